This is an optimization exercise on Yosys and OpenROAD, whose aim is small area and a short achievable clock period, not a production implementation. RTL that was checked went through simulation tests only; none was proved equivalent to the original. Runs are listed by start time; runs that overlapped did not see each other's results, and the first one shown may already differ from the original design. Not every run is shown, and edits may drop behaviour that the tests do not exercise. Function not checked in runs 2 to 10, 13 to 17, 19, 21, 23, 30, 31, 34, 35, 42 to 44, 49 to 52, 59, 62, 64, 67, 69, 70, 75, 78, 79, 81 and 82: the RTL went through the layout flow alone.

--- flow/config.mk ---
export PLATFORM = sky130hd
export DESIGN_NAME = MAC_25
export DESIGN_NICKNAME = MAC_25
export VERILOG_FILES = /design/flow/design.v
export SDC_FILE = /design/flow/constraint.sdc
export NUM_CORES = 4
export LEC_CHECK = 0
export CAP_MARGIN = 20
export CORE_MARGIN = 2
export CORE_UTILIZATION = 40
export SLEW_MARGIN = 20
--- flow/constraint.sdc ---
create_clock -name core_clock -period 12.0 [get_ports {sys_clk}]
set_input_delay 2.4000 -clock core_clock [delete_from_list [all_inputs] [get_ports {sys_clk}]]
set_output_delay 2.4000 -clock core_clock [all_outputs]
set_load 0.01 [all_outputs]
--- flow/design.v ---
`timescale 1ns / 1ps
module HA(
    a,
    b,
    sum,
    carry
    );
    input a;
    input b;
    output sum;
    output carry;
    assign sum = a^b;
    assign carry = a&b;
endmodule
`timescale 1ns / 1ps
module FA(
    a,
    b,
    cin,
    sum,
    carry
    );
    input a;
    input b;
    input cin;
    output sum;
    output carry;
    assign sum = a^b^cin;
    assign carry = (cin&(a^b))|(a&b);
endmodule
`timescale 1ns / 1ps
module CLA_1(
    a,
    b,
    cin,
    SO,
    Gi,
    Pi
    );
    input a;
    input b;
    input cin;
    output SO;
    output Gi;
    output Pi;
    assign Gi = a&b;
    assign Pi = a|b;
    assign SO = a^b^cin;
endmodule
`timescale 1ns / 1ps
module carry_LA(
    P,
    G,
    cin,
    coi,
    Gm,
    Pm
    );
    input [3:0]P;
    input [3:0]G;
    input cin;
    output [3:0]coi;
    output Gm;
    output Pm;
    assign coi[0] = G[0]|(P[0]&cin);
    assign coi[1] = G[1]|(P[1]&G[0])|(P[1]&P[0]&cin);
    assign coi[2] = G[2]|(P[2]&G[1])|(P[2]&P[1]&G[0])|(P[2]&P[1]&P[0]&cin);
    assign coi[3] = G[3]|(P[3]&G[2])|(P[3]&P[2]&G[1])|(P[3]&P[2]&P[1]&G[0])|(P[3]&P[2]&P[1]&P[0]&cin);
    assign Gm = G[3]|P[3]&G[2]|P[3]&P[2]&G[1]|P[3]&P[2]&P[1]&G[0];
    assign Pm = P[3]&P[2]&P[1]&P[0];
endmodule
`timescale 1ns / 1ps
module carry_LA_2(
    P,
    G,
    cin,
    coi,
    Gm,
    Pm
    );
    input [1:0]P;
    input [1:0]G;
    input cin;
    output [1:0]coi;
    output Gm;
    output Pm;
    assign coi[0] = G[0]|(P[0]&cin);
    assign coi[1] = G[1]|(P[1]&G[0])|(P[1]&P[0]&cin);
    assign Gm = G[1]|(P[1]&G[0]);
    assign Pm = P[1]&P[0];
endmodule
`timescale 1ns / 1ps
module CLA_4(
    a,
    b,
    cin,
    SO,
    Pm,
    Gm,
    Cout
    );
    input [3:0]a;
    input [3:0]b;
    input cin;
    output [3:0]SO;
    output Pm;
    output Gm;
    output Cout;
    wire [3:0]CI;
    wire [3:0]Pi;
    wire [3:0]Gi;
    CLA_1 C1(.a(a[0]), .b(b[0]), .cin(cin), .SO(SO[0]), .Gi(Gi[0]), .Pi(Pi[0]));
    CLA_1 C2(.a(a[1]), .b(b[1]), .cin(CI[0]), .SO(SO[1]), .Gi(Gi[1]), .Pi(Pi[1]));
    CLA_1 C3(.a(a[2]), .b(b[2]), .cin(CI[1]), .SO(SO[2]), .Gi(Gi[2]), .Pi(Pi[2]));
    CLA_1 C4(.a(a[3]), .b(b[3]), .cin(CI[2]), .SO(SO[3]), .Gi(Gi[3]), .Pi(Pi[3]));
    carry_LA co(.P(Pi), .G(Gi), .cin(cin), .coi(CI), .Gm(Gm), .Pm(Pm));
    assign Cout = CI[3];
endmodule
`timescale 1ns / 1ps
module CLA_8(
    a,
    b,
    cin,
    SO,
    Gm,
    Pm,
    cout
    );
    input [7:0]a;
    input [7:0]b;
    input cin;
    output [7:0]SO;
    output Gm;
    output Pm;
    output cout;
    wire [1:0]Gi;
    wire [1:0]Pi;
    wire [1:0]CI;
    CLA_4 c1(.a(a[3:0]), .b(b[3:0]), .cin(cin), .SO(SO[3:0]), .Gm(Gi[0]), .Pm(Pi[0]));
    CLA_4 c2(.a(a[7:4]), .b(b[7:4]), .cin(CI[0]), .SO(SO[7:4]), .Gm(Gi[1]), .Pm(Pi[1]));
    carry_LA_2 co(.P(Pi), .G(Gi), .cin(cin), .coi(CI), .Gm(Gm), .Pm(Pm));
    assign cout = CI[1];
endmodule
`timescale 1ns / 1ps
module CLA_16(
    a,
    b,
    cin,
    SO,
    Gm,
    Pm,
    cout
    );
    input [15:0]a;
    input [15:0]b;
    input cin;
    output [15:0]SO;
    output Gm;
    output Pm;
    output cout;
    wire [3:0]Gi;
    wire [3:0]Pi;
    wire [3:0]CI;
    CLA_4 c1(.a(a[3:0]), .b(b[3:0]), .cin(cin), .SO(SO[3:0]), .Gm(Gi[0]), .Pm(Pi[0]));
    CLA_4 c2(.a(a[7:4]), .b(b[7:4]), .cin(CI[0]), .SO(SO[7:4]), .Gm(Gi[1]), .Pm(Pi[1]));
    CLA_4 c3(.a(a[11:8]), .b(b[11:8]), .cin(CI[1]), .SO(SO[11:8]), .Gm(Gi[2]), .Pm(Pi[2]));
    CLA_4 c4(.a(a[15:12]), .b(b[15:12]), .cin(CI[2]), .SO(SO[15:12]), .Gm(Gi[3]), .Pm(Pi[3]));
    carry_LA co(.P(Pi), .G(Gi), .cin(cin), .coi(CI), .Gm(Gm), .Pm(Pm));
    assign cout = CI[3];
endmodule
`timescale 1ns / 1ps
module CLA_24(
    a,
    b,
    cin,
    SO,
    cout
    );
    input [23:0]a;
    input [23:0]b;
    input cin;
    output [23:0]SO;
    output cout;
    wire carry_mid;
    CLA_16 c1(.a(a[15:0]), .b(b[15:0]), .cin(cin), .SO(SO[15:0]), .Gm(), .Pm(), .cout(carry_mid));
    CLA_8 c2(.a(a[23:16]), .b(b[23:16]), .cin(carry_mid), .SO(SO[23:16]), .Gm(), .Pm(), .cout(cout));
endmodule
`timescale 1ns / 1ps
module CLA_25(
    a,
    b,
    cin,
    SO,
    cout
    );
    input [24:0]a;
    input [24:0]b;
    input cin;
    output [24:0]SO;
    output cout;
    wire carry_mid;
    CLA_24 c1(.a(a[23:0]), .b(b[23:0]), .cin(cin), .SO(SO[23:0]), .cout(carry_mid));
    FA f1(.a(a[24]), .b(b[24]), .cin(carry_mid), .sum(SO[24]), .carry(cout));
endmodule
`timescale 1ns / 1ps
module DFF(
    sys_clk,
    sys_en,
    rst_n,
    d,
    q
    );
    input sys_clk;
    input sys_en;
    input rst_n;
    input d;
    output reg q;
    always @(posedge sys_clk or negedge rst_n) begin
        if(!rst_n)
            q <= 1'b0;
        else if(sys_en)
            q <= d;
            else    q <= q;
    end
endmodule
`timescale 1ns / 1ps
module DFF_25(
    sys_clk,
    sys_en,
    rst_n,
    data_in,
    data_out
    );
    input sys_clk;
    input sys_en;
    input rst_n;
    input [24:0]data_in;
    output [24:0]data_out;
    DFF d0(.sys_clk(sys_clk), .sys_en(sys_en), .rst_n(rst_n), .d(data_in[0]), .q(data_out[0]));
    DFF d1(.sys_clk(sys_clk), .sys_en(sys_en), .rst_n(rst_n), .d(data_in[1]), .q(data_out[1]));
    DFF d2(.sys_clk(sys_clk), .sys_en(sys_en), .rst_n(rst_n), .d(data_in[2]), .q(data_out[2]));
    DFF d3(.sys_clk(sys_clk), .sys_en(sys_en), .rst_n(rst_n), .d(data_in[3]), .q(data_out[3]));
    DFF d4(.sys_clk(sys_clk), .sys_en(sys_en), .rst_n(rst_n), .d(data_in[4]), .q(data_out[4]));
    DFF d5(.sys_clk(sys_clk), .sys_en(sys_en), .rst_n(rst_n), .d(data_in[5]), .q(data_out[5]));
    DFF d6(.sys_clk(sys_clk), .sys_en(sys_en), .rst_n(rst_n), .d(data_in[6]), .q(data_out[6]));
    DFF d7(.sys_clk(sys_clk), .sys_en(sys_en), .rst_n(rst_n), .d(data_in[7]), .q(data_out[7]));
    DFF d8(.sys_clk(sys_clk), .sys_en(sys_en), .rst_n(rst_n), .d(data_in[8]), .q(data_out[8]));
    DFF d9(.sys_clk(sys_clk), .sys_en(sys_en), .rst_n(rst_n), .d(data_in[9]), .q(data_out[9]));
    DFF d10(.sys_clk(sys_clk), .sys_en(sys_en), .rst_n(rst_n), .d(data_in[10]), .q(data_out[10]));
    DFF d11(.sys_clk(sys_clk), .sys_en(sys_en), .rst_n(rst_n), .d(data_in[11]), .q(data_out[11]));
    DFF d12(.sys_clk(sys_clk), .sys_en(sys_en), .rst_n(rst_n), .d(data_in[12]), .q(data_out[12]));
    DFF d13(.sys_clk(sys_clk), .sys_en(sys_en), .rst_n(rst_n), .d(data_in[13]), .q(data_out[13]));
    DFF d14(.sys_clk(sys_clk), .sys_en(sys_en), .rst_n(rst_n), .d(data_in[14]), .q(data_out[14]));
    DFF d15(.sys_clk(sys_clk), .sys_en(sys_en), .rst_n(rst_n), .d(data_in[15]), .q(data_out[15]));
    DFF d16(.sys_clk(sys_clk), .sys_en(sys_en), .rst_n(rst_n), .d(data_in[16]), .q(data_out[16]));
    DFF d17(.sys_clk(sys_clk), .sys_en(sys_en), .rst_n(rst_n), .d(data_in[17]), .q(data_out[17]));
    DFF d18(.sys_clk(sys_clk), .sys_en(sys_en), .rst_n(rst_n), .d(data_in[18]), .q(data_out[18]));
    DFF d19(.sys_clk(sys_clk), .sys_en(sys_en), .rst_n(rst_n), .d(data_in[19]), .q(data_out[19]));
    DFF d20(.sys_clk(sys_clk), .sys_en(sys_en), .rst_n(rst_n), .d(data_in[20]), .q(data_out[20]));
    DFF d21(.sys_clk(sys_clk), .sys_en(sys_en), .rst_n(rst_n), .d(data_in[21]), .q(data_out[21]));
    DFF d22(.sys_clk(sys_clk), .sys_en(sys_en), .rst_n(rst_n), .d(data_in[22]), .q(data_out[22]));
    DFF d23(.sys_clk(sys_clk), .sys_en(sys_en), .rst_n(rst_n), .d(data_in[23]), .q(data_out[23]));
    DFF d24(.sys_clk(sys_clk), .sys_en(sys_en), .rst_n(rst_n), .d(data_in[24]), .q(data_out[24]));
endmodule
`timescale 1ns / 1ps
module accumulation_25(
    sys_clk,
    sys_en,
    rst_n,
    data_in,
    data_out,
    cout
    );
    input sys_clk;
    input sys_en;
    input rst_n;
    input [24:0]data_in;
    output [24:0]data_out;
    output cout;
    wire dff_en;
    wire dff_rst;
    wire [24:0]data_mid;
    wire [24:0]DFF_out;
    CLA_25 c1(.a(data_in), .b(DFF_out), .cin(1'b0), .SO(data_mid), .cout(cout));
    DFF_25 d1(.sys_clk(sys_clk), .sys_en(sys_en), .rst_n(rst_n), .data_in(data_mid), .data_out(DFF_out));
    assign data_out = DFF_out;
endmodule
`timescale 1ns / 1ps
module sign_num_enc(
    data_in,
    mul_in,
    sign_bit
    );
    input [7:0]data_in;
    output sign_bit;
    output [7:0]mul_in;
    wire [6:0]unsign_num;
    wire [6:0]sign_num;
    assign unsign_num = data_in[6:0];
    assign sign_num = ~data_in[6:0]+1;
    assign mul_in = data_in[7]?{{1'b0}, sign_num}:{data_in[7], unsign_num};
    assign sign_bit = data_in[7];
endmodule
`timescale 1ns / 1ps
module multiply_CSA(
    a,
    b,
    mul
    );
    input [7:0]a;
    input [7:0]b;
    output [15:0]mul;
    wire [7:0]mul_mid[7:0];
    wire [7:1]cout[13:1];
    wire [7:1]sum[13:1];
    assign mul_mid[0] = b[0]?a:0;
    assign mul_mid[1] = b[1]?a:0;
    assign mul_mid[2] = b[2]?a:0;
    assign mul_mid[3] = b[3]?a:0;
    assign mul_mid[4] = b[4]?a:0;
    assign mul_mid[5] = b[5]?a:0;
    assign mul_mid[6] = b[6]?a:0;
    assign mul_mid[7] = b[7]?a:0;
    assign mul[0] = mul_mid[0][0];
    HA h11(.a(mul_mid[0][1]),.b(mul_mid[1][0]),.sum(mul[1]),.carry(cout[1][1]));
    FA f12(.a(mul_mid[0][2]),.b(mul_mid[1][1]),.cin(mul_mid[2][0]),.sum(sum[2][1]),.carry(cout[2][1]));
    FA f13(.a(mul_mid[0][3]),.b(mul_mid[1][2]),.cin(mul_mid[2][1]),.sum(sum[3][1]),.carry(cout[3][1]));
    FA f14(.a(mul_mid[0][4]),.b(mul_mid[1][3]),.cin(mul_mid[2][2]),.sum(sum[4][1]),.carry(cout[4][1]));
    FA f15(.a(mul_mid[0][5]),.b(mul_mid[1][4]),.cin(mul_mid[2][3]),.sum(sum[5][1]),.carry(cout[5][1]));
    FA f16(.a(mul_mid[0][6]),.b(mul_mid[1][5]),.cin(mul_mid[2][4]),.sum(sum[6][1]),.carry(cout[6][1]));
    FA f17(.a(mul_mid[0][7]),.b(mul_mid[1][6]),.cin(mul_mid[2][5]),.sum(sum[7][1]),.carry(cout[7][1]));
    HA h18(.a(mul_mid[1][7]),.b(mul_mid[2][6]),.sum(sum[8][1]),.carry(cout[8][1]));
    HA h22(.a(sum[2][1]),.b(cout[1][1]),.sum(mul[2]),.carry(cout[2][2]));
    FA f23(.a(sum[3][1]),.b(cout[2][1]),.cin(mul_mid[3][0]),.sum(sum[3][2]),.carry(cout[3][2]));
    FA f24(.a(sum[4][1]),.b(cout[3][1]),.cin(mul_mid[3][1]),.sum(sum[4][2]),.carry(cout[4][2]));
    FA f25(.a(sum[5][1]),.b(cout[4][1]),.cin(mul_mid[3][2]),.sum(sum[5][2]),.carry(cout[5][2]));
    FA f26(.a(sum[6][1]),.b(cout[5][1]),.cin(mul_mid[3][3]),.sum(sum[6][2]),.carry(cout[6][2]));
    FA f27(.a(sum[7][1]),.b(cout[6][1]),.cin(mul_mid[3][4]),.sum(sum[7][2]),.carry(cout[7][2]));
    FA f28(.a(sum[8][1]),.b(cout[7][1]),.cin(mul_mid[3][5]),.sum(sum[8][2]),.carry(cout[8][2]));
    FA f29(.a(mul_mid[2][7]),.b(cout[8][1]),.cin(mul_mid[3][6]),.sum(sum[9][2]),.carry(cout[9][2]));
    HA h33(.a(sum[3][2]),.b(cout[2][2]),.sum(mul[3]),.carry(cout[3][3]));
    FA f34(.a(sum[4][2]),.b(cout[3][2]),.cin(mul_mid[4][0]),.sum(sum[4][3]),.carry(cout[4][3]));
    FA f35(.a(sum[5][2]),.b(cout[4][2]),.cin(mul_mid[4][1]),.sum(sum[5][3]),.carry(cout[5][3]));
    FA f36(.a(sum[6][2]),.b(cout[5][2]),.cin(mul_mid[4][2]),.sum(sum[6][3]),.carry(cout[6][3]));
    FA f37(.a(sum[7][2]),.b(cout[6][2]),.cin(mul_mid[4][3]),.sum(sum[7][3]),.carry(cout[7][3]));
    FA f38(.a(sum[8][2]),.b(cout[7][2]),.cin(mul_mid[4][4]),.sum(sum[8][3]),.carry(cout[8][3]));
    FA f39(.a(sum[9][2]),.b(cout[8][2]),.cin(mul_mid[4][5]),.sum(sum[9][3]),.carry(cout[9][3]));
    FA f310(.a(mul_mid[3][7]),.b(cout[9][2]),.cin(mul_mid[4][6]),.sum(sum[10][3]),.carry(cout[10][3]));
    HA h44(.a(sum[4][3]),.b(cout[3][3]),.sum(mul[4]),.carry(cout[4][4]));
    FA f45(.a(sum[5][3]),.b(cout[4][3]),.cin(mul_mid[5][0]),.sum(sum[5][4]),.carry(cout[5][4]));
    FA f46(.a(sum[6][3]),.b(cout[5][3]),.cin(mul_mid[5][1]),.sum(sum[6][4]),.carry(cout[6][4]));
    FA f47(.a(sum[7][3]),.b(cout[6][3]),.cin(mul_mid[5][2]),.sum(sum[7][4]),.carry(cout[7][4]));
    FA f48(.a(sum[8][3]),.b(cout[7][3]),.cin(mul_mid[5][3]),.sum(sum[8][4]),.carry(cout[8][4]));
    FA f49(.a(sum[9][3]),.b(cout[8][3]),.cin(mul_mid[5][4]),.sum(sum[9][4]),.carry(cout[9][4]));
    FA f410(.a(sum[10][3]),.b(cout[9][3]),.cin(mul_mid[5][5]),.sum(sum[10][4]),.carry(cout[10][4]));
    FA f411(.a(mul_mid[4][7]),.b(cout[10][3]),.cin(mul_mid[5][6]),.sum(sum[11][4]),.carry(cout[11][4]));
    HA h55(.a(sum[5][4]),.b(cout[4][4]),.sum(mul[5]),.carry(cout[5][5]));
    FA f56(.a(sum[6][4]),.b(cout[5][4]),.cin(mul_mid[6][0]),.sum(sum[6][5]),.carry(cout[6][5]));
    FA f57(.a(sum[7][4]),.b(cout[6][4]),.cin(mul_mid[6][1]),.sum(sum[7][5]),.carry(cout[7][5]));
    FA f58(.a(sum[8][4]),.b(cout[7][4]),.cin(mul_mid[6][2]),.sum(sum[8][5]),.carry(cout[8][5]));
    FA f59(.a(sum[9][4]),.b(cout[8][4]),.cin(mul_mid[6][3]),.sum(sum[9][5]),.carry(cout[9][5]));
    FA f510(.a(sum[10][4]),.b(cout[9][4]),.cin(mul_mid[6][4]),.sum(sum[10][5]),.carry(cout[10][5]));
    FA f511(.a(sum[11][4]),.b(cout[10][4]),.cin(mul_mid[6][5]),.sum(sum[11][5]),.carry(cout[11][5]));
    FA f512(.a(mul_mid[5][7]),.b(cout[11][4]),.cin(mul_mid[6][6]),.sum(sum[12][5]),.carry(cout[12][5]));
    HA h66(.a(sum[6][5]),.b(cout[5][5]),.sum(mul[6]),.carry(cout[6][6]));
    FA f67(.a(sum[7][5]),.b(cout[6][5]),.cin(mul_mid[7][0]),.sum(sum[7][6]),.carry(cout[7][6]));
    FA f68(.a(sum[8][5]),.b(cout[7][5]),.cin(mul_mid[7][1]),.sum(sum[8][6]),.carry(cout[8][6]));
    FA f69(.a(sum[9][5]),.b(cout[8][5]),.cin(mul_mid[7][2]),.sum(sum[9][6]),.carry(cout[9][6]));
    FA f610(.a(sum[10][5]),.b(cout[9][5]),.cin(mul_mid[7][3]),.sum(sum[10][6]),.carry(cout[10][6]));
    FA f611(.a(sum[11][5]),.b(cout[10][5]),.cin(mul_mid[7][4]),.sum(sum[11][6]),.carry(cout[11][6]));
    FA f612(.a(sum[12][5]),.b(cout[11][5]),.cin(mul_mid[7][5]),.sum(sum[12][6]),.carry(cout[12][6]));
    FA f613(.a(mul_mid[6][7]),.b(cout[12][5]),.cin(mul_mid[7][6]),.sum(sum[13][6]),.carry(cout[13][6]));
    HA h77(.a(sum[7][6]),.b(cout[6][6]),.sum(mul[7]),.carry(cout[7][7]));
    FA f78(.a(sum[8][6]),.b(cout[7][6]),.cin(cout[7][7]),.sum(mul[8]),.carry(cout[8][7]));
    FA f79(.a(sum[9][6]),.b(cout[8][6]),.cin(cout[8][7]),.sum(mul[9]),.carry(cout[9][7]));
    FA f710(.a(sum[10][6]),.b(cout[9][6]),.cin(cout[9][7]),.sum(mul[10]),.carry(cout[10][7]));
    FA f711(.a(sum[11][6]),.b(cout[10][6]),.cin(cout[10][7]),.sum(mul[11]),.carry(cout[11][7]));
    FA f712(.a(sum[12][6]),.b(cout[11][6]),.cin(cout[11][7]),.sum(mul[12]),.carry(cout[12][7]));
    FA f713(.a(sum[13][6]),.b(cout[12][6]),.cin(cout[12][7]),.sum(mul[13]),.carry(cout[13][7]));
    FA f714(.a(mul_mid[7][7]),.b(cout[13][6]),.cin(cout[13][7]),.sum(mul[14]),.carry(mul[15]));
endmodule
`timescale 1ns / 1ps
module sign_mul_out(
    mul_out,
    sign_a,
    sign_b,
    data_out
    );
    input [15:0]mul_out;
    input sign_a;
    input sign_b;
    output [15:0]data_out;
    wire sign_out;
    wire [14:0]sign_num;
    assign sign_out = sign_a^sign_b;
    assign sign_num = ~mul_out[14:0]+1;
    assign data_out = (!mul_out)?0:(sign_out?{sign_out, sign_num}:{{1'b0}, mul_out});
endmodule
`timescale 1ns / 1ps
module MAC_25(
    sys_clk,
    sys_en,
    rst_n,
    data_in_a,
    sign_data_in_a,
    data_in_b,
    mul_output,
    mac_output
    );
    input sys_clk;
    input sys_en;
    input rst_n;
    input [7:0]data_in_a;
    input sign_data_in_a;
    input [7:0]data_in_b;
    output [15:0]mul_output;
    output [24:0]mac_output;
    wire [24:0]accu_in;
    wire [15:0]mul_output;
    wire [7:0]unsign_b;
    wire [15:0]unsign_mul_out;
    wire signa1;
    wire signa2;
    wire signa3;
    wire signa4;
    wire signb1;
    wire signb2;
    wire signb3;
    wire signb4;
    sign_num_enc s2(.data_in(data_in_b), .mul_in(unsign_b));
    multiply_CSA m1(.a(data_in_a), .b(unsign_b), .mul(unsign_mul_out));
    sign_mul_out s3(.mul_out(unsign_mul_out), .sign_a(sign_data_in_a), .sign_b(data_in_b[7]), .data_out(mul_output));
    accumulation_25 a1(.sys_clk(sys_clk), .sys_en(sys_en), .rst_n(rst_n), .data_in(accu_in), .data_out(mac_output), .cout());
    assign accu_in = {{9{mul_output[15]}}, mul_output};
endmodule
--- flow/run.sh ---
#!/bin/bash
# synth_recipe.tcl (not shown) runs the flow's synth.tcl, then flattens the netlist and writes it again
# the make line also repeats each setting of config.mk as NAME=value (left out here)
make -C /OpenROAD-flow-scripts/flow DESIGN_CONFIG=/design/flow/config.mk WORK_HOME=/design/flow/orfs CLKGATE_MAP_FILE= SYNTH_SCRIPT=/design/flow/synth_recipe.tcl finish
==> results of run 1 <==
==> final cells by class <==
class / instances / share of cell area [%]
Multi-Input combinational cell: 354 / 59.9
Clock inverter: 1 / 0.134
Inverter: 91 / 6.15
Clock buffer: 3 / 1.34
Timing Repair Buffer: 119 / 18.2
Sequential cell: 25 / 11.2
Tap cell: 140 / 3.13
==> worst min-delay path by stage <==
stage                               to               startpoint  depth (start not counted)  slack (ns)
6_report       a1.d1.d24.q$_DFFE_PN0P_  a1.d1.d24.q$_DFFE_PN0P_                          1        0.48
5_1_grt        a1.d1.d24.q$_DFFE_PN0P_  a1.d1.d24.q$_DFFE_PN0P_                          1        0.49
4_1_cts        a1.d1.d24.q$_DFFE_PN0P_  a1.d1.d24.q$_DFFE_PN0P_                          1        0.49
3_5_place_dp   a1.d1.d24.q$_DFFE_PN0P_  a1.d1.d24.q$_DFFE_PN0P_                          1        0.47
3_3_place_gp   a1.d1.d24.q$_DFFE_PN0P_  a1.d1.d24.q$_DFFE_PN0P_                          1        0.46
2_1_floorplan  a1.d1.d24.q$_DFFE_PN0P_  a1.d1.d24.q$_DFFE_PN0P_                          1        0.44
==> critical path: cells and delay by family <==
family / cells / cell delay (ns)
fa+ha+maj: 13 / 4.87
simple gates: 4 / 0.48
xor+xnor: 1 / 0.20
buf+inv: 10 / 1.33
==> kinds of logic after synthesis <==
| kind of cell | Yosys count |
|---|---|
| buffers and inverters | 139 |
| and+or+nand+nor | 129 |
| adders and majority gates | 112 |
| AOI/OAI and AO/OA | 66 |
| xor gates and xnor gates | 36 |
| DFF | 25 |
| muxes | 11 |
==> per-stage QoR <==
| stage | utilization (%) | worst slack [ns] | area, sq um | TNS (ns) |
|---|---|---|---|---|
| detailed placement | 49.3 | -1.02 | 5390 | -11.54 |
| finish | 51.2 | 0.312 | 5590 | 0 |
| global placement | 49.3 | -0.880 | 5390 | -8.59 |
| floorplan | - | 0.0150 | 4540 | 0 |
| global route | 51.2 | -0.00429 | 5590 | -0.00429 |
| CTS | 50.6 | 0.00332 | 5530 | 0 |
==> synth_stat cells (3+ instances only) <==
cell	count
a21oi_1	25
and2_1	29
nor4_1	4
fa_1	46
o31ai_1	3
buf_4	41
ha_1	66
nand2b_1	5
nor2_1	19
o21bai_1	5
mux2i_1	10
dfrtp_1	25
o21ai_0	19
nor2b_1	4
nor3_1	4
xor2_1	12
clkbuf_1	5
inv_1	91
nand2_1	56
xnor2_1	24
==> timing repair <==
item	in CTS	in global routing
gates resized for setup	59	18
setup buffers	6	1
pin swaps	16	22
setup endpoints to repair	12	11
==> per-layer routing <==
layer | GRT usage [%] | vias up | share of wire (%)
met5 | 0 | - | 0
met1 | 21.2 | 1657 | 47
met3 | 1.29 | 8 | 2.7
met4 | 3.21 | 0 | 1.2
met2 | 30.4 | 46 | 50
li1 | - | 1724 | -
==> flow_summary.ini, run 1 <==
[setup_path]
rr_worst_depth = 11
crit_start = data_in_b[2]
worstPathRequired_ns = 9.60
endpoint = mul_output[0]
cp-end-kind = output port
reg2reg_slack_ns = 9.30
r2r-end = a1.d1.d20.q$_DFFE_PN0P_
worst_ep_arrival_time_ns = 9.29
critPathLaunchType = input port
regToRegStartpoint = a1.d1.d5.q$_DFFE_PN0P_
crit_path_top_delay_cell = fa_2
timing_worst_setup_path_type = input port to output port
max_stage_delay_ns = 0.56
crit_fanout = 4
path_common_cell = fa_2

[floorplan]
die_h_um = 110
die_w_um = 110
top_level_ports = 61
dieArea_sq_mm = 0.0121
core_sq_mm = 0.0109
start_util_pct = 41.2
rows = 38

[placement]
dp_cells = 723
post-dp-hpwl_um = 7770
gp_congestion = 0.799
port_buffers = 60

[finish]
area_growth_pct = 24.0
nets = 726
regArea_sq_um = 626
finalNonFillerCells = 733
layout_common_cells = inv_1 (84), ha_1 (62), buf_4 (57)
drive_gt1_share_pct = 19.6
multi_input_area_sq_mm = 0.00335
fill_cells = 1040
final_common_cell = inv_1
antenna_cells = 0

[timing]
period_minus_slack_ns = 11.69
hold_viol_final = 0
fin_skew_ns = 0.00737
hold_slack_ns = 0.479
clock.fmax_mhz = 85.6
fin_crit_sh_pct = 97.4
slew_headroom_pct = 51.5
worst_pin_slew_ns = 0.723
finalMaxSlewViolations = 0
finalSetupViolations = 0

[cts]
cts_tree = done
cts_buffers = 3
htree_levels = 1
clk_path_buf_depth = 2
numClockSinks = 25
clk_latency_ns = 0.27
hold_buffers = 0
clkSlewWorstSetupHoldPaths_ns = 0.07
clock_tree.root_cell = clkbuf_16

[global_route]
grt.total_usage_pct = 16.5
grt_pass1_wl_um = 16200
overflow = 0
grt_max_degree = 42
antenna_found_initial = 0
grt_pass1_vias = 3640

[yosys]
synthArstFlopShare_pct = 100
synth_edf_count = 0
netlist.area_leader.share_pct = 20.4
synthXorXnorAreaFrac_pct = 6.99
synthAdderAreaFrac_pct = 38.7
synth_area_per_cell_sq_um = 8.71
ys_seq_elements = 25
synth_top_family_by_area = adder cells
synth.area.top_cells = fa_1 (20%), ha_1 (18%), dfrtp_1 (14%)
yosys_warnings = 2
synth_cells = 518
synth_compound_area_share_pct = 9.29
yosysTopAreaCell = fa_1
synth.area.mux_share_pct = 2.47
yosysUniqueCellTypes = 39
synth_ff_type = dfrtp_1
synthesis.area_sq_mm = 0.00451
synthSimpleGateAreaFrac_pct = 13.7
ys_seq_area_share_pct = 13.9

[job]
drv_cap = 0

[drt]
drc = 0
wl_um = 9440
ant_nets = 0
vias = 3435
firstDrtPassIters = 4
wl_per_cell_um = 12.9
first_iter_violations = 139
vias_per_cell = 4.69

[worst_hold_path]
min_path_type = flip-flop to flip-flop

[run_status]
status = complete, no violations
Power of run 1 is not shown: the default activity estimate is doubtful for this run.
## Run 2: large edit since run 1, in outline
flow/design.v: 435 -> 249 lines; modules unchanged: 0
  MAC_25: edited, 36 -> 249 lines, shown in part
  removed: HA, FA, CLA_1, carry_LA, carry_LA_2, CLA_4, CLA_8, CLA_16, CLA_24, CLA_25, DFF, DFF_25, accumulation_25, sign_num_enc, multiply_CSA, sign_mul_out
  code outside the modules changed too, not shown
==> module MAC_25, changes in run 2, first 34 of 284 lines <==
@@ -1,36 +1,249 @@
 module MAC_25(
-    sys_clk,
-    sys_en,
-    rst_n,
-    data_in_a,
-    sign_data_in_a,
-    data_in_b,
-    mul_output,
-    mac_output
-    );
-    input sys_clk;
-    input sys_en;
-    input rst_n;
-    input [7:0]data_in_a;
-    input sign_data_in_a;
-    input [7:0]data_in_b;
-    output [15:0]mul_output;
-    output [24:0]mac_output;
-    wire [24:0]accu_in;
-    wire [15:0]mul_output;
-    wire [7:0]unsign_b;
-    wire [15:0]unsign_mul_out;
-    wire signa1;
-    wire signa2;
-    wire signa3;
-    wire signa4;
-    wire signb1;
-    wire signb2;
-    wire signb3;
-    wire signb4;
-    sign_num_enc s2(.data_in(data_in_b), .mul_in(unsign_b));
-    multiply_CSA m1(.a(data_in_a), .b(unsign_b), .mul(unsign_mul_out));
-    sign_mul_out s3(.mul_out(unsign_mul_out), .sign_a(sign_data_in_a), .sign_b(data_in_b[7]), .data_out(mul_output));
==> run 2 against run 1 <==
  * Cell area shrank 12%
  * Critical path depth shrank 11
  * Non-clock buffer count fell by 57
  * Sequential share of layout area grew 1.5 points
  * Via count rose by 1.5%
  * Synthesized area down 7.2%
==> flow_summary.ini, run 2 <==
[finish]
final_common_cell = inv_1
regArea_sq_um = 626
multi_input_area_sq_mm = 0.00323
fill_cells = 1023
finalNonFillerCells = 672
layout_common_cells = inv_1 (62), clkdlybuf4s50_1 (60), nand2_1 (55)
antenna_cells = 0

[yosys]
synthesis.area_sq_mm = 0.00419
synthTopCellsByCount = inv_1 (62), nand2_1 (55), ha_1 (44), fa_1 (40), and2_1 (31)
synthSimpleGateAreaFrac_pct = 19.5
yosysTopAreaCell = fa_1
yosys_warnings = 1
synth_cells = 492
synth_compound_area_share_pct = 18.6
synthArstFlopShare_pct = 100
synth.area.mux_share_pct = 0
synthAdderAreaFrac_pct = 32.3
synth_ff_type = dfrtp_1
synth_area_per_cell_sq_um = 8.51
ys_seq_elements = 25
yosys.cell_count.top_type = inv_1
netlist.area_leader.share_pct = 19.1

[setup_path]
crit_path_top_delay_cell = clkdlybuf4s50_1
cp-end-kind = output port
crit_fanout = 9
crit_family = adder cells
path_common_cell = fa_1
critPathBufInv = 5

[cts]
cts_buffers = 3
cts_tree = done
clkSlewWorstSetupHoldPaths_ns = 0.10
htree_levels = 1
ctsResizeCount = 0
numClockSinks = 25
clk_path_buf_depth = 2
clk_latency_ns = 0.28

[drt]
wl_met1_um = 4820
first_iter_violations = 121
vias = 3488
wl_um = 9390
drc = 0
firstDrtPassIters = 4
ant_nets = 0
highest_layer = met3
met3WireLength_um = 338

[run_status]
status = complete, no violations

[global_route]
overflow = 0
met1_usage_pct = 26.0
grt.total_usage_pct = 17.0
grt_pass1_wl_um = 15900
grt_max_degree = 26
met3_usage_pct = 2.45

[placement]
port_buffers = 60
dp_cells = 668
gp_congestion = 0.807
post-dp-hpwl_um = 7700
place_ws_ns = 1.57

[floorplan]
die_w_um = 106
dieArea_sq_mm = 0.0113
rows = 37
core_sq_mm = 0.0102
start_util_pct = 40.9
top_level_ports = 61
die_h_um = 106

[worst_hold_path]
min_path_type = flip-flop to flip-flop

[job]
drv_cap = 0

[timing]
slew_headroom_pct = 49.5
clock.fmax_mhz = 95.6
fin_skew_ns = 0.00146
worst_pin_slew_ns = 0.752
period_minus_slack_ns = 10.46
[run 2: final cells by class]
class | instances | share of cell area, %
repair buffers | 62 | 12.5
well taps | 136 | 3.46
clock inverters | 1 | 0.153
flip-flops and latches | 25 | 12.7
clock buffers | 3 | 0.839
multi-input cells | 383 | 65.6
inverters | 62 | 4.73
[run 2: metrics by stage]
stage | cell area (sq um) | hold WS (ns) | utilization (%)
after floorplan | 4190 | 0.545 | -
after global placement | 4870 | 0.503 | 47.6
after detailed placement | 4870 | 0.514 | 47.6
after CTS | 4920 | 0.538 | 48.1
after global routing | 4920 | 0.552 | 48.1
final | 4920 | 0.534 | 48.1
[run 2: final timing paths]
check / start / endpoint / slack (ns) / cells after the start
worst max register to register: acc[8]$_DFF_PN0_ / acc[21]$_DFF_PN0_ / 9.52 / 8
worst min-delay path: acc[0]$_DFF_PN0_ / acc[0]$_DFF_PN0_ / 0.53 / 1
min in group asynchronous: rst_n / acc[16]$_DFF_PN0_ / 2.47 / 2
worst min register to register: acc[0]$_DFF_PN0_ / acc[0]$_DFF_PN0_ / 0.53 / 1
max in group asynchronous: rst_n / acc[15]$_DFF_PN0_ / 9.26 / 2
worst max-delay path: sign_data_in_a / mul_output[12] / 1.54 / 17
Power of run 2 is not shown: the default activity estimate is doubtful for this run.
==> run 3: too many edits to list; what changed since run 2 <==
flow/design.v: 249 -> 341 lines; modules unchanged: 0
  MAC_25: edited, 249 -> 341 lines, shown in part
==> module MAC_25 as of run 3, first 22 of 341 lines <==
module MAC_25(
    input         sys_clk,
    input         sys_en,
    input         rst_n,
    input  [7:0]  data_in_a,
    input         sign_data_in_a,
    input  [7:0]  data_in_b,
    output [15:0] mul_output,
    output [24:0] mac_output
);
    wire [7:0] a = data_in_a;
    wire       t = sign_data_in_a;
    wire       bz = |data_in_b[6:0];
    wire [7:0] bp = {data_in_b[7] & bz, data_in_b[6:0]} ^ {8{t}};
    wire       sel1 = data_in_b[0];
    wire       sel2 = t & ~data_in_b[0];
    wire pp0_0 = (sel1 & a[0]);
    wire pp0_1 = (sel1 & a[1]) | (sel2 & a[0]);
    wire pp0_2 = (sel1 & a[2]) | (sel2 & a[1]);
    wire pp0_3 = (sel1 & a[3]) | (sel2 & a[2]);
    wire pp0_4 = (sel1 & a[4]) | (sel2 & a[3]);
    wire pp0_5 = (sel1 & a[5]) | (sel2 & a[4]);
--- a/flow/config.mk
+++ b/flow/config.mk
@@ -8,4 +8,5 @@
 export CAP_MARGIN = 20
 export CORE_MARGIN = 2
 export CORE_UTILIZATION = 40
+export SETUP_SLACK_MARGIN = 3
 export SLEW_MARGIN = 20
==> run 3 against run 2 <==
  * Synthesized cell count decreased by 26%
  * Wire length shrank 11%
  * Non-clock buffer count grew 51
  * Register-to-register slack worse by 1.2 ns
  * First-iteration DRC count decreased by 40%
  * Utilization rose by 13 points
  * Sequential cell count did not move
==> flow_summary.ini, run 3 <==
[run_status]
status = complete, no violations

[drt]
met3WireLength_um = 224
vias_per_cell = 4.86
highest_layer = met4
wl_per_cell_um = 14.6
firstDrtPassIters = 4
wl_met1_um = 3650
wl_um = 8350

[worst_hold_path]
min_path_type = flip-flop to flip-flop
hold_end = acc[24]$_DFF_PN0_
hold_start = acc[24]$_DFF_PN0_

[yosys]
synth_area_per_cell_sq_um = 9.43
synthXorXnorAreaFrac_pct = 9.24
synthSimpleGateAreaFrac_pct = 18.9
synthTopCellsByCount = inv_1 (47), fa_1 (46), nand2_1 (43), and2_1 (41), ha_1 (30)
yosys.cell_count.top_type = inv_1
synth.area.top_cells = fa_1 (27%), dfrtp_1 (18%), ha_1 (11%)
synth_compound_area_share_pct = 8.36
synth.area.mux_share_pct = 0.587
ys_seq_area_share_pct = 18.3
ys_seq_elements = 25
synthAdderAreaFrac_pct = 38.0
yosys_warnings = 1

[global_route]
grt.total_usage_pct = 17.9
grt_pass1_wl_um = 13100
top_usage_layer = met2
met1_usage_pct = 24.5

[finish]
fill_cells = 711
finalNonFillerCells = 574
layout_common_cells = inv_1 (46), fa_1 (41), nand2_1 (38), clkdlybuf4s50_1 (38), buf_4 (38)
antenna_cells = 0

[setup_path]
worstPathRequired_ns = 9.60
cp-end-kind = output port
crit_start = data_in_b[6]
regToRegStartpoint = acc[0]$_DFF_PN0_
critPathLaunchType = input port
r2r-end = acc[24]$_DFF_PN0_

[timing]
clock.fmax_mhz = 109
fin_crit_sh_pct = 76.3
worst_pin_slew_ns = 0.723
fin_setup_tns_ns = 0
hold_slack_ns = 0.490
slew_headroom_pct = 51.6

[cts]
clk_latency_ns = 0.28
ctsResizeCount = 103
cts_tree = done
clkSlewWorstSetupHoldPaths_ns = 0.10

[floorplan]
core_sq_mm = 0.00826

[placement]
post-dp-hpwl_um = 5950
-- run 3: changes by cell type after synthesis, sizes merged, moves of 10 or more --
cell   change
a21oi     -13
and2      +10
ha        -14
inv       -15
nand2     -12
o21ai     -11
-- run 3: layout make-up --
class	instances	area, sq um	share of cell area, %
multi-input combinational	280	3050	60.1
timing repair buffer	113	1040	20.5
sequential	25	626	12.3
inverter	47	176	3.48
tap	105	131	2.59
clock buffer	3	41.3	0.815
clock inverter	1	7.51	0.148
-- run 3: per-stage QoR --
| stage | area [sq um] | util (%) |
|---|---|---|
| after floorplan | 3540 | - |
| final | 5070 | 61.4 |
| after global placement | 4220 | 51.1 |
| after global routing | 5070 | 61.4 |
| after detailed placement | 4220 | 51.1 |
| after CTS | 4710 | 57.1 |
-- run 3: critical path, stage by stage --
cell	delay, ns
buf_6	0.09
or4_4	0.55
o41ai_4	0.28
xnor2_2	0.17
and2_4	0.19
fa_1	0.47
inv_1	0.04
fa_1	0.47
fa_1	0.63
ha_4	0.23
a21o_1	0.17
a21oi_2	0.19
o21ai_4	0.09
buf_4	0.15
a21oi_4	0.16
xnor2_2	0.14
buf_4	0.13
buf_4	0.10
buf_6	0.09
Power of run 3 is not shown: the default activity estimate is doubtful for this run.
==> run 4: changes to the inputs <==
--- a/flow/design.v
+++ b/flow/design.v
@@ -107,8 +107,8 @@
     wire c26 = (pp6_0 & c14) | (pp6_0 & c16) | (c14 & c16);
     wire s27 = s21 ^ s23 ^ c18;
     wire c28 = (s21 & s23) | (s21 & c18) | (s23 & c18);
-    wire s29 = s25 ^ s27 ^ c20;
-    wire c30 = (s25 & s27) | (s25 & c20) | (s27 & c20);
+    wire s29 = s25 ^ s27;
+    wire c30 = s25 & s27;
     wire s31 = 1'b1 ^ pp0_7 ^ pp1_6;
     wire c32 = (1'b1 & pp0_7) | (1'b1 & pp1_6) | (pp0_7 & pp1_6);
     wire s33 = pp2_5 ^ pp3_4 ^ pp4_3;
@@ -163,8 +163,8 @@
     wire c82 = (c74 & c76) | (c74 & s79) | (c76 & s79);
     wire s83 = pp6_7 ^ pp7_6 ^ c80;
     wire c84 = (pp6_7 & pp7_6) | (pp6_7 & c80) | (pp7_6 & c80);
-    wire [15:0] ra = {1'b1, pp7_7, c82, s81, c72, c64, c54, c42, s41, s29, s19, s11, s5, s1, pp0_1, pp0_0};
-    wire [15:0] rb = {1'b0, c84, s83, c78, s77, s71, s63, s53, c30, 1'b0, 1'b0, 1'b0, 1'b0, 1'b0, pp1_0, 1'b0};
+    wire [15:0] ra = {1'b1, pp7_7, c82, s81, c72, c64, c54, c42, c30, c20, s19, s11, s5, s1, pp0_1, pp0_0};
+    wire [15:0] rb = {1'b0, c84, s83, c78, s77, s71, s63, s53, s41, s29, 1'b0, 1'b0, 1'b0, 1'b0, pp1_0, 1'b0};
     wire [15:0] prod;
     wire [15:0] g85 = ra & rb;
     wire [15:0] p86 = ra ^ rb;
==> run 4 against run 3 <==
  * Count of clock-buffer cells in the layout grew 1
  * Register-to-register slack gained 0.10 ns
  * Die area grew 3.0%
  * Critical endpoint is now mul_output[15]
  * Via count shrank 1.3%
  * Setup slack gained 0.042 ns
  * First-iteration DRC count grew 8.2%
  * Synthesized area grew 3.2%
  * Critical path depth shrank 2
  * Wire length shrank 8.7%
  * Highest routed layer unchanged
==> flow_summary.ini, run 4 <==
[drt]
wl_per_cell_um = 13.8
wl_um = 7620
drc = 0

[finish]
design.seq.count = 25
multi_input_cells = 285
nets = 541
antenna_cells = 0
inverters = 39
multi_input_area_share_pct = 63.2
final-clk-cell-share_pct = 0.948
area_growth_pct = 35.0
drive_gt1_share_pct = 21.9
layout_common_cells = and2_1 (49), inv_1 (39), fa_1 (39)
fill_cells = 774
regArea_sq_um = 626
final_util_pct = 55.0
num-clock-buffers = 4
finalNonFillerCells = 551
final_cell_area_sq_mm = 0.00475

[global_route]
grt_max_degree = 26
grt.total_usage_pct = 16.5
overflow = 0

[floorplan]
rows = 34
core_sq_mm = 0.00864
dieArea_sq_mm = 0.00957
die_w_um = 97.8

[cts]
clock_tree.root_cell = clkbuf_8
hold_buffers = 0
numClockSinks = 25

[yosys]
synthesis.area_sq_mm = 0.00352
yosysUniqueCellTypes = 50
synth_top_family_by_area = adder cells
synth_compound_area_share_pct = 11.0
synthTopCellsByCount = and2_1 (53), fa_1 (45), inv_1 (39), ha_1 (32), dfrtp_1 (25)
ys_seq_elements = 25
yosys_warnings = 1

[job]
drv_cap = 0

[setup_path]
crit_fanout = 4
critPathBufInv = 3
path_common_cell = fa_1
worstPathRequired_ns = 9.60
crit_path_top_delay_cell = or4_4

[timing]
finalMaxSlewViolations = 0
fin_crit_sh_pct = 75.9
hold_slack_ns = 0.479
slew_headroom_pct = 53.8

[placement]
port_buffers = 60
place_ws_ns = 1.82

[run_status]
status = complete, no violations
run 4: cell types whose count changed after synthesis, moves of 2 or more:
cell | before | now
a22o_1 | 3 | 6
and2_1 | 41 | 53
clkbuf_1 | 6 | 4
ha_1 | 30 | 32
inv_1 | 47 | 39
nand2_1 | 43 | 23
nor2_1 | 10 | 6
nor3_1 | 1 | 5
or3_1 | 2 | 0
or3b_1 | 0 | 2
xor2_1 | 21 | 19
run 4: final timing paths:
check,cells after the start,from,to
worst max-delay path,17,data_in_b[6],mul_output[15]
worst min-delay path,1,acc[24]$_DFF_PN0_,acc[24]$_DFF_PN0_
worst max register to register,16,acc[0]$_DFF_PN0_,acc[24]$_DFF_PN0_
worst min register to register,1,acc[24]$_DFF_PN0_,acc[24]$_DFF_PN0_
max in group asynchronous,2,rst_n,acc[19]$_DFF_PN0_
min in group asynchronous,2,rst_n,acc[2]$_DFF_PN0_
run 4: what timing repair did:
item,in CTS,in global routing
endpoints found under the setup margin,17,11
gates resized for setup,74,23
setup buffers,24,5
pin swaps,23,19
run 4: per-layer routing:
layer	global-route usage (%)	routed length, um	part of all wire [%]
met1	21.5	3500	46
met4	4.49	88	1.2
met2	29.9	3870	51
met3	0.859	163	2.1
met5	0	0	0
Power of run 4 is not shown: the default activity estimate is doubtful for this run.
==> run 5: changes to the inputs <==
--- a/flow/config.mk
+++ b/flow/config.mk
@@ -5,6 +5,7 @@
 export SDC_FILE = /design/flow/constraint.sdc
 export NUM_CORES = 4
 export LEC_CHECK = 0
+export ABC_CLOCK_PERIOD_IN_PS = 2500
 export CAP_MARGIN = 20
 export CORE_MARGIN = 2
 export CORE_UTILIZATION = 40
==> run 5 against run 4 <==
  * Count of clock-buffer cells in the layout unchanged
  * Non-clock buffer count stayed put
  * Wire length unchanged
  * Maximum frequency is the same
  * Sequential cell count is the same
==> flow_summary.ini, run 5 <==
[setup_path]
crit_path_top_delay_cell = or4_4
crit_family = adder cells
timing_worst_setup_path_type = input port to output port
path_common_cell = fa_1
r2r-end = acc[24]$_DFF_PN0_
worstPathRequired_ns = 9.60
regToRegStartpoint = acc[0]$_DFF_PN0_
critPathLaunchType = input port
endpoint = mul_output[15]
worst_ep_arrival_time_ns = 6.71
max_stage_delay_ns = 0.54

[yosys]
yosys.cell_count.top_type = and2_1
yosysTopAreaCell = fa_1
synth_edf_count = 0
synthArstFlopShare_pct = 100
yosys_warnings = 1
synth_cells = 356
yosysUniqueCellTypes = 50
synthesis.area_sq_mm = 0.00352
netlist.area_leader.share_pct = 25.6

[run_status]
status = complete, no violations

[floorplan]
rows = 34
dieArea_sq_mm = 0.00957
die_w_um = 97.8

[cts]
cts_buffers = 3
numClockSinks = 25
clock_tree.root_cell = clkbuf_8
clk_latency_ns = 0.26
hold_buffers = 0
clk_path_buf_depth = 2

[drt]
wl_met1_um = 3500
wl_per_cell_um = 13.8
ant_nets = 0
drc = 0

[worst_hold_path]
holdPathStages = 1
hold_start = acc[24]$_DFF_PN0_
hold_end = acc[24]$_DFF_PN0_

[finish]
layout_common_cells = and2_1 (49), inv_1 (39), fa_1 (39)
nets = 541
final_cell_area_sq_mm = 0.00475
area_growth_pct = 35.0

[timing]
finalSetupViolations = 0
fin_skew_ns = 0.00334
hold_viol_final = 0

[placement]
post-dp-hpwl_um = 6100
gp_congestion = 0.822
dp_cells = 518

[global_route]
grt_pass1_vias = 2899

[job]
drv_cap = 0
[run 5: per-stage QoR]
stage,worst slack (ns),utilization [%]
after floorplan,2.84,-
after global placement,1.92,50.0
after detailed placement,1.82,50.0
after CTS,2.80,53.5
after global routing,2.66,55.0
final,2.89,55.0
[run 5: cell type report]
class,count,area [sq um]
Fill cell,774,3880
Multi-Input combinational cell,285,3000
Timing Repair Buffer,90,798
Sequential cell,25,626
Inverter,39,146
Tap cell,108,135
Clock buffer,4,45.0
[run 5: logic make-up after synthesis]
| kind of cell | after synthesis | share of synthesized area (%) |
|---|---|---|
| compound gates | 52 | 11.0 |
| xor+xnor | 34 | 8.46 |
| fa+ha+maj | 77 | 37.0 |
| buf+inv | 46 | 5.01 |
| flops | 25 | 17.8 |
| mux | 1 | 0.284 |
| simple gates | 121 | 20.5 |
[run 5: timing repair]
action | in CTS | in global routing
resized for setup | 74 | 23
endpoints found under the setup margin | 17 | 11
cloned | 0 | 0
buffers inserted | 24 | 5
pin swaps | 23 | 19
[run 5: metal layers]
metal  GRT usage [%]  vias to the layer above
li1                -                     1352
met1            21.5                     1348
met2            29.9                       49
met3           0.859                        6
met4            4.49                        0
met5               0                        -
Power of run 5 is not shown: the default activity estimate is doubtful for this run.
==> run 6: changes to the inputs <==
--- a/flow/config.mk
+++ b/flow/config.mk
@@ -5,7 +5,7 @@
 export SDC_FILE = /design/flow/constraint.sdc
 export NUM_CORES = 4
 export LEC_CHECK = 0
-export ABC_CLOCK_PERIOD_IN_PS = 2500
+export ABC_CLOCK_PERIOD_IN_PS = 5000
 export CAP_MARGIN = 20
 export CORE_MARGIN = 2
 export CORE_UTILIZATION = 40
==> run 6 against run 5 <==
  * Sequential share of layout area unchanged
  * Synthesized cell count unchanged
  * Critical path type unchanged
  * Global-route usage unchanged
  * Die area unchanged
  * Register-to-register slack about the same
  * First-iteration DRC count unchanged
  * Maximum frequency unchanged
  * Synthesized area unchanged
  * Count of clock-buffer cells in the layout unchanged
  * Final cell count unchanged
  * Clock skew unchanged
==> flow_summary.ini, run 6 <==
[finish]
nets = 541
final_common_cell = and2_1
drive_gt1_share_pct = 21.9
area_growth_pct = 35.0
largest_cell_class = multi-input combinational cells
fill_cells = 774
layout_common_cells = and2_1 (49), inv_1 (39), fa_1 (39)
final_cell_area_sq_mm = 0.00475
seq_share_pct = 13.2
inverters = 39
finalNonFillerCells = 551

[setup_path]
crit_chain = buf_6 -> or4_4 -> o41ai_4 -> xnor2_4 -> and2_4 -> fa_1 -> inv_1 -> fa_1 -> fa_1 -> ha_4 -> a21o_1 -> a21o_1 -> a21oi_4 -> o21ai_4 -> o311ai_4 -> nor2b_1 -> buf_2
worst_ep_arrival_time_ns = 6.71
crit_cells = 17
regToRegStartpoint = acc[0]$_DFF_PN0_
reg2reg_slack_ns = 8.45
crit_start = data_in_b[6]
critPathBufInv = 3
path_common_cell = fa_1

[drt]
vias = 2755
wl_per_cell_um = 13.8
vias_per_cell = 5.00

[job]
drv_cap = 0

[cts]
clk_path_buf_depth = 2
clock_tree.root_cell = clkbuf_8
hold_buffers = 0

[yosys]
ys_seq_elements = 25
synthArstFlopShare_pct = 100
synth_cells = 356
yosysUniqueCellTypes = 50
synthTopCellsByCount = and2_1 (53), fa_1 (45), inv_1 (39), ha_1 (32), dfrtp_1 (25)
yosys_warnings = 1
yosysTopAreaCell = fa_1
synth.area.top_cells = fa_1 (26%), dfrtp_1 (18%), ha_1 (11%)
synth_edf_count = 0

[worst_hold_path]
hold_start = acc[24]$_DFF_PN0_

[timing]
fin_skew_ns = 0.00334
finalSetupViolations = 0
finalMaxSlewViolations = 0
fin_setup_tns_ns = 0

[floorplan]
die_w_um = 97.8
dieArea_sq_mm = 0.00957

[global_route]
grt_pass1_wl_um = 13200
grt.total_usage_pct = 16.5
overflow = 0

[run_status]
status = complete, no violations

[placement]
place_ws_ns = 1.82
gp_congestion = 0.822
post-dp-hpwl_um = 6100
==> run 6: cell counts after synthesis <==
Identical to the previous run, type by type.
==> run 6: worst reg2reg max path, cell delays in order, from the launching register on <==
cell and delay (ns):
dfrtp_1 0.40, ha_1 0.20, inv_1 0.06, fa_1 0.19
nand2b_1 0.14, a21oi_1 0.14, o21ai_2 0.22, a31oi_1 0.10
or3b_4 0.41, a21oi_4 0.17, ha_2 0.17, or3b_4 0.37
or3_4 0.35, nor3_4 0.15, nor3b_2 0.18, a21oi_1 0.06
xnor2_1 0.13
==> run 6: cell families after synthesis <==
logic type / share of synthesized area (%)
buffers and inverters: 5.01
flip-flops: 17.8
AND/OR/NAND/NOR: 20.5
multiplexers: 0.284
AO/OA/AOI/OAI: 11.0
XOR/XNOR: 8.46
adder cells (fa/ha/maj): 37.0
==> run 6: metal layers <==
| layer | wire length (um) | track usage [%] | vias to the layer above |
|---|---|---|---|
| li1 | - | - | 1352 |
| met1 | 3500 | 21.5 | 1348 |
| met2 | 3870 | 29.9 | 49 |
| met3 | 163 | 0.859 | 6 |
| met4 | 88 | 4.49 | 0 |
| met5 | 0 | 0 | - |
Power of run 6 is not shown: the default activity estimate is doubtful for this run.
==> run 7: changes to the inputs <==
==> flow/config.mk (replaced) <==
export PLATFORM = sky130hd
export DESIGN_NAME = MAC_25
export DESIGN_NICKNAME = MAC_25
export VERILOG_FILES = /design/flow/design.v
export SDC_FILE = /design/flow/constraint.sdc
export NUM_CORES = 4
export LEC_CHECK = 0
export CAP_MARGIN = 20
export CORE_MARGIN = 2
export CORE_UTILIZATION = 40
export SETUP_SLACK_MARGIN = 2
export SLEW_MARGIN = 20
==> run 7 against run 6 <==
  * Maximum frequency fell by 7.4%
  * Final cell count shrank 4.7%
  * Critical path depth fell by 4
  * Register-to-register slack worse by 0.07 ns
  * Still clean
  * Die area did not move
  * Sequential cell count is the same
  * Highest routed layer unchanged
  * Synthesized cell count stayed put
  * Hold slack better by 0.016 ns
  * Cell area decreased by 8.3%
==> flow_summary.ini, run 7 <==
[setup_path]
cp-end-kind = output port
crit_family = adder cells
crit_chain = clkdlybuf4s50_1 -> xor2_1 -> and2_1 -> fa_1 -> fa_1 -> fa_1 -> fa_1 -> ha_1 -> a41o_2 -> a21oi_4 -> fa_1 -> xnor2_1 -> clkdlybuf4s50_1
critPathBufInv = 2
reg2reg_slack_ns = 8.38
path_common_cell = fa_1

[finish]
final_cell_area_sq_mm = 0.00436
multi_input_area_sq_mm = 0.00277
num-clock-buffers = 3
buf_share_pct = 14.5
regArea_sq_um = 626
layout_common_cells = clkdlybuf4s50_1 (56), and2_1 (53), fa_1 (45)
fill_cells = 822

[drt]
vias = 2720
wl_per_cell_um = 14.1
dr_wl_met2_um = 3610
met3WireLength_um = 274
ant_nets = 0
firstDrtPassIters = 4
wl_um = 7420
highest_layer = met4
drc = 0

[timing]
finalMaxSlewViolations = 0
hold_viol_final = 0
clock.fmax_mhz = 102
hold_slack_ns = 0.495
fin_skew_ns = 0.0113
slew_headroom_pct = 56.6
worst_pin_slew_ns = 0.649
period_minus_slack_ns = 9.84

[yosys]
synthTopCellsByCount = and2_1 (53), fa_1 (45), inv_1 (39), ha_1 (32), dfrtp_1 (25)
yosysUniqueCellTypes = 50
synthesis.area_sq_mm = 0.00352
yosys.cell_count.top_type = and2_1

[floorplan]
tap-cell-count = 108
die_h_um = 97.8
dieArea_sq_mm = 0.00957

[cts]
clk_path_buf_depth = 2
clk_latency_ns = 0.27
clkSlewWorstSetupHoldPaths_ns = 0.09
numClockSinks = 25
cts_buffers = 3

[global_route]
overflow = 0
antenna_found_initial = 0
use_met2_pct = 25.8

[placement]
gp_congestion = 0.808
place_ws_ns = 1.76

[worst_hold_path]
min_path_type = flip-flop to flip-flop

[run_status]
status = complete, no violations
run 7: final timing paths:
check	from	end	depth (start not counted)
worst max-delay path	data_in_b[1]	mul_output[9]	13
worst min-delay path	acc[24]$_DFF_PN0_	acc[24]$_DFF_PN0_	1
worst max register to register	acc[0]$_DFF_PN0_	acc[24]$_DFF_PN0_	16
worst min register to register	acc[24]$_DFF_PN0_	acc[24]$_DFF_PN0_	1
max in group asynchronous	rst_n	acc[19]$_DFF_PN0_	2
min in group asynchronous	rst_n	acc[8]$_DFF_PN0_	2
run 7: logic make-up (layout without fill, tap and decap cells):
kind of cell               Yosys count  in the layout  share of synthesized area [%]
DFF                                 25             25                           17.8
and+or+nand+nor                    121            121                           20.5
buffers and inverters               46            107                           5.01
muxes                                1              1                          0.284
xor gates and xnor gates            34             34                           8.46
AOI/OAI and AO/OA                   52             52                           11.0
adders and majority gates           77             77                           37.0
run 7: timing repair:
action                                  CTS  global route
resized for setup                         7             4
endpoints found under the setup margin    5            12
hold endpoints to repair                  0             0
pin swaps                                 4             2
buffers inserted                          2             1
hold buffers                              0             0
Power of run 7 is not shown: the default activity estimate is doubtful for this run.
==> run 8: changes to the inputs <==
--- a/flow/config.mk
+++ b/flow/config.mk
@@ -8,5 +8,5 @@
 export CAP_MARGIN = 20
 export CORE_MARGIN = 2
 export CORE_UTILIZATION = 40
-export SETUP_SLACK_MARGIN = 2
+export SETUP_SLACK_MARGIN = 2.5
 export SLEW_MARGIN = 20
==> run 8 against run 7 <==
  * Still clean
  * Non-clock buffer count is 4 higher
  * Global-route usage rose by 0.38 points
  * Cell area grew 4.3%
  * Critical path type unchanged
  * Critical endpoint is now mul_output[14]
  * Largest cell class unchanged
  * Highest routed layer unchanged
==> flow_summary.ini, run 8 <==
[global_route]
grt_pass1_wl_um = 13300
antenna_found_initial = 0
grt.total_usage_pct = 16.6
use_met2_pct = 26.6
overflow = 0

[setup_path]
reg2reg_slack_ns = 8.42
worst_ep_arrival_time_ns = 6.96
path_common_cell = fa_1
crit_chain = dlygate4sd2_1 -> or4_4 -> o41ai_4 -> xnor2_2 -> and2_4 -> fa_1 -> inv_1 -> fa_1 -> fa_1 -> ha_4 -> a21o_1 -> a21o_1 -> a21oi_4 -> nor2_2 -> nor4_4 -> dlygate4sd2_1
r2r-end = acc[24]$_DFF_PN0_
regToRegStartpoint = acc[0]$_DFF_PN0_
max_stage_delay_ns = 0.57
critPathBufInv = 3
crit_path_top_delay_cell = fa_1

[floorplan]
rows = 34
die_h_um = 97.8
core_sq_mm = 0.00864
start_util_pct = 40.8
dieArea_sq_mm = 0.00957
top_level_ports = 61

[cts]
htree_levels = 1
hold_buffers = 0
clk_latency_ns = 0.27

[yosys]
synth_top_family_by_area = adder cells
netlist.area_leader.share_pct = 25.6
synth_area_per_cell_sq_um = 9.89
synth.area.top_cells = fa_1 (26%), dfrtp_1 (18%), ha_1 (11%)
synth_compound_area_share_pct = 11.0
yosysTopAreaCell = fa_1
ys_seq_elements = 25
synthesis.area_sq_mm = 0.00352
synth_cells = 356
ys_seq_area_share_pct = 17.8

[timing]
hold_slack_ns = 0.495
fin_setup_tns_ns = 0
hold_viol_final = 0
fin_skew_ns = 0.0111
slew_headroom_pct = 65.8
finalSetupViolations = 0

[finish]
drive_gt1_share_pct = 11.9
fill_cells = 810
final_common_cell = and2_1

[drt]
first_iter_violations = 124
vias_per_cell = 5.19
wl_per_cell_um = 14.5

[placement]
gp_congestion = 0.808
place_ws_ns = 1.76

[job]
drv_cap = 0

[run_status]
status = complete, no violations
==> run 8: cell count changes in the layout (fill, tap and decap cells not counted), sizes merged <==
cell / delta
buf: +5
clkbuf: +2
clkdlybuf4s15: +1
clkdlybuf4s50: -13
dlygate4sd2: +5
dlymetal6s2s: +4
==> run 8: how the worst max path moves through the flow <==
| stage | startpoint | endpoint | slack (ns) | cells after the start |
|---|---|---|---|---|
| finish | data_in_b[3] | mul_output[14] | 2.64 | 16 |
| global route | data_in_b[3] | acc[24]$_DFF_PN0_ | 2.45 | 29 |
| CTS | data_in_b[2] | mul_output[8] | 2.40 | 13 |
| detailed placement | data_in_b[3] | mul_output[15] | 1.76 | 17 |
| global placement | sign_data_in_a | mul_output[15] | 1.84 | 17 |
| floorplan | data_in_b[3] | acc[24]$_DFF_PN0_ | 2.71 | 27 |
==> run 8: logic make-up after synthesis <==
group           Yosys count
compound gates           52
fa+ha+maj                77
xor+xnor                 34
flops                    25
mux                       1
buf+inv                  46
simple gates            121
==> run 8: layout make-up <==
class | count | area share (%)
clock buffers | 3 | 0.909
clock inverters | 1 | 0.110
inverters | 39 | 3.22
multi-input cells | 285 | 64.6
flip-flops and latches | 25 | 13.8
well taps | 108 | 2.97
repair buffers | 68 | 14.4
Power of run 8 is not shown: the default activity estimate is doubtful for this run.
==> run 9: changes to the inputs <==
==> flow/flow/run.sh (new file) <==
#!/bin/bash
set -euo pipefail
bash standard.sh "BUFFER_PORTS_ARGS=-buffer_cell sky130_fd_sc_hd__buf_1" finish > standard.log 2>&1
==> flow/standard.sh (new file) <==
#!/bin/bash
# synth_recipe.tcl (not shown) runs the flow's synth.tcl, then flattens the netlist and writes it again
# the make line also repeats each setting of config.mk as NAME=value (left out here)
make -C /OpenROAD-flow-scripts/flow DESIGN_CONFIG=/design/flow/config.mk WORK_HOME=/design/flow/orfs CLKGATE_MAP_FILE= SYNTH_SCRIPT=/design/flow/synth_recipe.tcl "${@:-finish}"
--- a/flow/config.mk
+++ b/flow/config.mk
@@ -8,5 +8,5 @@
 export CAP_MARGIN = 20
 export CORE_MARGIN = 2
 export CORE_UTILIZATION = 40
-export SETUP_SLACK_MARGIN = 2.5
+export SETUP_SLACK_MARGIN = 3
 export SLEW_MARGIN = 20
removed: flow/run.sh
==> run 9 against run 8 <==
  * Sequential cell count did not move
  * Cell area decreased by 3.8%
  * Still clean on timing, DRC and antenna
  * Die area did not move
  * Synthesized cell count stayed put
  * First-iteration DRC count decreased by 48%
  * Register-to-register slack improved by 0.03 ns
  * Global-route usage is 0.41 points lower
==> flow_summary.ini, run 9 <==
[run_status]
status = complete, no violations

[yosys]
ys_seq_elements = 25
yosysTopAreaCell = fa_1
synthesis.area_sq_mm = 0.00352
synth.area.mux_share_pct = 0.284
ys_seq_area_share_pct = 17.8
synthXorXnorAreaFrac_pct = 8.46
yosys_warnings = 1
synth_edf_count = 0
yosys.cell_count.top_type = and2_1
synth_cells = 356
synth.area.top_cells = fa_1 (26%), dfrtp_1 (18%), ha_1 (11%)

[timing]
slew_headroom_pct = 64.2
clock.fmax_mhz = 109
period_minus_slack_ns = 9.17
fin_crit_sh_pct = 76.4
finalSetupViolations = 0

[cts]
cts_tree = done
numClockSinks = 25
cts_setup_buffers = 8
clkSlewWorstSetupHoldPaths_ns = 0.09
cts_buffers = 3
clock_tree.root_cell = clkbuf_8
ctsResizeCount = 22
htree_levels = 1

[drt]
vias = 2692
highest_layer = met4
firstDrtPassIters = 4
first_iter_violations = 64
wl_um = 7460

[setup_path]
worst_ep_arrival_time_ns = 6.77
rr_worst_depth = 16
cp-end-kind = output port
max_stage_delay_ns = 0.55
endpoint = mul_output[15]
reg2reg_slack_ns = 8.45
crit_path_top_delay_cell = fa_1
worstPathRequired_ns = 9.60
regToRegStartpoint = acc[0]$_DFF_PN0_
crit_start = data_in_b[6]
critPathBufInv = 3
crit_cells = 17
critPathLaunchType = input port

[floorplan]
dieArea_sq_mm = 0.00957
die_w_um = 97.8
start_util_pct = 40.8
tap-cell-count = 108
die_h_um = 97.8

[global_route]
grt.total_usage_pct = 16.1
grt_pass1_vias = 2829
antenna_found_initial = 0
use_met2_pct = 28.6
met1_usage_pct = 21.5
met3_usage_pct = 0.931
top_usage_layer = met2

[placement]
post-dp-hpwl_um = 6190

[finish]
area_growth_pct = 24.2
fill_cells = 839
multi_input_area_sq_mm = 0.00305
drive_gt1_share_pct = 18.9
inverters = 39
regArea_sq_um = 626
layout_common_cells = buf_1 (52), and2_1 (48), fa_1 (41)
seq_share_pct = 14.3
largest_cell_class = multi-input combinational cells
design.seq.count = 25
buf_share_pct = 8.39
num-clock-buffers = 4
antenna_cells = 0
multi_input_cells = 285

[job]
drv_cap = 0
## run 9: cell types whose count changed in the layout (fill, tap and decap cells not counted), sizes merged
cell and delta:
buf +63, clkdlybuf4s50 -43, dlygate4sd2 -7, dlymetal6s2s -6, clkbuf +2, clkdlybuf4s15 -1
clkinv -1
## run 9: worst min-delay path by stage
stage	depth (start not counted)	start	slack [ns]	endpoint
floorplan	1	acc[24]$_DFF_PN0_	0.50	acc[24]$_DFF_PN0_
global placement	1	acc[24]$_DFF_PN0_	0.46	acc[24]$_DFF_PN0_
detailed placement	1	acc[24]$_DFF_PN0_	0.47	acc[24]$_DFF_PN0_
CTS	1	acc[24]$_DFF_PN0_	0.48	acc[24]$_DFF_PN0_
global route	1	acc[24]$_DFF_PN0_	0.50	acc[24]$_DFF_PN0_
finish	1	acc[24]$_DFF_PN0_	0.48	acc[24]$_DFF_PN0_
## run 9: stage by stage
step,instance area (sq um),instances,setup slack [ns],hold slack [ns],util (%)
2_1_floorplan,3600,356,2.84,0.499,-
3_3_place_gp,3940,518,2.24,0.455,45.6
3_5_place_dp,3940,518,2.13,0.466,45.6
4_1_cts,4180,530,2.92,0.478,48.4
5_1_grt,4370,536,2.64,0.499,50.6
6_report,4370,536,2.83,0.477,50.6
Power of run 9 is not shown: the default activity estimate is doubtful for this run.
==> run 10: changes to the inputs <==
==> flow/run.sh (new file) <==
#!/bin/bash
# synth_recipe.tcl (not shown) runs the flow's synth.tcl, then flattens the netlist and writes it again
# the make line also repeats each setting of config.mk as NAME=value (left out here)
make -C /OpenROAD-flow-scripts/flow DESIGN_CONFIG=/design/flow/config.mk WORK_HOME=/design/flow/orfs CLKGATE_MAP_FILE= SYNTH_SCRIPT=/design/flow/synth_recipe.tcl finish
--- a/flow/config.mk
+++ b/flow/config.mk
@@ -7,6 +7,6 @@
 export LEC_CHECK = 0
 export CAP_MARGIN = 20
 export CORE_MARGIN = 2
-export CORE_UTILIZATION = 40
-export SETUP_SLACK_MARGIN = 3
+export CORE_UTILIZATION = 65
+export SETUP_SLACK_MARGIN = 2.5
 export SLEW_MARGIN = 20
removed: flow/flow/run.sh
removed: flow/standard.sh
==> run 10 against run 9 <==
  * Still clean on timing, DRC and antenna
  * Non-clock buffer count is 1 higher
  * Register-to-register slack worse by 0.13 ns
  * Clock skew grew 0.0038 ns
  * Sequential cell count unchanged
  * Highest routed layer unchanged
==> flow_summary.ini, run 10 <==
[yosys]
yosysUniqueCellTypes = 50
synthArstFlopShare_pct = 100
synthAdderAreaFrac_pct = 37.0
ys_seq_area_share_pct = 17.8
yosys.cell_count.top_type = and2_1
synth.area.top_cells = fa_1 (26%), dfrtp_1 (18%), ha_1 (11%)
yosysTopAreaCell = fa_1
netlist.area_leader.share_pct = 25.6
synthesis.area_sq_mm = 0.00352
synth_area_per_cell_sq_um = 9.89
synth_cells = 356

[cts]
clk_path_buf_depth = 2
cts_buffers = 3
htree_levels = 1
clkSlewWorstSetupHoldPaths_ns = 0.09
clk_latency_ns = 0.28
clock_tree.root_cell = clkbuf_8

[finish]
final_common_cell = and2_1
nets = 527
drive_gt1_share_pct = 15.9
area_growth_pct = 30.3

[global_route]
grt_max_degree = 26
use_met2_pct = 48.3
grt_pass1_vias = 2895
antenna_found_initial = 0
grt_pass1_wl_um = 13400
met1_usage_pct = 36.7
met3_usage_pct = 4.65
grt.total_usage_pct = 27.6

[floorplan]
dieArea_sq_mm = 0.00602
start_util_pct = 68.0
rows = 26
core_sq_mm = 0.00517
top_level_ports = 61
die_h_um = 77.6

[timing]
hold_slack_ns = 0.478
clock.fmax_mhz = 106
finalSetupViolations = 0
fin_crit_sh_pct = 78.7
hold_viol_final = 0
fin_setup_tns_ns = 0
finalMaxSlewViolations = 0

[setup_path]
cp-end-kind = output port
timing_worst_setup_path_type = input port to output port
crit_fanout = 4
crit_family = adder cells
worstPathRequired_ns = 9.60
critPathBufInv = 4
crit_path_top_delay_cell = fa_1
path_common_cell = fa_1
worst_ep_arrival_time_ns = 7.05
crit_cells = 18
crit_start = data_in_b[5]
critPathLaunchType = input port
rr_worst_depth = 16
endpoint = mul_output[15]
max_stage_delay_ns = 0.56

[placement]
gp_congestion = 0.829
port_buffers = 60
post-dp-hpwl_um = 5930

[drt]
firstDrtPassIters = 5
vias_per_cell = 5.76
ant_nets = 0
first_iter_violations = 159
met3WireLength_um = 429

[worst_hold_path]
hold_end = acc[24]$_DFF_PN0_
hold_start = acc[24]$_DFF_PN0_
min_path_type = flip-flop to flip-flop
holdPathStages = 1

[job]
drv_cap = 0

[run_status]
status = complete, no violations
==> run 10: cell counts after synthesis <==
Identical to the previous run, type by type.
==> run 10: final cells by class <==
| type | instances | area, sq um |
|---|---|---|
| Multi-Input combinational cell | 285 | 2980 |
| Timing Repair Buffer | 76 | 703 |
| Sequential cell | 25 | 626 |
| Fill cell | 251 | 586 |
| Inverter | 39 | 146 |
| Tap cell | 70 | 87.6 |
| Clock buffer | 3 | 41.3 |
| Clock inverter | 1 | 7.51 |
==> run 10: repair_timing <==
item,4_1_cts,5_1_grt
buffers inserted,12,3
endpoints found under the setup margin,14,9
hold buffers,0,0
gates cloned,0,0
gates resized for setup,51,20
pin swaps,16,15
==> run 10: per-stage QoR <==
step           setup slack (ns)  utilization, %  area [sq um]  instances
4_1_cts                    2.53            87.0          4500        496
5_1_grt                    2.45            88.7          4590        499
6_report                   2.55            88.7          4590        499
2_1_floorplan              2.71               -          3520        356
3_5_place_dp               1.70            80.9          4190        480
3_3_place_gp               1.87            80.9          4190        480
Power of run 10 is not shown: the default activity estimate is doubtful for this run.
--- run 11: outline of the changes from run 10 ---
flow/design.v: 341 -> 420 lines; modules unchanged: 0
  MAC_25: edited, 341 -> 27 lines, not shown
  mac_pp: new, 74 lines, not shown
  mac_tree: new, 153 lines, not shown
  mac_cpa: new, 69 lines, not shown
  mac_acc: new, 97 lines, not shown
removed: flow/run.sh
==> flow/flow/run.sh (new file) <==
#!/bin/bash
set -euo pipefail
bash standard.sh "BUFFER_PORTS_ARGS=-buffer_cell sky130_fd_sc_hd__buf_1" finish > standard.log 2>&1
==> flow/standard.sh (new file) <==
#!/bin/bash
# synth_recipe.tcl (not shown) runs the flow's synth.tcl, then flattens the netlist and writes it again
# the make line also repeats each setting of config.mk as NAME=value (left out here)
make -C /OpenROAD-flow-scripts/flow DESIGN_CONFIG=/design/flow/config.mk WORK_HOME=/design/flow/orfs CLKGATE_MAP_FILE= SYNTH_SCRIPT=/design/flow/synth_recipe.tcl "${@:-finish}"
--- a/flow/config.mk
+++ b/flow/config.mk
@@ -7,6 +7,6 @@
 export LEC_CHECK = 0
 export CAP_MARGIN = 20
 export CORE_MARGIN = 2
-export CORE_UTILIZATION = 65
-export SETUP_SLACK_MARGIN = 2.5
+export CORE_UTILIZATION = 40
+export SETUP_SLACK_MARGIN = 3
 export SLEW_MARGIN = 20
==> run 11 against run 10 <==
  * Synthesized cell count increased by 6.7%
  * Cell area decreased by 6.4%
  * Register-to-register slack better by 0.39 ns
==> flow_summary.ini, run 11 <==
[yosys]
synthXorXnorAreaFrac_pct = 8.12
synth_area_per_cell_sq_um = 9.36
yosysTopAreaCell = fa_1
synthAdderAreaFrac_pct = 36.6
synthSimpleGateAreaFrac_pct = 19.1
synth_top_family_by_area = adder cells
synth_compound_area_share_pct = 11.1
synth_ff_type = dfrtp_1
ys_seq_area_share_pct = 17.6

[placement]
port_buffers = 60
dp_cells = 540
post-dp-hpwl_um = 6280
gp_congestion = 0.848

[cts]
htree_levels = 1
cts_buffers = 3
clock_tree.root_cell = clkbuf_8
clk_latency_ns = 0.26
cts_tree = done
clk_path_buf_depth = 2
numClockSinks = 25

[finish]
fill_cells = 853
finalNonFillerCells = 552
antenna_cells = 0
drive_gt1_share_pct = 11.7
final_util_pct = 49.5
nets = 542
layout_common_cells = inv_1 (49), buf_1 (49), fa_1 (44)

[setup_path]
worst_ep_arrival_time_ns = 6.47
path_common_cell = fa_1
critPathLaunchType = input port
crit_start = sign_data_in_a
timing_worst_setup_path_type = input port to output port
crit_path_top_delay_cell = fa_1
crit_chain = buf_16 -> xor2_4 -> buf_4 -> and2_1 -> fa_1 -> inv_1 -> fa_1 -> fa_1 -> inv_1 -> fa_1 -> ha_4 -> a21o_1 -> a31oi_4 -> o21ai_4 -> a2111oi_4 -> buf_2
reg2reg_slack_ns = 8.71
worstPathRequired_ns = 9.60
crit_fanout = 11
regToRegStartpoint = acc[5]$_DFF_PN0_

[global_route]
grt_pass1_vias = 2731
grt_pass1_wl_um = 13200
overflow = 0
met1_usage_pct = 21.7
grt_max_degree = 26

[timing]
slew_headroom_pct = 59.8
fin_crit_sh_pct = 73.9
worst_pin_slew_ns = 0.603
hold_viol_final = 0
hold_slack_ns = 0.471
fin_setup_tns_ns = 0
fin_ws_ns = 3.13
period_minus_slack_ns = 8.87

[drt]
met3WireLength_um = 280
firstDrtPassIters = 4
vias = 2786
wl_met1_um = 3420
dr_wl_met2_um = 3980
first_iter_violations = 73
wl_um = 7720
wl_per_cell_um = 14.0
highest_layer = met4
ant_nets = 0

[floorplan]
rows = 34
die_h_um = 98.3
top_level_ports = 61
start_util_pct = 41.0
die_w_um = 98.3
core_sq_mm = 0.00868
dieArea_sq_mm = 0.00967

[worst_hold_path]
hold_start = acc[24]$_DFF_PN0_
min_path_type = flip-flop to flip-flop

[run_status]
status = complete, no violations
-- run 11: cell types whose count changed in the layout (fill, tap and decap cells not counted), sizes merged, moves of 10 or more --
| cell | delta |
|---|---|
| buf | +44 |
| clkdlybuf4s50 | -44 |
| nand2 | +13 |
| inv | +12 |
| nor2 | +12 |
| and2 | -10 |
-- run 11: final timing paths --
path	to	cells past startpoint
setup reg to reg	acc[24]$_DFF_PN0_	12
hold reg to reg	acc[24]$_DFF_PN0_	1
setup / recovery	mul_output[14]	16
max in group asynchronous	acc[12]$_DFF_PN0_	2
hold / removal	acc[24]$_DFF_PN0_	1
min in group asynchronous	acc[2]$_DFF_PN0_	2
-- run 11: final cells by class --
class	instances	area, sq um	share of cell area (%)
Multi-Input combinational cell	295	2950	68.8
Sequential cell	25	626	14.6
Timing Repair Buffer	69	344	8.01
Inverter	51	191	4.46
Tap cell	108	135	3.15
Clock buffer	4	45.0	1.05
-- run 11: repair_timing --
item | 4_1_cts | 5_1_grt
buffers inserted | 3 | 5
endpoints found under the setup margin | 12 | 12
gates resized for setup | 18 | 39
hold buffers | 0 | 0
pin swaps | 3 | 11
Power of run 11 is not shown: the default activity estimate is doubtful for this run.
==> run 12: changes to the inputs <==
--- a/flow/config.mk
+++ b/flow/config.mk
@@ -10,3 +10,5 @@
 export CORE_UTILIZATION = 40
 export SETUP_SLACK_MARGIN = 3
 export SLEW_MARGIN = 20
+export SYNTH_HIERARCHICAL = 1
+export SYNTH_MINIMUM_KEEP_SIZE = 0
==> run 12 against run 11 <==
  * Via count is 9.7% higher
  * Count of clock-buffer cells in the layout is 1 lower
  * Highest routed layer unchanged
  * Sequential share of layout area is 1.1 points lower
  * Critical path depth fell by 2
==> flow_summary.ini, run 12 <==
[cts]
cts_setup_buffers = 1
cts_buffers = 3
hold_buffers = 0
numClockSinks = 25
clock_tree.root_cell = clkbuf_16
cts_tree = done
htree_levels = 1
clkSlewWorstSetupHoldPaths_ns = 0.06
clk_path_buf_depth = 2

[timing]
clock.fmax_mhz = 112
hold_slack_ns = 0.470
period_minus_slack_ns = 8.89
worst_pin_slew_ns = 0.673
fin_crit_sh_pct = 74.1
finalMaxSlewViolations = 0
slew_headroom_pct = 54.9

[finish]
nets = 592
drive_gt1_share_pct = 11.0
antenna_cells = 0
final_common_cell = inv_1
regArea_sq_um = 626
final_cell_area_sq_mm = 0.00463
area_growth_pct = 0.298
fill_cells = 1123
layout_common_cells = inv_1 (67), and2_1 (62), buf_1 (50)

[yosys]
ys_seq_area_share_pct = 13.6
synthSimpleGateAreaFrac_pct = 15.8
yosysUniqueCellTypes = 52
synthesis.area_sq_mm = 0.00462
synthTopCellsByCount = buf_4 (97), inv_1 (69), and2_1 (65), fa_1 (48), ha_1 (34)
synth_top_family_by_area = adder cells
synthArstFlopShare_pct = 100
netlist.area_leader.share_pct = 20.8
synth_area_per_cell_sq_um = 8.95
yosysTopAreaCell = fa_1
synth.area.top_cells = fa_1 (21%), buf_4 (16%), dfrtp_1 (14%)
synth_cells = 516
synth_ff_type = dfrtp_1
yosys.cell_count.top_type = buf_4
ys_seq_elements = 25

[drt]
wl_met1_um = 4020
dr_wl_met2_um = 4190
firstDrtPassIters = 4
highest_layer = met4
wl_um = 8580
ant_nets = 0
first_iter_violations = 156
drc = 0
vias_per_cell = 4.84

[job]
drv_cap = 0

[placement]
gp_congestion = 0.819
port_buffers = 60
place_ws_ns = 2.40

[worst_hold_path]
min_path_type = flip-flop to flip-flop
hold_end = acc[24]$_DFF_PN0_
holdPathStages = 1

[global_route]
overflow = 0
met3_usage_pct = 1.42
use_met2_pct = 25.3
grt.total_usage_pct = 14.2
grt_max_degree = 26

[setup_path]
crit_start = sign_data_in_a
cp-end-kind = output port
r2r-end = acc[24]$_DFF_PN0_
critPathLaunchType = input port
timing_worst_setup_path_type = input port to output port
crit_fanout = 11

[floorplan]
start_util_pct = 40.8
rows = 39
dieArea_sq_mm = 0.0124

[run_status]
status = complete, no violations
==> run 12: cell count changes in the layout (fill, tap and decap cells not counted), sizes merged, moves of 7 or more <==
cell	change
and2	+22
conb	+7
inv	+18
nand2	-22
nand3	+7
nor2	-7
o21ai	+10
==> run 12: modules after synthesis (local to each module, per instance) <==
module / cells inside / cell area [sq um] / flip-flops and latches / copies in the design
mac_tree: 124 / 1250 / 0 / 1
mac_pp: 148 / 1030 / 0 / 1
mac_cpa: 77 / 639 / 0 / 1
MAC_25: 25 / 626 / 25 / 1
mac_acc: 142 / 1070 / 0 / 1
==> run 12: cell type report <==
| type | count | share of cell area (%) |
|---|---|---|
| flip-flops and latches | 25 | 13.5 |
| repair buffers | 66 | 6.48 |
| inverters | 69 | 5.59 |
| clock buffers | 3 | 1.62 |
| clock inverters | 1 | 0.108 |
| multi-input cells | 325 | 68.8 |
| well taps | 143 | 3.86 |
==> run 12: critical path, cell delays in order <==
cell and delay, ns:
buf_12 0.14, xor2_4 0.21, and2_4 0.18, fa_1 0.43
fa_1 0.52, fa_1 0.44, fa_1 0.50, ha_1 0.32
nand3_1 0.11, or3_4 0.36, a211o_1 0.35, a211o_1 0.28
o311ai_2 0.08, buf_2 0.18
Power of run 12 is not shown: the default activity estimate is doubtful for this run.
--- run 13: outline of the changes from run 12 ---
flow/design.v: 420 -> 424 lines; modules unchanged: 2
  MAC_25: edited, 27 -> 27 lines
  mac_pp: edited, 74 -> 76 lines, not shown
  mac_tree: edited, 153 -> 155 lines, not shown
==> module MAC_25, changes in run 13 <==
@@ -8,7 +8,7 @@
     output [15:0] mul_output,
     output [24:0] mac_output
 );
-    wire [64:0] pp;
+    wire [66:0] pp;
     wire [15:0] ra, rb, prod;
     wire [24:0] acc_next;
     reg  [24:0] acc;
==> flow/flow/run.sh (replaced) <==
#!/bin/bash
set -euo pipefail
sed 's/yosys synth -nofsm -noshare/yosys synth -nofsm -noshare -noabc/' synth_recipe.tcl > my_synth.tcl
bash standard.sh "SYNTH_SCRIPT=$PWD/my_synth.tcl" "BUFFER_PORTS_ARGS=-buffer_cell sky130_fd_sc_hd__buf_1" finish > standard.log 2>&1
--- a/flow/config.mk
+++ b/flow/config.mk
@@ -10,5 +10,3 @@
 export CORE_UTILIZATION = 40
 export SETUP_SLACK_MARGIN = 3
 export SLEW_MARGIN = 20
-export SYNTH_HIERARCHICAL = 1
-export SYNTH_MINIMUM_KEEP_SIZE = 0
==> run 13 against run 12 <==
  * Still clean on timing, DRC and antenna
  * Register-to-register slack got worse by 0.22 ns
  * Sequential share of layout area rose by 1.1 points
  * First-iteration DRC count fell by 65%
  * Sequential cell count did not move
  * Setup slack got worse by 0.033 ns
  * Maximum frequency fell by 0.37%
  * Final cell count fell by 21%
  * Largest cell class unchanged
  * Highest routed layer unchanged
==> flow_summary.ini, run 13 <==
[drt]
drc = 0
highest_layer = met4
wl_met1_um = 3410
first_iter_violations = 55

[placement]
post-dp-hpwl_um = 5780
postPlaceCellArea_sq_mm = 0.00378
place_ws_ns = 2.05
port_buffers = 60
dp_cells = 475

[finish]
drive_gt1_share_pct = 22.4
area_growth_pct = 25.5
fill_cells = 758
finalNonFillerCells = 498
antenna_cells = 0
layout_common_cells = and2_1 (56), buf_1 (49), fa_1 (33)
nets = 490
final_common_cell = and2_1

[floorplan]
die_w_um = 96.5
dieArea_sq_mm = 0.00931

[timing]
fin_crit_sh_pct = 74.4
fin_setup_tns_ns = 0
fin_ws_ns = 3.08
period_minus_slack_ns = 8.92
finalSetupViolations = 0
clock.fmax_mhz = 112
worst_pin_slew_ns = 0.485

[setup_path]
rr_worst_depth = 13
regToRegStartpoint = acc[0]$_DFF_PN0_
cp-end-kind = output port
timing_worst_setup_path_type = input port to output port

[yosys]
synth.area.top_cells = fa_1 (27%), dfrtp_1 (18%), and2_1 (12%)
yosysUniqueCellTypes = 50
synth_cells = 318
ys_seq_elements = 25
yosys.cell_count.top_type = and2_1
synth_ff_type = dfrtp_1
synthesis.area_sq_mm = 0.00342
ys_seq_area_share_pct = 18.3
netlist.area_leader.share_pct = 26.9
synth_area_per_cell_sq_um = 10.8
yosysTopAreaCell = fa_1

[cts]
hold_buffers = 0

[global_route]
grt_pass1_wl_um = 12400
overflow = 0
grt_pass1_vias = 2614
met3_usage_pct = 2.64

[worst_hold_path]
min_path_type = flip-flop to flip-flop
hold_start = acc[24]$_DFF_PN0_

[run_status]
status = complete, no violations
-- run 13: cell count changes after synthesis, moves of 7 or more --
cell,change
xor2_1,+8
a21oi_1,-9
buf_4,-94
inv_1,-62
nand3_1,-7
o21ai_1,-8
-- run 13: worst max path at each step --
stage,from,endpoint,slack (ns)
floorplan,sign_data_in_a,mul_output[15],3.00
global placement,sign_data_in_a,acc[24]$_DFF_PN0_,2.22
detailed placement,sign_data_in_a,acc[24]$_DFF_PN0_,2.05
CTS,sign_data_in_a,mul_output[14],2.96
global route,sign_data_in_a,mul_output[15],2.90
finish,sign_data_in_a,mul_output[14],3.08
-- run 13: logic make-up (layout without fill, tap and decap cells) --
family	after synthesis	in the layout	synth area share, %
and+or+nand+nor	114	114	20.0
adders and majority gates	76	76	37.9
AOI/OAI and AO/OA	48	48	10.9
xor gates and xnor gates	37	37	10.0
DFF	25	25	18.3
buffers and inverters	17	92	2.56
muxes	1	1	0.293
-- run 13: cell type report --
type	count	area [sq um]	share of cell area [%]
clock inverters	1	5.00	0.117
multi-input cells	276	3000	69.8
clock buffers	3	41.3	0.962
inverters	8	32.5	0.758
well taps	105	131	3.06
flip-flops and latches	25	626	14.6
repair buffers	80	459	10.7
Power of run 13 is not shown: the default activity estimate is doubtful for this run.
==> run 14: changes to the inputs <==
--- a/flow/design.v
+++ b/flow/design.v
@@ -187,8 +187,8 @@
     wire c16 = (pp3_2 & pp4_1) | (pp3_2 & pp5_0) | (pp4_1 & pp5_0);
     wire s17 = c8 ^ s13 ^ s15;
     wire c18 = (c8 & s13) | (c8 & s15) | (s13 & s15);
-    wire s19 = c10 ^ s17 ^ c12;
-    wire c20 = (c10 & s17) | (c10 & c12) | (s17 & c12);
+    wire s19 = c10 ^ s17;
+    wire c20 = c10 & s17;
     wire s21 = pp0_6 ^ pp1_5 ^ pp2_4;
     wire c22 = (pp0_6 & pp1_5) | (pp0_6 & pp2_4) | (pp1_5 & pp2_4);
     wire s23 = pp3_3 ^ pp4_2 ^ pp5_1;
@@ -197,8 +197,8 @@
     wire c26 = (pp6_0 & c14) | (pp6_0 & c16) | (c14 & c16);
     wire s27 = s21 ^ s23 ^ c18;
     wire c28 = (s21 & s23) | (s21 & c18) | (s23 & c18);
-    wire s29 = s25 ^ s27;
-    wire c30 = s25 & s27;
+    wire s29 = s25 ^ c20;
+    wire c30 = s25 & c20;
     wire s31 = pp0_7 ^ pp1_6 ^ pp2_5;
     wire c32 = (pp0_7 & pp1_6) | (pp0_7 & pp2_5) | (pp1_6 & pp2_5);
     wire s33 = pp3_4 ^ pp4_3 ^ pp5_2;
@@ -209,8 +209,8 @@
     wire c38 = (s31 & s33) | (s31 & c26) | (s33 & c26);
     wire s39 = pp7_c ^ pp7_0 ^ s35;
     wire c40 = (pp7_c & pp7_0) | (pp7_c & s35) | (pp7_0 & s35);
-    wire s41 = c28 ^ s37 ^ s39;
-    wire c42 = (c28 & s37) | (c28 & s39) | (s37 & s39);
+    wire s41 = c28 ^ s37 ^ c30;
+    wire c42 = (c28 & s37) | (c28 & c30) | (s37 & c30);
     wire s43 = pp0_8 ^ pp1_7 ^ pp2_6;
     wire c44 = (pp0_8 & pp1_7) | (pp0_8 & pp2_6) | (pp1_7 & pp2_6);
     wire s45 = pp3_5 ^ pp4_4 ^ pp5_3;
@@ -253,8 +253,8 @@
     wire c82 = (pp7_5 & s79) | (pp7_5 & c76) | (s79 & c76);
     wire s83 = pp6_7 ^ c80 ^ pp7_6;
     wire c84 = (pp6_7 & c80) | (pp6_7 & pp7_6) | (c80 & pp7_6);
-    assign ra = {pp7_8, pp7_7, s83, c78, s77, c64, c54, c42, c30, c20, s19, s11, s5, s1, pp0_1, pp0_0};
-    assign rb = {1'b0, c84, c82, s81, c72, s71, s63, s53, s41, s29, 1'b0, 1'b0, 1'b0, 1'b0, pp1_0, 1'b0};
+    assign ra = {pp7_8, pp7_7, s83, c78, s77, c64, c54, c42, s39, s27, c12, s11, s5, s1, pp0_1, pp0_0};
+    assign rb = {1'b0, c84, c82, s81, c72, s71, s63, s53, s41, s29, s19, 1'b0, 1'b0, 1'b0, pp1_0, 1'b0};
 endmodule
 module mac_cpa(input [15:0] ra, input [15:0] rb, output [15:0] prod);
     wire [15:0] g85 = ra & rb;
==> run 14 against run 13 <==
  * Critical path depth is the same
  * Global-route usage fell by 0.15 points
  * Utilization is 2.4 points lower
  * Maximum frequency decreased by 0.14%
  * Highest routed layer unchanged
==> flow_summary.ini, run 14 <==
[placement]
port_buffers = 60
postPlaceCellArea_sq_mm = 0.00383
gp_congestion = 0.794

[drt]
dr_wl_met2_um = 3710
firstDrtPassIters = 4
wl_met1_um = 3690
ant_nets = 0
first_iter_violations = 85
met3WireLength_um = 317

[yosys]
synthXorXnorAreaFrac_pct = 8.54
synthAdderAreaFrac_pct = 37.3
yosysUniqueCellTypes = 43
synth.area.top_cells = fa_1 (26%), dfrtp_1 (18%), ha_1 (11%)
yosys.cell_count.top_type = and2_1
ys_seq_elements = 25
synth_area_per_cell_sq_um = 10.1
synthSimpleGateAreaFrac_pct = 20.1
synthArstFlopShare_pct = 100
ys_seq_area_share_pct = 17.9
yosysTopAreaCell = fa_1

[setup_path]
timing_worst_setup_path_type = input port to output port
crit_fanout = 7
cp-end-kind = output port
rr_worst_depth = 13
worstPathRequired_ns = 9.60
r2r-end = acc[24]$_DFF_PN0_
reg2reg_slack_ns = 8.65

[job]
drv_cap = 0

[finish]
multi_input_area_sq_mm = 0.00302
final_cell_area_sq_mm = 0.00426
final_common_cell = and2_1
finalNonFillerCells = 521

[worst_hold_path]
hold_end = acc[24]$_DFF_PN0_
min_path_type = flip-flop to flip-flop

[floorplan]
core_sq_mm = 0.00859
rows = 34
top_level_ports = 61

[global_route]
use_met2_pct = 27.0
grt_pass1_wl_um = 13400
met1_usage_pct = 24.3
met3_usage_pct = 2.81

[timing]
fin_skew_ns = 0.00796
hold_slack_ns = 0.479
finalMaxSlewViolations = 0
slew_headroom_pct = 61.6

[cts]
clkSlewWorstSetupHoldPaths_ns = 0.09
cts_buffers = 3
clk_path_buf_depth = 2

[run_status]
status = complete, no violations
## run 14: cell count changes after synthesis, sizes merged, moves of 3 or more
cell / before / now
nand3: 1 / 10
a21oi: 6 / 14
buf: 3 / 7
nor3: 1 / 5
a211oi: 3 / 6
inv: 8 / 11
nand2b: 1 / 4
nor2: 16 / 13
nor2b: 2 / 5
or2: 3 / 0
or3: 1 / 4
xnor2: 16 / 13
## run 14: repair_timing
| item | 4_1_cts | 5_1_grt |
|---|---|---|
| pin swaps | 10 | 7 |
| resized for setup | 49 | 9 |
| buffers inserted | 7 | 8 |
| endpoints found under the setup margin | 12 | 6 |
## run 14: how the worst max path moves through the flow
stage	from	to	slack (ns)
6_report	data_in_b[5]	mul_output[14]	3.06
5_1_grt	data_in_b[4]	mul_output[14]	2.97
4_1_cts	sign_data_in_a	mul_output[15]	3.00
3_5_place_dp	sign_data_in_a	mul_output[13]	2.33
3_3_place_gp	sign_data_in_a	mul_output[14]	2.36
2_1_floorplan	sign_data_in_a	mul_output[14]	3.00
## run 14: cell type report
class	count	area share [%]
repair buffers	77	9.30
well taps	108	3.17
flip-flops and latches	25	14.7
inverters	11	0.969
multi-input cells	296	70.8
clock inverters	1	0.117
clock buffers	3	0.969
Power of run 14 is not shown: the default activity estimate is doubtful for this run.
==> run 15: too many edits to list; what changed since run 14 <==
flow/design.v: 424 -> 412 lines; modules unchanged: 2
  mac_tree: edited, 155 -> 155 lines, not shown
  mac_cpa: edited, 69 -> 57 lines, not shown
  mac_acc: edited, 97 -> 97 lines, shown in part
==> module mac_acc, changes in run 15, first 22 of 137 lines <==
@@ -2,74 +2,74 @@
     wire [15:0] pg = prod & {16{sys_en}};
     wire cy16;
     wire [15:0] lo_sum;
-    wire [15:0] g151 = acc[15:0] & pg;
-    wire [15:0] p152 = acc[15:0] ^ pg;
-    wire G153 = g151[1] | (p152[1] & g151[0]);
-    wire P154 = p152[1] & p152[0];
-    wire G155 = g151[3] | (p152[3] & g151[2]);
-    wire P156 = p152[3] & p152[2];
-    wire G157 = g151[5] | (p152[5] & g151[4]);
-    wire P158 = p152[5] & p152[4];
-    wire G159 = g151[7] | (p152[7] & g151[6]);
-    wire P160 = p152[7] & p152[6];
-    wire G161 = g151[9] | (p152[9] & g151[8]);
-    wire P162 = p152[9] & p152[8];
-    wire G163 = g151[11] | (p152[11] & g151[10]);
-    wire P164 = p152[11] & p152[10];
-    wire G165 = g151[13] | (p152[13] & g151[12]);
-    wire P166 = p152[13] & p152[12];
-    wire G167 = g151[15] | (p152[15] & g151[14]);
-    wire P168 = p152[15] & p152[14];
==> run 15 against run 14 <==
  * Still clean
  * Sequential share of layout area down 0.28 points
  * Synthesized cell count fell by 10%
  * Sequential cell count unchanged
  * Via count is 8.8% lower
  * Cell area grew 2.0%
  * First-iteration DRC count fell by 60%
  * Critical path depth rose by 1
  * Synthesized area is 3.7% lower
  * Utilization up 3.6 points
  * Wire length decreased by 2.1%
  * Critical endpoint is now mul_output[15]
  * Largest cell class unchanged
  * Highest routed layer unchanged
==> flow_summary.ini, run 15 <==
[run_status]
status = complete, no violations

[drt]
drc = 0
vias = 2528
firstDrtPassIters = 4
met3WireLength_um = 266
highest_layer = met4
dr_wl_met2_um = 3960
ant_nets = 0

[worst_hold_path]
min_path_type = flip-flop to flip-flop
hold_end = acc[24]$_DFF_PN0_
holdPathStages = 1

[finish]
final_cell_area_sq_mm = 0.00435
nets = 483
final_common_cell = and2_1

[global_route]
met3_usage_pct = 1.34
overflow = 0
use_met2_pct = 34.1
top_usage_layer = met2
grt.total_usage_pct = 18.0

[setup_path]
r2r-end = acc[24]$_DFF_PN0_
max_stage_delay_ns = 0.56
path_common_cell = fa_2
cp-end-kind = output port
timing_worst_setup_path_type = input port to output port

[timing]
fin_setup_tns_ns = 0
finalMaxSlewViolations = 0
hold_viol_final = 0
worst_pin_slew_ns = 0.589
slew_headroom_pct = 60.7
clock.fmax_mhz = 110

[floorplan]
rows = 33
die_h_um = 95.7
core_sq_mm = 0.00818
start_util_pct = 41.1

[yosys]
ys_seq_elements = 25
synth_cells = 309
synth_area_per_cell_sq_um = 10.9
yosysTopAreaCell = fa_1
yosys_warnings = 1
synthArstFlopShare_pct = 100
synth_edf_count = 0

[placement]
post-dp-hpwl_um = 5980
postPlaceCellArea_sq_mm = 0.00381
port_buffers = 60

[cts]
clock_tree.root_cell = clkbuf_8
cts_setup_buffers = 16
hold_buffers = 0
numClockSinks = 25
cts_buffers = 3
## run 15: cell count changes after synthesis, moves of 4 or more
| cell | delta |
|---|---|
| nand3_1 | -10 |
| inv_1 | -7 |
| and2_1 | +5 |
| fa_1 | +5 |
| a211oi_1 | -4 |
| a21oi_1 | -4 |
| nor2_1 | +4 |
| or3_1 | -4 |
| xor2_1 | -4 |
## run 15: critical path, delay by kind of cell
kind | cells | cell delay (ns)
AND/OR/NAND/NOR | 1 | 0.18
AO/OA/AOI/OAI | 4 | 0.71
buffers and inverters | 2 | 0.27
XOR/XNOR | 2 | 0.40
adder cells (fa/ha/maj) | 7 | 2.75
## run 15: area by class of cell
cell class                      count  area [sq um]  area share (%)
Clock buffer                        4          45.0            1.04
Inverter                            4          15.0           0.345
Multi-Input combinational cell    272          3070            70.7
Sequential cell                    25           626            14.4
Tap cell                          105           131            3.02
Timing Repair Buffer               78           457            10.5
## run 15: logic make-up (layout without fill, tap and decap cells)
kind of cell	count (synthesis)	count (layout)	share of synthesized area, %
compound gates	44	44	9.79
xor+xnor	33	33	8.82
fa+ha+maj	79	79	40.6
buf+inv	12	86	1.68
flops	25	25	18.6
mux	2	2	0.596
simple gates	114	114	19.9
Power of run 15 is not shown: the default activity estimate is doubtful for this run.
## Run 16: large edit since run 15, in outline
flow/design.v: 412 -> 412 lines; modules unchanged: 3
  mac_cpa: edited, 57 -> 69 lines, not shown
  mac_acc: edited, 97 -> 85 lines, shown in part
==> module mac_acc as of run 16, first 22 of 85 lines <==
module mac_acc(input sys_en, input [24:0] acc, input [15:0] prod, output [24:0] acc_next);
    wire [15:0] pg = prod & {16{sys_en}};
    wire cy16;
    wire [15:0] lo_sum;
    wire [15:0] g151 = acc[15:0] & pg;
    wire [15:0] p152 = acc[15:0] ^ pg;
    wire G153 = g151[1] | (p152[1] & g151[0]);
    wire P154 = p152[1] & p152[0];
    wire G155 = g151[3] | (p152[3] & g151[2]);
    wire P156 = p152[3] & p152[2];
    wire G157 = g151[5] | (p152[5] & g151[4]);
    wire P158 = p152[5] & p152[4];
    wire G159 = g151[7] | (p152[7] & g151[6]);
    wire P160 = p152[7] & p152[6];
    wire G161 = g151[9] | (p152[9] & g151[8]);
    wire P162 = p152[9] & p152[8];
    wire G163 = g151[11] | (p152[11] & g151[10]);
    wire P164 = p152[11] & p152[10];
    wire G165 = g151[13] | (p152[13] & g151[12]);
    wire P166 = p152[13] & p152[12];
    wire G167 = g151[15] | (p152[15] & g151[14]);
    wire P168 = p152[15] & p152[14];
==> run 16 against run 15 <==
  * Global-route usage decreased by 2.6 points
  * Clock skew increased by 0.0029 ns
  * Die area increased by 3.2%
  * Maximum frequency increased by 3.0%
  * Count of clock-buffer cells in the layout decreased by 1
  * Cell area decreased by 4.3%
  * Final cell count increased by 3.5%
  * First-iteration DRC count increased by 68%
  * Synthesized cell count increased by 5.5%
  * Largest cell class unchanged
  * Highest routed layer unchanged
==> flow_summary.ini, run 16 <==
[yosys]
synth.area.top_cells = fa_1 (29%), dfrtp_1 (18%), and2_1 (11%)
ys_seq_elements = 25
ys_seq_area_share_pct = 18.0
synthArstFlopShare_pct = 100
yosys_warnings = 1
synth_area_per_cell_sq_um = 10.7
synth.area.mux_share_pct = 1.19
synthAdderAreaFrac_pct = 39.6
yosysTopAreaCell = fa_1
synthXorXnorAreaFrac_pct = 8.86
synth_cells = 326
synth_ff_type = dfrtp_1
yosysUniqueCellTypes = 45
synth_compound_area_share_pct = 9.94

[setup_path]
crit_start = data_in_b[4]
worstPathRequired_ns = 9.60
crit_fanout = 6
r2r-end = acc[23]$_DFF_PN0_
regToRegStartpoint = acc[0]$_DFF_PN0_
endpoint = mul_output[13]
timing_worst_setup_path_type = input port to output port

[cts]
hold_buffers = 0
htree_levels = 1
cts_buffers = 3
cts_tree = done

[timing]
fin_ws_ns = 3.16
hold_slack_ns = 0.492
fin_skew_ns = 0.00830
period_minus_slack_ns = 8.84

[finish]
final_util_pct = 48.6
drive_gt1_share_pct = 13.9
area_growth_pct = 19.7
final_common_cell = and2_1

[floorplan]
die_w_um = 97.2
top_level_ports = 61
die_h_um = 97.2
dieArea_sq_mm = 0.00945

[worst_hold_path]
min_path_type = flip-flop to flip-flop

[global_route]
overflow = 0
grt_pass1_vias = 2562
grt.total_usage_pct = 15.5
grt_max_degree = 26
grt_pass1_wl_um = 12200

[drt]
firstDrtPassIters = 6
first_iter_violations = 57
wl_um = 7400

[placement]
post-dp-hpwl_um = 5990
postPlaceCellArea_sq_mm = 0.00380

[run_status]
status = complete, no violations
-- run 16: metal layers --
metal	global-route usage, %	up-vias	wire [um]
met3	1.80	6	253
met4	3.36	0	81
li1	-	1251	-
met1	23.4	1288	3650
met5	0	-	0
met2	24.0	52	3420
-- run 16: layout make-up --
cell class,instances,area [sq um],area share [%]
clock buffers,3,41.3,0.993
inverters,6,25.0,0.602
clock inverters,1,8.76,0.211
repair buffers,75,364,8.75
flip-flops and latches,25,626,15.0
well taps,108,135,3.25
multi-input cells,287,2960,71.1
-- run 16: cells by family after synthesis --
kind of cell | Yosys count
AO/OA/AOI/OAI | 48
buffers and inverters | 14
multiplexers | 4
AND/OR/NAND/NOR | 122
XOR/XNOR | 33
adder cells (fa/ha/maj) | 80
flip-flops | 25
-- run 16: timing repair --
action / CTS / global route
buffers inserted: 5 / 8
resized for setup: 20 / 22
endpoints found under the setup margin: 13 / 9
cloned: 0 / 0
pin swaps: 2 / 10
-- run 16: critical path, stage by stage --
cell and delay, ns:
clkbuf_2 0.14, xor2_4 0.22, and2_1 0.19, fa_1 0.41, fa_1 0.54, fa_1 0.44
fa_1 0.53, ha_4 0.21, and4_1 0.14, a221o_1 0.41, a21oi_2 0.24, mux2_2 0.37
nand2_1 0.06, clkbuf_2 0.12
Power of run 16 is not shown: the default activity estimate is doubtful for this run.
--- run 17: outline of the changes from run 16 ---
flow/design.v: 412 -> 458 lines; modules unchanged: 3
  mac_cpa: edited, 69 -> 103 lines, shown in part
  mac_acc: edited, 85 -> 97 lines, not shown
==> module mac_cpa as of run 17, first 24 of 103 lines <==
module mac_cpa(input [15:0] ra, input [15:0] rb, output [15:0] prod);
    wire [15:0] g85 = ra & rb;
    wire [15:0] p86 = ra ^ rb;
    wire G87 = g85[1] | (p86[1] & g85[0]);
    wire P88 = p86[1] & p86[0];
    wire G89 = g85[2] | (p86[2] & g85[1]);
    wire P90 = p86[2] & p86[1];
    wire G91 = g85[3] | (p86[3] & g85[2]);
    wire P92 = p86[3] & p86[2];
    wire G93 = g85[4] | (p86[4] & g85[3]);
    wire P94 = p86[4] & p86[3];
    wire G95 = g85[5] | (p86[5] & g85[4]);
    wire P96 = p86[5] & p86[4];
    wire G97 = g85[6] | (p86[6] & g85[5]);
    wire P98 = p86[6] & p86[5];
    wire G99 = g85[7] | (p86[7] & g85[6]);
    wire P100 = p86[7] & p86[6];
    wire G101 = g85[8] | (p86[8] & g85[7]);
    wire P102 = p86[8] & p86[7];
    wire G103 = g85[9] | (p86[9] & g85[8]);
    wire P104 = p86[9] & p86[8];
    wire G105 = g85[10] | (p86[10] & g85[9]);
    wire P106 = p86[10] & p86[9];
    wire G107 = g85[11] | (p86[11] & g85[10]);
==> run 17 against run 16 <==
  * Synthesized area grew 1.3%
  * Sequential share of layout area decreased by 0.44 points
  * Wire length up 9.0%
  * Sequential cell count stayed put
  * Setup slack got worse by 0.039 ns
  * Die area up 1.2%
  * Critical path type unchanged
  * Highest routed layer unchanged
==> flow_summary.ini, run 17 <==
[run_status]
status = complete, no violations

[setup_path]
critPathLaunchType = input port
crit_family = adder cells
crit_path_top_delay_cell = fa_1
critPathBufInv = 2
crit_fanout = 8
cp-end-kind = output port
max_stage_delay_ns = 0.52
crit_chain = buf_12 -> xor2_4 -> and2_1 -> fa_1 -> fa_1 -> fa_2 -> fa_1 -> fa_1 -> ha_4 -> nand4_1 -> o22ai_4 -> or2_4 -> a31oi_4 -> xnor2_2 -> buf_2

[timing]
fin_skew_ns = 0.00946
fin_crit_sh_pct = 74.0
slew_headroom_pct = 62.9
hold_viol_final = 0
finalMaxSlewViolations = 0
period_minus_slack_ns = 8.88

[yosys]
ys_seq_elements = 25
synthesis.area_sq_mm = 0.00352
synthArstFlopShare_pct = 100
synth_cells = 344
yosys_warnings = 1
synth_area_per_cell_sq_um = 10.2
synth.area.top_cells = fa_1 (26%), dfrtp_1 (18%), and2_1 (12%)
ys_seq_area_share_pct = 17.8
synthTopCellsByCount = and2_1 (65), fa_1 (45), ha_1 (29), dfrtp_1 (25), xnor2_1 (22)

[placement]
place_ws_ns = 2.10

[global_route]
grt.total_usage_pct = 16.6
grt_pass1_wl_um = 13100
met1_usage_pct = 23.5
grt_pass1_vias = 2765

[floorplan]
top_level_ports = 61
die_w_um = 97.8
core_sq_mm = 0.00864

[cts]
cts_tree = done
clk_path_buf_depth = 2
clkSlewWorstSetupHoldPaths_ns = 0.10
cts_buffers = 3
clk_latency_ns = 0.28
clock_tree.root_cell = clkbuf_8

[drt]
first_iter_violations = 81
ant_nets = 0
vias = 2696
wl_per_cell_um = 15.5
vias_per_cell = 5.18
wl_met1_um = 3790

[job]
drv_cap = 0

[finish]
finalNonFillerCells = 520
area_growth_pct = 21.7
final_util_pct = 49.6
layout_common_cells = and2_1 (63), buf_1 (50), fa_1 (40)
==> run 17: worst paths after layout <==
check / from / endpoint / cells past startpoint
max: sign_data_in_a / mul_output[11] / 15
min: acc[24]$_DFF_PN0_ / acc[24]$_DFF_PN0_ / 1
max reg2reg: acc[0]$_DFF_PN0_ / acc[23]$_DFF_PN0_ / 13
min reg2reg: acc[24]$_DFF_PN0_ / acc[24]$_DFF_PN0_ / 1
max in group asynchronous: rst_n / acc[9]$_DFF_PN0_ / 2
min in group asynchronous: rst_n / acc[18]$_DFF_PN0_ / 2
==> run 17: logic make-up after synthesis <==
group	share of synthesized area, %
multiplexers	0.569
AND/OR/NAND/NOR	21.5
XOR/XNOR	9.99
AO/OA/AOI/OAI	11.9
adder cells (fa/ha/maj)	35.9
flip-flops	17.8
buffers and inverters	2.31
==> run 17: area by class of cell <==
class	instances	area (sq um)
Clock buffer	3	41.3
Fill cell	816	4350
Inverter	8	32.5
Multi-Input combinational cell	303	3080
Sequential cell	25	626
Timing Repair Buffer	72	358
Clock inverter	1	7.51
Tap cell	108	135
==> run 17: repair_timing <==
action	4_1_cts	5_1_grt
pin swaps	7	15
buffers inserted	4	7
endpoints found under the setup margin	14	12
gates resized for setup	28	32
Power of run 17 is not shown: the default activity estimate is doubtful for this run.
==> run 18: changes to the inputs <==
==> flow/design.v: back to that of run 11 <==
==> run 18 against run 17 <==
  * Critical path type unchanged
  * Register-to-register slack got worse by 0.04 ns
  * Non-clock buffer count decreased by 3
  * Via count decreased by 8.6%
  * Still clean on timing, DRC and antenna
==> flow_summary.ini, run 18 <==
[yosys]
synth_compound_area_share_pct = 10.7
synthArstFlopShare_pct = 100
synthSimpleGateAreaFrac_pct = 18.4
yosys.cell_count.top_type = and2_1
synthesis.area_sq_mm = 0.00341
synth_area_per_cell_sq_um = 10.6
yosysUniqueCellTypes = 44
synth_edf_count = 0
ys_seq_elements = 25
ys_seq_area_share_pct = 18.4
yosysTopAreaCell = fa_1
synth_top_family_by_area = adder cells
synthXorXnorAreaFrac_pct = 9.73
synth.area.top_cells = fa_1 (26%), dfrtp_1 (18%), and2_1 (12%)
yosys_warnings = 1
netlist.area_leader.share_pct = 26.4

[floorplan]
start_util_pct = 41.5
rows = 33
die_h_um = 96.3
tap-cell-count = 105
top_level_ports = 61

[drt]
wl_um = 6810
first_iter_violations = 61
vias = 2464
vias_per_cell = 5.02

[timing]
finalSetupViolations = 0
finalMaxSlewViolations = 0
worst_pin_slew_ns = 0.628
slew_headroom_pct = 58.1
fin_setup_tns_ns = 0
hold_viol_final = 0

[placement]
port_buffers = 60
gp_congestion = 0.814
dp_cells = 479
post-dp-hpwl_um = 5700
place_ws_ns = 2.36

[job]
drv_cap = 0

[cts]
numClockSinks = 25
clock_tree.root_cell = clkbuf_8
htree_levels = 1
cts_tree = done
clk_path_buf_depth = 2
clk_latency_ns = 0.27
clkSlewWorstSetupHoldPaths_ns = 0.08

[finish]
largest_cell_class = multi-input combinational cells
final_cell_area_sq_mm = 0.00409
nets = 483
num-clock-buffers = 4
multi_input_cells = 263
area_growth_pct = 20.0
multi_input_area_sq_mm = 0.00288
multi_input_area_share_pct = 70.4
seq_share_pct = 15.3
final_common_cell = and2_1
regArea_sq_um = 626
buffers = 69
buf_share_pct = 7.68

[global_route]
overflow = 0
antenna_found_initial = 0
grt_max_degree = 26

[setup_path]
critPathBufInv = 4
crit_cells = 16
rr_worst_depth = 14
endpoint = mul_output[14]
cp-end-kind = output port
worstPathRequired_ns = 9.60
critPathLaunchType = input port
crit_family = adder cells
timing_worst_setup_path_type = input port to output port

[run_status]
status = complete, no violations

[worst_hold_path]
min_path_type = flip-flop to flip-flop
-- run 18: routing by layer --
metal / share of wire, % / global-route usage, % / vias to the layer above
li1: - / - / 1186
met1: 44 / 20.4 / 1237
met2: 52 / 26.7 / 35
met3: 3.4 / 1.72 / 6
met4: 1.1 / 3.05 / 0
met5: 0 / 0 / -
-- run 18: worst min-delay path by stage --
stage,startpoint,to,slack (ns),cells past startpoint
global route,acc[24]$_DFF_PN0_,acc[24]$_DFF_PN0_,0.49,1
global placement,acc[24]$_DFF_PN0_,acc[24]$_DFF_PN0_,0.46,1
finish,acc[24]$_DFF_PN0_,acc[24]$_DFF_PN0_,0.47,1
detailed placement,acc[24]$_DFF_PN0_,acc[24]$_DFF_PN0_,0.46,1
CTS,acc[24]$_DFF_PN0_,acc[24]$_DFF_PN0_,0.48,1
floorplan,acc[24]$_DFF_PN0_,acc[24]$_DFF_PN0_,0.50,1
-- run 18: timing repair --
item | CTS | global route
endpoints found under the setup margin | 12 | 11
gates resized for setup | 21 | 26
pin swaps | 5 | 14
hold buffers | 0 | 0
endpoints found under the hold margin | 0 | 0
buffers inserted | 3 | 5
Power of run 18 is not shown: the default activity estimate is doubtful for this run.
==> run 19: changes to the inputs <==
--- a/flow/design.v
+++ b/flow/design.v
@@ -343,56 +343,44 @@
     wire P166 = p152[13] & p152[12];
     wire G167 = g151[15] | (p152[15] & g151[14]);
     wire P168 = p152[15] & p152[14];
-    wire G169 = g151[2] | (p152[2] & G153);
-    wire P170 = p152[2] & P154;
-    wire G171 = G155 | (P156 & G153);
-    wire P172 = P156 & P154;
-    wire G173 = g151[6] | (p152[6] & G157);
-    wire P174 = p152[6] & P158;
-    wire G175 = G159 | (P160 & G157);
-    wire P176 = P160 & P158;
-    wire G177 = g151[10] | (p152[10] & G161);
-    wire P178 = p152[10] & P162;
-    wire G179 = G163 | (P164 & G161);
-    wire P180 = P164 & P162;
-    wire G181 = g151[14] | (p152[14] & G165);
-    wire P182 = p152[14] & P166;
-    wire G183 = G167 | (P168 & G165);
-    wire P184 = P168 & P166;
-    wire G185 = g151[4] | (p152[4] & G171);
-    wire P186 = p152[4] & P172;
-    wire G187 = G157 | (P158 & G171);
-    wire P188 = P158 & P172;
-    wire G189 = G173 | (P174 & G171);
-    wire P190 = P174 & P172;
-    wire G191 = G175 | (P176 & G171);
-    wire P192 = P176 & P172;
-    wire G193 = g151[12] | (p152[12] & G179);
-    wire P194 = p152[12] & P180;
-    wire G195 = G165 | (P166 & G179);
-    wire P196 = P166 & P180;
-    wire G197 = G181 | (P182 & G179);
-    wire P198 = P182 & P180;
-    wire G199 = G183 | (P184 & G179);
-    wire P200 = P184 & P180;
-    wire G201 = g151[8] | (p152[8] & G191);
-    wire P202 = p152[8] & P192;
-    wire G203 = G161 | (P162 & G191);
-    wire P204 = P162 & P192;
-    wire G205 = G177 | (P178 & G191);
-    wire P206 = P178 & P192;
-    wire G207 = G179 | (P180 & G191);
-    wire P208 = P180 & P192;
-    wire G209 = G193 | (P194 & G191);
-    wire P210 = P194 & P192;
-    wire G211 = G195 | (P196 & G191);
-    wire P212 = P196 & P192;
-    wire G213 = G197 | (P198 & G191);
-    wire P214 = P198 & P192;
-    wire G215 = G199 | (P200 & G191);
-    wire P216 = P200 & P192;
-    assign lo_sum = p152 ^ {G213, G211, G209, G207, G205, G203, G201, G191, G189, G187, G185, G171, G169, G153, g151[0], 1'b0};
-    assign cy16 = G215;
+    wire G169 = G155 | (P156 & G153);
+    wire P170 = P156 & P154;
+    wire G171 = G159 | (P160 & G157);
+    wire P172 = P160 & P158;
+    wire G173 = G163 | (P164 & G161);
+    wire P174 = P164 & P162;
+    wire G175 = G167 | (P168 & G165);
+    wire P176 = P168 & P166;
+    wire G177 = G171 | (P172 & G169);
+    wire P178 = P172 & P170;
+    wire G179 = G175 | (P176 & G173);
+    wire P180 = P176 & P174;
+    wire G181 = G179 | (P180 & G177);
+    wire P182 = P180 & P178;
+    wire G183 = G173 | (P174 & G177);
+    wire P184 = P174 & P178;
+    wire G185 = G157 | (P158 & G169);
+    wire P186 = P158 & P170;
+    wire G187 = G161 | (P162 & G177);
+    wire P188 = P162 & P178;
+    wire G189 = G165 | (P166 & G183);
+    wire P190 = P166 & P184;
+    wire G191 = g151[2] | (p152[2] & G153);
+    wire P192 = p152[2] & P154;
+    wire G193 = g151[4] | (p152[4] & G169);
+    wire P194 = p152[4] & P170;
+    wire G195 = g151[6] | (p152[6] & G185);
+    wire P196 = p152[6] & P186;
+    wire G197 = g151[8] | (p152[8] & G177);
+    wire P198 = p152[8] & P178;
+    wire G199 = g151[10] | (p152[10] & G187);
+    wire P200 = p152[10] & P188;
+    wire G201 = g151[12] | (p152[12] & G183);
+    wire P202 = p152[12] & P184;
+    wire G203 = g151[14] | (p152[14] & G189);
+    wire P204 = p152[14] & P190;
+    assign lo_sum = p152 ^ {G203, G189, G201, G183, G199, G187, G197, G177, G195, G185, G193, G169, G191, G153, g151[0], 1'b0};
+    assign cy16 = G181;
     assign acc_next[15:0] = lo_sum;
     wire inc = cy16 & ~pg[15];
     wire dec = pg[15] & ~cy16;
==> run 19 against run 18 <==
  * Cell area is 3.9% higher
  * Non-clock buffer count increased by 3
  * Highest routed layer unchanged
  * Global-route usage up 0.89 points
  * Count of clock-buffer cells in the layout shrank 1
  * Utilization shrank 0.30 points
  * Synthesized area is 2.8% higher
  * Die area grew 2.6%
  * Critical path type unchanged
==> flow_summary.ini, run 19 <==
[finish]
fill_cells = 805
regArea_sq_um = 626
final_util_pct = 49.4
finalNonFillerCells = 521
final-clk-cell-share_pct = 1.09
design.seq.count = 25
antenna_cells = 0
largest_cell_class = multi-input combinational cells
multi_input_area_share_pct = 70.3
nets = 514
final_cell_area_sq_mm = 0.00425
inverters = 30
multi_input_area_sq_mm = 0.00299

[drt]
first_iter_violations = 48
wl_per_cell_um = 14.4
wl_um = 7510
highest_layer = met4
firstDrtPassIters = 4
dr_wl_met2_um = 3600
wl_met1_um = 3610
drc = 0

[timing]
finalMaxSlewViolations = 0
hold_viol_final = 0
slew_headroom_pct = 56.8
fin_skew_ns = 0.00641
worst_pin_slew_ns = 0.646
fin_crit_sh_pct = 73.6
fin_ws_ns = 3.16
finalSetupViolations = 0
fin_setup_tns_ns = 0

[worst_hold_path]
hold_start = acc[24]$_DFF_PN0_

[global_route]
grt.total_usage_pct = 16.1
grt_pass1_wl_um = 12800
overflow = 0
grt_pass1_vias = 2686
met3_usage_pct = 1.15

[placement]
place_ws_ns = 2.36
post-dp-hpwl_um = 6020
gp_congestion = 0.891
dp_cells = 506

[cts]
clkSlewWorstSetupHoldPaths_ns = 0.09
numClockSinks = 25
htree_levels = 1
clock_tree.root_cell = clkbuf_8

[floorplan]
tap-cell-count = 108
top_level_ports = 61
dieArea_sq_mm = 0.00952
core_sq_mm = 0.00859
rows = 34
start_util_pct = 40.7
die_h_um = 97.6

[job]
drv_cap = 0

[run_status]
status = complete, no violations

[yosys]
netlist.area_leader.share_pct = 28.0
synthArstFlopShare_pct = 100
yosysTopAreaCell = fa_1
synth.area.top_cells = fa_1 (28%), dfrtp_1 (18%), and2_1 (11%)
synthTopCellsByCount = and2_1 (64), fa_1 (49), ha_1 (31), inv_1 (30), dfrtp_1 (25)
yosys.cell_count.top_type = and2_1
ys_seq_area_share_pct = 17.9
synth_area_per_cell_sq_um = 10.2
yosysUniqueCellTypes = 44
yosys_warnings = 1

[setup_path]
r2r-end = acc[24]$_DFF_PN0_
worstPathRequired_ns = 9.60
reg2reg_slack_ns = 8.61
rr_worst_depth = 13
worst_ep_arrival_time_ns = 6.44
critPathLaunchType = input port
crit_fanout = 7
cp-end-kind = output port
[run 19: cell types whose count changed in the layout (fill, tap and decap cells not counted), moves of 4 or more]
cell,previous run,this run
nand2_1,6,12
o21ai_0,0,6
a21o_1,9,5
nor2_1,7,12
buf_2,5,1
xnor2_1,14,9
fa_1,39,46
inv_1,23,30
[run 19: worst max-delay path, cell delays in order]
cell,delay [ns]
clkbuf_2,0.15
xor2_4,0.22
and2_1,0.19
fa_1,0.44
fa_1,0.55
inv_1,0.06
fa_1,0.51
inv_1,0.06
fa_2,0.62
ha_4,0.22
nand2_1,0.11
nor2_4,0.06
a21o_1,0.21
mux2i_1,0.14
or3_1,0.36
buf_1,0.13
[run 19: cells by family after synthesis]
logic type               count (synthesis)  share of synthesized area, %
AO/OA/AOI/OAI                           45                          9.61
adder cells (fa/ha/maj)                 80                          39.1
flip-flops                              25                          17.9
multiplexers                             2                         0.572
AND/OR/NAND/NOR                        125                          20.8
XOR/XNOR                                30                          7.72
buffers and inverters                   37                          4.29
[run 19: repair_timing]
action	CTS	global route
pin swaps	2	10
setup buffers	4	7
resized for setup	21	30
setup endpoints to repair	12	12
Power of run 19 is not shown: the default activity estimate is doubtful for this run.
==> run 20: changes to the inputs <==
==> flow/design.v: back to that of run 11 <==
==> flow/flow/run.sh (replaced) <==
#!/bin/bash
set -euo pipefail
sed 's/yosys synth -nofsm -noshare/yosys synth -nofsm -noshare -noabc/' synth_recipe.tcl > my_synth.tcl
export DONT_USE_CELLS="sky130_fd_sc_hd__ha_1 sky130_fd_sc_hd__ha_2 sky130_fd_sc_hd__ha_4"
bash standard.sh "SYNTH_SCRIPT=$PWD/my_synth.tcl" "BUFFER_PORTS_ARGS=-buffer_cell sky130_fd_sc_hd__buf_1" finish > standard.log 2>&1
==> run 20 against run 19 <==
  * Die area is 2.6% lower
  * Critical path depth unchanged
  * Cell area decreased by 3.8%
  * Critical path type unchanged
  * Setup slack worse by 0.013 ns
  * Utilization rose by 0.30 points
  * Sequential share of layout area increased by 0.58 points
  * Count of clock-buffer cells in the layout is 1 higher
  * Wire length shrank 9.3%
==> flow_summary.ini, run 20 <==
[placement]
dp_cells = 479
gp_congestion = 0.814
post-dp-hpwl_um = 5700
port_buffers = 60

[global_route]
grt_max_degree = 26
overflow = 0
grt_pass1_wl_um = 11200
grt_pass1_vias = 2422

[drt]
vias_per_cell = 5.02
wl_met1_um = 2980
ant_nets = 0
drc = 0
met3WireLength_um = 229
dr_wl_met2_um = 3530
first_iter_violations = 61
firstDrtPassIters = 4

[setup_path]
crit_path_top_delay_cell = fa_2
timing_worst_setup_path_type = input port to output port
crit_chain = buf_8 -> xor2_4 -> and2_4 -> fa_2 -> fa_2 -> inv_1 -> fa_1 -> inv_1 -> fa_1 -> ha_4 -> a21o_1 -> a31o_4 -> a221oi_4 -> a21oi_2 -> xor2_1 -> buf_2
cp-end-kind = output port

[finish]
antenna_cells = 0
drive_gt1_share_pct = 15.0
final_common_cell = and2_1
area_growth_pct = 20.0
nets = 483

[cts]
cts_buffers = 3
hold_buffers = 0
clk_path_buf_depth = 2
cts_tree = done

[yosys]
synth_ff_type = dfrtp_1
netlist.area_leader.share_pct = 26.4
yosysTopAreaCell = fa_1
yosysUniqueCellTypes = 44
yosys.cell_count.top_type = and2_1
synth_edf_count = 0
ys_seq_elements = 25
synth_area_per_cell_sq_um = 10.6
synth_cells = 322

[timing]
worst_pin_slew_ns = 0.628
hold_viol_final = 0
finalSetupViolations = 0
fin_ws_ns = 3.15
fin_skew_ns = 0.00201
period_minus_slack_ns = 8.85
slew_headroom_pct = 58.1

[worst_hold_path]
hold_start = acc[24]$_DFF_PN0_

[run_status]
status = complete, no violations

[floorplan]
dieArea_sq_mm = 0.00927

[job]
drv_cap = 0
## run 20: path summary, 6_finish.rpt
check / end / slack [ns] / cells past startpoint
max in group asynchronous: acc[3]$_DFF_PN0_ / 9.65 / 2
min: acc[24]$_DFF_PN0_ / 0.47 / 1
min reg2reg: acc[24]$_DFF_PN0_ / 0.47 / 1
max: mul_output[14] / 3.15 / 16
max reg2reg: acc[24]$_DFF_PN0_ / 8.29 / 14
min in group asynchronous: acc[16]$_DFF_PN0_ / 2.10 / 2
## run 20: final cells by class
type	count	area (sq um)	area share, %
multi-input combinational	263	2880	70.4
sequential	25	626	15.3
tap	105	131	3.21
timing repair buffer	69	314	7.68
inverter	25	93.8	2.30
clock buffer	4	45.0	1.10
## run 20: kinds of logic (layout without fill, tap and decap cells)
group	count (synthesis)	count (layout)	synth area share (%)
compound gates	45	45	10.7
flops	25	25	18.4
xor+xnor	37	37	9.73
simple gates	103	103	18.4
fa+ha+maj	76	76	37.8
buf+inv	34	98	4.33
mux	2	2	0.588
## run 20: repair_timing
item / CTS / global route
setup buffers: 3 / 5
gates cloned: 0 / 0
endpoints found under the setup margin: 12 / 11
pin swaps: 5 / 14
resized for setup: 21 / 26
Power of run 20 is not shown: the default activity estimate is doubtful for this run.
==> run 21: changes to the inputs <==
==> flow/design.v: back to that of run 19 <==
==> run 21 against run 20 <==
  * Wire length is 10% higher
  * Final cell count is 6.1% higher
  * Cell area is 3.9% higher
  * Global-route usage is 0.89 points higher
  * Critical path depth stayed put
  * Die area is 2.6% higher
  * Non-clock buffer count is 3 higher
  * Sequential share of layout area is 0.58 points lower
  * Sequential cell count stayed put
  * Count of clock-buffer cells in the layout is 1 lower
  * Critical endpoint is now mul_output[13]
  * Highest routed layer unchanged
==> flow_summary.ini, run 21 <==
[drt]
drc = 0
vias = 2648
highest_layer = met4
met3WireLength_um = 227
firstDrtPassIters = 4
dr_wl_met2_um = 3600

[yosys]
synth_compound_area_share_pct = 9.61
synth_area_per_cell_sq_um = 10.2
synth_ff_type = dfrtp_1
yosysTopAreaCell = fa_1
ys_seq_area_share_pct = 17.9
synthTopCellsByCount = and2_1 (64), fa_1 (49), ha_1 (31), inv_1 (30), dfrtp_1 (25)
synthAdderAreaFrac_pct = 39.1
synth_cells = 344
synth_top_family_by_area = adder cells
synthesis.area_sq_mm = 0.00350

[placement]
post-dp-hpwl_um = 6020
gp_congestion = 0.891

[job]
drv_cap = 0

[setup_path]
max_stage_delay_ns = 0.62
rr_worst_depth = 13
crit_fanout = 7
worst_ep_arrival_time_ns = 6.44
critPathBufInv = 4
crit_path_top_delay_cell = fa_2
worstPathRequired_ns = 9.60
critPathLaunchType = input port
crit_start = data_in_b[4]

[cts]
htree_levels = 1
numClockSinks = 25
hold_buffers = 0
clk_path_buf_depth = 2
clock_tree.root_cell = clkbuf_8
clk_latency_ns = 0.27

[run_status]
status = complete, no violations

[timing]
hold_viol_final = 0
fin_setup_tns_ns = 0
fin_crit_sh_pct = 73.6

[worst_hold_path]
holdPathStages = 1
hold_end = acc[24]$_DFF_PN0_

[global_route]
antenna_found_initial = 0
use_met2_pct = 26.7
met1_usage_pct = 23.2
met3_usage_pct = 1.15

[floorplan]
rows = 34
die_h_um = 97.6
core_sq_mm = 0.00859
start_util_pct = 40.7

[finish]
layout_common_cells = and2_1 (63), buf_1 (51), fa_1 (46)
[run 21: cell types whose count changed after synthesis, moves of 4 or more]
cell / delta
fa_1: +4
inv_1: +5
xnor2_1: -5
a21o_1: -4
nor2_1: +6
nand2_1: +7
o21ai_0: +8
[run 21: cell type report]
type	count	area, sq um
Inverter	30	113
Timing Repair Buffer	72	344
Clock buffer	3	41.3
Multi-Input combinational cell	282	2990
Clock inverter	1	5.00
Sequential cell	25	626
Tap cell	108	135
Fill cell	805	4340
[run 21: cells by family after synthesis]
logic type	Yosys count
simple gates	125
fa+ha+maj	80
compound gates	45
buf+inv	37
xor+xnor	30
flops	25
mux	2
[run 21: metrics by stage]
step | area (sq um) | hold WS, ns | std cells | util, % | worst slack [ns]
after detailed placement | 3840 | 0.474 | 506 | 44.7 | 2.36
after global routing | 4250 | 0.504 | 521 | 49.4 | 3.00
final | 4250 | 0.485 | 521 | 49.4 | 3.16
after global placement | 3840 | 0.465 | 506 | 44.7 | 2.44
after CTS | 4030 | 0.491 | 514 | 46.9 | 2.98
after floorplan | 3510 | 0.508 | 344 | - | 3.03
Power of run 21 is not shown: the default activity estimate is doubtful for this run.
==> run 22: changes to the inputs <==
==> flow/design.v: back to that of run 11 <==
==> flow/flow/run.sh (replaced) <==
#!/bin/bash
set -euo pipefail
sed 's/yosys synth -nofsm -noshare/yosys synth -nofsm -noshare -noabc/' synth_recipe.tcl > my_synth.tcl
DU="sky130_fd_sc_hd__probe_p_8 sky130_fd_sc_hd__probec_p_8 sky130_fd_sc_hd__lpflow_bleeder_1 sky130_fd_sc_hd__lpflow_clkbufkapwr_1 sky130_fd_sc_hd__lpflow_clkbufkapwr_16 sky130_fd_sc_hd__lpflow_clkbufkapwr_2 sky130_fd_sc_hd__lpflow_clkbufkapwr_4 sky130_fd_sc_hd__lpflow_clkbufkapwr_8 sky130_fd_sc_hd__lpflow_clkinvkapwr_1 sky130_fd_sc_hd__lpflow_clkinvkapwr_16 sky130_fd_sc_hd__lpflow_clkinvkapwr_2 sky130_fd_sc_hd__lpflow_clkinvkapwr_4 sky130_fd_sc_hd__lpflow_clkinvkapwr_8 sky130_fd_sc_hd__lpflow_decapkapwr_12 sky130_fd_sc_hd__lpflow_decapkapwr_3 sky130_fd_sc_hd__lpflow_decapkapwr_4 sky130_fd_sc_hd__lpflow_decapkapwr_6 sky130_fd_sc_hd__lpflow_decapkapwr_8 sky130_fd_sc_hd__lpflow_inputiso0n_1 sky130_fd_sc_hd__lpflow_inputiso0p_1 sky130_fd_sc_hd__lpflow_inputiso1n_1 sky130_fd_sc_hd__lpflow_inputiso1p_1 sky130_fd_sc_hd__lpflow_inputisolatch_1 sky130_fd_sc_hd__lpflow_isobufsrc_1 sky130_fd_sc_hd__lpflow_isobufsrc_16 sky130_fd_sc_hd__lpflow_isobufsrc_2 sky130_fd_sc_hd__lpflow_isobufsrc_4 sky130_fd_sc_hd__lpflow_isobufsrc_8 sky130_fd_sc_hd__lpflow_isobufsrckapwr_16 sky130_fd_sc_hd__lpflow_lsbuf_lh_hl_isowell_tap_1 sky130_fd_sc_hd__lpflow_lsbuf_lh_hl_isowell_tap_2 sky130_fd_sc_hd__lpflow_lsbuf_lh_hl_isowell_tap_4 sky130_fd_sc_hd__lpflow_lsbuf_lh_isowell_4 sky130_fd_sc_hd__lpflow_lsbuf_lh_isowell_tap_1 sky130_fd_sc_hd__lpflow_lsbuf_lh_isowell_tap_2 sky130_fd_sc_hd__lpflow_lsbuf_lh_isowell_tap_4 sky130_fd_sc_hd__ha_1 sky130_fd_sc_hd__ha_2 sky130_fd_sc_hd__ha_4"
bash standard.sh "SYNTH_SCRIPT=$PWD/my_synth.tcl" "DONT_USE_CELLS=$DU" "BUFFER_PORTS_ARGS=-buffer_cell sky130_fd_sc_hd__buf_1" finish > standard.log 2>&1
==> run 22 against run 21 <==
  * Still clean
  * Critical path depth grew 4
  * Maximum frequency down 2.6%
  * Setup slack worse by 0.24 ns
  * Clock skew grew 0.0011 ns
  * Non-clock buffer count up 14
  * Count of clock-buffer cells in the layout did not move
  * Die area rose by 13%
  * Sequential cell count unchanged
  * Cell area up 17%
  * Register-to-register slack worse by 0.78 ns
  * First-iteration DRC count rose to 3.9 times the previous value
  * Wire length grew 29%
  * Highest routed layer unchanged
==> flow_summary.ini, run 22 <==
[run_status]
status = complete, no violations

[worst_hold_path]
hold_end = acc[24]$_DFF_PN0_
holdPathStages = 1
hold_start = acc[24]$_DFF_PN0_

[yosys]
yosysUniqueCellTypes = 55
yosys.cell_count.top_type = and2_1
ys_seq_area_share_pct = 15.7
yosysTopAreaCell = fa_1
yosys_warnings = 1
synthesis.area_sq_mm = 0.00399
synth_cells = 456
synthArstFlopShare_pct = 100
synth.area.top_cells = fa_1 (23%), dfrtp_1 (16%), and2_1 (9.7%)

[setup_path]
cp-end-kind = output port
rr_worst_depth = 15
worstPathRequired_ns = 9.60
crit_family = adder cells
r2r-end = acc[22]$_DFF_PN0_
crit_start = sign_data_in_a
crit_chain = buf_16 -> nor2b_4 -> a22o_1 -> fa_2 -> fa_2 -> inv_2 -> fa_1 -> inv_2 -> fa_2 -> buf_6 -> nor3b_4 -> o21ai_2 -> a211oi_2 -> o21ai_2 -> buf_4 -> a211oi_4 -> buf_6 -> o31ai_2 -> and2_1 -> buf_2
worst_ep_arrival_time_ns = 6.68

[placement]
place_ws_ns = 1.96
dp_cells = 627
gp_congestion = 0.831
port_buffers = 60
postPlaceCellArea_sq_mm = 0.00435

[drt]
dr_wl_met2_um = 4730
wl_per_cell_um = 14.8
ant_nets = 0
highest_layer = met4

[timing]
slew_headroom_pct = 39.4
hold_viol_final = 0
hold_slack_ns = 0.478
fin_setup_tns_ns = 0

[global_route]
grt_pass1_vias = 3396
antenna_found_initial = 0
met1_usage_pct = 25.4
met3_usage_pct = 1.25
use_met2_pct = 30.6

[job]
drv_cap = 0

[finish]
final_common_cell = and2_1
finalNonFillerCells = 656
antenna_cells = 0
fill_cells = 928
area_growth_pct = 24.7

[floorplan]
die_h_um = 104
top_level_ports = 61
core_sq_mm = 0.00973

[cts]
cts_tree = done
[run 22: worst max path at each step]
stage	to	slack, ns	depth (start not counted)
6_report	mul_output[15]	2.92	20
5_1_grt	mul_output[15]	2.74	19
4_1_cts	mul_output[14]	2.94	18
3_5_place_dp	mul_output[14]	1.96	17
3_3_place_gp	mul_output[14]	2.15	17
2_1_floorplan	mul_output[13]	3.00	17
[run 22: cell families (layout without fill, tap and decap cells)]
family,count (synthesis),after routing
xor+xnor,57,57
simple gates,171,171
fa+ha+maj,55,56
flops,25,25
buf+inv,54,120
mux,12,12
compound gates,82,82
[run 22: repair_timing]
| action | in CTS | in global routing |
|---|---|---|
| gates resized for setup | 57 | 38 |
| buffers inserted | 18 | 5 |
| endpoints found under the setup margin | 22 | 17 |
| pin swaps | 22 | 26 |
| hold buffers | 0 | 0 |
| cloned | 1 | 1 |
[run 22: area by class of cell]
type	count	area share [%]
clock buffer	3	0.829
clock inverter	1	0.151
inverter	30	2.26
multi-input combinational	378	70.1
sequential	25	12.6
tap	133	3.34
timing repair buffer	86	10.8
Power of run 22 is not shown: the default activity estimate is doubtful for this run.
==> run 23: changes to the inputs <==
==> flow/design.v: back to that of run 19 <==
==> run 23 against run 22 <==
  * Utilization down 0.30 points
  * Hold slack is essentially flat
  * Wire length fell by 13%
  * Setup slack better by 0.16 ns
  * Maximum frequency is 1.8% higher
  * Critical endpoint unchanged
  * Highest routed layer unchanged
==> flow_summary.ini, run 23 <==
[run_status]
status = complete, no violations

[finish]
final-clk-cell-share_pct = 1.03
multi_input_area_share_pct = 69.0
multi_input_cells = 331
finalNonFillerCells = 605

[cts]
clk_path_buf_depth = 2
clock_tree.root_cell = clkbuf_8
clkSlewWorstSetupHoldPaths_ns = 0.10
ctsResizeCount = 48
cts_tree = done
hold_buffers = 0

[yosys]
synth_edf_count = 0
synth.area.top_cells = fa_1 (25%), dfrtp_1 (16%), and2_1 (9.0%)
synth_ff_type = dfrtp_1
synthArstFlopShare_pct = 100
yosysTopAreaCell = fa_1
synthAdderAreaFrac_pct = 26.6
synthXorXnorAreaFrac_pct = 11.5
yosys_warnings = 1
netlist.area_leader.share_pct = 25.3
yosys.cell_count.top_type = and2_1
ys_seq_area_share_pct = 16.2

[setup_path]
worstPathRequired_ns = 9.60
crit_chain = buf_16 -> xor2_4 -> and2_4 -> fa_2 -> fa_2 -> inv_1 -> fa_1 -> inv_2 -> fa_2 -> and4bb_2 -> a311oi_2 -> o31ai_2 -> a211oi_2 -> o22a_2 -> maj3_2 -> a21o_1 -> buf_2
max_stage_delay_ns = 0.55
crit_path_top_delay_cell = fa_2
cp-end-kind = output port
timing_worst_setup_path_type = input port to output port

[timing]
hold_slack_ns = 0.478
period_minus_slack_ns = 8.91
fin_skew_ns = 0.00544
finalSetupViolations = 0
clock.fmax_mhz = 112
finalMaxSlewViolations = 0
worst_pin_slew_ns = 1.00
fin_setup_tns_ns = 0

[global_route]
grt_pass1_vias = 3041
grt_max_degree = 26

[placement]
port_buffers = 60
place_ws_ns = 1.92
gp_congestion = 0.836
dp_cells = 574

[drt]
ant_nets = 0
first_iter_violations = 60
wl_um = 8450
vias = 3085
firstDrtPassIters = 4

[floorplan]
die_h_um = 102

[job]
drv_cap = 0
==> run 23: cell count changes after synthesis, moves of 6 or more <==
| cell | change |
|---|---|
| nor2_1 | -14 |
| nor3_1 | -9 |
| nand2_1 | -8 |
| a211oi_1 | -6 |
| and2_1 | -6 |
| clkbuf_1 | -6 |
| o21ai_0 | -6 |
==> run 23: worst paths after layout <==
path / from / end / slack [ns] / depth (start not counted)
max in group asynchronous: rst_n / acc[9]$_DFF_PN0_ / 9.65 / 2
worst min-delay path: acc[24]$_DFF_PN0_ / acc[24]$_DFF_PN0_ / 0.48 / 1
worst max register to register: acc[0]$_DFF_PN0_ / acc[24]$_DFF_PN0_ / 7.88 / 12
min in group asynchronous: rst_n / acc[3]$_DFF_PN0_ / 2.10 / 2
worst min register to register: acc[24]$_DFF_PN0_ / acc[24]$_DFF_PN0_ / 0.48 / 1
worst max-delay path: sign_data_in_a / mul_output[15] / 3.09 / 17
==> run 23: layer usage <==
layer,vias up,share of wire [%],track usage [%]
met5,-,0,0
met3,4,2.2,0.547
met4,0,0.65,2.77
li1,1518,-,-
met2,44,47,28.9
met1,1519,50,26.6
Power of run 23 is not shown: the default activity estimate is doubtful for this run.
==> run 24: changes to the inputs <==
==> flow/design.v: back to that of run 11 <==
==> flow/flow/run.sh (replaced) <==
#!/bin/bash
set -euo pipefail
sed 's/yosys synth -nofsm -noshare/yosys synth -nofsm -noshare -noabc/' synth_recipe.tcl > my_synth.tcl
bash standard.sh "SYNTH_SCRIPT=$PWD/my_synth.tcl" "BUFFER_PORTS_ARGS=-buffer_cell sky130_fd_sc_hd__buf_1" finish > standard.log 2>&1
--- a/flow/config.mk
+++ b/flow/config.mk
@@ -8,5 +8,5 @@
 export CAP_MARGIN = 20
 export CORE_MARGIN = 2
 export CORE_UTILIZATION = 40
-export SETUP_SLACK_MARGIN = 3
+export SETUP_SLACK_MARGIN = 3.5
 export SLEW_MARGIN = 20
==> run 24 against run 23 <==
  * Utilization is 2.6 points higher
  * Die area fell by 12%
  * Synthesized cell count is 19% lower
  * Sequential cell count unchanged
  * Setup slack improved by 0.15 ns
  * Largest cell class unchanged
  * Sequential share of layout area increased by 1.0 points
  * Critical path type unchanged
  * Cell area shrank 7.4%
  * Wire length down 14%
  * Critical endpoint is now mul_output[13]
  * Clock skew up 0.0016 ns
  * Non-clock buffer count up 2
==> flow_summary.ini, run 24 <==
[finish]
final_cell_area_sq_mm = 0.00440
area_growth_pct = 29.1
final_util_pct = 53.5
multi_input_area_sq_mm = 0.00297
regArea_sq_um = 626
final_common_cell = and2_1
antenna_cells = 0
layout_common_cells = and2_1 (59), buf_1 (45), fa_1 (38)
drive_gt1_share_pct = 24.8

[setup_path]
crit_chain = buf_16 -> xor2_4 -> and2_1 -> fa_2 -> fa_1 -> inv_1 -> fa_1 -> inv_2 -> fa_1 -> ha_4 -> a21o_1 -> a21o_1 -> a221oi_4 -> o21bai_1 -> xor2_1 -> buf_2
critPathLaunchType = input port
timing_worst_setup_path_type = input port to output port
regToRegStartpoint = acc[0]$_DFF_PN0_
cp-end-kind = output port
critPathBufInv = 4

[yosys]
yosysUniqueCellTypes = 44
synthArstFlopShare_pct = 100
synth_top_family_by_area = adder cells
ys_seq_area_share_pct = 18.4
synth_area_per_cell_sq_um = 10.6
synthAdderAreaFrac_pct = 37.8
yosys.cell_count.top_type = and2_1
synth_cells = 322
ys_seq_elements = 25

[cts]
clk_path_buf_depth = 2
cts_buffers = 3
cts_tree = done
cts_setup_buffers = 22
htree_levels = 1

[run_status]
status = complete, no violations

[placement]
gp_congestion = 0.784
post-dp-hpwl_um = 5730
place_ws_ns = 2.55

[worst_hold_path]
hold_start = acc[24]$_DFF_PN0_

[timing]
slew_headroom_pct = 61.6
fin_skew_ns = 0.00700
finalSetupViolations = 0
fin_ws_ns = 3.24

[job]
drv_cap = 0

[drt]
ant_nets = 0
vias_per_cell = 5.04
wl_um = 7230
vias = 2587

[floorplan]
die_h_um = 96.3
core_sq_mm = 0.00822
top_level_ports = 61

[global_route]
grt.total_usage_pct = 16.4
grt_pass1_vias = 2543
antenna_found_initial = 0
[run 24: cell count changes in the layout (fill, tap and decap cells not counted), sizes merged, moves of 5 or more]
cell   delta
maj3      -5
nor2      -5
mux2i     -7
xnor2    -16
nand2    -14
o21ai     -6
and2      +8
ha       +31
[run 24: area by class of cell]
type / count / share of cell area (%)
Inverter: 25 / 2.13
Multi-Input combinational cell: 263 / 67.6
Clock buffer: 3 / 0.939
Timing Repair Buffer: 91 / 11.9
Tap cell: 105 / 2.99
Sequential cell: 25 / 14.2
Clock inverter: 1 / 0.171
[run 24: final timing paths]
path	slack (ns)	endpoint	cells after the start
worst max-delay path	3.24	mul_output[13]	16
worst min-delay path	0.48	acc[24]$_DFF_PN0_	1
worst max register to register	8.26	acc[24]$_DFF_PN0_	14
worst min register to register	0.48	acc[24]$_DFF_PN0_	1
max in group asynchronous	9.67	acc[8]$_DFF_PN0_	2
min in group asynchronous	2.09	acc[13]$_DFF_PN0_	2
[run 24: routing by layer]
metal / vias up / track usage (%) / wire (um)
li1: 1227 / - / -
met2: 61 / 28.9 / 3730
met4: 0 / 2.82 / 40
met1: 1294 / 22.0 / 3150
met3: 5 / 1.72 / 303
met5: - / 0 / 0
Power of run 24 is not shown: the default activity estimate is doubtful for this run.
==> run 25: changes to the inputs <==
--- a/flow/config.mk
+++ b/flow/config.mk
@@ -8,5 +8,5 @@
 export CAP_MARGIN = 20
 export CORE_MARGIN = 2
 export CORE_UTILIZATION = 40
-export SETUP_SLACK_MARGIN = 3.5
+export SETUP_SLACK_MARGIN = 1.5
 export SLEW_MARGIN = 20
==> run 25 against run 24 <==
  * Cell area is 14% lower
  * Register-to-register slack lost 0.13 ns
  * Utilization shrank 7.6 points
  * Highest routed layer unchanged
  * Sequential cell count did not move
  * Setup slack got worse by 0.76 ns
  * Via count decreased by 6.7%
==> flow_summary.ini, run 25 <==
[run_status]
status = complete, no violations

[cts]
numClockSinks = 25
clk_path_buf_depth = 2
ctsResizeCount = 0
htree_levels = 1
cts_tree = done
cts_setup_buffers = 0

[finish]
drive_gt1_share_pct = 3.69
final_util_pct = 45.9
area_growth_pct = 10.7
final_common_cell = and2_1

[timing]
slew_headroom_pct = 60.8
finalMaxSlewViolations = 0
worst_pin_slew_ns = 0.587
fin_skew_ns = 0.00196

[yosys]
synthAdderAreaFrac_pct = 37.8
synthSimpleGateAreaFrac_pct = 18.4
synth_area_per_cell_sq_um = 10.6
netlist.area_leader.share_pct = 26.4
yosys.cell_count.top_type = and2_1
yosys_warnings = 1
ys_seq_elements = 25
synth.area.top_cells = fa_1 (26%), dfrtp_1 (18%), and2_1 (12%)
synth_compound_area_share_pct = 10.7
yosysUniqueCellTypes = 44
synth_cells = 322
synth.area.mux_share_pct = 0.588

[drt]
highest_layer = met4
vias_per_cell = 4.99
wl_met1_um = 3010
ant_nets = 0

[global_route]
antenna_found_initial = 0
top_usage_layer = met2
grt_max_degree = 26
use_met2_pct = 24.9

[worst_hold_path]
holdPathStages = 1
hold_start = acc[24]$_DFF_PN0_

[setup_path]
path_common_cell = fa_1
cp-end-kind = output port
rr_worst_depth = 14
crit_chain = buf_1 -> xor2_1 -> and2_1 -> fa_1 -> fa_1 -> fa_1 -> inv_1 -> fa_1 -> inv_1 -> fa_1 -> ha_1 -> a21o_1 -> a21o_1 -> a221oi_4 -> a21oi_2 -> xor2_1 -> buf_1
critPathLaunchType = input port
crit_cells = 17
timing_worst_setup_path_type = input port to output port
worstPathRequired_ns = 9.60
crit_start = sign_data_in_a
crit_path_top_delay_cell = fa_1

[placement]
post-dp-hpwl_um = 5630
port_buffers = 60
==> run 25: cell types whose count changed in the layout (fill, tap and decap cells not counted), sizes merged <==
cell,before,now
clkinvlp,1,0
buf,90,62
==> run 25: worst paths after layout <==
kind | end | slack, ns
max in group asynchronous | acc[0]$_DFF_PN0_ | 9.65
setup reg to reg | acc[24]$_DFF_PN0_ | 8.13
hold reg to reg | acc[24]$_DFF_PN0_ | 0.48
setup / recovery | mul_output[14] | 2.48
hold / removal | acc[24]$_DFF_PN0_ | 0.48
min in group asynchronous | acc[18]$_DFF_PN0_ | 2.10
==> run 25: through the flow <==
step / area, sq um / instances / setup WS (ns) / hold slack, ns
floorplan: 3410 / 322 / 2.81 / 0.504
global placement: 3720 / 480 / 2.48 / 0.462
detailed placement: 3720 / 480 / 2.33 / 0.468
CTS: 3770 / 484 / 2.45 / 0.485
global route: 3770 / 484 / 2.16 / 0.500
finish: 3770 / 484 / 2.48 / 0.476
==> run 25: layout make-up <==
type                            count  area (sq um)  share of cell area (%)
Clock buffer                        4          45.0                    1.19
Multi-Input combinational cell    263          2630                    69.9
Tap cell                          105           131                    3.48
Timing Repair Buffer               62           240                    6.37
Inverter                           25          93.8                    2.49
Sequential cell                    25           626                    16.6
Power of run 25 is not shown: the default activity estimate is doubtful for this run.
==> run 26: changes to the inputs <==
--- a/flow/config.mk
+++ b/flow/config.mk
@@ -8,5 +8,5 @@
 export CAP_MARGIN = 20
 export CORE_MARGIN = 2
 export CORE_UTILIZATION = 40
-export SETUP_SLACK_MARGIN = 1.5
+export SETUP_SLACK_MARGIN = 2.0
 export SLEW_MARGIN = 20
==> run 26 against run 25 <==
  * Via count stayed put
  * Synthesized area stayed put
  * First-iteration DRC count stayed put
  * Sequential cell count stayed put
  * Setup slack stayed put
  * Clock skew stayed put
  * Count of clock-buffer cells in the layout stayed put
  * Critical path depth stayed put
  * Final cell count stayed put
  * Cell area stayed put
  * Highest routed layer unchanged
  * Synthesized cell count stayed put
==> flow_summary.ini, run 26 <==
[timing]
finalMaxSlewViolations = 0
finalSetupViolations = 0
worst_pin_slew_ns = 0.587
slew_headroom_pct = 60.8
hold_slack_ns = 0.476
fin_crit_sh_pct = 79.3
fin_setup_tns_ns = 0

[yosys]
synthTopCellsByCount = and2_1 (64), fa_1 (45), ha_1 (31), dfrtp_1 (25), inv_1 (25)
synth.area.top_cells = fa_1 (26%), dfrtp_1 (18%), and2_1 (12%)
synth_edf_count = 0
synth_cells = 322
synthesis.area_sq_mm = 0.00341
synthArstFlopShare_pct = 100
yosysUniqueCellTypes = 44
yosys.cell_count.top_type = and2_1

[setup_path]
cp-end-kind = output port
worstPathRequired_ns = 9.60
crit_family = adder cells
reg2reg_slack_ns = 8.13
critPathBufInv = 4
path_common_cell = fa_1
regToRegStartpoint = acc[0]$_DFF_PN0_
crit_chain = buf_1 -> xor2_1 -> and2_1 -> fa_1 -> fa_1 -> fa_1 -> inv_1 -> fa_1 -> inv_1 -> fa_1 -> ha_1 -> a21o_1 -> a21o_1 -> a221oi_4 -> a21oi_2 -> xor2_1 -> buf_1

[finish]
final_cell_area_sq_mm = 0.00377
fill_cells = 789
antenna_cells = 0
final_util_pct = 45.9
drive_gt1_share_pct = 3.69

[worst_hold_path]
hold_end = acc[24]$_DFF_PN0_
holdPathStages = 1

[floorplan]
dieArea_sq_mm = 0.00927
die_h_um = 96.3
core_sq_mm = 0.00822
rows = 33

[cts]
ctsResizeCount = 0
clk_path_buf_depth = 2
clkSlewWorstSetupHoldPaths_ns = 0.09
htree_levels = 1
cts_tree = done
hold_buffers = 0

[run_status]
status = complete, no violations

[drt]
first_iter_violations = 71
wl_per_cell_um = 13.5
wl_met1_um = 3010

[placement]
dp_cells = 480

[global_route]
grt_max_degree = 26
use_met2_pct = 24.9
grt_pass1_wl_um = 10800
grt.total_usage_pct = 14.9
run 26: cell counts after synthesis:
No cell type changed its count.
run 26: worst max-delay path by stage:
stage,startpoint,to,slack [ns],cells past startpoint
floorplan,sign_data_in_a,acc[24]$_DFF_PN0_,2.81,28
global placement,sign_data_in_a,acc[24]$_DFF_PN0_,2.48,28
detailed placement,sign_data_in_a,acc[24]$_DFF_PN0_,2.33,28
CTS,sign_data_in_a,mul_output[14],2.45,17
global route,sign_data_in_a,acc[24]$_DFF_PN0_,2.16,28
finish,sign_data_in_a,mul_output[14],2.48,17
run 26: cell families (layout without fill, tap and decap cells):
| group | Yosys count | count (layout) | share of synthesized area, % |
|---|---|---|---|
| adders and majority gates | 76 | 76 | 37.8 |
| AOI/OAI and AO/OA | 45 | 45 | 10.7 |
| xor gates and xnor gates | 37 | 37 | 9.73 |
| muxes | 2 | 2 | 0.588 |
| DFF | 25 | 25 | 18.4 |
| buffers and inverters | 34 | 91 | 4.33 |
| and+or+nand+nor | 103 | 103 | 18.4 |
run 26: cell type report:
cell class                 count  area share [%]
tap                          105            3.48
multi-input combinational    263            69.9
sequential                    25            16.6
inverter                      25            2.49
clock buffer                   4            1.19
timing repair buffer          62            6.37
Power of run 26 is not shown: the default activity estimate is doubtful for this run.
==> run 27: changes to the inputs <==
--- a/flow/config.mk
+++ b/flow/config.mk
@@ -8,5 +8,6 @@
 export CAP_MARGIN = 20
 export CORE_MARGIN = 2
 export CORE_UTILIZATION = 40
-export SETUP_SLACK_MARGIN = 2.0
+export CTS_BUF_LIST = sky130_fd_sc_hd__clkbuf_8
+export SETUP_SLACK_MARGIN = 2.5
 export SLEW_MARGIN = 20
==> run 27 against run 26 <==
  * Utilization up 0.65 points
  * Still clean
  * Cell area is 1.4% higher
  * Clock skew about the same
  * Die area unchanged
  * Critical path type unchanged
  * Synthesized cell count stayed put
==> flow_summary.ini, run 27 <==
[global_route]
grt_pass1_wl_um = 10800
met3_usage_pct = 2.11
top_usage_layer = met2
grt_max_degree = 26
antenna_found_initial = 0
met1_usage_pct = 20.8
grt.total_usage_pct = 14.9
use_met2_pct = 24.9

[placement]
port_buffers = 60
gp_congestion = 0.783
post-dp-hpwl_um = 5630

[timing]
finalSetupViolations = 0
finalMaxSlewViolations = 0
period_minus_slack_ns = 9.25
fin_skew_ns = 0.00196
hold_viol_final = 0

[job]
drv_cap = 0

[cts]
cts_buffers = 3
hold_buffers = 0
cts_setup_buffers = 0
clock_tree.root_cell = clkbuf_8
clk_latency_ns = 0.27
clk_path_buf_depth = 2

[finish]
nets = 476
num-clock-buffers = 3
antenna_cells = 0
regArea_sq_um = 626
drive_gt1_share_pct = 5.80
inverters = 25
largest_cell_class = multi-input combinational cells
fill_cells = 778
multi_input_area_sq_mm = 0.00268
seq_share_pct = 16.4
buf_share_pct = 6.41
design.seq.count = 25
area_growth_pct = 12.2
multi_input_area_share_pct = 70.2

[yosys]
ys_seq_elements = 25
yosys.cell_count.top_type = and2_1
yosys_warnings = 1
yosysTopAreaCell = fa_1
synth_edf_count = 0
synth.area.top_cells = fa_1 (26%), dfrtp_1 (18%), and2_1 (12%)
yosysUniqueCellTypes = 44
synthArstFlopShare_pct = 100
synthesis.area_sq_mm = 0.00341
synthTopCellsByCount = and2_1 (64), fa_1 (45), ha_1 (31), dfrtp_1 (25), inv_1 (25)

[setup_path]
crit_start = sign_data_in_a
endpoint = mul_output[14]
reg2reg_slack_ns = 8.16
r2r-end = acc[24]$_DFF_PN0_
rr_worst_depth = 14
worstPathRequired_ns = 9.60
regToRegStartpoint = acc[0]$_DFF_PN0_
crit_fanout = 8

[drt]
met3WireLength_um = 213
wl_met1_um = 2960
wl_per_cell_um = 13.5
vias_per_cell = 4.99
vias = 2416
highest_layer = met4
drc = 0
firstDrtPassIters = 4
ant_nets = 0

[run_status]
status = complete, no violations

[floorplan]
rows = 33
die_w_um = 96.3
top_level_ports = 61
die_h_um = 96.3
start_util_pct = 41.5
tap-cell-count = 105
[run 27: cell counts after synthesis]
Identical to the previous run, type by type.
[run 27: stage by stage]
step / setup slack [ns] / util (%) / instance area (sq um) / instances
floorplan: 2.81 / - / 3410 / 322
global placement: 2.48 / 45.3 / 3720 / 480
detailed placement: 2.33 / 45.3 / 3720 / 480
CTS: 2.51 / 45.9 / 3770 / 484
global route: 2.51 / 46.5 / 3820 / 484
finish: 2.75 / 46.5 / 3820 / 484
[run 27: worst max-delay path: stages]
cell,delay (ns)
clkbuf_4,0.20
xor2_2,0.25
and2_1,0.21
fa_1,0.44
fa_1,0.40
fa_1,0.36
inv_1,0.08
fa_1,0.41
inv_1,0.09
fa_1,0.40
ha_1,0.37
a21o_1,0.19
a21o_1,0.21
a221oi_4,0.31
a21oi_2,0.12
xor2_1,0.22
buf_1,0.18
[run 27: timing repair]
item | in CTS | in global routing
endpoints found under the setup margin | 2 | 9
gates cloned | 0 | 0
gates resized for setup | 1 | 9
[run 27: cell families (layout without fill, tap and decap cells)]
family	Yosys count	in the layout	synth area share [%]
compound gates	45	45	10.7
xor+xnor	37	37	9.73
fa+ha+maj	76	76	37.8
buf+inv	34	91	4.33
flops	25	25	18.4
mux	2	2	0.588
simple gates	103	103	18.4
Power of run 27 is not shown: the default activity estimate is doubtful for this run.
==> run 28: changes to the inputs <==
--- a/flow/config.mk
+++ b/flow/config.mk
@@ -8,6 +8,6 @@
 export CAP_MARGIN = 20
 export CORE_MARGIN = 2
 export CORE_UTILIZATION = 40
-export CTS_BUF_LIST = sky130_fd_sc_hd__clkbuf_8
+export CTS_BUF_LIST = sky130_fd_sc_hd__clkbuf_4 sky130_fd_sc_hd__clkbuf_8
 export SETUP_SLACK_MARGIN = 2.5
 export SLEW_MARGIN = 20
==> run 28 against run 27 <==
  * Global-route usage is the same
  * Via count is essentially flat
  * Clock skew is essentially flat
  * Hold slack is the same
  * Non-clock buffer count is the same
  * Die area is the same
  * Critical endpoint unchanged
==> flow_summary.ini, run 28 <==
[run_status]
status = complete, no violations

[yosys]
synth_ff_type = dfrtp_1
ys_seq_elements = 25
synth_area_per_cell_sq_um = 10.6
synthXorXnorAreaFrac_pct = 9.73
synth.area.mux_share_pct = 0.588
yosysUniqueCellTypes = 44
synthSimpleGateAreaFrac_pct = 18.4
yosys.cell_count.top_type = and2_1
synthTopCellsByCount = and2_1 (64), fa_1 (45), ha_1 (31), dfrtp_1 (25), inv_1 (25)

[job]
drv_cap = 0

[cts]
cts_buffers = 3
clock_tree.root_cell = clkbuf_8
cts_tree = done
htree_levels = 1
clk_latency_ns = 0.27

[floorplan]
top_level_ports = 61
dieArea_sq_mm = 0.00927
die_w_um = 96.3
die_h_um = 96.3
rows = 33
core_sq_mm = 0.00822

[setup_path]
crit_family = adder cells
cp-end-kind = output port
crit_chain = clkbuf_4 -> xor2_2 -> and2_1 -> fa_1 -> fa_1 -> fa_1 -> inv_1 -> fa_1 -> inv_1 -> fa_1 -> ha_1 -> a21o_1 -> a21o_1 -> a221oi_4 -> a21oi_2 -> xor2_1 -> buf_1
critPathBufInv = 4
crit_fanout = 8
worstPathRequired_ns = 9.60
timing_worst_setup_path_type = input port to output port

[finish]
design.seq.count = 25
num-clock-buffers = 4
nets = 476
antenna_cells = 0
fill_cells = 777
final_common_cell = and2_1
buffers = 62
final_util_pct = 46.6
multi_input_area_sq_mm = 0.00268
final-clk-cell-share_pct = 1.27
seq_share_pct = 16.3

[drt]
ant_nets = 0
highest_layer = met4
first_iter_violations = 54

[global_route]
grt_pass1_wl_um = 10800
grt_pass1_vias = 2334
grt.total_usage_pct = 14.9

[timing]
fin_skew_ns = 0.00182
fin_setup_tns_ns = 0
period_minus_slack_ns = 9.25
[run 28: cell counts after synthesis]
No cell type changed its count.
[run 28: final timing paths]
check | start | slack [ns] | to | cells after the start
max in group asynchronous | rst_n | 9.65 | acc[0]$_DFF_PN0_ | 2
min in group asynchronous | rst_n | 2.10 | acc[18]$_DFF_PN0_ | 2
setup / recovery | sign_data_in_a | 2.75 | mul_output[14] | 17
hold reg to reg | acc[24]$_DFF_PN0_ | 0.48 | acc[24]$_DFF_PN0_ | 1
hold / removal | acc[24]$_DFF_PN0_ | 0.48 | acc[24]$_DFF_PN0_ | 1
setup reg to reg | acc[0]$_DFF_PN0_ | 8.16 | acc[24]$_DFF_PN0_ | 14
[run 28: repair_timing]
action,CTS,global route
gates resized for setup,1,9
setup buffers,0,0
pin swaps,0,0
endpoints found under the setup margin,2,9
[run 28: through the flow]
step	instance area (sq um)	hold slack, ns	cells
floorplan	3410	0.504	322
global placement	3720	0.462	480
detailed placement	3720	0.468	480
CTS	3770	0.485	484
global route	3830	0.500	484
finish	3830	0.476	484
[run 28: metal layers]
metal,vias up,GRT usage (%)
met1,1198,20.8
met4,0,3.17
met3,6,2.11
li1,1173,-
met5,-,0
met2,38,24.9
Power of run 28 is not shown: the default activity estimate is doubtful for this run.
==> run 29: changes to the inputs <==
--- a/flow/config.mk
+++ b/flow/config.mk
@@ -8,6 +8,5 @@
 export CAP_MARGIN = 20
 export CORE_MARGIN = 2
 export CORE_UTILIZATION = 40
-export CTS_BUF_LIST = sky130_fd_sc_hd__clkbuf_4 sky130_fd_sc_hd__clkbuf_8
 export SETUP_SLACK_MARGIN = 2.5
 export SLEW_MARGIN = 20
==> run 29 against run 28 <==
  * Sequential cell count is the same
  * Via count hardly changed
  * Synthesized cell count stayed put
  * Setup slack unchanged
  * Non-clock buffer count is the same
==> flow_summary.ini, run 29 <==
[global_route]
use_met2_pct = 24.9
grt_pass1_vias = 2334
grt.total_usage_pct = 14.9
overflow = 0
top_usage_layer = met2
grt_pass1_wl_um = 10800
grt_max_degree = 26
antenna_found_initial = 0

[timing]
fin_skew_ns = 0.00195
finalMaxSlewViolations = 0
finalSetupViolations = 0
period_minus_slack_ns = 9.25
clock.fmax_mhz = 108
slew_headroom_pct = 61.8

[yosys]
synthXorXnorAreaFrac_pct = 9.73
synthAdderAreaFrac_pct = 37.8
synth_cells = 322
yosysUniqueCellTypes = 44
synth_area_per_cell_sq_um = 10.6
synth_edf_count = 0
synthSimpleGateAreaFrac_pct = 18.4
synth_top_family_by_area = adder cells
netlist.area_leader.share_pct = 26.4
synth.area.top_cells = fa_1 (26%), dfrtp_1 (18%), and2_1 (12%)
yosys_warnings = 1
yosysTopAreaCell = fa_1
ys_seq_elements = 25
synth.area.mux_share_pct = 0.588

[cts]
clk_path_buf_depth = 2
cts_tree = done
clk_latency_ns = 0.27
cts_buffers = 3
numClockSinks = 25

[job]
drv_cap = 0

[worst_hold_path]
hold_start = acc[24]$_DFF_PN0_
min_path_type = flip-flop to flip-flop
holdPathStages = 1

[finish]
fill_cells = 778
finalNonFillerCells = 484
area_growth_pct = 12.2
final_cell_area_sq_mm = 0.00382
nets = 476
drive_gt1_share_pct = 5.80
final_common_cell = and2_1
final_util_pct = 46.5
antenna_cells = 0

[floorplan]
die_w_um = 96.3
rows = 33
top_level_ports = 61
core_sq_mm = 0.00822
start_util_pct = 41.5
dieArea_sq_mm = 0.00927

[drt]
firstDrtPassIters = 4
dr_wl_met2_um = 3260
highest_layer = met4
drc = 0
vias_per_cell = 4.99
wl_met1_um = 2960
first_iter_violations = 54

[setup_path]
cp-end-kind = output port
r2r-end = acc[24]$_DFF_PN0_
max_stage_delay_ns = 0.44
crit_path_top_delay_cell = fa_1
rr_worst_depth = 14
path_common_cell = fa_1
crit_fanout = 8
crit_family = adder cells
critPathBufInv = 4

[placement]
dp_cells = 480
place_ws_ns = 2.33

[run_status]
status = complete, no violations
[run 29: cell counts after synthesis]
No cell type changed its count.
[run 29: cell type report]
cell class | count | area [sq um] | area share (%)
multi-input cells | 263 | 2680 | 70.2
flip-flops and latches | 25 | 626 | 16.4
inverters | 25 | 93.8 | 2.45
clock buffers | 4 | 45.0 | 1.18
well taps | 105 | 131 | 3.44
repair buffers | 62 | 245 | 6.41
[run 29: worst max path at each step]
| stage | start | endpoint | slack, ns | depth (start not counted) |
|---|---|---|---|---|
| global route | sign_data_in_a | mul_output[15] | 2.51 | 17 |
| finish | sign_data_in_a | mul_output[14] | 2.75 | 17 |
| detailed placement | sign_data_in_a | acc[24]$_DFF_PN0_ | 2.33 | 28 |
| CTS | data_in_b[0] | mul_output[14] | 2.51 | 17 |
| global placement | sign_data_in_a | acc[24]$_DFF_PN0_ | 2.48 | 28 |
| floorplan | sign_data_in_a | acc[24]$_DFF_PN0_ | 2.81 | 28 |
[run 29: what timing repair did]
action / in CTS / in global routing
cloned: 0 / 0
hold buffers: 0 / 0
gates resized for setup: 1 / 9
setup endpoints to repair: 2 / 9
Power of run 29 is not shown: the default activity estimate is doubtful for this run.
==> run 30: changes to the inputs <==
==> flow/design.v: back to that of run 13 <==
--- a/flow/config.mk
+++ b/flow/config.mk
@@ -8,5 +8,5 @@
 export CAP_MARGIN = 20
 export CORE_MARGIN = 2
 export CORE_UTILIZATION = 40
-export SETUP_SLACK_MARGIN = 2.5
+export SETUP_SLACK_MARGIN = 2.0
 export SLEW_MARGIN = 20
==> run 30 against run 29 <==
  * Die area is 0.43% higher
  * Wire length is 5.6% higher
  * Critical endpoint is now mul_output[15]
  * Synthesized cell count is 1.2% lower
==> flow_summary.ini, run 30 <==
[run_status]
status = complete, no violations

[timing]
hold_slack_ns = 0.485
period_minus_slack_ns = 9.76
hold_viol_final = 0
worst_pin_slew_ns = 0.618
finalSetupViolations = 0
slew_headroom_pct = 58.8

[global_route]
grt.total_usage_pct = 15.6
antenna_found_initial = 0
grt_max_degree = 26

[setup_path]
rr_worst_depth = 13
crit_fanout = 8
crit_path_top_delay_cell = a221oi_1
max_stage_delay_ns = 0.59
cp-end-kind = output port
path_common_cell = fa_1
crit_family = adder cells
critPathBufInv = 2
r2r-end = acc[24]$_DFF_PN0_
worst_ep_arrival_time_ns = 7.36
timing_worst_setup_path_type = input port to output port

[yosys]
synth_top_family_by_area = adder cells
yosysUniqueCellTypes = 50
synth_cells = 318
synth.area.top_cells = fa_1 (27%), dfrtp_1 (18%), and2_1 (12%)
synthesis.area_sq_mm = 0.00342
synth_edf_count = 0
yosysTopAreaCell = fa_1
synthTopCellsByCount = and2_1 (64), fa_1 (46), ha_1 (30), dfrtp_1 (25), xor2_1 (20)
synthXorXnorAreaFrac_pct = 10.0
synth_ff_type = dfrtp_1
ys_seq_elements = 25
synthAdderAreaFrac_pct = 37.9
yosys.cell_count.top_type = and2_1
ys_seq_area_share_pct = 18.3
yosys_warnings = 1
synthSimpleGateAreaFrac_pct = 20.0

[placement]
gp_congestion = 0.747
post-dp-hpwl_um = 5930
postPlaceCellArea_sq_mm = 0.00373

[finish]
drive_gt1_share_pct = 5.61
antenna_cells = 0
area_growth_pct = 10.8
final_util_pct = 45.9
layout_common_cells = and2_1 (64), buf_1 (58), fa_1 (46)
finalNonFillerCells = 479
fill_cells = 843
nets = 471

[cts]
htree_levels = 1
hold_buffers = 0
clkSlewWorstSetupHoldPaths_ns = 0.09
clk_path_buf_depth = 2
cts_setup_buffers = 0
numClockSinks = 25

[floorplan]
die_h_um = 96.5
top_level_ports = 61
dieArea_sq_mm = 0.00931
rows = 33
core_sq_mm = 0.00826

[drt]
drc = 0
ant_nets = 0
wl_um = 6880
wl_per_cell_um = 14.4
firstDrtPassIters = 4
first_iter_violations = 61
vias_per_cell = 5.18

[worst_hold_path]
hold_end = acc[24]$_DFF_PN0_
holdPathStages = 1
hold_start = acc[24]$_DFF_PN0_
min_path_type = flip-flop to flip-flop

[job]
drv_cap = 0
-- run 30: cell types whose count changed after synthesis, moves of 4 or more --
| cell | previous run | this run |
|---|---|---|
| o21ai_1 | 4 | 0 |
| inv_1 | 25 | 7 |
| o21ai_0 | 0 | 5 |
| nor2b_1 | 8 | 2 |
| a21o_1 | 9 | 5 |
| nor2_1 | 7 | 16 |
-- run 30: cell type report --
cell class                      count  area, sq um  share of cell area, %
Clock inverter                      1         5.00                  0.132
Inverter                            8         32.5                  0.858
Sequential cell                    25          626                   16.5
Clock buffer                        3         41.3                   1.09
Multi-Input combinational cell    276         2720                   71.8
Tap cell                          105          131                   3.46
Timing Repair Buffer               61          235                   6.20
-- run 30: worst max-delay path by stage --
stage,to,slack (ns),depth (start not counted)
floorplan,mul_output[15],2.68,15
global placement,mul_output[15],1.96,15
detailed placement,acc[24]$_DFF_PN0_,1.81,25
CTS,mul_output[15],2.05,15
global route,acc[24]$_DFF_PN0_,1.95,25
finish,mul_output[15],2.24,15
-- run 30: routing by layer --
metal	vias to the layer above	share of wire, %	track usage (%)
li1	1204	-	-
met1	1235	46	21.6
met2	37	51	27.0
met3	3	3.5	2.33
met4	0	0.25	1.41
met5	-	0	0
Power of run 30 is not shown: the default activity estimate is doubtful for this run.
==> run 31: changes to the inputs <==
--- a/flow/config.mk
+++ b/flow/config.mk
@@ -8,5 +8,5 @@
 export CAP_MARGIN = 20
 export CORE_MARGIN = 2
 export CORE_UTILIZATION = 40
-export SETUP_SLACK_MARGIN = 2.0
+export SETUP_SLACK_MARGIN = 2.5
 export SLEW_MARGIN = 20
==> run 31 against run 30 <==
  * Via count up 0.77%
  * Wire length rose by 1.6%
  * Sequential cell count stayed put
  * Setup slack improved by 0.46 ns
  * Final cell count grew 0.63%
  * Count of clock-buffer cells in the layout did not move
  * First-iteration DRC count grew 26%
  * Cell area increased by 4.3%
  * Global-route usage grew 0.093 points
  * Die area unchanged
  * Maximum frequency up 5.0%
==> flow_summary.ini, run 31 <==
[run_status]
status = complete, no violations

[finish]
layout_common_cells = and2_1 (62), buf_1 (53), fa_1 (44)
finalNonFillerCells = 482
area_growth_pct = 15.6
final_common_cell = and2_1
antenna_cells = 0
drive_gt1_share_pct = 11.4

[cts]
htree_levels = 1
cts_tree = done
numClockSinks = 25
clkSlewWorstSetupHoldPaths_ns = 0.09
cts_setup_buffers = 0

[yosys]
yosysUniqueCellTypes = 50
netlist.area_leader.share_pct = 26.9
synth_ff_type = dfrtp_1
synthTopCellsByCount = and2_1 (64), fa_1 (46), ha_1 (30), dfrtp_1 (25), xor2_1 (20)
synthXorXnorAreaFrac_pct = 10.0
synthAdderAreaFrac_pct = 37.9
synthSimpleGateAreaFrac_pct = 20.0
ys_seq_elements = 25
synth_area_per_cell_sq_um = 10.8

[floorplan]
die_h_um = 96.5
rows = 33
start_util_pct = 41.4
die_w_um = 96.5

[global_route]
grt_max_degree = 26
antenna_found_initial = 0
grt_pass1_wl_um = 11600

[setup_path]
max_stage_delay_ns = 0.56
regToRegStartpoint = acc[0]$_DFF_PN0_
crit_start = sign_data_in_a
critPathBufInv = 2
r2r-end = acc[24]$_DFF_PN0_
rr_worst_depth = 13

[placement]
port_buffers = 60
dp_cells = 475
postPlaceCellArea_sq_mm = 0.00373

[worst_hold_path]
holdPathStages = 1
hold_end = acc[24]$_DFF_PN0_
min_path_type = flip-flop to flip-flop

[timing]
hold_viol_final = 0
finalMaxSlewViolations = 0
fin_setup_tns_ns = 0
fin_skew_ns = 0.00531

[drt]
firstDrtPassIters = 4
vias_per_cell = 5.18
first_iter_violations = 77
wl_per_cell_um = 14.5
drc = 0
==> run 31: changes by cell type in the layout (fill, tap and decap cells not counted), moves of 2 or more <==
cell,delta
xor2_1,-4
xor2_4,+3
buf_4,+3
fa_2,+2
and2_4,+2
buf_1,-5
and2_1,-2
fa_1,-2
clkbuf_2,+3
a221oi_4,+2
a221oi_1,-2
==> run 31: metrics by stage <==
stage               setup WS, ns  hold WS (ns)
floorplan                   2.68         0.508
global placement            1.96         0.465
detailed placement          1.81         0.475
CTS                         2.50         0.492
global route                2.51         0.519
finish                      2.70         0.485
==> run 31: per-layer routing <==
metal  wire (um)  part of all wire (%)  GRT usage (%)
met4          16                  0.23           1.41
met2        3560                    51           27.3
met1        3180                    45           21.6
met3         240                   3.4           2.33
met5           0                     0              0
==> run 31: final cells by class <==
class / instances / area (sq um)
timing repair buffer: 64 / 270
clock buffer: 3 / 41.3
sequential: 25 / 626
tap: 105 / 131
fill: 827 / 4300
clock inverter: 1 / 5.00
inverter: 8 / 32.5
multi-input combinational: 276 / 2850
Power of run 31 is not shown: the default activity estimate is doubtful for this run.
==> run 32: changes to the inputs <==
==> flow/design.v: back to that of run 11 <==
--- a/flow/config.mk
+++ b/flow/config.mk
@@ -8,5 +8,5 @@
 export CAP_MARGIN = 20
 export CORE_MARGIN = 2
 export CORE_UTILIZATION = 40
-export SETUP_SLACK_MARGIN = 2.5
+export SETUP_SLACK_MARGIN = 2.65
 export SLEW_MARGIN = 20
==> run 32 against run 31 <==
  * Count of clock-buffer cells in the layout up 1
  * Synthesized area down 0.44%
  * First-iteration DRC count down 23%
  * Final cell count up 0.62%
  * Non-clock buffer count down 1
  * Via count down 3.1%
  * Sequential cell count unchanged
  * Register-to-register slack worse by 0.09 ns
  * Hold slack worse by 0.0092 ns
  * Global-route usage down 0.76 points
  * Critical path depth up 2
  * Maximum frequency up 1.6%
  * Critical path type unchanged
  * Largest cell class unchanged
  * Highest routed layer unchanged
==> flow_summary.ini, run 32 <==
[drt]
highest_layer = met4
wl_met1_um = 2980
vias_per_cell = 4.99
drc = 0

[yosys]
synthesis.area_sq_mm = 0.00341
yosys_warnings = 1
synth_compound_area_share_pct = 10.7
synthSimpleGateAreaFrac_pct = 18.4
ys_seq_elements = 25
synth.area.mux_share_pct = 0.588
synthArstFlopShare_pct = 100
synthXorXnorAreaFrac_pct = 9.73

[setup_path]
cp-end-kind = output port
path_common_cell = fa_1
worst_ep_arrival_time_ns = 6.75
critPathBufInv = 4
crit_chain = clkbuf_4 -> xor2_4 -> and2_1 -> fa_1 -> fa_1 -> fa_1 -> inv_1 -> fa_1 -> inv_1 -> fa_1 -> ha_4 -> a21o_1 -> a21o_1 -> a221oi_4 -> a21oi_2 -> xor2_2 -> clkbuf_2
rr_worst_depth = 14
r2r-end = acc[24]$_DFF_PN0_
regToRegStartpoint = acc[0]$_DFF_PN0_
crit_cells = 17

[timing]
fin_setup_tns_ns = 0
hold_slack_ns = 0.476
slew_headroom_pct = 62.8

[finish]
nets = 477
antenna_cells = 0
area_growth_pct = 13.9
finalNonFillerCells = 485
layout_common_cells = and2_1 (64), buf_1 (56), fa_1 (45)
drive_gt1_share_pct = 8.16
final_common_cell = and2_1
final_cell_area_sq_mm = 0.00388

[placement]
postPlaceCellArea_sq_mm = 0.00372
gp_congestion = 0.783
place_ws_ns = 2.33

[floorplan]
top_level_ports = 61
die_h_um = 96.3
start_util_pct = 41.5

[global_route]
top_usage_layer = met2
overflow = 0
met1_usage_pct = 20.8
use_met2_pct = 24.9
met3_usage_pct = 2.11
antenna_found_initial = 0

[run_status]
status = complete, no violations

[cts]
clk_latency_ns = 0.27
hold_buffers = 0
htree_levels = 1

[job]
drv_cap = 0
## run 32: cell count changes in the layout (fill, tap and decap cells not counted), moves of 3 or more
cell      change
nor2b_1       +6
a21oi_2       +3
buf_1         +3
nor2_1        -8
xor2_2        +4
inv_1        +18
o21ai_1       +3
o21ai_0       -5
a21o_1        +4
nand2_1       -3
nand2b_1      +3
xor2_4        -3
## run 32: worst register-to-register path, cell delays in order (launching register included)
cell and delay [ns]:
dfrtp_1 0.40, ha_1 0.22, fa_1 0.46, a211oi_1 0.23, o21ai_1 0.18, o31ai_2 0.31, o21ai_2 0.15, o31a_1 0.33
a21oi_1 0.17, ha_2 0.21, nor4b_4 0.21, nand2b_1 0.12, or3_1 0.36, o31ai_2 0.21, xor2_1 0.16
## run 32: timing repair
action / in CTS / in global routing
buffers inserted: 0 / 1
resized for setup: 2 / 17
pin swaps: 0 / 2
setup endpoints to repair: 5 / 6
gates cloned: 0 / 0
## run 32: area by class of cell
cell class	count	area [sq um]
fill	777	4340
multi-input combinational	263	2730
inverter	25	93.8
tap	105	131
timing repair buffer	63	255
sequential	25	626
clock buffer	4	45.0
Power of run 32 is not shown: the default activity estimate is doubtful for this run.
==> run 33: changes to the inputs <==
--- a/flow/config.mk
+++ b/flow/config.mk
@@ -8,5 +8,5 @@
 export CAP_MARGIN = 20
 export CORE_MARGIN = 2
 export CORE_UTILIZATION = 40
-export SETUP_SLACK_MARGIN = 2.65
+export SETUP_SLACK_MARGIN = 2.8
 export SLEW_MARGIN = 20
==> run 33 against run 32 <==
  * Still clean on timing, DRC and antenna
  * Critical path depth decreased by 1
  * Non-clock buffer count increased by 2
  * Via count grew 0.66%
  * Cell area up 1.1%
  * First-iteration DRC count up 22%
  * Register-to-register slack better by 0.04 ns
  * Count of clock-buffer cells in the layout unchanged
  * Maximum frequency increased by 0.92%
  * Utilization rose by 0.50 points
  * Sequential share of layout area shrank 0.17 points
  * Hold slack better by 0.0036 ns
  * Critical endpoint unchanged
==> flow_summary.ini, run 33 <==
[global_route]
met3_usage_pct = 2.11
grt_pass1_wl_um = 10900
grt_max_degree = 26
use_met2_pct = 25.2

[finish]
area_growth_pct = 15.1
antenna_cells = 0
buf_share_pct = 6.89
regArea_sq_um = 626
multi_input_area_share_pct = 70.3
drive_gt1_share_pct = 9.95
final-clk-cell-share_pct = 1.15
num-clock-buffers = 4
fill_cells = 772
multi_input_cells = 263
largest_cell_class = multi-input combinational cells
buffers = 65

[setup_path]
worstPathRequired_ns = 9.60
critPathBufInv = 4
crit_chain = buf_4 -> xor2_2 -> and2_1 -> fa_1 -> fa_2 -> inv_1 -> fa_1 -> inv_1 -> fa_1 -> ha_4 -> a21o_1 -> a31o_2 -> a221oi_4 -> a21oi_2 -> xor2_2 -> buf_2
worst_ep_arrival_time_ns = 6.67
timing_worst_setup_path_type = input port to output port
crit_family = adder cells
crit_fanout = 8

[timing]
worst_pin_slew_ns = 0.563
fin_skew_ns = 0.00197
clock.fmax_mhz = 110

[floorplan]
die_w_um = 96.3
top_level_ports = 61
core_sq_mm = 0.00822

[yosys]
synth_edf_count = 0
synth_ff_type = dfrtp_1
yosys_warnings = 1
yosysUniqueCellTypes = 44
synthArstFlopShare_pct = 100
yosys.cell_count.top_type = and2_1

[cts]
cts_setup_buffers = 2
ctsResizeCount = 7
clk_latency_ns = 0.27
hold_buffers = 0

[run_status]
status = complete, no violations

[drt]
vias_per_cell = 5.00
highest_layer = met4
dr_wl_met2_um = 3370
wl_met1_um = 3020
ant_nets = 0

[placement]
gp_congestion = 0.783
port_buffers = 60

[worst_hold_path]
min_path_type = flip-flop to flip-flop

[job]
drv_cap = 0
==> run 33: per-stage QoR <==
step | area (sq um) | util, % | instances | hold WS (ns)
6_report | 3920 | 47.7 | 487 | 0.479
3_5_place_dp | 3720 | 45.3 | 480 | 0.468
5_1_grt | 3920 | 47.7 | 487 | 0.500
4_1_cts | 3830 | 46.6 | 486 | 0.485
2_1_floorplan | 3410 | - | 322 | 0.504
3_3_place_gp | 3720 | 45.3 | 480 | 0.462
==> run 33: path summary, 6_finish.rpt <==
kind                            depth (start not counted)               from                 to  slack [ns]
worst max register to register                         14   acc[0]$_DFF_PN0_  acc[24]$_DFF_PN0_        8.26
min in group asynchronous                               2              rst_n  acc[18]$_DFF_PN0_        2.10
worst min-delay path                                    1  acc[24]$_DFF_PN0_  acc[24]$_DFF_PN0_        0.48
max in group asynchronous                               2              rst_n   acc[0]$_DFF_PN0_        9.65
worst min register to register                          1  acc[24]$_DFF_PN0_  acc[24]$_DFF_PN0_        0.48
worst max-delay path                                   16     sign_data_in_a     mul_output[14]        2.93
==> run 33: cell families after synthesis <==
group	after synthesis	synth area share (%)
buf+inv	34	4.33
mux	2	0.588
xor+xnor	37	9.73
fa+ha+maj	76	37.8
simple gates	103	18.4
flops	25	18.4
compound gates	45	10.7
Power of run 33 is not shown: the default activity estimate is doubtful for this run.
==> run 34: changes to the inputs <==
--- a/flow/design.v
+++ b/flow/design.v
@@ -203,8 +203,8 @@
     wire c36 = (pp5_2 & pp6_1) | (pp5_2 & c22) | (pp6_1 & c22);
     wire s37 = c24 ^ s31 ^ s33;
     wire c38 = (c24 & s31) | (c24 & s33) | (s31 & s33);
-    wire s39 = c26 ^ pp7_0 ^ s35;
-    wire c40 = (c26 & pp7_0) | (c26 & s35) | (pp7_0 & s35);
+    wire s39 = pp7_0 ^ c26 ^ s35;
+    wire c40 = (pp7_0 & c26) | (pp7_0 & s35) | (c26 & s35);
     wire s41 = s37 ^ c28 ^ s39;
     wire c42 = (s37 & c28) | (s37 & s39) | (c28 & s39);
     wire s43 = pp0_8 ^ pp1_7 ^ pp2_6;
@@ -213,44 +213,44 @@
     wire c46 = (pp3_5 & pp4_4) | (pp3_5 & pp5_3) | (pp4_4 & pp5_3);
     wire s47 = pp6_2 ^ c32 ^ c34;
     wire c48 = (pp6_2 & c32) | (pp6_2 & c34) | (c32 & c34);
-    wire s49 = s43 ^ s45 ^ c36;
-    wire c50 = (s43 & s45) | (s43 & c36) | (s45 & c36);
-    wire s51 = c38 ^ pp7_1 ^ s47;
-    wire c52 = (c38 & pp7_1) | (c38 & s47) | (pp7_1 & s47);
-    wire s53 = c40 ^ s49 ^ s51;
-    wire c54 = (c40 & s49) | (c40 & s51) | (s49 & s51);
+    wire s49 = s43 ^ s45 ^ pp7_1;
+    wire c50 = (s43 & s45) | (s43 & pp7_1) | (s45 & pp7_1);
+    wire s51 = c36 ^ c38 ^ s47;
+    wire c52 = (c36 & c38) | (c36 & s47) | (c38 & s47);
+    wire s53 = s49 ^ c40 ^ s51;
+    wire c54 = (s49 & c40) | (s49 & s51) | (c40 & s51);
     wire s55 = pp2_7 ^ pp3_6 ^ pp4_5;
     wire c56 = (pp2_7 & pp3_6) | (pp2_7 & pp4_5) | (pp3_6 & pp4_5);
     wire s57 = pp5_4 ^ pp6_3 ^ c44;
     wire c58 = (pp5_4 & pp6_3) | (pp5_4 & c44) | (pp6_3 & c44);
-    wire s59 = c46 ^ s55 ^ c48;
-    wire c60 = (c46 & s55) | (c46 & c48) | (s55 & c48);
-    wire s61 = pp7_2 ^ s57 ^ c50;
-    wire c62 = (pp7_2 & s57) | (pp7_2 & c50) | (s57 & c50);
-    wire s63 = c52 ^ s59 ^ s61;
-    wire c64 = (c52 & s59) | (c52 & s61) | (s59 & s61);
+    wire s59 = c46 ^ s55 ^ pp7_2;
+    wire c60 = (c46 & s55) | (c46 & pp7_2) | (s55 & pp7_2);
+    wire s61 = c48 ^ s57 ^ c50;
+    wire c62 = (c48 & s57) | (c48 & c50) | (s57 & c50);
+    wire s63 = s59 ^ c52 ^ s61;
+    wire c64 = (s59 & c52) | (s59 & s61) | (c52 & s61);
     wire s65 = pp3_7 ^ pp4_6 ^ pp5_5;
     wire c66 = (pp3_7 & pp4_6) | (pp3_7 & pp5_5) | (pp4_6 & pp5_5);
     wire s67 = pp6_4 ^ c56 ^ s65;
     wire c68 = (pp6_4 & c56) | (pp6_4 & s65) | (c56 & s65);
-    wire s69 = c58 ^ pp7_3 ^ s67;
-    wire c70 = (c58 & pp7_3) | (c58 & s67) | (pp7_3 & s67);
+    wire s69 = pp7_3 ^ c58 ^ s67;
+    wire c70 = (pp7_3 & c58) | (pp7_3 & s67) | (c58 & s67);
     wire s71 = c60 ^ s69 ^ c62;
     wire c72 = (c60 & s69) | (c60 & c62) | (s69 & c62);
     wire s73 = pp4_7 ^ pp5_6 ^ pp6_5;
     wire c74 = (pp4_7 & pp5_6) | (pp4_7 & pp6_5) | (pp5_6 & pp6_5);
-    wire s75 = c66 ^ s73 ^ c68;
-    wire c76 = (c66 & s73) | (c66 & c68) | (s73 & c68);
-    wire s77 = pp7_4 ^ c70 ^ s75;
-    wire c78 = (pp7_4 & c70) | (pp7_4 & s75) | (c70 & s75);
+    wire s75 = c66 ^ s73 ^ pp7_4;
+    wire c76 = (c66 & s73) | (c66 & pp7_4) | (s73 & pp7_4);
+    wire s77 = c68 ^ s75 ^ c70;
+    wire c78 = (c68 & s75) | (c68 & c70) | (s75 & c70);
     wire s79 = pp5_7 ^ pp6_6 ^ c74;
     wire c80 = (pp5_7 & pp6_6) | (pp5_7 & c74) | (pp6_6 & c74);
     wire s81 = pp7_5 ^ s79 ^ c76;
     wire c82 = (pp7_5 & s79) | (pp7_5 & c76) | (s79 & c76);
-    wire s83 = pp6_7 ^ c80 ^ pp7_6;
-    wire c84 = (pp6_7 & c80) | (pp6_7 & pp7_6) | (c80 & pp7_6);
-    assign ra = {1'b1, pp7_7, s83, c78, s77, c64, c54, c42, c30, c20, s19, s11, s5, s1, pp0_1, pp0_0};
-    assign rb = {1'b0, c84, c82, s81, c72, s71, s63, s53, s41, s29, 1'b0, 1'b0, 1'b0, 1'b0, pp1_0, 1'b0};
+    wire s83 = pp6_7 ^ pp7_6 ^ c80;
+    wire c84 = (pp6_7 & pp7_6) | (pp6_7 & c80) | (pp7_6 & c80);
+    assign ra = {1'b1, pp7_7, s83, s81, s77, c64, c54, c42, c30, s29, s19, s11, s5, s1, pp0_1, pp0_0};
+    assign rb = {1'b0, c84, c82, c78, c72, s71, s63, s53, s41, c20, 1'b0, 1'b0, 1'b0, 1'b0, pp1_0, 1'b0};
 endmodule
 module mac_cpa(input [15:0] ra, input [15:0] rb, output [15:0] prod);
     wire [15:0] g85 = ra & rb;
--- a/flow/config.mk
+++ b/flow/config.mk
@@ -8,5 +8,5 @@
 export CAP_MARGIN = 20
 export CORE_MARGIN = 2
 export CORE_UTILIZATION = 40
-export SETUP_SLACK_MARGIN = 2.8
+export SETUP_SLACK_MARGIN = 2.0
 export SLEW_MARGIN = 20
==> run 34 against run 33 <==
  * Still clean
  * Sequential share of layout area rose by 0.24 points
  * Cell area fell by 1.5%
  * Die area rose by 2.2%
  * Sequential cell count did not move
  * Utilization fell by 2.8 points
  * Setup slack got worse by 0.30 ns
  * Global-route usage rose by 0.15 points
  * Critical path depth fell by 1
  * Synthesized cell count rose by 5.9%
  * Final cell count rose by 4.1%
  * Critical endpoint is now mul_output[15]
  * Highest routed layer unchanged
==> flow_summary.ini, run 34 <==
[run_status]
status = complete, no violations

[global_route]
met3_usage_pct = 2.37
grt_pass1_vias = 2621
top_usage_layer = met2
grt_pass1_wl_um = 12000

[cts]
clock_tree.root_cell = clkbuf_8
htree_levels = 1
numClockSinks = 25
hold_buffers = 0

[drt]
firstDrtPassIters = 6
met3WireLength_um = 214
vias_per_cell = 5.08
wl_um = 6980
dr_wl_met2_um = 3460
ant_nets = 0
drc = 0

[setup_path]
critPathLaunchType = input port
crit_family = adder cells
crit_path_top_delay_cell = or4_4
timing_worst_setup_path_type = input port to output port
regToRegStartpoint = acc[0]$_DFF_PN0_
worst_ep_arrival_time_ns = 6.97

[floorplan]
top_level_ports = 61
dieArea_sq_mm = 0.00948
rows = 34
die_w_um = 97.4
core_sq_mm = 0.00859

[finish]
finalNonFillerCells = 507
layout_common_cells = and2_1 (64), buf_1 (58), fa_1 (45)
area_growth_pct = 10.8
final_cell_area_sq_mm = 0.00386

[placement]
gp_congestion = 0.820
place_ws_ns = 2.17
port_buffers = 60

[worst_hold_path]
hold_start = acc[24]$_DFF_PN0_
min_path_type = flip-flop to flip-flop
holdPathStages = 1

[timing]
clock.fmax_mhz = 107
slew_headroom_pct = 58.6
worst_pin_slew_ns = 0.616
finalSetupViolations = 0
hold_viol_final = 0
hold_slack_ns = 0.501

[yosys]
ys_seq_elements = 25
synthTopCellsByCount = and2_1 (64), fa_1 (45), ha_1 (31), dfrtp_1 (25), inv_1 (23)
netlist.area_leader.share_pct = 25.8
yosysUniqueCellTypes = 47
synth_cells = 341
ys_seq_area_share_pct = 17.9
-- run 34: worst max-delay path by stage --
stage,start,endpoint,slack (ns),cells after the start
CTS,sign_data_in_a,mul_output[9],2.36,16
floorplan,sign_data_in_a,acc[24]$_DFF_PN0_,3.03,29
detailed placement,sign_data_in_a,acc[24]$_DFF_PN0_,2.17,28
global route,sign_data_in_a,acc[24]$_DFF_PN0_,2.13,26
global placement,sign_data_in_a,acc[24]$_DFF_PN0_,2.28,28
finish,data_in_b[3],mul_output[15],2.63,15
-- run 34: cells by family after synthesis --
| logic type | count (synthesis) | synth area share, % |
|---|---|---|
| and+or+nand+nor | 118 | 20.1 |
| muxes | 2 | 0.574 |
| buffers and inverters | 30 | 3.59 |
| xor gates and xnor gates | 34 | 8.54 |
| DFF | 25 | 17.9 |
| adders and majority gates | 76 | 37.0 |
| AOI/OAI and AO/OA | 56 | 12.2 |
-- run 34: final cells by class --
class / count / area [sq um]
Clock buffer: 3 / 41.3
Clock inverter: 1 / 5.00
Fill cell: 882 / 4730
Inverter: 23 / 86.3
Multi-Input combinational cell: 286 / 2740
Sequential cell: 25 / 626
Tap cell: 108 / 135
Timing Repair Buffer: 61 / 235
Power of run 34 is not shown: the default activity estimate is doubtful for this run.
==> run 35: changes to the inputs <==
--- a/flow/config.mk
+++ b/flow/config.mk
@@ -8,5 +8,5 @@
 export CAP_MARGIN = 20
 export CORE_MARGIN = 2
 export CORE_UTILIZATION = 40
-export SETUP_SLACK_MARGIN = 2.0
+export SETUP_SLACK_MARGIN = 2.5
 export SLEW_MARGIN = 20
==> run 35 against run 34 <==
  * Clock skew decreased by 0.00087 ns
  * Maximum frequency increased by 1.2%
  * Utilization increased by 0.82 points
  * Highest routed layer unchanged
  * First-iteration DRC count decreased by 7.6%
  * Setup slack improved by 0.11 ns
  * Final cell count unchanged
==> flow_summary.ini, run 35 <==
[setup_path]
worst_ep_arrival_time_ns = 6.86
crit_fanout = 8
cp-end-kind = output port
critPathLaunchType = input port
timing_worst_setup_path_type = input port to output port
crit_path_top_delay_cell = fa_1
critPathBufInv = 5

[placement]
gp_congestion = 0.820
port_buffers = 60

[drt]
vias = 2592
dr_wl_met2_um = 3470
ant_nets = 0
wl_um = 7000
wl_met1_um = 3250
vias_per_cell = 5.11
highest_layer = met4

[cts]
cts_setup_buffers = 0
hold_buffers = 0
numClockSinks = 25
cts_tree = done

[floorplan]
die_w_um = 97.4
start_util_pct = 40.6
dieArea_sq_mm = 0.00948
tap-cell-count = 108
core_sq_mm = 0.00859
rows = 34

[global_route]
grt_max_degree = 26
overflow = 0
antenna_found_initial = 0
met1_usage_pct = 20.7
grt_pass1_vias = 2621

[finish]
final_util_pct = 45.8
multi_input_area_share_pct = 71.2
final_common_cell = and2_1
design.seq.count = 25
final_cell_area_sq_mm = 0.00393
multi_input_cells = 286
drive_gt1_share_pct = 5.51
regArea_sq_um = 626

[timing]
clock.fmax_mhz = 108
fin_setup_tns_ns = 0
period_minus_slack_ns = 9.26
finalSetupViolations = 0

[yosys]
synthesis.area_sq_mm = 0.00349
synth_area_per_cell_sq_um = 10.2
synth_cells = 341
yosys_warnings = 1

[run_status]
status = complete, no violations

[worst_hold_path]
hold_start = acc[24]$_DFF_PN0_
==> run 35: cell counts after synthesis <==
Identical to the previous run, type by type.
==> run 35: timing repair <==
action	in CTS	in global routing
resized for setup	2	13
endpoints found under the hold margin	0	0
pin swaps	0	1
endpoints found under the setup margin	5	10
==> run 35: worst max path at each step <==
stage                   startpoint  slack (ns)  depth (start not counted)           endpoint
floorplan           sign_data_in_a        3.03                         29  acc[24]$_DFF_PN0_
global placement    sign_data_in_a        2.28                         28  acc[24]$_DFF_PN0_
detailed placement  sign_data_in_a        2.17                         28  acc[24]$_DFF_PN0_
CTS                 sign_data_in_a        2.60                         14      mul_output[9]
global route        sign_data_in_a        2.49                         16      mul_output[9]
finish              sign_data_in_a        2.74                         16      mul_output[9]
==> run 35: cell families after synthesis <==
group           synth area share [%]
mux                            0.574
simple gates                    20.1
compound gates                  12.2
xor+xnor                        8.54
flops                           17.9
fa+ha+maj                       37.0
buf+inv                         3.59
==> run 35: per-stage QoR <==
step | setup slack, ns | std cells
final | 2.74 | 507
after detailed placement | 2.17 | 503
after global routing | 2.49 | 507
after floorplan | 3.03 | 341
after global placement | 2.28 | 503
after CTS | 2.60 | 507
Power of run 35 is not shown: the default activity estimate is doubtful for this run.
==> run 36: changes to the inputs <==
==> flow/design.v: back to that of run 11 <==
--- a/flow/config.mk
+++ b/flow/config.mk
@@ -5,8 +5,9 @@
 export SDC_FILE = /design/flow/constraint.sdc
 export NUM_CORES = 4
 export LEC_CHECK = 0
+export ABC_AREA = 1
 export CAP_MARGIN = 20
 export CORE_MARGIN = 2
 export CORE_UTILIZATION = 40
-export SETUP_SLACK_MARGIN = 2.5
+export SETUP_SLACK_MARGIN = 2.0
 export SLEW_MARGIN = 20
==> run 36 against run 35 <==
  * Still clean
  * Critical path depth up 3
  * Cell area up 0.48%
  * Clock skew up 0.0025 ns
  * Synthesized cell count up 35%
  * Register-to-register slack better by 0.59 ns
  * Sequential share of layout area down 0.076 points
  * Final cell count up 24%
  * Synthesized area up 2.3%
  * Hold slack better by 0.011 ns
  * Count of clock-buffer cells in the layout unchanged
  * Maximum frequency down 0.72%
  * Critical endpoint unchanged
  * Largest cell class unchanged
  * Highest routed layer unchanged
==> flow_summary.ini, run 36 <==
[finish]
fill_cells = 918
area_growth_pct = 10.8
nets = 619
final_common_cell = nand2_1
layout_common_cells = nand2_1 (102), inv_1 (79), nor2_1 (74)
drive_gt1_share_pct = 5.17
final_util_pct = 45.5

[cts]
clock_tree.root_cell = clkbuf_8
cts_tree = done
clk_path_buf_depth = 2
htree_levels = 1
ctsResizeCount = 0
hold_buffers = 0

[drt]
first_iter_violations = 146
wl_um = 7310
firstDrtPassIters = 4

[timing]
hold_slack_ns = 0.512
clock.fmax_mhz = 107
worst_pin_slew_ns = 0.772
period_minus_slack_ns = 9.33
slew_headroom_pct = 48.2
fin_crit_sh_pct = 77.7
hold_viol_final = 0

[floorplan]
core_sq_mm = 0.00868
start_util_pct = 41.1

[yosys]
synth.area.mux_share_pct = 0.316
yosys.cell_count.top_type = nand2_1
synth.area.top_cells = fa_1 (25%), dfrtp_1 (18%), ha_1 (11%)
ys_seq_elements = 25
synth_ff_type = dfrtp_1
synth_edf_count = 0
yosysUniqueCellTypes = 33
synthSimpleGateAreaFrac_pct = 25.7
synthXorXnorAreaFrac_pct = 5.33
yosysTopAreaCell = fa_1
synth_compound_area_share_pct = 4.95
synth_area_per_cell_sq_um = 7.72

[setup_path]
crit_path_top_delay_cell = xnor2_1
crit_chain = buf_1 -> xnor2_1 -> nor2_1 -> fa_1 -> fa_1 -> inv_1 -> fa_1 -> inv_1 -> fa_1 -> ha_1 -> nand2_1 -> nor2_1 -> nand2_1 -> nand2_2 -> fa_1 -> inv_1 -> or2_2 -> nand2_1 -> buf_1
crit_fanout = 8
worst_ep_arrival_time_ns = 6.93
cp-end-kind = output port

[global_route]
antenna_found_initial = 0
grt.total_usage_pct = 16.7

[placement]
place_ws_ns = 2.69
port_buffers = 60
gp_congestion = 0.824
dp_cells = 626

[run_status]
status = complete, no violations
run 36: cell type report:
cell class	instances	share of cell area (%)
clock buffer	3	1.04
clock inverter	1	0.190
sequential	25	15.8
multi-input combinational	345	65.4
tap	108	3.42
timing repair buffer	61	5.89
inverter	87	8.26
run 36: metal layers:
layer | share of wire (%) | global-route usage, %
met1 | 47 | 23.3
met4 | 0.23 | 0.948
met2 | 49 | 29.6
met3 | 3.8 | 2.06
met5 | 0 | 0
run 36: final timing paths:
kind	from	endpoint	slack, ns	depth (start not counted)
worst min register to register	acc[0]$_DFF_PN0_	acc[0]$_DFF_PN0_	0.51	1
min in group asynchronous	rst_n	acc[24]$_DFF_PN0_	2.10	2
worst max register to register	acc[0]$_DFF_PN0_	acc[24]$_DFF_PN0_	9.28	19
worst min-delay path	acc[0]$_DFF_PN0_	acc[0]$_DFF_PN0_	0.51	1
worst max-delay path	sign_data_in_a	mul_output[9]	2.67	19
max in group asynchronous	rst_n	acc[11]$_DFF_PN0_	9.64	2
Power of run 36 is not shown: the default activity estimate is doubtful for this run.
==> run 37: changes to the inputs <==
--- a/flow/config.mk
+++ b/flow/config.mk
@@ -9,5 +9,5 @@
 export CAP_MARGIN = 20
 export CORE_MARGIN = 2
 export CORE_UTILIZATION = 40
-export SETUP_SLACK_MARGIN = 2.0
+export SETUP_SLACK_MARGIN = 2.5
 export SLEW_MARGIN = 20
==> run 37 against run 36 <==
  * Via count grew 0.17%
  * Utilization grew 0.10 points
  * Critical path type unchanged
  * Highest routed layer unchanged
  * Critical endpoint unchanged
  * Setup slack gained 0.29 ns
  * Still clean on timing, DRC and antenna
==> flow_summary.ini, run 37 <==
[floorplan]
die_h_um = 98.4
dieArea_sq_mm = 0.00969
top_level_ports = 61
die_w_um = 98.4
rows = 34
core_sq_mm = 0.00868
tap-cell-count = 108

[drt]
first_iter_violations = 119
ant_nets = 0
vias_per_cell = 4.79
vias = 3017
drc = 0

[timing]
fin_skew_ns = 0.00744
finalMaxSlewViolations = 0
fin_ws_ns = 2.96
period_minus_slack_ns = 9.04
worst_pin_slew_ns = 0.763
finalSetupViolations = 0
slew_headroom_pct = 48.8

[worst_hold_path]
min_path_type = flip-flop to flip-flop
hold_end = acc[0]$_DFF_PN0_
hold_start = acc[0]$_DFF_PN0_

[cts]
clk_latency_ns = 0.27
cts_tree = done
hold_buffers = 0
clkSlewWorstSetupHoldPaths_ns = 0.10
cts_buffers = 3
clock_tree.root_cell = clkbuf_8
clk_path_buf_depth = 2

[global_route]
grt_pass1_vias = 3103
grt_max_degree = 26
grt_pass1_wl_um = 13700
overflow = 0

[yosys]
ys_seq_area_share_pct = 17.5
synthArstFlopShare_pct = 100
synth_edf_count = 0
synthTopCellsByCount = nand2_1 (102), inv_1 (79), nor2_1 (74), fa_1 (45), ha_1 (31)
ys_seq_elements = 25
synth.area.top_cells = fa_1 (25%), dfrtp_1 (18%), ha_1 (11%)
yosysUniqueCellTypes = 33
synth_ff_type = dfrtp_1
synth_area_per_cell_sq_um = 7.72
synth_cells = 462
netlist.area_leader.share_pct = 25.3

[finish]
final_common_cell = nand2_1
drive_gt1_share_pct = 5.56
nets = 619
multi_input_area_share_pct = 65.4
antenna_cells = 0
regArea_sq_um = 626
fill_cells = 916
finalNonFillerCells = 630
design.seq.count = 25
area_growth_pct = 11.0
largest_cell_class = multi-input combinational cells
buf_share_pct = 5.91
num-clock-buffers = 3

[setup_path]
worstPathRequired_ns = 9.60
reg2reg_slack_ns = 9.28
rr_worst_depth = 19
worst_ep_arrival_time_ns = 6.64
timing_worst_setup_path_type = input port to output port
regToRegStartpoint = acc[0]$_DFF_PN0_
crit_start = sign_data_in_a
crit_fanout = 8

[placement]
gp_congestion = 0.824
post-dp-hpwl_um = 6250
dp_cells = 626
place_ws_ns = 2.69
port_buffers = 60

[run_status]
status = complete, no violations
[run 37: cell counts after synthesis]
No cell type changed its count.
[run 37: logic make-up (layout without fill, tap and decap cells)]
kind of cell | count (synthesis) | after routing | synth area share (%)
compound gates | 31 | 31 | 4.95
xor+xnor | 20 | 20 | 5.33
fa+ha+maj | 76 | 76 | 36.1
buf+inv | 92 | 152 | 10.0
flops | 25 | 25 | 17.5
mux | 1 | 1 | 0.316
simple gates | 217 | 217 | 25.7
[run 37: critical path, cell delays in order]
cell	delay (ns)
clkbuf_2	0.20
xnor2_1	0.67
nor2_1	0.14
fa_1	0.45
fa_1	0.39
inv_1	0.08
fa_1	0.41
inv_1	0.09
fa_1	0.40
ha_1	0.34
nand2_1	0.07
nor2_1	0.08
nand2_1	0.07
nand2_2	0.12
fa_1	0.18
inv_1	0.04
or2_2	0.27
nand2_1	0.06
buf_1	0.17
[run 37: routing by layer]
metal	vias to the layer above	part of all wire, %	global-route usage, %
li1	1524	-	-
met3	6	3.8	2.06
met5	-	0	0
met1	1420	47	23.3
met2	67	49	29.6
met4	0	0.29	0.948
Power of run 37 is not shown: the default activity estimate is doubtful for this run.
==> run 38: changes to the inputs <==
--- a/flow/config.mk
+++ b/flow/config.mk
@@ -5,9 +5,11 @@
 export SDC_FILE = /design/flow/constraint.sdc
 export NUM_CORES = 4
 export LEC_CHECK = 0
-export ABC_AREA = 1
 export CAP_MARGIN = 20
 export CORE_MARGIN = 2
 export CORE_UTILIZATION = 40
+export CTS_BUF_LIST = sky130_fd_sc_hd__clkbuf_8
+export CTS_CLUSTER_DIAMETER = 200
+export CTS_CLUSTER_SIZE = 30
 export SETUP_SLACK_MARGIN = 2.5
 export SLEW_MARGIN = 20
==> run 38 against run 37 <==
  * Largest cell class unchanged
  * Non-clock buffer count up 1
  * Sequential share of layout area up 0.57 points
  * Still clean
  * Final cell count down 23%
  * Synthesized area down 4.5%
  * Wire length down 11%
  * Critical endpoint is now mul_output[14]
  * Via count down 20%
  * Critical path depth down 2
  * Highest routed layer unchanged
  * Synthesized cell count down 30%
==> flow_summary.ini, run 38 <==
[placement]
dp_cells = 480
port_buffers = 60

[setup_path]
critPathBufInv = 4
crit_start = sign_data_in_a
worst_ep_arrival_time_ns = 6.85
regToRegStartpoint = acc[0]$_DFF_PN0_
crit_cells = 17
r2r-end = acc[24]$_DFF_PN0_
reg2reg_slack_ns = 8.16

[drt]
highest_layer = met4
dr_wl_met2_um = 3270
wl_per_cell_um = 13.5
first_iter_violations = 54
firstDrtPassIters = 4
met3WireLength_um = 213
wl_met1_um = 2960

[global_route]
met1_usage_pct = 20.8
overflow = 0
grt_pass1_vias = 2334
top_usage_layer = met2

[yosys]
yosys_warnings = 1
synthesis.area_sq_mm = 0.00341
yosys.cell_count.top_type = and2_1
synth.area.top_cells = fa_1 (26%), dfrtp_1 (18%), and2_1 (12%)
yosysUniqueCellTypes = 44
synth_edf_count = 0
netlist.area_leader.share_pct = 26.4
synth_ff_type = dfrtp_1
synthArstFlopShare_pct = 100

[worst_hold_path]
min_path_type = flip-flop to flip-flop
hold_end = acc[24]$_DFF_PN0_
hold_start = acc[24]$_DFF_PN0_

[timing]
fin_crit_sh_pct = 77.0
hold_viol_final = 0
clock.fmax_mhz = 108
slew_headroom_pct = 61.8

[floorplan]
rows = 33
top_level_ports = 61
die_w_um = 96.3
die_h_um = 96.3
core_sq_mm = 0.00822
start_util_pct = 41.5

[cts]
ctsResizeCount = 1
clk_path_buf_depth = 2
hold_buffers = 0
numClockSinks = 25

[finish]
area_growth_pct = 12.2
final_common_cell = and2_1

[run_status]
status = complete, no violations
==> run 38: cell types whose count changed after synthesis, sizes merged, moves of 7 or more <==
| cell | delta |
|---|---|
| nand2 | -100 |
| nor2b | +8 |
| o22ai | -7 |
| inv | -57 |
| nor2 | -72 |
| a21oi | -9 |
| xor2 | +11 |
| a21o | +8 |
| and2 | +64 |
| nand3 | -19 |
==> run 38: cell type report <==
class	instances	area (sq um)	share of cell area (%)
clock buffers	3	41.3	1.08
inverters	25	93.8	2.45
clock inverters	1	3.75	0.0982
well taps	105	131	3.44
flip-flops and latches	25	626	16.4
multi-input cells	263	2680	70.2
repair buffers	62	245	6.41
==> run 38: per-stage QoR <==
stage                     hold slack [ns]  cell area, sq um  util, %
after CTS                           0.485              3770     45.9
after global placement              0.462              3720     45.3
final                               0.476              3820     46.5
after detailed placement            0.468              3720     45.3
after global routing                0.500              3820     46.5
after floorplan                     0.504              3410        -
==> run 38: logic make-up after synthesis <==
family / Yosys count / synth area share, %
adders and majority gates: 76 / 37.8
DFF: 25 / 18.4
xor gates and xnor gates: 37 / 9.73
buffers and inverters: 34 / 4.33
AOI/OAI and AO/OA: 45 / 10.7
and+or+nand+nor: 103 / 18.4
muxes: 2 / 0.588
Power of run 38 is not shown: the default activity estimate is doubtful for this run.
==> run 39: changes to the inputs <==
--- a/flow/config.mk
+++ b/flow/config.mk
@@ -8,7 +8,7 @@
 export CAP_MARGIN = 20
 export CORE_MARGIN = 2
 export CORE_UTILIZATION = 40
-export CTS_BUF_LIST = sky130_fd_sc_hd__clkbuf_8
+export CTS_BUF_LIST = sky130_fd_sc_hd__clkbuf_16
 export CTS_CLUSTER_DIAMETER = 200
 export CTS_CLUSTER_SIZE = 30
 export SETUP_SLACK_MARGIN = 2.5
==> run 39 against run 38 <==
  * Non-clock buffer count unchanged
  * Hold slack worse by 0.0033 ns
  * Still clean
  * Die area unchanged
  * Maximum frequency about the same
  * Synthesized cell count unchanged
  * Sequential share of layout area down 0.14 points
  * Global-route usage about the same
  * Clock skew up 0.00099 ns
  * Wire length up 0.31%
  * Utilization up 0.41 points
==> flow_summary.ini, run 39 <==
[yosys]
synthXorXnorAreaFrac_pct = 9.73
ys_seq_area_share_pct = 18.4
synthesis.area_sq_mm = 0.00341
synthArstFlopShare_pct = 100
synth_cells = 322
netlist.area_leader.share_pct = 26.4
synthSimpleGateAreaFrac_pct = 18.4
yosysTopAreaCell = fa_1
ys_seq_elements = 25
synth.area.top_cells = fa_1 (26%), dfrtp_1 (18%), and2_1 (12%)
synth_compound_area_share_pct = 10.7

[global_route]
met1_usage_pct = 20.9
grt_pass1_wl_um = 10800
top_usage_layer = met2
antenna_found_initial = 0

[setup_path]
worstPathRequired_ns = 9.60
crit_fanout = 8
timing_worst_setup_path_type = input port to output port
endpoint = mul_output[14]
crit_family = adder cells
cp-end-kind = output port

[finish]
nets = 476
final_common_cell = and2_1
antenna_cells = 0
area_growth_pct = 13.2

[run_status]
status = complete, no violations

[floorplan]
core_sq_mm = 0.00822

[timing]
finalMaxSlewViolations = 0
fin_setup_tns_ns = 0
slew_headroom_pct = 61.5
worst_pin_slew_ns = 0.575
fin_crit_sh_pct = 77.1
fin_skew_ns = 0.00296
finalSetupViolations = 0

[placement]
port_buffers = 60
gp_congestion = 0.783
post-dp-hpwl_um = 5630

[drt]
wl_per_cell_um = 13.5
firstDrtPassIters = 4
wl_um = 6530
vias_per_cell = 4.98
dr_wl_met2_um = 3260

[worst_hold_path]
hold_end = acc[24]$_DFF_PN0_

[cts]
hold_buffers = 0
clk_latency_ns = 0.26
cts_buffers = 3
htree_levels = 1
numClockSinks = 25
clock_tree.root_cell = clkbuf_16
[run 39: cell counts after synthesis]
No cell type changed its count.
[run 39: through the flow]
| stage | hold slack, ns | cell area [sq um] | utilization, % | cells |
|---|---|---|---|---|
| 6_report | 0.473 | 3860 | 46.9 | 484 |
| 5_1_grt | 0.496 | 3860 | 46.9 | 484 |
| 4_1_cts | 0.481 | 3800 | 46.3 | 484 |
| 3_5_place_dp | 0.468 | 3720 | 45.3 | 480 |
| 3_3_place_gp | 0.462 | 3720 | 45.3 | 480 |
| 2_1_floorplan | 0.504 | 3410 | - | 322 |
[run 39: area by class of cell]
type / instances / area, sq um / area share (%)
tap: 105 / 131 / 3.41
inverter: 25 / 93.8 / 2.43
clock inverter: 1 / 3.75 / 0.0973
timing repair buffer: 62 / 245 / 6.36
sequential: 25 / 626 / 16.2
multi-input combinational: 263 / 2680 / 69.5
clock buffer: 3 / 75.1 / 1.95
[run 39: kinds of logic (layout without fill, tap and decap cells)]
| logic type | Yosys count | after routing |
|---|---|---|
| flops | 25 | 25 |
| xor+xnor | 37 | 37 |
| compound gates | 45 | 45 |
| buf+inv | 34 | 91 |
| fa+ha+maj | 76 | 76 |
| mux | 2 | 2 |
| simple gates | 103 | 103 |
Power of run 39 is not shown: the default activity estimate is doubtful for this run.
==> run 40: changes to the inputs <==
--- a/flow/design.v
+++ b/flow/design.v
@@ -89,14 +89,15 @@
     wire pp6_5 = a[5] & bp[6];
     wire pp6_6 = a[6] & bp[6];
     wire pp6_7 = a[7] & bp[6];
-    wire pp7_0 = ~(a[0] & bp[7]);
-    wire pp7_1 = ~(a[1] & bp[7]);
-    wire pp7_2 = ~(a[2] & bp[7]);
-    wire pp7_3 = ~(a[3] & bp[7]);
-    wire pp7_4 = ~(a[4] & bp[7]);
-    wire pp7_5 = ~(a[5] & bp[7]);
-    wire pp7_6 = ~(a[6] & bp[7]);
-    wire pp7_7 = ~(a[7] & bp[7]);
+    wire nbp7 = ~bp[7];
+    wire pp7_0 = ~a[0] | nbp7;
+    wire pp7_1 = ~a[1] | nbp7;
+    wire pp7_2 = ~a[2] | nbp7;
+    wire pp7_3 = ~a[3] | nbp7;
+    wire pp7_4 = ~a[4] | nbp7;
+    wire pp7_5 = ~a[5] | nbp7;
+    wire pp7_6 = ~a[6] | nbp7;
+    wire pp7_7 = ~a[7] | nbp7;
     assign pp = {pp7_7, pp7_6, pp6_7, pp7_5, pp6_6, pp5_7, pp7_4, pp6_5, pp5_6, pp4_7, pp7_3, pp6_4, pp5_5, pp4_6, pp3_7, pp7_2, pp6_3, pp5_4, pp4_5, pp3_6, pp2_7, pp7_1, pp6_2, pp5_3, pp4_4, pp3_5, pp2_6, pp1_7, pp0_8, pp7_0, pp6_1, pp5_2, pp4_3, pp3_4, pp2_5, pp1_6, pp0_7, pp6_0, pp5_1, pp4_2, pp3_3, pp2_4, pp1_5, pp0_6, pp5_0, pp4_1, pp3_2, pp2_3, pp1_4, pp0_5, pp4_0, pp3_1, pp2_2, pp1_3, pp0_4, pp3_0, pp2_1, pp1_2, pp0_3, pp2_0, pp1_1, pp0_2, pp1_0, pp0_1, pp0_0};
 endmodule
 module mac_tree(input [64:0] pp, output [15:0] ra, output [15:0] rb);
--- a/flow/config.mk
+++ b/flow/config.mk
@@ -8,8 +8,5 @@
 export CAP_MARGIN = 20
 export CORE_MARGIN = 2
 export CORE_UTILIZATION = 40
-export CTS_BUF_LIST = sky130_fd_sc_hd__clkbuf_16
-export CTS_CLUSTER_DIAMETER = 200
-export CTS_CLUSTER_SIZE = 30
-export SETUP_SLACK_MARGIN = 2.5
+export SETUP_SLACK_MARGIN = 2.0
 export SLEW_MARGIN = 20
==> run 40 against run 39 <==
  * Largest cell class unchanged
  * Utilization down 1.3 points
  * Die area down 0.81%
  * First-iteration DRC count is 49% higher
  * Critical path type unchanged
  * Wire length up 3.6%
  * Sequential cell count unchanged
  * Synthesized cell count fell by 0.62%
  * Cell area shrank 2.8%
  * Highest routed layer unchanged
==> flow_summary.ini, run 40 <==
[yosys]
synth_cells = 320
yosys.cell_count.top_type = and2_1
synth_ff_type = dfrtp_1
ys_seq_elements = 25
synthesis.area_sq_mm = 0.00338
synth_edf_count = 0

[setup_path]
worstPathRequired_ns = 9.60
cp-end-kind = output port
crit_family = adder cells
path_common_cell = fa_1
crit_fanout = 8
critPathBufInv = 2
worst_ep_arrival_time_ns = 7.05

[drt]
met3WireLength_um = 266
ant_nets = 0
wl_met1_um = 3100
wl_per_cell_um = 14.0
wl_um = 6770
vias_per_cell = 5.15
drc = 0

[cts]
cts_tree = done
clk_latency_ns = 0.27
cts_buffers = 3
hold_buffers = 0
clk_path_buf_depth = 2

[floorplan]
die_h_um = 95.9
rows = 33
start_util_pct = 41.1
tap-cell-count = 105

[placement]
place_ws_ns = 2.48
postPlaceCellArea_sq_mm = 0.00371
port_buffers = 60

[finish]
multi_input_area_share_pct = 71.5
seq_share_pct = 16.7
nets = 475
buf_share_pct = 6.40
final-clk-cell-share_pct = 1.20
design.seq.count = 25
buffers = 62
regArea_sq_um = 626

[timing]
slew_headroom_pct = 50.8
fin_crit_sh_pct = 78.7
clock.fmax_mhz = 106
hold_slack_ns = 0.470
hold_viol_final = 0

[global_route]
antenna_found_initial = 0
met1_usage_pct = 21.8
grt_pass1_wl_um = 11300

[run_status]
status = complete, no violations
[run 40: changes by cell type in the layout (fill, tap and decap cells not counted), sizes merged, moves of 3 or more]
cell    before  now
nand2b       4    0
a21oi        9   14
a31oi        2    5
nor2b        8    4
nor3         1    4
nand2        6   14
inv         26    7
xor2        23   20
[run 40: kinds of logic after synthesis]
kind of cell	share of synthesized area (%)
DFF	18.5
muxes	1.52
xor gates and xnor gates	9.07
adders and majority gates	38.1
AOI/OAI and AO/OA	11.2
and+or+nand+nor	19.4
buffers and inverters	2.07
[run 40: final timing paths]
| path | startpoint | end | slack, ns | cells after the start |
|---|---|---|---|---|
| min in group asynchronous | rst_n | acc[9]$_DFF_PN0_ | 2.10 | 2 |
| hold / removal | acc[24]$_DFF_PN0_ | acc[24]$_DFF_PN0_ | 0.47 | 1 |
| setup / recovery | sign_data_in_a | mul_output[13] | 2.55 | 15 |
| hold reg to reg | acc[24]$_DFF_PN0_ | acc[24]$_DFF_PN0_ | 0.47 | 1 |
| max in group asynchronous | rst_n | acc[21]$_DFF_PN0_ | 9.65 | 2 |
| setup reg to reg | acc[0]$_DFF_PN0_ | acc[23]$_DFF_PN0_ | 8.37 | 13 |
Power of run 40 is not shown: the default activity estimate is doubtful for this run.
==> run 41: changes to the inputs <==
--- a/flow/config.mk
+++ b/flow/config.mk
@@ -8,5 +8,5 @@
 export CAP_MARGIN = 20
 export CORE_MARGIN = 2
 export CORE_UTILIZATION = 40
-export SETUP_SLACK_MARGIN = 2.0
+export SETUP_SLACK_MARGIN = 2.5
 export SLEW_MARGIN = 20
==> run 41 against run 40 <==
  * Wire length about the same
  * Critical path type unchanged
  * Maximum frequency increased by 2.2%
  * Die area unchanged
  * Synthesized cell count unchanged
  * Critical endpoint unchanged
  * Global-route usage unchanged
  * Via count increased by 0.16%
==> flow_summary.ini, run 41 <==
[timing]
finalMaxSlewViolations = 0
hold_viol_final = 0
period_minus_slack_ns = 9.25
finalSetupViolations = 0
hold_slack_ns = 0.470

[floorplan]
die_h_um = 95.9
dieArea_sq_mm = 0.00920

[yosys]
netlist.area_leader.share_pct = 26.7
synthTopCellsByCount = and2_1 (63), fa_1 (45), ha_1 (31), dfrtp_1 (25), xor2_1 (20)
synth_area_per_cell_sq_um = 10.6
yosysUniqueCellTypes = 42
yosysTopAreaCell = fa_1
synth_compound_area_share_pct = 11.2
synth.area.mux_share_pct = 1.52
ys_seq_area_share_pct = 18.5
synthAdderAreaFrac_pct = 38.1
synth_top_family_by_area = adder cells

[placement]
post-dp-hpwl_um = 5690
place_ws_ns = 2.48
port_buffers = 60
gp_congestion = 0.852

[setup_path]
crit_chain = clkbuf_2 -> xor2_1 -> and2_1 -> fa_1 -> fa_1 -> fa_1 -> fa_1 -> fa_1 -> ha_1 -> a21o_1 -> a31oi_1 -> o21a_1 -> mux2i_1 -> nand2_1 -> buf_1
max_stage_delay_ns = 0.49
worst_ep_arrival_time_ns = 6.85
cp-end-kind = output port
critPathBufInv = 2
timing_worst_setup_path_type = input port to output port
crit_family = adder cells
crit_fanout = 8

[global_route]
overflow = 0
antenna_found_initial = 0
grt_pass1_wl_um = 11300
grt.total_usage_pct = 15.4
grt_max_degree = 26

[finish]
drive_gt1_share_pct = 3.97
final_util_pct = 45.8
nets = 475
antenna_cells = 0

[drt]
vias = 2490
drc = 0

[job]
drv_cap = 0

[cts]
clk_path_buf_depth = 2
cts_tree = done
htree_levels = 1
ctsResizeCount = 0
numClockSinks = 25
hold_buffers = 0
cts_setup_buffers = 0

[run_status]
status = complete, no violations
[run 41: cell types whose count changed in the layout (fill, tap and decap cells not counted)]
cell,previous run,this run
buf_1,60,58
clkbuf_2,0,2
xor2_1,20,19
xor2_2,0,1
[run 41: area by class of cell]
class | instances | area, sq um
fillers | 818 | 4460
inverters | 7 | 26.3
well taps | 105 | 131
clock buffers | 4 | 45.0
repair buffers | 62 | 243
flip-flops and latches | 25 | 626
multi-input cells | 280 | 2690
[run 41: path summary, 6_finish.rpt]
kind                                    from           endpoint  slack [ns]  depth (start not counted)
max in group asynchronous              rst_n  acc[21]$_DFF_PN0_        9.66                          2
min in group asynchronous              rst_n  acc[15]$_DFF_PN0_        2.10                          2
min                        acc[24]$_DFF_PN0_  acc[24]$_DFF_PN0_        0.47                          1
max reg2reg                 acc[0]$_DFF_PN0_  acc[23]$_DFF_PN0_        8.37                         13
min reg2reg                acc[24]$_DFF_PN0_  acc[24]$_DFF_PN0_        0.47                          1
max                           sign_data_in_a     mul_output[13]        2.75                         15
[run 41: metal layers]
layer	up-vias	global-route usage [%]	wire (um)
met5	-	0	0
met4	0	1.79	22
met3	2	2.35	260
met2	43	25.8	3390
met1	1237	21.8	3090
li1	1208	-	-
Power of run 41 is not shown: the default activity estimate is doubtful for this run.
==> run 42: changes to the inputs <==
--- a/flow/design.v
+++ b/flow/design.v
@@ -344,56 +344,44 @@
     wire P166 = p152[13] & p152[12];
     wire G167 = g151[15] | (p152[15] & g151[14]);
     wire P168 = p152[15] & p152[14];
-    wire G169 = g151[2] | (p152[2] & G153);
-    wire P170 = p152[2] & P154;
-    wire G171 = G155 | (P156 & G153);
-    wire P172 = P156 & P154;
-    wire G173 = g151[6] | (p152[6] & G157);
-    wire P174 = p152[6] & P158;
-    wire G175 = G159 | (P160 & G157);
-    wire P176 = P160 & P158;
-    wire G177 = g151[10] | (p152[10] & G161);
-    wire P178 = p152[10] & P162;
-    wire G179 = G163 | (P164 & G161);
-    wire P180 = P164 & P162;
-    wire G181 = g151[14] | (p152[14] & G165);
-    wire P182 = p152[14] & P166;
-    wire G183 = G167 | (P168 & G165);
-    wire P184 = P168 & P166;
-    wire G185 = g151[4] | (p152[4] & G171);
-    wire P186 = p152[4] & P172;
-    wire G187 = G157 | (P158 & G171);
-    wire P188 = P158 & P172;
-    wire G189 = G173 | (P174 & G171);
-    wire P190 = P174 & P172;
-    wire G191 = G175 | (P176 & G171);
-    wire P192 = P176 & P172;
-    wire G193 = g151[12] | (p152[12] & G179);
-    wire P194 = p152[12] & P180;
-    wire G195 = G165 | (P166 & G179);
-    wire P196 = P166 & P180;
-    wire G197 = G181 | (P182 & G179);
-    wire P198 = P182 & P180;
-    wire G199 = G183 | (P184 & G179);
-    wire P200 = P184 & P180;
-    wire G201 = g151[8] | (p152[8] & G191);
-    wire P202 = p152[8] & P192;
-    wire G203 = G161 | (P162 & G191);
-    wire P204 = P162 & P192;
-    wire G205 = G177 | (P178 & G191);
-    wire P206 = P178 & P192;
-    wire G207 = G179 | (P180 & G191);
-    wire P208 = P180 & P192;
-    wire G209 = G193 | (P194 & G191);
-    wire P210 = P194 & P192;
-    wire G211 = G195 | (P196 & G191);
-    wire P212 = P196 & P192;
-    wire G213 = G197 | (P198 & G191);
-    wire P214 = P198 & P192;
-    wire G215 = G199 | (P200 & G191);
-    wire P216 = P200 & P192;
-    assign lo_sum = p152 ^ {G213, G211, G209, G207, G205, G203, G201, G191, G189, G187, G185, G171, G169, G153, g151[0], 1'b0};
-    assign cy16 = G215;
+    wire G169 = G155 | (P156 & G153);
+    wire P170 = P156 & P154;
+    wire G171 = G159 | (P160 & G157);
+    wire P172 = P160 & P158;
+    wire G173 = G163 | (P164 & G161);
+    wire P174 = P164 & P162;
+    wire G175 = G167 | (P168 & G165);
+    wire P176 = P168 & P166;
+    wire G177 = G171 | (P172 & G169);
+    wire P178 = P172 & P170;
+    wire G179 = G175 | (P176 & G173);
+    wire P180 = P176 & P174;
+    wire G181 = G179 | (P180 & G177);
+    wire P182 = P180 & P178;
+    wire G183 = G173 | (P174 & G177);
+    wire P184 = P174 & P178;
+    wire G185 = G157 | (P158 & G169);
+    wire P186 = P158 & P170;
+    wire G187 = G161 | (P162 & G177);
+    wire P188 = P162 & P178;
+    wire G189 = G165 | (P166 & G183);
+    wire P190 = P166 & P184;
+    wire G191 = g151[2] | (p152[2] & G153);
+    wire P192 = p152[2] & P154;
+    wire G193 = g151[4] | (p152[4] & G169);
+    wire P194 = p152[4] & P170;
+    wire G195 = g151[6] | (p152[6] & G185);
+    wire P196 = p152[6] & P186;
+    wire G197 = g151[8] | (p152[8] & G177);
+    wire P198 = p152[8] & P178;
+    wire G199 = g151[10] | (p152[10] & G187);
+    wire P200 = p152[10] & P188;
+    wire G201 = g151[12] | (p152[12] & G183);
+    wire P202 = p152[12] & P184;
+    wire G203 = g151[14] | (p152[14] & G189);
+    wire P204 = p152[14] & P190;
+    assign lo_sum = p152 ^ {G203, G189, G201, G183, G199, G187, G197, G177, G195, G185, G193, G169, G191, G153, g151[0], 1'b0};
+    assign cy16 = G181;
     assign acc_next[15:0] = lo_sum;
     wire inc = cy16 & ~pg[15];
     wire dec = pg[15] & ~cy16;
==> run 42 against run 41 <==
  * Setup slack got worse by 0.11 ns
  * Non-clock buffer count unchanged
  * Die area decreased by 1.4%
  * Utilization increased by 0.80 points
  * Highest routed layer unchanged
  * Still clean on timing, DRC and antenna
  * Cell area increased by 0.73%
  * Global-route usage decreased by 0.27 points
  * Critical path depth unchanged
  * Wire length decreased by 1.1%
==> flow_summary.ini, run 42 <==
[drt]
vias_per_cell = 5.22
drc = 0
vias = 2458
firstDrtPassIters = 4
first_iter_violations = 103
ant_nets = 0
wl_um = 6690
wl_per_cell_um = 14.2

[setup_path]
cp-end-kind = output port
critPathLaunchType = input port
crit_path_top_delay_cell = fa_1
reg2reg_slack_ns = 8.66
crit_start = sign_data_in_a
path_common_cell = fa_1
worstPathRequired_ns = 9.60
worst_ep_arrival_time_ns = 6.95
rr_worst_depth = 13
crit_family = adder cells
r2r-end = acc[24]$_DFF_PN0_
regToRegStartpoint = acc[0]$_DFF_PN0_

[finish]
finalNonFillerCells = 471
area_growth_pct = 13.7
nets = 467
layout_common_cells = and2_1 (62), buf_1 (57), fa_1 (49)
final_common_cell = and2_1
final_cell_area_sq_mm = 0.00379
final_util_pct = 46.6

[yosys]
ys_seq_elements = 25
synthesis.area_sq_mm = 0.00333
yosys.cell_count.top_type = and2_1
synth_cells = 307
synth_edf_count = 0
synthArstFlopShare_pct = 100
yosysUniqueCellTypes = 42
synth_ff_type = dfrtp_1
yosysTopAreaCell = fa_1
yosys_warnings = 1

[floorplan]
die_w_um = 95.3
top_level_ports = 61
rows = 33
die_h_um = 95.3

[cts]
clock_tree.root_cell = clkbuf_8
cts_tree = done
numClockSinks = 25
clkSlewWorstSetupHoldPaths_ns = 0.09
htree_levels = 1
clk_path_buf_depth = 2

[global_route]
antenna_found_initial = 0
grt_pass1_vias = 2369
grt_pass1_wl_um = 10900
grt_max_degree = 26
grt.total_usage_pct = 15.1
overflow = 0

[timing]
fin_ws_ns = 2.65
fin_crit_sh_pct = 77.9
period_minus_slack_ns = 9.35
hold_slack_ns = 0.478
worst_pin_slew_ns = 0.588
slew_headroom_pct = 60.6
hold_viol_final = 0
fin_setup_tns_ns = 0
finalMaxSlewViolations = 0

[run_status]
status = complete, no violations

[placement]
gp_congestion = 0.792
postPlaceCellArea_sq_mm = 0.00366
dp_cells = 466
port_buffers = 60
place_ws_ns = 2.25

[worst_hold_path]
hold_start = acc[24]$_DFF_PN0_
holdPathStages = 1

[job]
drv_cap = 0
[run 42: logic make-up (layout without fill, tap and decap cells)]
logic type	after synthesis	in the layout	share of synthesized area, %
xor+xnor	32	32	8.41
buf+inv	13	72	1.80
mux	3	3	0.939
compound gates	37	37	9.02
fa+ha+maj	80	80	41.1
flops	25	25	18.8
simple gates	117	117	19.9
[run 42: layer usage]
layer / wire length, um / vias to the layer above / global-route usage, % / share of wire (%)
met5: 0 / - / 0 / 0
met4: 35 / 0 / 1.57 / 0.52
met3: 272 / 4 / 2.69 / 4.1
met2: 3380 / 38 / 25.4 / 51
met1: 3000 / 1257 / 21.1 / 45
li1: - / 1159 / - / -
[run 42: repair_timing]
| action | in CTS | in global routing |
|---|---|---|
| pin swaps | 0 | 1 |
| endpoints found under the setup margin | 4 | 6 |
| resized for setup | 3 | 13 |
| hold buffers | 0 | 0 |
| setup buffers | 0 | 1 |
[run 42: final cells by class]
cell class                      count  area [sq um]
Fill cell                         802          4350
Multi-Input combinational cell    269          2720
Sequential cell                    25           626
Timing Repair Buffer               62           246
Tap cell                          105           131
Clock buffer                        3          41.3
Inverter                            6          22.5
Clock inverter                      1          5.00
Power of run 42 is not shown: the default activity estimate is doubtful for this run.
--- run 43: outline of the changes from run 42 ---
flow/design.v: 409 -> 421 lines; modules unchanged: 3
  mac_tree: edited, 153 -> 153 lines, not shown
  mac_acc: edited, 85 -> 97 lines, not shown
==> run 43 against run 42 <==
  * Critical path type unchanged
  * Sequential cell count stayed put
  * Final cell count is 3.0% higher
  * Cell area is 1.6% higher
  * Sequential share of layout area fell by 0.26 points
==> flow_summary.ini, run 43 <==
[cts]
cts_tree = done
clock_tree.root_cell = clkbuf_8
clk_latency_ns = 0.27
clk_path_buf_depth = 2
hold_buffers = 0
numClockSinks = 25
htree_levels = 1
clkSlewWorstSetupHoldPaths_ns = 0.09

[placement]
post-dp-hpwl_um = 6020
dp_cells = 480
postPlaceCellArea_sq_mm = 0.00374
port_buffers = 60
gp_congestion = 0.842

[yosys]
synthesis.area_sq_mm = 0.00344
synth_cells = 323
synth_compound_area_share_pct = 11.3
synth.area.mux_share_pct = 0.873
netlist.area_leader.share_pct = 26.2
yosysUniqueCellTypes = 53
synthXorXnorAreaFrac_pct = 8.91
synth_edf_count = 0
synth.area.top_cells = fa_1 (26%), dfrtp_1 (18%), ha_1 (11%)
synth_top_family_by_area = adder cells
yosysTopAreaCell = fa_1
synthSimpleGateAreaFrac_pct = 21.1
yosys.cell_count.top_type = and2_1
synth_ff_type = dfrtp_1
synth_area_per_cell_sq_um = 10.7

[global_route]
grt_pass1_vias = 2692
antenna_found_initial = 0
overflow = 0
grt.total_usage_pct = 16.0
grt_max_degree = 26

[drt]
ant_nets = 0
vias = 2547
first_iter_violations = 83
wl_per_cell_um = 15.0
firstDrtPassIters = 4

[setup_path]
crit_fanout = 8
reg2reg_slack_ns = 8.49
r2r-end = acc[23]$_DFF_PN0_
regToRegStartpoint = acc[0]$_DFF_PN0_
crit_start = sign_data_in_a
worstPathRequired_ns = 9.60
endpoint = mul_output[13]
timing_worst_setup_path_type = input port to output port

[floorplan]
dieArea_sq_mm = 0.00936
top_level_ports = 61
die_w_um = 96.7
die_h_um = 96.7
rows = 33

[timing]
finalSetupViolations = 0
fin_skew_ns = 0.00195
worst_pin_slew_ns = 0.599
fin_setup_tns_ns = 0
finalMaxSlewViolations = 0
clock.fmax_mhz = 109
fin_ws_ns = 2.82
hold_viol_final = 0
fin_crit_sh_pct = 76.5

[finish]
finalNonFillerCells = 485
area_growth_pct = 11.9
fill_cells = 818
layout_common_cells = and2_1 (61), buf_1 (58), fa_1 (45)
final_common_cell = and2_1
nets = 477

[worst_hold_path]
hold_end = acc[24]$_DFF_PN0_
holdPathStages = 1
min_path_type = flip-flop to flip-flop

[run_status]
status = complete, no violations

[job]
drv_cap = 0
## run 43: cell types whose count changed in the layout (fill, tap and decap cells not counted), moves of 3 or more
cell     delta
nand3_1     -4
or3_1       +3
nor3_1      +5
a211o_1     -3
fa_1        -4
o21a_1      +5
xnor2_1     +5
## run 43: metal layers
layer | global-route usage, % | up-vias | routed length (um)
met5 | 0 | - | 0
met4 | 2.71 | 0 | 61
met3 | 2.60 | 6 | 215
met2 | 26.9 | 47 | 3590
met1 | 22.3 | 1268 | 3410
li1 | - | 1226 | -
## run 43: layout make-up
cell class	count	area [sq um]	area share (%)
multi-input cells	285	2790	72.4
flip-flops and latches	25	626	16.3
repair buffers	62	245	6.37
well taps	105	131	3.41
clock buffers	4	45.0	1.17
inverters	4	15.0	0.390
## run 43: critical path, stage by stage
cell and delay, ns:
clkbuf_4 0.21, xor2_2 0.25, and2_1 0.21, fa_1 0.45, fa_1 0.53, fa_1 0.46
fa_1 0.50, ha_1 0.39, and4_1 0.25, a221oi_4 0.08, buf_4 0.16, nor2_1 0.09
and4bb_2 0.25, or3_1 0.39, buf_1 0.14
## run 43: repair_timing
action / in CTS / in global routing
buffers inserted: 0 / 1
pin swaps: 0 / 1
endpoints found under the setup margin: 1 / 9
gates resized for setup: 2 / 8
Power of run 43 is not shown: the default activity estimate is doubtful for this run.
==> run 44: changes to the inputs <==
--- a/flow/design.v
+++ b/flow/design.v
@@ -176,16 +176,16 @@
     wire c8 = (pp0_4 & pp1_3) | (pp0_4 & pp2_2) | (pp1_3 & pp2_2);
     wire s9 = pp3_1 ^ pp4_0 ^ c4;
     wire c10 = (pp3_1 & pp4_0) | (pp3_1 & c4) | (pp4_0 & c4);
-    wire s11 = s7 ^ c6 ^ s9;
-    wire c12 = (s7 & c6) | (s7 & s9) | (c6 & s9);
+    wire s11 = s7 ^ c6;
+    wire c12 = s7 & c6;
     wire s13 = pp0_5 ^ pp1_4 ^ pp2_3;
     wire c14 = (pp0_5 & pp1_4) | (pp0_5 & pp2_3) | (pp1_4 & pp2_3);
     wire s15 = pp3_2 ^ pp4_1 ^ pp5_0;
     wire c16 = (pp3_2 & pp4_1) | (pp3_2 & pp5_0) | (pp4_1 & pp5_0);
     wire s17 = c8 ^ s13 ^ s15;
     wire c18 = (c8 & s13) | (c8 & s15) | (s13 & s15);
-    wire s19 = c10 ^ s17 ^ c12;
-    wire c20 = (c10 & s17) | (c10 & c12) | (s17 & c12);
+    wire s19 = c10 ^ s17;
+    wire c20 = c10 & s17;
     wire s21 = pp0_6 ^ pp1_5 ^ pp2_4;
     wire c22 = (pp0_6 & pp1_5) | (pp0_6 & pp2_4) | (pp1_5 & pp2_4);
     wire s23 = pp3_3 ^ pp4_2 ^ pp5_1;
@@ -194,8 +194,8 @@
     wire c26 = (pp6_0 & c14) | (pp6_0 & c16) | (c14 & c16);
     wire s27 = s21 ^ s23 ^ c18;
     wire c28 = (s21 & s23) | (s21 & c18) | (s23 & c18);
-    wire s29 = s25 ^ s27;
-    wire c30 = s25 & s27;
+    wire s29 = s25 ^ c20;
+    wire c30 = s25 & c20;
     wire s31 = 1'b1 ^ pp0_7 ^ pp1_6;
     wire c32 = (1'b1 & pp0_7) | (1'b1 & pp1_6) | (pp0_7 & pp1_6);
     wire s33 = pp2_5 ^ pp3_4 ^ pp4_3;
@@ -204,54 +204,54 @@
     wire c36 = (pp5_2 & pp6_1) | (pp5_2 & c22) | (pp6_1 & c22);
     wire s37 = c24 ^ s31 ^ s33;
     wire c38 = (c24 & s31) | (c24 & s33) | (s31 & s33);
-    wire s39 = pp7_0 ^ c26 ^ s35;
-    wire c40 = (pp7_0 & c26) | (pp7_0 & s35) | (c26 & s35);
-    wire s41 = s37 ^ c28 ^ s39;
-    wire c42 = (s37 & c28) | (s37 & s39) | (c28 & s39);
+    wire s39 = c26 ^ pp7_0 ^ s35;
+    wire c40 = (c26 & pp7_0) | (c26 & s35) | (pp7_0 & s35);
+    wire s41 = s37 ^ c28 ^ c30;
+    wire c42 = (s37 & c28) | (s37 & c30) | (c28 & c30);
     wire s43 = pp0_8 ^ pp1_7 ^ pp2_6;
     wire c44 = (pp0_8 & pp1_7) | (pp0_8 & pp2_6) | (pp1_7 & pp2_6);
     wire s45 = pp3_5 ^ pp4_4 ^ pp5_3;
     wire c46 = (pp3_5 & pp4_4) | (pp3_5 & pp5_3) | (pp4_4 & pp5_3);
     wire s47 = pp6_2 ^ c32 ^ c34;
     wire c48 = (pp6_2 & c32) | (pp6_2 & c34) | (c32 & c34);
-    wire s49 = s43 ^ s45 ^ pp7_1;
-    wire c50 = (s43 & s45) | (s43 & pp7_1) | (s45 & pp7_1);
-    wire s51 = c36 ^ c38 ^ s47;
-    wire c52 = (c36 & c38) | (c36 & s47) | (c38 & s47);
-    wire s53 = s49 ^ c40 ^ s51;
-    wire c54 = (s49 & c40) | (s49 & s51) | (c40 & s51);
+    wire s49 = s43 ^ s45 ^ c36;
+    wire c50 = (s43 & s45) | (s43 & c36) | (s45 & c36);
+    wire s51 = c38 ^ pp7_1 ^ s47;
+    wire c52 = (c38 & pp7_1) | (c38 & s47) | (pp7_1 & s47);
+    wire s53 = c40 ^ s49 ^ s51;
+    wire c54 = (c40 & s49) | (c40 & s51) | (s49 & s51);
     wire s55 = pp2_7 ^ pp3_6 ^ pp4_5;
     wire c56 = (pp2_7 & pp3_6) | (pp2_7 & pp4_5) | (pp3_6 & pp4_5);
     wire s57 = pp5_4 ^ pp6_3 ^ c44;
     wire c58 = (pp5_4 & pp6_3) | (pp5_4 & c44) | (pp6_3 & c44);
-    wire s59 = c46 ^ s55 ^ pp7_2;
-    wire c60 = (c46 & s55) | (c46 & pp7_2) | (s55 & pp7_2);
-    wire s61 = c48 ^ s57 ^ c50;
-    wire c62 = (c48 & s57) | (c48 & c50) | (s57 & c50);
-    wire s63 = s59 ^ c52 ^ s61;
-    wire c64 = (s59 & c52) | (s59 & s61) | (c52 & s61);
+    wire s59 = c46 ^ s55 ^ c48;
+    wire c60 = (c46 & s55) | (c46 & c48) | (s55 & c48);
+    wire s61 = pp7_2 ^ s57 ^ c50;
+    wire c62 = (pp7_2 & s57) | (pp7_2 & c50) | (s57 & c50);
+    wire s63 = c52 ^ s59 ^ s61;
+    wire c64 = (c52 & s59) | (c52 & s61) | (s59 & s61);
     wire s65 = pp3_7 ^ pp4_6 ^ pp5_5;
     wire c66 = (pp3_7 & pp4_6) | (pp3_7 & pp5_5) | (pp4_6 & pp5_5);
     wire s67 = pp6_4 ^ c56 ^ s65;
     wire c68 = (pp6_4 & c56) | (pp6_4 & s65) | (c56 & s65);
-    wire s69 = pp7_3 ^ c58 ^ s67;
-    wire c70 = (pp7_3 & c58) | (pp7_3 & s67) | (c58 & s67);
+    wire s69 = c58 ^ pp7_3 ^ s67;
+    wire c70 = (c58 & pp7_3) | (c58 & s67) | (pp7_3 & s67);
     wire s71 = c60 ^ s69 ^ c62;
     wire c72 = (c60 & s69) | (c60 & c62) | (s69 & c62);
     wire s73 = pp4_7 ^ pp5_6 ^ pp6_5;
     wire c74 = (pp4_7 & pp5_6) | (pp4_7 & pp6_5) | (pp5_6 & pp6_5);
-    wire s75 = c66 ^ s73 ^ pp7_4;
-    wire c76 = (c66 & s73) | (c66 & pp7_4) | (s73 & pp7_4);
-    wire s77 = c68 ^ s75 ^ c70;
-    wire c78 = (c68 & s75) | (c68 & c70) | (s75 & c70);
+    wire s75 = c66 ^ s73 ^ c68;
+    wire c76 = (c66 & s73) | (c66 & c68) | (s73 & c68);
+    wire s77 = pp7_4 ^ c70 ^ s75;
+    wire c78 = (pp7_4 & c70) | (pp7_4 & s75) | (c70 & s75);
     wire s79 = pp5_7 ^ pp6_6 ^ c74;
     wire c80 = (pp5_7 & pp6_6) | (pp5_7 & c74) | (pp6_6 & c74);
     wire s81 = pp7_5 ^ s79 ^ c76;
     wire c82 = (pp7_5 & s79) | (pp7_5 & c76) | (s79 & c76);
-    wire s83 = pp6_7 ^ pp7_6 ^ c80;
-    wire c84 = (pp6_7 & pp7_6) | (pp6_7 & c80) | (pp7_6 & c80);
-    assign ra = {1'b1, pp7_7, s83, s81, s77, c64, c54, c42, c30, s29, s19, s11, s5, s1, pp0_1, pp0_0};
-    assign rb = {1'b0, c84, c82, c78, c72, s71, s63, s53, s41, c20, 1'b0, 1'b0, 1'b0, 1'b0, pp1_0, 1'b0};
+    wire s83 = pp6_7 ^ c80 ^ pp7_6;
+    wire c84 = (pp6_7 & c80) | (pp6_7 & pp7_6) | (c80 & pp7_6);
+    assign ra = {1'b1, pp7_7, s83, c78, s77, c64, c54, c42, s39, s27, c12, s9, s5, s1, pp0_1, pp0_0};
+    assign rb = {1'b0, c84, c82, s81, c72, s71, s63, s53, s41, s29, s19, s11, 1'b0, 1'b0, pp1_0, 1'b0};
 endmodule
 module mac_cpa(input [15:0] ra, input [15:0] rb, output [15:0] prod);
     wire [15:0] g85 = ra & rb;
==> run 44 against run 43 <==
  * Still clean
  * Die area increased by 0.81%
  * Register-to-register slack got worse by 0.48 ns
  * Setup slack got worse by 0.15 ns
  * Critical endpoint unchanged
==> flow_summary.ini, run 44 <==
[drt]
wl_um = 7200
dr_wl_met2_um = 3500
wl_per_cell_um = 14.4
drc = 0
vias_per_cell = 5.22

[cts]
clk_latency_ns = 0.27
htree_levels = 1
hold_buffers = 0
clk_path_buf_depth = 2

[setup_path]
regToRegStartpoint = acc[0]$_DFF_PN0_
worst_ep_arrival_time_ns = 6.93
r2r-end = acc[24]$_DFF_PN0_
crit_chain = buf_4 -> xor2_4 -> and2_1 -> fa_1 -> fa_1 -> fa_1 -> fa_1 -> fa_1 -> ha_4 -> a21oi_4 -> or4b_4 -> o2111a_2 -> nor3_4 -> xnor2_1 -> clkbuf_2
reg2reg_slack_ns = 8.01
crit_path_top_delay_cell = fa_1
crit_start = sign_data_in_a
crit_fanout = 8
endpoint = mul_output[13]

[yosys]
synth_cells = 335
synth.area.top_cells = fa_1 (25%), dfrtp_1 (18%), ha_1 (12%)
synthesis.area_sq_mm = 0.00347
yosys.cell_count.top_type = and2_1
netlist.area_leader.share_pct = 25.4
synth_edf_count = 0
synth_ff_type = dfrtp_1

[floorplan]
rows = 33
top_level_ports = 61
start_util_pct = 41.8

[finish]
design.seq.count = 25
area_growth_pct = 13.3
multi_input_cells = 297
buffers = 62
buf_share_pct = 6.27
largest_cell_class = multi-input combinational cells
drive_gt1_share_pct = 6.09
final_common_cell = and2_1
seq_share_pct = 15.9

[timing]
hold_viol_final = 0
worst_pin_slew_ns = 0.726
period_minus_slack_ns = 9.33
fin_crit_sh_pct = 77.7

[global_route]
grt.total_usage_pct = 15.6
antenna_found_initial = 0
top_usage_layer = met2

[run_status]
status = complete, no violations

[placement]
port_buffers = 60
gp_congestion = 0.854

[worst_hold_path]
holdPathStages = 1

[job]
drv_cap = 0
==> run 44: cell count changes after synthesis, sizes merged, moves of 3 or more <==
cell	previous run	this run
nand2	18	15
a31oi	3	8
a21o	5	10
and2	61	65
xor2	21	18
ha	31	34
nor2	10	15
nand3	0	3
==> run 44: cell families (layout without fill, tap and decap cells) <==
family / Yosys count / in the layout / share of synthesized area, %
xor+xnor: 34 / 34 / 8.58
compound gates: 58 / 58 / 12.1
flops: 25 / 25 / 18.0
simple gates: 125 / 125 / 21.3
fa+ha+maj: 78 / 78 / 37.6
buf+inv: 13 / 72 / 1.73
mux: 2 / 2 / 0.577
==> run 44: timing repair <==
action,in CTS,in global routing
pin swaps,0,2
gates resized for setup,5,10
endpoints found under the setup margin,5,5
==> run 44: metrics by stage <==
stage | cells | hold WS, ns | cell area (sq um) | worst slack (ns)
after global routing | 499 | 0.496 | 3930 | 2.54
after floorplan | 335 | 0.508 | 3470 | 2.66
final | 499 | 0.478 | 3930 | 2.67
after detailed placement | 495 | 0.475 | 3800 | 2.12
after global placement | 495 | 0.464 | 3800 | 2.31
after CTS | 499 | 0.487 | 3880 | 2.52
Power of run 44 is not shown: the default activity estimate is doubtful for this run.
==> run 45: changes to the inputs <==
==> flow/design.v: back to that of run 40 <==
--- a/flow/config.mk
+++ b/flow/config.mk
@@ -8,5 +8,6 @@
 export CAP_MARGIN = 20
 export CORE_MARGIN = 2
 export CORE_UTILIZATION = 40
-export SETUP_SLACK_MARGIN = 2.5
+export SETUP_SLACK_MARGIN = 3.0
 export SLEW_MARGIN = 20
+export TNS_END_PERCENT = 5
==> run 45 against run 44 <==
  * Cell area shrank 0.38%
  * Highest routed layer unchanged
  * Setup slack better by 0.45 ns
  * Sequential share of layout area grew 0.061 points
==> flow_summary.ini, run 45 <==
[floorplan]
core_sq_mm = 0.00822
die_w_um = 95.9
dieArea_sq_mm = 0.00920
rows = 33

[timing]
hold_viol_final = 0
finalMaxSlewViolations = 0
slew_headroom_pct = 58.2
fin_ws_ns = 3.12
worst_pin_slew_ns = 0.625
fin_skew_ns = 0.00522
fin_crit_sh_pct = 74.0
period_minus_slack_ns = 8.88
fin_setup_tns_ns = 0
hold_slack_ns = 0.470

[finish]
multi_input_cells = 280
regArea_sq_um = 626
largest_cell_class = multi-input combinational cells
nets = 476
final_common_cell = and2_1
multi_input_area_share_pct = 72.3

[cts]
htree_levels = 1
cts_tree = done
clkSlewWorstSetupHoldPaths_ns = 0.08

[yosys]
synthArstFlopShare_pct = 100
synthSimpleGateAreaFrac_pct = 19.4
netlist.area_leader.share_pct = 26.7
yosysUniqueCellTypes = 42
synth.area.mux_share_pct = 1.52
yosys.cell_count.top_type = and2_1
yosys_warnings = 1
synth.area.top_cells = fa_1 (27%), dfrtp_1 (19%), and2_1 (12%)
ys_seq_area_share_pct = 18.5

[setup_path]
max_stage_delay_ns = 0.57
crit_fanout = 8
critPathBufInv = 2
cp-end-kind = output port
path_common_cell = fa_1
crit_chain = buf_6 -> xor2_4 -> and2_4 -> fa_1 -> fa_1 -> fa_2 -> fa_1 -> fa_1 -> ha_4 -> a21o_1 -> a31oi_4 -> o21a_1 -> mux2i_1 -> nand2_1 -> buf_1
regToRegStartpoint = acc[0]$_DFF_PN0_

[global_route]
grt_pass1_vias = 2496
grt.total_usage_pct = 15.5
grt_pass1_wl_um = 11400
overflow = 0

[drt]
vias = 2500
wl_per_cell_um = 14.1

[run_status]
status = complete, no violations

[placement]
gp_congestion = 0.852
port_buffers = 60

[worst_hold_path]
min_path_type = flip-flop to flip-flop
## run 45: cell count changes after synthesis, sizes merged, moves of 2 or more
cell / change
ha: -3
and2: -2
nand2b: -2
o21ai: -2
mux2i: +2
a31oi: -3
nand4: +2
xor2: +2
buf: +2
a21oi: +5
nor2: -7
## run 45: metal layers
layer  part of all wire (%)  vias up  global-route usage, %
li1                       -     1214                      -
met1                     46     1239                   21.8
met2                     50       43                   26.2
met3                    3.4        4                   2.35
met4                   0.78        0                   1.79
met5                      0        -                      0
## run 45: timing repair
item                       CTS  global route
gates cloned                 0             0
pin swaps                    2             1
setup buffers                0             1
setup endpoints to repair   13            12
gates resized for setup     11            14
hold buffers                 0             0
## run 45: path summary, 6_finish.rpt
kind / cells after the start / slack [ns] / to
max reg2reg: 13 / 8.51 / acc[23]$_DFF_PN0_
min in group asynchronous: 2 / 2.11 / acc[17]$_DFF_PN0_
max: 15 / 3.12 / mul_output[13]
min reg2reg: 1 / 0.47 / acc[24]$_DFF_PN0_
min: 1 / 0.47 / acc[24]$_DFF_PN0_
max in group asynchronous: 2 / 9.65 / acc[10]$_DFF_PN0_
Power of run 45 is not shown: the default activity estimate is doubtful for this run.
==> run 46: changes to the inputs <==
--- a/flow/config.mk
+++ b/flow/config.mk
@@ -8,6 +8,6 @@
 export CAP_MARGIN = 20
 export CORE_MARGIN = 2
 export CORE_UTILIZATION = 40
-export SETUP_SLACK_MARGIN = 3.0
+export SETUP_SLACK_MARGIN = 3.5
 export SLEW_MARGIN = 20
 export TNS_END_PERCENT = 5
==> run 46 against run 45 <==
  * Still clean on timing, DRC and antenna
  * Cell area rose by 4.6%
  * Sequential share of layout area fell by 0.70 points
  * Synthesized cell count did not move
  * Hold slack improved by 0.0076 ns
  * Global-route usage rose by 0.22 points
  * Non-clock buffer count rose by 7
  * Final cell count rose by 1.4%
  * Register-to-register slack got worse by 0.07 ns
  * First-iteration DRC count fell by 21%
  * Maximum frequency rose by 3.3%
  * Critical path depth did not move
  * Critical endpoint unchanged
==> flow_summary.ini, run 46 <==
[run_status]
status = complete, no violations

[global_route]
use_met2_pct = 28.1
grt_max_degree = 26

[cts]
htree_levels = 1
clock_tree.root_cell = clkbuf_8
cts_buffers = 3
clk_path_buf_depth = 2
ctsResizeCount = 21

[placement]
dp_cells = 478
postPlaceCellArea_sq_mm = 0.00377
gp_congestion = 0.810
place_ws_ns = 2.63

[drt]
ant_nets = 0
drc = 0
wl_met1_um = 3020
vias = 2533
wl_per_cell_um = 14.3
met3WireLength_um = 238

[finish]
final_cell_area_sq_mm = 0.00410
finalNonFillerCells = 491
nets = 483
drive_gt1_share_pct = 15.8
antenna_cells = 0

[setup_path]
worst_ep_arrival_time_ns = 6.20
regToRegStartpoint = acc[0]$_DFF_PN0_
crit_path_top_delay_cell = fa_1
critPathBufInv = 2
reg2reg_slack_ns = 8.44
rr_worst_depth = 13
worstPathRequired_ns = 9.60

[yosys]
ys_seq_elements = 25
synthTopCellsByCount = and2_1 (63), fa_1 (45), ha_1 (31), dfrtp_1 (25), xor2_1 (20)
ys_seq_area_share_pct = 18.5
synth_top_family_by_area = adder cells
synth.area.mux_share_pct = 1.52
synthSimpleGateAreaFrac_pct = 19.4
synth_cells = 320
synth_area_per_cell_sq_um = 10.6
synthXorXnorAreaFrac_pct = 9.07
synth_compound_area_share_pct = 11.2
synthesis.area_sq_mm = 0.00338

[worst_hold_path]
min_path_type = flip-flop to flip-flop
hold_end = acc[24]$_DFF_PN0_

[timing]
hold_slack_ns = 0.478
slew_headroom_pct = 60.2
fin_ws_ns = 3.40

[floorplan]
rows = 33
die_h_um = 95.9
top_level_ports = 61
==> run 46: area by class of cell <==
| type | count | area [sq um] |
|---|---|---|
| Fill cell | 758 | 4120 |
| Multi-Input combinational cell | 280 | 2940 |
| Sequential cell | 25 | 626 |
| Timing Repair Buffer | 70 | 329 |
| Tap cell | 105 | 131 |
| Clock buffer | 4 | 45.0 |
| Inverter | 7 | 26.3 |
==> run 46: worst register-to-register path, stage by stage (launching register included) <==
cell	delay, ns
dfrtp_1	0.39
ha_1	0.21
fa_1	0.45
a211oi_1	0.37
o211ai_2	0.21
a31oi_2	0.26
o31ai_2	0.12
a21oi_1	0.17
ha_1	0.19
or4b_4	0.50
nor3_4	0.17
nor3b_2	0.19
a31oi_1	0.07
xnor2_1	0.14
==> run 46: worst max path at each step <==
stage / endpoint / slack (ns) / cells past startpoint
detailed placement: acc[23]$_DFF_PN0_ / 2.63 / 26
finish: mul_output[13] / 3.40 / 15
global placement: mul_output[9] / 2.73 / 14
CTS: mul_output[13] / 3.22 / 15
global route: mul_output[14] / 3.26 / 12
floorplan: acc[23]$_DFF_PN0_ / 3.49 / 26
Power of run 46 is not shown: the default activity estimate is doubtful for this run.
==> run 47: changes to the inputs <==
--- a/flow/config.mk
+++ b/flow/config.mk
@@ -8,6 +8,6 @@
 export CAP_MARGIN = 20
 export CORE_MARGIN = 2
 export CORE_UTILIZATION = 40
-export SETUP_SLACK_MARGIN = 3.5
+export SETUP_SLACK_MARGIN = 3.0
 export SLEW_MARGIN = 20
-export TNS_END_PERCENT = 5
+export TNS_END_PERCENT = 0
==> run 47 against run 46 <==
  * Register-to-register slack improved by 0.07 ns
  * Via count decreased by 1.3%
  * Critical endpoint unchanged
  * Hold slack got worse by 0.0076 ns
  * Clock skew down 0.00062 ns
  * Cell area down 4.4%
  * Sequential cell count unchanged
  * Count of clock-buffer cells in the layout stayed put
  * Still clean
==> flow_summary.ini, run 47 <==
[cts]
htree_levels = 1
clkSlewWorstSetupHoldPaths_ns = 0.08
numClockSinks = 25
hold_buffers = 0

[drt]
drc = 0
wl_met1_um = 3150
vias_per_cell = 5.17
dr_wl_met2_um = 3400
first_iter_violations = 71

[global_route]
grt_pass1_wl_um = 11400
met1_usage_pct = 21.8
antenna_found_initial = 0
use_met2_pct = 26.2
top_usage_layer = met2

[yosys]
ys_seq_elements = 25
synth_cells = 320
ys_seq_area_share_pct = 18.5
yosysUniqueCellTypes = 42
synth.area.mux_share_pct = 1.52
synth_top_family_by_area = adder cells
synthArstFlopShare_pct = 100
synthAdderAreaFrac_pct = 38.1
synth_edf_count = 0
synth_compound_area_share_pct = 11.2
yosys_warnings = 1

[setup_path]
timing_worst_setup_path_type = input port to output port
path_common_cell = fa_1
cp-end-kind = output port
max_stage_delay_ns = 0.57
critPathBufInv = 2
crit_chain = buf_6 -> xor2_4 -> and2_4 -> fa_1 -> fa_1 -> fa_2 -> fa_1 -> fa_1 -> ha_4 -> a21o_1 -> a31oi_4 -> o21a_1 -> mux2i_1 -> nand2_1 -> buf_1

[finish]
antenna_cells = 0
multi_input_area_share_pct = 72.3
seq_share_pct = 16.0
layout_common_cells = and2_1 (62), buf_1 (57), fa_1 (44)
final_common_cell = and2_1
buffers = 63
nets = 476
regArea_sq_um = 626
multi_input_cells = 280

[floorplan]
core_sq_mm = 0.00822
die_h_um = 95.9
die_w_um = 95.9

[placement]
gp_congestion = 0.852

[run_status]
status = complete, no violations

[timing]
worst_pin_slew_ns = 0.625
finalMaxSlewViolations = 0

[job]
drv_cap = 0

[worst_hold_path]
min_path_type = flip-flop to flip-flop
==> run 47: cell counts after synthesis <==
Identical to the previous run, type by type.
==> run 47: worst paths after layout <==
kind                            slack, ns           endpoint  cells past startpoint               from
min in group asynchronous            2.11  acc[17]$_DFF_PN0_                      2              rst_n
max in group asynchronous            9.65  acc[10]$_DFF_PN0_                      2              rst_n
worst min register to register       0.47  acc[24]$_DFF_PN0_                      1  acc[24]$_DFF_PN0_
worst max register to register       8.51  acc[23]$_DFF_PN0_                     13   acc[0]$_DFF_PN0_
worst max-delay path                 3.12     mul_output[13]                     15     sign_data_in_a
worst min-delay path                 0.47  acc[24]$_DFF_PN0_                      1  acc[24]$_DFF_PN0_
==> run 47: kinds of logic (layout without fill, tap and decap cells) <==
logic type	Yosys count	in the layout
muxes	5	5
adders and majority gates	76	76
DFF	25	25
and+or+nand+nor	110	110
AOI/OAI and AO/OA	54	54
xor gates and xnor gates	35	35
buffers and inverters	15	74
==> run 47: metrics by stage <==
stage	hold slack, ns	cells	cell area (sq um)
2_1_floorplan	0.508	320	3380
3_3_place_gp	0.461	479	3710
3_5_place_dp	0.463	479	3710
4_1_cts	0.479	483	3810
5_1_grt	0.507	484	3920
6_report	0.470	484	3920
Power of run 47 is not shown: the default activity estimate is doubtful for this run.
==> run 48: changes to the inputs <==
--- a/flow/config.mk
+++ b/flow/config.mk
@@ -8,6 +8,6 @@
 export CAP_MARGIN = 20
 export CORE_MARGIN = 2
 export CORE_UTILIZATION = 40
-export SETUP_SLACK_MARGIN = 3.0
+export SETUP_SLACK_MARGIN = 3.25
 export SLEW_MARGIN = 20
-export TNS_END_PERCENT = 0
+export TNS_END_PERCENT = 1
==> run 48 against run 47 <==
  * Global-route usage rose by 0.60 points
  * Cell area rose by 4.9%
  * First-iteration DRC count rose by 27%
  * Highest routed layer unchanged
==> flow_summary.ini, run 48 <==
[setup_path]
critPathBufInv = 3
crit_start = sign_data_in_a
worst_ep_arrival_time_ns = 6.29
r2r-end = acc[23]$_DFF_PN0_
cp-end-kind = output port
regToRegStartpoint = acc[0]$_DFF_PN0_
rr_worst_depth = 13

[yosys]
yosys.cell_count.top_type = and2_1
synthArstFlopShare_pct = 100
synthXorXnorAreaFrac_pct = 9.07
synth_top_family_by_area = adder cells
synth_cells = 320
synthTopCellsByCount = and2_1 (63), fa_1 (45), ha_1 (31), dfrtp_1 (25), xor2_1 (20)
synthesis.area_sq_mm = 0.00338
synth_compound_area_share_pct = 11.2
synthAdderAreaFrac_pct = 38.1
synth_area_per_cell_sq_um = 10.6
synth.area.mux_share_pct = 1.52
yosys_warnings = 1
yosysUniqueCellTypes = 42

[drt]
wl_um = 7160
first_iter_violations = 90

[global_route]
antenna_found_initial = 0
grt_max_degree = 26
grt_pass1_vias = 2553
grt.total_usage_pct = 16.1
overflow = 0

[cts]
clkSlewWorstSetupHoldPaths_ns = 0.09
clk_path_buf_depth = 2
clk_latency_ns = 0.26
cts_setup_buffers = 6
cts_buffers = 3

[timing]
finalMaxSlewViolations = 0
fin_crit_sh_pct = 72.4
slew_headroom_pct = 63.4

[finish]
final_common_cell = and2_1
regArea_sq_um = 626
fill_cells = 773
layout_common_cells = and2_1 (59), buf_1 (50), fa_1 (38)
multi_input_area_sq_mm = 0.00294
nets = 484

[floorplan]
top_level_ports = 61
start_util_pct = 41.1
core_sq_mm = 0.00822
die_h_um = 95.9
dieArea_sq_mm = 0.00920

[job]
drv_cap = 0

[run_status]
status = complete, no violations

[worst_hold_path]
hold_end = acc[24]$_DFF_PN0_
run 48: layer usage:
layer | vias to the layer above | GRT usage (%) | part of all wire (%)
li1 | 1227 | - | -
met1 | 1264 | 22.0 | 44
met2 | 49 | 27.9 | 52
met3 | 6 | 2.27 | 2.8
met4 | 0 | 2.14 | 1.0
met5 | - | 0 | 0
run 48: through the flow:
step                hold WS (ns)  setup slack [ns]  instance area, sq um  instances  util (%)
global placement           0.461              2.73                  3720        478      45.2
detailed placement         0.471              2.57                  3720        478      45.2
global route               0.509              3.20                  4110        492      50.0
finish                     0.478              3.31                  4110        492      50.0
floorplan                  0.508              3.23                  3400        320         -
CTS                        0.483              3.20                  3980        488      48.4
run 48: final cells by class:
| type | count | area share [%] |
|---|---|---|
| timing repair buffer | 71 | 8.23 |
| tap | 105 | 3.20 |
| sequential | 25 | 15.2 |
| clock buffer | 4 | 1.10 |
| multi-input combinational | 280 | 71.6 |
| inverter | 7 | 0.640 |
run 48: cell families after synthesis:
group | count (synthesis)
buffers and inverters | 15
XOR/XNOR | 35
adder cells (fa/ha/maj) | 76
AO/OA/AOI/OAI | 54
multiplexers | 5
AND/OR/NAND/NOR | 110
flip-flops | 25
Power of run 48 is not shown: the default activity estimate is doubtful for this run.
## Run 49: large edit since run 48, in outline
flow/design.v: 421 -> 413 lines; modules unchanged: 3
  mac_cpa: edited, 69 -> 61 lines, not shown
  mac_acc: edited, 97 -> 97 lines, shown in part
==> module mac_acc, changes in run 49, first 18 of 133 lines <==
@@ -2,74 +2,74 @@
     wire [15:0] pg = prod & {16{sys_en}};
     wire cy16;
     wire [15:0] lo_sum;
-    wire [15:0] g151 = acc[15:0] & pg;
-    wire [15:0] p152 = acc[15:0] ^ pg;
-    wire G153 = g151[1] | (p152[1] & g151[0]);
-    wire P154 = p152[1] & p152[0];
-    wire G155 = g151[3] | (p152[3] & g151[2]);
-    wire P156 = p152[3] & p152[2];
-    wire G157 = g151[5] | (p152[5] & g151[4]);
-    wire P158 = p152[5] & p152[4];
-    wire G159 = g151[7] | (p152[7] & g151[6]);
-    wire P160 = p152[7] & p152[6];
-    wire G161 = g151[9] | (p152[9] & g151[8]);
-    wire P162 = p152[9] & p152[8];
-    wire G163 = g151[11] | (p152[11] & g151[10]);
-    wire P164 = p152[11] & p152[10];
--- a/flow/config.mk
+++ b/flow/config.mk
@@ -8,6 +8,5 @@
 export CAP_MARGIN = 20
 export CORE_MARGIN = 2
 export CORE_UTILIZATION = 40
-export SETUP_SLACK_MARGIN = 3.25
+export SETUP_SLACK_MARGIN = 2.5
 export SLEW_MARGIN = 20
-export TNS_END_PERCENT = 1
==> run 49 against run 48 <==
  * Hold slack got worse by 0.0048 ns
  * Sequential share of layout area is 1.1 points higher
  * Setup slack got worse by 0.62 ns
  * Sequential cell count did not move
  * Maximum frequency is 6.7% lower
  * Synthesized area rose by 0.96%
  * Clock skew hardly changed
  * Utilization shrank 3.6 points
  * Cell area fell by 6.8%
  * Non-clock buffer count fell by 10
  * First-iteration DRC count decreased by 6.7%
==> flow_summary.ini, run 49 <==
[setup_path]
crit_family = adder cells
worstPathRequired_ns = 9.60
timing_worst_setup_path_type = input port to output port
critPathBufInv = 2
path_common_cell = fa_1

[finish]
regArea_sq_um = 626
largest_cell_class = multi-input combinational cells
num-clock-buffers = 4
area_growth_pct = 12.2
layout_common_cells = and2_1 (61), buf_1 (58), fa_1 (45)
inverters = 9
final_cell_area_sq_mm = 0.00383
finalNonFillerCells = 482
antenna_cells = 0
fill_cells = 817
seq_share_pct = 16.3
multi_input_area_share_pct = 72.0

[placement]
postPlaceCellArea_sq_mm = 0.00372
gp_congestion = 0.814
place_ws_ns = 2.30

[timing]
clock.fmax_mhz = 107
hold_slack_ns = 0.473
finalSetupViolations = 0
fin_setup_tns_ns = 0

[floorplan]
dieArea_sq_mm = 0.00928
rows = 33
die_w_um = 96.3

[yosys]
yosys.cell_count.top_type = and2_1
yosysUniqueCellTypes = 45
synthXorXnorAreaFrac_pct = 8.99
synthAdderAreaFrac_pct = 37.8
synth_edf_count = 0
synthTopCellsByCount = and2_1 (61), fa_1 (45), ha_1 (31), dfrtp_1 (25), xor2_1 (21)
netlist.area_leader.share_pct = 26.4
synth_cells = 322

[global_route]
top_usage_layer = met2
grt.total_usage_pct = 15.6
use_met2_pct = 25.2
grt_pass1_vias = 2446
grt_pass1_wl_um = 11400

[cts]
clk_path_buf_depth = 2
cts_tree = done
cts_buffers = 3
clock_tree.root_cell = clkbuf_8
clkSlewWorstSetupHoldPaths_ns = 0.08

[drt]
wl_per_cell_um = 14.4
wl_um = 6920

[worst_hold_path]
min_path_type = flip-flop to flip-flop

[run_status]
status = complete, no violations
run 49: kinds of logic (layout without fill, tap and decap cells):
group / count (synthesis) / in the layout
fa+ha+maj: 76 / 76
xor+xnor: 35 / 35
simple gates: 110 / 110
mux: 2 / 2
buf+inv: 19 / 74
compound gates: 55 / 55
flops: 25 / 25
run 49: what timing repair did:
item                       in CTS  in global routing
hold buffers                    0                  0
resized for setup               1                 11
buffers inserted                0                  0
setup endpoints to repair       2                  9
run 49: worst paths after layout:
kind	slack [ns]	depth (start not counted)	end
max	2.69	14	mul_output[15]
min	0.47	1	acc[24]$_DFF_PN0_
max reg2reg	8.26	12	acc[24]$_DFF_PN0_
min reg2reg	0.47	1	acc[24]$_DFF_PN0_
max in group asynchronous	9.64	2	acc[0]$_DFF_PN0_
min in group asynchronous	2.10	2	acc[17]$_DFF_PN0_
run 49: metal layers:
| layer | wire length (um) | vias up |
|---|---|---|
| met4 | 48 | 0 |
| met2 | 3330 | 44 |
| met1 | 3240 | 1238 |
| met5 | 0 | - |
| li1 | - | 1213 |
| met3 | 303 | 5 |
Power of run 49 is not shown: the default activity estimate is doubtful for this run.
## Run 50: large edit since run 49, in outline
flow/design.v: 413 -> 455 lines; modules unchanged: 3
  mac_cpa: edited, 61 -> 103 lines, shown in part
  mac_acc: edited, 97 -> 97 lines, not shown
==> module mac_cpa as of run 50, first 24 of 103 lines <==
module mac_cpa(input [15:0] ra, input [15:0] rb, output [15:0] prod);
    wire [15:0] g85 = ra & rb;
    wire [15:0] p86 = ra ^ rb;
    wire G87 = g85[1] | (p86[1] & g85[0]);
    wire P88 = p86[1] & p86[0];
    wire G89 = g85[2] | (p86[2] & g85[1]);
    wire P90 = p86[2] & p86[1];
    wire G91 = g85[3] | (p86[3] & g85[2]);
    wire P92 = p86[3] & p86[2];
    wire G93 = g85[4] | (p86[4] & g85[3]);
    wire P94 = p86[4] & p86[3];
    wire G95 = g85[5] | (p86[5] & g85[4]);
    wire P96 = p86[5] & p86[4];
    wire G97 = g85[6] | (p86[6] & g85[5]);
    wire P98 = p86[6] & p86[5];
    wire G99 = g85[7] | (p86[7] & g85[6]);
    wire P100 = p86[7] & p86[6];
    wire G101 = g85[8] | (p86[8] & g85[7]);
    wire P102 = p86[8] & p86[7];
    wire G103 = g85[9] | (p86[9] & g85[8]);
    wire P104 = p86[9] & p86[8];
    wire G105 = g85[10] | (p86[10] & g85[9]);
    wire P106 = p86[10] & p86[9];
    wire G107 = g85[11] | (p86[11] & g85[10]);
==> run 50 against run 49 <==
  * Non-clock buffer count unchanged
  * Count of clock-buffer cells in the layout unchanged
  * Register-to-register slack better by 0.22 ns
  * Critical path type unchanged
  * Critical endpoint unchanged
  * Highest routed layer unchanged
==> flow_summary.ini, run 50 <==
[run_status]
status = complete, no violations

[finish]
drive_gt1_share_pct = 3.50
final_cell_area_sq_mm = 0.00385
nets = 495
final_common_cell = and2_1
antenna_cells = 0
finalNonFillerCells = 505

[floorplan]
start_util_pct = 41.7
die_w_um = 97.0
die_h_um = 97.0
top_level_ports = 61
dieArea_sq_mm = 0.00941
core_sq_mm = 0.00830

[global_route]
grt_max_degree = 26
overflow = 0
use_met2_pct = 26.2
antenna_found_initial = 0
top_usage_layer = met2
met1_usage_pct = 23.4
grt.total_usage_pct = 16.1
grt_pass1_wl_um = 12800

[setup_path]
crit_fanout = 8
cp-end-kind = output port
crit_path_top_delay_cell = fa_1
worstPathRequired_ns = 9.60
worst_ep_arrival_time_ns = 6.81
critPathLaunchType = input port
path_common_cell = fa_1
crit_chain = clkbuf_2 -> xor2_1 -> and2_1 -> fa_1 -> fa_1 -> fa_1 -> fa_1 -> ha_1 -> a21oi_1 -> o221ai_1 -> a21o_1 -> o21ai_1 -> nor2b_1 -> buf_1
crit_family = adder cells

[placement]
port_buffers = 60
gp_congestion = 0.796
post-dp-hpwl_um = 6150
dp_cells = 501
postPlaceCellArea_sq_mm = 0.00378

[yosys]
synthesis.area_sq_mm = 0.00346
yosys_warnings = 1
synth_cells = 343
synthArstFlopShare_pct = 100
ys_seq_elements = 25
ys_seq_area_share_pct = 18.1
yosysUniqueCellTypes = 49
synth_area_per_cell_sq_um = 10.1

[drt]
drc = 0
wl_um = 7460
highest_layer = met4
vias_per_cell = 5.29
first_iter_violations = 110
wl_met1_um = 3500
ant_nets = 0
met3WireLength_um = 262
wl_per_cell_um = 14.8
firstDrtPassIters = 4

[timing]
fin_skew_ns = 0.00535
hold_viol_final = 0
fin_crit_sh_pct = 76.7
worst_pin_slew_ns = 0.754
hold_slack_ns = 0.481
finalMaxSlewViolations = 0
finalSetupViolations = 0
fin_setup_tns_ns = 0
period_minus_slack_ns = 9.21
slew_headroom_pct = 49.4

[cts]
cts_buffers = 3
htree_levels = 1
hold_buffers = 0
numClockSinks = 25
cts_setup_buffers = 0
cts_tree = done
clkSlewWorstSetupHoldPaths_ns = 0.09

[worst_hold_path]
min_path_type = flip-flop to flip-flop
[run 50: area by class of cell]
cell class / count / area, sq um
Clock buffer: 4 / 45.0
Fill cell: 826 / 4450
Inverter: 10 / 37.5
Multi-Input combinational cell: 300 / 2770
Sequential cell: 25 / 626
Tap cell: 105 / 131
Timing Repair Buffer: 61 / 235
[run 50: kinds of logic after synthesis]
logic type	count (synthesis)	share of synthesized area, %
buffers and inverters	18	2.28
and+or+nand+nor	127	20.8
adders and majority gates	74	36.3
muxes	3	0.868
xor gates and xnor gates	36	9.11
AOI/OAI and AO/OA	60	12.5
DFF	25	18.1
[run 50: worst paths after layout]
check	from	end	slack [ns]	cells after the start
max	sign_data_in_a	mul_output[15]	2.79	14
min	acc[24]$_DFF_PN0_	acc[24]$_DFF_PN0_	0.48	1
max reg2reg	acc[0]$_DFF_PN0_	acc[23]$_DFF_PN0_	8.48	13
min reg2reg	acc[24]$_DFF_PN0_	acc[24]$_DFF_PN0_	0.48	1
max in group asynchronous	rst_n	acc[0]$_DFF_PN0_	9.65	2
min in group asynchronous	rst_n	acc[17]$_DFF_PN0_	2.09	2
Power of run 50 is not shown: the default activity estimate is doubtful for this run.
--- run 51: outline of the changes from run 50 ---
flow/design.v: 455 -> 355 lines; modules unchanged: 3
  mac_cpa: edited, 103 -> 3 lines
  mac_acc: edited, 97 -> 97 lines, shown in part
==> module mac_cpa as of run 51 <==
module mac_cpa(input [15:0] ra, input [15:0] rb, output [15:0] prod);
    assign prod = ra + rb;
endmodule
==> module mac_acc as of run 51, first 21 of 97 lines <==
module mac_acc(input sys_en, input [24:0] acc, input [15:0] prod, output [24:0] acc_next);
    wire [15:0] pg = prod & {16{sys_en}};
    wire cy16;
    wire [15:0] lo_sum;
    wire [15:0] g85 = acc[15:0] & pg;
    wire [15:0] p86 = acc[15:0] ^ pg;
    wire G87 = g85[1] | (p86[1] & g85[0]);
    wire P88 = p86[1] & p86[0];
    wire G89 = g85[3] | (p86[3] & g85[2]);
    wire P90 = p86[3] & p86[2];
    wire G91 = g85[5] | (p86[5] & g85[4]);
    wire P92 = p86[5] & p86[4];
    wire G93 = g85[7] | (p86[7] & g85[6]);
    wire P94 = p86[7] & p86[6];
    wire G95 = g85[9] | (p86[9] & g85[8]);
    wire P96 = p86[9] & p86[8];
    wire G97 = g85[11] | (p86[11] & g85[10]);
    wire P98 = p86[11] & p86[10];
    wire G99 = g85[13] | (p86[13] & g85[12]);
    wire P100 = p86[13] & p86[12];
    wire G101 = g85[15] | (p86[15] & g85[14]);
==> run 51 against run 50 <==
  * Utilization is 0.13 points lower
  * Cell area is 0.78% lower
  * Critical endpoint unchanged
  * Count of clock-buffer cells in the layout stayed put
  * Setup slack worse by 0.033 ns
  * Register-to-register slack worse by 0.31 ns
==> flow_summary.ini, run 51 <==
[run_status]
status = complete, no violations

[setup_path]
regToRegStartpoint = acc[0]$_DFF_PN0_
cp-end-kind = output port
reg2reg_slack_ns = 8.17
worstPathRequired_ns = 9.60
crit_path_top_delay_cell = fa_1
path_common_cell = fa_1
max_stage_delay_ns = 0.47
critPathLaunchType = input port
rr_worst_depth = 13
timing_worst_setup_path_type = input port to output port

[worst_hold_path]
hold_start = acc[24]$_DFF_PN0_
hold_end = acc[24]$_DFF_PN0_
holdPathStages = 1

[yosys]
synth_cells = 326
synthSimpleGateAreaFrac_pct = 19.5
synth_area_per_cell_sq_um = 10.5
synth_edf_count = 0
yosys.cell_count.top_type = and2_1
synthTopCellsByCount = and2_1 (64), fa_1 (44), ha_1 (30), dfrtp_1 (25), xor2_1 (20)
yosysUniqueCellTypes = 42
synth_compound_area_share_pct = 12.7
synth.area.top_cells = fa_1 (26%), dfrtp_1 (18%), and2_1 (12%)
yosysTopAreaCell = fa_1
ys_seq_area_share_pct = 18.4

[global_route]
antenna_found_initial = 0
met1_usage_pct = 23.5
top_usage_layer = met2
met3_usage_pct = 2.11
use_met2_pct = 26.9
grt_pass1_vias = 2508
grt_pass1_wl_um = 11900

[timing]
hold_viol_final = 0
fin_skew_ns = 0.00776
finalMaxSlewViolations = 0
hold_slack_ns = 0.468

[cts]
clock_tree.root_cell = clkbuf_8
ctsResizeCount = 0
clkSlewWorstSetupHoldPaths_ns = 0.08
clk_latency_ns = 0.27
cts_tree = done
clk_path_buf_depth = 2
htree_levels = 1

[drt]
vias = 2527
first_iter_violations = 70
dr_wl_met2_um = 3530
firstDrtPassIters = 4
wl_um = 7080
met3WireLength_um = 171
vias_per_cell = 5.17
ant_nets = 0
drc = 0
wl_met1_um = 3350

[placement]
port_buffers = 60
gp_congestion = 0.797
place_ws_ns = 2.55
dp_cells = 485

[finish]
area_growth_pct = 12.0
antenna_cells = 0
finalNonFillerCells = 489
nets = 479
final_cell_area_sq_mm = 0.00382
multi_input_area_sq_mm = 0.00276
fill_cells = 827
regArea_sq_um = 626

[floorplan]
core_sq_mm = 0.00826
rows = 33
start_util_pct = 41.3
dieArea_sq_mm = 0.00927
die_h_um = 96.3

[job]
drv_cap = 0
## run 51: changes by cell type after synthesis, moves of 3 or more
cell,previous run,this run
nand2_1,23,19
inv_1,10,6
a31oi_1,0,4
o21ai_0,7,10
xor2_1,16,20
a21oi_1,13,9
nor2_1,10,5
## run 51: final cells by class
cell class	instances	share of cell area (%)
multi-input combinational	288	72.2
sequential	25	16.4
timing repair buffer	61	6.16
tap	105	3.44
clock buffer	4	1.18
inverter	6	0.590
## run 51: worst max-delay path: cells and delay by family
kind,cells,cell delay [ns]
adders and majority gates,6,2.44
xor gates and xnor gates,1,0.27
AOI/OAI and AO/OA,4,0.99
and+or+nand+nor,1,0.25
buffers and inverters,2,0.46
## run 51: worst max path at each step
| stage | endpoint | depth (start not counted) |
|---|---|---|
| after floorplan | acc[24]$_DFF_PN0_ | 26 |
| after global placement | mul_output[15] | 13 |
| after detailed placement | acc[23]$_DFF_PN0_ | 25 |
| after CTS | mul_output[15] | 13 |
| after global routing | mul_output[15] | 14 |
| final | mul_output[15] | 14 |
Power of run 51 is not shown: the default activity estimate is doubtful for this run.
==> run 52: changes to the inputs <==
--- a/flow/design.v
+++ b/flow/design.v
@@ -254,80 +254,97 @@
     assign rb = {1'b0, c84, c82, s81, c72, s71, s63, s53, s41, s29, 1'b0, 1'b0, 1'b0, 1'b0, pp1_0, 1'b0};
 endmodule
 module mac_cpa(input [15:0] ra, input [15:0] rb, output [15:0] prod);
-    assign prod = ra + rb;
+    wire [15:0] g85 = ra & rb;
+    wire [15:0] p86 = ra ^ rb;
+    wire G87 = g85[1] | (p86[1] & g85[0]);
+    wire G88 = g85[2] | (p86[2] & G87);
+    wire G89 = g85[3] | (p86[3] & G88);
+    wire G90 = g85[4] | (p86[4] & G89);
+    wire G91 = g85[5] | (p86[5] & G90);
+    wire G92 = g85[6] | (p86[6] & G91);
+    wire G93 = g85[7] | (p86[7] & G92);
+    wire G94 = g85[8] | (p86[8] & G93);
+    wire G95 = g85[9] | (p86[9] & G94);
+    wire G96 = g85[10] | (p86[10] & G95);
+    wire G97 = g85[11] | (p86[11] & G96);
+    wire G98 = g85[12] | (p86[12] & G97);
+    wire G99 = g85[13] | (p86[13] & G98);
+    wire G100 = g85[14] | (p86[14] & G99);
+    wire G101 = g85[15] | (p86[15] & G100);
+    assign prod = p86 ^ {G100, G99, G98, G97, G96, G95, G94, G93, G92, G91, G90, G89, G88, G87, g85[0], 1'b0};
 endmodule
 module mac_acc(input sys_en, input [24:0] acc, input [15:0] prod, output [24:0] acc_next);
     wire [15:0] pg = prod & {16{sys_en}};
     wire cy16;
     wire [15:0] lo_sum;
-    wire [15:0] g85 = acc[15:0] & pg;
-    wire [15:0] p86 = acc[15:0] ^ pg;
-    wire G87 = g85[1] | (p86[1] & g85[0]);
-    wire P88 = p86[1] & p86[0];
-    wire G89 = g85[3] | (p86[3] & g85[2]);
-    wire P90 = p86[3] & p86[2];
-    wire G91 = g85[5] | (p86[5] & g85[4]);
-    wire P92 = p86[5] & p86[4];
-    wire G93 = g85[7] | (p86[7] & g85[6]);
-    wire P94 = p86[7] & p86[6];
-    wire G95 = g85[9] | (p86[9] & g85[8]);
-    wire P96 = p86[9] & p86[8];
-    wire G97 = g85[11] | (p86[11] & g85[10]);
-    wire P98 = p86[11] & p86[10];
-    wire G99 = g85[13] | (p86[13] & g85[12]);
-    wire P100 = p86[13] & p86[12];
-    wire G101 = g85[15] | (p86[15] & g85[14]);
-    wire P102 = p86[15] & p86[14];
-    wire G103 = g85[2] | (p86[2] & G87);
-    wire P104 = p86[2] & P88;
-    wire G105 = G89 | (P90 & G87);
-    wire P106 = P90 & P88;
-    wire G107 = g85[6] | (p86[6] & G91);
-    wire P108 = p86[6] & P92;
-    wire G109 = G93 | (P94 & G91);
-    wire P110 = P94 & P92;
-    wire G111 = g85[10] | (p86[10] & G95);
-    wire P112 = p86[10] & P96;
-    wire G113 = G97 | (P98 & G95);
-    wire P114 = P98 & P96;
-    wire G115 = g85[14] | (p86[14] & G99);
-    wire P116 = p86[14] & P100;
-    wire G117 = G101 | (P102 & G99);
-    wire P118 = P102 & P100;
-    wire G119 = g85[4] | (p86[4] & G105);
-    wire P120 = p86[4] & P106;
-    wire G121 = G91 | (P92 & G105);
-    wire P122 = P92 & P106;
-    wire G123 = G107 | (P108 & G105);
-    wire P124 = P108 & P106;
-    wire G125 = G109 | (P110 & G105);
-    wire P126 = P110 & P106;
-    wire G127 = g85[12] | (p86[12] & G113);
-    wire P128 = p86[12] & P114;
-    wire G129 = G99 | (P100 & G113);
-    wire P130 = P100 & P114;
-    wire G131 = G115 | (P116 & G113);
-    wire P132 = P116 & P114;
-    wire G133 = G117 | (P118 & G113);
-    wire P134 = P118 & P114;
-    wire G135 = g85[8] | (p86[8] & G125);
-    wire P136 = p86[8] & P126;
-    wire G137 = G95 | (P96 & G125);
-    wire P138 = P96 & P126;
-    wire G139 = G111 | (P112 & G125);
-    wire P140 = P112 & P126;
-    wire G141 = G113 | (P114 & G125);
-    wire P142 = P114 & P126;
-    wire G143 = G127 | (P128 & G125);
-    wire P144 = P128 & P126;
-    wire G145 = G129 | (P130 & G125);
-    wire P146 = P130 & P126;
-    wire G147 = G131 | (P132 & G125);
-    wire P148 = P132 & P126;
-    wire G149 = G133 | (P134 & G125);
-    wire P150 = P134 & P126;
-    assign lo_sum = p86 ^ {G147, G145, G143, G141, G139, G137, G135, G125, G123, G121, G119, G105, G103, G87, g85[0], 1'b0};
-    assign cy16 = G149;
+    wire [15:0] g102 = acc[15:0] & pg;
+    wire [15:0] p103 = acc[15:0] ^ pg;
+    wire G104 = g102[1] | (p103[1] & g102[0]);
+    wire P105 = p103[1] & p103[0];
+    wire G106 = g102[3] | (p103[3] & g102[2]);
+    wire P107 = p103[3] & p103[2];
+    wire G108 = g102[5] | (p103[5] & g102[4]);
+    wire P109 = p103[5] & p103[4];
+    wire G110 = g102[7] | (p103[7] & g102[6]);
+    wire P111 = p103[7] & p103[6];
+    wire G112 = g102[9] | (p103[9] & g102[8]);
+    wire P113 = p103[9] & p103[8];
+    wire G114 = g102[11] | (p103[11] & g102[10]);
+    wire P115 = p103[11] & p103[10];
+    wire G116 = g102[13] | (p103[13] & g102[12]);
+    wire P117 = p103[13] & p103[12];
+    wire G118 = g102[15] | (p103[15] & g102[14]);
+    wire P119 = p103[15] & p103[14];
+    wire G120 = g102[2] | (p103[2] & G104);
+    wire P121 = p103[2] & P105;
+    wire G122 = G106 | (P107 & G104);
+    wire P123 = P107 & P105;
+    wire G124 = g102[6] | (p103[6] & G108);
+    wire P125 = p103[6] & P109;
+    wire G126 = G110 | (P111 & G108);
+    wire P127 = P111 & P109;
+    wire G128 = g102[10] | (p103[10] & G112);
+    wire P129 = p103[10] & P113;
+    wire G130 = G114 | (P115 & G112);
+    wire P131 = P115 & P113;
+    wire G132 = g102[14] | (p103[14] & G116);
+    wire P133 = p103[14] & P117;
+    wire G134 = G118 | (P119 & G116);
+    wire P135 = P119 & P117;
+    wire G136 = g102[4] | (p103[4] & G122);
+    wire P137 = p103[4] & P123;
+    wire G138 = G108 | (P109 & G122);
+    wire P139 = P109 & P123;
+    wire G140 = G124 | (P125 & G122);
+    wire P141 = P125 & P123;
+    wire G142 = G126 | (P127 & G122);
+    wire P143 = P127 & P123;
+    wire G144 = g102[12] | (p103[12] & G130);
+    wire P145 = p103[12] & P131;
+    wire G146 = G116 | (P117 & G130);
+    wire P147 = P117 & P131;
+    wire G148 = G132 | (P133 & G130);
+    wire P149 = P133 & P131;
+    wire G150 = G134 | (P135 & G130);
+    wire P151 = P135 & P131;
+    wire G152 = g102[8] | (p103[8] & G142);
+    wire P153 = p103[8] & P143;
+    wire G154 = G112 | (P113 & G142);
+    wire P155 = P113 & P143;
+    wire G156 = G128 | (P129 & G142);
+    wire P157 = P129 & P143;
+    wire G158 = G130 | (P131 & G142);
+    wire P159 = P131 & P143;
+    wire G160 = G144 | (P145 & G142);
+    wire P161 = P145 & P143;
+    wire G162 = G146 | (P147 & G142);
+    wire P163 = P147 & P143;
+    wire G164 = G148 | (P149 & G142);
+    wire P165 = P149 & P143;
+    wire G166 = G150 | (P151 & G142);
+    wire P167 = P151 & P143;
+    assign lo_sum = p103 ^ {G164, G162, G160, G158, G156, G154, G152, G142, G140, G138, G136, G122, G120, G104, g102[0], 1'b0};
+    assign cy16 = G166;
     assign acc_next[15:0] = lo_sum;
     wire inc = cy16 & ~pg[15];
     wire dec = pg[15] & ~cy16;
==> run 52 against run 51 <==
  * Sequential cell count is the same
  * Via count shrank 2.1%
  * Largest cell class unchanged
  * First-iteration DRC count grew 11%
  * Setup slack lost 1.4 ns
  * Hold slack gained 0.0033 ns
  * Non-clock buffer count grew 13
  * Cell area grew 4.8%
  * Die area shrank 2.9%
  * Still clean
  * Global-route usage grew 0.19 points
  * Maximum frequency shrank 14%
  * Highest routed layer unchanged
  * Utilization grew 3.2 points
  * Register-to-register slack gained 0.37 ns
==> flow_summary.ini, run 52 <==
[cts]
ctsResizeCount = 25
clkSlewWorstSetupHoldPaths_ns = 0.10
cts_tree = done
htree_levels = 1
clock_tree.root_cell = clkbuf_8
clk_path_buf_depth = 2

[timing]
fin_crit_sh_pct = 89.0
slew_headroom_pct = 61.0
fin_skew_ns = 0.0113
worst_pin_slew_ns = 0.583
fin_setup_tns_ns = 0
clock.fmax_mhz = 93.6
finalMaxSlewViolations = 0
hold_viol_final = 0

[finish]
multi_input_area_sq_mm = 0.00276
drive_gt1_share_pct = 16.8
final_cell_area_sq_mm = 0.00400
area_growth_pct = 21.0
final_common_cell = and2_1
layout_common_cells = and2_1 (62), buf_1 (50), fa_1 (39)

[yosys]
synth_area_per_cell_sq_um = 10.5
synth_edf_count = 0
ys_seq_area_share_pct = 18.9
synthesis.area_sq_mm = 0.00330
synthTopCellsByCount = and2_1 (64), fa_1 (53), nand2_1 (31), dfrtp_1 (25), ha_1 (24)
netlist.area_leader.share_pct = 32.1
synth.area.top_cells = fa_1 (32%), dfrtp_1 (19%), and2_1 (12%)

[floorplan]
rows = 33
die_w_um = 94.9
top_level_ports = 61
dieArea_sq_mm = 0.00900
die_h_um = 94.9

[global_route]
grt.total_usage_pct = 16.5
grt_pass1_vias = 2581

[setup_path]
max_stage_delay_ns = 0.55
reg2reg_slack_ns = 8.54
worst_ep_arrival_time_ns = 8.28
critPathBufInv = 3
worstPathRequired_ns = 9.60
crit_fanout = 7

[drt]
firstDrtPassIters = 4
wl_per_cell_um = 14.3
ant_nets = 0

[placement]
gp_congestion = 0.772
dp_cells = 474
post-dp-hpwl_um = 5690

[worst_hold_path]
min_path_type = flip-flop to flip-flop
hold_start = acc[24]$_DFF_PN0_

[run_status]
status = complete, no violations
-- run 52: changes by cell type after synthesis, moves of 4 or more --
cell     before  now
ha_1         30   24
xnor2_1      18   10
nand2_1      19   31
xor2_1       20   14
a22o_1        6    0
a21o_1       10    3
mux2i_1       4    0
fa_1         44   53
-- run 52: layer usage --
metal / vias to the layer above / global-route usage, % / wire length [um]
met5: - / 0 / 0
met4: 0 / 1.69 / 25
met3: 4 / 3.03 / 298
met2: 49 / 27.7 / 3410
met1: 1228 / 23.1 / 3240
li1: 1193 / - / -
-- run 52: cell families after synthesis --
| family | synth area share [%] |
|---|---|
| buf+inv | 2.35 |
| fa+ha+maj | 41.2 |
| xor+xnor | 6.85 |
| flops | 18.9 |
| simple gates | 21.2 |
| compound gates | 9.43 |
-- run 52: worst max-delay path by stage --
stage                          end  cells past startpoint
floorplan           mul_output[14]                     18
global placement    mul_output[14]                     18
detailed placement  mul_output[14]                     18
CTS                 mul_output[14]                     19
global route        mul_output[14]                     19
finish              mul_output[14]                     19
-- run 52: cell type report --
class	instances	area share, %
multi-input combinational	271	69.1
timing repair buffer	74	10.1
clock inverter	1	0.125
clock buffer	3	1.03
tap	105	3.29
sequential	25	15.6
inverter	8	0.751
Power of run 52 is not shown: the default activity estimate is doubtful for this run.
==> run 53: changes to the inputs <==
==> flow/design.v: back to that of run 40 <==
==> flow/flow/run.sh (replaced) <==
#!/bin/bash
set -euo pipefail
HERE=$PWD
sed -e 's#^source \$::env(SCRIPTS_DIR)/synth_preamble.tcl#source $::env(SCRIPTS_DIR)/synth_preamble.tcl\nset abc_args [lreplace $abc_args 1 1 '"$HERE"'/flow/abc.script]#' \
    "$FLOW_HOME/scripts/synth.tcl" > my_synth_core.tcl
sed -e 's/yosys synth -nofsm -noshare/yosys synth -nofsm -noshare -noabc/' \
    -e 's#^source \$::env(SCRIPTS_DIR)/synth.tcl#source '"$HERE"'/my_synth_core.tcl#' synth_recipe.tcl > my_synth.tcl
bash standard.sh "SYNTH_SCRIPT=$HERE/my_synth.tcl" "BUFFER_PORTS_ARGS=-buffer_cell sky130_fd_sc_hd__buf_1" finish > standard.log 2>&1
==> flow/flow/abc.script (new file) <==
&get -n
&st
&dch
&nf
&put
buffer -c
topo
stime -c
upsize -c
dnsize -c
==> run 53 against run 52 <==
  * Sequential share of layout area grew 1.0 points
  * Cell area shrank 6.0%
  * Hold slack gained 0.0088 ns
  * Critical endpoint unchanged
==> flow_summary.ini, run 53 <==
[yosys]
yosys.cell_count.top_type = and2_1
synth_top_family_by_area = adder cells
yosysUniqueCellTypes = 37
synth_cells = 317
synth_edf_count = 0
synth.area.top_cells = fa_1 (27%), dfrtp_1 (19%), and2_1 (13%)
synth_compound_area_share_pct = 10.5
synth_area_per_cell_sq_um = 10.5
synthArstFlopShare_pct = 100
synth.area.mux_share_pct = 0.602
synth_ff_type = dfrtp_1
ys_seq_elements = 25
ys_seq_area_share_pct = 18.8
synthSimpleGateAreaFrac_pct = 19.8
yosys_warnings = 1
synthXorXnorAreaFrac_pct = 9.48

[setup_path]
worstPathRequired_ns = 9.60
crit_start = sign_data_in_a
worst_ep_arrival_time_ns = 6.91
max_stage_delay_ns = 0.49
timing_worst_setup_path_type = input port to output port
rr_worst_depth = 13
regToRegStartpoint = acc[0]$_DFF_PN0_
crit_chain = clkbuf_2 -> xor2_2 -> and2_1 -> fa_1 -> fa_1 -> fa_1 -> fa_1 -> fa_1 -> ha_1 -> a21o_1 -> a31o_2 -> a221oi_2 -> xnor2_1 -> buf_1
endpoint = mul_output[14]
cp-end-kind = output port

[drt]
met3WireLength_um = 228
wl_um = 6700
wl_per_cell_um = 14.0
firstDrtPassIters = 4
ant_nets = 0
vias = 2444
vias_per_cell = 5.09
dr_wl_met2_um = 3330

[global_route]
antenna_found_initial = 0
grt.total_usage_pct = 15.2
grt_max_degree = 26
met1_usage_pct = 22.2
overflow = 0
top_usage_layer = met2

[finish]
drive_gt1_share_pct = 6.13
nets = 472
layout_common_cells = and2_1 (67), buf_1 (58), fa_1 (45)
area_growth_pct = 13.1
fill_cells = 775
multi_input_area_sq_mm = 0.00269
final_common_cell = and2_1
antenna_cells = 0

[floorplan]
die_h_um = 95.2
die_w_um = 95.2
core_sq_mm = 0.00813
start_util_pct = 40.9
dieArea_sq_mm = 0.00906

[cts]
clock_tree.root_cell = clkbuf_8
cts_setup_buffers = 0
ctsResizeCount = 0
hold_buffers = 0
cts_buffers = 3

[worst_hold_path]
hold_start = acc[24]$_DFF_PN0_
holdPathStages = 1

[timing]
slew_headroom_pct = 58.2
period_minus_slack_ns = 9.31
finalMaxSlewViolations = 0
hold_viol_final = 0
finalSetupViolations = 0
clock.fmax_mhz = 107
worst_pin_slew_ns = 0.625
fin_skew_ns = 0.00217

[placement]
post-dp-hpwl_um = 5670
port_buffers = 60

[run_status]
status = complete, no violations
==> run 53: layout make-up <==
| type | instances | area share (%) |
|---|---|---|
| clock buffers | 3 | 1.10 |
| clock inverters | 1 | 0.133 |
| inverters | 8 | 0.799 |
| multi-input cells | 277 | 71.6 |
| flip-flops and latches | 25 | 16.6 |
| well taps | 105 | 3.50 |
| repair buffers | 61 | 6.26 |
==> run 53: through the flow <==
| stage | cells | setup slack [ns] | instance area, sq um | hold WS [ns] | utilization [%] |
|---|---|---|---|---|---|
| floorplan | 317 | 3.02 | 3320 | 0.504 | - |
| global placement | 476 | 2.56 | 3650 | 0.458 | 44.9 |
| detailed placement | 476 | 2.44 | 3650 | 0.473 | 44.9 |
| CTS | 480 | 2.57 | 3700 | 0.487 | 45.5 |
| global route | 480 | 2.51 | 3760 | 0.515 | 46.2 |
| finish | 480 | 2.69 | 3760 | 0.480 | 46.2 |
==> run 53: critical path: cells and delay by family <==
family | cells | cell delay [ns]
compound gates | 3 | 0.80
simple gates | 1 | 0.22
buf+inv | 2 | 0.43
xor+xnor | 2 | 0.47
fa+ha+maj | 6 | 2.58
Power of run 53 is not shown: the default activity estimate is doubtful for this run.
==> run 54: changes to the inputs <==
==> flow/flow/abc.script (replaced) <==
&get -n
&st
&dch
&nf
&st
&syn2
&synch2
&nf
&st
&syn2
&synch2
&nf
&st
&syn2
&synch2
&nf
&st
&syn2
&synch2
&nf
&st
&syn2
&synch2
&nf
&put
buffer -c
topo
stime -c
upsize -c
dnsize -c
==> run 54 against run 53 <==
  * Cell area is 1.1% lower
  * First-iteration DRC count shrank 39%
  * Sequential cell count unchanged
  * Maximum frequency about the same
  * Utilization up 1.9 points
  * Critical path type unchanged
==> flow_summary.ini, run 54 <==
[run_status]
status = complete, no violations

[finish]
area_growth_pct = 16.2
finalNonFillerCells = 463
antenna_cells = 0
final_common_cell = and2_1
nets = 458

[global_route]
met3_usage_pct = 2.58
grt_pass1_vias = 2279
use_met2_pct = 26.1
grt_pass1_wl_um = 10800
grt_max_degree = 26
antenna_found_initial = 0
top_usage_layer = met2
met1_usage_pct = 21.6
grt.total_usage_pct = 15.4

[timing]
fin_setup_tns_ns = 0
hold_viol_final = 0
fin_crit_sh_pct = 77.6
slew_headroom_pct = 60.4
worst_pin_slew_ns = 0.593
fin_skew_ns = 0.00487
clock.fmax_mhz = 107
period_minus_slack_ns = 9.31

[drt]
first_iter_violations = 67
vias = 2270
dr_wl_met2_um = 3240
vias_per_cell = 4.90
ant_nets = 0
wl_um = 6300
highest_layer = met4
firstDrtPassIters = 4
wl_met1_um = 2840
met3WireLength_um = 210
drc = 0

[cts]
htree_levels = 1
clock_tree.root_cell = clkbuf_8
clk_latency_ns = 0.27
clk_path_buf_depth = 2
cts_tree = done
cts_buffers = 3
hold_buffers = 0

[placement]
gp_congestion = 0.827
post-dp-hpwl_um = 5290

[yosys]
synthSimpleGateAreaFrac_pct = 19.7
synth_compound_area_share_pct = 8.64
synthAdderAreaFrac_pct = 40.3
synth_top_family_by_area = adder cells
synthArstFlopShare_pct = 100
netlist.area_leader.share_pct = 28.2
synthTopCellsByCount = and2_1 (63), fa_1 (45), ha_1 (31), dfrtp_1 (25), nand2_1 (25)
synth_ff_type = dfrtp_1
synth_cells = 303
yosysUniqueCellTypes = 35
synthesis.area_sq_mm = 0.00320

[floorplan]
dieArea_sq_mm = 0.00873
start_util_pct = 41.4
die_h_um = 93.4
die_w_um = 93.4
rows = 32

[setup_path]
worstPathRequired_ns = 9.60
crit_start = sign_data_in_a
crit_family = adder cells
r2r-end = acc[24]$_DFF_PN0_
critPathBufInv = 2
crit_cells = 17
crit_path_top_delay_cell = fa_1
endpoint = mul_output[15]
rr_worst_depth = 21

[worst_hold_path]
min_path_type = flip-flop to flip-flop
holdPathStages = 1
hold_end = acc[24]$_DFF_PN0_
==> run 54: cell count changes after synthesis, sizes merged, moves of 4 or more <==
cell,before,now
a22o,6,0
and2,67,63
a21oi,20,8
nor3,1,6
nand2,20,25
xor2,21,16
nor2,4,10
o21a,1,5
==> run 54: repair_timing <==
action	4_1_cts	5_1_grt
resized for setup	14	10
setup endpoints to repair	4	3
pin swaps	0	2
buffers inserted	0	2
==> run 54: metrics by stage <==
step,instance area [sq um],hold WS [ns],setup WS [ns],utilization (%)
2_1_floorplan,3200,0.508,2.55,-
3_3_place_gp,3510,0.458,2.09,45.5
3_5_place_dp,3510,0.468,1.94,45.5
4_1_cts,3660,0.486,2.56,47.4
5_1_grt,3720,0.511,2.48,48.1
6_report,3720,0.480,2.69,48.1
==> run 54: final cells by class <==
cell class | instances | area [sq um] | share of cell area [%]
inverters | 9 | 33.8 | 0.909
well taps | 102 | 128 | 3.43
repair buffers | 63 | 265 | 7.14
flip-flops and latches | 25 | 626 | 16.8
multi-input cells | 260 | 2620 | 70.4
clock inverters | 1 | 5.00 | 0.135
clock buffers | 3 | 41.3 | 1.11
Power of run 54 is not shown: the default activity estimate is doubtful for this run.
==> run 55: changes to the inputs <==
==> flow/flow/abc.script (replaced) <==
&get -n
&st
&dch
&nf
&st
&syn2
&synch2
&nf
&put
buffer -c
topo
stime -c
upsize -c
dnsize -c
==> run 55 against run 54 <==
  * Still clean
  * Clock skew rose by 0.0021 ns
  * Non-clock buffer count decreased by 2
  * Hold slack worse by 0.0023 ns
  * Utilization fell by 1.3 points
  * Count of clock-buffer cells in the layout did not move
  * Synthesized cell count increased by 2.0%
  * Sequential share of layout area shrank 0.31 points
  * Via count grew 3.2%
  * Critical path depth increased by 1
  * Wire length is 2.3% higher
  * Final cell count grew 1.7%
  * Maximum frequency down 0.15%
  * Critical path type unchanged
  * Highest routed layer unchanged
==> flow_summary.ini, run 55 <==
[run_status]
status = complete, no violations

[global_route]
antenna_found_initial = 0
overflow = 0
grt_pass1_wl_um = 10700

[setup_path]
endpoint = mul_output[15]
reg2reg_slack_ns = 7.79
crit_path_top_delay_cell = fa_1
critPathLaunchType = input port

[timing]
worst_pin_slew_ns = 0.639
hold_slack_ns = 0.477
finalSetupViolations = 0
fin_crit_sh_pct = 77.7
period_minus_slack_ns = 9.32
hold_viol_final = 0
fin_setup_tns_ns = 0

[drt]
met3WireLength_um = 224
wl_per_cell_um = 13.7
vias = 2343
wl_um = 6440
firstDrtPassIters = 4
dr_wl_met2_um = 3300
wl_met1_um = 2870
highest_layer = met4
vias_per_cell = 4.97
ant_nets = 0
drc = 0

[yosys]
yosys.cell_count.top_type = and2_1
synthTopCellsByCount = and2_1 (63), fa_1 (45), ha_1 (31), nand2_1 (27), dfrtp_1 (25)
synthArstFlopShare_pct = 100
synth_ff_type = dfrtp_1
synth_edf_count = 0

[finish]
regArea_sq_um = 626
antenna_cells = 0
final_util_pct = 46.8
final_common_cell = and2_1
layout_common_cells = and2_1 (63), buf_1 (57), fa_1 (45)

[cts]
cts_buffers = 3
clk_latency_ns = 0.27
hold_buffers = 0
clk_path_buf_depth = 2
numClockSinks = 25

[floorplan]
start_util_pct = 40.5
die_h_um = 94.5
dieArea_sq_mm = 0.00893

[worst_hold_path]
holdPathStages = 1
hold_end = acc[24]$_DFF_PN0_
hold_start = acc[24]$_DFF_PN0_

[placement]
gp_congestion = 0.815
post-dp-hpwl_um = 5450
-- run 55: critical path, delay by kind of cell --
| family | cells | cell delay (ns) |
|---|---|---|
| xor gates and xnor gates | 1 | 0.22 |
| buffers and inverters | 2 | 0.30 |
| adders and majority gates | 6 | 2.56 |
| AOI/OAI and AO/OA | 5 | 0.83 |
| and+or+nand+nor | 4 | 0.63 |
-- run 55: what timing repair did --
item                                    4_1_cts  5_1_grt
endpoints found under the setup margin        6        6
resized for setup                             3       17
cloned                                        0        0
-- run 55: metal layers --
| layer | GRT usage, % | vias up |
|---|---|---|
| met2 | 26.5 | 38 |
| met4 | 2.29 | 0 |
| met5 | 0 | - |
| met1 | 19.7 | 1166 |
| met3 | 2.95 | 6 |
| li1 | - | 1133 |
-- run 55: cells by family after synthesis --
family / count (synthesis) / synth area share [%]
buf+inv: 16 / 2.18
simple gates: 117 / 20.2
xor+xnor: 36 / 9.63
fa+ha+maj: 76 / 39.3
compound gates: 37 / 8.90
flops: 25 / 19.1
mux: 2 / 0.611
-- run 55: cell type report --
class | instances | area share (%)
multi-input cells | 268 | 71.5
inverters | 8 | 0.793
flip-flops and latches | 25 | 16.5
repair buffers | 61 | 6.51
well taps | 105 | 3.47
clock inverters | 1 | 0.132
clock buffers | 3 | 1.09
Power of run 55 is not shown: the default activity estimate is doubtful for this run.
==> run 56: changes to the inputs <==
==> flow/flow/abc.script (replaced) <==
&get -n
&st
&dch -f
&nf -a
&put
buffer -c
topo
stime -c
upsize -c
dnsize -c
==> run 56 against run 55 <==
  * Highest routed layer unchanged
  * Utilization down 0.41 points
  * Critical path type unchanged
  * First-iteration DRC count up 3.4%
  * Global-route usage rose by 1.2 points
  * Register-to-register slack better by 0.53 ns
  * Synthesized area grew 1.5%
  * Critical endpoint is now mul_output[13]
==> flow_summary.ini, run 56 <==
[finish]
fill_cells = 818
antenna_cells = 0
area_growth_pct = 13.5
finalNonFillerCells = 480

[drt]
wl_met1_um = 3150
vias_per_cell = 5.09
wl_um = 6950
vias = 2441
first_iter_violations = 61
wl_per_cell_um = 14.5
dr_wl_met2_um = 3560

[yosys]
ys_seq_area_share_pct = 18.8
netlist.area_leader.share_pct = 27.1
synth_edf_count = 0
yosys_warnings = 1
synthArstFlopShare_pct = 100
ys_seq_elements = 25
synth_cells = 317
synth_ff_type = dfrtp_1
synthesis.area_sq_mm = 0.00332
synth_area_per_cell_sq_um = 10.5

[cts]
cts_buffers = 3
numClockSinks = 25
hold_buffers = 0
clk_latency_ns = 0.27
clkSlewWorstSetupHoldPaths_ns = 0.09

[worst_hold_path]
hold_start = acc[24]$_DFF_PN0_
holdPathStages = 1

[timing]
fin_crit_sh_pct = 76.9
clock.fmax_mhz = 108
fin_ws_ns = 2.77
finalSetupViolations = 0
period_minus_slack_ns = 9.23

[setup_path]
max_stage_delay_ns = 0.49
crit_start = sign_data_in_a
endpoint = mul_output[13]
crit_path_top_delay_cell = fa_1
rr_worst_depth = 13
crit_cells = 14
timing_worst_setup_path_type = input port to output port
reg2reg_slack_ns = 8.32

[floorplan]
rows = 33
die_w_um = 95.2
dieArea_sq_mm = 0.00905

[global_route]
antenna_found_initial = 0

[placement]
gp_congestion = 0.814
port_buffers = 60
post-dp-hpwl_um = 5820

[run_status]
status = complete, no violations
[run 56: cell types whose count changed after synthesis, sizes merged, moves of 3 or more]
cell / delta
o21ai: -3
a21oi: +8
and2: +3
a221oi: +3
a22o: +6
nand2: -8
a21o: -3
[run 56: cell families (layout without fill, tap and decap cells)]
family	after synthesis	in the layout	share of synthesized area, %
multiplexers	1	1	0.301
XOR/XNOR	38	38	10.0
AO/OA/AOI/OAI	48	48	9.75
flip-flops	25	25	18.8
AND/OR/NAND/NOR	115	115	20.4
adder cells (fa/ha/maj)	76	76	38.8
buffers and inverters	14	72	1.92
[run 56: per-stage QoR]
step / instance area (sq um) / utilization, %
4_1_cts: 3700 / 45.4
3_3_place_gp: 3650 / 44.9
6_report: 3770 / 46.4
3_5_place_dp: 3650 / 44.9
5_1_grt: 3770 / 46.4
2_1_floorplan: 3320 / -
[run 56: layout make-up]
class / instances / area, sq um / area share [%]
Clock buffer: 3 / 41.3 / 1.09
Clock inverter: 1 / 5.00 / 0.133
Tap cell: 105 / 131 / 3.48
Multi-Input combinational cell: 278 / 2700 / 71.7
Sequential cell: 25 / 626 / 16.6
Timing Repair Buffer: 61 / 238 / 6.30
Inverter: 7 / 26.3 / 0.697
Power of run 56 is not shown: the default activity estimate is doubtful for this run.
==> run 57: changes to the inputs <==
==> flow/flow/run.sh (replaced) <==
#!/bin/bash
set -euo pipefail
sed 's/yosys synth -nofsm -noshare/yosys synth -nofsm -noshare -noabc/' synth_recipe.tcl > my_synth.tcl
bash standard.sh "SYNTH_SCRIPT=$PWD/my_synth.tcl" "BUFFER_PORTS_ARGS=-buffer_cell sky130_fd_sc_hd__buf_1" "SETUP_MOVE_SEQUENCE=unbuffer,sizeup,swap" finish > standard.log 2>&1
--- a/flow/config.mk
+++ b/flow/config.mk
@@ -8,5 +8,5 @@
 export CAP_MARGIN = 20
 export CORE_MARGIN = 2
 export CORE_UTILIZATION = 40
-export SETUP_SLACK_MARGIN = 2.5
+export SETUP_SLACK_MARGIN = 3.0
 export SLEW_MARGIN = 20
removed: flow/flow/abc.script
==> run 57 against run 56 <==
  * First-iteration DRC count increased by 28%
  * Die area increased by 1.6%
  * Sequential share of layout area decreased by 0.61 points
  * Critical path type unchanged
  * Critical endpoint unchanged
  * Largest cell class unchanged
==> flow_summary.ini, run 57 <==
[drt]
wl_um = 6850
ant_nets = 0
wl_per_cell_um = 14.2
firstDrtPassIters = 4
first_iter_violations = 78

[floorplan]
start_util_pct = 41.1
dieArea_sq_mm = 0.00920
die_w_um = 95.9
die_h_um = 95.9

[global_route]
grt_pass1_vias = 2496
overflow = 0
grt.total_usage_pct = 15.5
grt_max_degree = 26

[setup_path]
worst_ep_arrival_time_ns = 6.44
crit_path_top_delay_cell = fa_1
crit_start = sign_data_in_a
crit_family = adder cells
critPathLaunchType = input port
crit_chain = buf_6 -> nor2b_2 -> and2_1 -> fa_1 -> fa_2 -> fa_1 -> fa_1 -> ha_4 -> a21o_1 -> a31oi_4 -> o21a_1 -> mux2i_1 -> nand2_1 -> buf_1
timing_worst_setup_path_type = input port to output port
reg2reg_slack_ns = 8.45
max_stage_delay_ns = 0.57

[worst_hold_path]
hold_start = acc[24]$_DFF_PN0_
min_path_type = flip-flop to flip-flop
hold_end = acc[24]$_DFF_PN0_

[yosys]
yosysTopAreaCell = fa_1
synth_cells = 320
synthTopCellsByCount = and2_1 (63), fa_1 (45), ha_1 (31), dfrtp_1 (25), xor2_1 (20)
yosys.cell_count.top_type = and2_1
synthArstFlopShare_pct = 100
ys_seq_elements = 25
synth_edf_count = 0
netlist.area_leader.share_pct = 26.7

[finish]
nets = 475
layout_common_cells = and2_1 (62), buf_1 (57), fa_1 (42)
fill_cells = 797

[run_status]
status = complete, no violations

[timing]
hold_viol_final = 0
fin_setup_tns_ns = 0
finalMaxSlewViolations = 0
worst_pin_slew_ns = 0.621

[job]
drv_cap = 0

[placement]
post-dp-hpwl_um = 5690
gp_congestion = 0.852
port_buffers = 60

[cts]
clock_tree.root_cell = clkbuf_8
clkSlewWorstSetupHoldPaths_ns = 0.08
numClockSinks = 25
cts_buffers = 3
-- run 57: cell count changes after synthesis, sizes merged, moves of 3 or more --
cell,before,now
a21oi,17,14
xor2,23,20
a21o,4,9
mux2i,1,4
a31oi,1,5
o211ai,0,3
and2,67,63
nand2,19,14
a221oi,3,0
-- run 57: routing by layer --
layer | part of all wire [%] | track usage [%]
met1 | 46 | 21.8
met2 | 50 | 26.2
met3 | 3.4 | 2.35
met4 | 0.77 | 1.79
met5 | 0 | 0
-- run 57: cell type report --
type | count | area, sq um | share of cell area, %
sequential | 25 | 626 | 16.0
clock buffer | 4 | 45.0 | 1.15
inverter | 7 | 26.3 | 0.671
multi-input combinational | 280 | 2840 | 72.5
tap | 105 | 131 | 3.35
timing repair buffer | 62 | 250 | 6.39
-- run 57: per-stage QoR --
step	worst slack (ns)	instances	utilization [%]
CTS	3.00	483	46.4
floorplan	3.17	320	-
detailed placement	2.48	479	45.1
global placement	2.58	479	45.1
global route	3.00	483	47.7
finish	3.16	483	47.7
-- run 57: kinds of logic after synthesis --
kind of cell	synth area share (%)
flip-flops	18.5
XOR/XNOR	9.07
AO/OA/AOI/OAI	11.2
buffers and inverters	2.07
AND/OR/NAND/NOR	19.4
adder cells (fa/ha/maj)	38.1
multiplexers	1.52
Power of run 57 is not shown: the default activity estimate is doubtful for this run.
==> run 58: changes to the inputs <==
==> flow/flow/run.sh (replaced) <==
#!/bin/bash
set -euo pipefail
sed 's/yosys synth -nofsm -noshare/yosys synth -nofsm -noshare -noabc/' synth_recipe.tcl > my_synth.tcl
bash standard.sh "SYNTH_SCRIPT=$PWD/my_synth.tcl" "BUFFER_PORTS_ARGS=-buffer_cell sky130_fd_sc_hd__buf_1" "SKIP_GATE_CLONING=1" finish > standard.log 2>&1
==> run 58 against run 57 <==
  * Critical endpoint unchanged
  * Critical path depth is 1 higher
  * Wire length fell by 0.34%
  * Still clean on timing, DRC and antenna
  * Maximum frequency hardly changed
  * Largest cell class unchanged
  * Critical path type unchanged
==> flow_summary.ini, run 58 <==
[floorplan]
die_w_um = 95.9
dieArea_sq_mm = 0.00920
tap-cell-count = 105
top_level_ports = 61
start_util_pct = 41.1

[cts]
hold_buffers = 0
clk_path_buf_depth = 2
clk_latency_ns = 0.26
cts_tree = done
clkSlewWorstSetupHoldPaths_ns = 0.08
numClockSinks = 25

[drt]
drc = 0
wl_um = 6830
wl_per_cell_um = 14.1
highest_layer = met4
ant_nets = 0
wl_met1_um = 3150
dr_wl_met2_um = 3400
firstDrtPassIters = 4

[finish]
final-clk-cell-share_pct = 1.15
nets = 476
buf_share_pct = 6.57
multi_input_area_sq_mm = 0.00284
design.seq.count = 25
layout_common_cells = and2_1 (62), buf_1 (57), fa_1 (42)
final_util_pct = 47.7
fill_cells = 797
area_growth_pct = 16.1
final_cell_area_sq_mm = 0.00392
final_common_cell = and2_1
multi_input_area_share_pct = 72.3
buffers = 63
finalNonFillerCells = 484

[setup_path]
critPathLaunchType = input port
crit_family = adder cells
max_stage_delay_ns = 0.57
cp-end-kind = output port
crit_path_top_delay_cell = fa_1
timing_worst_setup_path_type = input port to output port
worst_ep_arrival_time_ns = 6.44
path_common_cell = fa_2
critPathBufInv = 2

[timing]
hold_slack_ns = 0.470
fin_ws_ns = 3.16
slew_headroom_pct = 58.3
fin_crit_sh_pct = 73.6
finalSetupViolations = 0
period_minus_slack_ns = 8.84
worst_pin_slew_ns = 0.624
fin_skew_ns = 0.00521
hold_viol_final = 0
clock.fmax_mhz = 113

[global_route]
grt_pass1_wl_um = 11400
met3_usage_pct = 2.35
top_usage_layer = met2
use_met2_pct = 26.2
overflow = 0
grt.total_usage_pct = 15.5
antenna_found_initial = 0

[job]
drv_cap = 0

[yosys]
synth_cells = 320
synthArstFlopShare_pct = 100
synth_edf_count = 0
synth_area_per_cell_sq_um = 10.6
ys_seq_area_share_pct = 18.5
yosysUniqueCellTypes = 42
yosys_warnings = 1
yosys.cell_count.top_type = and2_1

[run_status]
status = complete, no violations

[placement]
dp_cells = 479
place_ws_ns = 2.48
[run 58: cell types whose count changed in the layout (fill, tap and decap cells not counted), sizes merged]
| cell | delta |
|---|---|
| buf | +1 |
[run 58: timing repair]
item,4_1_cts,5_1_grt
setup endpoints to repair,13,12
pin swaps,2,3
setup buffers,0,1
endpoints found under the hold margin,0,0
resized for setup,11,16
[run 58: final timing paths]
check	startpoint	endpoint	depth (start not counted)
min in group asynchronous	rst_n	acc[17]$_DFF_PN0_	2
setup reg to reg	acc[0]$_DFF_PN0_	acc[23]$_DFF_PN0_	13
setup / recovery	sign_data_in_a	mul_output[13]	15
hold / removal	acc[24]$_DFF_PN0_	acc[24]$_DFF_PN0_	1
max in group asynchronous	rst_n	acc[10]$_DFF_PN0_	2
hold reg to reg	acc[24]$_DFF_PN0_	acc[24]$_DFF_PN0_	1
[run 58: cell families (layout without fill, tap and decap cells)]
family	Yosys count	count (layout)	share of synthesized area, %
and+or+nand+nor	110	110	19.4
adders and majority gates	76	76	38.1
xor gates and xnor gates	35	35	9.07
AOI/OAI and AO/OA	54	54	11.2
DFF	25	25	18.5
muxes	5	5	1.52
buffers and inverters	15	74	2.07
Power of run 58 is not shown: the default activity estimate is doubtful for this run.
==> run 59: changes to the inputs <==
--- a/flow/design.v
+++ b/flow/design.v
@@ -329,71 +329,52 @@
     wire [15:0] g151 = acc[15:0] & pg;
     wire [15:0] p152 = acc[15:0] ^ pg;
     wire G153 = g151[1] | (p152[1] & g151[0]);
-    wire P154 = p152[1] & p152[0];
-    wire G155 = g151[3] | (p152[3] & g151[2]);
-    wire P156 = p152[3] & p152[2];
-    wire G157 = g151[5] | (p152[5] & g151[4]);
-    wire P158 = p152[5] & p152[4];
-    wire G159 = g151[7] | (p152[7] & g151[6]);
-    wire P160 = p152[7] & p152[6];
-    wire G161 = g151[9] | (p152[9] & g151[8]);
-    wire P162 = p152[9] & p152[8];
-    wire G163 = g151[11] | (p152[11] & g151[10]);
-    wire P164 = p152[11] & p152[10];
-    wire G165 = g151[13] | (p152[13] & g151[12]);
-    wire P166 = p152[13] & p152[12];
-    wire G167 = g151[15] | (p152[15] & g151[14]);
-    wire P168 = p152[15] & p152[14];
-    wire G169 = g151[2] | (p152[2] & G153);
-    wire P170 = p152[2] & P154;
-    wire G171 = G155 | (P156 & G153);
-    wire P172 = P156 & P154;
-    wire G173 = g151[6] | (p152[6] & G157);
-    wire P174 = p152[6] & P158;
-    wire G175 = G159 | (P160 & G157);
-    wire P176 = P160 & P158;
-    wire G177 = g151[10] | (p152[10] & G161);
-    wire P178 = p152[10] & P162;
-    wire G179 = G163 | (P164 & G161);
-    wire P180 = P164 & P162;
-    wire G181 = g151[14] | (p152[14] & G165);
-    wire P182 = p152[14] & P166;
-    wire G183 = G167 | (P168 & G165);
-    wire P184 = P168 & P166;
-    wire G185 = g151[4] | (p152[4] & G171);
-    wire P186 = p152[4] & P172;
-    wire G187 = G157 | (P158 & G171);
-    wire P188 = P158 & P172;
-    wire G189 = G173 | (P174 & G171);
-    wire P190 = P174 & P172;
-    wire G191 = G175 | (P176 & G171);
-    wire P192 = P176 & P172;
-    wire G193 = g151[12] | (p152[12] & G179);
-    wire P194 = p152[12] & P180;
-    wire G195 = G165 | (P166 & G179);
-    wire P196 = P166 & P180;
-    wire G197 = G181 | (P182 & G179);
-    wire P198 = P182 & P180;
-    wire G199 = G183 | (P184 & G179);
-    wire P200 = P184 & P180;
-    wire G201 = g151[8] | (p152[8] & G191);
-    wire P202 = p152[8] & P192;
-    wire G203 = G161 | (P162 & G191);
-    wire P204 = P162 & P192;
-    wire G205 = G177 | (P178 & G191);
-    wire P206 = P178 & P192;
-    wire G207 = G179 | (P180 & G191);
-    wire P208 = P180 & P192;
-    wire G209 = G193 | (P194 & G191);
-    wire P210 = P194 & P192;
-    wire G211 = G195 | (P196 & G191);
-    wire P212 = P196 & P192;
-    wire G213 = G197 | (P198 & G191);
-    wire P214 = P198 & P192;
-    wire G215 = G199 | (P200 & G191);
-    wire P216 = P200 & P192;
-    assign lo_sum = p152 ^ {G213, G211, G209, G207, G205, G203, G201, G191, G189, G187, G185, G171, G169, G153, g151[0], 1'b0};
-    assign cy16 = G215;
+    wire G154 = g151[2] | (p152[2] & G153);
+    wire G155 = g151[3] | (p152[3] & G154);
+    wire G156 = g151[4] | (p152[4] & G155);
+    wire G157 = g151[5] | (p152[5] & G156);
+    wire G158 = g151[7] | (p152[7] & g151[6]);
+    wire P159 = p152[7] & p152[6];
+    wire G160 = g151[9] | (p152[9] & g151[8]);
+    wire P161 = p152[9] & p152[8];
+    wire G162 = g151[11] | (p152[11] & g151[10]);
+    wire P163 = p152[11] & p152[10];
+    wire G164 = g151[13] | (p152[13] & g151[12]);
+    wire P165 = p152[13] & p152[12];
+    wire G166 = g151[15] | (p152[15] & g151[14]);
+    wire P167 = p152[15] & p152[14];
+    wire G168 = g151[8] | (p152[8] & G158);
+    wire P169 = p152[8] & P159;
+    wire G170 = G160 | (P161 & G158);
+    wire P171 = P161 & P159;
+    wire G172 = g151[12] | (p152[12] & G162);
+    wire P173 = p152[12] & P163;
+    wire G174 = G164 | (P165 & G162);
+    wire P175 = P165 & P163;
+    wire G176 = g151[10] | (p152[10] & G170);
+    wire P177 = p152[10] & P171;
+    wire G178 = G162 | (P163 & G170);
+    wire P179 = P163 & P171;
+    wire G180 = G172 | (P173 & G170);
+    wire P181 = P173 & P171;
+    wire G182 = G174 | (P175 & G170);
+    wire P183 = P175 & P171;
+    wire G184 = g151[14] | (p152[14] & G182);
+    wire P185 = p152[14] & P183;
+    wire G186 = G166 | (P167 & G182);
+    wire P187 = P167 & P183;
+    wire G188 = g151[6] | (p152[6] & G157);
+    wire G189 = G158 | (P159 & G157);
+    wire G190 = G168 | (P169 & G157);
+    wire G191 = G170 | (P171 & G157);
+    wire G192 = G176 | (P177 & G157);
+    wire G193 = G178 | (P179 & G157);
+    wire G194 = G180 | (P181 & G157);
+    wire G195 = G182 | (P183 & G157);
+    wire G196 = G184 | (P185 & G157);
+    wire G197 = G186 | (P187 & G157);
+    assign lo_sum = p152 ^ {G196, G195, G194, G193, G192, G191, G190, G189, G188, G157, G156, G155, G154, G153, g151[0], 1'b0};
+    assign cy16 = G197;
     assign acc_next[15:0] = lo_sum;
     wire inc = cy16 & ~pg[15];
     wire dec = pg[15] & ~cy16;
==> flow/flow/run.sh (replaced) <==
#!/bin/bash
set -euo pipefail
sed 's/yosys synth -nofsm -noshare/yosys synth -nofsm -noshare -noabc/' synth_recipe.tcl > my_synth.tcl
bash standard.sh "SYNTH_SCRIPT=$PWD/my_synth.tcl" "BUFFER_PORTS_ARGS=-buffer_cell sky130_fd_sc_hd__buf_1" finish > standard.log 2>&1
--- a/flow/config.mk
+++ b/flow/config.mk
@@ -8,5 +8,5 @@
 export CAP_MARGIN = 20
 export CORE_MARGIN = 2
 export CORE_UTILIZATION = 40
-export SETUP_SLACK_MARGIN = 3.0
+export SETUP_SLACK_MARGIN = 2.5
 export SLEW_MARGIN = 20
==> run 59 against run 58 <==
  * Register-to-register slack worse by 1.8 ns
  * Clock skew about the same
  * Final cell count unchanged
  * Non-clock buffer count fell by 2
  * Synthesized cell count rose by 0.63%
  * Cell area down 3.8%
  * Sequential share of layout area is 0.64 points higher
==> flow_summary.ini, run 59 <==
[run_status]
status = complete, no violations

[yosys]
synthTopCellsByCount = and2_1 (61), fa_1 (47), ha_1 (27), dfrtp_1 (25)
ys_seq_area_share_pct = 18.6
synth_cells = 322
ys_seq_elements = 25
synth_top_family_by_area = adder cells
synth.area.mux_share_pct = 0.893
synthArstFlopShare_pct = 100
yosys.cell_count.top_type = and2_1
yosysUniqueCellTypes = 48
synth_edf_count = 0
yosys_warnings = 1

[timing]
slew_headroom_pct = 59.8
clock.fmax_mhz = 108
worst_pin_slew_ns = 0.601
fin_skew_ns = 0.00505
finalSetupViolations = 0

[floorplan]
dieArea_sq_mm = 0.00916
tap-cell-count = 105
rows = 33
top_level_ports = 61
core_sq_mm = 0.00818
start_util_pct = 41.1

[finish]
fill_cells = 791
final_util_pct = 46.1
buffers = 61
seq_share_pct = 16.6
finalNonFillerCells = 484
layout_common_cells = and2_1 (61), buf_1 (58), fa_1 (47)

[placement]
port_buffers = 60
postPlaceCellArea_sq_mm = 0.00368

[global_route]
top_usage_layer = met2
grt.total_usage_pct = 15.8
met1_usage_pct = 22.9
grt_pass1_vias = 2401

[worst_hold_path]
holdPathStages = 1
min_path_type = flip-flop to flip-flop
hold_start = acc[24]$_DFF_PN0_
hold_end = acc[24]$_DFF_PN0_

[drt]
vias_per_cell = 5.20
firstDrtPassIters = 4

[setup_path]
worst_ep_arrival_time_ns = 6.90
regToRegStartpoint = acc[0]$_DFF_PN0_
crit_family = adder cells

[cts]
numClockSinks = 25
clock_tree.root_cell = clkbuf_8
cts_tree = done
clkSlewWorstSetupHoldPaths_ns = 0.09
clk_path_buf_depth = 2
[run 59: repair_timing]
item                                    in CTS  in global routing
gates resized for setup                      0                  8
endpoints found under the setup margin       0                  9
hold buffers                                 0                  0
[run 59: logic make-up after synthesis]
| kind of cell | Yosys count |
|---|---|
| buffers and inverters | 17 |
| AO/OA/AOI/OAI | 46 |
| flip-flops | 25 |
| adder cells (fa/ha/maj) | 74 |
| XOR/XNOR | 33 |
| multiplexers | 3 |
| AND/OR/NAND/NOR | 124 |
[run 59: worst max-delay path by stage]
stage	startpoint	to	cells past startpoint
floorplan	sign_data_in_a	mul_output[15]	15
global placement	sign_data_in_a	mul_output[15]	15
detailed placement	sign_data_in_a	acc[24]$_DFF_PN0_	26
CTS	sign_data_in_a	mul_output[15]	15
global route	sign_data_in_a	mul_output[15]	15
finish	sign_data_in_a	mul_output[15]	15
[run 59: routing by layer]
| layer | wire length (um) | up-vias |
|---|---|---|
| li1 | - | 1199 |
| met1 | 3120 | 1267 |
| met2 | 3460 | 45 |
| met3 | 307 | 6 |
| met4 | 60 | 0 |
| met5 | 0 | - |
Power of run 59 is not shown: the default activity estimate is doubtful for this run.
==> run 60: changes to the inputs <==
==> flow/design.v: back to that of run 40 <==
==> flow/flow/run.sh (replaced) <==
#!/bin/bash
set -euo pipefail
HERE=$PWD
sed -e 's#^source \$::env(SCRIPTS_DIR)/synth_preamble.tcl#source $::env(SCRIPTS_DIR)/synth_preamble.tcl\nset abc_args [lreplace $abc_args 1 1 '"$HERE"'/flow/abc.script]#' \
    "$FLOW_HOME/scripts/synth.tcl" > my_synth_core.tcl
sed -e 's/yosys synth -nofsm -noshare/yosys synth -nofsm -noshare -noabc/' \
    -e 's#^source \$::env(SCRIPTS_DIR)/synth.tcl#source '"$HERE"'/my_synth_core.tcl#' synth_recipe.tcl > my_synth.tcl
bash standard.sh "SYNTH_SCRIPT=$HERE/my_synth.tcl" "BUFFER_PORTS_ARGS=-buffer_cell sky130_fd_sc_hd__buf_1" "SETUP_MOVE_SEQUENCE=unbuffer,sizeup,swap" finish > standard.log 2>&1
==> flow/flow/abc.script (new file) <==
&get -n
&st
&dch
&nf
&st
&syn2
&synch2
&nf
&st
&syn2
&synch2
&nf
&st
&syn2
&synch2
&nf
&st
&syn2
&synch2
&nf
&st
&syn2
&synch2
&nf
&put
buffer -c
topo
stime -c
upsize -c
dnsize -c
--- a/flow/config.mk
+++ b/flow/config.mk
@@ -8,5 +8,5 @@
 export CAP_MARGIN = 20
 export CORE_MARGIN = 2
 export CORE_UTILIZATION = 40
-export SETUP_SLACK_MARGIN = 2.5
+export SETUP_SLACK_MARGIN = 3.0
 export SLEW_MARGIN = 20
==> run 60 against run 59 <==
  * Non-clock buffer count stayed put
  * Sequential cell count stayed put
  * Hold slack worse by 0.012 ns
  * Die area is 4.7% lower
  * Utilization is 4.7 points higher
  * Register-to-register slack better by 0.72 ns
  * Critical path type unchanged
==> flow_summary.ini, run 60 <==
[job]
drv_cap = 0

[setup_path]
crit_start = sign_data_in_a
critPathLaunchType = input port
worstPathRequired_ns = 9.60
worst_ep_arrival_time_ns = 6.65
critPathBufInv = 3
max_stage_delay_ns = 0.55
crit_cells = 19
crit_chain = buf_16 -> xor2_4 -> and2_4 -> fa_2 -> fa_2 -> fa_1 -> fa_1 -> ha_4 -> inv_2 -> o21bai_4 -> a21oi_4 -> nor2b_4 -> o21a_1 -> o21a_1 -> o21a_1 -> o21a_1 -> o21a_1 -> nor2_2 -> buf_2
crit_path_top_delay_cell = fa_2
crit_family = adder cells

[cts]
clock_tree.root_cell = clkbuf_8
clkSlewWorstSetupHoldPaths_ns = 0.08
clk_path_buf_depth = 2

[drt]
drc = 0
ant_nets = 0
vias_per_cell = 4.98

[yosys]
synthesis.area_sq_mm = 0.00320
synthTopCellsByCount = and2_1 (63), fa_1 (45), ha_1 (31), dfrtp_1 (25), nand2_1 (25)
synthXorXnorAreaFrac_pct = 8.76
synth_cells = 303
yosys_warnings = 1
yosysTopAreaCell = fa_1
yosys.cell_count.top_type = and2_1
synth_edf_count = 0

[floorplan]
top_level_ports = 61
rows = 32
die_w_um = 93.4

[finish]
area_growth_pct = 22.7
drive_gt1_share_pct = 19.2
final_cell_area_sq_mm = 0.00393

[run_status]
status = complete, no violations

[timing]
finalSetupViolations = 0
period_minus_slack_ns = 9.05
clock.fmax_mhz = 110
finalMaxSlewViolations = 0
fin_crit_sh_pct = 75.5
slew_headroom_pct = 67.2
worst_pin_slew_ns = 0.492

[global_route]
met3_usage_pct = 2.74
grt.total_usage_pct = 15.1
antenna_found_initial = 0
top_usage_layer = met2

[worst_hold_path]
min_path_type = flip-flop to flip-flop
hold_start = acc[24]$_DFF_PN0_

[placement]
postPlaceCellArea_sq_mm = 0.00361
post-dp-hpwl_um = 5210
port_buffers = 60
gp_congestion = 0.783
run 60: cell types whose count changed after synthesis, moves of 3 or more:
cell,before,now
a22o_1,6,0
clkbuf_1,2,6
a211oi_1,3,0
nand4_1,3,0
a21oi_1,11,4
nand2_1,13,25
ha_1,27,31
nor2_1,17,10
run 60: timing repair:
| item | CTS | global route |
|---|---|---|
| setup buffers | 0 | 0 |
| gates resized for setup | 37 | 22 |
| hold buffers | 0 | 0 |
| endpoints found under the setup margin | 12 | 5 |
| pin swaps | 19 | 16 |
run 60: worst reg2reg max path, stage by stage (launching register included):
cell      delay [ns]
dfrtp_1         0.38
ha_1            0.21
fa_1            0.44
a21o_1          0.19
a21o_1          0.20
a31o_1          0.25
a21oi_2         0.19
o21bai_1        0.13
a21o_1          0.19
a21o_1          0.20
a21oi_2         0.21
o21bai_2        0.11
a21oi_4         0.21
o21bai_4        0.09
a21oi_4         0.20
o21ba_1         0.14
ha_1            0.18
nand2_1         0.11
nor4_2          0.28
nor4b_1         0.28
a31oi_1         0.09
xnor2_1         0.14
run 60: cell type report:
type	count	area (sq um)
tap	102	128
clock buffer	4	45.0
multi-input combinational	260	2820
inverter	9	33.8
timing repair buffer	61	270
fill	732	3800
sequential	25	626
Power of run 60 is not shown: the default activity estimate is doubtful for this run.
==> run 61: changes to the inputs <==
==> flow/flow/run.sh (replaced) <==
#!/bin/bash
set -euo pipefail
HERE=$PWD
sed -e 's#^source \$::env(SCRIPTS_DIR)/synth_preamble.tcl#source $::env(SCRIPTS_DIR)/synth_preamble.tcl\nset abc_args [lreplace $abc_args 1 1 '"$HERE"'/flow/abc.script]#' \
    "$FLOW_HOME/scripts/synth.tcl" > my_synth_core.tcl
sed -e 's/yosys synth -nofsm -noshare/yosys synth -nofsm -noshare -noabc/' \
    -e 's#^source \$::env(SCRIPTS_DIR)/synth.tcl#source '"$HERE"'/my_synth_core.tcl#' synth_recipe.tcl > my_synth.tcl
bash standard.sh "SYNTH_SCRIPT=$HERE/my_synth.tcl" "BUFFER_PORTS_ARGS=-buffer_cell sky130_fd_sc_hd__buf_1"  finish > standard.log 2>&1
--- a/flow/config.mk
+++ b/flow/config.mk
@@ -8,5 +8,5 @@
 export CAP_MARGIN = 20
 export CORE_MARGIN = 2
 export CORE_UTILIZATION = 40
-export SETUP_SLACK_MARGIN = 3.0
+export SETUP_SLACK_MARGIN = 2.75
 export SLEW_MARGIN = 20
==> run 61 against run 60 <==
  * Highest routed layer unchanged
  * Largest cell class unchanged
  * Wire length grew 1.2%
  * First-iteration DRC count stayed put
  * Clock skew is essentially flat
  * Count of clock-buffer cells in the layout stayed put
  * Synthesized area stayed put
  * Sequential cell count unchanged
  * Critical path depth down 2
  * Via count rose by 0.22%
  * Hold slack gained 0.0077 ns
  * Setup slack worse by 0.032 ns
  * Maximum frequency decreased by 0.35%
  * Still clean
==> flow_summary.ini, run 61 <==
[global_route]
antenna_found_initial = 0
use_met2_pct = 25.3
grt_pass1_wl_um = 10300
grt_pass1_vias = 2330
met3_usage_pct = 2.26
grt_max_degree = 26
overflow = 0

[timing]
fin_setup_tns_ns = 0
worst_pin_slew_ns = 0.571
period_minus_slack_ns = 9.09
clock.fmax_mhz = 110

[floorplan]
dieArea_sq_mm = 0.00873
top_level_ports = 61
die_h_um = 93.4
core_sq_mm = 0.00773

[finish]
layout_common_cells = and2_1 (62), buf_1 (50), fa_1 (39)
final_util_pct = 49.4
drive_gt1_share_pct = 13.4
finalNonFillerCells = 468
final-clk-cell-share_pct = 1.18
regArea_sq_um = 626
fill_cells = 728
seq_share_pct = 16.4
area_growth_pct = 19.4

[yosys]
synth_edf_count = 0
synth_ff_type = dfrtp_1
synthesis.area_sq_mm = 0.00320
synth.area.top_cells = fa_1 (28%), dfrtp_1 (20%), and2_1 (12%)
synth.area.mux_share_pct = 0.626
synthXorXnorAreaFrac_pct = 8.76
synthAdderAreaFrac_pct = 40.3
yosysUniqueCellTypes = 35
yosysTopAreaCell = fa_1
yosys.cell_count.top_type = and2_1
synth_area_per_cell_sq_um = 10.6

[setup_path]
crit_start = data_in_b[4]
worst_ep_arrival_time_ns = 6.69
endpoint = mul_output[15]
rr_worst_depth = 21
timing_worst_setup_path_type = input port to output port
reg2reg_slack_ns = 7.27

[cts]
cts_setup_buffers = 1
cts_buffers = 3
htree_levels = 1
clk_latency_ns = 0.27
hold_buffers = 0

[drt]
wl_per_cell_um = 13.4
wl_um = 6250

[run_status]
status = complete, no violations
[run 61: critical path: stages]
cell and delay [ns]:
clkbuf_2 0.13, xor2_4 0.21, and2_1 0.19, fa_1 0.47
fa_1 0.49, fa_1 0.56, fa_1 0.45, ha_1 0.32
a21oi_2 0.14, nor2b_1 0.07, o21a_1 0.19, o21a_1 0.19
o21a_1 0.20, o21a_1 0.19, o21a_1 0.20, nor2_2 0.13
buf_2 0.14
[run 61: how the worst min path moves through the flow]
stage	cells after the start	slack, ns	to	from
finish	1	0.48	acc[24]$_DFF_PN0_	acc[24]$_DFF_PN0_
floorplan	1	0.51	acc[24]$_DFF_PN0_	acc[24]$_DFF_PN0_
detailed placement	1	0.47	acc[24]$_DFF_PN0_	acc[24]$_DFF_PN0_
global placement	1	0.46	acc[24]$_DFF_PN0_	acc[24]$_DFF_PN0_
global route	1	0.52	acc[24]$_DFF_PN0_	acc[24]$_DFF_PN0_
CTS	1	0.48	acc[24]$_DFF_PN0_	acc[24]$_DFF_PN0_
[run 61: per-layer routing]
| metal | share of wire, % | vias up |
|---|---|---|
| met5 | 0 | - |
| met4 | 0.30 | 0 |
| met3 | 4.0 | 2 |
| met2 | 53 | 38 |
| met1 | 43 | 1135 |
| li1 | - | 1125 |
Power of run 61 is not shown: the default activity estimate is doubtful for this run.
==> run 62: changes to the inputs <==
--- a/flow/design.v
+++ b/flow/design.v
@@ -329,71 +329,36 @@
     wire [15:0] g151 = acc[15:0] & pg;
     wire [15:0] p152 = acc[15:0] ^ pg;
     wire G153 = g151[1] | (p152[1] & g151[0]);
-    wire P154 = p152[1] & p152[0];
-    wire G155 = g151[3] | (p152[3] & g151[2]);
-    wire P156 = p152[3] & p152[2];
-    wire G157 = g151[5] | (p152[5] & g151[4]);
-    wire P158 = p152[5] & p152[4];
-    wire G159 = g151[7] | (p152[7] & g151[6]);
-    wire P160 = p152[7] & p152[6];
-    wire G161 = g151[9] | (p152[9] & g151[8]);
-    wire P162 = p152[9] & p152[8];
-    wire G163 = g151[11] | (p152[11] & g151[10]);
-    wire P164 = p152[11] & p152[10];
-    wire G165 = g151[13] | (p152[13] & g151[12]);
-    wire P166 = p152[13] & p152[12];
-    wire G167 = g151[15] | (p152[15] & g151[14]);
-    wire P168 = p152[15] & p152[14];
-    wire G169 = g151[2] | (p152[2] & G153);
-    wire P170 = p152[2] & P154;
-    wire G171 = G155 | (P156 & G153);
-    wire P172 = P156 & P154;
-    wire G173 = g151[6] | (p152[6] & G157);
-    wire P174 = p152[6] & P158;
-    wire G175 = G159 | (P160 & G157);
-    wire P176 = P160 & P158;
-    wire G177 = g151[10] | (p152[10] & G161);
-    wire P178 = p152[10] & P162;
-    wire G179 = G163 | (P164 & G161);
-    wire P180 = P164 & P162;
-    wire G181 = g151[14] | (p152[14] & G165);
-    wire P182 = p152[14] & P166;
-    wire G183 = G167 | (P168 & G165);
-    wire P184 = P168 & P166;
-    wire G185 = g151[4] | (p152[4] & G171);
-    wire P186 = p152[4] & P172;
-    wire G187 = G157 | (P158 & G171);
-    wire P188 = P158 & P172;
-    wire G189 = G173 | (P174 & G171);
-    wire P190 = P174 & P172;
-    wire G191 = G175 | (P176 & G171);
-    wire P192 = P176 & P172;
-    wire G193 = g151[12] | (p152[12] & G179);
-    wire P194 = p152[12] & P180;
-    wire G195 = G165 | (P166 & G179);
-    wire P196 = P166 & P180;
-    wire G197 = G181 | (P182 & G179);
-    wire P198 = P182 & P180;
-    wire G199 = G183 | (P184 & G179);
-    wire P200 = P184 & P180;
-    wire G201 = g151[8] | (p152[8] & G191);
-    wire P202 = p152[8] & P192;
-    wire G203 = G161 | (P162 & G191);
-    wire P204 = P162 & P192;
-    wire G205 = G177 | (P178 & G191);
-    wire P206 = P178 & P192;
-    wire G207 = G179 | (P180 & G191);
-    wire P208 = P180 & P192;
-    wire G209 = G193 | (P194 & G191);
-    wire P210 = P194 & P192;
-    wire G211 = G195 | (P196 & G191);
-    wire P212 = P196 & P192;
-    wire G213 = G197 | (P198 & G191);
-    wire P214 = P198 & P192;
-    wire G215 = G199 | (P200 & G191);
-    wire P216 = P200 & P192;
-    assign lo_sum = p152 ^ {G213, G211, G209, G207, G205, G203, G201, G191, G189, G187, G185, G171, G169, G153, g151[0], 1'b0};
-    assign cy16 = G215;
+    wire G154 = g151[2] | (p152[2] & G153);
+    wire G155 = g151[3] | (p152[3] & G154);
+    wire G156 = g151[4] | (p152[4] & G155);
+    wire G157 = g151[5] | (p152[5] & G156);
+    wire G158 = g151[6] | (p152[6] & G157);
+    wire G159 = g151[7] | (p152[7] & G158);
+    wire G160 = g151[8] | (p152[8] & G159);
+    wire G161 = g151[9] | (p152[9] & G160);
+    wire G162 = g151[11] | (p152[11] & g151[10]);
+    wire P163 = p152[11] & p152[10];
+    wire G164 = g151[13] | (p152[13] & g151[12]);
+    wire P165 = p152[13] & p152[12];
+    wire G166 = g151[15] | (p152[15] & g151[14]);
+    wire P167 = p152[15] & p152[14];
+    wire G168 = g151[12] | (p152[12] & G162);
+    wire P169 = p152[12] & P163;
+    wire G170 = G164 | (P165 & G162);
+    wire P171 = P165 & P163;
+    wire G172 = g151[14] | (p152[14] & G170);
+    wire P173 = p152[14] & P171;
+    wire G174 = G166 | (P167 & G170);
+    wire P175 = P167 & P171;
+    wire G176 = g151[10] | (p152[10] & G161);
+    wire G177 = G162 | (P163 & G161);
+    wire G178 = G168 | (P169 & G161);
+    wire G179 = G170 | (P171 & G161);
+    wire G180 = G172 | (P173 & G161);
+    wire G181 = G174 | (P175 & G161);
+    assign lo_sum = p152 ^ {G180, G179, G178, G177, G176, G161, G160, G159, G158, G157, G156, G155, G154, G153, g151[0], 1'b0};
+    assign cy16 = G181;
     assign acc_next[15:0] = lo_sum;
     wire inc = cy16 & ~pg[15];
     wire dec = pg[15] & ~cy16;
==> flow/flow/run.sh (replaced) <==
#!/bin/bash
set -euo pipefail
sed 's/yosys synth -nofsm -noshare/yosys synth -nofsm -noshare -noabc/' synth_recipe.tcl > my_synth.tcl
bash standard.sh "SYNTH_SCRIPT=$PWD/my_synth.tcl" "BUFFER_PORTS_ARGS=-buffer_cell sky130_fd_sc_hd__buf_1" finish > standard.log 2>&1
--- a/flow/config.mk
+++ b/flow/config.mk
@@ -8,5 +8,5 @@
 export CAP_MARGIN = 20
 export CORE_MARGIN = 2
 export CORE_UTILIZATION = 40
-export SETUP_SLACK_MARGIN = 2.75
+export SETUP_SLACK_MARGIN = 2.5
 export SLEW_MARGIN = 20
removed: flow/flow/abc.script
==> run 62 against run 61 <==
  * First-iteration DRC count up 29%
  * Synthesized cell count shrank 2.3%
  * Die area fell by 1.2%
  * Sequential cell count is the same
  * Still clean on timing, DRC and antenna
  * Final cell count down 2.4%
  * Register-to-register slack got worse by 1.7 ns
  * Highest routed layer unchanged
  * Critical endpoint unchanged
==> flow_summary.ini, run 62 <==
[yosys]
synthXorXnorAreaFrac_pct = 8.59
synthTopCellsByCount = and2_1 (60), fa_1 (51), nand2_1 (29), dfrtp_1 (25), ha_1 (23)
yosysUniqueCellTypes = 34
ys_seq_area_share_pct = 19.8
ys_seq_elements = 25
synth_top_family_by_area = adder cells
yosys_warnings = 1
synth_area_per_cell_sq_um = 10.7
synth_cells = 296
synthAdderAreaFrac_pct = 41.4
yosys.cell_count.top_type = and2_1

[drt]
wl_met1_um = 2680
dr_wl_met2_um = 3190
wl_um = 6180
firstDrtPassIters = 4
wl_per_cell_um = 13.5

[timing]
finalMaxSlewViolations = 0
fin_crit_sh_pct = 77.0
fin_skew_ns = 0.00354
hold_viol_final = 0
finalSetupViolations = 0
period_minus_slack_ns = 9.24
hold_slack_ns = 0.474

[global_route]
grt.total_usage_pct = 15.3
grt_pass1_vias = 2274
use_met2_pct = 26.0

[finish]
layout_common_cells = and2_1 (59), buf_1 (52), fa_1 (43)
area_growth_pct = 17.8
antenna_cells = 0
final_cell_area_sq_mm = 0.00372
final_util_pct = 48.4

[setup_path]
critPathLaunchType = input port
crit_fanout = 6
worst_ep_arrival_time_ns = 6.84
crit_family = adder cells
cp-end-kind = output port

[cts]
cts_buffers = 3
cts_tree = done
htree_levels = 1
clk_path_buf_depth = 2
clkSlewWorstSetupHoldPaths_ns = 0.09
clock_tree.root_cell = clkbuf_8
numClockSinks = 25

[worst_hold_path]
min_path_type = flip-flop to flip-flop

[placement]
postPlaceCellArea_sq_mm = 0.00353
place_ws_ns = 1.59

[job]
drv_cap = 0

[run_status]
status = complete, no violations

[floorplan]
core_sq_mm = 0.00769
run 62: cell types whose count changed after synthesis, moves of 4 or more:
cell      before  now
and3_1         3    7
fa_1          45   51
ha_1          31   23
inv_1          9    5
nand2_1       25   29
nand2b_1       0    4
o21a_1         5    1
run 62: timing repair:
action	CTS	global route
resized for setup	9	18
endpoints found under the setup margin	13	9
hold buffers	0	0
pin swaps	0	7
buffers inserted	0	3
run 62: worst paths after layout:
kind / startpoint / endpoint / slack [ns] / depth (start not counted)
worst max-delay path: data_in_b[2] / mul_output[15] / 2.76 / 14
worst min-delay path: acc[24]$_DFF_PN0_ / acc[24]$_DFF_PN0_ / 0.47 / 1
worst max register to register: acc[0]$_DFF_PN0_ / acc[23]$_DFF_PN0_ / 5.55 / 20
worst min register to register: acc[24]$_DFF_PN0_ / acc[24]$_DFF_PN0_ / 0.47 / 1
max in group asynchronous: rst_n / acc[0]$_DFF_PN0_ / 9.65 / 2
min in group asynchronous: rst_n / acc[18]$_DFF_PN0_ / 2.10 / 2
run 62: layout make-up:
type	count	area, sq um
fill	753	3970
multi-input combinational	257	2620
timing repair buffer	64	280
tap	102	128
clock buffer	4	45.0
inverter	5	18.8
sequential	25	626
Power of run 62 is not shown: the default activity estimate is doubtful for this run.
==> run 63: changes to the inputs <==
--- a/flow/design.v
+++ b/flow/design.v
@@ -335,30 +335,40 @@
     wire G157 = g151[5] | (p152[5] & G156);
     wire G158 = g151[6] | (p152[6] & G157);
     wire G159 = g151[7] | (p152[7] & G158);
-    wire G160 = g151[8] | (p152[8] & G159);
-    wire G161 = g151[9] | (p152[9] & G160);
+    wire G160 = g151[9] | (p152[9] & g151[8]);
+    wire P161 = p152[9] & p152[8];
     wire G162 = g151[11] | (p152[11] & g151[10]);
     wire P163 = p152[11] & p152[10];
     wire G164 = g151[13] | (p152[13] & g151[12]);
     wire P165 = p152[13] & p152[12];
     wire G166 = g151[15] | (p152[15] & g151[14]);
     wire P167 = p152[15] & p152[14];
-    wire G168 = g151[12] | (p152[12] & G162);
-    wire P169 = p152[12] & P163;
-    wire G170 = G164 | (P165 & G162);
-    wire P171 = P165 & P163;
-    wire G172 = g151[14] | (p152[14] & G170);
-    wire P173 = p152[14] & P171;
-    wire G174 = G166 | (P167 & G170);
-    wire P175 = P167 & P171;
-    wire G176 = g151[10] | (p152[10] & G161);
-    wire G177 = G162 | (P163 & G161);
-    wire G178 = G168 | (P169 & G161);
-    wire G179 = G170 | (P171 & G161);
-    wire G180 = G172 | (P173 & G161);
-    wire G181 = G174 | (P175 & G161);
-    assign lo_sum = p152 ^ {G180, G179, G178, G177, G176, G161, G160, G159, G158, G157, G156, G155, G154, G153, g151[0], 1'b0};
-    assign cy16 = G181;
+    wire G168 = g151[10] | (p152[10] & G160);
+    wire P169 = p152[10] & P161;
+    wire G170 = G162 | (P163 & G160);
+    wire P171 = P163 & P161;
+    wire G172 = g151[14] | (p152[14] & G164);
+    wire P173 = p152[14] & P165;
+    wire G174 = G166 | (P167 & G164);
+    wire P175 = P167 & P165;
+    wire G176 = g151[12] | (p152[12] & G170);
+    wire P177 = p152[12] & P171;
+    wire G178 = G164 | (P165 & G170);
+    wire P179 = P165 & P171;
+    wire G180 = G172 | (P173 & G170);
+    wire P181 = P173 & P171;
+    wire G182 = G174 | (P175 & G170);
+    wire P183 = P175 & P171;
+    wire G184 = g151[8] | (p152[8] & G159);
+    wire G185 = G160 | (P161 & G159);
+    wire G186 = G168 | (P169 & G159);
+    wire G187 = G170 | (P171 & G159);
+    wire G188 = G176 | (P177 & G159);
+    wire G189 = G178 | (P179 & G159);
+    wire G190 = G180 | (P181 & G159);
+    wire G191 = G182 | (P183 & G159);
+    assign lo_sum = p152 ^ {G190, G189, G188, G187, G186, G185, G184, G159, G158, G157, G156, G155, G154, G153, g151[0], 1'b0};
+    assign cy16 = G191;
     assign acc_next[15:0] = lo_sum;
     wire inc = cy16 & ~pg[15];
     wire dec = pg[15] & ~cy16;
==> run 63 against run 62 <==
  * Count of clock-buffer cells in the layout shrank 1
  * Clock skew grew 0.0022 ns
  * Utilization shrank 2.9 points
  * Final cell count grew 4.8%
  * First-iteration DRC count grew 5.6%
  * Synthesized area grew 5.2%
  * Critical path depth is the same
  * Die area grew 5.0%
==> flow_summary.ini, run 63 <==
[setup_path]
crit_path_top_delay_cell = fa_1
crit_family = adder cells
timing_worst_setup_path_type = input port to output port
path_common_cell = fa_1
cp-end-kind = output port
crit_fanout = 8
crit_start = sign_data_in_a

[placement]
gp_congestion = 0.801
postPlaceCellArea_sq_mm = 0.00363
dp_cells = 475

[finish]
final-clk-cell-share_pct = 1.25
regArea_sq_um = 626
drive_gt1_share_pct = 4.55
antenna_cells = 0
buffers = 61
largest_cell_class = multi-input combinational cells
seq_share_pct = 16.9
buf_share_pct = 6.36
fill_cells = 786
num-clock-buffers = 3
nets = 469
finalNonFillerCells = 479
inverters = 5
design.seq.count = 25

[cts]
clkSlewWorstSetupHoldPaths_ns = 0.09
cts_setup_buffers = 0
cts_buffers = 3
clk_latency_ns = 0.28
hold_buffers = 0

[floorplan]
top_level_ports = 61
tap-cell-count = 105
rows = 33
dieArea_sq_mm = 0.00905
die_h_um = 95.2
core_sq_mm = 0.00813

[yosys]
synth.area.top_cells = fa_1 (30%), dfrtp_1 (19%), and2_1 (11%)
synth_top_family_by_area = adder cells
ys_seq_elements = 25
synthSimpleGateAreaFrac_pct = 21.7
synth_compound_area_share_pct = 9.53
synth_edf_count = 0
yosys.cell_count.top_type = and2_1
yosysUniqueCellTypes = 44
ys_seq_area_share_pct = 18.8
synth_area_per_cell_sq_um = 10.5
yosysTopAreaCell = fa_1
netlist.area_leader.share_pct = 29.5
synthTopCellsByCount = and2_1 (61), fa_1 (49), dfrtp_1 (25), ha_1 (25), nand2_1 (17)
synth_cells = 318
synth.area.mux_share_pct = 1.20

[drt]
drc = 0
met3WireLength_um = 225
wl_met1_um = 3140
vias_per_cell = 5.08
firstDrtPassIters = 4
first_iter_violations = 76

[global_route]
met3_usage_pct = 2.85
antenna_found_initial = 0
use_met2_pct = 27.4
grt_pass1_vias = 2496
grt.total_usage_pct = 16.3
grt_max_degree = 26

[timing]
worst_pin_slew_ns = 0.732
fin_skew_ns = 0.00570
slew_headroom_pct = 50.9
finalMaxSlewViolations = 0
finalSetupViolations = 0
fin_setup_tns_ns = 0

[worst_hold_path]
hold_start = acc[24]$_DFF_PN0_

[run_status]
status = complete, no violations

[job]
drv_cap = 0
run 63: cell count changes in the layout (fill, tap and decap cells not counted), sizes merged, moves of 4 or more:
cell / previous run / this run
nand2: 29 / 17
o21a: 1 / 6
a22o: 0 / 6
nor3: 3 / 7
clkbuf: 10 / 4
nand3: 0 / 6
a21oi: 7 / 11
run 63: path summary, 6_finish.rpt:
kind / end / slack (ns) / depth (start not counted)
max: mul_output[14] / 2.83 / 14
min: acc[24]$_DFF_PN0_ / 0.48 / 1
max reg2reg: acc[24]$_DFF_PN0_ / 5.99 / 17
min reg2reg: acc[24]$_DFF_PN0_ / 0.48 / 1
max in group asynchronous: acc[21]$_DFF_PN0_ / 9.65 / 2
min in group asynchronous: acc[17]$_DFF_PN0_ / 2.09 / 2
run 63: logic make-up (layout without fill, tap and decap cells):
kind of cell / Yosys count / after routing
adder cells (fa/ha/maj): 74 / 74
AND/OR/NAND/NOR: 127 / 127
AO/OA/AOI/OAI: 45 / 45
buffers and inverters: 14 / 70
flip-flops: 25 / 25
XOR/XNOR: 29 / 29
multiplexers: 4 / 4
Power of run 63 is not shown: the default activity estimate is doubtful for this run.
==> run 64: changes to the inputs <==
--- a/flow/design.v
+++ b/flow/design.v
@@ -257,118 +257,99 @@
     wire [15:0] g85 = ra & rb;
     wire [15:0] p86 = ra ^ rb;
     wire G87 = g85[1] | (p86[1] & g85[0]);
-    wire P88 = p86[1] & p86[0];
-    wire G89 = g85[3] | (p86[3] & g85[2]);
-    wire P90 = p86[3] & p86[2];
-    wire G91 = g85[5] | (p86[5] & g85[4]);
-    wire P92 = p86[5] & p86[4];
-    wire G93 = g85[7] | (p86[7] & g85[6]);
-    wire P94 = p86[7] & p86[6];
-    wire G95 = g85[9] | (p86[9] & g85[8]);
-    wire P96 = p86[9] & p86[8];
-    wire G97 = g85[11] | (p86[11] & g85[10]);
-    wire P98 = p86[11] & p86[10];
-    wire G99 = g85[13] | (p86[13] & g85[12]);
-    wire P100 = p86[13] & p86[12];
-    wire G101 = g85[15] | (p86[15] & g85[14]);
-    wire P102 = p86[15] & p86[14];
-    wire G103 = g85[2] | (p86[2] & G87);
-    wire P104 = p86[2] & P88;
-    wire G105 = G89 | (P90 & G87);
-    wire P106 = P90 & P88;
-    wire G107 = g85[6] | (p86[6] & G91);
-    wire P108 = p86[6] & P92;
-    wire G109 = G93 | (P94 & G91);
-    wire P110 = P94 & P92;
-    wire G111 = g85[10] | (p86[10] & G95);
-    wire P112 = p86[10] & P96;
-    wire G113 = G97 | (P98 & G95);
-    wire P114 = P98 & P96;
-    wire G115 = g85[14] | (p86[14] & G99);
-    wire P116 = p86[14] & P100;
-    wire G117 = G101 | (P102 & G99);
-    wire P118 = P102 & P100;
-    wire G119 = g85[4] | (p86[4] & G105);
-    wire P120 = p86[4] & P106;
-    wire G121 = G91 | (P92 & G105);
-    wire P122 = P92 & P106;
-    wire G123 = G107 | (P108 & G105);
-    wire P124 = P108 & P106;
-    wire G125 = G109 | (P110 & G105);
-    wire P126 = P110 & P106;
-    wire G127 = g85[12] | (p86[12] & G113);
-    wire P128 = p86[12] & P114;
-    wire G129 = G99 | (P100 & G113);
-    wire P130 = P100 & P114;
-    wire G131 = G115 | (P116 & G113);
-    wire P132 = P116 & P114;
-    wire G133 = G117 | (P118 & G113);
-    wire P134 = P118 & P114;
-    wire G135 = g85[8] | (p86[8] & G125);
-    wire P136 = p86[8] & P126;
-    wire G137 = G95 | (P96 & G125);
-    wire P138 = P96 & P126;
-    wire G139 = G111 | (P112 & G125);
-    wire P140 = P112 & P126;
-    wire G141 = G113 | (P114 & G125);
-    wire P142 = P114 & P126;
-    wire G143 = G127 | (P128 & G125);
-    wire P144 = P128 & P126;
-    wire G145 = G129 | (P130 & G125);
-    wire P146 = P130 & P126;
-    wire G147 = G131 | (P132 & G125);
-    wire P148 = P132 & P126;
-    wire G149 = G133 | (P134 & G125);
-    wire P150 = P134 & P126;
-    assign prod = p86 ^ {G147, G145, G143, G141, G139, G137, G135, G125, G123, G121, G119, G105, G103, G87, g85[0], 1'b0};
+    wire G88 = g85[2] | (p86[2] & G87);
+    wire G89 = g85[3] | (p86[3] & G88);
+    wire G90 = g85[4] | (p86[4] & G89);
+    wire G91 = g85[5] | (p86[5] & G90);
+    wire G92 = g85[7] | (p86[7] & g85[6]);
+    wire P93 = p86[7] & p86[6];
+    wire G94 = g85[9] | (p86[9] & g85[8]);
+    wire P95 = p86[9] & p86[8];
+    wire G96 = g85[11] | (p86[11] & g85[10]);
+    wire P97 = p86[11] & p86[10];
+    wire G98 = g85[13] | (p86[13] & g85[12]);
+    wire P99 = p86[13] & p86[12];
+    wire G100 = g85[15] | (p86[15] & g85[14]);
+    wire P101 = p86[15] & p86[14];
+    wire G102 = g85[8] | (p86[8] & G92);
+    wire P103 = p86[8] & P93;
+    wire G104 = G94 | (P95 & G92);
+    wire P105 = P95 & P93;
+    wire G106 = g85[12] | (p86[12] & G96);
+    wire P107 = p86[12] & P97;
+    wire G108 = G98 | (P99 & G96);
+    wire P109 = P99 & P97;
+    wire G110 = g85[10] | (p86[10] & G104);
+    wire P111 = p86[10] & P105;
+    wire G112 = G96 | (P97 & G104);
+    wire P113 = P97 & P105;
+    wire G114 = G106 | (P107 & G104);
+    wire P115 = P107 & P105;
+    wire G116 = G108 | (P109 & G104);
+    wire P117 = P109 & P105;
+    wire G118 = g85[14] | (p86[14] & G116);
+    wire P119 = p86[14] & P117;
+    wire G120 = G100 | (P101 & G116);
+    wire P121 = P101 & P117;
+    wire G122 = g85[6] | (p86[6] & G91);
+    wire G123 = G92 | (P93 & G91);
+    wire G124 = G102 | (P103 & G91);
+    wire G125 = G104 | (P105 & G91);
+    wire G126 = G110 | (P111 & G91);
+    wire G127 = G112 | (P113 & G91);
+    wire G128 = G114 | (P115 & G91);
+    wire G129 = G116 | (P117 & G91);
+    wire G130 = G118 | (P119 & G91);
+    wire G131 = G120 | (P121 & G91);
+    assign prod = p86 ^ {G130, G129, G128, G127, G126, G125, G124, G123, G122, G91, G90, G89, G88, G87, g85[0], 1'b0};
 endmodule
 module mac_acc(input sys_en, input [24:0] acc, input [15:0] prod, output [24:0] acc_next);
     wire [15:0] pg = prod & {16{sys_en}};
     wire cy16;
     wire [15:0] lo_sum;
-    wire [15:0] g151 = acc[15:0] & pg;
-    wire [15:0] p152 = acc[15:0] ^ pg;
-    wire G153 = g151[1] | (p152[1] & g151[0]);
-    wire G154 = g151[2] | (p152[2] & G153);
-    wire G155 = g151[3] | (p152[3] & G154);
-    wire G156 = g151[4] | (p152[4] & G155);
-    wire G157 = g151[5] | (p152[5] & G156);
-    wire G158 = g151[6] | (p152[6] & G157);
-    wire G159 = g151[7] | (p152[7] & G158);
-    wire G160 = g151[9] | (p152[9] & g151[8]);
-    wire P161 = p152[9] & p152[8];
-    wire G162 = g151[11] | (p152[11] & g151[10]);
-    wire P163 = p152[11] & p152[10];
-    wire G164 = g151[13] | (p152[13] & g151[12]);
-    wire P165 = p152[13] & p152[12];
-    wire G166 = g151[15] | (p152[15] & g151[14]);
-    wire P167 = p152[15] & p152[14];
-    wire G168 = g151[10] | (p152[10] & G160);
-    wire P169 = p152[10] & P161;
-    wire G170 = G162 | (P163 & G160);
-    wire P171 = P163 & P161;
-    wire G172 = g151[14] | (p152[14] & G164);
-    wire P173 = p152[14] & P165;
-    wire G174 = G166 | (P167 & G164);
-    wire P175 = P167 & P165;
-    wire G176 = g151[12] | (p152[12] & G170);
-    wire P177 = p152[12] & P171;
-    wire G178 = G164 | (P165 & G170);
-    wire P179 = P165 & P171;
-    wire G180 = G172 | (P173 & G170);
-    wire P181 = P173 & P171;
-    wire G182 = G174 | (P175 & G170);
-    wire P183 = P175 & P171;
-    wire G184 = g151[8] | (p152[8] & G159);
-    wire G185 = G160 | (P161 & G159);
-    wire G186 = G168 | (P169 & G159);
-    wire G187 = G170 | (P171 & G159);
-    wire G188 = G176 | (P177 & G159);
-    wire G189 = G178 | (P179 & G159);
-    wire G190 = G180 | (P181 & G159);
-    wire G191 = G182 | (P183 & G159);
-    assign lo_sum = p152 ^ {G190, G189, G188, G187, G186, G185, G184, G159, G158, G157, G156, G155, G154, G153, g151[0], 1'b0};
-    assign cy16 = G191;
+    wire [15:0] g132 = acc[15:0] & pg;
+    wire [15:0] p133 = acc[15:0] ^ pg;
+    wire G134 = g132[1] | (p133[1] & g132[0]);
+    wire G135 = g132[2] | (p133[2] & G134);
+    wire G136 = g132[3] | (p133[3] & G135);
+    wire G137 = g132[4] | (p133[4] & G136);
+    wire G138 = g132[5] | (p133[5] & G137);
+    wire G139 = g132[6] | (p133[6] & G138);
+    wire G140 = g132[7] | (p133[7] & G139);
+    wire G141 = g132[9] | (p133[9] & g132[8]);
+    wire P142 = p133[9] & p133[8];
+    wire G143 = g132[11] | (p133[11] & g132[10]);
+    wire P144 = p133[11] & p133[10];
+    wire G145 = g132[13] | (p133[13] & g132[12]);
+    wire P146 = p133[13] & p133[12];
+    wire G147 = g132[15] | (p133[15] & g132[14]);
+    wire P148 = p133[15] & p133[14];
+    wire G149 = g132[10] | (p133[10] & G141);
+    wire P150 = p133[10] & P142;
+    wire G151 = G143 | (P144 & G141);
+    wire P152 = P144 & P142;
+    wire G153 = g132[14] | (p133[14] & G145);
+    wire P154 = p133[14] & P146;
+    wire G155 = G147 | (P148 & G145);
+    wire P156 = P148 & P146;
+    wire G157 = g132[12] | (p133[12] & G151);
+    wire P158 = p133[12] & P152;
+    wire G159 = G145 | (P146 & G151);
+    wire P160 = P146 & P152;
+    wire G161 = G153 | (P154 & G151);
+    wire P162 = P154 & P152;
+    wire G163 = G155 | (P156 & G151);
+    wire P164 = P156 & P152;
+    wire G165 = g132[8] | (p133[8] & G140);
+    wire G166 = G141 | (P142 & G140);
+    wire G167 = G149 | (P150 & G140);
+    wire G168 = G151 | (P152 & G140);
+    wire G169 = G157 | (P158 & G140);
+    wire G170 = G159 | (P160 & G140);
+    wire G171 = G161 | (P162 & G140);
+    wire G172 = G163 | (P164 & G140);
+    assign lo_sum = p133 ^ {G171, G170, G169, G168, G167, G166, G165, G140, G139, G138, G137, G136, G135, G134, g132[0], 1'b0};
+    assign cy16 = G172;
     assign acc_next[15:0] = lo_sum;
     wire inc = cy16 & ~pg[15];
     wire dec = pg[15] & ~cy16;
==> run 64 against run 63 <==
  * Critical path depth shrank 1
  * Hold slack gained 0.012 ns
  * Die area grew 0.72%
  * Via count grew 1.9%
  * Critical path type unchanged
  * Still clean on timing, DRC and antenna
  * Largest cell class unchanged
==> flow_summary.ini, run 64 <==
[run_status]
status = complete, no violations

[setup_path]
crit_path_top_delay_cell = nor2b_1
path_common_cell = fa_1
endpoint = mul_output[14]
max_stage_delay_ns = 0.57
crit_start = sign_data_in_a
crit_chain = clkbuf_2 -> nor2b_1 -> a22o_1 -> fa_1 -> fa_1 -> fa_1 -> fa_1 -> ha_1 -> a211oi_1 -> o21ai_0 -> a41oi_1 -> xnor2_1 -> buf_1
crit_cells = 13
worstPathRequired_ns = 9.60
crit_family = adder cells

[global_route]
grt_pass1_vias = 2377
antenna_found_initial = 0
grt_pass1_wl_um = 11300
grt_max_degree = 26
grt.total_usage_pct = 15.7

[yosys]
ys_seq_elements = 25
yosys.cell_count.top_type = and2_1
synth_edf_count = 0
synthesis.area_sq_mm = 0.00335
synth_ff_type = dfrtp_1
synth.area.top_cells = fa_1 (29%), dfrtp_1 (19%), and2_1 (11%)
synthArstFlopShare_pct = 100

[timing]
fin_crit_sh_pct = 76.6
finalSetupViolations = 0
period_minus_slack_ns = 9.19
slew_headroom_pct = 57.3

[finish]
layout_common_cells = and2_1 (59), buf_1 (58), fa_1 (49)
finalNonFillerCells = 479
antenna_cells = 0
final_common_cell = and2_1

[cts]
clkSlewWorstSetupHoldPaths_ns = 0.09
cts_buffers = 3
hold_buffers = 0
numClockSinks = 25
htree_levels = 1
clk_path_buf_depth = 2
clock_tree.root_cell = clkbuf_8

[floorplan]
top_level_ports = 61
start_util_pct = 41.0
rows = 33

[drt]
wl_um = 6770
drc = 0
first_iter_violations = 68
firstDrtPassIters = 4

[worst_hold_path]
holdPathStages = 1
hold_start = acc[24]$_DFF_PN0_

[placement]
port_buffers = 60
dp_cells = 475
postPlaceCellArea_sq_mm = 0.00366
## run 64: cell count changes in the layout (fill, tap and decap cells not counted), moves of 3 or more
cell,delta
o21a_1,-4
nand3_1,+4
inv_1,+4
nand2b_1,-4
nand2_1,+3
## run 64: final cells by class
| cell class | count | area (sq um) |
|---|---|---|
| Fill cell | 806 | 4460 |
| Multi-Input combinational cell | 275 | 2640 |
| Sequential cell | 25 | 626 |
| Timing Repair Buffer | 61 | 235 |
| Tap cell | 105 | 131 |
| Clock buffer | 4 | 45.0 |
| Inverter | 9 | 33.8 |
## run 64: what timing repair did
action	4_1_cts	5_1_grt
endpoints found under the setup margin	0	5
hold endpoints to repair	0	0
resized for setup	0	2
## run 64: cell families after synthesis
logic type	count (synthesis)	synth area share (%)
simple gates	120	20.3
fa+ha+maj	76	39.4
compound gates	48	10.7
xor+xnor	27	7.29
flops	25	18.7
buf+inv	18	2.43
mux	4	1.20
## run 64: metal layers
layer  GRT usage, %  vias up  share of wire [%]
met5              0        -                  0
met3           2.69        2                4.0
met2           26.3       51                 50
met4           1.43        0               0.32
li1               -     1203                  -
met1           22.3     1223                 46
Power of run 64 is not shown: the default activity estimate is doubtful for this run.
==> run 65: changes to the inputs <==
==> flow/design.v: back to that of run 63 <==
==> flow/flow/run.sh (replaced) <==
#!/bin/bash
set -euo pipefail
sed 's/yosys synth -nofsm -noshare/yosys synth -nofsm -noshare -noabc/' synth_recipe.tcl > my_synth.tcl
bash standard.sh "SYNTH_SCRIPT=$PWD/my_synth.tcl" "BUFFER_PORTS_ARGS=-buffer_cell sky130_fd_sc_hd__buf_1"  finish > standard.log 2>&1
--- a/flow/config.mk
+++ b/flow/config.mk
@@ -8,5 +8,5 @@
 export CAP_MARGIN = 20
 export CORE_MARGIN = 2
 export CORE_UTILIZATION = 40
-export SETUP_SLACK_MARGIN = 2.5
+export SETUP_SLACK_MARGIN = 2.75
 export SLEW_MARGIN = 20
==> run 65 against run 64 <==
  * Maximum frequency increased by 1.4%
  * Sequential cell count unchanged
  * Utilization is 0.95 points higher
  * Synthesized cell count unchanged
  * Non-clock buffer count is the same
  * Count of clock-buffer cells in the layout is 1 lower
  * Critical path depth is 1 higher
  * First-iteration DRC count is 4.4% higher
  * Still clean
  * Wire length grew 1.9%
  * Synthesized area down 0.75%
  * Global-route usage up 0.58 points
  * Highest routed layer unchanged
  * Register-to-register slack worse by 0.14 ns
==> flow_summary.ini, run 65 <==
[setup_path]
crit_chain = clkbuf_4 -> xor2_2 -> and2_1 -> fa_1 -> fa_1 -> fa_1 -> fa_1 -> fa_1 -> ha_1 -> a21oi_1 -> o21ai_2 -> a221o_1 -> nor3_1 -> buf_1
worstPathRequired_ns = 9.60
path_common_cell = fa_1
max_stage_delay_ns = 0.49

[cts]
clkSlewWorstSetupHoldPaths_ns = 0.09
clk_path_buf_depth = 2
cts_buffers = 3
numClockSinks = 25
ctsResizeCount = 4
clk_latency_ns = 0.28
cts_setup_buffers = 0

[drt]
ant_nets = 0

[yosys]
synth.area.mux_share_pct = 1.20
yosys.cell_count.top_type = and2_1
yosysUniqueCellTypes = 44
synthSimpleGateAreaFrac_pct = 21.7
ys_seq_area_share_pct = 18.8
synthesis.area_sq_mm = 0.00332
synth.area.top_cells = fa_1 (30%), dfrtp_1 (19%), and2_1 (11%)
synth_compound_area_share_pct = 9.53
synthArstFlopShare_pct = 100
yosys_warnings = 1
synth_edf_count = 0
synthTopCellsByCount = and2_1 (61), fa_1 (49), dfrtp_1 (25), ha_1 (25), nand2_1 (17)

[finish]
largest_cell_class = multi-input combinational cells
finalNonFillerCells = 479
inverters = 5
num-clock-buffers = 3
regArea_sq_um = 626
nets = 469
seq_share_pct = 16.6
layout_common_cells = and2_1 (61), buf_1 (58), fa_1 (49)
final_cell_area_sq_mm = 0.00377
design.seq.count = 25
multi_input_cells = 279

[timing]
hold_slack_ns = 0.476
slew_headroom_pct = 49.3
fin_setup_tns_ns = 0
period_minus_slack_ns = 9.06
fin_crit_sh_pct = 75.5

[global_route]
overflow = 0
grt.total_usage_pct = 16.3
grt_max_degree = 26
grt_pass1_vias = 2490

[placement]
post-dp-hpwl_um = 5720
dp_cells = 475
postPlaceCellArea_sq_mm = 0.00363

[run_status]
status = complete, no violations

[floorplan]
die_w_um = 95.2
## run 65: cell types whose count changed after synthesis, sizes merged, moves of 3 or more
cell    previous run  this run
inv                9         5
nand2b             0         4
nand3             10         6
o21a               2         6
nand2             20        17
## run 65: per-layer routing
layer | vias up | wire, um | track usage, %
met4 | 0 | 67 | 2.78
li1 | 1194 | - | -
met5 | - | 0 | 0
met1 | 1219 | 3160 | 22.5
met2 | 42 | 3450 | 27.3
met3 | 7 | 223 | 2.85
## run 65: path summary, 6_finish.rpt
kind / to / startpoint / cells after the start
setup / recovery: mul_output[14] / sign_data_in_a / 14
hold / removal: acc[24]$_DFF_PN0_ / acc[24]$_DFF_PN0_ / 1
setup reg to reg: acc[24]$_DFF_PN0_ / acc[0]$_DFF_PN0_ / 17
hold reg to reg: acc[24]$_DFF_PN0_ / acc[24]$_DFF_PN0_ / 1
max in group asynchronous: acc[21]$_DFF_PN0_ / rst_n / 2
min in group asynchronous: acc[18]$_DFF_PN0_ / rst_n / 2
## run 65: worst max-delay path, delay by kind of cell
family	cells	cell delay, ns
fa+ha+maj	6	2.53
compound gates	3	0.75
buf+inv	2	0.37
simple gates	2	0.36
xor+xnor	1	0.24
Power of run 65 is not shown: the default activity estimate is doubtful for this run.
==> run 66: changes to the inputs <==
==> flow/flow/run.sh (replaced) <==
#!/bin/bash
set -euo pipefail
sed 's/yosys synth -nofsm -noshare/yosys synth -nofsm -noshare -noabc/' synth_recipe.tcl > my_synth.tcl
bash standard.sh "SYNTH_SCRIPT=$PWD/my_synth.tcl" "BUFFER_PORTS_ARGS=-buffer_cell sky130_fd_sc_hd__buf_1" "SETUP_MOVE_SEQUENCE=unbuffer,sizeup,swap" finish > standard.log 2>&1
--- a/flow/config.mk
+++ b/flow/config.mk
@@ -8,5 +8,5 @@
 export CAP_MARGIN = 20
 export CORE_MARGIN = 2
 export CORE_UTILIZATION = 40
-export SETUP_SLACK_MARGIN = 2.75
+export SETUP_SLACK_MARGIN = 3.0
 export SLEW_MARGIN = 20
==> run 66 against run 65 <==
  * Die area is the same
  * Hold slack about the same
  * Clock skew increased by 0.0087 ns
  * Critical path depth fell by 1
  * Via count is 3.1% higher
  * Utilization is 1.6 points higher
  * Final cell count stayed put
  * First-iteration DRC count decreased by 20%
  * Cell area is 3.4% higher
  * Synthesized area unchanged
  * Wire length up 2.4%
==> flow_summary.ini, run 66 <==
[run_status]
status = complete, no violations

[timing]
worst_pin_slew_ns = 0.651
finalSetupViolations = 0
clock.fmax_mhz = 113

[setup_path]
max_stage_delay_ns = 0.60
crit_path_top_delay_cell = fa_1
path_common_cell = fa_1
critPathBufInv = 2
critPathLaunchType = input port
cp-end-kind = output port
crit_cells = 13

[yosys]
ys_seq_elements = 25
synth.area.top_cells = fa_1 (30%), dfrtp_1 (19%), and2_1 (11%)
yosys.cell_count.top_type = and2_1
synth_ff_type = dfrtp_1
synthesis.area_sq_mm = 0.00332
synthArstFlopShare_pct = 100
synth_cells = 318
ys_seq_area_share_pct = 18.8
synth_area_per_cell_sq_um = 10.5
netlist.area_leader.share_pct = 29.5
synth_edf_count = 0
yosys_warnings = 1
yosysTopAreaCell = fa_1
yosysUniqueCellTypes = 44

[worst_hold_path]
hold_end = acc[24]$_DFF_PN0_
min_path_type = flip-flop to flip-flop
holdPathStages = 1

[drt]
wl_um = 7070
first_iter_violations = 57
wl_per_cell_um = 14.8
drc = 0
vias_per_cell = 5.30
ant_nets = 0

[global_route]
antenna_found_initial = 0
grt_pass1_vias = 2525
grt.total_usage_pct = 16.5
overflow = 0

[cts]
cts_buffers = 3
clk_path_buf_depth = 2
clk_latency_ns = 0.27

[placement]
dp_cells = 475
gp_congestion = 0.817
post-dp-hpwl_um = 5770

[floorplan]
core_sq_mm = 0.00813
die_w_um = 95.2
top_level_ports = 61

[job]
drv_cap = 0

[finish]
drive_gt1_share_pct = 10.2
-- run 66: routing by layer --
layer  share of wire, %  wire (um)  up-vias  GRT usage, %
met3                3.1        222       10          3.00
met1                 44       3090     1282          22.4
met4                1.3         95        0          2.78
li1                   -          -     1197             -
met2                 52       3670       50          28.0
met5                  0          0        -             0
-- run 66: area by class of cell --
cell class | count | area, sq um
Tap cell | 105 | 131
Fill cell | 775 | 4230
Clock inverter | 1 | 5.00
Timing Repair Buffer | 61 | 245
Clock buffer | 3 | 41.3
Inverter | 5 | 18.8
Multi-Input combinational cell | 279 | 2830
Sequential cell | 25 | 626
-- run 66: cells by family (layout without fill, tap and decap cells) --
logic type,count (synthesis),after routing,share of synthesized area (%)
AOI/OAI and AO/OA,45,45,9.53
buffers and inverters,14,70,2.15
DFF,25,25,18.8
xor gates and xnor gates,29,29,7.64
adders and majority gates,74,74,38.9
muxes,4,4,1.20
and+or+nand+nor,127,127,21.7
-- run 66: timing repair --
action	CTS	global route
pin swaps	1	6
endpoints found under the setup margin	11	11
hold buffers	0	0
gates resized for setup	18	19
Power of run 66 is not shown: the default activity estimate is doubtful for this run.
==> run 67: too many edits to list; what changed since run 66 <==
flow/design.v: 396 -> 397 lines; modules unchanged: 1
  mac_pp: edited, 75 -> 75 lines, shown in part
  mac_tree: edited, 153 -> 153 lines, not shown
  mac_cpa: edited, 69 -> 70 lines, not shown
  mac_acc: edited, 72 -> 72 lines, not shown
==> module mac_pp as of run 67, first 7 of 75 lines <==
module mac_pp(input [7:0] data_in_a, input sign_data_in_a, input [7:0] data_in_b, output [64:0] pp);
    wire [7:0] a = data_in_a;
    wire       t = sign_data_in_a;
    wire       bz = |data_in_b[6:0];
    wire [7:0] bp = {data_in_b[7] & bz, data_in_b[6:0]} ^ {8{t}};
    wire       sel1 = data_in_b[0];
    wire       sel2 = t & ~data_in_b[0];
==> flow/flow/run.sh (replaced) <==
#!/bin/bash
set -euo pipefail
sed 's/yosys synth -nofsm -noshare/yosys synth -nofsm -noshare -noabc/' synth_recipe.tcl > my_synth.tcl
bash standard.sh "SYNTH_SCRIPT=$PWD/my_synth.tcl" "BUFFER_PORTS_ARGS=-buffer_cell sky130_fd_sc_hd__buf_1" finish > standard.log 2>&1
--- a/flow/config.mk
+++ b/flow/config.mk
@@ -8,5 +8,5 @@
 export CAP_MARGIN = 20
 export CORE_MARGIN = 2
 export CORE_UTILIZATION = 40
-export SETUP_SLACK_MARGIN = 3.0
+export SETUP_SLACK_MARGIN = 2.5
 export SLEW_MARGIN = 20
==> run 67 against run 66 <==
  * Still clean
  * Wire length decreased by 0.59%
  * Synthesized cell count grew 6.3%
  * Register-to-register slack got worse by 0.19 ns
  * First-iteration DRC count decreased by 8.8%
  * Non-clock buffer count up 1
  * Die area rose by 0.39%
  * Utilization fell by 1.7 points
  * Cell area down 3.5%
  * Final cell count grew 2.9%
  * Critical path depth up 1
==> flow_summary.ini, run 67 <==
[run_status]
status = complete, no violations

[timing]
slew_headroom_pct = 69.3
worst_pin_slew_ns = 0.456
fin_setup_tns_ns = 0
fin_crit_sh_pct = 77.4
finalSetupViolations = 0
hold_slack_ns = 0.486

[setup_path]
crit_fanout = 15
worst_ep_arrival_time_ns = 6.89
critPathLaunchType = input port
endpoint = mul_output[13]
regToRegStartpoint = acc[0]$_DFF_PN0_

[yosys]
synthSimpleGateAreaFrac_pct = 19.6
synthTopCellsByCount = nand2_1 (62), fa_1 (49), dfrtp_1 (25), ha_1 (25), xnor2_1 (19)
ys_seq_area_share_pct = 18.7
ys_seq_elements = 25
synthArstFlopShare_pct = 100
synth_area_per_cell_sq_um = 9.87
synthesis.area_sq_mm = 0.00334
yosysTopAreaCell = fa_1
yosysUniqueCellTypes = 50

[worst_hold_path]
holdPathStages = 1
hold_end = acc[24]$_DFF_PN0_
hold_start = acc[24]$_DFF_PN0_
min_path_type = flip-flop to flip-flop

[floorplan]
start_util_pct = 41.0
top_level_ports = 61
core_sq_mm = 0.00813
die_h_um = 95.3

[finish]
antenna_cells = 0
finalNonFillerCells = 493
nets = 483
final_util_pct = 46.3
area_growth_pct = 12.8

[cts]
cts_buffers = 3
hold_buffers = 0
clock_tree.root_cell = clkbuf_8

[global_route]
top_usage_layer = met2
grt_pass1_vias = 2592

[drt]
ant_nets = 0
met3WireLength_um = 275
highest_layer = met4
dr_wl_met2_um = 3460
vias_per_cell = 5.21
firstDrtPassIters = 4

[placement]
postPlaceCellArea_sq_mm = 0.00363
post-dp-hpwl_um = 5910
port_buffers = 60
place_ws_ns = 1.95
run 67: cell count changes in the layout (fill, tap and decap cells not counted), moves of 4 or more:
cell,change
a22o_1,-6
nand2_1,+45
and2_1,-48
nor2_1,+4
nor2b_1,+9
a21oi_1,+5
xnor2_1,+4
inv_1,+6
run 67: timing repair:
| item | 4_1_cts | 5_1_grt |
|---|---|---|
| resized for setup | 6 | 10 |
| cloned | 0 | 0 |
| setup endpoints to repair | 14 | 11 |
run 67: critical path, stage by stage:
cell	delay, ns
buf_6	0.21
xor2_4	0.27
nand2_1	0.12
fa_1	0.45
fa_1	0.38
fa_1	0.38
fa_1	0.47
fa_1	0.49
ha_1	0.36
a21o_1	0.20
a221o_1	0.45
a2111oi_2	0.42
nor3_1	0.11
buf_1	0.14
run 67: kinds of logic after synthesis:
group,after synthesis
AO/OA/AOI/OAI,46
XOR/XNOR,29
adder cells (fa/ha/maj),74
buffers and inverters,27
flip-flops,25
multiplexers,4
AND/OR/NAND/NOR,133
run 67: area by class of cell:
type                    instances  area, sq um  area share [%]
inverters                      11         41.3            1.10
well taps                     105          131            3.49
repair buffers                 62          251            6.68
multi-input cells             286         2670            70.9
flip-flops and latches         25          626            16.6
clock buffers                   4         45.0            1.20
Power of run 67 is not shown: the default activity estimate is doubtful for this run.
==> run 68: changes to the inputs <==
--- a/flow/design.v
+++ b/flow/design.v
@@ -194,8 +194,8 @@
     wire c26 = (pp6_0 & c14) | (pp6_0 & c16) | (c14 & c16);
     wire s27 = s21 ^ s23 ^ c18;
     wire c28 = (s21 & s23) | (s21 & c18) | (s23 & c18);
-    wire s29 = ~(s25 ^ s27);
-    wire c30 = s25 | s27;
+    wire s29 = s25 ^ s27 ^ c20;
+    wire c30 = (s25 & s27) | (s25 & c20) | (s27 & c20);
     wire s31 = 1'b0 ^ pp0_7 ^ pp1_6;
     wire c32 = (1'b0 & pp0_7) | (1'b0 & pp1_6) | (pp0_7 & pp1_6);
     wire s33 = pp2_5 ^ pp3_4 ^ pp4_3;
@@ -250,8 +250,8 @@
     wire c82 = (pp7_5 & s79) | (pp7_5 & c76) | (s79 & c76);
     wire s83 = pp6_7 ^ c80 ^ pp7_6;
     wire c84 = (pp6_7 & c80) | (pp6_7 & pp7_6) | (c80 & pp7_6);
-    assign ra = {1'b0, pp7_7, s83, c78, s77, c64, c54, c42, c30, c20, s19, s11, s5, s1, pp0_1, pp0_0};
-    assign rb = {1'b1, c84, c82, s81, c72, s71, s63, s53, s41, s29, 1'b1, 1'b1, 1'b1, 1'b1, pp1_0, 1'b1};
+    assign ra = {1'b0, pp7_7, s83, c78, s77, c64, c54, c42, s41, s29, s19, s11, s5, s1, pp0_1, pp0_0};
+    assign rb = {1'b1, c84, c82, s81, c72, s71, s63, s53, c30, 1'b1, 1'b1, 1'b1, 1'b1, 1'b1, pp1_0, 1'b1};
 endmodule
 module mac_cpa(input [15:0] ra, input [15:0] rb, output [15:0] prod);
     wire [15:0] g85 = ra & rb;
==> run 68 against run 67 <==
  * Still clean
  * Wire length down 7.9%
  * Sequential cell count did not move
  * Setup slack better by 0.14 ns
  * Clock skew decreased by 0.0068 ns
  * Critical path depth unchanged
  * Hold slack worse by 0.00076 ns
  * Sequential share of layout area grew 0.72 points
  * Synthesized cell count is 5.9% lower
  * Die area decreased by 4.7%
  * Synthesized area decreased by 4.9%
  * Critical endpoint unchanged
  * Largest cell class unchanged
  * Highest routed layer unchanged
==> flow_summary.ini, run 68 <==
[timing]
slew_headroom_pct = 60.7
fin_crit_sh_pct = 76.2

[drt]
wl_met1_um = 2900
vias_per_cell = 4.98
wl_um = 6470
dr_wl_met2_um = 3260
met3WireLength_um = 272
first_iter_violations = 65
vias = 2342
drc = 0

[yosys]
ys_seq_elements = 25
synthSimpleGateAreaFrac_pct = 18.7
synth_ff_type = dfrtp_1
synth_compound_area_share_pct = 8.32
synthXorXnorAreaFrac_pct = 8.80
yosys_warnings = 1
synth_area_per_cell_sq_um = 9.97
synth_cells = 318
synthArstFlopShare_pct = 100
synth_top_family_by_area = adder cells

[finish]
area_growth_pct = 13.8
drive_gt1_share_pct = 7.61
num-clock-buffers = 4
buf_share_pct = 7.14
inverters = 6
antenna_cells = 0
nets = 462

[setup_path]
critPathLaunchType = input port
critPathBufInv = 2
crit_chain = buf_6 -> xor2_4 -> nand2_1 -> fa_1 -> fa_1 -> fa_1 -> fa_1 -> fa_1 -> ha_1 -> a21o_1 -> a21oi_1 -> o21ai_0 -> o31ai_1 -> buf_1
worstPathRequired_ns = 9.60
path_common_cell = fa_1
r2r-end = acc[24]$_DFF_PN0_
crit_family = adder cells

[cts]
htree_levels = 1
clk_path_buf_depth = 2
hold_buffers = 0
numClockSinks = 25
cts_setup_buffers = 0
cts_buffers = 3

[global_route]
use_met2_pct = 27.2
grt_max_degree = 26

[worst_hold_path]
holdPathStages = 1
hold_end = acc[24]$_DFF_PN0_

[floorplan]
top_level_ports = 61
dieArea_sq_mm = 0.00866
rows = 32
tap-cell-count = 102

[run_status]
status = complete, no violations
[run 68: through the flow]
| stage | instance area (sq um) | setup slack [ns] | instances | util (%) | hold slack [ns] |
|---|---|---|---|---|---|
| floorplan | 3180 | 2.51 | 318 | - | 0.508 |
| global placement | 3460 | 2.14 | 464 | 45.0 | 0.469 |
| detailed placement | 3460 | 1.94 | 464 | 45.0 | 0.479 |
| CTS | 3580 | 2.54 | 468 | 46.6 | 0.490 |
| global route | 3610 | 2.51 | 470 | 46.9 | 0.507 |
| finish | 3610 | 2.85 | 470 | 46.9 | 0.485 |
[run 68: worst max-delay path by stage]
stage / startpoint / endpoint / slack (ns) / depth (start not counted)
after floorplan: sign_data_in_a / acc[24]$_DFF_PN0_ / 2.51 / 26
after global placement: sign_data_in_a / acc[24]$_DFF_PN0_ / 2.14 / 24
after detailed placement: sign_data_in_a / acc[24]$_DFF_PN0_ / 1.94 / 23
after CTS: sign_data_in_a / mul_output[13] / 2.54 / 14
after global routing: sign_data_in_a / acc[24]$_DFF_PN0_ / 2.51 / 24
final: sign_data_in_a / mul_output[13] / 2.85 / 14
Power of run 68 is not shown: the default activity estimate is doubtful for this run.
==> run 69: changes to the inputs <==
--- a/flow/design.v
+++ b/flow/design.v
@@ -258,118 +258,99 @@
     wire [15:0] p86 = ra ^ rb;
     wire g87 = ra[0] | rb[0];
     wire G88 = g85[1] | (p86[1] & g87);
-    wire P89 = p86[1] & p86[0];
-    wire G90 = g85[3] | (p86[3] & g85[2]);
-    wire P91 = p86[3] & p86[2];
-    wire G92 = g85[5] | (p86[5] & g85[4]);
-    wire P93 = p86[5] & p86[4];
-    wire G94 = g85[7] | (p86[7] & g85[6]);
-    wire P95 = p86[7] & p86[6];
-    wire G96 = g85[9] | (p86[9] & g85[8]);
-    wire P97 = p86[9] & p86[8];
-    wire G98 = g85[11] | (p86[11] & g85[10]);
-    wire P99 = p86[11] & p86[10];
-    wire G100 = g85[13] | (p86[13] & g85[12]);
-    wire P101 = p86[13] & p86[12];
-    wire G102 = g85[15] | (p86[15] & g85[14]);
-    wire P103 = p86[15] & p86[14];
-    wire G104 = g85[2] | (p86[2] & G88);
-    wire P105 = p86[2] & P89;
-    wire G106 = G90 | (P91 & G88);
-    wire P107 = P91 & P89;
-    wire G108 = g85[6] | (p86[6] & G92);
-    wire P109 = p86[6] & P93;
-    wire G110 = G94 | (P95 & G92);
-    wire P111 = P95 & P93;
-    wire G112 = g85[10] | (p86[10] & G96);
-    wire P113 = p86[10] & P97;
-    wire G114 = G98 | (P99 & G96);
-    wire P115 = P99 & P97;
-    wire G116 = g85[14] | (p86[14] & G100);
-    wire P117 = p86[14] & P101;
-    wire G118 = G102 | (P103 & G100);
-    wire P119 = P103 & P101;
-    wire G120 = g85[4] | (p86[4] & G106);
-    wire P121 = p86[4] & P107;
-    wire G122 = G92 | (P93 & G106);
-    wire P123 = P93 & P107;
-    wire G124 = G108 | (P109 & G106);
-    wire P125 = P109 & P107;
-    wire G126 = G110 | (P111 & G106);
-    wire P127 = P111 & P107;
-    wire G128 = g85[12] | (p86[12] & G114);
-    wire P129 = p86[12] & P115;
-    wire G130 = G100 | (P101 & G114);
-    wire P131 = P101 & P115;
-    wire G132 = G116 | (P117 & G114);
-    wire P133 = P117 & P115;
-    wire G134 = G118 | (P119 & G114);
-    wire P135 = P119 & P115;
-    wire G136 = g85[8] | (p86[8] & G126);
-    wire P137 = p86[8] & P127;
-    wire G138 = G96 | (P97 & G126);
-    wire P139 = P97 & P127;
-    wire G140 = G112 | (P113 & G126);
-    wire P141 = P113 & P127;
-    wire G142 = G114 | (P115 & G126);
-    wire P143 = P115 & P127;
-    wire G144 = G128 | (P129 & G126);
-    wire P145 = P129 & P127;
-    wire G146 = G130 | (P131 & G126);
-    wire P147 = P131 & P127;
-    wire G148 = G132 | (P133 & G126);
-    wire P149 = P133 & P127;
-    wire G150 = G134 | (P135 & G126);
-    wire P151 = P135 & P127;
-    assign prod = ~(p86 ^ {G148, G146, G144, G142, G140, G138, G136, G126, G124, G122, G120, G106, G104, G88, g87, 1'b1});
+    wire G89 = g85[2] | (p86[2] & G88);
+    wire G90 = g85[3] | (p86[3] & G89);
+    wire G91 = g85[4] | (p86[4] & G90);
+    wire G92 = g85[5] | (p86[5] & G91);
+    wire G93 = g85[7] | (p86[7] & g85[6]);
+    wire P94 = p86[7] & p86[6];
+    wire G95 = g85[9] | (p86[9] & g85[8]);
+    wire P96 = p86[9] & p86[8];
+    wire G97 = g85[11] | (p86[11] & g85[10]);
+    wire P98 = p86[11] & p86[10];
+    wire G99 = g85[13] | (p86[13] & g85[12]);
+    wire P100 = p86[13] & p86[12];
+    wire G101 = g85[15] | (p86[15] & g85[14]);
+    wire P102 = p86[15] & p86[14];
+    wire G103 = g85[8] | (p86[8] & G93);
+    wire P104 = p86[8] & P94;
+    wire G105 = G95 | (P96 & G93);
+    wire P106 = P96 & P94;
+    wire G107 = g85[12] | (p86[12] & G97);
+    wire P108 = p86[12] & P98;
+    wire G109 = G99 | (P100 & G97);
+    wire P110 = P100 & P98;
+    wire G111 = g85[10] | (p86[10] & G105);
+    wire P112 = p86[10] & P106;
+    wire G113 = G97 | (P98 & G105);
+    wire P114 = P98 & P106;
+    wire G115 = G107 | (P108 & G105);
+    wire P116 = P108 & P106;
+    wire G117 = G109 | (P110 & G105);
+    wire P118 = P110 & P106;
+    wire G119 = g85[14] | (p86[14] & G117);
+    wire P120 = p86[14] & P118;
+    wire G121 = G101 | (P102 & G117);
+    wire P122 = P102 & P118;
+    wire G123 = g85[6] | (p86[6] & G92);
+    wire G124 = G93 | (P94 & G92);
+    wire G125 = G103 | (P104 & G92);
+    wire G126 = G105 | (P106 & G92);
+    wire G127 = G111 | (P112 & G92);
+    wire G128 = G113 | (P114 & G92);
+    wire G129 = G115 | (P116 & G92);
+    wire G130 = G117 | (P118 & G92);
+    wire G131 = G119 | (P120 & G92);
+    wire G132 = G121 | (P122 & G92);
+    assign prod = ~(p86 ^ {G131, G130, G129, G128, G127, G126, G125, G124, G123, G92, G91, G90, G89, G88, g87, 1'b1});
 endmodule
 module mac_acc(input sys_en, input [24:0] acc, input [15:0] prod, output [24:0] acc_next);
     wire [15:0] pg = prod & {16{sys_en}};
     wire cy16;
     wire [15:0] lo_sum;
-    wire [15:0] g152 = acc[15:0] & pg;
-    wire [15:0] p153 = acc[15:0] ^ pg;
-    wire G154 = g152[1] | (p153[1] & g152[0]);
-    wire G155 = g152[2] | (p153[2] & G154);
-    wire G156 = g152[3] | (p153[3] & G155);
-    wire G157 = g152[4] | (p153[4] & G156);
-    wire G158 = g152[5] | (p153[5] & G157);
-    wire G159 = g152[6] | (p153[6] & G158);
-    wire G160 = g152[7] | (p153[7] & G159);
-    wire G161 = g152[9] | (p153[9] & g152[8]);
-    wire P162 = p153[9] & p153[8];
-    wire G163 = g152[11] | (p153[11] & g152[10]);
-    wire P164 = p153[11] & p153[10];
-    wire G165 = g152[13] | (p153[13] & g152[12]);
-    wire P166 = p153[13] & p153[12];
-    wire G167 = g152[15] | (p153[15] & g152[14]);
-    wire P168 = p153[15] & p153[14];
-    wire G169 = g152[10] | (p153[10] & G161);
-    wire P170 = p153[10] & P162;
-    wire G171 = G163 | (P164 & G161);
-    wire P172 = P164 & P162;
-    wire G173 = g152[14] | (p153[14] & G165);
-    wire P174 = p153[14] & P166;
-    wire G175 = G167 | (P168 & G165);
-    wire P176 = P168 & P166;
-    wire G177 = g152[12] | (p153[12] & G171);
-    wire P178 = p153[12] & P172;
-    wire G179 = G165 | (P166 & G171);
-    wire P180 = P166 & P172;
-    wire G181 = G173 | (P174 & G171);
-    wire P182 = P174 & P172;
-    wire G183 = G175 | (P176 & G171);
-    wire P184 = P176 & P172;
-    wire G185 = g152[8] | (p153[8] & G160);
-    wire G186 = G161 | (P162 & G160);
-    wire G187 = G169 | (P170 & G160);
-    wire G188 = G171 | (P172 & G160);
-    wire G189 = G177 | (P178 & G160);
-    wire G190 = G179 | (P180 & G160);
-    wire G191 = G181 | (P182 & G160);
-    wire G192 = G183 | (P184 & G160);
-    assign lo_sum = p153 ^ {G191, G190, G189, G188, G187, G186, G185, G160, G159, G158, G157, G156, G155, G154, g152[0], 1'b0};
-    assign cy16 = G192;
+    wire [15:0] g133 = acc[15:0] & pg;
+    wire [15:0] p134 = acc[15:0] ^ pg;
+    wire G135 = g133[1] | (p134[1] & g133[0]);
+    wire G136 = g133[2] | (p134[2] & G135);
+    wire G137 = g133[3] | (p134[3] & G136);
+    wire G138 = g133[4] | (p134[4] & G137);
+    wire G139 = g133[5] | (p134[5] & G138);
+    wire G140 = g133[6] | (p134[6] & G139);
+    wire G141 = g133[7] | (p134[7] & G140);
+    wire G142 = g133[9] | (p134[9] & g133[8]);
+    wire P143 = p134[9] & p134[8];
+    wire G144 = g133[11] | (p134[11] & g133[10]);
+    wire P145 = p134[11] & p134[10];
+    wire G146 = g133[13] | (p134[13] & g133[12]);
+    wire P147 = p134[13] & p134[12];
+    wire G148 = g133[15] | (p134[15] & g133[14]);
+    wire P149 = p134[15] & p134[14];
+    wire G150 = g133[10] | (p134[10] & G142);
+    wire P151 = p134[10] & P143;
+    wire G152 = G144 | (P145 & G142);
+    wire P153 = P145 & P143;
+    wire G154 = g133[14] | (p134[14] & G146);
+    wire P155 = p134[14] & P147;
+    wire G156 = G148 | (P149 & G146);
+    wire P157 = P149 & P147;
+    wire G158 = g133[12] | (p134[12] & G152);
+    wire P159 = p134[12] & P153;
+    wire G160 = G146 | (P147 & G152);
+    wire P161 = P147 & P153;
+    wire G162 = G154 | (P155 & G152);
+    wire P163 = P155 & P153;
+    wire G164 = G156 | (P157 & G152);
+    wire P165 = P157 & P153;
+    wire G166 = g133[8] | (p134[8] & G141);
+    wire G167 = G142 | (P143 & G141);
+    wire G168 = G150 | (P151 & G141);
+    wire G169 = G152 | (P153 & G141);
+    wire G170 = G158 | (P159 & G141);
+    wire G171 = G160 | (P161 & G141);
+    wire G172 = G162 | (P163 & G141);
+    wire G173 = G164 | (P165 & G141);
+    assign lo_sum = p134 ^ {G172, G171, G170, G169, G168, G167, G166, G141, G140, G139, G138, G137, G136, G135, g133[0], 1'b0};
+    assign cy16 = G173;
     assign acc_next[15:0] = lo_sum;
     wire inc = cy16 & ~pg[15];
     wire dec = pg[15] & ~cy16;
==> run 69 against run 68 <==
  * Sequential share of layout area about the same
  * Still clean
  * Global-route usage down 0.31 points
  * Critical endpoint is now mul_output[14]
  * Critical path depth down 1
  * Count of clock-buffer cells in the layout down 1
  * Utilization down 0.56 points
  * Sequential cell count unchanged
  * Critical path type unchanged
  * Die area up 1.1%
  * Final cell count unchanged
  * Setup slack worse by 0.10 ns
  * First-iteration DRC count up 63%
  * Largest cell class unchanged
==> flow_summary.ini, run 69 <==
[run_status]
status = complete, no violations

[yosys]
synth_ff_type = dfrtp_1
ys_seq_elements = 25
ys_seq_area_share_pct = 19.5
netlist.area_leader.share_pct = 30.6
synthArstFlopShare_pct = 100
synth.area.top_cells = fa_1 (31%), dfrtp_1 (20%), ha_1 (10%)
synth_cells = 322
yosysUniqueCellTypes = 45
yosys_warnings = 1
synth_edf_count = 0

[setup_path]
regToRegStartpoint = acc[0]$_DFF_PN0_
crit_fanout = 15
rr_worst_depth = 19
timing_worst_setup_path_type = input port to output port
cp-end-kind = output port
crit_start = sign_data_in_a
reg2reg_slack_ns = 6.03
critPathLaunchType = input port
r2r-end = acc[24]$_DFF_PN0_

[finish]
nets = 464
finalNonFillerCells = 470
antenna_cells = 0
final_util_pct = 46.4
area_growth_pct = 12.3
final_common_cell = buf_1
drive_gt1_share_pct = 5.98

[global_route]
overflow = 0
met1_usage_pct = 24.6
grt_max_degree = 26
met3_usage_pct = 2.26
grt_pass1_wl_um = 11100
grt_pass1_vias = 2322
antenna_found_initial = 0
grt.total_usage_pct = 15.8

[placement]
postPlaceCellArea_sq_mm = 0.00348
place_ws_ns = 2.10
post-dp-hpwl_um = 5390
gp_congestion = 0.888

[drt]
highest_layer = met4
wl_um = 6560
wl_per_cell_um = 14.0
vias_per_cell = 5.10
met3WireLength_um = 231
drc = 0

[timing]
fin_setup_tns_ns = 0
fin_crit_sh_pct = 77.1
fin_ws_ns = 2.75
fin_skew_ns = 0.00237
slew_headroom_pct = 50.1
worst_pin_slew_ns = 0.746
finalMaxSlewViolations = 0
finalSetupViolations = 0
clock.fmax_mhz = 108
hold_viol_final = 0
hold_slack_ns = 0.484

[cts]
cts_tree = done
clkSlewWorstSetupHoldPaths_ns = 0.09
clock_tree.root_cell = clkbuf_8
clk_path_buf_depth = 2
cts_buffers = 3
htree_levels = 1
clk_latency_ns = 0.27

[floorplan]
core_sq_mm = 0.00777
die_h_um = 93.5
rows = 32
start_util_pct = 41.3
dieArea_sq_mm = 0.00875

[job]
drv_cap = 0

[worst_hold_path]
hold_start = acc[24]$_DFF_PN0_
min_path_type = flip-flop to flip-flop
-- run 69: timing repair --
item,4_1_cts,5_1_grt
resized for setup,4,7
endpoints found under the setup margin,6,7
setup buffers,0,0
-- run 69: worst max-delay path, stage by stage --
cell      delay (ns)
clkbuf_4        0.32
xor2_1          0.64
nand2_1         0.18
fa_1            0.46
fa_1            0.38
fa_1            0.47
fa_1            0.49
ha_1            0.32
o21a_1          0.17
nor2_1          0.08
o311ai_1        0.50
xnor2_1         0.24
buf_1           0.19
-- run 69: layout make-up --
type                    instances  area, sq um  area share, %
well taps                     102          128           3.54
flip-flops and latches         25          626           17.4
multi-input cells             268         2530           70.2
repair buffers                 61          236           6.56
clock buffers                   3         41.3           1.15
clock inverters                 1         5.00          0.139
inverters                      10         37.5           1.04
-- run 69: logic make-up (layout without fill, tap and decap cells) --
kind of cell    after synthesis  count (layout)  share of synthesized area [%]
simple gates                126             126                           19.6
mux                           2               2                          0.624
fa+ha+maj                    75              75                           40.7
compound gates               36              36                           7.37
xor+xnor                     29              29                           8.15
flops                        25              25                           19.5
buf+inv                      29              75                           4.02
Power of run 69 is not shown: the default activity estimate is doubtful for this run.
==> run 70: changes to the inputs <==
--- a/flow/design.v
+++ b/flow/design.v
@@ -258,99 +258,108 @@
     wire [15:0] p86 = ra ^ rb;
     wire g87 = ra[0] | rb[0];
     wire G88 = g85[1] | (p86[1] & g87);
-    wire G89 = g85[2] | (p86[2] & G88);
-    wire G90 = g85[3] | (p86[3] & G89);
-    wire G91 = g85[4] | (p86[4] & G90);
-    wire G92 = g85[5] | (p86[5] & G91);
-    wire G93 = g85[7] | (p86[7] & g85[6]);
-    wire P94 = p86[7] & p86[6];
-    wire G95 = g85[9] | (p86[9] & g85[8]);
-    wire P96 = p86[9] & p86[8];
-    wire G97 = g85[11] | (p86[11] & g85[10]);
-    wire P98 = p86[11] & p86[10];
-    wire G99 = g85[13] | (p86[13] & g85[12]);
-    wire P100 = p86[13] & p86[12];
-    wire G101 = g85[15] | (p86[15] & g85[14]);
-    wire P102 = p86[15] & p86[14];
-    wire G103 = g85[8] | (p86[8] & G93);
-    wire P104 = p86[8] & P94;
-    wire G105 = G95 | (P96 & G93);
-    wire P106 = P96 & P94;
-    wire G107 = g85[12] | (p86[12] & G97);
-    wire P108 = p86[12] & P98;
-    wire G109 = G99 | (P100 & G97);
-    wire P110 = P100 & P98;
-    wire G111 = g85[10] | (p86[10] & G105);
-    wire P112 = p86[10] & P106;
-    wire G113 = G97 | (P98 & G105);
-    wire P114 = P98 & P106;
-    wire G115 = G107 | (P108 & G105);
-    wire P116 = P108 & P106;
-    wire G117 = G109 | (P110 & G105);
-    wire P118 = P110 & P106;
-    wire G119 = g85[14] | (p86[14] & G117);
-    wire P120 = p86[14] & P118;
-    wire G121 = G101 | (P102 & G117);
-    wire P122 = P102 & P118;
-    wire G123 = g85[6] | (p86[6] & G92);
-    wire G124 = G93 | (P94 & G92);
-    wire G125 = G103 | (P104 & G92);
-    wire G126 = G105 | (P106 & G92);
-    wire G127 = G111 | (P112 & G92);
-    wire G128 = G113 | (P114 & G92);
-    wire G129 = G115 | (P116 & G92);
-    wire G130 = G117 | (P118 & G92);
-    wire G131 = G119 | (P120 & G92);
-    wire G132 = G121 | (P122 & G92);
-    assign prod = ~(p86 ^ {G131, G130, G129, G128, G127, G126, G125, G124, G123, G92, G91, G90, G89, G88, g87, 1'b1});
+    wire P89 = p86[1] & p86[0];
+    wire G90 = g85[3] | (p86[3] & g85[2]);
+    wire P91 = p86[3] & p86[2];
+    wire G92 = g85[5] | (p86[5] & g85[4]);
+    wire P93 = p86[5] & p86[4];
+    wire G94 = g85[7] | (p86[7] & g85[6]);
+    wire P95 = p86[7] & p86[6];
+    wire G96 = g85[9] | (p86[9] & g85[8]);
+    wire P97 = p86[9] & p86[8];
+    wire G98 = g85[11] | (p86[11] & g85[10]);
+    wire P99 = p86[11] & p86[10];
+    wire G100 = g85[13] | (p86[13] & g85[12]);
+    wire P101 = p86[13] & p86[12];
+    wire G102 = g85[15] | (p86[15] & g85[14]);
+    wire P103 = p86[15] & p86[14];
+    wire G104 = g85[2] | (p86[2] & G88);
+    wire P105 = p86[2] & P89;
+    wire G106 = G90 | (P91 & G88);
+    wire P107 = P91 & P89;
+    wire G108 = g85[6] | (p86[6] & G92);
+    wire P109 = p86[6] & P93;
+    wire G110 = G94 | (P95 & G92);
+    wire P111 = P95 & P93;
+    wire G112 = g85[10] | (p86[10] & G96);
+    wire P113 = p86[10] & P97;
+    wire G114 = G98 | (P99 & G96);
+    wire P115 = P99 & P97;
+    wire G116 = g85[14] | (p86[14] & G100);
+    wire P117 = p86[14] & P101;
+    wire G118 = G102 | (P103 & G100);
+    wire P119 = P103 & P101;
+    wire G120 = g85[4] | (p86[4] & G106);
+    wire P121 = p86[4] & P107;
+    wire G122 = G92 | (P93 & G106);
+    wire P123 = P93 & P107;
+    wire G124 = G108 | (P109 & G106);
+    wire P125 = P109 & P107;
+    wire G126 = G110 | (P111 & G106);
+    wire P127 = P111 & P107;
+    wire G128 = g85[12] | (p86[12] & G114);
+    wire P129 = p86[12] & P115;
+    wire G130 = G100 | (P101 & G114);
+    wire P131 = P101 & P115;
+    wire G132 = G116 | (P117 & G114);
+    wire P133 = P117 & P115;
+    wire G134 = G118 | (P119 & G114);
+    wire P135 = P119 & P115;
+    wire G136 = g85[8] | (p86[8] & G126);
+    wire P137 = p86[8] & P127;
+    wire G138 = G96 | (P97 & G126);
+    wire P139 = P97 & P127;
+    wire G140 = G112 | (P113 & G126);
+    wire P141 = P113 & P127;
+    wire G142 = G114 | (P115 & G126);
+    wire P143 = P115 & P127;
+    wire G144 = G128 | (P129 & G126);
+    wire P145 = P129 & P127;
+    wire G146 = G130 | (P131 & G126);
+    wire P147 = P131 & P127;
+    wire G148 = G132 | (P133 & G126);
+    wire P149 = P133 & P127;
+    wire G150 = G134 | (P135 & G126);
+    wire P151 = P135 & P127;
+    assign prod = ~(p86 ^ {G148, G146, G144, G142, G140, G138, G136, G126, G124, G122, G120, G106, G104, G88, g87, 1'b1});
 endmodule
 module mac_acc(input sys_en, input [24:0] acc, input [15:0] prod, output [24:0] acc_next);
     wire [15:0] pg = prod & {16{sys_en}};
     wire cy16;
     wire [15:0] lo_sum;
-    wire [15:0] g133 = acc[15:0] & pg;
-    wire [15:0] p134 = acc[15:0] ^ pg;
-    wire G135 = g133[1] | (p134[1] & g133[0]);
-    wire G136 = g133[2] | (p134[2] & G135);
-    wire G137 = g133[3] | (p134[3] & G136);
-    wire G138 = g133[4] | (p134[4] & G137);
-    wire G139 = g133[5] | (p134[5] & G138);
-    wire G140 = g133[6] | (p134[6] & G139);
-    wire G141 = g133[7] | (p134[7] & G140);
-    wire G142 = g133[9] | (p134[9] & g133[8]);
-    wire P143 = p134[9] & p134[8];
-    wire G144 = g133[11] | (p134[11] & g133[10]);
-    wire P145 = p134[11] & p134[10];
-    wire G146 = g133[13] | (p134[13] & g133[12]);
-    wire P147 = p134[13] & p134[12];
-    wire G148 = g133[15] | (p134[15] & g133[14]);
-    wire P149 = p134[15] & p134[14];
-    wire G150 = g133[10] | (p134[10] & G142);
-    wire P151 = p134[10] & P143;
-    wire G152 = G144 | (P145 & G142);
-    wire P153 = P145 & P143;
-    wire G154 = g133[14] | (p134[14] & G146);
-    wire P155 = p134[14] & P147;
-    wire G156 = G148 | (P149 & G146);
-    wire P157 = P149 & P147;
-    wire G158 = g133[12] | (p134[12] & G152);
-    wire P159 = p134[12] & P153;
-    wire G160 = G146 | (P147 & G152);
-    wire P161 = P147 & P153;
-    wire G162 = G154 | (P155 & G152);
-    wire P163 = P155 & P153;
-    wire G164 = G156 | (P157 & G152);
-    wire P165 = P157 & P153;
-    wire G166 = g133[8] | (p134[8] & G141);
-    wire G167 = G142 | (P143 & G141);
-    wire G168 = G150 | (P151 & G141);
-    wire G169 = G152 | (P153 & G141);
-    wire G170 = G158 | (P159 & G141);
-    wire G171 = G160 | (P161 & G141);
-    wire G172 = G162 | (P163 & G141);
-    wire G173 = G164 | (P165 & G141);
-    assign lo_sum = p134 ^ {G172, G171, G170, G169, G168, G167, G166, G141, G140, G139, G138, G137, G136, G135, g133[0], 1'b0};
-    assign cy16 = G173;
+    wire [15:0] g152 = acc[15:0] & pg;
+    wire [15:0] p153 = acc[15:0] ^ pg;
+    wire G154 = g152[1] | (p153[1] & g152[0]);
+    wire G155 = g152[2] | (p153[2] & G154);
+    wire G156 = g152[3] | (p153[3] & G155);
+    wire G157 = g152[4] | (p153[4] & G156);
+    wire G158 = g152[5] | (p153[5] & G157);
+    wire G159 = g152[6] | (p153[6] & G158);
+    wire G160 = g152[7] | (p153[7] & G159);
+    wire G161 = g152[8] | (p153[8] & G160);
+    wire G162 = g152[9] | (p153[9] & G161);
+    wire G163 = g152[11] | (p153[11] & g152[10]);
+    wire P164 = p153[11] & p153[10];
+    wire G165 = g152[13] | (p153[13] & g152[12]);
+    wire P166 = p153[13] & p153[12];
+    wire G167 = g152[15] | (p153[15] & g152[14]);
+    wire P168 = p153[15] & p153[14];
+    wire G169 = g152[12] | (p153[12] & G163);
+    wire P170 = p153[12] & P164;
+    wire G171 = G165 | (P166 & G163);
+    wire P172 = P166 & P164;
+    wire G173 = g152[14] | (p153[14] & G171);
+    wire P174 = p153[14] & P172;
+    wire G175 = G167 | (P168 & G171);
+    wire P176 = P168 & P172;
+    wire G177 = g152[10] | (p153[10] & G162);
+    wire G178 = G163 | (P164 & G162);
+    wire G179 = G169 | (P170 & G162);
+    wire G180 = G171 | (P172 & G162);
+    wire G181 = G173 | (P174 & G162);
+    wire G182 = G175 | (P176 & G162);
+    assign lo_sum = p153 ^ {G181, G180, G179, G178, G177, G162, G161, G160, G159, G158, G157, G156, G155, G154, g152[0], 1'b0};
+    assign cy16 = G182;
     assign acc_next[15:0] = lo_sum;
     wire inc = cy16 & ~pg[15];
     wire dec = pg[15] & ~cy16;
==> run 70 against run 69 <==
  * Final cell count decreased by 0.43%
  * Setup slack got worse by 0.025 ns
  * Synthesized cell count decreased by 3.7%
  * Critical path depth increased by 4
  * Synthesized area decreased by 1.8%
  * Via count decreased by 2.0%
==> flow_summary.ini, run 70 <==
[setup_path]
path_common_cell = fa_1
timing_worst_setup_path_type = input port to output port
cp-end-kind = output port
crit_family = adder cells
max_stage_delay_ns = 0.50
endpoint = mul_output[14]
r2r-end = acc[24]$_DFF_PN0_
reg2reg_slack_ns = 5.61
crit_cells = 17

[global_route]
grt_max_degree = 26
grt_pass1_wl_um = 10800
antenna_found_initial = 0
met3_usage_pct = 2.77
use_met2_pct = 23.7
overflow = 0
grt_pass1_vias = 2254
grt.total_usage_pct = 15.5

[drt]
met3WireLength_um = 349
vias = 2350
firstDrtPassIters = 4
first_iter_violations = 127
highest_layer = met4
wl_met1_um = 2880
drc = 0
ant_nets = 0
wl_per_cell_um = 13.5
vias_per_cell = 5.02

[cts]
htree_levels = 1
hold_buffers = 0
numClockSinks = 25
clock_tree.root_cell = clkbuf_8
clk_latency_ns = 0.27
clkSlewWorstSetupHoldPaths_ns = 0.08
cts_tree = done
cts_buffers = 3

[yosys]
yosysTopAreaCell = fa_1
synth_ff_type = dfrtp_1
ys_seq_area_share_pct = 19.9
yosys_warnings = 1
yosys.cell_count.top_type = nand2_1
yosysUniqueCellTypes = 38
ys_seq_elements = 25
synth_cells = 310
synthArstFlopShare_pct = 100

[timing]
finalSetupViolations = 0
fin_crit_sh_pct = 77.3
finalMaxSlewViolations = 0
hold_viol_final = 0
slew_headroom_pct = 54.8
fin_setup_tns_ns = 0
worst_pin_slew_ns = 0.676

[finish]
antenna_cells = 0
fill_cells = 770
layout_common_cells = nand2_1 (68), buf_1 (53), fa_1 (46)
final_common_cell = nand2_1
nets = 460
finalNonFillerCells = 468
area_growth_pct = 16.2

[placement]
dp_cells = 456
port_buffers = 60

[worst_hold_path]
min_path_type = flip-flop to flip-flop
hold_end = acc[24]$_DFF_PN0_
holdPathStages = 1
hold_start = acc[24]$_DFF_PN0_

[floorplan]
die_h_um = 92.7
die_w_um = 92.7
dieArea_sq_mm = 0.00860
core_sq_mm = 0.00769
top_level_ports = 61

[job]
drv_cap = 0

[run_status]
status = complete, no violations
[run 70: per-stage QoR]
stage          utilization, %  instance area, sq um
2_1_floorplan               -                  3200
3_3_place_gp             45.1                  3470
3_5_place_dp             45.1                  3470
4_1_cts                  46.2                  3550
5_1_grt                  47.6                  3660
6_report                 47.6                  3660
[run 70: cell type report]
class / count / area (sq um) / share of cell area [%]
Sequential cell: 25 / 626 / 17.1
Timing Repair Buffer: 69 / 319 / 8.72
Multi-Input combinational cell: 261 / 2510 / 68.7
Tap cell: 102 / 128 / 3.49
Clock buffer: 4 / 45.0 / 1.23
Inverter: 7 / 26.3 / 0.718
[run 70: cells by family after synthesis]
| kind of cell | count (synthesis) | share of synthesized area, % |
|---|---|---|
| AO/OA/AOI/OAI | 30 | 6.48 |
| buffers and inverters | 24 | 3.30 |
| flip-flops | 25 | 19.9 |
| AND/OR/NAND/NOR | 124 | 19.1 |
| multiplexers | 4 | 1.27 |
| XOR/XNOR | 30 | 8.59 |
| adder cells (fa/ha/maj) | 73 | 41.4 |
[run 70: what timing repair did]
item | CTS | global route
gates cloned | 0 | 0
pin swaps | 0 | 9
setup endpoints to repair | 14 | 7
gates resized for setup | 10 | 16
buffers inserted | 0 | 8
Power of run 70 is not shown: the default activity estimate is doubtful for this run.
==> run 71: changes to the inputs <==
--- a/flow/design.v
+++ b/flow/design.v
@@ -336,30 +336,40 @@
     wire G158 = g152[5] | (p153[5] & G157);
     wire G159 = g152[6] | (p153[6] & G158);
     wire G160 = g152[7] | (p153[7] & G159);
-    wire G161 = g152[8] | (p153[8] & G160);
-    wire G162 = g152[9] | (p153[9] & G161);
+    wire G161 = g152[9] | (p153[9] & g152[8]);
+    wire P162 = p153[9] & p153[8];
     wire G163 = g152[11] | (p153[11] & g152[10]);
     wire P164 = p153[11] & p153[10];
     wire G165 = g152[13] | (p153[13] & g152[12]);
     wire P166 = p153[13] & p153[12];
     wire G167 = g152[15] | (p153[15] & g152[14]);
     wire P168 = p153[15] & p153[14];
-    wire G169 = g152[12] | (p153[12] & G163);
-    wire P170 = p153[12] & P164;
-    wire G171 = G165 | (P166 & G163);
-    wire P172 = P166 & P164;
-    wire G173 = g152[14] | (p153[14] & G171);
-    wire P174 = p153[14] & P172;
-    wire G175 = G167 | (P168 & G171);
-    wire P176 = P168 & P172;
-    wire G177 = g152[10] | (p153[10] & G162);
-    wire G178 = G163 | (P164 & G162);
-    wire G179 = G169 | (P170 & G162);
-    wire G180 = G171 | (P172 & G162);
-    wire G181 = G173 | (P174 & G162);
-    wire G182 = G175 | (P176 & G162);
-    assign lo_sum = p153 ^ {G181, G180, G179, G178, G177, G162, G161, G160, G159, G158, G157, G156, G155, G154, g152[0], 1'b0};
-    assign cy16 = G182;
+    wire G169 = g152[10] | (p153[10] & G161);
+    wire P170 = p153[10] & P162;
+    wire G171 = G163 | (P164 & G161);
+    wire P172 = P164 & P162;
+    wire G173 = g152[14] | (p153[14] & G165);
+    wire P174 = p153[14] & P166;
+    wire G175 = G167 | (P168 & G165);
+    wire P176 = P168 & P166;
+    wire G177 = g152[12] | (p153[12] & G171);
+    wire P178 = p153[12] & P172;
+    wire G179 = G165 | (P166 & G171);
+    wire P180 = P166 & P172;
+    wire G181 = G173 | (P174 & G171);
+    wire P182 = P174 & P172;
+    wire G183 = G175 | (P176 & G171);
+    wire P184 = P176 & P172;
+    wire G185 = g152[8] | (p153[8] & G160);
+    wire G186 = G161 | (P162 & G160);
+    wire G187 = G169 | (P170 & G160);
+    wire G188 = G171 | (P172 & G160);
+    wire G189 = G177 | (P178 & G160);
+    wire G190 = G179 | (P180 & G160);
+    wire G191 = G181 | (P182 & G160);
+    wire G192 = G183 | (P184 & G160);
+    assign lo_sum = p153 ^ {G191, G190, G189, G188, G187, G186, G185, G160, G159, G158, G157, G156, G155, G154, g152[0], 1'b0};
+    assign cy16 = G192;
     assign acc_next[15:0] = lo_sum;
     wire inc = cy16 & ~pg[15];
     wire dec = pg[15] & ~cy16;
==> flow/flow/run.sh (replaced) <==
#!/bin/bash
set -euo pipefail
sed 's/yosys synth -nofsm -noshare/yosys synth -nofsm -noshare -noabc/' synth_recipe.tcl > my_synth.tcl
bash standard.sh "SYNTH_SCRIPT=$PWD/my_synth.tcl" "BUFFER_PORTS_ARGS=-buffer_cell sky130_fd_sc_hd__buf_1"  finish > standard.log 2>&1
--- a/flow/config.mk
+++ b/flow/config.mk
@@ -8,5 +8,5 @@
 export CAP_MARGIN = 20
 export CORE_MARGIN = 2
 export CORE_UTILIZATION = 40
-export SETUP_SLACK_MARGIN = 2.5
+export SETUP_SLACK_MARGIN = 2.75
 export SLEW_MARGIN = 20
==> run 71 against run 70 <==
  * Still clean on timing, DRC and antenna
  * Highest routed layer unchanged
  * Maximum frequency increased by 2.8%
  * Clock skew is 0.0012 ns higher
  * Synthesized cell count rose by 2.6%
  * Die area increased by 0.71%
==> flow_summary.ini, run 71 <==
[job]
drv_cap = 0

[global_route]
grt.total_usage_pct = 15.6
overflow = 0
grt_pass1_vias = 2305

[yosys]
synthTopCellsByCount = nand2_1 (64), fa_1 (50), dfrtp_1 (25), ha_1 (23), xnor2_1 (18)
synth_area_per_cell_sq_um = 9.97
synth.area.top_cells = fa_1 (32%), dfrtp_1 (20%), ha_1 (9.1%)
yosys_warnings = 1
synth_edf_count = 0
synth_cells = 318
yosysTopAreaCell = fa_1
synthesis.area_sq_mm = 0.00317
yosys.cell_count.top_type = nand2_1
ys_seq_area_share_pct = 19.7

[worst_hold_path]
hold_end = acc[24]$_DFF_PN0_
hold_start = acc[24]$_DFF_PN0_

[floorplan]
core_sq_mm = 0.00769
die_h_um = 93.0
die_w_um = 93.0
dieArea_sq_mm = 0.00866

[cts]
numClockSinks = 25
clk_path_buf_depth = 2
htree_levels = 1
clkSlewWorstSetupHoldPaths_ns = 0.08
cts_tree = done

[finish]
regArea_sq_um = 626
multi_input_cells = 270
multi_input_area_sq_mm = 0.00257
finalNonFillerCells = 477
antenna_cells = 0
num-clock-buffers = 4
drive_gt1_share_pct = 12.0
largest_cell_class = multi-input combinational cells
inverters = 6
seq_share_pct = 16.9

[timing]
finalMaxSlewViolations = 0
clock.fmax_mhz = 111
fin_skew_ns = 0.0104
worst_pin_slew_ns = 0.570

[placement]
dp_cells = 464

[setup_path]
crit_start = sign_data_in_a
worst_ep_arrival_time_ns = 6.62
reg2reg_slack_ns = 5.88
cp-end-kind = output port
crit_fanout = 15
rr_worst_depth = 19
timing_worst_setup_path_type = input port to output port

[drt]
wl_per_cell_um = 13.5

[run_status]
status = complete, no violations
-- run 71: logic make-up after synthesis --
family | share of synthesized area [%]
AOI/OAI and AO/OA | 8.32
xor gates and xnor gates | 8.80
adders and majority gates | 40.6
buffers and inverters | 3.16
DFF | 19.7
muxes | 0.631
and+or+nand+nor | 18.7
-- run 71: worst max-delay path: cells and delay by family --
kind,cells,cell delay (ns)
compound gates,3,0.87
xor+xnor,1,0.24
fa+ha+maj,6,2.58
buf+inv,2,0.34
simple gates,2,0.20
-- run 71: repair_timing --
| item | CTS | global route |
|---|---|---|
| setup endpoints to repair | 15 | 11 |
| pin swaps | 0 | 3 |
| resized for setup | 11 | 18 |
| buffers inserted | 0 | 9 |
| gates cloned | 0 | 0 |
-- run 71: through the flow --
stage	utilization, %	worst slack (ns)	hold WS (ns)
final	48.3	2.98	0.469
after global routing	48.3	2.75	0.499
after CTS	46.5	2.74	0.479
after detailed placement	45.3	1.86	0.467
after global placement	45.3	2.08	0.463
after floorplan	-	2.77	0.508
-- run 71: per-layer routing --
metal	track usage, %	share of wire (%)
met5	0	0
met1	22.6	45
met3	2.10	4.1
met4	2.70	1.2
met2	25.5	50
Power of run 71 is not shown: the default activity estimate is doubtful for this run.
==> run 72: changes to the inputs <==
==> flow/flow/run.sh (replaced) <==
#!/bin/bash
set -euo pipefail
sed 's/yosys synth -nofsm -noshare/yosys synth -nofsm -noshare -noabc/' synth_recipe.tcl > my_synth.tcl
bash standard.sh "SYNTH_SCRIPT=$PWD/my_synth.tcl" "BUFFER_PORTS_ARGS=-buffer_cell sky130_fd_sc_hd__buf_1" "SETUP_MOVE_SEQUENCE=unbuffer,sizeup,swap" finish > standard.log 2>&1
--- a/flow/config.mk
+++ b/flow/config.mk
@@ -8,5 +8,5 @@
 export CAP_MARGIN = 20
 export CORE_MARGIN = 2
 export CORE_UTILIZATION = 40
-export SETUP_SLACK_MARGIN = 2.75
+export SETUP_SLACK_MARGIN = 3.0
 export SLEW_MARGIN = 20
==> run 72 against run 71 <==
  * Clock skew decreased by 0.0082 ns
  * Sequential share of layout area decreased by 0.49 points
  * First-iteration DRC count decreased by 6.6%
  * Setup slack improved by 0.16 ns
  * Die area unchanged
  * Global-route usage increased by 0.30 points
  * Critical path depth unchanged
  * Hold slack improved by 0.021 ns
  * Sequential cell count unchanged
  * Via count decreased by 0.91%
  * Maximum frequency increased by 1.8%
  * Critical path type unchanged
  * Highest routed layer unchanged
==> flow_summary.ini, run 72 <==
[yosys]
synthArstFlopShare_pct = 100
yosys.cell_count.top_type = nand2_1
ys_seq_elements = 25
synth_ff_type = dfrtp_1
synth.area.top_cells = fa_1 (32%), dfrtp_1 (20%), ha_1 (9.1%)
synth_area_per_cell_sq_um = 9.97
synthTopCellsByCount = nand2_1 (64), fa_1 (50), dfrtp_1 (25), ha_1 (23), xnor2_1 (18)
yosysTopAreaCell = fa_1
ys_seq_area_share_pct = 19.7

[timing]
slew_headroom_pct = 59.0
hold_viol_final = 0
fin_setup_tns_ns = 0
worst_pin_slew_ns = 0.615
period_minus_slack_ns = 8.86

[global_route]
met3_usage_pct = 2.58
overflow = 0
grt_max_degree = 26
grt.total_usage_pct = 15.9
met1_usage_pct = 22.4
grt_pass1_vias = 2445

[setup_path]
crit_path_top_delay_cell = fa_1
critPathLaunchType = input port
max_stage_delay_ns = 0.51
crit_fanout = 15
crit_family = adder cells
cp-end-kind = output port
timing_worst_setup_path_type = input port to output port

[cts]
numClockSinks = 25
cts_setup_buffers = 0
htree_levels = 1
cts_tree = done
hold_buffers = 0
clk_path_buf_depth = 2

[floorplan]
start_util_pct = 41.3
rows = 32
core_sq_mm = 0.00769
dieArea_sq_mm = 0.00866

[drt]
first_iter_violations = 71
vias_per_cell = 5.10
wl_met1_um = 2940

[finish]
final_common_cell = nand2_1
multi_input_area_share_pct = 71.6
multi_input_cells = 270
inverters = 6
final-clk-cell-share_pct = 1.18
num-clock-buffers = 4
buf_share_pct = 6.97

[job]
drv_cap = 0

[run_status]
status = complete, no violations
-- run 72: cell counts after synthesis --
Identical to the previous run, type by type.
-- run 72: cell families after synthesis --
group / after synthesis / synth area share (%)
xor gates and xnor gates: 31 / 8.80
buffers and inverters: 23 / 3.16
and+or+nand+nor: 124 / 18.7
AOI/OAI and AO/OA: 40 / 8.32
DFF: 25 / 19.7
adders and majority gates: 73 / 40.6
muxes: 2 / 0.631
-- run 72: path summary, 6_finish.rpt --
kind	from	to	slack (ns)	cells past startpoint
max	sign_data_in_a	mul_output[15]	3.14	14
min	acc[24]$_DFF_PN0_	acc[24]$_DFF_PN0_	0.49	1
max reg2reg	acc[0]$_DFF_PN0_	acc[24]$_DFF_PN0_	6.05	19
min reg2reg	acc[24]$_DFF_PN0_	acc[24]$_DFF_PN0_	0.49	1
max in group asynchronous	rst_n	acc[2]$_DFF_PN0_	9.65	2
min in group asynchronous	rst_n	acc[16]$_DFF_PN0_	2.10	2
-- run 72: what timing repair did --
| action | 4_1_cts | 5_1_grt |
|---|---|---|
| resized for setup | 21 | 39 |
| gates cloned | 0 | 0 |
| setup endpoints to repair | 16 | 12 |
| pin swaps | 4 | 18 |
Power of run 72 is not shown: the default activity estimate is doubtful for this run.
==> run 73: changes to the inputs <==
==> flow/flow/run.sh (replaced) <==
#!/bin/bash
set -euo pipefail
sed 's/yosys synth -nofsm -noshare/yosys synth -nofsm -noshare -noabc/' synth_recipe.tcl > my_synth.tcl
bash standard.sh "SYNTH_SCRIPT=$PWD/my_synth.tcl" "BUFFER_PORTS_ARGS=-buffer_cell sky130_fd_sc_hd__buf_1"  finish > standard.log 2>&1
--- a/flow/config.mk
+++ b/flow/config.mk
@@ -8,5 +8,5 @@
 export CAP_MARGIN = 20
 export CORE_MARGIN = 2
 export CORE_UTILIZATION = 40
-export SETUP_SLACK_MARGIN = 3.0
+export SETUP_SLACK_MARGIN = 2.25
 export SLEW_MARGIN = 20
==> run 73 against run 72 <==
  * Critical path depth did not move
  * Non-clock buffer count did not move
  * Die area did not move
  * Setup slack got worse by 0.40 ns
  * Count of clock-buffer cells in the layout did not move
  * Final cell count did not move
  * Clock skew rose by 0.0037 ns
  * Synthesized cell count did not move
  * Hold slack got worse by 0.012 ns
  * Still clean on timing, DRC and antenna
  * Global-route usage rose by 0.31 points
==> flow_summary.ini, run 73 <==
[finish]
regArea_sq_um = 626
nets = 460
final_cell_area_sq_mm = 0.00356
finalNonFillerCells = 468
area_growth_pct = 12.1
multi_input_area_sq_mm = 0.00250
layout_common_cells = nand2_1 (64), buf_1 (59), fa_1 (50)
final_util_pct = 46.3
drive_gt1_share_pct = 6.28

[floorplan]
die_h_um = 93.0
dieArea_sq_mm = 0.00866
start_util_pct = 41.3
core_sq_mm = 0.00769

[global_route]
grt.total_usage_pct = 16.2
met3_usage_pct = 2.90
overflow = 0
antenna_found_initial = 0
grt_pass1_vias = 2350

[setup_path]
worst_ep_arrival_time_ns = 6.86
timing_worst_setup_path_type = input port to output port
crit_fanout = 15
crit_path_top_delay_cell = fa_1

[yosys]
synth_top_family_by_area = adder cells
yosys_warnings = 1
yosys.cell_count.top_type = nand2_1
synth_cells = 318
synth_ff_type = dfrtp_1
synth.area.mux_share_pct = 0.631
synth_area_per_cell_sq_um = 9.97

[drt]
firstDrtPassIters = 4
met3WireLength_um = 280
drc = 0
first_iter_violations = 90
ant_nets = 0
vias_per_cell = 5.00
vias = 2340
dr_wl_met2_um = 3140

[timing]
hold_viol_final = 0
fin_skew_ns = 0.00588
worst_pin_slew_ns = 0.698
clock.fmax_mhz = 108
finalMaxSlewViolations = 0
fin_ws_ns = 2.74
period_minus_slack_ns = 9.26

[worst_hold_path]
min_path_type = flip-flop to flip-flop

[placement]
port_buffers = 60

[run_status]
status = complete, no violations

[cts]
cts_buffers = 3
hold_buffers = 0
[run 73: cell types whose count changed in the layout (fill, tap and decap cells not counted), moves of 4 or more]
cell	before	now
buf_1	51	59
ha_1	19	23
nand2_2	5	0
nand2_1	59	64
fa_1	40	50
fa_2	10	0
xor2_4	5	1
clkbuf_2	5	0
[run 73: worst paths after layout]
| check | startpoint | to | slack (ns) | depth (start not counted) |
|---|---|---|---|---|
| worst max register to register | acc[0]$_DFF_PN0_ | acc[24]$_DFF_PN0_ | 5.80 | 19 |
| max in group asynchronous | rst_n | acc[8]$_DFF_PN0_ | 9.65 | 2 |
| worst min-delay path | acc[24]$_DFF_PN0_ | acc[24]$_DFF_PN0_ | 0.48 | 1 |
| worst max-delay path | sign_data_in_a | mul_output[13] | 2.74 | 14 |
| worst min register to register | acc[24]$_DFF_PN0_ | acc[24]$_DFF_PN0_ | 0.48 | 1 |
| min in group asynchronous | rst_n | acc[14]$_DFF_PN0_ | 2.10 | 2 |
[run 73: cell type report]
class                   instances  share of cell area [%]
clock buffers                   4                    1.27
inverters                       6                   0.633
multi-input cells             270                    70.3
flip-flops and latches         25                    17.6
well taps                     102                    3.59
repair buffers                 61                    6.65
Power of run 73 is not shown: the default activity estimate is doubtful for this run.
==> run 74: changes to the inputs <==
--- a/flow/config.mk
+++ b/flow/config.mk
@@ -8,5 +8,5 @@
 export CAP_MARGIN = 20
 export CORE_MARGIN = 2
 export CORE_UTILIZATION = 40
-export SETUP_SLACK_MARGIN = 2.25
+export SETUP_SLACK_MARGIN = 2.0
 export SLEW_MARGIN = 20
==> run 74 against run 73 <==
  * Synthesized area did not move
  * Wire length grew 0.13%
  * Register-to-register slack about the same
  * Maximum frequency is 1.6% lower
  * Final cell count unchanged
  * Non-clock buffer count unchanged
  * Synthesized cell count did not move
  * Cell area shrank 0.21%
  * Utilization fell by 0.098 points
  * Sequential cell count unchanged
  * Critical endpoint unchanged
  * Largest cell class unchanged
==> flow_summary.ini, run 74 <==
[run_status]
status = complete, no violations

[worst_hold_path]
holdPathStages = 1
hold_end = acc[24]$_DFF_PN0_

[yosys]
synth_compound_area_share_pct = 8.32
synthSimpleGateAreaFrac_pct = 18.7
synth.area.mux_share_pct = 0.631
synthXorXnorAreaFrac_pct = 8.80
yosys.cell_count.top_type = nand2_1
synth_cells = 318
synth_area_per_cell_sq_um = 9.97
ys_seq_area_share_pct = 19.7
synth_edf_count = 0
synth_ff_type = dfrtp_1
synthArstFlopShare_pct = 100
synthesis.area_sq_mm = 0.00317
ys_seq_elements = 25

[timing]
fin_setup_tns_ns = 0
hold_viol_final = 0
period_minus_slack_ns = 9.41

[floorplan]
start_util_pct = 41.3
core_sq_mm = 0.00769
die_h_um = 93.0
rows = 32
die_w_um = 93.0
dieArea_sq_mm = 0.00866

[cts]
numClockSinks = 25
cts_tree = done
hold_buffers = 0
cts_buffers = 3
clkSlewWorstSetupHoldPaths_ns = 0.08

[drt]
firstDrtPassIters = 4
vias_per_cell = 4.99
dr_wl_met2_um = 3140
wl_um = 6350
ant_nets = 0
wl_per_cell_um = 13.6

[setup_path]
crit_fanout = 15
crit_start = sign_data_in_a
reg2reg_slack_ns = 5.80
timing_worst_setup_path_type = input port to output port
worstPathRequired_ns = 9.60
regToRegStartpoint = acc[0]$_DFF_PN0_

[finish]
nets = 460
area_growth_pct = 11.9
layout_common_cells = nand2_1 (64), buf_1 (59), fa_1 (50)

[global_route]
met3_usage_pct = 2.90
overflow = 0

[placement]
port_buffers = 60

[job]
drv_cap = 0
## run 74: cell counts after synthesis
Identical to the previous run, type by type.
## run 74: through the flow
step	instance area (sq um)	std cells	util, %	hold slack, ns	setup WS, ns
2_1_floorplan	3170	318	-	0.508	2.40
3_3_place_gp	3450	464	44.9	0.469	2.11
3_5_place_dp	3450	464	44.9	0.469	1.92
4_1_cts	3500	468	45.5	0.480	2.18
5_1_grt	3550	468	46.2	0.499	2.14
6_report	3550	468	46.2	0.478	2.59
## run 74: layout make-up
type / instances / area, sq um
Tap cell: 102 / 128
Fill cell: 766 / 4140
Timing Repair Buffer: 61 / 234
Clock buffer: 4 / 45.0
Multi-Input combinational cell: 270 / 2490
Sequential cell: 25 / 626
Inverter: 6 / 22.5
## run 74: what timing repair did
item / in CTS / in global routing
setup buffers: 0 / 0
hold endpoints to repair: 0 / 0
gates resized for setup: 0 / 8
endpoints found under the setup margin: 0 / 10
## run 74: worst max-delay path, cell delays in order
cell and delay, ns:
clkbuf_2 0.44, xor2_2 0.37, nand2_1 0.13, fa_1 0.42, fa_1 0.38, fa_1 0.39
fa_1 0.47, fa_1 0.49, ha_1 0.36, a21o_1 0.17, a21oi_1 0.32, o21ai_0 0.15
o31ai_1 0.32, buf_1 0.19
Power of run 74 is not shown: the default activity estimate is doubtful for this run.
==> run 75: changes to the inputs <==
--- a/flow/design.v
+++ b/flow/design.v
@@ -204,8 +204,8 @@
     wire c36 = (pp5_2 & pp6_1) | (pp5_2 & c22) | (pp6_1 & c22);
     wire s37 = c24 ^ s31 ^ s33;
     wire c38 = (c24 & s31) | (c24 & s33) | (s31 & s33);
-    wire s39 = c26 ^ pp7_0 ^ s35;
-    wire c40 = (c26 & pp7_0) | (c26 & s35) | (pp7_0 & s35);
+    wire s39 = pp7_0 ^ c26 ^ s35;
+    wire c40 = (pp7_0 & c26) | (pp7_0 & s35) | (c26 & s35);
     wire s41 = s37 ^ c28 ^ s39;
     wire c42 = (s37 & c28) | (s37 & s39) | (c28 & s39);
     wire s43 = pp0_8 ^ pp1_7 ^ pp2_6;
@@ -214,44 +214,44 @@
     wire c46 = (pp3_5 & pp4_4) | (pp3_5 & pp5_3) | (pp4_4 & pp5_3);
     wire s47 = pp6_2 ^ c32 ^ c34;
     wire c48 = (pp6_2 & c32) | (pp6_2 & c34) | (c32 & c34);
-    wire s49 = s43 ^ s45 ^ c36;
-    wire c50 = (s43 & s45) | (s43 & c36) | (s45 & c36);
-    wire s51 = c38 ^ pp7_1 ^ s47;
-    wire c52 = (c38 & pp7_1) | (c38 & s47) | (pp7_1 & s47);
-    wire s53 = c40 ^ s49 ^ s51;
-    wire c54 = (c40 & s49) | (c40 & s51) | (s49 & s51);
+    wire s49 = s43 ^ s45 ^ pp7_1;
+    wire c50 = (s43 & s45) | (s43 & pp7_1) | (s45 & pp7_1);
+    wire s51 = c36 ^ c38 ^ s47;
+    wire c52 = (c36 & c38) | (c36 & s47) | (c38 & s47);
+    wire s53 = s49 ^ c40 ^ s51;
+    wire c54 = (s49 & c40) | (s49 & s51) | (c40 & s51);
     wire s55 = pp2_7 ^ pp3_6 ^ pp4_5;
     wire c56 = (pp2_7 & pp3_6) | (pp2_7 & pp4_5) | (pp3_6 & pp4_5);
     wire s57 = pp5_4 ^ pp6_3 ^ c44;
     wire c58 = (pp5_4 & pp6_3) | (pp5_4 & c44) | (pp6_3 & c44);
-    wire s59 = c46 ^ s55 ^ c48;
-    wire c60 = (c46 & s55) | (c46 & c48) | (s55 & c48);
-    wire s61 = pp7_2 ^ s57 ^ c50;
-    wire c62 = (pp7_2 & s57) | (pp7_2 & c50) | (s57 & c50);
-    wire s63 = c52 ^ s59 ^ s61;
-    wire c64 = (c52 & s59) | (c52 & s61) | (s59 & s61);
+    wire s59 = c46 ^ s55 ^ pp7_2;
+    wire c60 = (c46 & s55) | (c46 & pp7_2) | (s55 & pp7_2);
+    wire s61 = c48 ^ s57 ^ c50;
+    wire c62 = (c48 & s57) | (c48 & c50) | (s57 & c50);
+    wire s63 = s59 ^ c52 ^ s61;
+    wire c64 = (s59 & c52) | (s59 & s61) | (c52 & s61);
     wire s65 = pp3_7 ^ pp4_6 ^ pp5_5;
     wire c66 = (pp3_7 & pp4_6) | (pp3_7 & pp5_5) | (pp4_6 & pp5_5);
     wire s67 = pp6_4 ^ c56 ^ s65;
     wire c68 = (pp6_4 & c56) | (pp6_4 & s65) | (c56 & s65);
-    wire s69 = c58 ^ pp7_3 ^ s67;
-    wire c70 = (c58 & pp7_3) | (c58 & s67) | (pp7_3 & s67);
+    wire s69 = pp7_3 ^ c58 ^ s67;
+    wire c70 = (pp7_3 & c58) | (pp7_3 & s67) | (c58 & s67);
     wire s71 = c60 ^ s69 ^ c62;
     wire c72 = (c60 & s69) | (c60 & c62) | (s69 & c62);
     wire s73 = pp4_7 ^ pp5_6 ^ pp6_5;
     wire c74 = (pp4_7 & pp5_6) | (pp4_7 & pp6_5) | (pp5_6 & pp6_5);
-    wire s75 = c66 ^ s73 ^ c68;
-    wire c76 = (c66 & s73) | (c66 & c68) | (s73 & c68);
-    wire s77 = pp7_4 ^ c70 ^ s75;
-    wire c78 = (pp7_4 & c70) | (pp7_4 & s75) | (c70 & s75);
+    wire s75 = c66 ^ s73 ^ pp7_4;
+    wire c76 = (c66 & s73) | (c66 & pp7_4) | (s73 & pp7_4);
+    wire s77 = c68 ^ s75 ^ c70;
+    wire c78 = (c68 & s75) | (c68 & c70) | (s75 & c70);
     wire s79 = pp5_7 ^ pp6_6 ^ c74;
     wire c80 = (pp5_7 & pp6_6) | (pp5_7 & c74) | (pp6_6 & c74);
     wire s81 = pp7_5 ^ s79 ^ c76;
     wire c82 = (pp7_5 & s79) | (pp7_5 & c76) | (s79 & c76);
-    wire s83 = pp6_7 ^ c80 ^ pp7_6;
-    wire c84 = (pp6_7 & c80) | (pp6_7 & pp7_6) | (c80 & pp7_6);
-    assign ra = {1'b0, pp7_7, s83, c78, s77, c64, c54, c42, s41, s29, s19, s11, s5, s1, pp0_1, pp0_0};
-    assign rb = {1'b1, c84, c82, s81, c72, s71, s63, s53, c30, 1'b1, 1'b1, 1'b1, 1'b1, 1'b1, pp1_0, 1'b1};
+    wire s83 = pp6_7 ^ pp7_6 ^ c80;
+    wire c84 = (pp6_7 & pp7_6) | (pp6_7 & c80) | (pp7_6 & c80);
+    assign ra = {1'b0, pp7_7, s83, s81, s77, c64, c54, c42, s41, s29, s19, s11, s5, s1, pp0_1, pp0_0};
+    assign rb = {1'b1, c84, c82, c78, c72, s71, s63, s53, c30, 1'b1, 1'b1, 1'b1, 1'b1, 1'b1, pp1_0, 1'b1};
 endmodule
 module mac_cpa(input [15:0] ra, input [15:0] rb, output [15:0] prod);
     wire [15:0] g85 = ra & rb;
==> flow/flow/run.sh (replaced) <==
#!/bin/bash
set -euo pipefail
sed 's/yosys synth -nofsm -noshare/yosys synth -nofsm -noshare -noabc/' synth_recipe.tcl > my_synth.tcl
bash standard.sh "SYNTH_SCRIPT=$PWD/my_synth.tcl" "BUFFER_PORTS_ARGS=-buffer_cell sky130_fd_sc_hd__buf_1" finish > standard.log 2>&1
--- a/flow/config.mk
+++ b/flow/config.mk
@@ -8,5 +8,5 @@
 export CAP_MARGIN = 20
 export CORE_MARGIN = 2
 export CORE_UTILIZATION = 40
-export SETUP_SLACK_MARGIN = 2.0
+export SETUP_SLACK_MARGIN = 2.5
 export SLEW_MARGIN = 20
==> run 75 against run 74 <==
  * Still clean
  * Highest routed layer unchanged
  * Sequential cell count did not move
  * Hold slack got worse by 0.00077 ns
  * Sequential share of layout area fell by 0.087 points
  * Wire length rose by 1.2%
  * Cell area rose by 0.49%
  * Die area fell by 0.23%
  * Setup slack improved by 0.18 ns
  * Clock skew barely moved
  * Count of clock-buffer cells in the layout did not move
  * Synthesized cell count fell by 0.63%
==> flow_summary.ini, run 75 <==
[run_status]
status = complete, no violations

[worst_hold_path]
hold_start = acc[24]$_DFF_PN0_
holdPathStages = 1

[global_route]
met1_usage_pct = 22.4

[drt]
vias_per_cell = 5.02
met3WireLength_um = 249
drc = 0

[floorplan]
dieArea_sq_mm = 0.00864
die_w_um = 92.9
core_sq_mm = 0.00769
start_util_pct = 41.2
top_level_ports = 61

[placement]
gp_congestion = 0.837
postPlaceCellArea_sq_mm = 0.00345
dp_cells = 463
place_ws_ns = 2.07
post-dp-hpwl_um = 5340
port_buffers = 60

[timing]
fin_ws_ns = 2.77
fin_crit_sh_pct = 76.9
finalSetupViolations = 0
period_minus_slack_ns = 9.23
hold_viol_final = 0

[yosys]
yosysTopAreaCell = fa_1
yosys_warnings = 1
ys_seq_area_share_pct = 19.8
synth_cells = 316
yosysUniqueCellTypes = 40
yosys.cell_count.top_type = nand2_1
synth_area_per_cell_sq_um = 10.0
synthTopCellsByCount = nand2_1 (65), fa_1 (50), dfrtp_1 (25), ha_1 (23)
netlist.area_leader.share_pct = 31.6

[cts]
clkSlewWorstSetupHoldPaths_ns = 0.08
hold_buffers = 0
cts_tree = done
clk_latency_ns = 0.27
clk_path_buf_depth = 2

[finish]
area_growth_pct = 12.7
antenna_cells = 0
regArea_sq_um = 626
multi_input_area_sq_mm = 0.00250

[setup_path]
path_common_cell = fa_1
reg2reg_slack_ns = 6.07
r2r-end = acc[23]$_DFF_PN0_
crit_chain = buf_1 -> or4_4 -> o41ai_4 -> xor2_4 -> nor2b_1 -> fa_1 -> fa_1 -> fa_1 -> ha_1 -> a21o_1 -> a21oi_1 -> o21ai_0 -> o31ai_1 -> buf_1
timing_worst_setup_path_type = input port to output port
critPathLaunchType = input port
regToRegStartpoint = acc[0]$_DFF_PN0_
rr_worst_depth = 18
==> run 75: worst max-delay path by stage <==
stage	from	end	slack, ns	cells after the start
3_5_place_dp	sign_data_in_a	acc[24]$_DFF_PN0_	2.07	23
2_1_floorplan	sign_data_in_a	acc[24]$_DFF_PN0_	2.88	25
3_3_place_gp	sign_data_in_a	acc[24]$_DFF_PN0_	2.14	23
4_1_cts	sign_data_in_a	mul_output[13]	2.52	13
5_1_grt	sign_data_in_a	acc[23]$_DFF_PN0_	2.47	23
6_report	data_in_b[2]	mul_output[13]	2.77	14
==> run 75: layout make-up <==
class / instances / share of cell area, %
sequential: 25 / 17.5
clock buffer: 4 / 1.26
tap: 102 / 3.58
timing repair buffer: 61 / 6.66
multi-input combinational: 268 / 70.2
inverter: 7 / 0.737
==> run 75: kinds of logic after synthesis <==
| family | synth area share (%) |
|---|---|
| muxes | 0.949 |
| adders and majority gates | 40.7 |
| xor gates and xnor gates | 8.82 |
| AOI/OAI and AO/OA | 8.54 |
| DFF | 19.8 |
| and+or+nand+nor | 18.0 |
| buffers and inverters | 3.16 |
Power of run 75 is not shown: the default activity estimate is doubtful for this run.
==> run 76: changes to the inputs <==
--- a/flow/design.v
+++ b/flow/design.v
@@ -234,10 +234,10 @@
     wire c66 = (pp3_7 & pp4_6) | (pp3_7 & pp5_5) | (pp4_6 & pp5_5);
     wire s67 = pp6_4 ^ c56 ^ s65;
     wire c68 = (pp6_4 & c56) | (pp6_4 & s65) | (c56 & s65);
-    wire s69 = pp7_3 ^ c58 ^ s67;
-    wire c70 = (pp7_3 & c58) | (pp7_3 & s67) | (c58 & s67);
-    wire s71 = c60 ^ s69 ^ c62;
-    wire c72 = (c60 & s69) | (c60 & c62) | (s69 & c62);
+    wire s69 = pp7_3 ^ c58 ^ c60;
+    wire c70 = (pp7_3 & c58) | (pp7_3 & c60) | (c58 & c60);
+    wire s71 = s67 ^ c62 ^ s69;
+    wire c72 = (s67 & c62) | (s67 & s69) | (c62 & s69);
     wire s73 = pp4_7 ^ pp5_6 ^ pp6_5;
     wire c74 = (pp4_7 & pp5_6) | (pp4_7 & pp6_5) | (pp5_6 & pp6_5);
     wire s75 = c66 ^ s73 ^ pp7_4;
@@ -250,8 +250,8 @@
     wire c82 = (pp7_5 & s79) | (pp7_5 & c76) | (s79 & c76);
     wire s83 = pp6_7 ^ pp7_6 ^ c80;
     wire c84 = (pp6_7 & pp7_6) | (pp6_7 & c80) | (pp7_6 & c80);
-    assign ra = {1'b0, pp7_7, s83, s81, s77, c64, c54, c42, s41, s29, s19, s11, s5, s1, pp0_1, pp0_0};
-    assign rb = {1'b1, c84, c82, c78, c72, s71, s63, s53, c30, 1'b1, 1'b1, 1'b1, 1'b1, 1'b1, pp1_0, 1'b1};
+    assign ra = {1'b0, pp7_7, s83, s81, c72, c64, c54, c42, s41, s29, s19, s11, s5, s1, pp0_1, pp0_0};
+    assign rb = {1'b1, c84, c82, c78, s77, s71, s63, s53, c30, 1'b1, 1'b1, 1'b1, 1'b1, 1'b1, pp1_0, 1'b1};
 endmodule
 module mac_cpa(input [15:0] ra, input [15:0] rb, output [15:0] prod);
     wire [15:0] g85 = ra & rb;
==> run 76 against run 75 <==
  * Still clean on timing, DRC and antenna
  * Hold slack lost 0.0085 ns
  * Final cell count did not move
  * Utilization up 0.21 points
  * Sequential share of layout area shrank 0.080 points
  * Die area unchanged
  * Global-route usage fell by 0.55 points
  * Register-to-register slack about the same
  * Sequential cell count did not move
  * Count of clock-buffer cells in the layout down 1
  * Cell area rose by 0.46%
  * First-iteration DRC count is 41% higher
  * Critical endpoint is now mul_output[9]
  * Highest routed layer unchanged
==> flow_summary.ini, run 76 <==
[finish]
regArea_sq_um = 626
antenna_cells = 0
drive_gt1_share_pct = 6.58
multi_input_area_sq_mm = 0.00252
final_common_cell = nand2_1
layout_common_cells = nand2_1 (65), buf_1 (58), fa_1 (50)

[timing]
finalMaxSlewViolations = 0
clock.fmax_mhz = 109
finalSetupViolations = 0

[cts]
clk_latency_ns = 0.27
cts_setup_buffers = 0
cts_tree = done
clkSlewWorstSetupHoldPaths_ns = 0.08
htree_levels = 1
clk_path_buf_depth = 2
hold_buffers = 0
cts_buffers = 3

[setup_path]
crit_cells = 13
worstPathRequired_ns = 9.60
regToRegStartpoint = acc[0]$_DFF_PN0_
crit_fanout = 15
critPathBufInv = 2
worst_ep_arrival_time_ns = 6.79
critPathLaunchType = input port
rr_worst_depth = 18
reg2reg_slack_ns = 6.06
endpoint = mul_output[9]

[floorplan]
start_util_pct = 41.2
rows = 32
die_h_um = 92.9

[global_route]
grt.total_usage_pct = 15.7
overflow = 0
met3_usage_pct = 2.60
met1_usage_pct = 20.9
grt_max_degree = 26

[placement]
port_buffers = 60
gp_congestion = 0.786
post-dp-hpwl_um = 5240

[job]
drv_cap = 0

[yosys]
synth_edf_count = 0
yosysTopAreaCell = fa_1
synthArstFlopShare_pct = 100
synth.area.top_cells = fa_1 (32%), dfrtp_1 (20%), ha_1 (9.1%)
synthesis.area_sq_mm = 0.00316

[run_status]
status = complete, no violations

[worst_hold_path]
min_path_type = flip-flop to flip-flop
holdPathStages = 1
hold_start = acc[24]$_DFF_PN0_

[drt]
vias = 2345
-- run 76: area by class of cell --
cell class	count	area share (%)
sequential	25	17.5
clock inverter	1	0.140
clock buffer	3	1.15
tap	102	3.56
inverter	7	0.733
multi-input combinational	268	70.3
timing repair buffer	61	6.63
-- run 76: logic make-up (layout without fill, tap and decap cells) --
family / after synthesis / after routing / share of synthesized area, %
simple gates: 121 / 121 / 18.0
fa+ha+maj: 73 / 73 / 40.7
compound gates: 40 / 40 / 8.54
xor+xnor: 31 / 31 / 8.82
flops: 25 / 25 / 19.8
buf+inv: 23 / 72 / 3.16
mux: 3 / 3 / 0.949
-- run 76: metal layers --
metal	part of all wire (%)	vias up
met5	0	-
met4	1.2	0
met3	3.2	6
met2	51	40
met1	45	1175
li1	-	1124
-- run 76: what timing repair did --
item	4_1_cts	5_1_grt
setup endpoints to repair	11	11
endpoints found under the hold margin	0	0
resized for setup	1	12
-- run 76: metrics by stage --
step                      hold WS [ns]  utilization [%]  std cells  instance area [sq um]
after CTS                        0.473             45.5        467                   3500
after global routing             0.498             46.6        467                   3580
final                            0.468             46.6        467                   3580
after floorplan                  0.504                -        316                   3160
after detailed placement         0.458             44.9        463                   3450
after global placement           0.454             44.9        463                   3450
Power of run 76 is not shown: the default activity estimate is doubtful for this run.
==> run 77: changes to the inputs <==
==> flow/flow/run.sh (replaced) <==
#!/bin/bash
set -euo pipefail
sed 's/yosys synth -nofsm -noshare/yosys synth -nofsm -noshare -noabc/' synth_recipe.tcl > my_synth.tcl
bash standard.sh "SYNTH_SCRIPT=$PWD/my_synth.tcl" "BUFFER_PORTS_ARGS=-buffer_cell sky130_fd_sc_hd__buf_1"  finish > standard.log 2>&1
--- a/flow/config.mk
+++ b/flow/config.mk
@@ -8,5 +8,6 @@
 export CAP_MARGIN = 20
 export CORE_MARGIN = 2
 export CORE_UTILIZATION = 40
+export GPL_TIMING_DRIVEN = 1
 export SETUP_SLACK_MARGIN = 2.5
 export SLEW_MARGIN = 20
==> run 77 against run 76 <==
  * First-iteration DRC count unchanged
  * Cell area unchanged
  * Non-clock buffer count unchanged
  * Hold slack unchanged
  * Final cell count unchanged
  * Utilization unchanged
  * Clock skew unchanged
  * Critical path depth unchanged
  * Register-to-register slack about the same
==> flow_summary.ini, run 77 <==
[cts]
htree_levels = 1
cts_buffers = 3
numClockSinks = 25
hold_buffers = 0
cts_setup_buffers = 0
cts_tree = done
clock_tree.root_cell = clkbuf_8
ctsResizeCount = 1

[worst_hold_path]
holdPathStages = 1
hold_start = acc[24]$_DFF_PN0_

[setup_path]
cp-end-kind = output port
timing_worst_setup_path_type = input port to output port
reg2reg_slack_ns = 6.06
crit_cells = 13
crit_path_top_delay_cell = fa_1
r2r-end = acc[24]$_DFF_PN0_
crit_fanout = 15
rr_worst_depth = 18
worst_ep_arrival_time_ns = 6.79
critPathLaunchType = input port
endpoint = mul_output[9]
worstPathRequired_ns = 9.60
regToRegStartpoint = acc[0]$_DFF_PN0_
path_common_cell = fa_1

[timing]
period_minus_slack_ns = 9.19
hold_viol_final = 0
finalMaxSlewViolations = 0
worst_pin_slew_ns = 0.755
fin_crit_sh_pct = 76.6
clock.fmax_mhz = 109
fin_setup_tns_ns = 0
fin_skew_ns = 0.00960

[finish]
drive_gt1_share_pct = 6.58
layout_common_cells = nand2_1 (65), buf_1 (58), fa_1 (50)
regArea_sq_um = 626
fill_cells = 766
multi_input_area_sq_mm = 0.00252
final_cell_area_sq_mm = 0.00358
antenna_cells = 0
nets = 459
area_growth_pct = 13.2

[floorplan]
rows = 32
dieArea_sq_mm = 0.00864
top_level_ports = 61
core_sq_mm = 0.00769
die_w_um = 92.9

[run_status]
status = complete, no violations

[global_route]
overflow = 0
grt_pass1_wl_um = 10900
grt_max_degree = 26
grt_pass1_vias = 2416
antenna_found_initial = 0

[placement]
port_buffers = 60
gp_congestion = 0.786
post-dp-hpwl_um = 5240
postPlaceCellArea_sq_mm = 0.00345

[yosys]
ys_seq_elements = 25
synth.area.top_cells = fa_1 (32%), dfrtp_1 (20%), ha_1 (9.1%)
ys_seq_area_share_pct = 19.8
synth_cells = 316
synth_edf_count = 0
synthesis.area_sq_mm = 0.00316
yosys_warnings = 1
synth_ff_type = dfrtp_1

[drt]
vias = 2345
drc = 0
ant_nets = 0
wl_per_cell_um = 13.4
vias_per_cell = 5.02
wl_um = 6250

[job]
drv_cap = 0
==> run 77: cells by family (layout without fill, tap and decap cells) <==
kind of cell	Yosys count	count (layout)	share of synthesized area, %
AO/OA/AOI/OAI	40	40	8.54
XOR/XNOR	31	31	8.82
adder cells (fa/ha/maj)	73	73	40.7
buffers and inverters	23	72	3.16
flip-flops	25	25	19.8
multiplexers	3	3	0.949
AND/OR/NAND/NOR	121	121	18.0
==> run 77: cell type report <==
class	count	area share [%]
well taps	102	3.56
repair buffers	61	6.63
inverters	7	0.733
clock inverters	1	0.140
clock buffers	3	1.15
flip-flops and latches	25	17.5
multi-input cells	268	70.3
==> run 77: per-layer routing <==
metal	wire [um]	track usage, %	vias up	share of wire (%)
met4	78	3.55	0	1.2
met1	2800	20.9	1175	45
met2	3170	26.8	40	51
met3	202	2.60	6	3.2
met5	0	0	-	0
li1	-	-	1124	-
==> run 77: metrics by stage <==
stage	worst slack, ns	instances	util [%]	hold WS, ns
after global placement	2.18	463	44.9	0.454
after floorplan	2.88	316	-	0.504
after detailed placement	2.08	463	44.9	0.458
after global routing	2.50	467	46.6	0.498
final	2.81	467	46.6	0.468
after CTS	2.50	467	45.5	0.473
Power of run 77 is not shown: the default activity estimate is doubtful for this run.
==> run 78: changes to the inputs <==
--- a/flow/design.v
+++ b/flow/design.v
@@ -273,103 +273,91 @@
     wire P101 = p86[13] & p86[12];
     wire G102 = g85[15] | (p86[15] & g85[14]);
     wire P103 = p86[15] & p86[14];
-    wire G104 = g85[2] | (p86[2] & G88);
-    wire P105 = p86[2] & P89;
-    wire G106 = G90 | (P91 & G88);
-    wire P107 = P91 & P89;
-    wire G108 = g85[6] | (p86[6] & G92);
-    wire P109 = p86[6] & P93;
-    wire G110 = G94 | (P95 & G92);
-    wire P111 = P95 & P93;
-    wire G112 = g85[10] | (p86[10] & G96);
-    wire P113 = p86[10] & P97;
-    wire G114 = G98 | (P99 & G96);
-    wire P115 = P99 & P97;
-    wire G116 = g85[14] | (p86[14] & G100);
-    wire P117 = p86[14] & P101;
-    wire G118 = G102 | (P103 & G100);
-    wire P119 = P103 & P101;
-    wire G120 = g85[4] | (p86[4] & G106);
-    wire P121 = p86[4] & P107;
-    wire G122 = G92 | (P93 & G106);
-    wire P123 = P93 & P107;
-    wire G124 = G108 | (P109 & G106);
-    wire P125 = P109 & P107;
-    wire G126 = G110 | (P111 & G106);
-    wire P127 = P111 & P107;
-    wire G128 = g85[12] | (p86[12] & G114);
-    wire P129 = p86[12] & P115;
-    wire G130 = G100 | (P101 & G114);
-    wire P131 = P101 & P115;
-    wire G132 = G116 | (P117 & G114);
-    wire P133 = P117 & P115;
-    wire G134 = G118 | (P119 & G114);
-    wire P135 = P119 & P115;
-    wire G136 = g85[8] | (p86[8] & G126);
-    wire P137 = p86[8] & P127;
-    wire G138 = G96 | (P97 & G126);
-    wire P139 = P97 & P127;
-    wire G140 = G112 | (P113 & G126);
-    wire P141 = P113 & P127;
-    wire G142 = G114 | (P115 & G126);
-    wire P143 = P115 & P127;
-    wire G144 = G128 | (P129 & G126);
-    wire P145 = P129 & P127;
-    wire G146 = G130 | (P131 & G126);
-    wire P147 = P131 & P127;
-    wire G148 = G132 | (P133 & G126);
-    wire P149 = P133 & P127;
-    wire G150 = G134 | (P135 & G126);
-    wire P151 = P135 & P127;
-    assign prod = ~(p86 ^ {G148, G146, G144, G142, G140, G138, G136, G126, G124, G122, G120, G106, G104, G88, g87, 1'b1});
+    wire G104 = G90 | (P91 & G88);
+    wire P105 = P91 & P89;
+    wire G106 = G94 | (P95 & G92);
+    wire P107 = P95 & P93;
+    wire G108 = G98 | (P99 & G96);
+    wire P109 = P99 & P97;
+    wire G110 = G102 | (P103 & G100);
+    wire P111 = P103 & P101;
+    wire G112 = G106 | (P107 & G104);
+    wire P113 = P107 & P105;
+    wire G114 = G110 | (P111 & G108);
+    wire P115 = P111 & P109;
+    wire G116 = G114 | (P115 & G112);
+    wire P117 = P115 & P113;
+    wire G118 = G108 | (P109 & G112);
+    wire P119 = P109 & P113;
+    wire G120 = G92 | (P93 & G104);
+    wire P121 = P93 & P105;
+    wire G122 = G96 | (P97 & G112);
+    wire P123 = P97 & P113;
+    wire G124 = G100 | (P101 & G118);
+    wire P125 = P101 & P119;
+    wire G126 = g85[2] | (p86[2] & G88);
+    wire P127 = p86[2] & P89;
+    wire G128 = g85[4] | (p86[4] & G104);
+    wire P129 = p86[4] & P105;
+    wire G130 = g85[6] | (p86[6] & G120);
+    wire P131 = p86[6] & P121;
+    wire G132 = g85[8] | (p86[8] & G112);
+    wire P133 = p86[8] & P113;
+    wire G134 = g85[10] | (p86[10] & G122);
+    wire P135 = p86[10] & P123;
+    wire G136 = g85[12] | (p86[12] & G118);
+    wire P137 = p86[12] & P119;
+    wire G138 = g85[14] | (p86[14] & G124);
+    wire P139 = p86[14] & P125;
+    assign prod = ~(p86 ^ {G138, G124, G136, G118, G134, G122, G132, G112, G130, G120, G128, G104, G126, G88, g87, 1'b1});
 endmodule
 module mac_acc(input sys_en, input [24:0] acc, input [15:0] prod, output [24:0] acc_next);
     wire [15:0] pg = prod & {16{sys_en}};
     wire cy16;
     wire [15:0] lo_sum;
-    wire [15:0] g152 = acc[15:0] & pg;
-    wire [15:0] p153 = acc[15:0] ^ pg;
-    wire G154 = g152[1] | (p153[1] & g152[0]);
-    wire G155 = g152[2] | (p153[2] & G154);
-    wire G156 = g152[3] | (p153[3] & G155);
-    wire G157 = g152[4] | (p153[4] & G156);
-    wire G158 = g152[5] | (p153[5] & G157);
-    wire G159 = g152[6] | (p153[6] & G158);
-    wire G160 = g152[7] | (p153[7] & G159);
-    wire G161 = g152[9] | (p153[9] & g152[8]);
-    wire P162 = p153[9] & p153[8];
-    wire G163 = g152[11] | (p153[11] & g152[10]);
-    wire P164 = p153[11] & p153[10];
-    wire G165 = g152[13] | (p153[13] & g152[12]);
-    wire P166 = p153[13] & p153[12];
-    wire G167 = g152[15] | (p153[15] & g152[14]);
-    wire P168 = p153[15] & p153[14];
-    wire G169 = g152[10] | (p153[10] & G161);
-    wire P170 = p153[10] & P162;
-    wire G171 = G163 | (P164 & G161);
-    wire P172 = P164 & P162;
-    wire G173 = g152[14] | (p153[14] & G165);
-    wire P174 = p153[14] & P166;
-    wire G175 = G167 | (P168 & G165);
-    wire P176 = P168 & P166;
-    wire G177 = g152[12] | (p153[12] & G171);
-    wire P178 = p153[12] & P172;
-    wire G179 = G165 | (P166 & G171);
-    wire P180 = P166 & P172;
-    wire G181 = G173 | (P174 & G171);
-    wire P182 = P174 & P172;
-    wire G183 = G175 | (P176 & G171);
-    wire P184 = P176 & P172;
-    wire G185 = g152[8] | (p153[8] & G160);
-    wire G186 = G161 | (P162 & G160);
-    wire G187 = G169 | (P170 & G160);
-    wire G188 = G171 | (P172 & G160);
-    wire G189 = G177 | (P178 & G160);
-    wire G190 = G179 | (P180 & G160);
-    wire G191 = G181 | (P182 & G160);
-    wire G192 = G183 | (P184 & G160);
-    assign lo_sum = p153 ^ {G191, G190, G189, G188, G187, G186, G185, G160, G159, G158, G157, G156, G155, G154, g152[0], 1'b0};
-    assign cy16 = G192;
+    wire [15:0] g140 = acc[15:0] & pg;
+    wire [15:0] p141 = acc[15:0] ^ pg;
+    wire G142 = g140[1] | (p141[1] & g140[0]);
+    wire G143 = g140[2] | (p141[2] & G142);
+    wire G144 = g140[3] | (p141[3] & G143);
+    wire G145 = g140[4] | (p141[4] & G144);
+    wire G146 = g140[5] | (p141[5] & G145);
+    wire G147 = g140[6] | (p141[6] & G146);
+    wire G148 = g140[7] | (p141[7] & G147);
+    wire G149 = g140[9] | (p141[9] & g140[8]);
+    wire P150 = p141[9] & p141[8];
+    wire G151 = g140[11] | (p141[11] & g140[10]);
+    wire P152 = p141[11] & p141[10];
+    wire G153 = g140[13] | (p141[13] & g140[12]);
+    wire P154 = p141[13] & p141[12];
+    wire G155 = g140[15] | (p141[15] & g140[14]);
+    wire P156 = p141[15] & p141[14];
+    wire G157 = g140[10] | (p141[10] & G149);
+    wire P158 = p141[10] & P150;
+    wire G159 = G151 | (P152 & G149);
+    wire P160 = P152 & P150;
+    wire G161 = g140[14] | (p141[14] & G153);
+    wire P162 = p141[14] & P154;
+    wire G163 = G155 | (P156 & G153);
+    wire P164 = P156 & P154;
+    wire G165 = g140[12] | (p141[12] & G159);
+    wire P166 = p141[12] & P160;
+    wire G167 = G153 | (P154 & G159);
+    wire P168 = P154 & P160;
+    wire G169 = G161 | (P162 & G159);
+    wire P170 = P162 & P160;
+    wire G171 = G163 | (P164 & G159);
+    wire P172 = P164 & P160;
+    wire G173 = g140[8] | (p141[8] & G148);
+    wire G174 = G149 | (P150 & G148);
+    wire G175 = G157 | (P158 & G148);
+    wire G176 = G159 | (P160 & G148);
+    wire G177 = G165 | (P166 & G148);
+    wire G178 = G167 | (P168 & G148);
+    wire G179 = G169 | (P170 & G148);
+    wire G180 = G171 | (P172 & G148);
+    assign lo_sum = p141 ^ {G179, G178, G177, G176, G175, G174, G173, G148, G147, G146, G145, G144, G143, G142, g140[0], 1'b0};
+    assign cy16 = G180;
     assign acc_next[15:0] = lo_sum;
     wire inc = cy16 & ~pg[15];
     wire dec = pg[15] & ~cy16;
==> flow/flow/run.sh (replaced) <==
#!/bin/bash
set -euo pipefail
sed 's/yosys synth -nofsm -noshare/yosys synth -nofsm -noshare -noabc/' synth_recipe.tcl > my_synth.tcl
bash standard.sh "SYNTH_SCRIPT=$PWD/my_synth.tcl" "BUFFER_PORTS_ARGS=-buffer_cell sky130_fd_sc_hd__buf_1" finish > standard.log 2>&1
--- a/flow/config.mk
+++ b/flow/config.mk
@@ -8,6 +8,5 @@
 export CAP_MARGIN = 20
 export CORE_MARGIN = 2
 export CORE_UTILIZATION = 40
-export GPL_TIMING_DRIVEN = 1
 export SETUP_SLACK_MARGIN = 2.5
 export SLEW_MARGIN = 20
==> run 78 against run 77 <==
  * Count of clock-buffer cells in the layout is the same
  * Via count shrank 1.2%
  * Sequential share of layout area shrank 0.18 points
  * Non-clock buffer count grew 4
  * Still clean on timing, DRC and antenna
  * Clock skew shrank 0.0026 ns
==> flow_summary.ini, run 78 <==
[run_status]
status = complete, no violations

[timing]
clock.fmax_mhz = 109
hold_viol_final = 0
fin_crit_sh_pct = 76.5

[drt]
ant_nets = 0
firstDrtPassIters = 4
vias = 2316
met3WireLength_um = 221
wl_met1_um = 2990
vias_per_cell = 4.93
wl_per_cell_um = 13.5
dr_wl_met2_um = 3130
wl_um = 6370

[global_route]
grt.total_usage_pct = 15.6
grt_pass1_wl_um = 10900
antenna_found_initial = 0
overflow = 0

[setup_path]
crit_family = adder cells
max_stage_delay_ns = 0.47
timing_worst_setup_path_type = input port to output port
cp-end-kind = output port

[finish]
largest_cell_class = multi-input combinational cells
area_growth_pct = 14.1
regArea_sq_um = 626
final-clk-cell-share_pct = 1.35
inverters = 10
multi_input_area_share_pct = 69.2
antenna_cells = 0
seq_share_pct = 17.3
drive_gt1_share_pct = 6.52
multi_input_cells = 264
finalNonFillerCells = 470

[yosys]
yosysTopAreaCell = fa_1
yosysUniqueCellTypes = 38
yosys.cell_count.top_type = nand2_1
synthSimpleGateAreaFrac_pct = 19.6
synth_top_family_by_area = adder cells
ys_seq_area_share_pct = 19.7
ys_seq_elements = 25
synthAdderAreaFrac_pct = 42.5
synth_cells = 315

[cts]
clk_path_buf_depth = 2
hold_buffers = 0
cts_buffers = 3
clkSlewWorstSetupHoldPaths_ns = 0.09

[placement]
dp_cells = 462
gp_congestion = 0.885
post-dp-hpwl_um = 5320

[floorplan]
tap-cell-count = 102
run 78: stage by stage:
| stage | hold slack (ns) | utilization [%] | instance area [sq um] | setup WS (ns) |
|---|---|---|---|---|
| 2_1_floorplan | 0.508 | - | 3170 | 2.77 |
| 3_3_place_gp | 0.460 | 45.0 | 3460 | 2.17 |
| 3_5_place_dp | 0.473 | 45.0 | 3460 | 2.06 |
| 4_1_cts | 0.491 | 45.9 | 3530 | 2.50 |
| 5_1_grt | 0.516 | 47.1 | 3620 | 2.47 |
| 6_report | 0.483 | 47.1 | 3620 | 2.82 |
run 78: path summary, 6_finish.rpt:
path	start	end	slack, ns
min in group asynchronous	rst_n	acc[19]$_DFF_PN0_	2.10
max in group asynchronous	rst_n	acc[9]$_DFF_PN0_	9.65
hold / removal	acc[24]$_DFF_PN0_	acc[24]$_DFF_PN0_	0.48
setup reg to reg	acc[0]$_DFF_PN0_	acc[24]$_DFF_PN0_	6.04
hold reg to reg	acc[24]$_DFF_PN0_	acc[24]$_DFF_PN0_	0.48
setup / recovery	sign_data_in_a	mul_output[14]	2.82
run 78: what timing repair did:
item	4_1_cts	5_1_grt
resized for setup	4	12
pin swaps	0	2
buffers inserted	0	4
setup endpoints to repair	12	12
Power of run 78 is not shown: the default activity estimate is doubtful for this run.
==> run 79: changes to the inputs <==
--- a/flow/design.v
+++ b/flow/design.v
@@ -273,91 +273,87 @@
     wire P101 = p86[13] & p86[12];
     wire G102 = g85[15] | (p86[15] & g85[14]);
     wire P103 = p86[15] & p86[14];
-    wire G104 = G90 | (P91 & G88);
-    wire P105 = P91 & P89;
-    wire G106 = G94 | (P95 & G92);
-    wire P107 = P95 & P93;
-    wire G108 = G98 | (P99 & G96);
-    wire P109 = P99 & P97;
-    wire G110 = G102 | (P103 & G100);
-    wire P111 = P103 & P101;
-    wire G112 = G106 | (P107 & G104);
-    wire P113 = P107 & P105;
-    wire G114 = G110 | (P111 & G108);
-    wire P115 = P111 & P109;
-    wire G116 = G114 | (P115 & G112);
-    wire P117 = P115 & P113;
-    wire G118 = G108 | (P109 & G112);
-    wire P119 = P109 & P113;
-    wire G120 = G92 | (P93 & G104);
-    wire P121 = P93 & P105;
-    wire G122 = G96 | (P97 & G112);
-    wire P123 = P97 & P113;
-    wire G124 = G100 | (P101 & G118);
-    wire P125 = P101 & P119;
-    wire G126 = g85[2] | (p86[2] & G88);
-    wire P127 = p86[2] & P89;
-    wire G128 = g85[4] | (p86[4] & G104);
-    wire P129 = p86[4] & P105;
-    wire G130 = g85[6] | (p86[6] & G120);
-    wire P131 = p86[6] & P121;
-    wire G132 = g85[8] | (p86[8] & G112);
-    wire P133 = p86[8] & P113;
-    wire G134 = g85[10] | (p86[10] & G122);
-    wire P135 = p86[10] & P123;
-    wire G136 = g85[12] | (p86[12] & G118);
-    wire P137 = p86[12] & P119;
-    wire G138 = g85[14] | (p86[14] & G124);
-    wire P139 = p86[14] & P125;
-    assign prod = ~(p86 ^ {G138, G124, G136, G118, G134, G122, G132, G112, G130, G120, G128, G104, G126, G88, g87, 1'b1});
+    wire G104 = g85[2] | (p86[2] & G88);
+    wire P105 = p86[2] & P89;
+    wire G106 = G90 | (P91 & G88);
+    wire P107 = P91 & P89;
+    wire G108 = g85[6] | (p86[6] & G92);
+    wire P109 = p86[6] & P93;
+    wire G110 = G94 | (P95 & G92);
+    wire P111 = P95 & P93;
+    wire G112 = g85[10] | (p86[10] & G96);
+    wire P113 = p86[10] & P97;
+    wire G114 = G98 | (P99 & G96);
+    wire P115 = P99 & P97;
+    wire G116 = g85[14] | (p86[14] & G100);
+    wire P117 = p86[14] & P101;
+    wire G118 = G102 | (P103 & G100);
+    wire P119 = P103 & P101;
+    wire G120 = g85[4] | (p86[4] & G106);
+    wire P121 = p86[4] & P107;
+    wire G122 = G92 | (P93 & G106);
+    wire P123 = P93 & P107;
+    wire G124 = G108 | (P109 & G106);
+    wire P125 = P109 & P107;
+    wire G126 = G110 | (P111 & G106);
+    wire P127 = P111 & P107;
+    wire G128 = g85[12] | (p86[12] & G114);
+    wire P129 = p86[12] & P115;
+    wire G130 = G100 | (P101 & G114);
+    wire P131 = P101 & P115;
+    wire G132 = G116 | (P117 & G114);
+    wire P133 = P117 & P115;
+    wire G134 = G118 | (P119 & G114);
+    wire P135 = P119 & P115;
+    wire G136 = g85[8] | (p86[8] & G126);
+    wire P137 = p86[8] & P127;
+    wire G138 = G96 | (P97 & G126);
+    wire P139 = P97 & P127;
+    wire G140 = G112 | (P113 & G126);
+    wire P141 = P113 & P127;
+    wire G142 = G114 | (P115 & G126);
+    wire P143 = P115 & P127;
+    wire G144 = G128 | (P129 & G126);
+    wire P145 = P129 & P127;
+    wire G146 = G130 | (P131 & G126);
+    wire P147 = P131 & P127;
+    wire G148 = G132 | (P133 & G126);
+    wire P149 = P133 & P127;
+    wire G150 = G134 | (P135 & G126);
+    wire P151 = P135 & P127;
+    assign prod = ~(p86 ^ {G148, G146, G144, G142, G140, G138, G136, G126, G124, G122, G120, G106, G104, G88, g87, 1'b1});
 endmodule
 module mac_acc(input sys_en, input [24:0] acc, input [15:0] prod, output [24:0] acc_next);
     wire [15:0] pg = prod & {16{sys_en}};
     wire cy16;
     wire [15:0] lo_sum;
-    wire [15:0] g140 = acc[15:0] & pg;
-    wire [15:0] p141 = acc[15:0] ^ pg;
-    wire G142 = g140[1] | (p141[1] & g140[0]);
-    wire G143 = g140[2] | (p141[2] & G142);
-    wire G144 = g140[3] | (p141[3] & G143);
-    wire G145 = g140[4] | (p141[4] & G144);
-    wire G146 = g140[5] | (p141[5] & G145);
-    wire G147 = g140[6] | (p141[6] & G146);
-    wire G148 = g140[7] | (p141[7] & G147);
-    wire G149 = g140[9] | (p141[9] & g140[8]);
-    wire P150 = p141[9] & p141[8];
-    wire G151 = g140[11] | (p141[11] & g140[10]);
-    wire P152 = p141[11] & p141[10];
-    wire G153 = g140[13] | (p141[13] & g140[12]);
-    wire P154 = p141[13] & p141[12];
-    wire G155 = g140[15] | (p141[15] & g140[14]);
-    wire P156 = p141[15] & p141[14];
-    wire G157 = g140[10] | (p141[10] & G149);
-    wire P158 = p141[10] & P150;
-    wire G159 = G151 | (P152 & G149);
-    wire P160 = P152 & P150;
-    wire G161 = g140[14] | (p141[14] & G153);
-    wire P162 = p141[14] & P154;
-    wire G163 = G155 | (P156 & G153);
-    wire P164 = P156 & P154;
-    wire G165 = g140[12] | (p141[12] & G159);
-    wire P166 = p141[12] & P160;
-    wire G167 = G153 | (P154 & G159);
-    wire P168 = P154 & P160;
-    wire G169 = G161 | (P162 & G159);
-    wire P170 = P162 & P160;
-    wire G171 = G163 | (P164 & G159);
-    wire P172 = P164 & P160;
-    wire G173 = g140[8] | (p141[8] & G148);
-    wire G174 = G149 | (P150 & G148);
-    wire G175 = G157 | (P158 & G148);
-    wire G176 = G159 | (P160 & G148);
-    wire G177 = G165 | (P166 & G148);
-    wire G178 = G167 | (P168 & G148);
-    wire G179 = G169 | (P170 & G148);
-    wire G180 = G171 | (P172 & G148);
-    assign lo_sum = p141 ^ {G179, G178, G177, G176, G175, G174, G173, G148, G147, G146, G145, G144, G143, G142, g140[0], 1'b0};
-    assign cy16 = G180;
+    wire [15:0] g152 = acc[15:0] & pg;
+    wire [15:0] p153 = acc[15:0] ^ pg;
+    wire G154 = g152[1] | (p153[1] & g152[0]);
+    wire G155 = g152[2] | (p153[2] & G154);
+    wire G156 = g152[3] | (p153[3] & G155);
+    wire G157 = g152[4] | (p153[4] & G156);
+    wire G158 = g152[5] | (p153[5] & G157);
+    wire G159 = g152[6] | (p153[6] & G158);
+    wire G160 = g152[7] | (p153[7] & G159);
+    wire G161 = g152[8] | (p153[8] & G160);
+    wire G162 = g152[9] | (p153[9] & G161);
+    wire G163 = g152[10] | (p153[10] & G162);
+    wire G164 = g152[11] | (p153[11] & G163);
+    wire G165 = g152[13] | (p153[13] & g152[12]);
+    wire P166 = p153[13] & p153[12];
+    wire G167 = g152[15] | (p153[15] & g152[14]);
+    wire P168 = p153[15] & p153[14];
+    wire G169 = g152[14] | (p153[14] & G165);
+    wire P170 = p153[14] & P166;
+    wire G171 = G167 | (P168 & G165);
+    wire P172 = P168 & P166;
+    wire G173 = g152[12] | (p153[12] & G164);
+    wire G174 = G165 | (P166 & G164);
+    wire G175 = G169 | (P170 & G164);
+    wire G176 = G171 | (P172 & G164);
+    assign lo_sum = p153 ^ {G175, G174, G173, G164, G163, G162, G161, G160, G159, G158, G157, G156, G155, G154, g152[0], 1'b0};
+    assign cy16 = G176;
     assign acc_next[15:0] = lo_sum;
     wire inc = cy16 & ~pg[15];
     wire dec = pg[15] & ~cy16;
==> run 79 against run 78 <==
  * Wire length increased by 7.2%
  * First-iteration DRC count decreased by 34%
  * Synthesized area decreased by 0.75%
  * Cell area increased by 10%
  * Synthesized cell count is 4.8% lower
  * Highest routed layer unchanged
  * Critical path type is now input port to flip-flop
  * Final cell count increased by 0.85%
  * Register-to-register slack worse by 0.88 ns
  * Sequential cell count is the same
==> flow_summary.ini, run 79 <==
[yosys]
netlist.area_leader.share_pct = 34.3
synthSimpleGateAreaFrac_pct = 18.7
yosysUniqueCellTypes = 44
synth_area_per_cell_sq_um = 10.5
synth_ff_type = dfrtp_1
synth_edf_count = 0
synthesis.area_sq_mm = 0.00315
synth_top_family_by_area = adder cells
synth.area.mux_share_pct = 0.954
synth_compound_area_share_pct = 7.59

[global_route]
met3_usage_pct = 1.95
grt_max_degree = 26
overflow = 0
grt_pass1_vias = 2409
grt.total_usage_pct = 16.3

[timing]
hold_slack_ns = 0.499
clock.fmax_mhz = 104
fin_setup_tns_ns = 0
fin_skew_ns = 0.00371
finalMaxSlewViolations = 0
period_minus_slack_ns = 9.61
slew_headroom_pct = 67.8
hold_viol_final = 0
worst_pin_slew_ns = 0.483
fin_ws_ns = 2.39

[drt]
met3WireLength_um = 232
drc = 0
ant_nets = 0
vias_per_cell = 5.02
firstDrtPassIters = 4
wl_um = 6820
first_iter_violations = 68
vias = 2378
wl_met1_um = 2890

[floorplan]
core_sq_mm = 0.00769
dieArea_sq_mm = 0.00860
start_util_pct = 41.0
top_level_ports = 61

[cts]
clk_latency_ns = 0.27
numClockSinks = 25
clock_tree.root_cell = clkbuf_8
htree_levels = 1

[setup_path]
worst_ep_arrival_time_ns = 9.77
timing_worst_setup_path_type = input port to flip-flop
max_stage_delay_ns = 0.54
crit_fanout = 5
path_common_cell = fa_2

[placement]
dp_cells = 449
gp_congestion = 0.796
place_ws_ns = 1.59
post-dp-hpwl_um = 5140

[finish]
buffers = 84
multi_input_area_sq_mm = 0.00266
final_cell_area_sq_mm = 0.00399
area_growth_pct = 26.5
layout_common_cells = nand2_1 (57), buf_1 (54), fa_1 (35)
fill_cells = 713
num-clock-buffers = 3
regArea_sq_um = 626
multi_input_area_share_pct = 66.7
final-clk-cell-share_pct = 1.16
buf_share_pct = 12.6
inverters = 6
finalNonFillerCells = 474
final_common_cell = nand2_1
final_util_pct = 51.8
largest_cell_class = multi-input combinational cells
nets = 466

[job]
drv_cap = 0

[worst_hold_path]
min_path_type = flip-flop to flip-flop

[run_status]
status = complete, no violations
## run 79: cell types whose count changed after synthesis, sizes merged, moves of 4 or more
| cell | change |
|---|---|
| ha | -4 |
| inv | -4 |
| nor2 | -5 |
| nor3 | -4 |
| xnor2 | +4 |
## run 79: worst max-delay path: cells and delay by family
| kind | cells | cell delay, ns |
|---|---|---|
| simple gates | 8 | 1.80 |
| buf+inv | 4 | 0.48 |
| xor+xnor | 2 | 0.36 |
| compound gates | 4 | 0.57 |
| fa+ha+maj | 12 | 4.14 |
## run 79: worst paths after layout
kind / from / endpoint / slack, ns / depth (start not counted)
worst max register to register: acc[0]$_DFF_PN0_ / acc[23]$_DFF_PN0_ / 5.16 / 24
worst min-delay path: acc[24]$_DFF_PN0_ / acc[24]$_DFF_PN0_ / 0.50 / 1
max in group asynchronous: rst_n / acc[21]$_DFF_PN0_ / 9.65 / 2
worst max-delay path: sign_data_in_a / acc[23]$_DFF_PN0_ / 2.39 / 30
worst min register to register: acc[24]$_DFF_PN0_ / acc[24]$_DFF_PN0_ / 0.50 / 1
min in group asynchronous: rst_n / acc[18]$_DFF_PN0_ / 2.10 / 2
Power of run 79 is not shown: the default activity estimate is doubtful for this run.
==> run 80: changes to the inputs <==
--- a/flow/design.v
+++ b/flow/design.v
@@ -336,24 +336,40 @@
     wire G158 = g152[5] | (p153[5] & G157);
     wire G159 = g152[6] | (p153[6] & G158);
     wire G160 = g152[7] | (p153[7] & G159);
-    wire G161 = g152[8] | (p153[8] & G160);
-    wire G162 = g152[9] | (p153[9] & G161);
-    wire G163 = g152[10] | (p153[10] & G162);
-    wire G164 = g152[11] | (p153[11] & G163);
+    wire G161 = g152[9] | (p153[9] & g152[8]);
+    wire P162 = p153[9] & p153[8];
+    wire G163 = g152[11] | (p153[11] & g152[10]);
+    wire P164 = p153[11] & p153[10];
     wire G165 = g152[13] | (p153[13] & g152[12]);
     wire P166 = p153[13] & p153[12];
     wire G167 = g152[15] | (p153[15] & g152[14]);
     wire P168 = p153[15] & p153[14];
-    wire G169 = g152[14] | (p153[14] & G165);
-    wire P170 = p153[14] & P166;
-    wire G171 = G167 | (P168 & G165);
-    wire P172 = P168 & P166;
-    wire G173 = g152[12] | (p153[12] & G164);
-    wire G174 = G165 | (P166 & G164);
-    wire G175 = G169 | (P170 & G164);
-    wire G176 = G171 | (P172 & G164);
-    assign lo_sum = p153 ^ {G175, G174, G173, G164, G163, G162, G161, G160, G159, G158, G157, G156, G155, G154, g152[0], 1'b0};
-    assign cy16 = G176;
+    wire G169 = g152[10] | (p153[10] & G161);
+    wire P170 = p153[10] & P162;
+    wire G171 = G163 | (P164 & G161);
+    wire P172 = P164 & P162;
+    wire G173 = g152[14] | (p153[14] & G165);
+    wire P174 = p153[14] & P166;
+    wire G175 = G167 | (P168 & G165);
+    wire P176 = P168 & P166;
+    wire G177 = g152[12] | (p153[12] & G171);
+    wire P178 = p153[12] & P172;
+    wire G179 = G165 | (P166 & G171);
+    wire P180 = P166 & P172;
+    wire G181 = G173 | (P174 & G171);
+    wire P182 = P174 & P172;
+    wire G183 = G175 | (P176 & G171);
+    wire P184 = P176 & P172;
+    wire G185 = g152[8] | (p153[8] & G160);
+    wire G186 = G161 | (P162 & G160);
+    wire G187 = G169 | (P170 & G160);
+    wire G188 = G171 | (P172 & G160);
+    wire G189 = G177 | (P178 & G160);
+    wire G190 = G179 | (P180 & G160);
+    wire G191 = G181 | (P182 & G160);
+    wire G192 = G183 | (P184 & G160);
+    assign lo_sum = p153 ^ {G191, G190, G189, G188, G187, G186, G185, G160, G159, G158, G157, G156, G155, G154, g152[0], 1'b0};
+    assign cy16 = G192;
     assign acc_next[15:0] = lo_sum;
     wire inc = cy16 & ~pg[15];
     wire dec = pg[15] & ~cy16;
==> flow/flow/run.sh (replaced) <==
#!/bin/bash
set -euo pipefail
sed 's/yosys synth -nofsm -noshare/yosys synth -nofsm -noshare -noabc/' synth_recipe.tcl > my_synth.tcl
bash standard.sh "SYNTH_SCRIPT=$PWD/my_synth.tcl" "BUFFER_PORTS_ARGS=-buffer_cell sky130_fd_sc_hd__buf_1"  finish > standard.log 2>&1
--- a/flow/config.mk
+++ b/flow/config.mk
@@ -7,6 +7,6 @@
 export LEC_CHECK = 0
 export CAP_MARGIN = 20
 export CORE_MARGIN = 2
-export CORE_UTILIZATION = 40
+export CORE_UTILIZATION = 55
 export SETUP_SLACK_MARGIN = 2.5
 export SLEW_MARGIN = 20
==> run 80 against run 79 <==
  * Sequential cell count unchanged
  * Non-clock buffer count decreased by 23
  * Synthesized cell count rose by 5.3%
  * Utilization grew 12 points
  * Hold slack better by 0.0087 ns
  * Via count rose by 0.38%
  * Die area decreased by 26%
  * Sequential share of layout area rose by 2.0 points
  * First-iteration DRC count rose by 54%
  * Critical path depth is 16 lower
  * Synthesized area up 0.48%
  * Global-route usage is 5.1 points higher
  * Highest routed layer unchanged
==> flow_summary.ini, run 80 <==
[finish]
final_cell_area_sq_mm = 0.00353
nets = 459
final_util_pct = 63.6
layout_common_cells = nand2_1 (65), buf_1 (59), fa_1 (50)

[timing]
fin_ws_ns = 2.80
slew_headroom_pct = 50.7
clock.fmax_mhz = 109
hold_viol_final = 0
hold_slack_ns = 0.507

[yosys]
synth_top_family_by_area = adder cells
yosysTopAreaCell = fa_1
yosysUniqueCellTypes = 40
synth.area.top_cells = fa_1 (32%), dfrtp_1 (20%), ha_1 (9.1%)
synth.area.mux_share_pct = 0.949
synth_edf_count = 0
ys_seq_elements = 25

[job]
drv_cap = 0

[drt]
wl_um = 6380
drc = 0
met3WireLength_um = 300
first_iter_violations = 105
vias = 2387
dr_wl_met2_um = 3220
firstDrtPassIters = 4

[setup_path]
path_common_cell = fa_1
critPathLaunchType = input port
crit_start = data_in_b[2]
worst_ep_arrival_time_ns = 6.80
worstPathRequired_ns = 9.60
rr_worst_depth = 18
timing_worst_setup_path_type = input port to output port
max_stage_delay_ns = 0.55

[global_route]
overflow = 0
met1_usage_pct = 32.2
grt_pass1_wl_um = 10700
antenna_found_initial = 0
use_met2_pct = 34.5
top_usage_layer = met2

[cts]
cts_setup_buffers = 0
clk_latency_ns = 0.28
cts_buffers = 3
clock_tree.root_cell = clkbuf_8
clk_path_buf_depth = 2
htree_levels = 1

[floorplan]
top_level_ports = 61

[placement]
gp_congestion = 0.791
dp_cells = 433
postPlaceCellArea_sq_mm = 0.00341

[run_status]
status = complete, no violations
==> run 80: final cells by class <==
| type | instances | area (sq um) | share of cell area (%) |
|---|---|---|---|
| multi-input combinational | 268 | 2500 | 70.9 |
| sequential | 25 | 626 | 17.7 |
| timing repair buffer | 61 | 236 | 6.71 |
| tap | 72 | 90.1 | 2.56 |
| clock buffer | 3 | 41.3 | 1.17 |
| inverter | 7 | 26.3 | 0.745 |
| clock inverter | 1 | 7.51 | 0.213 |
==> run 80: worst min-delay path by stage <==
stage / cells past startpoint / endpoint / slack [ns] / start
2_1_floorplan: 1 / acc[24]$_DFF_PN0_ / 0.50 / acc[24]$_DFF_PN0_
3_3_place_gp: 1 / acc[24]$_DFF_PN0_ / 0.46 / acc[24]$_DFF_PN0_
3_5_place_dp: 1 / acc[0]$_DFF_PN0_ / 0.50 / acc[0]$_DFF_PN0_
4_1_cts: 1 / acc[0]$_DFF_PN0_ / 0.52 / acc[0]$_DFF_PN0_
5_1_grt: 1 / acc[0]$_DFF_PN0_ / 0.53 / acc[0]$_DFF_PN0_
6_report: 1 / acc[24]$_DFF_PN0_ / 0.51 / acc[24]$_DFF_PN0_
Power of run 80 is not shown: the default activity estimate is doubtful for this run.
## Run 81: large edit since run 80, in outline
flow/design.v: 397 -> 388 lines; modules unchanged: 1
  MAC_25: edited, 27 -> 313 lines, not shown
  removed: mac_tree, mac_cpa, mac_acc
--- a/flow/config.mk
+++ b/flow/config.mk
@@ -10,3 +10,5 @@
 export CORE_UTILIZATION = 55
 export SETUP_SLACK_MARGIN = 2.5
 export SLEW_MARGIN = 20
+export SYNTH_HIERARCHICAL = 1
+export SYNTH_MINIMUM_KEEP_SIZE = 0
==> run 81 against run 80 <==
  * Non-clock buffer count did not move
  * Critical endpoint is now mul_output[9]
  * Maximum frequency decreased by 0.44%
  * Clock skew down 0.0020 ns
  * Still clean on timing, DRC and antenna
  * Synthesized cell count up 20%
  * Count of clock-buffer cells in the layout unchanged
==> flow_summary.ini, run 81 <==
[drt]
wl_um = 6400
ant_nets = 0
highest_layer = met4
vias_per_cell = 5.32
firstDrtPassIters = 5

[timing]
fin_ws_ns = 2.75
clock.fmax_mhz = 108
period_minus_slack_ns = 9.25
hold_viol_final = 0
slew_headroom_pct = 52.6
worst_pin_slew_ns = 0.709
fin_setup_tns_ns = 0

[yosys]
synth_edf_count = 0
yosysTopAreaCell = fa_1
synth_area_per_cell_sq_um = 10.0
netlist.area_leader.share_pct = 26.4
synth_cells = 378
ys_seq_elements = 25
synth.area.top_cells = fa_1 (26%), dfrtp_1 (17%), buf_4 (15%)
ys_seq_area_share_pct = 16.5
synthTopCellsByCount = buf_4 (77), nand2_1 (61), fa_1 (50), dfrtp_1 (25), ha_1 (23)
synthesis.area_sq_mm = 0.00379
yosys_warnings = 7
synthArstFlopShare_pct = 100

[setup_path]
critPathBufInv = 2
crit_family = adder cells
r2r-end = acc[24]$_DFF_PN0_
cp-end-kind = output port
timing_worst_setup_path_type = input port to output port
crit_start = sign_data_in_a
critPathLaunchType = input port
regToRegStartpoint = acc[0]$_DFF_PN0_
rr_worst_depth = 19
crit_path_top_delay_cell = fa_1
reg2reg_slack_ns = 6.31
crit_fanout = 10

[finish]
antenna_cells = 0
fill_cells = 627
final_common_cell = nand2_1
buf_share_pct = 6.52
nets = 456
finalNonFillerCells = 442
buffers = 61
design.seq.count = 25
seq_share_pct = 17.2
drive_gt1_share_pct = 7.18
regArea_sq_um = 626
largest_cell_class = multi-input combinational cells

[cts]
cts_tree = done
hold_buffers = 0
clkSlewWorstSetupHoldPaths_ns = 0.09
clk_path_buf_depth = 2
htree_levels = 1
ctsResizeCount = 4

[worst_hold_path]
hold_start = acc[24]$_DFF_PN0_
min_path_type = flip-flop to flip-flop
hold_end = acc[24]$_DFF_PN0_

[global_route]
grt.total_usage_pct = 18.4
overflow = 0
grt_pass1_wl_um = 11100

[placement]
gp_congestion = 0.813
postPlaceCellArea_sq_mm = 0.00352
post-dp-hpwl_um = 5410
place_ws_ns = 2.20

[floorplan]
die_h_um = 87.0
rows = 30
start_util_pct = 56.4
core_sq_mm = 0.00672
tap-cell-count = 80

[job]
drv_cap = 0

[run_status]
status = complete, no violations
run 81: changes by cell type after synthesis, moves of 4 or more:
cell	before	now
or3_1	0	4
buf_4	3	77
a22oi_1	0	7
nor2_1	14	4
and2_1	16	10
a21oi_1	15	6
a21boi_1	0	8
clkbuf_1	10	3
nor2b_1	9	2
nand2_1	65	61
run 81: logic make-up (layout without fill, tap and decap cells):
kind of cell             Yosys count  in the layout  synth area share [%]
adder cells (fa/ha/maj)           73             73                  34.0
AND/OR/NAND/NOR                  103            103                  14.3
buffers and inverters             91             75                  16.7
AO/OA/AOI/OAI                     52             52                  10.4
flip-flops                        25             25                  16.5
multiplexers                       4              4                  1.16
XOR/XNOR                          30             30                  6.94
run 81: per-layer routing:
layer  vias up  GRT usage (%)
met4         0           3.13
met3         4           3.03
li1       1135              -
met2        42           28.6
met1      1171           27.7
met5         -              0
run 81: how the worst max path moves through the flow:
stage                              endpoint  slack, ns
after floorplan               mul_output[9]       2.95
after global placement        mul_output[9]       2.34
after detailed placement  acc[24]$_DFF_PN0_       2.20
after CTS                     mul_output[9]       2.63
after global routing      acc[24]$_DFF_PN0_       2.56
final                         mul_output[9]       2.75
Power of run 81 is not shown: the default activity estimate is doubtful for this run.
==> run 82: changes to the inputs <==
--- a/flow/config.mk
+++ b/flow/config.mk
@@ -10,5 +10,3 @@
 export CORE_UTILIZATION = 55
 export SETUP_SLACK_MARGIN = 2.5
 export SLEW_MARGIN = 20
-export SYNTH_HIERARCHICAL = 1
-export SYNTH_MINIMUM_KEEP_SIZE = 0
==> run 82 against run 81 <==
  * Setup slack worse by 0.023 ns
  * Sequential cell count unchanged
  * Count of clock-buffer cells in the layout unchanged
  * Largest cell class unchanged
  * Die area down 13%
  * Cell area up 0.93%
  * Synthesized cell count down 12%
  * Wire length up 4.2%
  * Maximum frequency down 0.25%
  * Sequential share of layout area down 0.16 points
  * Via count up 8.2%
  * Critical path depth unchanged
==> flow_summary.ini, run 82 <==
[global_route]
grt_pass1_wl_um = 11000
grt.total_usage_pct = 21.6
met1_usage_pct = 30.9
antenna_found_initial = 0
grt_pass1_vias = 2421

[drt]
vias = 2544
wl_um = 6670
wl_per_cell_um = 14.6
highest_layer = met4
drc = 0
met3WireLength_um = 404
dr_wl_met2_um = 3270

[cts]
htree_levels = 1
numClockSinks = 25

[finish]
multi_input_area_sq_mm = 0.00263
regArea_sq_um = 626
final_common_cell = nand2_1
final_util_pct = 62.9
antenna_cells = 0
nets = 477
area_growth_pct = 12.2
layout_common_cells = nand2_1 (65), buf_1 (57), fa_1 (50)

[yosys]
ys_seq_area_share_pct = 19.1
ys_seq_elements = 25
yosysUniqueCellTypes = 50
netlist.area_leader.share_pct = 30.5
synth_area_per_cell_sq_um = 9.84
synth.area.top_cells = fa_1 (31%), dfrtp_1 (19%), ha_1 (8.8%)

[setup_path]
critPathBufInv = 2
worst_ep_arrival_time_ns = 6.87
cp-end-kind = output port
crit_fanout = 9
max_stage_delay_ns = 0.57
timing_worst_setup_path_type = input port to output port
worstPathRequired_ns = 9.60
critPathLaunchType = input port

[timing]
worst_pin_slew_ns = 0.719
hold_viol_final = 0
period_minus_slack_ns = 9.27

[job]
drv_cap = 0

[floorplan]
die_h_um = 81.2
die_w_um = 81.2
dieArea_sq_mm = 0.00659
start_util_pct = 56.0
rows = 28

[run_status]
status = complete, no violations

[placement]
gp_congestion = 0.861
port_buffers = 60

[worst_hold_path]
hold_start = acc[24]$_DFF_PN0_
run 82: worst paths after layout:
kind | depth (start not counted) | endpoint | slack, ns
worst min register to register | 1 | acc[24]$_DFF_PN0_ | 0.47
worst min-delay path | 1 | acc[24]$_DFF_PN0_ | 0.47
min in group asynchronous | 2 | acc[19]$_DFF_PN0_ | 2.10
worst max register to register | 17 | acc[24]$_DFF_PN0_ | 6.42
max in group asynchronous | 2 | acc[9]$_DFF_PN0_ | 9.65
worst max-delay path | 14 | mul_output[9] | 2.73
run 82: cell type report:
class	instances	area share, %
clock buffers	3	1.12
flip-flops and latches	25	17.0
inverters	5	0.510
repair buffers	63	7.01
clock inverters	1	0.204
well taps	75	2.55
multi-input cells	286	71.6
run 82: logic make-up after synthesis:
kind of cell / share of synthesized area [%]
compound gates: 10.4
xor+xnor: 7.44
fa+ha+maj: 39.3
buf+inv: 2.94
flops: 19.1
mux: 1.26
simple gates: 19.6
run 82: what timing repair did:
item	4_1_cts	5_1_grt
resized for setup	3	13
pin swaps	0	0
endpoints found under the setup margin	13	12
buffers inserted	0	2
hold buffers	0	0
gates cloned	0	0
Power of run 82 is not shown: the default activity estimate is doubtful for this run.
==> run 83: changes to the inputs <==
==> flow/design.v: back to that of run 76 <==
--- a/flow/config.mk
+++ b/flow/config.mk
@@ -7,6 +7,6 @@
 export LEC_CHECK = 0
 export CAP_MARGIN = 20
 export CORE_MARGIN = 2
-export CORE_UTILIZATION = 55
+export CORE_UTILIZATION = 50
 export SETUP_SLACK_MARGIN = 2.5
 export SLEW_MARGIN = 20
==> run 83 against run 82 <==
  * Die area increased by 5.9%
  * Register-to-register slack got worse by 0.35 ns
  * Clock skew down 0.0012 ns
  * Utilization decreased by 3.9 points
  * Count of clock-buffer cells in the layout is the same
  * Via count down 8.7%
  * Still clean on timing, DRC and antenna
  * Synthesized cell count shrank 5.1%
  * Synthesized area down 3.5%
  * Hold slack gained 0.0051 ns
==> flow_summary.ini, run 83 <==
[yosys]
synth_area_per_cell_sq_um = 10.0
synth_edf_count = 0
yosys_warnings = 1
synth_ff_type = dfrtp_1
synthTopCellsByCount = nand2_1 (65), fa_1 (50), dfrtp_1 (25), ha_1 (23)
synthesis.area_sq_mm = 0.00316

[global_route]
antenna_found_initial = 0
met1_usage_pct = 27.0
use_met2_pct = 29.9
grt_max_degree = 26

[placement]
port_buffers = 60
post-dp-hpwl_um = 5090
postPlaceCellArea_sq_mm = 0.00342

[drt]
firstDrtPassIters = 4
highest_layer = met4
drc = 0
vias = 2323
vias_per_cell = 5.28
wl_met1_um = 2760
wl_um = 6140
ant_nets = 0

[setup_path]
path_common_cell = fa_1
crit_chain = clkbuf_4 -> xor2_4 -> nand2_1 -> fa_1 -> fa_1 -> fa_1 -> fa_1 -> fa_1 -> or2_2 -> a21o_1 -> fa_1 -> xnor2_1 -> buf_1
rr_worst_depth = 18
cp-end-kind = output port
worst_ep_arrival_time_ns = 6.76
r2r-end = acc[23]$_DFF_PN0_
critPathBufInv = 2

[floorplan]
start_util_pct = 52.5
rows = 28
core_sq_mm = 0.00603
die_w_um = 83.6
die_h_um = 83.6

[timing]
hold_slack_ns = 0.475
slew_headroom_pct = 52.0
clock.fmax_mhz = 109

[cts]
clk_latency_ns = 0.28
htree_levels = 1
cts_tree = done
clk_path_buf_depth = 2

[finish]
inverters = 7
num-clock-buffers = 3
regArea_sq_um = 626
layout_common_cells = nand2_1 (65), buf_1 (58), fa_1 (50)
buf_share_pct = 6.69
buffers = 61

[worst_hold_path]
min_path_type = flip-flop to flip-flop

[job]
drv_cap = 0

[run_status]
status = complete, no violations
==> run 83: how the worst max path moves through the flow <==
stage	startpoint	end	slack [ns]	cells past startpoint
2_1_floorplan	sign_data_in_a	acc[24]$_DFF_PN0_	2.88	25
3_3_place_gp	sign_data_in_a	acc[24]$_DFF_PN0_	2.10	23
3_5_place_dp	sign_data_in_a	acc[24]$_DFF_PN0_	2.11	23
4_1_cts	sign_data_in_a	mul_output[9]	2.60	13
5_1_grt	sign_data_in_a	mul_output[14]	2.50	14
6_report	sign_data_in_a	mul_output[9]	2.84	13
==> run 83: kinds of logic (layout without fill, tap and decap cells) <==
logic type                 Yosys count  after routing  share of synthesized area [%]
and+or+nand+nor                    121            121                           18.0
adders and majority gates           73             73                           40.7
AOI/OAI and AO/OA                   40             40                           8.54
xor gates and xnor gates            31             31                           8.82
DFF                                 25             25                           19.8
buffers and inverters               23             72                           3.16
muxes                                3              3                          0.949
==> run 83: stage by stage <==
step | cells | setup WS, ns
finish | 440 | 2.84
detailed placement | 436 | 2.11
global placement | 436 | 2.10
floorplan | 316 | 2.88
CTS | 440 | 2.60
global route | 440 | 2.50
==> run 83: repair_timing <==
item,4_1_cts,5_1_grt
resized for setup,2,12
hold buffers,0,0
setup endpoints to repair,11,10
Power of run 83 is not shown: the default activity estimate is doubtful for this run.
==> run 84: changes to the inputs <==
--- a/flow/config.mk
+++ b/flow/config.mk
@@ -7,6 +7,6 @@
 export LEC_CHECK = 0
 export CAP_MARGIN = 20
 export CORE_MARGIN = 2
-export CORE_UTILIZATION = 50
+export CORE_UTILIZATION = 60
 export SETUP_SLACK_MARGIN = 2.5
 export SLEW_MARGIN = 20
==> run 84 against run 83 <==
  * Still clean on timing, DRC and antenna
  * Count of clock-buffer cells in the layout unchanged
  * Critical path depth increased by 1
  * Register-to-register slack about the same
  * Critical path type unchanged
  * Utilization increased by 9.9 points
==> flow_summary.ini, run 84 <==
[run_status]
status = complete, no violations

[global_route]
overflow = 0
met1_usage_pct = 30.2
grt.total_usage_pct = 21.6

[placement]
place_ws_ns = 2.15
post-dp-hpwl_um = 5020
dp_cells = 431
gp_congestion = 0.836
postPlaceCellArea_sq_mm = 0.00341

[cts]
hold_buffers = 0
clkSlewWorstSetupHoldPaths_ns = 0.08
clock_tree.root_cell = clkbuf_8
cts_setup_buffers = 0
numClockSinks = 25
htree_levels = 1

[yosys]
ys_seq_elements = 25
synth.area.top_cells = fa_1 (32%), dfrtp_1 (20%), ha_1 (9.1%)
synthXorXnorAreaFrac_pct = 8.82
synth_cells = 316
synth_compound_area_share_pct = 8.54
synth.area.mux_share_pct = 0.949
yosys.cell_count.top_type = nand2_1
synthArstFlopShare_pct = 100

[timing]
fin_crit_sh_pct = 77.0
hold_slack_ns = 0.474
slew_headroom_pct = 48.9
finalMaxSlewViolations = 0
clock.fmax_mhz = 108
hold_viol_final = 0
fin_skew_ns = 0.00179

[finish]
area_growth_pct = 11.3
final_common_cell = nand2_1
drive_gt1_share_pct = 5.75
final_util_pct = 68.9
nets = 459

[drt]
wl_per_cell_um = 13.7
highest_layer = met4
firstDrtPassIters = 4
met3WireLength_um = 244
ant_nets = 0
vias_per_cell = 5.42

[setup_path]
max_stage_delay_ns = 0.47
path_common_cell = fa_1
crit_path_top_delay_cell = fa_1

[floorplan]
core_sq_mm = 0.00511
rows = 26
dieArea_sq_mm = 0.00587
start_util_pct = 62.0

[job]
drv_cap = 0
[run 84: cell types whose count changed in the layout (fill, tap and decap cells not counted), sizes merged]
cell / delta
buf: +1
clkbuf: -1
[run 84: what timing repair did]
item	4_1_cts	5_1_grt
gates resized for setup	1	8
gates cloned	0	0
endpoints found under the setup margin	10	11
[run 84: worst max-delay path by stage]
stage / slack, ns / cells after the start / startpoint / to
after floorplan: 2.88 / 25 / sign_data_in_a / acc[24]$_DFF_PN0_
after global placement: 2.18 / 23 / sign_data_in_a / acc[23]$_DFF_PN0_
after detailed placement: 2.15 / 23 / sign_data_in_a / acc[23]$_DFF_PN0_
after CTS: 2.55 / 14 / sign_data_in_a / mul_output[13]
after global routing: 2.48 / 14 / sign_data_in_a / mul_output[14]
final: 2.77 / 14 / sign_data_in_a / mul_output[14]
[run 84: final cells by class]
class | count | area (sq um) | area share (%)
Clock buffer | 3 | 41.3 | 1.17
Tap cell | 70 | 87.6 | 2.49
Inverter | 7 | 26.3 | 0.746
Clock inverter | 1 | 5.00 | 0.142
Timing Repair Buffer | 61 | 236 | 6.72
Sequential cell | 25 | 626 | 17.8
Multi-Input combinational cell | 268 | 2500 | 71.0
Power of run 84 is not shown: the default activity estimate is doubtful for this run.

==> re-timing with driven ports <==
How much do the figures lean on ideal ports? The routed layouts below were timed once more, with nothing changed but the port constraints. Step 1 sets driving cells, clkbuf_16 on the clock port and buf_2 on the other inputs (assumed; they add their load-dependent delay and slew). Step 2 times the ports against the registers' clock, not the clock port: input delays grow and output delays shrink by t, the midpoint of the rising clock arrivals with the driver on. a / b / c = no drivers / after step 1 / after step 2; a / b = the first two.
| run | shift t [ns] | slack for setup (ns) | clock arrival spread, ns | worst register clock-pin slew, ns | cell pins on the clock port's net |
|---|---|---|---|---|---|
| run 1 | 0.299 | 0.312 / 0.283 / 0.283 | 0.008 / 0.007 | 0.07 / 0.07 | 1 |
| run 2 | 0.300 | 1.537 / 1.515 / 1.515 | 0.002 / 0.001 | 0.10 / 0.10 | 1 |
| run 3 | 0.300 | 2.846 / 2.815 / 2.613 | 0.007 / 0.007 | 0.10 / 0.10 | 1 |
| run 4 | 0.291 | 2.888 / 2.857 / 2.695 | 0.003 / 0.003 | 0.09 / 0.09 | 1 |
| run 5 | 0.291 | 2.888 / 2.857 / 2.695 | 0.003 / 0.003 | 0.09 / 0.09 | 1 |
| run 6 | 0.291 | 2.888 / 2.857 / 2.695 | 0.003 / 0.003 | 0.09 / 0.09 | 1 |
| run 7 | 0.288 | 2.160 / 2.136 / 1.989 | 0.011 / 0.012 | 0.09 / 0.09 | 1 |
| run 8 | 0.288 | 2.639 / 2.623 / 2.446 | 0.011 / 0.012 | 0.09 / 0.09 | 1 |
| run 9 | 0.299 | 2.830 / 2.797 / 2.680 | 0.006 / 0.006 | 0.09 / 0.09 | 1 |
| run 10 | 0.294 | 2.551 / 2.530 / 2.335 | 0.009 / 0.009 | 0.09 / 0.09 | 1 |
| run 11 | 0.285 | 3.129 / 3.070 / 2.939 | 0.003 / 0.003 | 0.09 / 0.09 | 1 |
| run 12 | 0.291 | 3.110 / 3.064 / 3.064 | 0.004 / 0.004 | 0.07 / 0.07 | 1 |
| run 13 | 0.294 | 3.077 / 3.017 / 3.017 | 0.008 / 0.007 | 0.09 / 0.09 | 1 |
| run 14 | 0.298 | 3.065 / 3.020 / 3.020 | 0.008 / 0.008 | 0.10 / 0.10 | 1 |
| run 15 | 0.291 | 2.898 / 2.842 / 2.722 | 0.005 / 0.006 | 0.09 / 0.09 | 1 |
| run 16 | 0.296 | 3.163 / 3.141 / 2.985 | 0.009 / 0.008 | 0.10 / 0.10 | 1 |
| run 17 | 0.305 | 3.124 / 3.077 / 2.939 | 0.009 / 0.010 | 0.10 / 0.10 | 1 |
| run 18 | 0.292 | 3.150 / 3.110 / 3.040 | 0.002 / 0.002 | 0.08 / 0.08 | 1 |
| run 19 | 0.294 | 3.163 / 3.141 / 2.980 | 0.006 / 0.007 | 0.09 / 0.09 | 1 |
| run 20 | 0.292 | 3.150 / 3.110 / 3.040 | 0.002 / 0.002 | 0.08 / 0.08 | 1 |
| run 21 | 0.294 | 3.163 / 3.141 / 2.980 | 0.006 / 0.007 | 0.09 / 0.09 | 1 |
| run 22 | 0.298 | 2.925 / 2.834 / 2.834 | 0.007 / 0.007 | 0.10 / 0.10 | 1 |
| run 23 | 0.299 | 3.087 / 2.986 / 2.986 | 0.006 / 0.006 | 0.10 / 0.10 | 1 |
| run 24 | 0.301 | 3.239 / 3.179 / 3.024 | 0.007 / 0.007 | 0.09 / 0.09 | 1 |
| run 25 | 0.295 | 2.483 / 2.455 / 2.328 | 0.002 / 0.001 | 0.09 / 0.09 | 1 |
| run 26 | 0.295 | 2.483 / 2.455 / 2.328 | 0.002 / 0.001 | 0.09 / 0.09 | 1 |
| run 27 | 0.295 | 2.755 / 2.729 / 2.622 | 0.001 / 0.002 | 0.09 / 0.09 | 1 |
| run 28 | 0.295 | 2.755 / 2.729 / 2.622 | 0.002 / 0.002 | 0.09 / 0.09 | 1 |
| run 29 | 0.295 | 2.755 / 2.729 / 2.622 | 0.002 / 0.002 | 0.09 / 0.09 | 1 |
| run 30 | 0.294 | 2.244 / 2.221 / 2.190 | 0.005 / 0.005 | 0.09 / 0.09 | 1 |
| run 31 | 0.295 | 2.704 / 2.672 / 2.672 | 0.006 / 0.005 | 0.09 / 0.09 | 1 |
| run 32 | 0.296 | 2.848 / 2.822 / 2.686 | 0.002 / 0.002 | 0.09 / 0.09 | 1 |
| run 33 | 0.296 | 2.931 / 2.904 / 2.802 | 0.002 / 0.002 | 0.09 / 0.09 | 1 |
| run 34 | 0.293 | 2.629 / 2.606 / 2.453 | 0.006 / 0.006 | 0.09 / 0.09 | 1 |
| run 35 | 0.292 | 2.738 / 2.718 / 2.697 | 0.005 / 0.005 | 0.09 / 0.09 | 1 |
| run 36 | 0.294 | 2.671 / 2.650 / 2.650 | 0.007 / 0.007 | 0.10 / 0.10 | 1 |
| run 37 | 0.294 | 2.965 / 2.944 / 2.944 | 0.007 / 0.007 | 0.10 / 0.10 | 1 |
| run 38 | 0.295 | 2.755 / 2.729 / 2.622 | 0.001 / 0.002 | 0.09 / 0.09 | 1 |
| run 39 | 0.289 | 2.747 / 2.722 / 2.610 | 0.002 / 0.003 | 0.06 / 0.06 | 1 |
| run 40 | 0.289 | 2.551 / 2.528 / 2.469 | 0.007 / 0.008 | 0.09 / 0.09 | 1 |
| run 41 | 0.289 | 2.752 / 2.731 / 2.658 | 0.004 / 0.004 | 0.08 / 0.08 | 1 |
| run 42 | 0.291 | 2.647 / 2.624 / 2.615 | 0.006 / 0.006 | 0.09 / 0.09 | 1 |
| run 43 | 0.296 | 2.825 / 2.800 / 2.718 | 0.002 / 0.002 | 0.09 / 0.09 | 1 |
| run 44 | 0.292 | 2.670 / 2.647 / 2.580 | 0.003 / 0.003 | 0.09 / 0.09 | 1 |
| run 45 | 0.288 | 3.125 / 3.093 / 2.997 | 0.006 / 0.005 | 0.08 / 0.08 | 1 |
| run 46 | 0.292 | 3.404 / 3.358 / 3.337 | 0.006 / 0.006 | 0.09 / 0.09 | 1 |
| run 47 | 0.288 | 3.125 / 3.093 / 2.997 | 0.006 / 0.005 | 0.08 / 0.08 | 1 |
| run 48 | 0.289 | 3.314 / 3.261 / 3.179 | 0.003 / 0.003 | 0.09 / 0.09 | 1 |
| run 49 | 0.295 | 2.692 / 2.671 / 2.634 | 0.002 / 0.002 | 0.08 / 0.08 | 1 |
| run 50 | 0.294 | 2.794 / 2.766 / 2.766 | 0.006 / 0.005 | 0.09 / 0.09 | 1 |
| run 51 | 0.294 | 2.761 / 2.738 / 2.656 | 0.008 / 0.008 | 0.09 / 0.09 | 1 |
| run 52 | 0.293 | 1.315 / 1.270 / 1.270 | 0.011 / 0.012 | 0.10 / 0.10 | 1 |
| run 53 | 0.290 | 2.690 / 2.670 / 2.669 | 0.002 / 0.002 | 0.08 / 0.08 | 1 |
| run 54 | 0.290 | 2.692 / 2.653 / 2.653 | 0.005 / 0.005 | 0.09 / 0.09 | 1 |
| run 55 | 0.296 | 2.678 / 2.640 / 2.640 | 0.007 / 0.007 | 0.09 / 0.09 | 1 |
| run 56 | 0.301 | 2.767 / 2.746 / 2.624 | 0.004 / 0.004 | 0.09 / 0.09 | 1 |
| run 57 | 0.288 | 3.162 / 3.123 / 3.053 | 0.006 / 0.005 | 0.08 / 0.08 | 1 |
| run 58 | 0.288 | 3.164 / 3.130 / 3.028 | 0.006 / 0.005 | 0.08 / 0.08 | 1 |
| run 59 | 0.299 | 2.700 / 2.678 / 2.666 | 0.005 / 0.005 | 0.09 / 0.09 | 1 |
| run 60 | 0.289 | 2.946 / 2.873 / 2.873 | 0.003 / 0.004 | 0.08 / 0.08 | 1 |
| run 61 | 0.290 | 2.914 / 2.866 / 2.866 | 0.004 / 0.004 | 0.09 / 0.09 | 1 |
| run 62 | 0.290 | 2.762 / 2.740 / 2.549 | 0.003 / 0.004 | 0.09 / 0.09 | 1 |
| run 63 | 0.304 | 2.834 / 2.807 / 2.759 | 0.006 / 0.006 | 0.09 / 0.09 | 1 |
| run 64 | 0.290 | 2.812 / 2.788 / 2.788 | 0.003 / 0.004 | 0.09 / 0.09 | 1 |
| run 65 | 0.304 | 2.940 / 2.914 / 2.914 | 0.005 / 0.005 | 0.09 / 0.09 | 1 |
| run 66 | 0.291 | 3.131 / 3.098 / 3.048 | 0.015 / 0.015 | 0.10 / 0.10 | 1 |
| run 67 | 0.294 | 2.713 / 2.665 / 2.665 | 0.014 / 0.013 | 0.10 / 0.10 | 1 |
| run 68 | 0.289 | 2.853 / 2.815 / 2.597 | 0.006 / 0.007 | 0.09 / 0.09 | 1 |
| run 69 | 0.292 | 2.751 / 2.725 / 2.725 | 0.002 / 0.002 | 0.09 / 0.09 | 1 |
| run 70 | 0.290 | 2.725 / 2.662 / 2.520 | 0.009 / 0.009 | 0.09 / 0.09 | 1 |
| run 71 | 0.290 | 2.978 / 2.907 / 2.745 | 0.011 / 0.011 | 0.09 / 0.09 | 1 |
| run 72 | 0.288 | 3.141 / 3.057 / 2.918 | 0.002 / 0.003 | 0.09 / 0.09 | 1 |
| run 73 | 0.292 | 2.742 / 2.719 / 2.485 | 0.006 / 0.006 | 0.09 / 0.09 | 1 |
| run 74 | 0.292 | 2.592 / 2.570 / 2.334 | 0.006 / 0.006 | 0.09 / 0.09 | 1 |
| run 75 | 0.291 | 2.775 / 2.745 / 2.632 | 0.006 / 0.006 | 0.09 / 0.09 | 1 |
| run 76 | 0.295 | 2.806 / 2.782 / 2.665 | 0.010 / 0.009 | 0.09 / 0.09 | 1 |
| run 77 | 0.295 | 2.806 / 2.782 / 2.665 | 0.010 / 0.009 | 0.09 / 0.09 | 1 |
| run 78 | 0.292 | 2.817 / 2.780 / 2.780 | 0.007 / 0.007 | 0.09 / 0.09 | 1 |
| run 79 | 0.293 | 2.392 / 2.378 / 2.085 | 0.004 / 0.004 | 0.09 / 0.09 | 1 |
| run 80 | 0.296 | 2.795 / 2.773 / 2.639 | 0.007 / 0.006 | 0.10 / 0.10 | 1 |
| run 81 | 0.292 | 2.754 / 2.727 / 2.695 | 0.004 / 0.004 | 0.09 / 0.09 | 1 |
| run 82 | 0.295 | 2.731 / 2.705 / 2.705 | 0.008 / 0.008 | 0.09 / 0.09 | 1 |
| run 83 | 0.297 | 2.841 / 2.815 / 2.669 | 0.006 / 0.007 | 0.09 / 0.09 | 1 |
| run 84 | 0.287 | 2.766 / 2.742 / 2.697 | 0.002 / 0.002 | 0.08 / 0.08 | 1 |
After both steps setup and hold are still met in every run listed. For run 79, which loses most, drivers alone change the setup slack by -0.014 ns; drivers and shift together by -0.307 ns.
